This is an optimization exercise on Yosys and OpenROAD, whose aim is small area, not a production implementation.
At most, simulation tests tie the RTL to the original design; equivalence was not proved.
Runs are listed by start time; runs that overlapped did not see each other's results, and the first one shown may already differ from the original design.
Not every run is shown, and edits may drop behaviour that the tests do not exercise.
No functional check of the RTL was part of runs 2 to 5.

===== flow/config.mk =====
export PLATFORM = sky130hd
export DESIGN_NAME = snake_top
export DESIGN_NICKNAME = snake_top
export VERILOG_FILES = /design/flow/design.v
export SDC_FILE = /design/flow/constraint.sdc
export NUM_CORES = 8
export LEC_CHECK = 0
export CAP_MARGIN = 20
export CORE_MARGIN = 2
export CORE_UTILIZATION = 28
export SLEW_MARGIN = 20
export SYNTH_MEMORY_MAX_BITS = 65536

===== flow/constraint.sdc =====
create_clock -name core_clock -period 40.0 [get_ports {clk}]
set_input_delay 8.0000 -clock core_clock [delete_from_list [all_inputs] [get_ports {clk}]]
set_output_delay 8.0000 -clock core_clock [all_outputs]
set_load 0.01 [all_outputs]

===== flow/design.v =====
module PS2_key (
    input i_clk,
    input i_rst_n,
    input i_key_clk,
    input i_key_data,
    output o_P1_UP,
    output o_P1_DOWN,
    output o_P1_LEFT,
    output o_P1_RIGHT,
	output o_P2_UP,
    output o_P2_DOWN,
    output o_P2_LEFT,
    output o_P2_RIGHT
);
logic	[3:0] Dir_P1;
assign o_P1_UP = Dir_P1[3];
assign o_P1_DOWN = Dir_P1[2];
assign o_P1_LEFT = Dir_P1[1];
assign o_P1_RIGHT = Dir_P1[0];
logic	[3:0] Dir_P2;
assign o_P2_UP = Dir_P2[3];
assign o_P2_DOWN = Dir_P2[2];
assign o_P2_LEFT = Dir_P2[1];
assign o_P2_RIGHT = Dir_P2[0];
logic	key_clk_r0, key_clk_r1;
logic	key_data_r0, key_data_r1;
always_ff @ (posedge i_clk or negedge i_rst_n) begin
	if(!i_rst_n) begin
		key_clk_r0 <= 1'b1;
		key_clk_r1 <= 1'b1;
		key_data_r0 <= 1'b1;
		key_data_r1 <= 1'b1;
	end else begin
		key_clk_r0 <= i_key_clk;
		key_clk_r1 <= key_clk_r0;
		key_data_r0 <= i_key_data;
		key_data_r1 <= key_data_r0;
	end
end
logic	key_clk_neg;
assign key_clk_neg = key_clk_r1 & (~key_clk_r0); 
logic				[3:0]	cnt; 
logic				[7:0]	temp_data;
logic						key_break;   
logic				[7:0]	key_byte;
always_ff @ (posedge i_clk or negedge i_rst_n) begin
	if(!i_rst_n) begin
		cnt <= 4'd0;
		temp_data <= 8'd0;
		key_break <= 1'b0;
		key_byte <= 1'b0;
		Dir_P1 <= 0;
		Dir_P2 <= 0;
	end else if(key_clk_neg) begin 
		if(cnt >= 4'd10) cnt <= 4'd0;
		else cnt <= cnt + 1'b1;
		case (cnt)
			4'd0: ;	 
			4'd1: temp_data[0] <= key_data_r1;
			4'd2: temp_data[1] <= key_data_r1;
			4'd3: temp_data[2] <= key_data_r1;
			4'd4: temp_data[3] <= key_data_r1;
			4'd5: temp_data[4] <= key_data_r1;
			4'd6: temp_data[5] <= key_data_r1;
			4'd7: temp_data[6] <= key_data_r1;
			4'd8: temp_data[7] <= key_data_r1;
			4'd9: ;
			4'd10: begin
				if(temp_data == 8'hf0) key_break <= 1'b1;	 
				else if(!key_break) begin	
					key_byte <= temp_data; 
					case (temp_data) 
						8'h1D : Dir_P1 <= 4'b1000;
						8'h1B : Dir_P1 <= 4'b0100;
						8'h1C : Dir_P1 <= 4'b0010;
						8'h23 : Dir_P1 <= 4'b0001;
						8'h43 : Dir_P2 <= 4'b1000;
						8'h42 : Dir_P2 <= 4'b0100;
						8'h3B : Dir_P2 <= 4'b0010;
						8'h4B : Dir_P2 <= 4'b0001;
					endcase
				end 
				else begin
					key_break <= 1'b0;
					case (temp_data)
						8'h1D : Dir_P1 <= 0;
						8'h1B : Dir_P1 <= 0;
						8'h1C : Dir_P1 <= 0;
						8'h23 : Dir_P1 <= 0;
						8'h43 : Dir_P2 <= 0;
						8'h42 : Dir_P2 <= 0;
						8'h3B : Dir_P2 <= 0;
						8'h4B : Dir_P2 <= 0;
					endcase
				end
				temp_data <= 0;
			end
			default: ;
		endcase
	end
end
endmodule
module VGA_control
(
	input clk,	
	input rst_n,
	input [1:0] snake_show1,			
	input [1:0] snake_show2,
	input [3:0] snake_image1,
	input [3:0] snake_image2,
	input [1:0] game_status,
	input [11:0] bcd_data,	
	input [5:0] apple_x1,
	input [4:0] apple_y1,
	input [5:0] apple_x2,
	input [4:0] apple_y2,
	input [5:0] apple_x3,
	input [4:0] apple_y3,
	input [2:0] i_apple_exist,
	input green_win,
	input red_win,
	input [5:0] boom_x_1,
	input [5:0] boom_y_1,
	input [5:0] boom1_x_1,
	input [5:0] boom1_y_1,
	input [5:0] boom2_x_1,
	input [5:0] boom2_y_1,
	input [5:0] boom3_x_1,
	input [5:0] boom3_y_1,
	input boom_display_1,
	input outside1_1,
	input outside2_1,
	input outside3_1,
	input [5:0] boom_x_2,
	input [5:0] boom_y_2,
	input [5:0] boom1_x_2,
	input [5:0] boom1_y_2,
	input [5:0] boom2_x_2,
	input [5:0] boom2_y_2,
	input [5:0] boom3_x_2,
	input [5:0] boom3_y_2,
	input boom_display_2,
	input outside1_2,
	input outside2_2,
	input outside3_2,
	output [9:0] pos_x,	
	output [9:0] pos_y,	
	output logic vga_hs,		
	output logic vga_vs,		
	output logic [23:0] vga_rgb,
	output vga_blank_n		
);
	localparam RESTART = 2'b00;		
	localparam START = 2'b01;			
	localparam PLAY = 2'b10;			
	localparam DIE = 2'b11;				
	localparam NONE = 2'b00;
	localparam HEAD = 2'b01;
	localparam BODY = 2'b10;
	localparam WALL = 2'b11;
    localparam	RED    = 24'b11111111_00000000_00000000; 
    localparam	GREEN  = 24'b00000000_11111111_00000000; 
    localparam	BLUE   = 24'b00000000_00000000_11111111;
	localparam	YELLOW = 24'b11111111_11111111_00000000;
    localparam	PINK   = 24'b11111111_00000000_11111111; 
	localparam	WHITE  = 24'b11111111_11111111_11111111;
	localparam	BLACK  = 24'b00000000_00000000_00000000;
    parameter	HS_A = 96;	
    parameter	HS_B = 48;	
    parameter	HS_C = 640;	
    parameter	HS_D = 16;	
    parameter	HS_E = 800;	
    parameter	VS_A = 2;	
    parameter	VS_B = 33;	
    parameter	VS_C = 480;	
    parameter	VS_D = 10;	
    parameter	VS_E = 525;	
    parameter	HS_WIDTH = 10;
    parameter	VS_WIDTH = 10;	
    localparam	SIDE_W  = 11'd16;	
    localparam	BLOCK_W = 11'd16;	
	parameter	height = 480;		
	parameter	width  = 640;		
	parameter	CHAR_W = 160;  	
	parameter	CHAR_H = 32;   	
	logic	[HS_WIDTH - 1:0] cnt_hs; 
    logic	[VS_WIDTH - 1:0] cnt_vs;
	logic	[27:0]	cnt;
	logic	[18:0]	cnt_rom_address1; 
	logic	[18:0]	cnt_rom_address2;
	logic   [18:0]  cnt_rom_address;
	logic	[11:0]	addr_h;   
	logic	[11:0]	addr_v;   
    logic en_hs;	
    logic en_vs;	
    logic en;	
	logic flag_clear_rom_address1;
	logic flag_clear_rom_address2;
	logic flag_clear_rom_address;
	logic flag_begin_h;			 
	logic flag_begin_v;			  
	logic picture_flag_enable;		  
	logic [23:0] rom_data;
	logic [23:0] snake_cover_data;
	logic [23:0] snake_image_data_1;
	logic [23:0] snake_image_data_2;
	logic [23:0] apple_image_data;
	logic [23:0] boom_image_data;
    always_ff @(posedge clk, negedge rst_n) begin
        if (!rst_n) begin
            cnt_hs <= 0;
		end else begin
            if (cnt_hs < HS_E - 1) begin
                cnt_hs <= cnt_hs + 1'b1;
			end else begin
                cnt_hs <= 0;
			end
		end
	end
    always_ff @ (posedge clk, negedge rst_n) begin
        if (!rst_n) begin
            cnt_vs <= 0;
		end else begin
            if (cnt_hs == HS_E - 1) begin
                if (cnt_vs < VS_E - 1) begin
                    cnt_vs <= cnt_vs + 1'b1;
				end else begin
                    cnt_vs <= 0;
				end
			end else begin
                cnt_vs <= cnt_vs;
			end
		end
	end
    always_ff @ (posedge clk, negedge rst_n) begin
        if (!rst_n) begin
            vga_hs <= 1'b1;
		end else begin
            if (cnt_hs < HS_A - 1) begin 
                vga_hs <= 1'b0;
			end else begin
                vga_hs <= 1'b1;
			end
		end
	end
    always_ff @ (posedge clk, negedge rst_n) begin
        if (!rst_n) begin
            vga_vs <= 1'b1;
		end else begin
            if (cnt_vs < VS_A - 1) begin
                vga_vs <= 1'b0;
			end else begin
                vga_vs <= 1'b1;
			end
		end
	end
	assign en_hs = (cnt_hs > HS_A + HS_B - 1)&& (cnt_hs < HS_E - HS_D);		
	assign en_vs = (cnt_vs > VS_A + VS_B - 1) && (cnt_vs < VS_E - VS_D);	
	assign en = en_hs && en_vs;
	assign vga_blank_n = en; 
	assign pos_x = en ? (cnt_hs - (HS_A + HS_B - 1'b1)) : 0;
	assign pos_y = en ? (cnt_vs - (VS_A + VS_B - 1'b1)) : 0;
	always_ff @ (posedge clk or negedge rst_n) begin
		if(!rst_n) begin
			cnt <= 0;
			vga_rgb <= 24'b000000000000000000000000;
		end else if (game_status == RESTART) begin
			vga_rgb<= 24'b000000000000000000000000;
		end else if (game_status == PLAY | game_status == START) begin 
			cnt <=0;
			if (pos_x[9:4] == apple_x1 && pos_y[9:4] == apple_y1 && i_apple_exist[0]) begin
				vga_rgb <= apple_image_data;
			end else if (pos_x[9:4] == apple_x2 && pos_y[9:4] == apple_y2 && i_apple_exist[1]) begin
				vga_rgb <= apple_image_data;
			end else if (pos_x[9:4] == apple_x3 && pos_y[9:4] == apple_y3 && i_apple_exist[2]) begin
				vga_rgb <= apple_image_data;
			end 
			else if (boom_display_1 && pos_x[9:4] == boom_x_1 && pos_y[9:4] == boom_y_1) begin
				vga_rgb <= boom_image_data;
			end else if (!boom_display_1 && ((pos_x[9:4] == boom1_x_1 && pos_y[9:4] == boom1_y_1 && !outside1_1) || (pos_x[9:4] == boom2_x_1 && pos_y[9:4] == boom2_y_1 && !outside2_1) || (pos_x[9:4] == boom3_x_1&& pos_y[9:4] == boom3_y_1 && !outside3_1))) begin
				vga_rgb <= boom_image_data;
			end else if (boom_display_2 && pos_x[9:4] == boom_x_2 && pos_y[9:4] == boom_y_2) begin
				vga_rgb <= boom_image_data;
			end else if (!boom_display_2 && ((pos_x[9:4] == boom1_x_2 && pos_y[9:4] == boom1_y_2 && !outside1_2) || (pos_x[9:4] == boom2_x_2 && pos_y[9:4] == boom2_y_2 && !outside2_2) || (pos_x[9:4] == boom3_x_2&& pos_y[9:4] == boom3_y_2 && !outside3_2))) begin
				vga_rgb <= boom_image_data;
			end	
			else if (snake_show1 == NONE && snake_show2 == NONE) begin
				vga_rgb <= BLACK; 
			end else if (snake_show1 == WALL && snake_show2 == WALL) begin
				vga_rgb <= RED;
			end else if (snake_show1 == HEAD | snake_show1 == BODY | snake_show2 == HEAD | snake_show2 == BODY) begin
				if (snake_show1 == HEAD) begin
					vga_rgb <= snake_image_data_1;
				end else if (snake_show1 == BODY) begin
					vga_rgb <= snake_image_data_1;
				end else if (snake_show2 == HEAD) begin
					vga_rgb <= snake_image_data_2;
				end else if (snake_show2 == BODY) begin
					vga_rgb <= snake_image_data_2;
				end
			end else begin
				vga_rgb <= BLACK;
			end
		end
		else if (game_status == DIE )  begin
			if(cnt < 5000)begin
				cnt<=cnt+1;
				if (pos_x[9:4] == apple_x1 && pos_y[9:4] == apple_y1 && i_apple_exist[0]) begin
					vga_rgb <= apple_image_data;
				end else if (pos_x[9:4] == apple_x2 && pos_y[9:4] == apple_y2 && i_apple_exist[1]) begin
					vga_rgb <= apple_image_data;
				end else if (pos_x[9:4] == apple_x3 && pos_y[9:4] == apple_y3 && i_apple_exist[2]) begin
					vga_rgb <= apple_image_data;
				end 
				else if (boom_display_1 && pos_x[9:4] == boom_x_1 && pos_y[9:4] == boom_y_1) begin
					vga_rgb <= boom_image_data;
				end else if (!boom_display_1 && ((pos_x[9:4] == boom1_x_1 && pos_y[9:4] == boom1_y_1 && !outside1_1) || (pos_x[9:4] == boom2_x_1 && pos_y[9:4] == boom2_y_1 && !outside2_1) || (pos_x[9:4] == boom3_x_1&& pos_y[9:4] == boom3_y_1 && !outside3_1))) begin
					vga_rgb <= boom_image_data;
				end	else if (boom_display_2 && pos_x[9:4] == boom_x_2 && pos_y[9:4] == boom_y_2) begin
					vga_rgb <= boom_image_data;
				end else if (!boom_display_2 && ((pos_x[9:4] == boom1_x_2 && pos_y[9:4] == boom1_y_2 && !outside1_2) || (pos_x[9:4] == boom2_x_2 && pos_y[9:4] == boom2_y_2 && !outside2_2) || (pos_x[9:4] == boom3_x_2&& pos_y[9:4] == boom3_y_2 && !outside3_2))) begin
					vga_rgb <= boom_image_data;
				end	
				else if (snake_show1 == NONE && snake_show2 == NONE) begin
					vga_rgb <= BLACK; 
				end else if (snake_show1 == WALL && snake_show2 == WALL) begin
					vga_rgb <= RED;
				end else if (snake_show1 == HEAD | snake_show1 == BODY | snake_show2 == HEAD | snake_show2 == BODY) begin
					if (snake_show1 == HEAD) begin
						vga_rgb <= snake_image_data_1;
					end else if (snake_show1 == BODY) begin
						vga_rgb <= snake_image_data_1;
					end else if (snake_show2 == HEAD) begin
						vga_rgb <= snake_image_data_2;
					end else if (snake_show2 == BODY) begin
						vga_rgb <= snake_image_data_2;
					end
				end else begin
					vga_rgb <= BLACK;
				end
			end else if(cnt >= 5000) begin
				if (red_win) begin
					if (pos_x[9:4] >= 15 && pos_x[9:4] < 25 && pos_y[9:4] >= 8 && pos_y[9:4] < 10 && char_red_win[char_y][159-char_x] == 1'b1) begin
						vga_rgb <= RED;
					end else begin
						vga_rgb <= BLACK;
					end
				end else begin
					if (pos_x[9:4] >= 15 && pos_x[9:4] < 25 && pos_y[9:4] >= 8 && pos_y[9:4] < 10 && char_green_win[char_y][159-char_x] == 1'b1) begin
						vga_rgb <= GREEN;
					end else begin
						vga_rgb <= BLACK;
					end
				end
			end
			else
				vga_rgb <= 24'h000000;
		end
	end
	logic [18:0] bike_rom_addr;
	logic [23:0] bike_rom_data1;
	logic [23:0] bike_rom_data2;
	assign bike_rom_addr = { pos_y[3:0], pos_x[3:0] };
	snake_image_rom_green snake_image_rom_green (
		.i_clk(clk),
    	.i_snake_image(snake_image1),
		.i_pos_x(pos_x),
		.i_pos_y(pos_y),
    	.o_snake_image_data(snake_image_data_1)
	);
	snake_image_rom_red snake_image_rom_red (
		.i_clk(clk),
    	.i_snake_image(snake_image2),
		.i_pos_x(pos_x),
		.i_pos_y(pos_y),
    	.o_snake_image_data(snake_image_data_2)
	);
	apple_image_rom apple_image_rom (
		.i_clk(clk),
		.i_pos_x(pos_x),
		.i_pos_y(pos_y),
    	.o_apple_image_data(apple_image_data)
	);
	boom_image_rom boom_image_rom (
		.i_clk(clk),
		.i_pos_x(pos_x),
		.i_pos_y(pos_y),
    	.o_boom_image_data(boom_image_data)
	);
logic    [9:0]   char_x  ; 
logic    [9:0]   char_y  ;  
logic     [159:0] char_green_win [31:0];  
logic     [159:0] char_red_win [31:0];   
assign  char_x  =   (pos_x[9:4] >=15 && pos_x[9:4] < 25 && pos_y[9:4] >= 8 && pos_y[9:4] < 10)? (pos_x - 15*16) : 0;
assign  char_y  =   (pos_x[9:4] >=15 && pos_x[9:4] < 25 && pos_y[9:4] >= 8 && pos_y[9:4] < 10)? (pos_y - 8*16) : 0;
always_comb begin
	char_red_win[0]     =  160'h0000000000000000000000000000000000000000;
	char_red_win[1]     =  160'h0000000000380000000000000000000000000000; 
	char_red_win[2]     =  160'h00c00000003e000003801c000020e1c018761e60; 
	char_red_win[3]     =  160'h01e00000007e000003c01e002078f1f81fff1ef0; 
	char_red_win[4]     =  160'h01e0007800783c0003800f007878e1fc1c7f9cf8;
	char_red_win[5]     =  160'h03c3fffc00fffe0003800f001efffffe1c73dde0;
	char_red_win[6]     =  160'h0783ce0001f07e00038187000feee1c01c71dfc0; 
	char_red_win[7]     =  160'h07180e0001e078000381871c07e0fdc01c71dfe0; 
	char_red_win[8]     =  160'h0f3c0e0003c0f0000381fffe03c3ff801c71fff0; 
	char_red_win[9]     =  160'h1e3c0e000780e000339f801e07c79e001c7ffff8; 
	char_red_win[10]     =  160'h7ff80e000f81c1c03fff80380fc78e781ff73818;
	char_red_win[11]     =  160'h7ff00e001fffffe03bbf80381fcffffc1c70383c; 
	char_red_win[12]     =  160'h3ee00e001f83c1c03bbff0303def0e701c7ffffe; 
	char_red_win[13]     =  160'h11d80e007f83c1c03bbc780071fffff81c7e7600; 
	char_red_win[14]     =  160'h03dc0e007783c1c03bbc703061ff0e001c70f700; 
	char_red_win[15]     =  160'h079e0e000783c1c03bbc707803ff0e701c71f3c0; 
	char_red_win[16]     =  160'h1f0e0e000783c1c03bbc70f803e7fff81c73fdf0; 
	char_red_win[17]     =  160'h3fff0e000783c1c03bbc71f007e70e001ff7bcfe; 
	char_red_win[18]     =  160'h3fff0e0007ffffc03bbc73e00fe70e381c7f387e; 
	char_red_win[19]     =  160'h3f0f0e00078001c03ffc7f800ee7fffc1c7e38fc; 
	char_red_win[20]     =  160'h181e0e00078001c03bbc7e001ee700001c7ffff0; 
	char_red_win[21]     =  160'h1b9c0e000780001c33a078003ce700e01c7778e0;
	char_red_win[22]     =  160'h1b8e0e000780001c03f8701c38effff01c7070e0; 
	char_red_win[23]     =  160'h19cf0e000780001c03bc701c70e7c1f0387070e0;
	char_red_win[24]     =  160'h19ef0e000780001c039c701ce0e0e3c03870f0e0; 
	char_red_win[25]     =  160'h39e70e000780001c03fe701c00e077803871e0e0; 
	char_red_win[26]     =  160'h39e70e1c0780001c3ffe701c01e03f003871c1e0;
	char_red_win[27]     =  160'h79e00e3c0780001e7f0e701c01e03f0077f3c1c0; 
	char_red_win[28]     =  160'h78dffffe07fffffe780c7ffe1fc1fffe77ff1fc0; 
	char_red_win[29]     =  160'h701e000003fffffc30007ffe0fcfe3fe61fe0fc0;
	char_red_win[30]     =  160'h00000000000000000000000007ff0078e0fc0380; 
	char_red_win[31]     =  160'h0000000000000000000000000000000000000000;
end
always_comb begin
	char_green_win[0] = 160'h0000000000000000000000000000000000000000;
	char_green_win[1] = 160'h0000000000380000000000000000000000000000;
	char_green_win[2] = 160'h0381e000003e000003801c000020e1c018761e60;
	char_green_win[3] = 160'h03c1e000007e000003c01e002078f1f81fff1ef0;
	char_green_win[4] = 160'h03c1c1c000783c0003800f007878e1fc1c7f9cf8;
	char_green_win[5] = 160'h0781ffe000fffe0003800f001efffffe1c73dde0;
	char_green_win[6] = 160'h0703c1e001f07e00038187000feee1c01c71dfc0;
	char_green_win[7] = 160'h0e0381c001e078000381871c07e0fdc01c71dfe0;
	char_green_win[8] = 160'h1e7381c003c0f0000381fffe03c3ff801c71fff0;
	char_green_win[9] = 160'h1cf381c00780e000339f801e07c79e001c7ffff8;
	char_green_win[10] = 160'h38f7ffc00f81c1c03fff80380fc78e781ff73818;
	char_green_win[11] = 160'h7fe381c01fffffe03bbf80381fcffffc1c70383c;
	char_green_win[12] = 160'h7fc003d81f83c1c03bbff0303def0e701c7ffffe;
	char_green_win[13] = 160'h338003fc7f83c1c03bbc780071fffff81c7e7600;
	char_green_win[14] = 160'h07fffffe7783c1c03bbc703061ff0e001c70f700;
	char_green_win[15] = 160'h0f7e1c000783c1c03bbc707803ff0e701c71f3c0;
	char_green_win[16] = 160'h1e7e1c300783c1c03bbc70f803e7fff81c73fdf0;
	char_green_win[17] = 160'h3c7f9c380783c1c03bbc71f007e70e001ff7bcfe;
	char_green_win[18] = 160'h7ffbde7c07ffffc03bbc73e00fe70e381c7f387e;
	char_green_win[19] = 160'h7fbbdef0078001c03ffc7f800ee7fffc1c7e38fc;
	char_green_win[20] = 160'h38f9dfe0078001c03bbc7e001ee700001c7ffff0;
	char_green_win[21] = 160'h06f1ff800780001c33a078003ce700e01c7778e0;
	char_green_win[22] = 160'h1f78ffc00780001c03f8701c38effff01c7070e0;
	char_green_win[23] = 160'h3fb9fde00780001c03bc701c70e7c1f0387070e0;
	char_green_win[24] = 160'h3bbbddf00780001c039c701ce0e0e3c03870f0e0;
	char_green_win[25] = 160'h7b9f9cfc0780001c03fe701c00e077803871e0e0;
	char_green_win[26] = 160'h73bf1c7e0780001c3ffe701c01e03f003871c1e0;
	char_green_win[27] = 160'hf3bf1c3c0780001e7f0e701c01e03f0077f3c1c0;
	char_green_win[28] = 160'h701ffc1807fffffe780c7ffe1fc1fffe77ff1fc0;
	char_green_win[29] = 160'h0000fc0003fffffc30007ffe0fcfe3fe61fe0fc0;
	char_green_win[30] = 160'h00003800000000000000000007ff0078e0fc0380;
	char_green_win[31] = 160'h0000000000000000000000000000000000000000;
end
endmodule
module apple (
	input [7:0] address,
	input clock,
	output logic [23:0] q
);
logic [7:0] addr_r;
logic [23:0] data;
always_ff @(posedge clock) begin
	addr_r <= address;
	q <= data;
end
always_comb begin
	case(addr_r)
		0: data = 24'h000000;
		1: data = 24'h000000;
		2: data = 24'h000000;
		3: data = 24'h000000;
		4: data = 24'h000000;
		5: data = 24'h000000;
		6: data = 24'h000000;
		7: data = 24'h6b3e1e;
		8: data = 24'h6b3e1e;
		9: data = 24'h000000;
		10: data = 24'h000000;
		11: data = 24'h000000;
		12: data = 24'h000000;
		13: data = 24'h000000;
		14: data = 24'h000000;
		15: data = 24'h000000;
		16: data = 24'h000000;
		17: data = 24'h000000;
		18: data = 24'h000000;
		19: data = 24'h000000;
		20: data = 24'h000000;
		21: data = 24'h000000;
		22: data = 24'h000000;
		23: data = 24'h6b3e1e;
		24: data = 24'h6b3e1e;
		25: data = 24'h2fa83a;
		26: data = 24'h2fa83a;
		27: data = 24'h000000;
		28: data = 24'h000000;
		29: data = 24'h000000;
		30: data = 24'h000000;
		31: data = 24'h000000;
		32: data = 24'h000000;
		33: data = 24'h000000;
		34: data = 24'h000000;
		35: data = 24'h000000;
		36: data = 24'h000000;
		37: data = 24'h000000;
		38: data = 24'h000000;
		39: data = 24'h6b3e1e;
		40: data = 24'h6b3e1e;
		41: data = 24'h2fa83a;
		42: data = 24'h2fa83a;
		43: data = 24'h2fa83a;
		44: data = 24'h2fa83a;
		45: data = 24'h000000;
		46: data = 24'h000000;
		47: data = 24'h000000;
		48: data = 24'h000000;
		49: data = 24'h000000;
		50: data = 24'h000000;
		51: data = 24'h000000;
		52: data = 24'h000000;
		53: data = 24'h000000;
		54: data = 24'h000000;
		55: data = 24'h6b3e1e;
		56: data = 24'h6b3e1e;
		57: data = 24'h000000;
		58: data = 24'h2fa83a;
		59: data = 24'h2fa83a;
		60: data = 24'h2fa83a;
		61: data = 24'h000000;
		62: data = 24'h000000;
		63: data = 24'h000000;
		64: data = 24'h000000;
		65: data = 24'h000000;
		66: data = 24'h000000;
		67: data = 24'h000000;
		68: data = 24'h000000;
		69: data = 24'h000000;
		70: data = 24'h000000;
		71: data = 24'ha01010;
		72: data = 24'ha01010;
		73: data = 24'h000000;
		74: data = 24'h000000;
		75: data = 24'h000000;
		76: data = 24'h2fa83a;
		77: data = 24'h000000;
		78: data = 24'h000000;
		79: data = 24'h000000;
		80: data = 24'h000000;
		81: data = 24'h000000;
		82: data = 24'h000000;
		83: data = 24'h000000;
		84: data = 24'h000000;
		85: data = 24'ha01010;
		86: data = 24'ha01010;
		87: data = 24'hd81e1e;
		88: data = 24'hd81e1e;
		89: data = 24'ha01010;
		90: data = 24'ha01010;
		91: data = 24'h000000;
		92: data = 24'h000000;
		93: data = 24'h000000;
		94: data = 24'h000000;
		95: data = 24'h000000;
		96: data = 24'h000000;
		97: data = 24'h000000;
		98: data = 24'h000000;
		99: data = 24'ha01010;
		100: data = 24'ha01010;
		101: data = 24'hff9f9f;
		102: data = 24'hff9f9f;
		103: data = 24'hd81e1e;
		104: data = 24'hd81e1e;
		105: data = 24'hd81e1e;
		106: data = 24'hd81e1e;
		107: data = 24'ha01010;
		108: data = 24'ha01010;
		109: data = 24'h000000;
		110: data = 24'h000000;
		111: data = 24'h000000;
		112: data = 24'h000000;
		113: data = 24'h000000;
		114: data = 24'h000000;
		115: data = 24'ha01010;
		116: data = 24'hd81e1e;
		117: data = 24'hff9f9f;
		118: data = 24'hff9f9f;
		119: data = 24'hd81e1e;
		120: data = 24'hd81e1e;
		121: data = 24'hd81e1e;
		122: data = 24'hd81e1e;
		123: data = 24'hd81e1e;
		124: data = 24'ha01010;
		125: data = 24'h000000;
		126: data = 24'h000000;
		127: data = 24'h000000;
		128: data = 24'h000000;
		129: data = 24'h000000;
		130: data = 24'h000000;
		131: data = 24'ha01010;
		132: data = 24'hd81e1e;
		133: data = 24'hff9f9f;
		134: data = 24'hff9f9f;
		135: data = 24'hd81e1e;
		136: data = 24'hd81e1e;
		137: data = 24'hd81e1e;
		138: data = 24'hd81e1e;
		139: data = 24'hd81e1e;
		140: data = 24'ha01010;
		141: data = 24'h000000;
		142: data = 24'h000000;
		143: data = 24'h000000;
		144: data = 24'h000000;
		145: data = 24'h000000;
		146: data = 24'ha01010;
		147: data = 24'hd81e1e;
		148: data = 24'hd81e1e;
		149: data = 24'hd81e1e;
		150: data = 24'hd81e1e;
		151: data = 24'hd81e1e;
		152: data = 24'hd81e1e;
		153: data = 24'hd81e1e;
		154: data = 24'hd81e1e;
		155: data = 24'hd81e1e;
		156: data = 24'hd81e1e;
		157: data = 24'ha01010;
		158: data = 24'h000000;
		159: data = 24'h000000;
		160: data = 24'h000000;
		161: data = 24'h000000;
		162: data = 24'h000000;
		163: data = 24'ha01010;
		164: data = 24'hd81e1e;
		165: data = 24'hd81e1e;
		166: data = 24'hd81e1e;
		167: data = 24'hd81e1e;
		168: data = 24'hd81e1e;
		169: data = 24'hd81e1e;
		170: data = 24'hd81e1e;
		171: data = 24'hd81e1e;
		172: data = 24'ha01010;
		173: data = 24'h000000;
		174: data = 24'h000000;
		175: data = 24'h000000;
		176: data = 24'h000000;
		177: data = 24'h000000;
		178: data = 24'h000000;
		179: data = 24'ha01010;
		180: data = 24'hd81e1e;
		181: data = 24'hd81e1e;
		182: data = 24'hd81e1e;
		183: data = 24'hd81e1e;
		184: data = 24'hd81e1e;
		185: data = 24'hd81e1e;
		186: data = 24'hd81e1e;
		187: data = 24'hd81e1e;
		188: data = 24'ha01010;
		189: data = 24'h000000;
		190: data = 24'h000000;
		191: data = 24'h000000;
		192: data = 24'h000000;
		193: data = 24'h000000;
		194: data = 24'h000000;
		195: data = 24'ha01010;
		196: data = 24'ha01010;
		197: data = 24'hd81e1e;
		198: data = 24'hd81e1e;
		199: data = 24'hd81e1e;
		200: data = 24'hd81e1e;
		201: data = 24'hd81e1e;
		202: data = 24'hd81e1e;
		203: data = 24'ha01010;
		204: data = 24'ha01010;
		205: data = 24'h000000;
		206: data = 24'h000000;
		207: data = 24'h000000;
		208: data = 24'h000000;
		209: data = 24'h000000;
		210: data = 24'h000000;
		211: data = 24'h000000;
		212: data = 24'h000000;
		213: data = 24'ha01010;
		214: data = 24'ha01010;
		215: data = 24'hd81e1e;
		216: data = 24'hd81e1e;
		217: data = 24'ha01010;
		218: data = 24'ha01010;
		219: data = 24'h000000;
		220: data = 24'h000000;
		221: data = 24'h000000;
		222: data = 24'h000000;
		223: data = 24'h000000;
		224: data = 24'h000000;
		225: data = 24'h000000;
		226: data = 24'h000000;
		227: data = 24'h000000;
		228: data = 24'h000000;
		229: data = 24'h000000;
		230: data = 24'h000000;
		231: data = 24'ha01010;
		232: data = 24'ha01010;
		233: data = 24'h000000;
		234: data = 24'h000000;
		235: data = 24'h000000;
		236: data = 24'h000000;
		237: data = 24'h000000;
		238: data = 24'h000000;
		239: data = 24'h000000;
		240: data = 24'h000000;
		241: data = 24'h000000;
		242: data = 24'h000000;
		243: data = 24'h000000;
		244: data = 24'h000000;
		245: data = 24'h000000;
		246: data = 24'h000000;
		247: data = 24'h000000;
		248: data = 24'h000000;
		249: data = 24'h000000;
		250: data = 24'h000000;
		251: data = 24'h000000;
		252: data = 24'h000000;
		253: data = 24'h000000;
		254: data = 24'h000000;
		255: data = 24'h000000;
		default: data = 24'h000000;
	endcase
end
endmodule
module apple_generate #(
	parameter Time = 0
) (
	input i_clk,  					
	input i_rst_n,					
	input [5:0] i_head_x1,			
	input [5:0] i_head_y1,			
	input [5:0] i_head_x2,
	input [5:0] i_head_y2,
	output [5:0] o_apple_x,		
	output [4:0] o_apple_y,		
	output logic o_apple_exist,
	output o_add_cube1,			
	output o_add_cube2
);
parameter S_WAIT = 0;
parameter S_GEN = 1;
parameter SECOND = 28'd2500;
logic state_r, state_w;
logic [27:0] cnt_time_r, cnt_time_w;
logic [10:0]	random_num, random_num_nxt;  
logic add_cube1, add_cube_nxt1, add_cube2, add_cube_nxt2;
logic [5:0] apple_x, apple_x_nxt;
logic [4:0] apple_y, apple_y_nxt;
assign o_apple_x = apple_x;
assign o_apple_y = apple_y;
assign o_add_cube1 = add_cube1;
assign o_add_cube2 = add_cube2;
logic apple_cnt, apple_cnt_nxt;
always_comb begin
	random_num_nxt = random_num + 999 * (Time+1);
	state_w = state_r;
	cnt_time_w = cnt_time_r;
	add_cube_nxt1 = 0;
	add_cube_nxt2 = 0;
	apple_x_nxt = apple_x;
	apple_y_nxt = apple_y;
	case (state_r)
		S_WAIT: begin
			o_apple_exist = 0;
			if (cnt_time_r >= SECOND * Time + 500) begin
				state_w = S_GEN;
				cnt_time_w = 0;
				apple_x_nxt = (random_num[10:5] > 38) ? (random_num[10:5] - 25) : (random_num[10:5] == 0) ? 1 : random_num[10:5];
				apple_y_nxt = (random_num[4:0] > 28) ? (random_num[4:0] - 3) : (random_num[4:0] == 0) ? 1 :random_num[4:0];
			end
			else begin
				cnt_time_w = cnt_time_r + 1;
			end
		end
		S_GEN: begin
			o_apple_exist = 1;
			if(apple_x == i_head_x1 && apple_y == i_head_y1) begin
				state_w = S_WAIT;
				cnt_time_w = 0;
				add_cube_nxt1 = 1;
				add_cube_nxt2 = add_cube2;
			end else if (apple_x == i_head_x2 && apple_y == i_head_y2) begin
				state_w = S_WAIT;
				cnt_time_w = 0;
				add_cube_nxt1 = add_cube1;
				add_cube_nxt2 = 1;
			end else begin
				add_cube_nxt1 = 0;
				add_cube_nxt2 = 0;
				apple_x_nxt = apple_x;
				apple_y_nxt = apple_y;
			end
		end
	endcase
end
always_ff@(posedge i_clk or negedge i_rst_n) begin
	if(!i_rst_n)
		random_num <= 0;
	else
		random_num <= random_num_nxt;
end
always_ff@(posedge i_clk or negedge i_rst_n) begin
	if(!i_rst_n) begin
		state_r <= S_WAIT;
		cnt_time_r <= 0;
		apple_x <= 24;
		apple_y <= 10;
		add_cube1 <= 0;
		add_cube2 <= 0;
	end else begin
		state_r <= state_w;
		cnt_time_r <= cnt_time_w;
		apple_x <= apple_x_nxt;
		apple_y <= apple_y_nxt;
		add_cube1 <= add_cube_nxt1;
		add_cube2 <= add_cube_nxt2;
	end
end
endmodule
module apple_image_rom (
    input i_clk,
    input [9:0] i_pos_x,
    input [9:0] i_pos_y,
    output [23:0] o_apple_image_data
);
logic [7:0] apple_rom_addr;
logic [23:0] apple_rom_data;
logic [3:0] addr1;
assign addr1 = i_pos_y[3:0] + 1;
logic [3:0] addr2;
assign addr2 = i_pos_x[3:0] + 1;
assign apple_rom_addr = { addr1, addr2 };
apple apple_init1 (
    .address(apple_rom_addr),
    .clock(i_clk),
    .q(o_apple_image_data)
);
endmodule
module boom_image_rom (
    input i_clk,
    input [9:0] i_pos_x,
    input [9:0] i_pos_y,
    output [23:0] o_boom_image_data
);
localparam	RED    = 24'b11111111_00000000_00000000; 	
localparam	GREEN  = 24'b00000000_11111111_00000000; 	
localparam	BLUE   = 24'b00000000_00000000_11111111; 
localparam	YELLOW = 24'b11111111_11111111_00000000; 
logic [7:0] bomb_rom_addr;
logic [23:0] bomb_rom_data;
logic [3:0] addr1;
assign addr1 = i_pos_y[3:0] - 1;
logic [3:0] addr2;
assign addr2 = i_pos_x[3:0] - 1;
assign bomb_rom_addr = { addr1, addr2 };
boom bomb_init1 (
    .address(bomb_rom_addr),
    .clock(i_clk),
    .q(o_boom_image_data)
);
endmodule
module boom (
	input [7:0] address,
	input clock,
	output logic [23:0] q
);
logic [7:0] addr_r;
logic [23:0] data;
always_ff @(posedge clock) begin
	addr_r <= address;
	q <= data;
end
always_comb begin
	case(addr_r)
		0: data = 24'h000000;
		1: data = 24'h000000;
		2: data = 24'h000000;
		3: data = 24'h000000;
		4: data = 24'h000000;
		5: data = 24'h000000;
		6: data = 24'h000000;
		7: data = 24'h000000;
		8: data = 24'h000000;
		9: data = 24'h000000;
		10: data = 24'h000000;
		11: data = 24'h000000;
		12: data = 24'hffc000;
		13: data = 24'h000000;
		14: data = 24'h000000;
		15: data = 24'h000000;
		16: data = 24'h000000;
		17: data = 24'h000000;
		18: data = 24'h000000;
		19: data = 24'h000000;
		20: data = 24'h000000;
		21: data = 24'h000000;
		22: data = 24'h000000;
		23: data = 24'h000000;
		24: data = 24'h000000;
		25: data = 24'h000000;
		26: data = 24'h000000;
		27: data = 24'hffc000;
		28: data = 24'hff4000;
		29: data = 24'hffc000;
		30: data = 24'h000000;
		31: data = 24'h000000;
		32: data = 24'h000000;
		33: data = 24'h000000;
		34: data = 24'h000000;
		35: data = 24'h000000;
		36: data = 24'h000000;
		37: data = 24'h000000;
		38: data = 24'h000000;
		39: data = 24'h000000;
		40: data = 24'h000000;
		41: data = 24'h8c6a3a;
		42: data = 24'h8c6a3a;
		43: data = 24'h000000;
		44: data = 24'hffc000;
		45: data = 24'h000000;
		46: data = 24'h000000;
		47: data = 24'h000000;
		48: data = 24'h000000;
		49: data = 24'h000000;
		50: data = 24'h000000;
		51: data = 24'h000000;
		52: data = 24'h000000;
		53: data = 24'h000000;
		54: data = 24'h000000;
		55: data = 24'h000000;
		56: data = 24'h000000;
		57: data = 24'h8c6a3a;
		58: data = 24'h8c6a3a;
		59: data = 24'h000000;
		60: data = 24'h000000;
		61: data = 24'h000000;
		62: data = 24'h000000;
		63: data = 24'h000000;
		64: data = 24'h000000;
		65: data = 24'h000000;
		66: data = 24'h000000;
		67: data = 24'h000000;
		68: data = 24'h000000;
		69: data = 24'h000000;
		70: data = 24'h18181c;
		71: data = 24'h18181c;
		72: data = 24'h18181c;
		73: data = 24'h18181c;
		74: data = 24'h000000;
		75: data = 24'h000000;
		76: data = 24'h000000;
		77: data = 24'h000000;
		78: data = 24'h000000;
		79: data = 24'h000000;
		80: data = 24'h000000;
		81: data = 24'h000000;
		82: data = 24'h000000;
		83: data = 24'h000000;
		84: data = 24'h18181c;
		85: data = 24'h18181c;
		86: data = 24'h30303a;
		87: data = 24'h30303a;
		88: data = 24'h30303a;
		89: data = 24'h30303a;
		90: data = 24'h18181c;
		91: data = 24'h18181c;
		92: data = 24'h000000;
		93: data = 24'h000000;
		94: data = 24'h000000;
		95: data = 24'h000000;
		96: data = 24'h000000;
		97: data = 24'h000000;
		98: data = 24'h000000;
		99: data = 24'h18181c;
		100: data = 24'h18181c;
		101: data = 24'h30303a;
		102: data = 24'h30303a;
		103: data = 24'h30303a;
		104: data = 24'h30303a;
		105: data = 24'h30303a;
		106: data = 24'h30303a;
		107: data = 24'h18181c;
		108: data = 24'h18181c;
		109: data = 24'h000000;
		110: data = 24'h000000;
		111: data = 24'h000000;
		112: data = 24'h000000;
		113: data = 24'h000000;
		114: data = 24'h000000;
		115: data = 24'h18181c;
		116: data = 24'h30303a;
		117: data = 24'h9a9aa8;
		118: data = 24'h9a9aa8;
		119: data = 24'h30303a;
		120: data = 24'h30303a;
		121: data = 24'h30303a;
		122: data = 24'h30303a;
		123: data = 24'h30303a;
		124: data = 24'h18181c;
		125: data = 24'h000000;
		126: data = 24'h000000;
		127: data = 24'h000000;
		128: data = 24'h000000;
		129: data = 24'h000000;
		130: data = 24'h000000;
		131: data = 24'h18181c;
		132: data = 24'h30303a;
		133: data = 24'h9a9aa8;
		134: data = 24'h9a9aa8;
		135: data = 24'h30303a;
		136: data = 24'h30303a;
		137: data = 24'h30303a;
		138: data = 24'h30303a;
		139: data = 24'h30303a;
		140: data = 24'h18181c;
		141: data = 24'h000000;
		142: data = 24'h000000;
		143: data = 24'h000000;
		144: data = 24'h000000;
		145: data = 24'h000000;
		146: data = 24'h000000;
		147: data = 24'h18181c;
		148: data = 24'h30303a;
		149: data = 24'h30303a;
		150: data = 24'h30303a;
		151: data = 24'h30303a;
		152: data = 24'h30303a;
		153: data = 24'h30303a;
		154: data = 24'h30303a;
		155: data = 24'h30303a;
		156: data = 24'h18181c;
		157: data = 24'h000000;
		158: data = 24'h000000;
		159: data = 24'h000000;
		160: data = 24'h000000;
		161: data = 24'h000000;
		162: data = 24'h000000;
		163: data = 24'h18181c;
		164: data = 24'h30303a;
		165: data = 24'h30303a;
		166: data = 24'h30303a;
		167: data = 24'h30303a;
		168: data = 24'h30303a;
		169: data = 24'h30303a;
		170: data = 24'h30303a;
		171: data = 24'h30303a;
		172: data = 24'h18181c;
		173: data = 24'h000000;
		174: data = 24'h000000;
		175: data = 24'h000000;
		176: data = 24'h000000;
		177: data = 24'h000000;
		178: data = 24'h000000;
		179: data = 24'h18181c;
		180: data = 24'h30303a;
		181: data = 24'h30303a;
		182: data = 24'h30303a;
		183: data = 24'h30303a;
		184: data = 24'h30303a;
		185: data = 24'h30303a;
		186: data = 24'h30303a;
		187: data = 24'h30303a;
		188: data = 24'h18181c;
		189: data = 24'h000000;
		190: data = 24'h000000;
		191: data = 24'h000000;
		192: data = 24'h000000;
		193: data = 24'h000000;
		194: data = 24'h000000;
		195: data = 24'h18181c;
		196: data = 24'h18181c;
		197: data = 24'h30303a;
		198: data = 24'h30303a;
		199: data = 24'h30303a;
		200: data = 24'h30303a;
		201: data = 24'h30303a;
		202: data = 24'h30303a;
		203: data = 24'h18181c;
		204: data = 24'h18181c;
		205: data = 24'h000000;
		206: data = 24'h000000;
		207: data = 24'h000000;
		208: data = 24'h000000;
		209: data = 24'h000000;
		210: data = 24'h000000;
		211: data = 24'h000000;
		212: data = 24'h18181c;
		213: data = 24'h18181c;
		214: data = 24'h30303a;
		215: data = 24'h30303a;
		216: data = 24'h30303a;
		217: data = 24'h30303a;
		218: data = 24'h18181c;
		219: data = 24'h18181c;
		220: data = 24'h000000;
		221: data = 24'h000000;
		222: data = 24'h000000;
		223: data = 24'h000000;
		224: data = 24'h000000;
		225: data = 24'h000000;
		226: data = 24'h000000;
		227: data = 24'h000000;
		228: data = 24'h000000;
		229: data = 24'h000000;
		230: data = 24'h18181c;
		231: data = 24'h18181c;
		232: data = 24'h18181c;
		233: data = 24'h18181c;
		234: data = 24'h000000;
		235: data = 24'h000000;
		236: data = 24'h000000;
		237: data = 24'h000000;
		238: data = 24'h000000;
		239: data = 24'h000000;
		240: data = 24'h000000;
		241: data = 24'h000000;
		242: data = 24'h000000;
		243: data = 24'h000000;
		244: data = 24'h000000;
		245: data = 24'h000000;
		246: data = 24'h000000;
		247: data = 24'h000000;
		248: data = 24'h000000;
		249: data = 24'h000000;
		250: data = 24'h000000;
		251: data = 24'h000000;
		252: data = 24'h000000;
		253: data = 24'h000000;
		254: data = 24'h000000;
		255: data = 24'h000000;
		default: data = 24'h000000;
	endcase
end
endmodule
module boom_generate #(
  parameter [10:0] seed = 11'd35
) (
  input i_rst_n,
  input i_clk,  
  input [5:0] i_head_x1,
  input [5:0] i_head_y1,
  input [5:0] i_head_x2,
  input [5:0] i_head_y2,
  input ready_next_boom,
  output [5:0] o_boom_x,
  output [4:0] o_boom_y,
  output o_boom_active1,
  output o_boom_active2,
  output o_boom_display
);
  logic [10:0]  random_num, random_num_nxt;
  logic boom_active1, boom_active_nxt1, boom_active2, boom_active_nxt2;
  logic [5:0] boom_x, boom_x_nxt;
  logic [4:0] boom_y, boom_y_nxt;
  logic boom_display, boom_display_nxt;
  assign o_boom_x = boom_x;
  assign o_boom_y = boom_y;
  assign o_boom_active1 = boom_active1;
  assign o_boom_active2 = boom_active2;
  assign o_boom_display = boom_display;
  always_comb begin
    random_num_nxt = random_num + seed;
    if (ready_next_boom) begin
      boom_x_nxt = (random_num[10:5] > 38) ? (random_num[10:5] - 25) : (random_num[10:5] <= 1) ? 2 : random_num[10:5];
      boom_y_nxt = (random_num[4:0] > 28) ? (random_num[4:0] - 3) : (random_num[4:0] <= 1) ? 2 : random_num[4:0];
    end else begin
      boom_x_nxt = boom_x;
      boom_y_nxt = boom_y;
    end
    if (ready_next_boom) begin
      boom_display_nxt = 1;
    end else if((boom_x == i_head_x1 && boom_y == i_head_y1) || (boom_x == i_head_x2 && boom_y == i_head_y2)) begin
      boom_display_nxt = 0;
    end else begin
      boom_display_nxt = boom_display;
    end
    if (boom_x == i_head_x1 && boom_y == i_head_y1) begin
      boom_active_nxt1 = 1;
    end else begin
      boom_active_nxt1 = 0;
    end
    if (boom_x == i_head_x2 && boom_y == i_head_y2) begin
      boom_active_nxt2 = 1;
    end else begin
      boom_active_nxt2 = 0;
    end
  end
always@(posedge i_clk or negedge i_rst_n) begin
  if(!i_rst_n)  begin
    boom_x      <= seed;
    boom_y      <= seed;
    boom_active1 <= 0;
    boom_active2 <= 0;
    boom_display <= 1;
  end else begin
    boom_x <= boom_x_nxt;
    boom_y <= boom_y_nxt;
    boom_active1 <= boom_active_nxt1;
    boom_active2 <= boom_active_nxt2;
    boom_display <= boom_display_nxt;
  end
end
always_ff @(posedge i_clk or negedge i_rst_n) begin
  if(!i_rst_n)
    random_num <= 0;
  else
    random_num <= random_num_nxt;
end
endmodule
module boom_movement (
    input   clk,
    input   rst_n,
    input   [1:0]   player1_direct,
    input   [1:0]   player2_direct,
    input   [5:0]   head_x1,
    input   [5:0]   head_y1,
    input   [5:0]   head_x2,
    input   [5:0]   head_y2,
    input   [24:0]  speed,
    input   boom_active1,
    input   boom_active2,
    input  boom_display,
    output o_outside1,
    output o_outside2,
    output o_outside3,
    output [5:0]    o_boom1_x,
    output [5:0]    o_boom1_y,
    output [5:0]    o_boom2_x,
    output [5:0]    o_boom2_y,
    output [5:0]    o_boom3_x,
    output [5:0]    o_boom3_y,
    output  o_ready_next_boom
);
localparam UP    = 2'd0;
localparam DOWN  = 2'd1;
localparam LEFT  = 2'd2;
localparam RIGHT = 2'd3;
parameter S_WAIT = 0;
parameter S_PLAYER1_ACT  = 1;
parameter S_PLAYER2_ACT  = 2;
logic ready_next_boom, ready_next_boom_nxt;
logic [31:0] clk_cnt, clk_cnt_nxt; 
logic [5:0] boom1_x, boom1_x_nxt;
logic [5:0] boom1_y, boom1_y_nxt;
logic [5:0] boom2_x, boom2_x_nxt;
logic [5:0] boom2_y, boom2_y_nxt;
logic [5:0] boom3_x, boom3_x_nxt;
logic [5:0] boom3_y, boom3_y_nxt;
logic outside1, outside1_nxt;
logic outside2, outside2_nxt;
logic outside3, outside3_nxt;
logic [1:0] direct1, direct1_nxt;
logic [1:0] direct2, direct2_nxt;
assign o_boom1_x = boom1_x;
assign o_boom1_y = boom1_y;
assign o_boom2_x = boom2_x;
assign o_boom2_y = boom2_y;
assign o_boom3_x = boom3_x;
assign o_boom3_y = boom3_y;
assign o_ready_next_boom = ready_next_boom;
assign o_outside1 = outside1;
assign o_outside2 = outside2;
assign o_outside3 = outside3;
logic all_out, all_out_nxt;
logic [1:0] state, state_nxt;
always_comb begin
    state_nxt = state;
    clk_cnt_nxt = clk_cnt;
    boom1_x_nxt = boom1_x;
    boom1_y_nxt = boom1_y;
    boom2_x_nxt = boom2_x;
    boom2_y_nxt = boom2_y;
    boom3_x_nxt = boom3_x;
    boom3_y_nxt = boom3_y;
    direct1_nxt = direct1;
    direct2_nxt = direct2;
    case (state)
        S_WAIT : begin
            clk_cnt_nxt = 0;
            boom1_x_nxt = 0;
            boom1_y_nxt = 0;
            boom2_x_nxt = 0;
            boom2_y_nxt = 0;
            boom3_x_nxt = 0;
            boom3_y_nxt = 0;
            if (boom_active1) begin
                case (player1_direct)
                    UP: begin
                        boom1_x_nxt = head_x1 - 2;
								boom1_y_nxt = head_y1;
								boom2_x_nxt = head_x1;
                        boom2_y_nxt = head_y1 - 2;
                        boom3_x_nxt = head_x1 + 2;  
								boom3_y_nxt = head_y1;
                    end 
                    DOWN: begin
                        boom1_x_nxt = head_x1 + 2;
								boom1_y_nxt = head_y1;
								boom2_x_nxt = head_x1;
                        boom2_y_nxt = head_y1 + 2;
                        boom3_x_nxt = head_x1 - 2;
								boom3_y_nxt = head_y1;
                    end
                    LEFT: begin
								boom1_x_nxt = head_x1;
                        boom1_y_nxt = head_y1 + 2;
                        boom2_x_nxt = head_x1 - 2;
								boom2_y_nxt = head_y1;
								boom3_x_nxt = head_x1;
                        boom3_y_nxt = head_y1 - 2;    
                    end
                    RIGHT: begin
								boom1_x_nxt = head_x1;
                        boom1_y_nxt = head_y1 - 2;
                        boom2_x_nxt = head_x1 + 2;
								boom2_y_nxt = head_y1;
								boom3_x_nxt = head_x1;
                        boom3_y_nxt = head_y1 + 2;
                    end 
                endcase
                direct1_nxt = player1_direct; 
                state_nxt = S_PLAYER1_ACT;
            end else if (boom_active2) begin
                case (player2_direct)
                        UP: begin
                            boom1_x_nxt = head_x2 - 2;
									 boom1_y_nxt = head_y2;
									 boom2_x_nxt = head_x2;
                            boom2_y_nxt = head_y2 - 2;
                            boom3_x_nxt = head_x2 + 2;  
									 boom3_y_nxt = head_y2; 
                        end 
                        DOWN: begin
                            boom1_x_nxt = head_x2 + 2;
									 boom1_y_nxt = head_y2;
									 boom2_x_nxt = head_x2;
                            boom2_y_nxt = head_y2 + 2;
                            boom3_x_nxt = head_x2 - 2;
									 boom3_y_nxt = head_y2; 
                        end
                        LEFT: begin
									 boom1_x_nxt = head_x2;
                            boom1_y_nxt = head_y2 + 2;
                            boom2_x_nxt = head_x2 - 2;
									 boom2_y_nxt = head_y2;
									 boom3_x_nxt = head_x2;
                            boom3_y_nxt = head_y2 - 2;    
                        end
                        RIGHT: begin
									 boom1_x_nxt = head_x2;
                            boom1_y_nxt = head_y2 - 2;
                            boom2_x_nxt = head_x2 + 2;
									 boom2_y_nxt = head_y2;
									 boom3_x_nxt = head_x2;
                            boom3_y_nxt = head_y2 + 2;
                        end 
                    endcase
                direct2_nxt = player2_direct;
                state_nxt = S_PLAYER2_ACT;
            end else begin
                state_nxt = S_WAIT;
            end
        end 
        S_PLAYER1_ACT : begin
            clk_cnt_nxt = clk_cnt + 1;
            if (all_out) begin
                state_nxt = S_WAIT;
            end else begin
                if (clk_cnt == speed)  begin
                    clk_cnt_nxt = 0;
                    case (direct1)
                        UP: begin
                            boom1_x_nxt = boom1_x - 1;
                            boom2_y_nxt = boom2_y - 1;
                            boom3_x_nxt = boom3_x + 1;  
                        end 
                        DOWN: begin
                            boom1_x_nxt = boom1_x + 1;
                            boom2_y_nxt = boom2_y + 1;
                            boom3_x_nxt = boom3_x - 1;
                        end
                        LEFT: begin
                            boom1_y_nxt = boom1_y + 1;
                            boom2_x_nxt = boom2_x - 1;
                            boom3_y_nxt = boom3_y - 1;    
                        end
                        RIGHT: begin
                            boom1_y_nxt = boom1_y - 1;
                            boom2_x_nxt = boom2_x + 1;
                            boom3_y_nxt = boom3_y + 1;
                        end 
                    endcase
                end
            end
        end
        S_PLAYER2_ACT : begin
            clk_cnt_nxt = clk_cnt + 1;
            if (all_out) begin
                state_nxt = S_WAIT;
            end else begin
                if (clk_cnt == speed)  begin
                    clk_cnt_nxt = 0;
                    case (direct2)
                        UP: begin
                            boom1_x_nxt = boom1_x - 1;
                            boom2_y_nxt = boom2_y - 1;
                            boom3_x_nxt = boom3_x + 1;  
                        end 
                        DOWN: begin
                            boom1_x_nxt = boom1_x + 1;
                            boom2_y_nxt = boom2_y + 1;
                            boom3_x_nxt = boom3_x - 1;
                        end
                        LEFT: begin
                            boom1_y_nxt = boom1_y + 1;
                            boom2_x_nxt = boom2_x - 1;
                            boom3_y_nxt = boom3_y - 1;    
                        end
                        RIGHT: begin
                            boom1_y_nxt = boom1_y - 1;
                            boom2_x_nxt = boom2_x + 1;
                            boom3_y_nxt = boom3_y + 1;
                        end 
                    endcase
                end
            end
        end
    endcase
end
always_comb begin
    if (all_out && !ready_next_boom) begin
        ready_next_boom_nxt = 1;
    end else begin
        ready_next_boom_nxt = 0;
    end
end
always_comb begin
    if (outside1 && outside2 && outside3) begin
        all_out_nxt = 1;
    end else  begin
        all_out_nxt = 0;
    end
end
always_comb begin
    if (state == S_WAIT) begin
        outside1_nxt = 0;
    end else if ((boom1_x > 38 || boom1_x < 0 || boom1_y > 28 || boom1_y < 0) && !boom_display) begin
        outside1_nxt = 1;
    end else if (all_out) begin
        outside1_nxt = 0;
    end else begin
        outside1_nxt = outside1;
    end
    if (state == S_WAIT) begin
        outside2_nxt = 0;
    end else if ((boom2_x > 38 || boom2_x < 0 || boom2_y > 28 || boom2_y < 0) && !boom_display) begin
        outside2_nxt = 1;
    end else if (all_out) begin
        outside2_nxt = 0;
    end else begin
        outside2_nxt = outside2;
    end
    if (state == S_WAIT) begin
        outside3_nxt = 0;
    end else if ((boom3_x > 38 || boom3_x < 0 || boom3_y > 28 || boom3_y < 0) && !boom_display) begin
        outside3_nxt = 1;
    end else if (all_out) begin
        outside3_nxt = 0;
    end else begin
        outside3_nxt = outside3;
    end
end
always_ff @(posedge clk or negedge rst_n) begin
    if (!rst_n) begin
        state  <= S_WAIT;
        ready_next_boom <= 0;
        all_out <= 0;
        boom1_x <= 0;
        boom1_y <= 0;
        boom2_x <= 0;
        boom2_y <= 0;
        boom3_x <= 0;
        boom3_y <= 0;
        clk_cnt <= 0;
        outside1 <= 0;
        outside2 <= 0;
        outside3 <= 0;
        direct1 <= 0;
        direct2 <= 0;
    end
    else begin
        state <= state_nxt;
        ready_next_boom <= ready_next_boom_nxt;
        all_out <= all_out_nxt;
        boom1_x <= boom1_x_nxt;
        boom1_y <= boom1_y_nxt;
        boom2_x <= boom2_x_nxt;
        boom2_y <= boom2_y_nxt;
        boom3_x <= boom3_x_nxt;
        boom3_y <= boom3_y_nxt;
        clk_cnt <= clk_cnt_nxt;
        outside1 <= outside1_nxt;
        outside2 <= outside2_nxt;
        outside3 <= outside3_nxt;
        direct1 <= direct1_nxt;
        direct2 <= direct2_nxt;
    end
end
endmodule
module game_ctrl_unit
(
 input i_clk,    
 input i_rst_n,   
 input [3:0] i_key_P1,
 input [3:0] i_key_P2,
 input key0,
 input key1,
 input key2,
 input key3,
 input [15:0][5:0] P1_cube_x,
 input [15:0][5:0] P1_cube_y,
 input [15:0][5:0] P2_cube_x,
 input [15:0][5:0] P2_cube_y,
 input [15:0] P1_is_exist,
 input [15:0] P2_is_exist,
 input i_hit_wall1,   
 input i_hit_wall2,
 input i_hit_body1,   
 input i_hit_body2,
 input [11:0] i_bcd_data1, 
 input [11:0] i_bcd_data2,
 output [1:0] o_game_status, 
 output o_red_win,
 output o_green_win
);
 localparam S_RESTART = 2'b00;   
 localparam S_START = 2'b01; 
 localparam S_PLAY = 2'b10;   
 localparam S_DIE = 2'b11;  
 logic [31:0] flash_cnt, flash_cnt_nxt; 
 logic [1:0] state, state_nxt;
 logic green_win, green_win_nxt;
 logic red_win, red_win_nxt;
 assign o_game_status = state;
 assign o_green_win = green_win;
 assign o_red_win = red_win;
 always_comb begin
 flash_cnt_nxt = flash_cnt;
 state_nxt = state;
 red_win_nxt = red_win;
 green_win_nxt = green_win;
  case(state)
   S_RESTART: begin  
    if(key0) begin
      state_nxt = S_START; 
    end else begin
      state_nxt = S_RESTART;
    end
   end
   S_START: begin
    if ((| i_key_P1 )|| (| i_key_P2)) begin 
     state_nxt = S_PLAY;
     green_win_nxt = 0;
     red_win_nxt = 0;
    end else begin
     state_nxt = S_START;
    end
   end
   S_PLAY: begin
    if(i_hit_wall1 || i_hit_body1) begin 
      state_nxt = S_DIE;
      red_win_nxt = 1;
      green_win_nxt = 0;
    end 
    else if (i_hit_wall2 || i_hit_body2) begin
      state_nxt = S_DIE;
      green_win_nxt = 1;
      red_win_nxt = 0;
    end 
    else if (
      (P1_cube_y[0] == P2_cube_y[1] && P1_cube_x[0] == P2_cube_x[1] && P2_is_exist[1] == 1)||
      (P1_cube_y[0] == P2_cube_y[2] && P1_cube_x[0] == P2_cube_x[2] && P2_is_exist[2] == 1)||
      (P1_cube_y[0] == P2_cube_y[3] && P1_cube_x[0] == P2_cube_x[3] && P2_is_exist[3] == 1)||
      (P1_cube_y[0] == P2_cube_y[4] && P1_cube_x[0] == P2_cube_x[4] && P2_is_exist[4] == 1)||
      (P1_cube_y[0] == P2_cube_y[5] && P1_cube_x[0] == P2_cube_x[5] && P2_is_exist[5] == 1)||
      (P1_cube_y[0] == P2_cube_y[6] && P1_cube_x[0] == P2_cube_x[6] && P2_is_exist[6] == 1)||
      (P1_cube_y[0] == P2_cube_y[7] && P1_cube_x[0] == P2_cube_x[7] && P2_is_exist[7] == 1)||
      (P1_cube_y[0] == P2_cube_y[8] && P1_cube_x[0] == P2_cube_x[8] && P2_is_exist[8] == 1)||
      (P1_cube_y[0] == P2_cube_y[9] && P1_cube_x[0] == P2_cube_x[9] && P2_is_exist[9] == 1)||
      (P1_cube_y[0] == P2_cube_y[10] && P1_cube_x[0] == P2_cube_x[10] && P2_is_exist[10] == 1)||
      (P1_cube_y[0] == P2_cube_y[11] && P1_cube_x[0] == P2_cube_x[11] && P2_is_exist[11] == 1)||
      (P1_cube_y[0] == P2_cube_y[12] && P1_cube_x[0] == P2_cube_x[12] && P2_is_exist[12] == 1)||
      (P1_cube_y[0] == P2_cube_y[13] && P1_cube_x[0] == P2_cube_x[13] && P2_is_exist[13] == 1)||
      (P1_cube_y[0] == P2_cube_y[14] && P1_cube_x[0] == P2_cube_x[14] && P2_is_exist[14] == 1)||
      (P1_cube_y[0] == P2_cube_y[15] && P1_cube_x[0] == P2_cube_x[15] && P2_is_exist[15] == 1)) begin
      red_win_nxt = 1;
		green_win_nxt = 0;
      state_nxt = S_DIE;
    end 
    else if (
      (P2_cube_y[0] == P1_cube_y[1] && P2_cube_x[0] == P1_cube_x[1] && P1_is_exist[1] == 1)||
      (P2_cube_y[0] == P1_cube_y[2] && P2_cube_x[0] == P1_cube_x[2] && P1_is_exist[2] == 1)||
      (P2_cube_y[0] == P1_cube_y[3] && P2_cube_x[0] == P1_cube_x[3] && P1_is_exist[3] == 1)||
      (P2_cube_y[0] == P1_cube_y[4] && P2_cube_x[0] == P1_cube_x[4] && P1_is_exist[4] == 1)||
      (P2_cube_y[0] == P1_cube_y[5] && P2_cube_x[0] == P1_cube_x[5] && P1_is_exist[5] == 1)||
      (P2_cube_y[0] == P1_cube_y[6] && P2_cube_x[0] == P1_cube_x[6] && P1_is_exist[6] == 1)||
      (P2_cube_y[0] == P1_cube_y[7] && P2_cube_x[0] == P1_cube_x[7] && P1_is_exist[7] == 1)||
      (P2_cube_y[0] == P1_cube_y[8] && P2_cube_x[0] == P1_cube_x[8] && P1_is_exist[8] == 1)||
      (P2_cube_y[0] == P1_cube_y[9] && P2_cube_x[0] == P1_cube_x[9] && P1_is_exist[9] == 1)||
      (P2_cube_y[0] == P1_cube_y[10] && P2_cube_x[0] == P1_cube_x[10] && P1_is_exist[10] == 1)||
      (P2_cube_y[0] == P1_cube_y[11] && P2_cube_x[0] == P1_cube_x[11] && P1_is_exist[11] == 1)||
      (P2_cube_y[0] == P1_cube_y[12] && P2_cube_x[0] == P1_cube_x[12] && P1_is_exist[12] == 1)||
      (P2_cube_y[0] == P1_cube_y[13] && P2_cube_x[0] == P1_cube_x[13] && P1_is_exist[13] == 1)||
      (P2_cube_y[0] == P1_cube_y[14] && P2_cube_x[0] == P1_cube_x[14] && P1_is_exist[14] == 1)||
      (P2_cube_y[0] == P1_cube_y[15] && P2_cube_x[0] == P1_cube_x[15] && P1_is_exist[15] == 1)) begin
      green_win_nxt = 1;
      state_nxt = S_DIE;
    end 
    else begin
      state_nxt = S_PLAY;
      green_win_nxt = 0;
      red_win_nxt = 0;
    end
   end
   S_DIE:begin
    if(flash_cnt <= 5000) begin  
     flash_cnt_nxt = flash_cnt + 1'b1; 
    end else if((| i_key_P1 )|| (| i_key_P2)) begin 
     flash_cnt_nxt = 0;
     state_nxt = S_RESTART;
    end else begin
     state_nxt = S_DIE;
    end
   end 
   default:begin                
    state_nxt = S_RESTART; 
   end
  endcase
 end
 always_ff @(posedge i_clk or negedge i_rst_n) begin
  if(!i_rst_n) begin
   flash_cnt <= 0;
   state <= S_RESTART; 
   green_win <= 0;
   red_win <= 0;
  end else begin
   flash_cnt <= flash_cnt_nxt;
   state <= state_nxt;
   green_win <= green_win_nxt;
   red_win <= red_win_nxt;
  end
 end
endmodule
module green_UL_data (
	input [7:0] i_addr,
	output logic [23:0] head_rom_data
);
always_comb begin
	case(i_addr)
		0: head_rom_data = 24'h 181b1d;
		1: head_rom_data = 24'h 181b1d;
		2: head_rom_data = 24'h 181b1d;
		3: head_rom_data = 24'h 074b2b;
		4: head_rom_data = 24'h c3ed80;
		5: head_rom_data = 24'h c3ed80;
		6: head_rom_data = 24'h c3ed80;
		7: head_rom_data = 24'h c3ed80;
		8: head_rom_data = 24'h c3ed80;
		9: head_rom_data = 24'h c3ed80;
		10: head_rom_data = 24'h c3ed80;
		11: head_rom_data = 24'h c3ed80;
		12: head_rom_data = 24'h 074b2b;
		13: head_rom_data = 24'h 181b1d;
		14: head_rom_data = 24'h 181b1d;
		15: head_rom_data = 24'h 181b1d;
		16: head_rom_data = 24'h 181b1d;
		17: head_rom_data = 24'h 181b1d;
		18: head_rom_data = 24'h 181b1d;
		19: head_rom_data = 24'h 074b2b;
		20: head_rom_data = 24'h c3ed80;
		21: head_rom_data = 24'h c3ed80;
		22: head_rom_data = 24'h c3ed80;
		23: head_rom_data = 24'h c3ed80;
		24: head_rom_data = 24'h c3ed80;
		25: head_rom_data = 24'h c3ed80;
		26: head_rom_data = 24'h c3ed80;
		27: head_rom_data = 24'h c3ed80;
		28: head_rom_data = 24'h 074b2b;
		29: head_rom_data = 24'h 181b1d;
		30: head_rom_data = 24'h 181b1d;
		31: head_rom_data = 24'h 181b1d;
		32: head_rom_data = 24'h 181b1d;
		33: head_rom_data = 24'h 181b1d;
		34: head_rom_data = 24'h 181b1d;
		35: head_rom_data = 24'h 074b2b;
		36: head_rom_data = 24'h 5d8721;
		37: head_rom_data = 24'h c3ed80;
		38: head_rom_data = 24'h c3ed80;
		39: head_rom_data = 24'h c3ed80;
		40: head_rom_data = 24'h c3ed80;
		41: head_rom_data = 24'h c3ed80;
		42: head_rom_data = 24'h c3ed80;
		43: head_rom_data = 24'h c3ed80;
		44: head_rom_data = 24'h 5d8721;
		45: head_rom_data = 24'h 181b1d;
		46: head_rom_data = 24'h 181b1d;
		47: head_rom_data = 24'h 181b1d;
		48: head_rom_data = 24'h 074b2b;
		49: head_rom_data = 24'h 074b2b;
		50: head_rom_data = 24'h 074b2b;
		51: head_rom_data = 24'h 5d8721;
		52: head_rom_data = 24'h 5d8721;
		53: head_rom_data = 24'h c3ed80;
		54: head_rom_data = 24'h c3ed80;
		55: head_rom_data = 24'h c3ed80;
		56: head_rom_data = 24'h c3ed80;
		57: head_rom_data = 24'h 85bf2f;
		58: head_rom_data = 24'h 85bf2f;
		59: head_rom_data = 24'h 85bf2f;
		60: head_rom_data = 24'h 5d8721;
		61: head_rom_data = 24'h 181b1d;
		62: head_rom_data = 24'h 181b1d;
		63: head_rom_data = 24'h 181b1d;
		64: head_rom_data = 24'h c3ed80;
		65: head_rom_data = 24'h c3ed80;
		66: head_rom_data = 24'h 5d8721;
		67: head_rom_data = 24'h 5d8721;
		68: head_rom_data = 24'h 85bf2f;
		69: head_rom_data = 24'h c3ed80;
		70: head_rom_data = 24'h c3ed80;
		71: head_rom_data = 24'h c3ed80;
		72: head_rom_data = 24'h c3ed80;
		73: head_rom_data = 24'h 85bf2f;
		74: head_rom_data = 24'h 85bf2f;
		75: head_rom_data = 24'h 85bf2f;
		76: head_rom_data = 24'h 5d8721;
		77: head_rom_data = 24'h 181b1d;
		78: head_rom_data = 24'h 181b1d;
		79: head_rom_data = 24'h 181b1d;
		80: head_rom_data = 24'h c3ed80;
		81: head_rom_data = 24'h c3ed80;
		82: head_rom_data = 24'h c3ed80;
		83: head_rom_data = 24'h 85bf2f;
		84: head_rom_data = 24'h 85bf2f;
		85: head_rom_data = 24'h 85bf2f;
		86: head_rom_data = 24'h c3ed80;
		87: head_rom_data = 24'h c3ed80;
		88: head_rom_data = 24'h c3ed80;
		89: head_rom_data = 24'h c3ed80;
		90: head_rom_data = 24'h c3ed80;
		91: head_rom_data = 24'h c3ed80;
		92: head_rom_data = 24'h 5d8721;
		93: head_rom_data = 24'h 181b1d;
		94: head_rom_data = 24'h 181b1d;
		95: head_rom_data = 24'h 181b1d;
		96: head_rom_data = 24'h c3ed80;
		97: head_rom_data = 24'h c3ed80;
		98: head_rom_data = 24'h c3ed80;
		99: head_rom_data = 24'h c3ed80;
		100: head_rom_data = 24'h 85bf2f;
		101: head_rom_data = 24'h 85bf2f;
		102: head_rom_data = 24'h c3ed80;
		103: head_rom_data = 24'h c3ed80;
		104: head_rom_data = 24'h c3ed80;
		105: head_rom_data = 24'h c3ed80;
		106: head_rom_data = 24'h c3ed80;
		107: head_rom_data = 24'h c3ed80;
		108: head_rom_data = 24'h 074b2b;
		109: head_rom_data = 24'h 181b1d;
		110: head_rom_data = 24'h 181b1d;
		111: head_rom_data = 24'h 181b1d;
		112: head_rom_data = 24'h c3ed80;
		113: head_rom_data = 24'h c3ed80;
		114: head_rom_data = 24'h c3ed80;
		115: head_rom_data = 24'h c3ed80;
		116: head_rom_data = 24'h c3ed80;
		117: head_rom_data = 24'h c3ed80;
		118: head_rom_data = 24'h c3ed80;
		119: head_rom_data = 24'h c3ed80;
		120: head_rom_data = 24'h c3ed80;
		121: head_rom_data = 24'h c3ed80;
		122: head_rom_data = 24'h c3ed80;
		123: head_rom_data = 24'h c3ed80;
		124: head_rom_data = 24'h 074b2b;
		125: head_rom_data = 24'h 181b1d;
		126: head_rom_data = 24'h 181b1d;
		127: head_rom_data = 24'h 181b1d;
		128: head_rom_data = 24'h c3ed80;
		129: head_rom_data = 24'h c3ed80;
		130: head_rom_data = 24'h c3ed80;
		131: head_rom_data = 24'h c3ed80;
		132: head_rom_data = 24'h c3ed80;
		133: head_rom_data = 24'h c3ed80;
		134: head_rom_data = 24'h c3ed80;
		135: head_rom_data = 24'h c3ed80;
		136: head_rom_data = 24'h c3ed80;
		137: head_rom_data = 24'h c3ed80;
		138: head_rom_data = 24'h c3ed80;
		139: head_rom_data = 24'h c3ed80;
		140: head_rom_data = 24'h 074b2b;
		141: head_rom_data = 24'h 181b1d;
		142: head_rom_data = 24'h 181b1d;
		143: head_rom_data = 24'h 181b1d;
		144: head_rom_data = 24'h c3ed80;
		145: head_rom_data = 24'h c3ed80;
		146: head_rom_data = 24'h c3ed80;
		147: head_rom_data = 24'h c3ed80;
		148: head_rom_data = 24'h c3ed80;
		149: head_rom_data = 24'h 85bf2f;
		150: head_rom_data = 24'h 85bf2f;
		151: head_rom_data = 24'h c3ed80;
		152: head_rom_data = 24'h c3ed80;
		153: head_rom_data = 24'h c3ed80;
		154: head_rom_data = 24'h c3ed80;
		155: head_rom_data = 24'h 074b2b;
		156: head_rom_data = 24'h 074b2b;
		157: head_rom_data = 24'h 181b1d;
		158: head_rom_data = 24'h 181b1d;
		159: head_rom_data = 24'h 181b1d;
		160: head_rom_data = 24'h c3ed80;
		161: head_rom_data = 24'h c3ed80;
		162: head_rom_data = 24'h c3ed80;
		163: head_rom_data = 24'h c3ed80;
		164: head_rom_data = 24'h c3ed80;
		165: head_rom_data = 24'h 85bf2f;
		166: head_rom_data = 24'h 85bf2f;
		167: head_rom_data = 24'h c3ed80;
		168: head_rom_data = 24'h c3ed80;
		169: head_rom_data = 24'h c3ed80;
		170: head_rom_data = 24'h c3ed80;
		171: head_rom_data = 24'h 074b2b;
		172: head_rom_data = 24'h 181b1d;
		173: head_rom_data = 24'h 181b1d;
		174: head_rom_data = 24'h 181b1d;
		175: head_rom_data = 24'h 181b1d;
		176: head_rom_data = 24'h c3ed80;
		177: head_rom_data = 24'h c3ed80;
		178: head_rom_data = 24'h c3ed80;
		179: head_rom_data = 24'h c3ed80;
		180: head_rom_data = 24'h c3ed80;
		181: head_rom_data = 24'h 85bf2f;
		182: head_rom_data = 24'h 85bf2f;
		183: head_rom_data = 24'h c3ed80;
		184: head_rom_data = 24'h c3ed80;
		185: head_rom_data = 24'h 074b2b;
		186: head_rom_data = 24'h 074b2b;
		187: head_rom_data = 24'h 181b1d;
		188: head_rom_data = 24'h 181b1d;
		189: head_rom_data = 24'h 181b1d;
		190: head_rom_data = 24'h 181b1d;
		191: head_rom_data = 24'h 181b1d;
		192: head_rom_data = 24'h 074b2b;
		193: head_rom_data = 24'h 074b2b;
		194: head_rom_data = 24'h 074b2b;
		195: head_rom_data = 24'h 074b2b;
		196: head_rom_data = 24'h 5d8721;
		197: head_rom_data = 24'h 5d8721;
		198: head_rom_data = 24'h 5d8721;
		199: head_rom_data = 24'h 074b2b;
		200: head_rom_data = 24'h 074b2b;
		201: head_rom_data = 24'h 181b1d;
		202: head_rom_data = 24'h 181b1d;
		203: head_rom_data = 24'h 181b1d;
		204: head_rom_data = 24'h 181b1d;
		205: head_rom_data = 24'h 181b1d;
		206: head_rom_data = 24'h 181b1d;
		207: head_rom_data = 24'h 181b1d;
		208: head_rom_data = 24'h 181b1d;
		209: head_rom_data = 24'h 181b1d;
		210: head_rom_data = 24'h 181b1d;
		211: head_rom_data = 24'h 181b1d;
		212: head_rom_data = 24'h 181b1d;
		213: head_rom_data = 24'h 181b1d;
		214: head_rom_data = 24'h 181b1d;
		215: head_rom_data = 24'h 181b1d;
		216: head_rom_data = 24'h 181b1d;
		217: head_rom_data = 24'h 181b1d;
		218: head_rom_data = 24'h 181b1d;
		219: head_rom_data = 24'h 181b1d;
		220: head_rom_data = 24'h 181b1d;
		221: head_rom_data = 24'h 181b1d;
		222: head_rom_data = 24'h 181b1d;
		223: head_rom_data = 24'h 181b1d;
		224: head_rom_data = 24'h 181b1d;
		225: head_rom_data = 24'h 181b1d;
		226: head_rom_data = 24'h 181b1d;
		227: head_rom_data = 24'h 181b1d;
		228: head_rom_data = 24'h 181b1d;
		229: head_rom_data = 24'h 181b1d;
		230: head_rom_data = 24'h 181b1d;
		231: head_rom_data = 24'h 181b1d;
		232: head_rom_data = 24'h 181b1d;
		233: head_rom_data = 24'h 181b1d;
		234: head_rom_data = 24'h 181b1d;
		235: head_rom_data = 24'h 181b1d;
		236: head_rom_data = 24'h 181b1d;
		237: head_rom_data = 24'h 181b1d;
		238: head_rom_data = 24'h 181b1d;
		239: head_rom_data = 24'h 181b1d;
		240: head_rom_data = 24'h 181b1d;
		241: head_rom_data = 24'h 181b1d;
		242: head_rom_data = 24'h 181b1d;
		243: head_rom_data = 24'h 181b1d;
		244: head_rom_data = 24'h 181b1d;
		245: head_rom_data = 24'h 181b1d;
		246: head_rom_data = 24'h 181b1d;
		247: head_rom_data = 24'h 181b1d;
		248: head_rom_data = 24'h 181b1d;
		249: head_rom_data = 24'h 181b1d;
		250: head_rom_data = 24'h 181b1d;
		251: head_rom_data = 24'h 181b1d;
		252: head_rom_data = 24'h 181b1d;
		253: head_rom_data = 24'h 181b1d;
		254: head_rom_data = 24'h 181b1d;
		255: head_rom_data = 24'h 181b1d;
		default: ;
	endcase
end
endmodule
module green_UR_data (
	input [7:0] i_addr,
	output logic [23:0] head_rom_data
);
always_comb begin
		head_rom_data = {24{1'b1}};
	case(i_addr)
		0: head_rom_data = 24'h 181b1d;
		1: head_rom_data = 24'h 181b1d;
		2: head_rom_data = 24'h 181b1d;
		3: head_rom_data = 24'h 074b2b;
		4: head_rom_data = 24'h c3ed80;
		5: head_rom_data = 24'h c3ed80;
		6: head_rom_data = 24'h c3ed80;
		7: head_rom_data = 24'h c3ed80;
		8: head_rom_data = 24'h c3ed80;
		9: head_rom_data = 24'h c3ed80;
		10: head_rom_data = 24'h c3ed80;
		11: head_rom_data = 24'h c3ed80;
		12: head_rom_data = 24'h 074b2b;
		13: head_rom_data = 24'h 181b1d;
		14: head_rom_data = 24'h 181b1d;
		15: head_rom_data = 24'h 181b1d;
		16: head_rom_data = 24'h 181b1d;
		17: head_rom_data = 24'h 181b1d;
		18: head_rom_data = 24'h 181b1d;
		19: head_rom_data = 24'h 074b2b;
		20: head_rom_data = 24'h c3ed80;
		21: head_rom_data = 24'h c3ed80;
		22: head_rom_data = 24'h c3ed80;
		23: head_rom_data = 24'h c3ed80;
		24: head_rom_data = 24'h c3ed80;
		25: head_rom_data = 24'h c3ed80;
		26: head_rom_data = 24'h c3ed80;
		27: head_rom_data = 24'h c3ed80;
		28: head_rom_data = 24'h 074b2b;
		29: head_rom_data = 24'h 181b1d;
		30: head_rom_data = 24'h 181b1d;
		31: head_rom_data = 24'h 181b1d;
		32: head_rom_data = 24'h 181b1d;
		33: head_rom_data = 24'h 181b1d;
		34: head_rom_data = 24'h 181b1d;
		35: head_rom_data = 24'h 074b2b;
		36: head_rom_data = 24'h c3ed80;
		37: head_rom_data = 24'h c3ed80;
		38: head_rom_data = 24'h c3ed80;
		39: head_rom_data = 24'h c3ed80;
		40: head_rom_data = 24'h c3ed80;
		41: head_rom_data = 24'h c3ed80;
		42: head_rom_data = 24'h c3ed80;
		43: head_rom_data = 24'h 5d8721;
		44: head_rom_data = 24'h 074b2b;
		45: head_rom_data = 24'h 181b1d;
		46: head_rom_data = 24'h 181b1d;
		47: head_rom_data = 24'h 181b1d;
		48: head_rom_data = 24'h 181b1d;
		49: head_rom_data = 24'h 181b1d;
		50: head_rom_data = 24'h 181b1d;
		51: head_rom_data = 24'h 074b2b;
		52: head_rom_data = 24'h c3ed80;
		53: head_rom_data = 24'h c3ed80;
		54: head_rom_data = 24'h c3ed80;
		55: head_rom_data = 24'h c3ed80;
		56: head_rom_data = 24'h c3ed80;
		57: head_rom_data = 24'h c3ed80;
		58: head_rom_data = 24'h 85bf2f;
		59: head_rom_data = 24'h 5d8721;
		60: head_rom_data = 24'h 5d8721;
		61: head_rom_data = 24'h 074b2b;
		62: head_rom_data = 24'h 074b2b;
		63: head_rom_data = 24'h 074b2b;
		64: head_rom_data = 24'h 181b1d;
		65: head_rom_data = 24'h 181b1d;
		66: head_rom_data = 24'h 181b1d;
		67: head_rom_data = 24'h 5d8721;
		68: head_rom_data = 24'h c3ed80;
		69: head_rom_data = 24'h c3ed80;
		70: head_rom_data = 24'h c3ed80;
		71: head_rom_data = 24'h c3ed80;
		72: head_rom_data = 24'h c3ed80;
		73: head_rom_data = 24'h 85bf2f;
		74: head_rom_data = 24'h 85bf2f;
		75: head_rom_data = 24'h 85bf2f;
		76: head_rom_data = 24'h 5d8721;
		77: head_rom_data = 24'h 5d8721;
		78: head_rom_data = 24'h c3ed80;
		79: head_rom_data = 24'h c3ed80;
		80: head_rom_data = 24'h 181b1d;
		81: head_rom_data = 24'h 181b1d;
		82: head_rom_data = 24'h 181b1d;
		83: head_rom_data = 24'h 5d8721;
		84: head_rom_data = 24'h 85bf2f;
		85: head_rom_data = 24'h 85bf2f;
		86: head_rom_data = 24'h 85bf2f;
		87: head_rom_data = 24'h c3ed80;
		88: head_rom_data = 24'h c3ed80;
		89: head_rom_data = 24'h 85bf2f;
		90: head_rom_data = 24'h 85bf2f;
		91: head_rom_data = 24'h c3ed80;
		92: head_rom_data = 24'h c3ed80;
		93: head_rom_data = 24'h c3ed80;
		94: head_rom_data = 24'h c3ed80;
		95: head_rom_data = 24'h c3ed80;
		96: head_rom_data = 24'h 181b1d;
		97: head_rom_data = 24'h 181b1d;
		98: head_rom_data = 24'h 181b1d;
		99: head_rom_data = 24'h 5d8721;
		100: head_rom_data = 24'h 85bf2f;
		101: head_rom_data = 24'h 85bf2f;
		102: head_rom_data = 24'h 85bf2f;
		103: head_rom_data = 24'h c3ed80;
		104: head_rom_data = 24'h c3ed80;
		105: head_rom_data = 24'h c3ed80;
		106: head_rom_data = 24'h c3ed80;
		107: head_rom_data = 24'h c3ed80;
		108: head_rom_data = 24'h c3ed80;
		109: head_rom_data = 24'h c3ed80;
		110: head_rom_data = 24'h c3ed80;
		111: head_rom_data = 24'h c3ed80;
		112: head_rom_data = 24'h 181b1d;
		113: head_rom_data = 24'h 181b1d;
		114: head_rom_data = 24'h 181b1d;
		115: head_rom_data = 24'h 074b2b;
		116: head_rom_data = 24'h c3ed80;
		117: head_rom_data = 24'h c3ed80;
		118: head_rom_data = 24'h c3ed80;
		119: head_rom_data = 24'h c3ed80;
		120: head_rom_data = 24'h c3ed80;
		121: head_rom_data = 24'h c3ed80;
		122: head_rom_data = 24'h c3ed80;
		123: head_rom_data = 24'h c3ed80;
		124: head_rom_data = 24'h c3ed80;
		125: head_rom_data = 24'h c3ed80;
		126: head_rom_data = 24'h c3ed80;
		127: head_rom_data = 24'h c3ed80;
		128: head_rom_data = 24'h 181b1d;
		129: head_rom_data = 24'h 181b1d;
		130: head_rom_data = 24'h 181b1d;
		131: head_rom_data = 24'h 074b2b;
		132: head_rom_data = 24'h c3ed80;
		133: head_rom_data = 24'h c3ed80;
		134: head_rom_data = 24'h c3ed80;
		135: head_rom_data = 24'h c3ed80;
		136: head_rom_data = 24'h c3ed80;
		137: head_rom_data = 24'h c3ed80;
		138: head_rom_data = 24'h c3ed80;
		139: head_rom_data = 24'h c3ed80;
		140: head_rom_data = 24'h c3ed80;
		141: head_rom_data = 24'h c3ed80;
		142: head_rom_data = 24'h c3ed80;
		143: head_rom_data = 24'h c3ed80;
		144: head_rom_data = 24'h 181b1d;
		145: head_rom_data = 24'h 181b1d;
		146: head_rom_data = 24'h 181b1d;
		147: head_rom_data = 24'h 181b1d;
		148: head_rom_data = 24'h 074b2b;
		149: head_rom_data = 24'h c3ed80;
		150: head_rom_data = 24'h c3ed80;
		151: head_rom_data = 24'h c3ed80;
		152: head_rom_data = 24'h c3ed80;
		153: head_rom_data = 24'h c3ed80;
		154: head_rom_data = 24'h c3ed80;
		155: head_rom_data = 24'h 85bf2f;
		156: head_rom_data = 24'h 85bf2f;
		157: head_rom_data = 24'h c3ed80;
		158: head_rom_data = 24'h c3ed80;
		159: head_rom_data = 24'h c3ed80;
		160: head_rom_data = 24'h 181b1d;
		161: head_rom_data = 24'h 181b1d;
		162: head_rom_data = 24'h 181b1d;
		163: head_rom_data = 24'h 181b1d;
		164: head_rom_data = 24'h 074b2b;
		165: head_rom_data = 24'h c3ed80;
		166: head_rom_data = 24'h c3ed80;
		167: head_rom_data = 24'h c3ed80;
		168: head_rom_data = 24'h c3ed80;
		169: head_rom_data = 24'h c3ed80;
		170: head_rom_data = 24'h c3ed80;
		171: head_rom_data = 24'h 85bf2f;
		172: head_rom_data = 24'h 85bf2f;
		173: head_rom_data = 24'h c3ed80;
		174: head_rom_data = 24'h c3ed80;
		175: head_rom_data = 24'h c3ed80;
		176: head_rom_data = 24'h 181b1d;
		177: head_rom_data = 24'h 181b1d;
		178: head_rom_data = 24'h 181b1d;
		179: head_rom_data = 24'h 181b1d;
		180: head_rom_data = 24'h 181b1d;
		181: head_rom_data = 24'h 074b2b;
		182: head_rom_data = 24'h 074b2b;
		183: head_rom_data = 24'h c3ed80;
		184: head_rom_data = 24'h c3ed80;
		185: head_rom_data = 24'h c3ed80;
		186: head_rom_data = 24'h c3ed80;
		187: head_rom_data = 24'h 85bf2f;
		188: head_rom_data = 24'h 85bf2f;
		189: head_rom_data = 24'h c3ed80;
		190: head_rom_data = 24'h c3ed80;
		191: head_rom_data = 24'h c3ed80;
		192: head_rom_data = 24'h 181b1d;
		193: head_rom_data = 24'h 181b1d;
		194: head_rom_data = 24'h 181b1d;
		195: head_rom_data = 24'h 181b1d;
		196: head_rom_data = 24'h 181b1d;
		197: head_rom_data = 24'h 181b1d;
		198: head_rom_data = 24'h 074b2b;
		199: head_rom_data = 24'h 074b2b;
		200: head_rom_data = 24'h 074b2b;
		201: head_rom_data = 24'h 074b2b;
		202: head_rom_data = 24'h 5d8721;
		203: head_rom_data = 24'h 5d8721;
		204: head_rom_data = 24'h 5d8721;
		205: head_rom_data = 24'h 5d8721;
		206: head_rom_data = 24'h 074b2b;
		207: head_rom_data = 24'h 074b2b;
		208: head_rom_data = 24'h 181b1d;
		209: head_rom_data = 24'h 181b1d;
		210: head_rom_data = 24'h 181b1d;
		211: head_rom_data = 24'h 181b1d;
		212: head_rom_data = 24'h 181b1d;
		213: head_rom_data = 24'h 181b1d;
		214: head_rom_data = 24'h 181b1d;
		215: head_rom_data = 24'h 181b1d;
		216: head_rom_data = 24'h 181b1d;
		217: head_rom_data = 24'h 181b1d;
		218: head_rom_data = 24'h 181b1d;
		219: head_rom_data = 24'h 181b1d;
		220: head_rom_data = 24'h 181b1d;
		221: head_rom_data = 24'h 181b1d;
		222: head_rom_data = 24'h 181b1d;
		223: head_rom_data = 24'h 181b1d;
		224: head_rom_data = 24'h 181b1d;
		225: head_rom_data = 24'h 181b1d;
		226: head_rom_data = 24'h 181b1d;
		227: head_rom_data = 24'h 181b1d;
		228: head_rom_data = 24'h 181b1d;
		229: head_rom_data = 24'h 181b1d;
		230: head_rom_data = 24'h 181b1d;
		231: head_rom_data = 24'h 181b1d;
		232: head_rom_data = 24'h 181b1d;
		233: head_rom_data = 24'h 181b1d;
		234: head_rom_data = 24'h 181b1d;
		235: head_rom_data = 24'h 181b1d;
		236: head_rom_data = 24'h 181b1d;
		237: head_rom_data = 24'h 181b1d;
		238: head_rom_data = 24'h 181b1d;
		239: head_rom_data = 24'h 181b1d;
		240: head_rom_data = 24'h 181b1d;
		241: head_rom_data = 24'h 181b1d;
		242: head_rom_data = 24'h 181b1d;
		243: head_rom_data = 24'h 181b1d;
		244: head_rom_data = 24'h 181b1d;
		245: head_rom_data = 24'h 181b1d;
		246: head_rom_data = 24'h 181b1d;
		247: head_rom_data = 24'h 181b1d;
		248: head_rom_data = 24'h 181b1d;
		249: head_rom_data = 24'h 181b1d;
		250: head_rom_data = 24'h 181b1d;
		251: head_rom_data = 24'h 181b1d;
		252: head_rom_data = 24'h 181b1d;
		253: head_rom_data = 24'h 181b1d;
		254: head_rom_data = 24'h 181b1d;
		255: head_rom_data = 24'h 181b1d;
		default: ;
	endcase
end
endmodule
module green_body_data (
	input [7:0] i_addr,
	output logic [23:0] head_rom_data
);
always_comb begin
	case(i_addr)
		0: head_rom_data = 24'h 1a1a1c;
		1: head_rom_data = 24'h 1a1a1c;
		2: head_rom_data = 24'h 1a1a1c;
		3: head_rom_data = 24'h 074b2b;
		4: head_rom_data = 24'h c3ed80;
		5: head_rom_data = 24'h c3ed80;
		6: head_rom_data = 24'h c3ed80;
		7: head_rom_data = 24'h c3ed80;
		8: head_rom_data = 24'h c3ed80;
		9: head_rom_data = 24'h c3ed80;
		10: head_rom_data = 24'h c3ed80;
		11: head_rom_data = 24'h c3ed80;
		12: head_rom_data = 24'h 074b2b;
		13: head_rom_data = 24'h 1a1a1c;
		14: head_rom_data = 24'h 1a1a1c;
		15: head_rom_data = 24'h 1a1a1c;
		16: head_rom_data = 24'h 1a1a1c;
		17: head_rom_data = 24'h 1a1a1c;
		18: head_rom_data = 24'h 181b1d;
		19: head_rom_data = 24'h 074b2b;
		20: head_rom_data = 24'h c3ed80;
		21: head_rom_data = 24'h c3ed80;
		22: head_rom_data = 24'h c3ed80;
		23: head_rom_data = 24'h c3ed80;
		24: head_rom_data = 24'h c3ed80;
		25: head_rom_data = 24'h c3ed80;
		26: head_rom_data = 24'h c3ed80;
		27: head_rom_data = 24'h c3ed80;
		28: head_rom_data = 24'h 074b2b;
		29: head_rom_data = 24'h 1a1a1c;
		30: head_rom_data = 24'h 1a1a1c;
		31: head_rom_data = 24'h 1a1a1c;
		32: head_rom_data = 24'h 1a1a1c;
		33: head_rom_data = 24'h 1a1a1c;
		34: head_rom_data = 24'h 181b1d;
		35: head_rom_data = 24'h 5d8721;
		36: head_rom_data = 24'h c3ed80;
		37: head_rom_data = 24'h c3ed80;
		38: head_rom_data = 24'h c3ed80;
		39: head_rom_data = 24'h c3ed80;
		40: head_rom_data = 24'h c3ed80;
		41: head_rom_data = 24'h c3ed80;
		42: head_rom_data = 24'h c3ed80;
		43: head_rom_data = 24'h c3ed80;
		44: head_rom_data = 24'h 5d8721;
		45: head_rom_data = 24'h 181b1d;
		46: head_rom_data = 24'h 1a1a1c;
		47: head_rom_data = 24'h 1a1a1c;
		48: head_rom_data = 24'h 1a1a1c;
		49: head_rom_data = 24'h 1a1a1c;
		50: head_rom_data = 24'h 181b1d;
		51: head_rom_data = 24'h 5d8721;
		52: head_rom_data = 24'h 85bf2f;
		53: head_rom_data = 24'h 85bf2f;
		54: head_rom_data = 24'h 85bf2f;
		55: head_rom_data = 24'h c3ed80;
		56: head_rom_data = 24'h c3ed80;
		57: head_rom_data = 24'h 85bf2f;
		58: head_rom_data = 24'h 85bf2f;
		59: head_rom_data = 24'h 85bf2f;
		60: head_rom_data = 24'h 5d8721;
		61: head_rom_data = 24'h 181b1d;
		62: head_rom_data = 24'h 1a1a1c;
		63: head_rom_data = 24'h 1a1a1c;
		64: head_rom_data = 24'h 1a1a1c;
		65: head_rom_data = 24'h 1a1a1c;
		66: head_rom_data = 24'h 181b1d;
		67: head_rom_data = 24'h 5d8721;
		68: head_rom_data = 24'h 85bf2f;
		69: head_rom_data = 24'h 85bf2f;
		70: head_rom_data = 24'h 85bf2f;
		71: head_rom_data = 24'h c3ed80;
		72: head_rom_data = 24'h c3ed80;
		73: head_rom_data = 24'h 85bf2f;
		74: head_rom_data = 24'h 85bf2f;
		75: head_rom_data = 24'h 85bf2f;
		76: head_rom_data = 24'h 5d8721;
		77: head_rom_data = 24'h 181b1d;
		78: head_rom_data = 24'h 1a1a1c;
		79: head_rom_data = 24'h 1a1a1c;
		80: head_rom_data = 24'h 1a1a1c;
		81: head_rom_data = 24'h 1a1a1c;
		82: head_rom_data = 24'h 181b1d;
		83: head_rom_data = 24'h 5d8721;
		84: head_rom_data = 24'h c3ed80;
		85: head_rom_data = 24'h c3ed80;
		86: head_rom_data = 24'h c3ed80;
		87: head_rom_data = 24'h c3ed80;
		88: head_rom_data = 24'h c3ed80;
		89: head_rom_data = 24'h c3ed80;
		90: head_rom_data = 24'h c3ed80;
		91: head_rom_data = 24'h c3ed80;
		92: head_rom_data = 24'h 5d8721;
		93: head_rom_data = 24'h 181b1d;
		94: head_rom_data = 24'h 1a1a1c;
		95: head_rom_data = 24'h 1a1a1c;
		96: head_rom_data = 24'h 1a1a1c;
		97: head_rom_data = 24'h 1a1a1c;
		98: head_rom_data = 24'h 181b1d;
		99: head_rom_data = 24'h 074b2b;
		100: head_rom_data = 24'h c3ed80;
		101: head_rom_data = 24'h c3ed80;
		102: head_rom_data = 24'h c3ed80;
		103: head_rom_data = 24'h c3ed80;
		104: head_rom_data = 24'h c3ed80;
		105: head_rom_data = 24'h c3ed80;
		106: head_rom_data = 24'h c3ed80;
		107: head_rom_data = 24'h c3ed80;
		108: head_rom_data = 24'h 074b2b;
		109: head_rom_data = 24'h 181b1d;
		110: head_rom_data = 24'h 1a1a1c;
		111: head_rom_data = 24'h 1a1a1c;
		112: head_rom_data = 24'h 1a1a1c;
		113: head_rom_data = 24'h 1a1a1c;
		114: head_rom_data = 24'h 181b1d;
		115: head_rom_data = 24'h 074b2b;
		116: head_rom_data = 24'h c3ed80;
		117: head_rom_data = 24'h c3ed80;
		118: head_rom_data = 24'h c3ed80;
		119: head_rom_data = 24'h c3ed80;
		120: head_rom_data = 24'h c3ed80;
		121: head_rom_data = 24'h c3ed80;
		122: head_rom_data = 24'h c3ed80;
		123: head_rom_data = 24'h c3ed80;
		124: head_rom_data = 24'h 074b2b;
		125: head_rom_data = 24'h 181b1d;
		126: head_rom_data = 24'h 1a1a1c;
		127: head_rom_data = 24'h 1a1a1c;
		128: head_rom_data = 24'h 1a1a1c;
		129: head_rom_data = 24'h 1a1a1c;
		130: head_rom_data = 24'h 181b1d;
		131: head_rom_data = 24'h 074b2b;
		132: head_rom_data = 24'h c3ed80;
		133: head_rom_data = 24'h c3ed80;
		134: head_rom_data = 24'h c3ed80;
		135: head_rom_data = 24'h c3ed80;
		136: head_rom_data = 24'h c3ed80;
		137: head_rom_data = 24'h c3ed80;
		138: head_rom_data = 24'h c3ed80;
		139: head_rom_data = 24'h c3ed80;
		140: head_rom_data = 24'h 074b2b;
		141: head_rom_data = 24'h 181b1d;
		142: head_rom_data = 24'h 1a1a1c;
		143: head_rom_data = 24'h 181b1d;
		144: head_rom_data = 24'h 1a1a1c;
		145: head_rom_data = 24'h 1a1a1c;
		146: head_rom_data = 24'h 181b1d;
		147: head_rom_data = 24'h 074b2b;
		148: head_rom_data = 24'h c3ed80;
		149: head_rom_data = 24'h c3ed80;
		150: head_rom_data = 24'h c3ed80;
		151: head_rom_data = 24'h c3ed80;
		152: head_rom_data = 24'h c3ed80;
		153: head_rom_data = 24'h c3ed80;
		154: head_rom_data = 24'h c3ed80;
		155: head_rom_data = 24'h c3ed80;
		156: head_rom_data = 24'h 074b2b;
		157: head_rom_data = 24'h 181b1d;
		158: head_rom_data = 24'h 1a1a1c;
		159: head_rom_data = 24'h 1a1a1c;
		160: head_rom_data = 24'h 1a1a1c;
		161: head_rom_data = 24'h 1a1a1c;
		162: head_rom_data = 24'h 181b1d;
		163: head_rom_data = 24'h 5d8721;
		164: head_rom_data = 24'h c3ed80;
		165: head_rom_data = 24'h c3ed80;
		166: head_rom_data = 24'h c3ed80;
		167: head_rom_data = 24'h c3ed80;
		168: head_rom_data = 24'h c3ed80;
		169: head_rom_data = 24'h c3ed80;
		170: head_rom_data = 24'h c3ed80;
		171: head_rom_data = 24'h c3ed80;
		172: head_rom_data = 24'h 5d8721;
		173: head_rom_data = 24'h 181b1d;
		174: head_rom_data = 24'h 1a1a1c;
		175: head_rom_data = 24'h 1a1a1c;
		176: head_rom_data = 24'h 1a1a1c;
		177: head_rom_data = 24'h 1a1a1c;
		178: head_rom_data = 24'h 181b1d;
		179: head_rom_data = 24'h 5d8721;
		180: head_rom_data = 24'h 85bf2f;
		181: head_rom_data = 24'h 85bf2f;
		182: head_rom_data = 24'h 85bf2f;
		183: head_rom_data = 24'h c3ed80;
		184: head_rom_data = 24'h c3ed80;
		185: head_rom_data = 24'h 85bf2f;
		186: head_rom_data = 24'h 85bf2f;
		187: head_rom_data = 24'h 85bf2f;
		188: head_rom_data = 24'h 5d8721;
		189: head_rom_data = 24'h 181b1d;
		190: head_rom_data = 24'h 1a1a1c;
		191: head_rom_data = 24'h 1a1a1c;
		192: head_rom_data = 24'h 1a1a1c;
		193: head_rom_data = 24'h 1a1a1c;
		194: head_rom_data = 24'h 181b1d;
		195: head_rom_data = 24'h 5d8721;
		196: head_rom_data = 24'h 85bf2f;
		197: head_rom_data = 24'h 85bf2f;
		198: head_rom_data = 24'h 85bf2f;
		199: head_rom_data = 24'h c3ed80;
		200: head_rom_data = 24'h c3ed80;
		201: head_rom_data = 24'h 85bf2f;
		202: head_rom_data = 24'h 85bf2f;
		203: head_rom_data = 24'h 85bf2f;
		204: head_rom_data = 24'h 5d8721;
		205: head_rom_data = 24'h 181b1d;
		206: head_rom_data = 24'h 1a1a1c;
		207: head_rom_data = 24'h 1a1a1c;
		208: head_rom_data = 24'h 1a1a1c;
		209: head_rom_data = 24'h 1a1a1c;
		210: head_rom_data = 24'h 181b1d;
		211: head_rom_data = 24'h 5d8721;
		212: head_rom_data = 24'h c3ed80;
		213: head_rom_data = 24'h c3ed80;
		214: head_rom_data = 24'h c3ed80;
		215: head_rom_data = 24'h c3ed80;
		216: head_rom_data = 24'h c3ed80;
		217: head_rom_data = 24'h c3ed80;
		218: head_rom_data = 24'h c3ed80;
		219: head_rom_data = 24'h c3ed80;
		220: head_rom_data = 24'h 5d8721;
		221: head_rom_data = 24'h 181b1d;
		222: head_rom_data = 24'h 1a1a1c;
		223: head_rom_data = 24'h 1a1a1c;
		224: head_rom_data = 24'h 1a1a1c;
		225: head_rom_data = 24'h 1a1a1c;
		226: head_rom_data = 24'h 181b1d;
		227: head_rom_data = 24'h 074b2b;
		228: head_rom_data = 24'h c3ed80;
		229: head_rom_data = 24'h c3ed80;
		230: head_rom_data = 24'h c3ed80;
		231: head_rom_data = 24'h c3ed80;
		232: head_rom_data = 24'h c3ed80;
		233: head_rom_data = 24'h c3ed80;
		234: head_rom_data = 24'h c3ed80;
		235: head_rom_data = 24'h c3ed80;
		236: head_rom_data = 24'h 074b2b;
		237: head_rom_data = 24'h 181b1d;
		238: head_rom_data = 24'h 1a1a1c;
		239: head_rom_data = 24'h 1a1a1c;
		240: head_rom_data = 24'h 1a1a1c;
		241: head_rom_data = 24'h 1a1a1c;
		242: head_rom_data = 24'h 1a1a1c;
		243: head_rom_data = 24'h 074b2b;
		244: head_rom_data = 24'h c3ed80;
		245: head_rom_data = 24'h c3ed80;
		246: head_rom_data = 24'h c3ed80;
		247: head_rom_data = 24'h c3ed80;
		248: head_rom_data = 24'h c3ed80;
		249: head_rom_data = 24'h c3ed80;
		250: head_rom_data = 24'h c3ed80;
		251: head_rom_data = 24'h c3ed80;
		252: head_rom_data = 24'h 074b2b;
		253: head_rom_data = 24'h 1a1a1c;
		254: head_rom_data = 24'h 1a1a1c;
		255: head_rom_data = 24'h 1a1a1c;
		default: ;
	endcase
end
endmodule
module green_head_data (
	input [7:0] i_addr,
	output logic [23:0] head_rom_data
);
always_comb begin
	case(i_addr)
		0: head_rom_data = 24'h 1a1a1c;
		1: head_rom_data = 24'h 1a1a1c;
		2: head_rom_data = 24'h 1a1a1c;
		3: head_rom_data = 24'h 1a1a1c;
		4: head_rom_data = 24'h 1a1a1c;
		5: head_rom_data = 24'h cf212b;
		6: head_rom_data = 24'h 1a1a1c;
		7: head_rom_data = 24'h 1a1a1c;
		8: head_rom_data = 24'h 1a1a1c;
		9: head_rom_data = 24'h 1a1a1c;
		10: head_rom_data = 24'h cf212b;
		11: head_rom_data = 24'h 1a1a1c;
		12: head_rom_data = 24'h 1a1a1c;
		13: head_rom_data = 24'h 1a1a1c;
		14: head_rom_data = 24'h 1a1a1c;
		15: head_rom_data = 24'h 1a1a1c;
		16: head_rom_data = 24'h 1a1a1c;
		17: head_rom_data = 24'h 1a1a1c;
		18: head_rom_data = 24'h 1a1a1c;
		19: head_rom_data = 24'h 1a1a1c;
		20: head_rom_data = 24'h 1a1a1c;
		21: head_rom_data = 24'h 1a1a1c;
		22: head_rom_data = 24'h cf212b;
		23: head_rom_data = 24'h 1a1a1c;
		24: head_rom_data = 24'h 1a1a1c;
		25: head_rom_data = 24'h cf212b;
		26: head_rom_data = 24'h 1a1a1c;
		27: head_rom_data = 24'h 1a1a1c;
		28: head_rom_data = 24'h 1a1a1c;
		29: head_rom_data = 24'h 1a1a1c;
		30: head_rom_data = 24'h 1a1a1c;
		31: head_rom_data = 24'h 1a1a1c;
		32: head_rom_data = 24'h 1a1a1c;
		33: head_rom_data = 24'h 1a1a1c;
		34: head_rom_data = 24'h 1a1a1c;
		35: head_rom_data = 24'h 1a1a1c;
		36: head_rom_data = 24'h 1a1a1c;
		37: head_rom_data = 24'h 1a1a1c;
		38: head_rom_data = 24'h 181b1d;
		39: head_rom_data = 24'h cf212b;
		40: head_rom_data = 24'h cf212b;
		41: head_rom_data = 24'h 181b1d;
		42: head_rom_data = 24'h 1a1a1c;
		43: head_rom_data = 24'h 1a1a1c;
		44: head_rom_data = 24'h 1a1a1c;
		45: head_rom_data = 24'h 1a1a1c;
		46: head_rom_data = 24'h 1a1a1c;
		47: head_rom_data = 24'h 1a1a1c;
		48: head_rom_data = 24'h 1a1a1c;
		49: head_rom_data = 24'h 1a1a1c;
		50: head_rom_data = 24'h 1a1a1c;
		51: head_rom_data = 24'h 1a1a1c;
		52: head_rom_data = 24'h 074b2b;
		53: head_rom_data = 24'h 074b2b;
		54: head_rom_data = 24'h 074b2b;
		55: head_rom_data = 24'h cf212b;
		56: head_rom_data = 24'h cf212b;
		57: head_rom_data = 24'h 074b2b;
		58: head_rom_data = 24'h 074b2b;
		59: head_rom_data = 24'h 074b2b;
		60: head_rom_data = 24'h 1a1a1c;
		61: head_rom_data = 24'h 1a1a1c;
		62: head_rom_data = 24'h 1a1a1c;
		63: head_rom_data = 24'h 1a1a1c;
		64: head_rom_data = 24'h 1a1a1c;
		65: head_rom_data = 24'h 1a1a1c;
		66: head_rom_data = 24'h 1a1a1c;
		67: head_rom_data = 24'h 1a1a1c;
		68: head_rom_data = 24'h 074b2b;
		69: head_rom_data = 24'h c3ed80;
		70: head_rom_data = 24'h c3ed80;
		71: head_rom_data = 24'h cf212b;
		72: head_rom_data = 24'h cf212b;
		73: head_rom_data = 24'h c3ed80;
		74: head_rom_data = 24'h c3ed80;
		75: head_rom_data = 24'h 074b2b;
		76: head_rom_data = 24'h 1a1a1c;
		77: head_rom_data = 24'h 1a1a1c;
		78: head_rom_data = 24'h 1a1a1c;
		79: head_rom_data = 24'h 1a1a1c;
		80: head_rom_data = 24'h 1a1a1c;
		81: head_rom_data = 24'h 1a1a1c;
		82: head_rom_data = 24'h 1a1a1c;
		83: head_rom_data = 24'h 074b2b;
		84: head_rom_data = 24'h 074b2b;
		85: head_rom_data = 24'h c3ed80;
		86: head_rom_data = 24'h c3ed80;
		87: head_rom_data = 24'h c3ed80;
		88: head_rom_data = 24'h c3ed80;
		89: head_rom_data = 24'h c3ed80;
		90: head_rom_data = 24'h c3ed80;
		91: head_rom_data = 24'h 074b2b;
		92: head_rom_data = 24'h 074b2b;
		93: head_rom_data = 24'h 1a1a1c;
		94: head_rom_data = 24'h 1a1a1c;
		95: head_rom_data = 24'h 1a1a1c;
		96: head_rom_data = 24'h 1a1a1c;
		97: head_rom_data = 24'h 1a1a1c;
		98: head_rom_data = 24'h 1a1a1c;
		99: head_rom_data = 24'h 074b2b;
		100: head_rom_data = 24'h c3ed80;
		101: head_rom_data = 24'h c3ed80;
		102: head_rom_data = 24'h c3ed80;
		103: head_rom_data = 24'h c3ed80;
		104: head_rom_data = 24'h c3ed80;
		105: head_rom_data = 24'h c3ed80;
		106: head_rom_data = 24'h c3ed80;
		107: head_rom_data = 24'h c3ed80;
		108: head_rom_data = 24'h 074b2b;
		109: head_rom_data = 24'h 1a1a1c;
		110: head_rom_data = 24'h 1a1a1c;
		111: head_rom_data = 24'h 1a1a1c;
		112: head_rom_data = 24'h 1a1a1c;
		113: head_rom_data = 24'h 1a1a1c;
		114: head_rom_data = 24'h 1a1a1c;
		115: head_rom_data = 24'h 074b2b;
		116: head_rom_data = 24'h c3ed80;
		117: head_rom_data = 24'h 1a1a1c;
		118: head_rom_data = 24'h ffffff;
		119: head_rom_data = 24'h c3ed80;
		120: head_rom_data = 24'h c3ed80;
		121: head_rom_data = 24'h ffffff;
		122: head_rom_data = 24'h 1a1a1c;
		123: head_rom_data = 24'h c3ed80;
		124: head_rom_data = 24'h 074b2b;
		125: head_rom_data = 24'h 1a1a1c;
		126: head_rom_data = 24'h 1a1a1c;
		127: head_rom_data = 24'h 1a1a1c;
		128: head_rom_data = 24'h 1a1a1c;
		129: head_rom_data = 24'h 1a1a1c;
		130: head_rom_data = 24'h 1a1a1c;
		131: head_rom_data = 24'h 074b2b;
		132: head_rom_data = 24'h c3ed80;
		133: head_rom_data = 24'h 1a1a1c;
		134: head_rom_data = 24'h 1a1a1c;
		135: head_rom_data = 24'h c3ed80;
		136: head_rom_data = 24'h c3ed80;
		137: head_rom_data = 24'h 1a1a1c;
		138: head_rom_data = 24'h 1a1a1c;
		139: head_rom_data = 24'h c3ed80;
		140: head_rom_data = 24'h 074b2b;
		141: head_rom_data = 24'h 1a1a1c;
		142: head_rom_data = 24'h 1a1a1c;
		143: head_rom_data = 24'h 1a1a1c;
		144: head_rom_data = 24'h 1a1a1c;
		145: head_rom_data = 24'h 1a1a1c;
		146: head_rom_data = 24'h 1a1a1c;
		147: head_rom_data = 24'h 074b2b;
		148: head_rom_data = 24'h c3ed80;
		149: head_rom_data = 24'h c3ed80;
		150: head_rom_data = 24'h c3ed80;
		151: head_rom_data = 24'h c3ed80;
		152: head_rom_data = 24'h c3ed80;
		153: head_rom_data = 24'h c3ed80;
		154: head_rom_data = 24'h c3ed80;
		155: head_rom_data = 24'h c3ed80;
		156: head_rom_data = 24'h 074b2b;
		157: head_rom_data = 24'h 1a1a1c;
		158: head_rom_data = 24'h 1a1a1c;
		159: head_rom_data = 24'h 1a1a1c;
		160: head_rom_data = 24'h 1a1a1c;
		161: head_rom_data = 24'h 1a1a1c;
		162: head_rom_data = 24'h 1a1a1c;
		163: head_rom_data = 24'h 074b2b;
		164: head_rom_data = 24'h c3ed80;
		165: head_rom_data = 24'h c3ed80;
		166: head_rom_data = 24'h c3ed80;
		167: head_rom_data = 24'h 85bf2f;
		168: head_rom_data = 24'h 85bf2f;
		169: head_rom_data = 24'h c3ed80;
		170: head_rom_data = 24'h c3ed80;
		171: head_rom_data = 24'h c3ed80;
		172: head_rom_data = 24'h 074b2b;
		173: head_rom_data = 24'h 1a1a1c;
		174: head_rom_data = 24'h 1a1a1c;
		175: head_rom_data = 24'h 1a1a1c;
		176: head_rom_data = 24'h 1a1a1c;
		177: head_rom_data = 24'h 1a1a1c;
		178: head_rom_data = 24'h 1a1a1c;
		179: head_rom_data = 24'h 074b2b;
		180: head_rom_data = 24'h 5d8721;
		181: head_rom_data = 24'h c3ed80;
		182: head_rom_data = 24'h c3ed80;
		183: head_rom_data = 24'h c3ed80;
		184: head_rom_data = 24'h c3ed80;
		185: head_rom_data = 24'h c3ed80;
		186: head_rom_data = 24'h c3ed80;
		187: head_rom_data = 24'h 5d8721;
		188: head_rom_data = 24'h 074b2b;
		189: head_rom_data = 24'h 1a1a1c;
		190: head_rom_data = 24'h 1a1a1c;
		191: head_rom_data = 24'h 1a1a1c;
		192: head_rom_data = 24'h 1a1a1c;
		193: head_rom_data = 24'h 1a1a1c;
		194: head_rom_data = 24'h 1a1a1c;
		195: head_rom_data = 24'h 074b2b;
		196: head_rom_data = 24'h 5d8721;
		197: head_rom_data = 24'h c3ed80;
		198: head_rom_data = 24'h c3ed80;
		199: head_rom_data = 24'h c3ed80;
		200: head_rom_data = 24'h c3ed80;
		201: head_rom_data = 24'h c3ed80;
		202: head_rom_data = 24'h c3ed80;
		203: head_rom_data = 24'h 5d8721;
		204: head_rom_data = 24'h 074b2b;
		205: head_rom_data = 24'h 1a1a1c;
		206: head_rom_data = 24'h 1a1a1c;
		207: head_rom_data = 24'h 1a1a1c;
		208: head_rom_data = 24'h 1a1a1c;
		209: head_rom_data = 24'h 1a1a1c;
		210: head_rom_data = 24'h 1a1a1c;
		211: head_rom_data = 24'h 074b2b;
		212: head_rom_data = 24'h c3ed80;
		213: head_rom_data = 24'h c3ed80;
		214: head_rom_data = 24'h 85bf2f;
		215: head_rom_data = 24'h 85bf2f;
		216: head_rom_data = 24'h 85bf2f;
		217: head_rom_data = 24'h 85bf2f;
		218: head_rom_data = 24'h c3ed80;
		219: head_rom_data = 24'h c3ed80;
		220: head_rom_data = 24'h 074b2b;
		221: head_rom_data = 24'h 1a1a1c;
		222: head_rom_data = 24'h 1a1a1c;
		223: head_rom_data = 24'h 1a1a1c;
		224: head_rom_data = 24'h 1a1a1c;
		225: head_rom_data = 24'h 1a1a1c;
		226: head_rom_data = 24'h 1a1a1c;
		227: head_rom_data = 24'h 074b2b;
		228: head_rom_data = 24'h c3ed80;
		229: head_rom_data = 24'h c3ed80;
		230: head_rom_data = 24'h 85bf2f;
		231: head_rom_data = 24'h 85bf2f;
		232: head_rom_data = 24'h 85bf2f;
		233: head_rom_data = 24'h 85bf2f;
		234: head_rom_data = 24'h c3ed80;
		235: head_rom_data = 24'h c3ed80;
		236: head_rom_data = 24'h 074b2b;
		237: head_rom_data = 24'h 1a1a1c;
		238: head_rom_data = 24'h 1a1a1c;
		239: head_rom_data = 24'h 1a1a1c;
		240: head_rom_data = 24'h 1a1a1c;
		241: head_rom_data = 24'h 1a1a1c;
		242: head_rom_data = 24'h 1a1a1c;
		243: head_rom_data = 24'h 074b2b;
		244: head_rom_data = 24'h c3ed80;
		245: head_rom_data = 24'h c3ed80;
		246: head_rom_data = 24'h c3ed80;
		247: head_rom_data = 24'h c3ed80;
		248: head_rom_data = 24'h c3ed80;
		249: head_rom_data = 24'h c3ed80;
		250: head_rom_data = 24'h c3ed80;
		251: head_rom_data = 24'h c3ed80;
		252: head_rom_data = 24'h 074b2b;
		253: head_rom_data = 24'h 1a1a1c;
		254: head_rom_data = 24'h 1a1a1c;
		255: head_rom_data = 24'h 1a1a1c;
		default: ;
	endcase
end
endmodule
module green_tail_data (
	input [7:0] i_addr,
	output logic [23:0] head_rom_data
);
always_comb begin
	case(i_addr)
		0: head_rom_data = 24'h 181b1d;
		1: head_rom_data = 24'h 181b1d;
		2: head_rom_data = 24'h 181b1d;
		3: head_rom_data = 24'h 074b2b;
		4: head_rom_data = 24'h c3ed80;
		5: head_rom_data = 24'h c3ed80;
		6: head_rom_data = 24'h c3ed80;
		7: head_rom_data = 24'h c3ed80;
		8: head_rom_data = 24'h c3ed80;
		9: head_rom_data = 24'h c3ed80;
		10: head_rom_data = 24'h c3ed80;
		11: head_rom_data = 24'h c3ed80;
		12: head_rom_data = 24'h 074b2b;
		13: head_rom_data = 24'h 181b1d;
		14: head_rom_data = 24'h 181b1d;
		15: head_rom_data = 24'h 181b1d;
		16: head_rom_data = 24'h 181b1d;
		17: head_rom_data = 24'h 181b1d;
		18: head_rom_data = 24'h 181b1d;
		19: head_rom_data = 24'h 074b2b;
		20: head_rom_data = 24'h c3ed80;
		21: head_rom_data = 24'h c3ed80;
		22: head_rom_data = 24'h c3ed80;
		23: head_rom_data = 24'h c3ed80;
		24: head_rom_data = 24'h c3ed80;
		25: head_rom_data = 24'h c3ed80;
		26: head_rom_data = 24'h c3ed80;
		27: head_rom_data = 24'h c3ed80;
		28: head_rom_data = 24'h 074b2b;
		29: head_rom_data = 24'h 181b1d;
		30: head_rom_data = 24'h 181b1d;
		31: head_rom_data = 24'h 181b1d;
		32: head_rom_data = 24'h 181b1d;
		33: head_rom_data = 24'h 181b1d;
		34: head_rom_data = 24'h 181b1d;
		35: head_rom_data = 24'h 074b2b;
		36: head_rom_data = 24'h c3ed80;
		37: head_rom_data = 24'h c3ed80;
		38: head_rom_data = 24'h c3ed80;
		39: head_rom_data = 24'h c3ed80;
		40: head_rom_data = 24'h c3ed80;
		41: head_rom_data = 24'h c3ed80;
		42: head_rom_data = 24'h c3ed80;
		43: head_rom_data = 24'h c3ed80;
		44: head_rom_data = 24'h 074b2b;
		45: head_rom_data = 24'h 181b1d;
		46: head_rom_data = 24'h 181b1d;
		47: head_rom_data = 24'h 181b1d;
		48: head_rom_data = 24'h 181b1d;
		49: head_rom_data = 24'h 181b1d;
		50: head_rom_data = 24'h 181b1d;
		51: head_rom_data = 24'h 074b2b;
		52: head_rom_data = 24'h 85bf2f;
		53: head_rom_data = 24'h 85bf2f;
		54: head_rom_data = 24'h 85bf2f;
		55: head_rom_data = 24'h c3ed80;
		56: head_rom_data = 24'h c3ed80;
		57: head_rom_data = 24'h 85bf2f;
		58: head_rom_data = 24'h 85bf2f;
		59: head_rom_data = 24'h 85bf2f;
		60: head_rom_data = 24'h 074b2b;
		61: head_rom_data = 24'h 181b1d;
		62: head_rom_data = 24'h 181b1d;
		63: head_rom_data = 24'h 181b1d;
		64: head_rom_data = 24'h 181b1d;
		65: head_rom_data = 24'h 181b1d;
		66: head_rom_data = 24'h 181b1d;
		67: head_rom_data = 24'h 074b2b;
		68: head_rom_data = 24'h 85bf2f;
		69: head_rom_data = 24'h 85bf2f;
		70: head_rom_data = 24'h 85bf2f;
		71: head_rom_data = 24'h c3ed80;
		72: head_rom_data = 24'h c3ed80;
		73: head_rom_data = 24'h 85bf2f;
		74: head_rom_data = 24'h 85bf2f;
		75: head_rom_data = 24'h 85bf2f;
		76: head_rom_data = 24'h 074b2b;
		77: head_rom_data = 24'h 181b1d;
		78: head_rom_data = 24'h 181b1d;
		79: head_rom_data = 24'h 181b1d;
		80: head_rom_data = 24'h 181b1d;
		81: head_rom_data = 24'h 181b1d;
		82: head_rom_data = 24'h 181b1d;
		83: head_rom_data = 24'h 074b2b;
		84: head_rom_data = 24'h c3ed80;
		85: head_rom_data = 24'h c3ed80;
		86: head_rom_data = 24'h c3ed80;
		87: head_rom_data = 24'h c3ed80;
		88: head_rom_data = 24'h c3ed80;
		89: head_rom_data = 24'h c3ed80;
		90: head_rom_data = 24'h c3ed80;
		91: head_rom_data = 24'h c3ed80;
		92: head_rom_data = 24'h 074b2b;
		93: head_rom_data = 24'h 181b1d;
		94: head_rom_data = 24'h 181b1d;
		95: head_rom_data = 24'h 181b1d;
		96: head_rom_data = 24'h 181b1d;
		97: head_rom_data = 24'h 181b1d;
		98: head_rom_data = 24'h 181b1d;
		99: head_rom_data = 24'h 074b2b;
		100: head_rom_data = 24'h c3ed80;
		101: head_rom_data = 24'h c3ed80;
		102: head_rom_data = 24'h c3ed80;
		103: head_rom_data = 24'h c3ed80;
		104: head_rom_data = 24'h c3ed80;
		105: head_rom_data = 24'h c3ed80;
		106: head_rom_data = 24'h c3ed80;
		107: head_rom_data = 24'h c3ed80;
		108: head_rom_data = 24'h 074b2b;
		109: head_rom_data = 24'h 181b1d;
		110: head_rom_data = 24'h 181b1d;
		111: head_rom_data = 24'h 181b1d;
		112: head_rom_data = 24'h 181b1d;
		113: head_rom_data = 24'h 181b1d;
		114: head_rom_data = 24'h 181b1d;
		115: head_rom_data = 24'h 074b2b;
		116: head_rom_data = 24'h c3ed80;
		117: head_rom_data = 24'h c3ed80;
		118: head_rom_data = 24'h c3ed80;
		119: head_rom_data = 24'h 9ce238;
		120: head_rom_data = 24'h 9ce238;
		121: head_rom_data = 24'h c3ed80;
		122: head_rom_data = 24'h c3ed80;
		123: head_rom_data = 24'h c3ed80;
		124: head_rom_data = 24'h 074b2b;
		125: head_rom_data = 24'h 181b1d;
		126: head_rom_data = 24'h 181b1d;
		127: head_rom_data = 24'h 181b1d;
		128: head_rom_data = 24'h 181b1d;
		129: head_rom_data = 24'h 181b1d;
		130: head_rom_data = 24'h 181b1d;
		131: head_rom_data = 24'h 074b2b;
		132: head_rom_data = 24'h 5d8721;
		133: head_rom_data = 24'h c3ed80;
		134: head_rom_data = 24'h c3ed80;
		135: head_rom_data = 24'h 9ce238;
		136: head_rom_data = 24'h 9ce238;
		137: head_rom_data = 24'h c3ed80;
		138: head_rom_data = 24'h c3ed80;
		139: head_rom_data = 24'h 5d8721;
		140: head_rom_data = 24'h 074b2b;
		141: head_rom_data = 24'h 181b1d;
		142: head_rom_data = 24'h 181b1d;
		143: head_rom_data = 24'h 181b1d;
		144: head_rom_data = 24'h 181b1d;
		145: head_rom_data = 24'h 181b1d;
		146: head_rom_data = 24'h 181b1d;
		147: head_rom_data = 24'h 074b2b;
		148: head_rom_data = 24'h 5d8721;
		149: head_rom_data = 24'h c3ed80;
		150: head_rom_data = 24'h c3ed80;
		151: head_rom_data = 24'h c3ed80;
		152: head_rom_data = 24'h c3ed80;
		153: head_rom_data = 24'h c3ed80;
		154: head_rom_data = 24'h c3ed80;
		155: head_rom_data = 24'h 5d8721;
		156: head_rom_data = 24'h 074b2b;
		157: head_rom_data = 24'h 181b1d;
		158: head_rom_data = 24'h 181b1d;
		159: head_rom_data = 24'h 181b1d;
		160: head_rom_data = 24'h 181b1d;
		161: head_rom_data = 24'h 181b1d;
		162: head_rom_data = 24'h 181b1d;
		163: head_rom_data = 24'h 181b1d;
		164: head_rom_data = 24'h 074b2b;
		165: head_rom_data = 24'h c3ed80;
		166: head_rom_data = 24'h c3ed80;
		167: head_rom_data = 24'h c3ed80;
		168: head_rom_data = 24'h c3ed80;
		169: head_rom_data = 24'h c3ed80;
		170: head_rom_data = 24'h c3ed80;
		171: head_rom_data = 24'h 074b2b;
		172: head_rom_data = 24'h 181b1d;
		173: head_rom_data = 24'h 181b1d;
		174: head_rom_data = 24'h 181b1d;
		175: head_rom_data = 24'h 181b1d;
		176: head_rom_data = 24'h 181b1d;
		177: head_rom_data = 24'h 181b1d;
		178: head_rom_data = 24'h 181b1d;
		179: head_rom_data = 24'h 181b1d;
		180: head_rom_data = 24'h 074b2b;
		181: head_rom_data = 24'h 5d8721;
		182: head_rom_data = 24'h 5d8721;
		183: head_rom_data = 24'h c3ed80;
		184: head_rom_data = 24'h c3ed80;
		185: head_rom_data = 24'h 5d8721;
		186: head_rom_data = 24'h 5d8721;
		187: head_rom_data = 24'h 074b2b;
		188: head_rom_data = 24'h 181b1d;
		189: head_rom_data = 24'h 181b1d;
		190: head_rom_data = 24'h 181b1d;
		191: head_rom_data = 24'h 181b1d;
		192: head_rom_data = 24'h 181b1d;
		193: head_rom_data = 24'h 181b1d;
		194: head_rom_data = 24'h 181b1d;
		195: head_rom_data = 24'h 181b1d;
		196: head_rom_data = 24'h 074b2b;
		197: head_rom_data = 24'h 074b2b;
		198: head_rom_data = 24'h 5d8721;
		199: head_rom_data = 24'h c3ed80;
		200: head_rom_data = 24'h c3ed80;
		201: head_rom_data = 24'h 5d8721;
		202: head_rom_data = 24'h 074b2b;
		203: head_rom_data = 24'h 074b2b;
		204: head_rom_data = 24'h 181b1d;
		205: head_rom_data = 24'h 181b1d;
		206: head_rom_data = 24'h 181b1d;
		207: head_rom_data = 24'h 181b1d;
		208: head_rom_data = 24'h 181b1d;
		209: head_rom_data = 24'h 181b1d;
		210: head_rom_data = 24'h 181b1d;
		211: head_rom_data = 24'h 181b1d;
		212: head_rom_data = 24'h 181b1d;
		213: head_rom_data = 24'h 181b1d;
		214: head_rom_data = 24'h 074b2b;
		215: head_rom_data = 24'h c3ed80;
		216: head_rom_data = 24'h c3ed80;
		217: head_rom_data = 24'h 074b2b;
		218: head_rom_data = 24'h 181b1d;
		219: head_rom_data = 24'h 181b1d;
		220: head_rom_data = 24'h 181b1d;
		221: head_rom_data = 24'h 181b1d;
		222: head_rom_data = 24'h 181b1d;
		223: head_rom_data = 24'h 181b1d;
		224: head_rom_data = 24'h 181b1d;
		225: head_rom_data = 24'h 181b1d;
		226: head_rom_data = 24'h 181b1d;
		227: head_rom_data = 24'h 181b1d;
		228: head_rom_data = 24'h 181b1d;
		229: head_rom_data = 24'h 181b1d;
		230: head_rom_data = 24'h 074b2b;
		231: head_rom_data = 24'h 5d8721;
		232: head_rom_data = 24'h 5d8721;
		233: head_rom_data = 24'h 074b2b;
		234: head_rom_data = 24'h 181b1d;
		235: head_rom_data = 24'h 181b1d;
		236: head_rom_data = 24'h 181b1d;
		237: head_rom_data = 24'h 181b1d;
		238: head_rom_data = 24'h 181b1d;
		239: head_rom_data = 24'h 181b1d;
		240: head_rom_data = 24'h 181b1d;
		241: head_rom_data = 24'h 181b1d;
		242: head_rom_data = 24'h 181b1d;
		243: head_rom_data = 24'h 181b1d;
		244: head_rom_data = 24'h 181b1d;
		245: head_rom_data = 24'h 181b1d;
		246: head_rom_data = 24'h 181b1d;
		247: head_rom_data = 24'h 07443a;
		248: head_rom_data = 24'h 07443a;
		249: head_rom_data = 24'h 181b1d;
		250: head_rom_data = 24'h 181b1d;
		251: head_rom_data = 24'h 181b1d;
		252: head_rom_data = 24'h 181b1d;
		253: head_rom_data = 24'h 181b1d;
		254: head_rom_data = 24'h 181b1d;
		255: head_rom_data = 24'h 181b1d;
		default: ;
	endcase
end
endmodule
module red_UL_data (
	input [7:0] i_addr,
	output logic [23:0] head_rom_data
);
always_comb begin
	case(i_addr)
		0: head_rom_data = 24'h 181b1d;
		1: head_rom_data = 24'h 181b1d;
		2: head_rom_data = 24'h 181b1d;
		3: head_rom_data = 24'h cf212b;
		4: head_rom_data = 24'h f42834;
		5: head_rom_data = 24'h f42834;
		6: head_rom_data = 24'h f42834;
		7: head_rom_data = 24'h f42834;
		8: head_rom_data = 24'h f42834;
		9: head_rom_data = 24'h f42834;
		10: head_rom_data = 24'h f42834;
		11: head_rom_data = 24'h f42834;
		12: head_rom_data = 24'h cf212b;
		13: head_rom_data = 24'h 181b1d;
		14: head_rom_data = 24'h 181b1d;
		15: head_rom_data = 24'h 181b1d;
		16: head_rom_data = 24'h 181b1d;
		17: head_rom_data = 24'h 1a1a1c;
		18: head_rom_data = 24'h 181b1d;
		19: head_rom_data = 24'h cf212b;
		20: head_rom_data = 24'h f42834;
		21: head_rom_data = 24'h f42834;
		22: head_rom_data = 24'h f42834;
		23: head_rom_data = 24'h f42834;
		24: head_rom_data = 24'h f42834;
		25: head_rom_data = 24'h f42834;
		26: head_rom_data = 24'h f42834;
		27: head_rom_data = 24'h f42834;
		28: head_rom_data = 24'h cf212b;
		29: head_rom_data = 24'h 1a1a1c;
		30: head_rom_data = 24'h 181b1d;
		31: head_rom_data = 24'h 181b1d;
		32: head_rom_data = 24'h 181b1d;
		33: head_rom_data = 24'h 181b1d;
		34: head_rom_data = 24'h 1a1a1c;
		35: head_rom_data = 24'h 91171f;
		36: head_rom_data = 24'h f42834;
		37: head_rom_data = 24'h f42834;
		38: head_rom_data = 24'h f42834;
		39: head_rom_data = 24'h f42834;
		40: head_rom_data = 24'h f42834;
		41: head_rom_data = 24'h f42834;
		42: head_rom_data = 24'h f42834;
		43: head_rom_data = 24'h f42834;
		44: head_rom_data = 24'h 91171f;
		45: head_rom_data = 24'h 1a1a1c;
		46: head_rom_data = 24'h 181b1d;
		47: head_rom_data = 24'h 181b1d;
		48: head_rom_data = 24'h cf212b;
		49: head_rom_data = 24'h cf212b;
		50: head_rom_data = 24'h cf212b;
		51: head_rom_data = 24'h 91171f;
		52: head_rom_data = 24'h f42834;
		53: head_rom_data = 24'h f42834;
		54: head_rom_data = 24'h f42834;
		55: head_rom_data = 24'h f42834;
		56: head_rom_data = 24'h f42834;
		57: head_rom_data = 24'h f42834;
		58: head_rom_data = 24'h f42834;
		59: head_rom_data = 24'h f42834;
		60: head_rom_data = 24'h 91171f;
		61: head_rom_data = 24'h 1a1a1c;
		62: head_rom_data = 24'h 181b1d;
		63: head_rom_data = 24'h 181b1d;
		64: head_rom_data = 24'h f42834;
		65: head_rom_data = 24'h 91171f;
		66: head_rom_data = 24'h 91171f;
		67: head_rom_data = 24'h 91171f;
		68: head_rom_data = 24'h cf212b;
		69: head_rom_data = 24'h f42834;
		70: head_rom_data = 24'h f42834;
		71: head_rom_data = 24'h f42834;
		72: head_rom_data = 24'h f42834;
		73: head_rom_data = 24'h f42834;
		74: head_rom_data = 24'h f42834;
		75: head_rom_data = 24'h f42834;
		76: head_rom_data = 24'h 91171f;
		77: head_rom_data = 24'h 1a1a1c;
		78: head_rom_data = 24'h 181b1d;
		79: head_rom_data = 24'h 181b1d;
		80: head_rom_data = 24'h f42834;
		81: head_rom_data = 24'h f42834;
		82: head_rom_data = 24'h f42834;
		83: head_rom_data = 24'h cf212b;
		84: head_rom_data = 24'h cf212b;
		85: head_rom_data = 24'h cf212b;
		86: head_rom_data = 24'h f42834;
		87: head_rom_data = 24'h f42834;
		88: head_rom_data = 24'h f42834;
		89: head_rom_data = 24'h f42834;
		90: head_rom_data = 24'h f42834;
		91: head_rom_data = 24'h f42834;
		92: head_rom_data = 24'h 91171f;
		93: head_rom_data = 24'h 1a1a1c;
		94: head_rom_data = 24'h 181b1d;
		95: head_rom_data = 24'h 181b1d;
		96: head_rom_data = 24'h f42834;
		97: head_rom_data = 24'h f42834;
		98: head_rom_data = 24'h f42834;
		99: head_rom_data = 24'h f42834;
		100: head_rom_data = 24'h cf212b;
		101: head_rom_data = 24'h cf212b;
		102: head_rom_data = 24'h f42834;
		103: head_rom_data = 24'h f42834;
		104: head_rom_data = 24'h f42834;
		105: head_rom_data = 24'h f42834;
		106: head_rom_data = 24'h f42834;
		107: head_rom_data = 24'h f42834;
		108: head_rom_data = 24'h cf212b;
		109: head_rom_data = 24'h 1a1a1c;
		110: head_rom_data = 24'h 181b1d;
		111: head_rom_data = 24'h 181b1d;
		112: head_rom_data = 24'h f42834;
		113: head_rom_data = 24'h f42834;
		114: head_rom_data = 24'h f42834;
		115: head_rom_data = 24'h f42834;
		116: head_rom_data = 24'h f42834;
		117: head_rom_data = 24'h f42834;
		118: head_rom_data = 24'h f42834;
		119: head_rom_data = 24'h cf212b;
		120: head_rom_data = 24'h cf212b;
		121: head_rom_data = 24'h f42834;
		122: head_rom_data = 24'h f42834;
		123: head_rom_data = 24'h f42834;
		124: head_rom_data = 24'h cf212b;
		125: head_rom_data = 24'h 1a1a1c;
		126: head_rom_data = 24'h 181b1d;
		127: head_rom_data = 24'h 181b1d;
		128: head_rom_data = 24'h f42834;
		129: head_rom_data = 24'h f42834;
		130: head_rom_data = 24'h f42834;
		131: head_rom_data = 24'h f42834;
		132: head_rom_data = 24'h f42834;
		133: head_rom_data = 24'h f42834;
		134: head_rom_data = 24'h f42834;
		135: head_rom_data = 24'h cf212b;
		136: head_rom_data = 24'h cf212b;
		137: head_rom_data = 24'h cf212b;
		138: head_rom_data = 24'h 91171f;
		139: head_rom_data = 24'h 91171f;
		140: head_rom_data = 24'h cf212b;
		141: head_rom_data = 24'h 1a1a1c;
		142: head_rom_data = 24'h 181b1d;
		143: head_rom_data = 24'h 181b1d;
		144: head_rom_data = 24'h f42834;
		145: head_rom_data = 24'h f42834;
		146: head_rom_data = 24'h f42834;
		147: head_rom_data = 24'h f42834;
		148: head_rom_data = 24'h f42834;
		149: head_rom_data = 24'h f42834;
		150: head_rom_data = 24'h f42834;
		151: head_rom_data = 24'h f42834;
		152: head_rom_data = 24'h cf212b;
		153: head_rom_data = 24'h 91171f;
		154: head_rom_data = 24'h 91171f;
		155: head_rom_data = 24'h cf212b;
		156: head_rom_data = 24'h cf212b;
		157: head_rom_data = 24'h 1a1a1c;
		158: head_rom_data = 24'h 181b1d;
		159: head_rom_data = 24'h 181b1d;
		160: head_rom_data = 24'h f42834;
		161: head_rom_data = 24'h f42834;
		162: head_rom_data = 24'h f42834;
		163: head_rom_data = 24'h f42834;
		164: head_rom_data = 24'h f42834;
		165: head_rom_data = 24'h f42834;
		166: head_rom_data = 24'h f42834;
		167: head_rom_data = 24'h f42834;
		168: head_rom_data = 24'h 91171f;
		169: head_rom_data = 24'h 91171f;
		170: head_rom_data = 24'h cf212b;
		171: head_rom_data = 24'h 1a1a1c;
		172: head_rom_data = 24'h 1a1a1c;
		173: head_rom_data = 24'h 1a1a1c;
		174: head_rom_data = 24'h 181b1d;
		175: head_rom_data = 24'h 181b1d;
		176: head_rom_data = 24'h f42834;
		177: head_rom_data = 24'h f42834;
		178: head_rom_data = 24'h 91171f;
		179: head_rom_data = 24'h 91171f;
		180: head_rom_data = 24'h 91171f;
		181: head_rom_data = 24'h 91171f;
		182: head_rom_data = 24'h f42834;
		183: head_rom_data = 24'h f42834;
		184: head_rom_data = 24'h cf212b;
		185: head_rom_data = 24'h cf212b;
		186: head_rom_data = 24'h 1a1a1c;
		187: head_rom_data = 24'h 1a1a1c;
		188: head_rom_data = 24'h 1a1a1c;
		189: head_rom_data = 24'h 1a1a1c;
		190: head_rom_data = 24'h 181b1d;
		191: head_rom_data = 24'h 181b1d;
		192: head_rom_data = 24'h cf212b;
		193: head_rom_data = 24'h cf212b;
		194: head_rom_data = 24'h cf212b;
		195: head_rom_data = 24'h cf212b;
		196: head_rom_data = 24'h cf212b;
		197: head_rom_data = 24'h cf212b;
		198: head_rom_data = 24'h cf212b;
		199: head_rom_data = 24'h cf212b;
		200: head_rom_data = 24'h cf212b;
		201: head_rom_data = 24'h 1a1a1c;
		202: head_rom_data = 24'h 1a1a1c;
		203: head_rom_data = 24'h 1a1a1c;
		204: head_rom_data = 24'h 1a1a1c;
		205: head_rom_data = 24'h 1a1a1c;
		206: head_rom_data = 24'h 1a1a1c;
		207: head_rom_data = 24'h 1a1a1c;
		208: head_rom_data = 24'h 181b1d;
		209: head_rom_data = 24'h 1a1a1c;
		210: head_rom_data = 24'h 1a1a1c;
		211: head_rom_data = 24'h 1a1a1c;
		212: head_rom_data = 24'h 1a1a1c;
		213: head_rom_data = 24'h 1a1a1c;
		214: head_rom_data = 24'h 1a1a1c;
		215: head_rom_data = 24'h 1a1a1c;
		216: head_rom_data = 24'h 1a1a1c;
		217: head_rom_data = 24'h 1a1a1c;
		218: head_rom_data = 24'h 1a1a1c;
		219: head_rom_data = 24'h 1a1a1c;
		220: head_rom_data = 24'h 1a1a1c;
		221: head_rom_data = 24'h 1a1a1c;
		222: head_rom_data = 24'h 1a1a1c;
		223: head_rom_data = 24'h 1a1a1c;
		224: head_rom_data = 24'h 181b1d;
		225: head_rom_data = 24'h 181b1d;
		226: head_rom_data = 24'h 181b1d;
		227: head_rom_data = 24'h 1a1a1c;
		228: head_rom_data = 24'h 1a1a1c;
		229: head_rom_data = 24'h 1a1a1c;
		230: head_rom_data = 24'h 1a1a1c;
		231: head_rom_data = 24'h 1a1a1c;
		232: head_rom_data = 24'h 1a1a1c;
		233: head_rom_data = 24'h 1a1a1c;
		234: head_rom_data = 24'h 1a1a1c;
		235: head_rom_data = 24'h 1a1a1c;
		236: head_rom_data = 24'h 1a1a1c;
		237: head_rom_data = 24'h 1a1a1c;
		238: head_rom_data = 24'h 1a1a1c;
		239: head_rom_data = 24'h 1a1a1c;
		240: head_rom_data = 24'h 181b1d;
		241: head_rom_data = 24'h 181b1d;
		242: head_rom_data = 24'h 181b1d;
		243: head_rom_data = 24'h 1a1a1c;
		244: head_rom_data = 24'h 1a1a1c;
		245: head_rom_data = 24'h 1a1a1c;
		246: head_rom_data = 24'h 1a1a1c;
		247: head_rom_data = 24'h 1a1a1c;
		248: head_rom_data = 24'h 1a1a1c;
		249: head_rom_data = 24'h 1a1a1c;
		250: head_rom_data = 24'h 1a1a1c;
		251: head_rom_data = 24'h 1a1a1c;
		252: head_rom_data = 24'h 1a1a1c;
		253: head_rom_data = 24'h 1a1a1c;
		254: head_rom_data = 24'h 1a1a1c;
		255: head_rom_data = 24'h 1a1a1c;
		default: ;
	endcase
end
endmodule
module red_UR_data (
	input [7:0] i_addr,
	output logic [23:0] head_rom_data
);
always_comb begin
		head_rom_data = {24{1'b1}};
	case(i_addr)
		0: head_rom_data = 24'h 181b1d;
		1: head_rom_data = 24'h 181b1d;
		2: head_rom_data = 24'h 181b1d;
		3: head_rom_data = 24'h cf212b;
		4: head_rom_data = 24'h f42834;
		5: head_rom_data = 24'h f42834;
		6: head_rom_data = 24'h f42834;
		7: head_rom_data = 24'h f42834;
		8: head_rom_data = 24'h f42834;
		9: head_rom_data = 24'h f42834;
		10: head_rom_data = 24'h f42834;
		11: head_rom_data = 24'h f42834;
		12: head_rom_data = 24'h cf212b;
		13: head_rom_data = 24'h 181b1d;
		14: head_rom_data = 24'h 181b1d;
		15: head_rom_data = 24'h 181b1d;
		16: head_rom_data = 24'h 181b1d;
		17: head_rom_data = 24'h 181b1d;
		18: head_rom_data = 24'h 1a1a1c;
		19: head_rom_data = 24'h cf212b;
		20: head_rom_data = 24'h f42834;
		21: head_rom_data = 24'h f42834;
		22: head_rom_data = 24'h f42834;
		23: head_rom_data = 24'h f42834;
		24: head_rom_data = 24'h f42834;
		25: head_rom_data = 24'h f42834;
		26: head_rom_data = 24'h f42834;
		27: head_rom_data = 24'h 91171f;
		28: head_rom_data = 24'h cf212b;
		29: head_rom_data = 24'h 181b1d;
		30: head_rom_data = 24'h 1a1a1c;
		31: head_rom_data = 24'h 181b1d;
		32: head_rom_data = 24'h 181b1d;
		33: head_rom_data = 24'h 181b1d;
		34: head_rom_data = 24'h 1a1a1c;
		35: head_rom_data = 24'h cf212b;
		36: head_rom_data = 24'h 91171f;
		37: head_rom_data = 24'h f42834;
		38: head_rom_data = 24'h f42834;
		39: head_rom_data = 24'h f42834;
		40: head_rom_data = 24'h f42834;
		41: head_rom_data = 24'h f42834;
		42: head_rom_data = 24'h f42834;
		43: head_rom_data = 24'h 91171f;
		44: head_rom_data = 24'h cf212b;
		45: head_rom_data = 24'h 1a1a1c;
		46: head_rom_data = 24'h 181b1d;
		47: head_rom_data = 24'h 181b1d;
		48: head_rom_data = 24'h 1a1a1c;
		49: head_rom_data = 24'h 1a1a1c;
		50: head_rom_data = 24'h 1a1a1c;
		51: head_rom_data = 24'h cf212b;
		52: head_rom_data = 24'h 91171f;
		53: head_rom_data = 24'h f42834;
		54: head_rom_data = 24'h f42834;
		55: head_rom_data = 24'h f42834;
		56: head_rom_data = 24'h f42834;
		57: head_rom_data = 24'h f42834;
		58: head_rom_data = 24'h cf212b;
		59: head_rom_data = 24'h 91171f;
		60: head_rom_data = 24'h 91171f;
		61: head_rom_data = 24'h 91171f;
		62: head_rom_data = 24'h cf212b;
		63: head_rom_data = 24'h cf212b;
		64: head_rom_data = 24'h 1a1a1c;
		65: head_rom_data = 24'h 1a1a1c;
		66: head_rom_data = 24'h 1a1a1c;
		67: head_rom_data = 24'h cf212b;
		68: head_rom_data = 24'h 91171f;
		69: head_rom_data = 24'h f42834;
		70: head_rom_data = 24'h f42834;
		71: head_rom_data = 24'h f42834;
		72: head_rom_data = 24'h f42834;
		73: head_rom_data = 24'h cf212b;
		74: head_rom_data = 24'h cf212b;
		75: head_rom_data = 24'h cf212b;
		76: head_rom_data = 24'h f42834;
		77: head_rom_data = 24'h f42834;
		78: head_rom_data = 24'h f42834;
		79: head_rom_data = 24'h f42834;
		80: head_rom_data = 24'h 1a1a1c;
		81: head_rom_data = 24'h 1a1a1c;
		82: head_rom_data = 24'h 1a1a1c;
		83: head_rom_data = 24'h cf212b;
		84: head_rom_data = 24'h 91171f;
		85: head_rom_data = 24'h f42834;
		86: head_rom_data = 24'h f42834;
		87: head_rom_data = 24'h f42834;
		88: head_rom_data = 24'h f42834;
		89: head_rom_data = 24'h cf212b;
		90: head_rom_data = 24'h cf212b;
		91: head_rom_data = 24'h f42834;
		92: head_rom_data = 24'h f42834;
		93: head_rom_data = 24'h f42834;
		94: head_rom_data = 24'h f42834;
		95: head_rom_data = 24'h f42834;
		96: head_rom_data = 24'h 1a1a1c;
		97: head_rom_data = 24'h 1a1a1c;
		98: head_rom_data = 24'h 1a1a1c;
		99: head_rom_data = 24'h cf212b;
		100: head_rom_data = 24'h f42834;
		101: head_rom_data = 24'h f42834;
		102: head_rom_data = 24'h f42834;
		103: head_rom_data = 24'h f42834;
		104: head_rom_data = 24'h f42834;
		105: head_rom_data = 24'h f42834;
		106: head_rom_data = 24'h f42834;
		107: head_rom_data = 24'h f42834;
		108: head_rom_data = 24'h f42834;
		109: head_rom_data = 24'h f42834;
		110: head_rom_data = 24'h f42834;
		111: head_rom_data = 24'h f42834;
		112: head_rom_data = 24'h 1a1a1c;
		113: head_rom_data = 24'h 1a1a1c;
		114: head_rom_data = 24'h 1a1a1c;
		115: head_rom_data = 24'h cf212b;
		116: head_rom_data = 24'h f42834;
		117: head_rom_data = 24'h f42834;
		118: head_rom_data = 24'h f42834;
		119: head_rom_data = 24'h cf212b;
		120: head_rom_data = 24'h cf212b;
		121: head_rom_data = 24'h f42834;
		122: head_rom_data = 24'h f42834;
		123: head_rom_data = 24'h f42834;
		124: head_rom_data = 24'h f42834;
		125: head_rom_data = 24'h f42834;
		126: head_rom_data = 24'h f42834;
		127: head_rom_data = 24'h f42834;
		128: head_rom_data = 24'h 1a1a1c;
		129: head_rom_data = 24'h 1a1a1c;
		130: head_rom_data = 24'h 1a1a1c;
		131: head_rom_data = 24'h cf212b;
		132: head_rom_data = 24'h cf212b;
		133: head_rom_data = 24'h 91171f;
		134: head_rom_data = 24'h cf212b;
		135: head_rom_data = 24'h cf212b;
		136: head_rom_data = 24'h cf212b;
		137: head_rom_data = 24'h f42834;
		138: head_rom_data = 24'h f42834;
		139: head_rom_data = 24'h f42834;
		140: head_rom_data = 24'h f42834;
		141: head_rom_data = 24'h f42834;
		142: head_rom_data = 24'h f42834;
		143: head_rom_data = 24'h f42834;
		144: head_rom_data = 24'h 1a1a1c;
		145: head_rom_data = 24'h 1a1a1c;
		146: head_rom_data = 24'h 1a1a1c;
		147: head_rom_data = 24'h 1a1a1c;
		148: head_rom_data = 24'h cf212b;
		149: head_rom_data = 24'h 91171f;
		150: head_rom_data = 24'h 91171f;
		151: head_rom_data = 24'h cf212b;
		152: head_rom_data = 24'h f42834;
		153: head_rom_data = 24'h f42834;
		154: head_rom_data = 24'h f42834;
		155: head_rom_data = 24'h f42834;
		156: head_rom_data = 24'h f42834;
		157: head_rom_data = 24'h f42834;
		158: head_rom_data = 24'h f42834;
		159: head_rom_data = 24'h f42834;
		160: head_rom_data = 24'h 1a1a1c;
		161: head_rom_data = 24'h 1a1a1c;
		162: head_rom_data = 24'h 1a1a1c;
		163: head_rom_data = 24'h 1a1a1c;
		164: head_rom_data = 24'h 1a1a1c;
		165: head_rom_data = 24'h cf212b;
		166: head_rom_data = 24'h 91171f;
		167: head_rom_data = 24'h 91171f;
		168: head_rom_data = 24'h f42834;
		169: head_rom_data = 24'h f42834;
		170: head_rom_data = 24'h f42834;
		171: head_rom_data = 24'h f42834;
		172: head_rom_data = 24'h f42834;
		173: head_rom_data = 24'h f42834;
		174: head_rom_data = 24'h f42834;
		175: head_rom_data = 24'h f42834;
		176: head_rom_data = 24'h 1a1a1c;
		177: head_rom_data = 24'h 1a1a1c;
		178: head_rom_data = 24'h 1a1a1c;
		179: head_rom_data = 24'h 1a1a1c;
		180: head_rom_data = 24'h 1a1a1c;
		181: head_rom_data = 24'h 1a1a1c;
		182: head_rom_data = 24'h cf212b;
		183: head_rom_data = 24'h 91171f;
		184: head_rom_data = 24'h f42834;
		185: head_rom_data = 24'h f42834;
		186: head_rom_data = 24'h f42834;
		187: head_rom_data = 24'h f42834;
		188: head_rom_data = 24'h f42834;
		189: head_rom_data = 24'h f42834;
		190: head_rom_data = 24'h f42834;
		191: head_rom_data = 24'h f42834;
		192: head_rom_data = 24'h 1a1a1c;
		193: head_rom_data = 24'h 1a1a1c;
		194: head_rom_data = 24'h 1a1a1c;
		195: head_rom_data = 24'h 1a1a1c;
		196: head_rom_data = 24'h 1a1a1c;
		197: head_rom_data = 24'h 1a1a1c;
		198: head_rom_data = 24'h cf212b;
		199: head_rom_data = 24'h cf212b;
		200: head_rom_data = 24'h cf212b;
		201: head_rom_data = 24'h cf212b;
		202: head_rom_data = 24'h 91171f;
		203: head_rom_data = 24'h 91171f;
		204: head_rom_data = 24'h 91171f;
		205: head_rom_data = 24'h 91171f;
		206: head_rom_data = 24'h cf212b;
		207: head_rom_data = 24'h cf212b;
		208: head_rom_data = 24'h 1a1a1c;
		209: head_rom_data = 24'h 1a1a1c;
		210: head_rom_data = 24'h 1a1a1c;
		211: head_rom_data = 24'h 1a1a1c;
		212: head_rom_data = 24'h 1a1a1c;
		213: head_rom_data = 24'h 1a1a1c;
		214: head_rom_data = 24'h 1a1a1c;
		215: head_rom_data = 24'h 1a1a1c;
		216: head_rom_data = 24'h 1a1a1c;
		217: head_rom_data = 24'h 1a1a1c;
		218: head_rom_data = 24'h 1a1a1c;
		219: head_rom_data = 24'h 1a1a1c;
		220: head_rom_data = 24'h 1a1a1c;
		221: head_rom_data = 24'h 1a1a1c;
		222: head_rom_data = 24'h 1a1a1c;
		223: head_rom_data = 24'h 181b1d;
		224: head_rom_data = 24'h 1a1a1c;
		225: head_rom_data = 24'h 1a1a1c;
		226: head_rom_data = 24'h 1a1a1c;
		227: head_rom_data = 24'h 1a1a1c;
		228: head_rom_data = 24'h 181b1d;
		229: head_rom_data = 24'h 181b1d;
		230: head_rom_data = 24'h 181b1d;
		231: head_rom_data = 24'h 181b1d;
		232: head_rom_data = 24'h 181b1d;
		233: head_rom_data = 24'h 181b1d;
		234: head_rom_data = 24'h 181b1d;
		235: head_rom_data = 24'h 181b1d;
		236: head_rom_data = 24'h 181b1d;
		237: head_rom_data = 24'h 181b1d;
		238: head_rom_data = 24'h 181b1d;
		239: head_rom_data = 24'h 181b1d;
		240: head_rom_data = 24'h 1a1a1c;
		241: head_rom_data = 24'h 1a1a1c;
		242: head_rom_data = 24'h 1a1a1c;
		243: head_rom_data = 24'h 1a1a1c;
		244: head_rom_data = 24'h 181b1d;
		245: head_rom_data = 24'h 181b1d;
		246: head_rom_data = 24'h 181b1d;
		247: head_rom_data = 24'h 181b1d;
		248: head_rom_data = 24'h 181b1d;
		249: head_rom_data = 24'h 181b1d;
		250: head_rom_data = 24'h 181b1d;
		251: head_rom_data = 24'h 181b1d;
		252: head_rom_data = 24'h 181b1d;
		253: head_rom_data = 24'h 181b1d;
		254: head_rom_data = 24'h 181b1d;
		255: head_rom_data = 24'h 181b1d;
		default: ;
	endcase
end
endmodule
module red_body_data (
	input [7:0] i_addr,
	output logic [23:0] head_rom_data
);
always_comb begin
	case(i_addr)
		0: head_rom_data = 24'h 181b1d;
		1: head_rom_data = 24'h 181b1d;
		2: head_rom_data = 24'h 181b1d;
		3: head_rom_data = 24'h cf212b;
		4: head_rom_data = 24'h f42834;
		5: head_rom_data = 24'h f42834;
		6: head_rom_data = 24'h f42834;
		7: head_rom_data = 24'h f42834;
		8: head_rom_data = 24'h f42834;
		9: head_rom_data = 24'h f42834;
		10: head_rom_data = 24'h f42834;
		11: head_rom_data = 24'h f42834;
		12: head_rom_data = 24'h cf212b;
		13: head_rom_data = 24'h 181b1d;
		14: head_rom_data = 24'h 181b1d;
		15: head_rom_data = 24'h 181b1d;
		16: head_rom_data = 24'h 181b1d;
		17: head_rom_data = 24'h 181b1d;
		18: head_rom_data = 24'h 181b1d;
		19: head_rom_data = 24'h cf212b;
		20: head_rom_data = 24'h f42834;
		21: head_rom_data = 24'h f42834;
		22: head_rom_data = 24'h f42834;
		23: head_rom_data = 24'h f42834;
		24: head_rom_data = 24'h f42834;
		25: head_rom_data = 24'h f42834;
		26: head_rom_data = 24'h f42834;
		27: head_rom_data = 24'h f42834;
		28: head_rom_data = 24'h cf212b;
		29: head_rom_data = 24'h 181b1d;
		30: head_rom_data = 24'h 181b1d;
		31: head_rom_data = 24'h 181b1d;
		32: head_rom_data = 24'h 181b1d;
		33: head_rom_data = 24'h 181b1d;
		34: head_rom_data = 24'h 181b1d;
		35: head_rom_data = 24'h 91171f;
		36: head_rom_data = 24'h f42834;
		37: head_rom_data = 24'h f42834;
		38: head_rom_data = 24'h f42834;
		39: head_rom_data = 24'h f42834;
		40: head_rom_data = 24'h f42834;
		41: head_rom_data = 24'h f42834;
		42: head_rom_data = 24'h f42834;
		43: head_rom_data = 24'h f42834;
		44: head_rom_data = 24'h 91171f;
		45: head_rom_data = 24'h 181b1d;
		46: head_rom_data = 24'h 181b1d;
		47: head_rom_data = 24'h 181b1d;
		48: head_rom_data = 24'h 181b1d;
		49: head_rom_data = 24'h 181b1d;
		50: head_rom_data = 24'h 181b1d;
		51: head_rom_data = 24'h 91171f;
		52: head_rom_data = 24'h cf212b;
		53: head_rom_data = 24'h cf212b;
		54: head_rom_data = 24'h cf212b;
		55: head_rom_data = 24'h f42834;
		56: head_rom_data = 24'h f42834;
		57: head_rom_data = 24'h cf212b;
		58: head_rom_data = 24'h cf212b;
		59: head_rom_data = 24'h cf212b;
		60: head_rom_data = 24'h 91171f;
		61: head_rom_data = 24'h 181b1d;
		62: head_rom_data = 24'h 181b1d;
		63: head_rom_data = 24'h 181b1d;
		64: head_rom_data = 24'h 181b1d;
		65: head_rom_data = 24'h 181b1d;
		66: head_rom_data = 24'h 181b1d;
		67: head_rom_data = 24'h 91171f;
		68: head_rom_data = 24'h cf212b;
		69: head_rom_data = 24'h cf212b;
		70: head_rom_data = 24'h cf212b;
		71: head_rom_data = 24'h f42834;
		72: head_rom_data = 24'h f42834;
		73: head_rom_data = 24'h cf212b;
		74: head_rom_data = 24'h cf212b;
		75: head_rom_data = 24'h cf212b;
		76: head_rom_data = 24'h 91171f;
		77: head_rom_data = 24'h 181b1d;
		78: head_rom_data = 24'h 181b1d;
		79: head_rom_data = 24'h 181b1d;
		80: head_rom_data = 24'h 181b1d;
		81: head_rom_data = 24'h 181b1d;
		82: head_rom_data = 24'h 181b1d;
		83: head_rom_data = 24'h 91171f;
		84: head_rom_data = 24'h f42834;
		85: head_rom_data = 24'h f42834;
		86: head_rom_data = 24'h f42834;
		87: head_rom_data = 24'h f42834;
		88: head_rom_data = 24'h f42834;
		89: head_rom_data = 24'h f42834;
		90: head_rom_data = 24'h f42834;
		91: head_rom_data = 24'h f42834;
		92: head_rom_data = 24'h 91171f;
		93: head_rom_data = 24'h 181b1d;
		94: head_rom_data = 24'h 181b1d;
		95: head_rom_data = 24'h 181b1d;
		96: head_rom_data = 24'h 181b1d;
		97: head_rom_data = 24'h 181b1d;
		98: head_rom_data = 24'h 181b1d;
		99: head_rom_data = 24'h cf212b;
		100: head_rom_data = 24'h f42834;
		101: head_rom_data = 24'h f42834;
		102: head_rom_data = 24'h f42834;
		103: head_rom_data = 24'h f42834;
		104: head_rom_data = 24'h f42834;
		105: head_rom_data = 24'h f42834;
		106: head_rom_data = 24'h f42834;
		107: head_rom_data = 24'h f42834;
		108: head_rom_data = 24'h cf212b;
		109: head_rom_data = 24'h 181b1d;
		110: head_rom_data = 24'h 181b1d;
		111: head_rom_data = 24'h 181b1d;
		112: head_rom_data = 24'h 181b1d;
		113: head_rom_data = 24'h 181b1d;
		114: head_rom_data = 24'h 181b1d;
		115: head_rom_data = 24'h cf212b;
		116: head_rom_data = 24'h f42834;
		117: head_rom_data = 24'h f42834;
		118: head_rom_data = 24'h f42934;
		119: head_rom_data = 24'h f42934;
		120: head_rom_data = 24'h f42934;
		121: head_rom_data = 24'h f42834;
		122: head_rom_data = 24'h f42834;
		123: head_rom_data = 24'h f42834;
		124: head_rom_data = 24'h cf212b;
		125: head_rom_data = 24'h 181b1d;
		126: head_rom_data = 24'h 181b1d;
		127: head_rom_data = 24'h 181b1d;
		128: head_rom_data = 24'h 181b1d;
		129: head_rom_data = 24'h 181b1d;
		130: head_rom_data = 24'h 181b1d;
		131: head_rom_data = 24'h cf212b;
		132: head_rom_data = 24'h f42834;
		133: head_rom_data = 24'h f42834;
		134: head_rom_data = 24'h f42934;
		135: head_rom_data = 24'h f42934;
		136: head_rom_data = 24'h f42934;
		137: head_rom_data = 24'h f42834;
		138: head_rom_data = 24'h f42834;
		139: head_rom_data = 24'h f42834;
		140: head_rom_data = 24'h cf212b;
		141: head_rom_data = 24'h 181b1d;
		142: head_rom_data = 24'h 181b1d;
		143: head_rom_data = 24'h 181b1d;
		144: head_rom_data = 24'h 181b1d;
		145: head_rom_data = 24'h 181b1d;
		146: head_rom_data = 24'h 181b1d;
		147: head_rom_data = 24'h cf212b;
		148: head_rom_data = 24'h f42834;
		149: head_rom_data = 24'h f42834;
		150: head_rom_data = 24'h f42834;
		151: head_rom_data = 24'h f42834;
		152: head_rom_data = 24'h f42834;
		153: head_rom_data = 24'h f42834;
		154: head_rom_data = 24'h f42834;
		155: head_rom_data = 24'h f42834;
		156: head_rom_data = 24'h cf212b;
		157: head_rom_data = 24'h 181b1d;
		158: head_rom_data = 24'h 181b1d;
		159: head_rom_data = 24'h 181b1d;
		160: head_rom_data = 24'h 181b1d;
		161: head_rom_data = 24'h 181b1d;
		162: head_rom_data = 24'h 181b1d;
		163: head_rom_data = 24'h 91171f;
		164: head_rom_data = 24'h f42834;
		165: head_rom_data = 24'h f42834;
		166: head_rom_data = 24'h f42834;
		167: head_rom_data = 24'h f42834;
		168: head_rom_data = 24'h f42834;
		169: head_rom_data = 24'h f42834;
		170: head_rom_data = 24'h f42834;
		171: head_rom_data = 24'h f42834;
		172: head_rom_data = 24'h 91171f;
		173: head_rom_data = 24'h 181b1d;
		174: head_rom_data = 24'h 181b1d;
		175: head_rom_data = 24'h 181b1d;
		176: head_rom_data = 24'h 181b1d;
		177: head_rom_data = 24'h 181b1d;
		178: head_rom_data = 24'h 181b1d;
		179: head_rom_data = 24'h 91171f;
		180: head_rom_data = 24'h cf212b;
		181: head_rom_data = 24'h cf212b;
		182: head_rom_data = 24'h cf212b;
		183: head_rom_data = 24'h f42834;
		184: head_rom_data = 24'h f42834;
		185: head_rom_data = 24'h cf212b;
		186: head_rom_data = 24'h cf212b;
		187: head_rom_data = 24'h cf212b;
		188: head_rom_data = 24'h 91171f;
		189: head_rom_data = 24'h 181b1d;
		190: head_rom_data = 24'h 181b1d;
		191: head_rom_data = 24'h 181b1d;
		192: head_rom_data = 24'h 181b1d;
		193: head_rom_data = 24'h 181b1d;
		194: head_rom_data = 24'h 181b1d;
		195: head_rom_data = 24'h 91171f;
		196: head_rom_data = 24'h cf212b;
		197: head_rom_data = 24'h cf212b;
		198: head_rom_data = 24'h cf212b;
		199: head_rom_data = 24'h f42834;
		200: head_rom_data = 24'h f42834;
		201: head_rom_data = 24'h cf212b;
		202: head_rom_data = 24'h cf212b;
		203: head_rom_data = 24'h cf212b;
		204: head_rom_data = 24'h 91171f;
		205: head_rom_data = 24'h 181b1d;
		206: head_rom_data = 24'h 181b1d;
		207: head_rom_data = 24'h 181b1d;
		208: head_rom_data = 24'h 181b1d;
		209: head_rom_data = 24'h 181b1d;
		210: head_rom_data = 24'h 181b1d;
		211: head_rom_data = 24'h 91171f;
		212: head_rom_data = 24'h f42834;
		213: head_rom_data = 24'h f42834;
		214: head_rom_data = 24'h f42834;
		215: head_rom_data = 24'h f42834;
		216: head_rom_data = 24'h f42834;
		217: head_rom_data = 24'h f42834;
		218: head_rom_data = 24'h f42834;
		219: head_rom_data = 24'h f42834;
		220: head_rom_data = 24'h 91171f;
		221: head_rom_data = 24'h 181b1d;
		222: head_rom_data = 24'h 181b1d;
		223: head_rom_data = 24'h 181b1d;
		224: head_rom_data = 24'h 181b1d;
		225: head_rom_data = 24'h 181b1d;
		226: head_rom_data = 24'h 181b1d;
		227: head_rom_data = 24'h cf212b;
		228: head_rom_data = 24'h f42834;
		229: head_rom_data = 24'h f42834;
		230: head_rom_data = 24'h f42834;
		231: head_rom_data = 24'h f42834;
		232: head_rom_data = 24'h f42834;
		233: head_rom_data = 24'h f42834;
		234: head_rom_data = 24'h f42834;
		235: head_rom_data = 24'h f42834;
		236: head_rom_data = 24'h cf212b;
		237: head_rom_data = 24'h 181b1d;
		238: head_rom_data = 24'h 181b1d;
		239: head_rom_data = 24'h 181b1d;
		240: head_rom_data = 24'h 181b1d;
		241: head_rom_data = 24'h 181b1d;
		242: head_rom_data = 24'h 181b1d;
		243: head_rom_data = 24'h cf212b;
		244: head_rom_data = 24'h f42834;
		245: head_rom_data = 24'h f42834;
		246: head_rom_data = 24'h f42834;
		247: head_rom_data = 24'h f42834;
		248: head_rom_data = 24'h f42834;
		249: head_rom_data = 24'h f42834;
		250: head_rom_data = 24'h f42834;
		251: head_rom_data = 24'h f42834;
		252: head_rom_data = 24'h cf212b;
		253: head_rom_data = 24'h 181b1d;
		254: head_rom_data = 24'h 181b1d;
		255: head_rom_data = 24'h 181b1d;
		default: ;
	endcase
end
endmodule
module red_head_data (
	input [7:0] i_addr,
	output logic [23:0] head_rom_data
);
always_comb begin
	case(i_addr)
		0: head_rom_data = 24'h 181b1d;
		1: head_rom_data = 24'h 181b1d;
		2: head_rom_data = 24'h 181b1d;
		3: head_rom_data = 24'h 181b1d;
		4: head_rom_data = 24'h 181b1d;
		5: head_rom_data = 24'h f9b3b5;
		6: head_rom_data = 24'h 181b1d;
		7: head_rom_data = 24'h 181b1d;
		8: head_rom_data = 24'h 181b1d;
		9: head_rom_data = 24'h 181b1d;
		10: head_rom_data = 24'h f9b3b5;
		11: head_rom_data = 24'h 181b1d;
		12: head_rom_data = 24'h 181b1d;
		13: head_rom_data = 24'h 181b1d;
		14: head_rom_data = 24'h 181b1d;
		15: head_rom_data = 24'h 181b1d;
		16: head_rom_data = 24'h 181b1d;
		17: head_rom_data = 24'h 181b1d;
		18: head_rom_data = 24'h 181b1d;
		19: head_rom_data = 24'h 181b1d;
		20: head_rom_data = 24'h 181b1d;
		21: head_rom_data = 24'h 181b1d;
		22: head_rom_data = 24'h f9b3b5;
		23: head_rom_data = 24'h 181b1d;
		24: head_rom_data = 24'h 181b1d;
		25: head_rom_data = 24'h f9b3b5;
		26: head_rom_data = 24'h 181b1d;
		27: head_rom_data = 24'h 181b1d;
		28: head_rom_data = 24'h 181b1d;
		29: head_rom_data = 24'h 181b1d;
		30: head_rom_data = 24'h 181b1d;
		31: head_rom_data = 24'h 181b1d;
		32: head_rom_data = 24'h 181b1d;
		33: head_rom_data = 24'h 181b1d;
		34: head_rom_data = 24'h 181b1d;
		35: head_rom_data = 24'h 181b1d;
		36: head_rom_data = 24'h 181b1d;
		37: head_rom_data = 24'h 181b1d;
		38: head_rom_data = 24'h 181b1d;
		39: head_rom_data = 24'h f9b3b5;
		40: head_rom_data = 24'h f9b3b5;
		41: head_rom_data = 24'h 181b1d;
		42: head_rom_data = 24'h 181b1d;
		43: head_rom_data = 24'h 181b1d;
		44: head_rom_data = 24'h 181b1d;
		45: head_rom_data = 24'h 181b1d;
		46: head_rom_data = 24'h 181b1d;
		47: head_rom_data = 24'h 181b1d;
		48: head_rom_data = 24'h 181b1d;
		49: head_rom_data = 24'h 181b1d;
		50: head_rom_data = 24'h 181b1d;
		51: head_rom_data = 24'h 181b1d;
		52: head_rom_data = 24'h cf212b;
		53: head_rom_data = 24'h cf212b;
		54: head_rom_data = 24'h cf212b;
		55: head_rom_data = 24'h f9b3b5;
		56: head_rom_data = 24'h f9b3b5;
		57: head_rom_data = 24'h cf212b;
		58: head_rom_data = 24'h cf212b;
		59: head_rom_data = 24'h cf212b;
		60: head_rom_data = 24'h 181b1d;
		61: head_rom_data = 24'h 181b1d;
		62: head_rom_data = 24'h 181b1d;
		63: head_rom_data = 24'h 181b1d;
		64: head_rom_data = 24'h 181b1d;
		65: head_rom_data = 24'h 181b1d;
		66: head_rom_data = 24'h 181b1d;
		67: head_rom_data = 24'h 181b1d;
		68: head_rom_data = 24'h cf212b;
		69: head_rom_data = 24'h f42834;
		70: head_rom_data = 24'h f42834;
		71: head_rom_data = 24'h f9b3b5;
		72: head_rom_data = 24'h f9b3b5;
		73: head_rom_data = 24'h f42834;
		74: head_rom_data = 24'h f42834;
		75: head_rom_data = 24'h cf212b;
		76: head_rom_data = 24'h 181b1d;
		77: head_rom_data = 24'h 181b1d;
		78: head_rom_data = 24'h 181b1d;
		79: head_rom_data = 24'h 181b1d;
		80: head_rom_data = 24'h 181b1d;
		81: head_rom_data = 24'h 181b1d;
		82: head_rom_data = 24'h 181b1d;
		83: head_rom_data = 24'h cf212b;
		84: head_rom_data = 24'h cf212b;
		85: head_rom_data = 24'h f42834;
		86: head_rom_data = 24'h f42834;
		87: head_rom_data = 24'h f42834;
		88: head_rom_data = 24'h f42834;
		89: head_rom_data = 24'h f42834;
		90: head_rom_data = 24'h f42834;
		91: head_rom_data = 24'h cf212b;
		92: head_rom_data = 24'h cf212b;
		93: head_rom_data = 24'h 181b1d;
		94: head_rom_data = 24'h 181b1d;
		95: head_rom_data = 24'h 181b1d;
		96: head_rom_data = 24'h 181b1d;
		97: head_rom_data = 24'h 181b1d;
		98: head_rom_data = 24'h 181b1d;
		99: head_rom_data = 24'h cf212b;
		100: head_rom_data = 24'h f42834;
		101: head_rom_data = 24'h f42834;
		102: head_rom_data = 24'h f42834;
		103: head_rom_data = 24'h f42834;
		104: head_rom_data = 24'h f42834;
		105: head_rom_data = 24'h f42834;
		106: head_rom_data = 24'h f42834;
		107: head_rom_data = 24'h f42834;
		108: head_rom_data = 24'h cf212b;
		109: head_rom_data = 24'h 181b1d;
		110: head_rom_data = 24'h 181b1d;
		111: head_rom_data = 24'h 181b1d;
		112: head_rom_data = 24'h 181b1d;
		113: head_rom_data = 24'h 181b1d;
		114: head_rom_data = 24'h 181b1d;
		115: head_rom_data = 24'h cf212b;
		116: head_rom_data = 24'h f42834;
		117: head_rom_data = 24'h 1a1a1c;
		118: head_rom_data = 24'h ffffff;
		119: head_rom_data = 24'h f42834;
		120: head_rom_data = 24'h f42834;
		121: head_rom_data = 24'h ffffff;
		122: head_rom_data = 24'h 1a1a1c;
		123: head_rom_data = 24'h f42834;
		124: head_rom_data = 24'h cf212b;
		125: head_rom_data = 24'h 181b1d;
		126: head_rom_data = 24'h 181b1d;
		127: head_rom_data = 24'h 181b1d;
		128: head_rom_data = 24'h 181b1d;
		129: head_rom_data = 24'h 181b1d;
		130: head_rom_data = 24'h 181b1d;
		131: head_rom_data = 24'h cf212b;
		132: head_rom_data = 24'h f42834;
		133: head_rom_data = 24'h ffffff;
		134: head_rom_data = 24'h ffffff;
		135: head_rom_data = 24'h f42834;
		136: head_rom_data = 24'h f42834;
		137: head_rom_data = 24'h ffffff;
		138: head_rom_data = 24'h ffffff;
		139: head_rom_data = 24'h f42834;
		140: head_rom_data = 24'h cf212b;
		141: head_rom_data = 24'h 181b1d;
		142: head_rom_data = 24'h 181b1d;
		143: head_rom_data = 24'h 181b1d;
		144: head_rom_data = 24'h 181b1d;
		145: head_rom_data = 24'h 181b1d;
		146: head_rom_data = 24'h 181b1d;
		147: head_rom_data = 24'h cf212b;
		148: head_rom_data = 24'h f42834;
		149: head_rom_data = 24'h f42834;
		150: head_rom_data = 24'h f42834;
		151: head_rom_data = 24'h f42834;
		152: head_rom_data = 24'h f42834;
		153: head_rom_data = 24'h f42834;
		154: head_rom_data = 24'h f42834;
		155: head_rom_data = 24'h f42834;
		156: head_rom_data = 24'h cf212b;
		157: head_rom_data = 24'h 181b1d;
		158: head_rom_data = 24'h 181b1d;
		159: head_rom_data = 24'h 181b1d;
		160: head_rom_data = 24'h 181b1d;
		161: head_rom_data = 24'h 181b1d;
		162: head_rom_data = 24'h 181b1d;
		163: head_rom_data = 24'h cf212b;
		164: head_rom_data = 24'h f42834;
		165: head_rom_data = 24'h f42834;
		166: head_rom_data = 24'h f42834;
		167: head_rom_data = 24'h cf212b;
		168: head_rom_data = 24'h cf212b;
		169: head_rom_data = 24'h f42834;
		170: head_rom_data = 24'h f42834;
		171: head_rom_data = 24'h f42834;
		172: head_rom_data = 24'h cf212b;
		173: head_rom_data = 24'h 181b1d;
		174: head_rom_data = 24'h 181b1d;
		175: head_rom_data = 24'h 181b1d;
		176: head_rom_data = 24'h 181b1d;
		177: head_rom_data = 24'h 181b1d;
		178: head_rom_data = 24'h 181b1d;
		179: head_rom_data = 24'h cf212b;
		180: head_rom_data = 24'h cf212b;
		181: head_rom_data = 24'h f42834;
		182: head_rom_data = 24'h f42834;
		183: head_rom_data = 24'h f42834;
		184: head_rom_data = 24'h f42834;
		185: head_rom_data = 24'h f42834;
		186: head_rom_data = 24'h f42834;
		187: head_rom_data = 24'h cf212b;
		188: head_rom_data = 24'h cf212b;
		189: head_rom_data = 24'h 181b1d;
		190: head_rom_data = 24'h 181b1d;
		191: head_rom_data = 24'h 181b1d;
		192: head_rom_data = 24'h 181b1d;
		193: head_rom_data = 24'h 181b1d;
		194: head_rom_data = 24'h 181b1d;
		195: head_rom_data = 24'h cf212b;
		196: head_rom_data = 24'h cf212b;
		197: head_rom_data = 24'h f42834;
		198: head_rom_data = 24'h f42834;
		199: head_rom_data = 24'h f42834;
		200: head_rom_data = 24'h f42834;
		201: head_rom_data = 24'h f42834;
		202: head_rom_data = 24'h f42834;
		203: head_rom_data = 24'h cf212b;
		204: head_rom_data = 24'h cf212b;
		205: head_rom_data = 24'h 181b1d;
		206: head_rom_data = 24'h 181b1d;
		207: head_rom_data = 24'h 181b1d;
		208: head_rom_data = 24'h 181b1d;
		209: head_rom_data = 24'h 181b1d;
		210: head_rom_data = 24'h 181b1d;
		211: head_rom_data = 24'h cf212b;
		212: head_rom_data = 24'h f42834;
		213: head_rom_data = 24'h f42834;
		214: head_rom_data = 24'h cf212b;
		215: head_rom_data = 24'h cf212b;
		216: head_rom_data = 24'h cf212b;
		217: head_rom_data = 24'h cf212b;
		218: head_rom_data = 24'h f42834;
		219: head_rom_data = 24'h f42834;
		220: head_rom_data = 24'h cf212b;
		221: head_rom_data = 24'h 181b1d;
		222: head_rom_data = 24'h 181b1d;
		223: head_rom_data = 24'h 181b1d;
		224: head_rom_data = 24'h 181b1d;
		225: head_rom_data = 24'h 181b1d;
		226: head_rom_data = 24'h 181b1d;
		227: head_rom_data = 24'h cf212b;
		228: head_rom_data = 24'h f42834;
		229: head_rom_data = 24'h f42834;
		230: head_rom_data = 24'h cf212b;
		231: head_rom_data = 24'h cf212b;
		232: head_rom_data = 24'h cf212b;
		233: head_rom_data = 24'h cf212b;
		234: head_rom_data = 24'h f42834;
		235: head_rom_data = 24'h f42834;
		236: head_rom_data = 24'h cf212b;
		237: head_rom_data = 24'h 181b1d;
		238: head_rom_data = 24'h 181b1d;
		239: head_rom_data = 24'h 181b1d;
		240: head_rom_data = 24'h 181b1d;
		241: head_rom_data = 24'h 181b1d;
		242: head_rom_data = 24'h 181b1d;
		243: head_rom_data = 24'h cf212b;
		244: head_rom_data = 24'h f42834;
		245: head_rom_data = 24'h f42834;
		246: head_rom_data = 24'h f42834;
		247: head_rom_data = 24'h f42834;
		248: head_rom_data = 24'h f42834;
		249: head_rom_data = 24'h f42834;
		250: head_rom_data = 24'h f42834;
		251: head_rom_data = 24'h f42834;
		252: head_rom_data = 24'h cf212b;
		253: head_rom_data = 24'h 181b1d;
		254: head_rom_data = 24'h 181b1d;
		255: head_rom_data = 24'h 181b1d;
		default: ;
	endcase
end
endmodule
module red_tail_data (
	input [7:0] i_addr,
	output logic [23:0] head_rom_data
);
always_comb begin
	case(i_addr)
		0: head_rom_data = 24'h 1a1a1c;
		1: head_rom_data = 24'h 1a1a1c;
		2: head_rom_data = 24'h 1a1a1c;
		3: head_rom_data = 24'h cf212b;
		4: head_rom_data = 24'h f42834;
		5: head_rom_data = 24'h f42834;
		6: head_rom_data = 24'h f42834;
		7: head_rom_data = 24'h f42834;
		8: head_rom_data = 24'h f42834;
		9: head_rom_data = 24'h f42834;
		10: head_rom_data = 24'h f42834;
		11: head_rom_data = 24'h f42834;
		12: head_rom_data = 24'h cf212b;
		13: head_rom_data = 24'h 181b1d;
		14: head_rom_data = 24'h 181b1d;
		15: head_rom_data = 24'h 181b1d;
		16: head_rom_data = 24'h 1a1a1c;
		17: head_rom_data = 24'h 1a1a1c;
		18: head_rom_data = 24'h 1a1a1c;
		19: head_rom_data = 24'h cf212b;
		20: head_rom_data = 24'h f42834;
		21: head_rom_data = 24'h f42834;
		22: head_rom_data = 24'h f42834;
		23: head_rom_data = 24'h f42834;
		24: head_rom_data = 24'h f42834;
		25: head_rom_data = 24'h f42834;
		26: head_rom_data = 24'h f42834;
		27: head_rom_data = 24'h f42834;
		28: head_rom_data = 24'h cf212b;
		29: head_rom_data = 24'h 181b1d;
		30: head_rom_data = 24'h 181b1d;
		31: head_rom_data = 24'h 181b1d;
		32: head_rom_data = 24'h 1a1a1c;
		33: head_rom_data = 24'h 1a1a1c;
		34: head_rom_data = 24'h 1a1a1c;
		35: head_rom_data = 24'h 91171f;
		36: head_rom_data = 24'h f42834;
		37: head_rom_data = 24'h f42834;
		38: head_rom_data = 24'h f42834;
		39: head_rom_data = 24'h f42834;
		40: head_rom_data = 24'h f42834;
		41: head_rom_data = 24'h f42834;
		42: head_rom_data = 24'h f42834;
		43: head_rom_data = 24'h f42834;
		44: head_rom_data = 24'h 91171f;
		45: head_rom_data = 24'h 1a1a1c;
		46: head_rom_data = 24'h 181b1d;
		47: head_rom_data = 24'h 181b1d;
		48: head_rom_data = 24'h 1a1a1c;
		49: head_rom_data = 24'h 1a1a1c;
		50: head_rom_data = 24'h 1a1a1c;
		51: head_rom_data = 24'h 91171f;
		52: head_rom_data = 24'h cf212b;
		53: head_rom_data = 24'h cf212b;
		54: head_rom_data = 24'h cf212b;
		55: head_rom_data = 24'h f42834;
		56: head_rom_data = 24'h f42834;
		57: head_rom_data = 24'h cf212b;
		58: head_rom_data = 24'h cf212b;
		59: head_rom_data = 24'h cf212b;
		60: head_rom_data = 24'h 91171f;
		61: head_rom_data = 24'h 1a1a1c;
		62: head_rom_data = 24'h 181b1d;
		63: head_rom_data = 24'h 181b1d;
		64: head_rom_data = 24'h 1a1a1c;
		65: head_rom_data = 24'h 1a1a1c;
		66: head_rom_data = 24'h 1a1a1c;
		67: head_rom_data = 24'h 91171f;
		68: head_rom_data = 24'h cf212b;
		69: head_rom_data = 24'h cf212b;
		70: head_rom_data = 24'h cf212b;
		71: head_rom_data = 24'h f42834;
		72: head_rom_data = 24'h f42834;
		73: head_rom_data = 24'h cf212b;
		74: head_rom_data = 24'h cf212b;
		75: head_rom_data = 24'h cf212b;
		76: head_rom_data = 24'h 91171f;
		77: head_rom_data = 24'h 1a1a1c;
		78: head_rom_data = 24'h 181b1d;
		79: head_rom_data = 24'h 181b1d;
		80: head_rom_data = 24'h 1a1a1c;
		81: head_rom_data = 24'h 1a1a1c;
		82: head_rom_data = 24'h 1a1a1c;
		83: head_rom_data = 24'h 91171f;
		84: head_rom_data = 24'h f42834;
		85: head_rom_data = 24'h f42834;
		86: head_rom_data = 24'h f42834;
		87: head_rom_data = 24'h f42834;
		88: head_rom_data = 24'h f42834;
		89: head_rom_data = 24'h f42834;
		90: head_rom_data = 24'h f42834;
		91: head_rom_data = 24'h f42834;
		92: head_rom_data = 24'h 91171f;
		93: head_rom_data = 24'h 1a1a1c;
		94: head_rom_data = 24'h 181b1d;
		95: head_rom_data = 24'h 181b1d;
		96: head_rom_data = 24'h 1a1a1c;
		97: head_rom_data = 24'h 1a1a1c;
		98: head_rom_data = 24'h 1a1a1c;
		99: head_rom_data = 24'h cf212b;
		100: head_rom_data = 24'h f42834;
		101: head_rom_data = 24'h f42834;
		102: head_rom_data = 24'h f42834;
		103: head_rom_data = 24'h f42834;
		104: head_rom_data = 24'h f42834;
		105: head_rom_data = 24'h f42834;
		106: head_rom_data = 24'h f42834;
		107: head_rom_data = 24'h f42834;
		108: head_rom_data = 24'h cf212b;
		109: head_rom_data = 24'h 1a1a1c;
		110: head_rom_data = 24'h 1a1a1c;
		111: head_rom_data = 24'h 181b1d;
		112: head_rom_data = 24'h 1a1a1c;
		113: head_rom_data = 24'h 1a1a1c;
		114: head_rom_data = 24'h 1a1a1c;
		115: head_rom_data = 24'h cf212b;
		116: head_rom_data = 24'h f42834;
		117: head_rom_data = 24'h f42834;
		118: head_rom_data = 24'h f42834;
		119: head_rom_data = 24'h cf212b;
		120: head_rom_data = 24'h cf212b;
		121: head_rom_data = 24'h f42834;
		122: head_rom_data = 24'h f42834;
		123: head_rom_data = 24'h f42834;
		124: head_rom_data = 24'h cf212b;
		125: head_rom_data = 24'h 1a1a1c;
		126: head_rom_data = 24'h 1a1a1c;
		127: head_rom_data = 24'h 181b1d;
		128: head_rom_data = 24'h 1a1a1c;
		129: head_rom_data = 24'h 1a1a1c;
		130: head_rom_data = 24'h 1a1a1c;
		131: head_rom_data = 24'h cf212b;
		132: head_rom_data = 24'h f42834;
		133: head_rom_data = 24'h f42834;
		134: head_rom_data = 24'h f42834;
		135: head_rom_data = 24'h cf212b;
		136: head_rom_data = 24'h cf212b;
		137: head_rom_data = 24'h f42834;
		138: head_rom_data = 24'h f42834;
		139: head_rom_data = 24'h f42834;
		140: head_rom_data = 24'h cf212b;
		141: head_rom_data = 24'h 1a1a1c;
		142: head_rom_data = 24'h 1a1a1c;
		143: head_rom_data = 24'h 181b1d;
		144: head_rom_data = 24'h 1a1a1c;
		145: head_rom_data = 24'h 1a1a1c;
		146: head_rom_data = 24'h 1a1a1c;
		147: head_rom_data = 24'h cf212b;
		148: head_rom_data = 24'h f42834;
		149: head_rom_data = 24'h f42834;
		150: head_rom_data = 24'h f42834;
		151: head_rom_data = 24'h f42834;
		152: head_rom_data = 24'h f42834;
		153: head_rom_data = 24'h f42834;
		154: head_rom_data = 24'h f42834;
		155: head_rom_data = 24'h f42834;
		156: head_rom_data = 24'h cf212b;
		157: head_rom_data = 24'h 1a1a1c;
		158: head_rom_data = 24'h 1a1a1c;
		159: head_rom_data = 24'h 181b1d;
		160: head_rom_data = 24'h 1a1a1c;
		161: head_rom_data = 24'h 1a1a1c;
		162: head_rom_data = 24'h 1a1a1c;
		163: head_rom_data = 24'h 1a1a1c;
		164: head_rom_data = 24'h f42834;
		165: head_rom_data = 24'h f42834;
		166: head_rom_data = 24'h f42834;
		167: head_rom_data = 24'h f42834;
		168: head_rom_data = 24'h f42834;
		169: head_rom_data = 24'h f42834;
		170: head_rom_data = 24'h f42834;
		171: head_rom_data = 24'h f42834;
		172: head_rom_data = 24'h 1a1a1c;
		173: head_rom_data = 24'h 1a1a1c;
		174: head_rom_data = 24'h 1a1a1c;
		175: head_rom_data = 24'h 181b1d;
		176: head_rom_data = 24'h 1a1a1c;
		177: head_rom_data = 24'h 1a1a1c;
		178: head_rom_data = 24'h 1a1a1c;
		179: head_rom_data = 24'h 1a1a1c;
		180: head_rom_data = 24'h cf212b;
		181: head_rom_data = 24'h cf212b;
		182: head_rom_data = 24'h cf212b;
		183: head_rom_data = 24'h f42834;
		184: head_rom_data = 24'h f42834;
		185: head_rom_data = 24'h cf212b;
		186: head_rom_data = 24'h cf212b;
		187: head_rom_data = 24'h cf212b;
		188: head_rom_data = 24'h 1a1a1c;
		189: head_rom_data = 24'h 1a1a1c;
		190: head_rom_data = 24'h 1a1a1c;
		191: head_rom_data = 24'h 181b1d;
		192: head_rom_data = 24'h 1a1a1c;
		193: head_rom_data = 24'h 1a1a1c;
		194: head_rom_data = 24'h 1a1a1c;
		195: head_rom_data = 24'h 1a1a1c;
		196: head_rom_data = 24'h 1a1a1c;
		197: head_rom_data = 24'h cf212b;
		198: head_rom_data = 24'h cf212b;
		199: head_rom_data = 24'h f42834;
		200: head_rom_data = 24'h f42834;
		201: head_rom_data = 24'h cf212b;
		202: head_rom_data = 24'h cf212b;
		203: head_rom_data = 24'h 1a1a1c;
		204: head_rom_data = 24'h 1a1a1c;
		205: head_rom_data = 24'h 1a1a1c;
		206: head_rom_data = 24'h 181b1d;
		207: head_rom_data = 24'h 181b1d;
		208: head_rom_data = 24'h 1a1a1c;
		209: head_rom_data = 24'h 1a1a1c;
		210: head_rom_data = 24'h 1a1a1c;
		211: head_rom_data = 24'h 1a1a1c;
		212: head_rom_data = 24'h 1a1a1c;
		213: head_rom_data = 24'h 1a1a1c;
		214: head_rom_data = 24'h cf212b;
		215: head_rom_data = 24'h f42834;
		216: head_rom_data = 24'h f42834;
		217: head_rom_data = 24'h cf212b;
		218: head_rom_data = 24'h 1a1a1c;
		219: head_rom_data = 24'h 1a1a1c;
		220: head_rom_data = 24'h 1a1a1c;
		221: head_rom_data = 24'h 1a1a1c;
		222: head_rom_data = 24'h 181b1d;
		223: head_rom_data = 24'h 181b1d;
		224: head_rom_data = 24'h 1a1a1c;
		225: head_rom_data = 24'h 1a1a1c;
		226: head_rom_data = 24'h 1a1a1c;
		227: head_rom_data = 24'h 1a1a1c;
		228: head_rom_data = 24'h 1a1a1c;
		229: head_rom_data = 24'h 1a1a1c;
		230: head_rom_data = 24'h cf212b;
		231: head_rom_data = 24'h cf212b;
		232: head_rom_data = 24'h cf212b;
		233: head_rom_data = 24'h cf212b;
		234: head_rom_data = 24'h 1a1a1c;
		235: head_rom_data = 24'h 1a1a1c;
		236: head_rom_data = 24'h 1a1a1c;
		237: head_rom_data = 24'h 181b1d;
		238: head_rom_data = 24'h 181b1d;
		239: head_rom_data = 24'h 181b1d;
		240: head_rom_data = 24'h 1a1a1c;
		241: head_rom_data = 24'h 1a1a1c;
		242: head_rom_data = 24'h 1a1a1c;
		243: head_rom_data = 24'h 1a1a1c;
		244: head_rom_data = 24'h 1a1a1c;
		245: head_rom_data = 24'h 1a1a1c;
		246: head_rom_data = 24'h 1a1a1c;
		247: head_rom_data = 24'h 1a1a1c;
		248: head_rom_data = 24'h 1a1a1c;
		249: head_rom_data = 24'h 1a1a1c;
		250: head_rom_data = 24'h 1a1a1c;
		251: head_rom_data = 24'h 1a1a1c;
		252: head_rom_data = 24'h 1a1a1c;
		253: head_rom_data = 24'h 181b1d;
		254: head_rom_data = 24'h 181b1d;
		255: head_rom_data = 24'h 181b1d;
		default: ;
	endcase
end
endmodule
module score_ctrl
(
	input clk,
	input rst_n,
	input add_cube,
	input [1:0]game_status,
	output [11:0] bcd_data
);
	logic [7:0]bin_data;
   localparam RESTART = 2'b00;
	always_ff@(posedge clk or negedge rst_n) begin
		if(!rst_n) 										
			bin_data <= 0;
		else if(game_status==RESTART)					
			bin_data <= 0;	
		else if(add_cube==1 && bin_data < 8'd100)		
			bin_data <= bin_data + 1;
		else 
			bin_data <= bin_data;
		end
	assign bcd_data[3:0]  = bin_data%10;				
	assign bcd_data[7:4]  = (bin_data/10)%10;			
	assign bcd_data[11:8] = (bin_data/100)%10;
endmodule
module snake #(
	parameter [4:0] x = 5'd10,
	parameter [4:0] y = 5'd5
) (
	input clk,		
	input rst_n,	
	input [11:0] score,
	input key0_right,	
	input key1_left,	
	input key2_down,	
	input key3_up,		
	input [9:0]pos_x,	
	input [9:0]pos_y,	
	input	[5:0]	boom1_x_1,
	input	[5:0]	boom1_y_1,
	input	[5:0]	boom2_x_1,
	input	[5:0]	boom2_y_1,
	input	[5:0]	boom3_x_1,
	input	[5:0]	boom3_y_1,
	input	[5:0]	boom1_x_2,
	input	[5:0]	boom1_y_2,
	input	[5:0]	boom2_x_2,
	input	[5:0]	boom2_y_2,
	input	[5:0]	boom3_x_2,
	input	[5:0]	boom3_y_2,
	output [5:0]head_x,	
	output [5:0]head_y,	
	output [1:0] o_direct,
	output [24:0] o_speed,
	input add_cube,		 
	input [1:0]game_status,
	output logic [3:0] LEDG,
	output o_hit_body,
	output reg hit_wall, 
	output [15:0][5:0] o_cube_x,
	output [15:0][5:0] o_cube_y,
	output [15:0] o_is_exist,
	output reg [1:0]snake_show,
	output logic [3:0] o_snake_image
);
	localparam UP = 2'b00;
	localparam DOWN = 2'b01;
	localparam LEFT = 2'b10;
	localparam RIGHT = 2'b11;
	localparam NONE = 2'b00;
	localparam HEAD = 2'b01;
	localparam BODY = 2'b10;
	localparam WALL = 2'b11;
    localparam RESTART = 2'b00;
	localparam PLAY = 2'b10;
	localparam DIE = 2'b11;	
	logic dead;
	logic hit_body;
	logic [3:0]cube_num;
	logic [5:0]cube_x[15:0];
	logic [5:0]cube_y[15:0];
	logic [15:0]is_exist;  
	logic addcube_state;
	logic[31:0]clk_cnt;
	logic[23:0] speed;     
	logic[1:0]direct_r;		
	logic[1:0]direct_next;	
	logic [3:0] image [15:0];
	parameter IM_HEAD_UP = 4'd0;
	parameter IM_HEAD_DOWN = 4'd1;
	parameter IM_HEAD_LEFT = 4'd2;
	parameter IM_HEAD_RIGHT = 4'd3;
	parameter IM_BODY_VERTI = 4'd4;
	parameter IM_BODY_PARAL = 4'd5;
	parameter IM_BODY_UP_RIGHT = 4'd6;
	parameter IM_BODY_DOWN_RIGHT = 4'd7;
	parameter IM_BODY_UP_LEFT = 4'd8;
	parameter IM_BODY_DOWN_LEFT = 4'd9;
	parameter IM_TAIL_UP = 4'd10;
	parameter IM_TAIL_DOWN = 4'd11;
	parameter IM_TAIL_LEFT = 4'd12;
	parameter IM_TAIL_RIGHT = 4'd13;
	integer i;
	assign head_x = cube_x[0];
	assign head_y = cube_y[0];
	genvar g;
	generate
		for (g = 0; g < 16; g = g + 1) begin : g_cube_out
			assign o_cube_x[g] = cube_x[g];
			assign o_cube_y[g] = cube_y[g];
		end
	endgenerate
	assign o_is_exist = is_exist;
	assign o_direct = direct_r;
	assign o_speed = speed;
	assign o_hit_body = hit_body | dead;
	always_ff @(posedge clk or negedge rst_n) begin		
		if(!rst_n) begin
			speed<= 24'd1250;
			direct_r<=RIGHT;
		end
		else if(game_status==RESTART) begin
			speed<= 24'd1250;
			direct_r<=RIGHT;
		end
		else begin
			direct_r <= direct_next;
			if (score <= 4) begin
				speed <= 24'd625;
			end else if (score <= 6) begin
				speed <= 24'd500;
			end else if (score <= 8) begin
				speed <= 24'd416;
			end else if (score <= 10) begin
				speed <= 24'd357;
			end else if (score <= 12) begin
				speed <= 24'd277;
			end else if (score <= 14) begin
				speed <= 24'd250;
			end else if (score <= 16) begin
				speed <= 24'd227;
			end else if (score <= 18) begin
				speed <= 24'd208;
			end else if (score <= 20) begin
				speed <= 24'd192;
			end else if (score <= 22) begin
				speed <= 24'd178;
			end else if (score <= 24) begin
				speed <= 24'd166;
			end else begin
				speed <= 24'd156;
			end
		end		
	end
	always_ff @(posedge clk or negedge rst_n) begin
		if(!rst_n) begin
			clk_cnt <= 0;
			cube_x[0] <= x;	
			cube_y[0] <= y;
			cube_x[1] <= x-1;	
			cube_y[1] <= y;
			cube_x[2] <= x-2;
			cube_y[2] <= y;
			cube_x[3] <= 0;
			cube_y[3] <= 0;
			cube_x[4] <= 0;
			cube_y[4] <= 0;
			cube_x[5] <= 0;
			cube_y[5] <= 0;
			cube_x[6] <= 0;
			cube_y[6] <= 0;
			cube_x[7] <= 0;
			cube_y[7] <= 0;
			cube_x[8] <= 0;
			cube_y[8] <= 0;
			cube_x[9] <= 0;
			cube_y[9] <= 0;					
			cube_x[10] <= 0;
			cube_y[10] <= 0;
			cube_x[11] <= 0;
			cube_y[11] <= 0;
         cube_x[12] <= 0;
			cube_y[12] <= 0;
			cube_x[13] <= 0;
			cube_y[13] <= 0;
			cube_x[14] <= 0;
			cube_y[14] <= 0;
			cube_x[15] <= 0;
			cube_y[15] <= 0;
			hit_wall <= 0;
			hit_body <= 0;
		end	
		else if(game_status==RESTART) begin
			clk_cnt <= 0;
			cube_x[0] <= x;	
			cube_y[0] <= y;
			cube_x[1] <= x-1;	
			cube_y[1] <= y;
			cube_x[2] <= x-2;	
			cube_y[2] <= y;
			cube_x[3] <= 0;
			cube_y[3] <= 0;
			cube_x[4] <= 0;
			cube_y[4] <= 0;
			cube_x[5] <= 0;
			cube_y[5] <= 0;
			cube_x[6] <= 0;
			cube_y[6] <= 0;
			cube_x[7] <= 0;
			cube_y[7] <= 0;
			cube_x[8] <= 0;
			cube_y[8] <= 0;
			cube_x[9] <= 0;
			cube_y[9] <= 0;					
			cube_x[10] <= 0;
			cube_y[10] <= 0;
			cube_x[11] <= 0;
			cube_y[11] <= 0;
         cube_x[12] <= 0;
			cube_y[12] <= 0;
			cube_x[13] <= 0;
			cube_y[13] <= 0;
			cube_x[14] <= 0;
			cube_y[14] <= 0;
			cube_x[15] <= 0;
			cube_y[15] <= 0;
			hit_wall <= 0;
			hit_body <= 0; 
		end
		else begin
			clk_cnt <= clk_cnt + 1;
				if(clk_cnt == speed) begin
					clk_cnt <= 0;
					if(game_status==PLAY) begin
						if((direct_r==UP && cube_y[0] == 1)||(direct_r==DOWN && cube_y[0] == 28)||(direct_r==LEFT && cube_x[0] == 1)||(direct_r==RIGHT && cube_x[0] == 38))begin
							hit_wall <= 1; end			
						else if((cube_y[0] == cube_y[1] && cube_x[0] == cube_x[1] && is_exist[1] == 1)||
								(cube_y[0] == cube_y[2] && cube_x[0] == cube_x[2] && is_exist[2] == 1)||
								(cube_y[0] == cube_y[3] && cube_x[0] == cube_x[3] && is_exist[3] == 1)||
								(cube_y[0] == cube_y[4] && cube_x[0] == cube_x[4] && is_exist[4] == 1)||
								(cube_y[0] == cube_y[5] && cube_x[0] == cube_x[5] && is_exist[5] == 1)||
								(cube_y[0] == cube_y[6] && cube_x[0] == cube_x[6] && is_exist[6] == 1)||
								(cube_y[0] == cube_y[7] && cube_x[0] == cube_x[7] && is_exist[7] == 1)||
								(cube_y[0] == cube_y[8] && cube_x[0] == cube_x[8] && is_exist[8] == 1)||
								(cube_y[0] == cube_y[9] && cube_x[0] == cube_x[9] && is_exist[9] == 1)||
								(cube_y[0] == cube_y[10] && cube_x[0] == cube_x[10] && is_exist[10] == 1)||
								(cube_y[0] == cube_y[11] && cube_x[0] == cube_x[11] && is_exist[11] == 1)||
								(cube_y[0] == cube_y[12] && cube_x[0] == cube_x[12] && is_exist[12] == 1)||
								(cube_y[0] == cube_y[13] && cube_x[0] == cube_x[13] && is_exist[13] == 1)||
								(cube_y[0] == cube_y[14] && cube_x[0] == cube_x[14] && is_exist[14] == 1)||
								(cube_y[0] == cube_y[15] && cube_x[0] == cube_x[15] && is_exist[15] == 1)) begin
								hit_body <= 1; end
							else begin
								cube_x[1] <= cube_x[0];
								cube_y[1] <= cube_y[0];
								cube_x[2] <= cube_x[1];
								cube_y[2] <= cube_y[1];
								cube_x[3] <= cube_x[2];
								cube_y[3] <= cube_y[2];
								cube_x[4] <= cube_x[3];
								cube_y[4] <= cube_y[3];
								cube_x[5] <= cube_x[4];
								cube_y[5] <= cube_y[4];
								cube_x[6] <= cube_x[5];
								cube_y[6] <= cube_y[5];
								cube_x[7] <= cube_x[6];
								cube_y[7] <= cube_y[6];
								cube_x[8] <= cube_x[7];
								cube_y[8] <= cube_y[7];
								cube_x[9] <= cube_x[8];
								cube_y[9] <= cube_y[8];
								cube_x[10] <= cube_x[9];
								cube_y[10] <= cube_y[9];
								cube_x[11] <= cube_x[10];
								cube_y[11] <= cube_y[10];
								cube_x[12] <= cube_x[11];
								cube_y[12] <= cube_y[11];
								cube_x[13] <= cube_x[12];
								cube_y[13] <= cube_y[12];
								cube_x[14] <= cube_x[13];
								cube_y[14] <= cube_y[13];
								cube_x[15] <= cube_x[14];
								cube_y[15] <= cube_y[14];
								if(direct_r==UP)begin
										if(cube_y[0] == 1)
										hit_wall <= 1;
										else
											cube_y[0] <= cube_y[0]-1;
										end
								else if(direct_r==DOWN)begin
										if(cube_y[0] == 28)
											hit_wall <= 1;
										else
											cube_y[0] <= cube_y[0] + 1;
										end
								else if(direct_r==LEFT)begin
										if(cube_x[0] == 1)
											hit_wall <= 1;
										else
											cube_x[0] <= cube_x[0] - 1;											
										end
								else if(direct_r==RIGHT)begin
										if(cube_x[0] == 38)
											hit_wall <= 1;
										else
											cube_x[0] <= cube_x[0] + 1;
										end
							end
						end
					end
				end
			end
	always_comb begin
		if (cube_y[0] == cube_y[1] - 1) image[0] = IM_HEAD_UP;
		else if (cube_y[0] == cube_y[1] + 1) image[0] = IM_HEAD_DOWN;
		else if (cube_x[0] == cube_x[1] + 1) image[0] = IM_HEAD_RIGHT;
		else image[0] = IM_HEAD_LEFT;
		for (i=1; i<16; i=i+1) begin
			if ((i+1 == cube_num) | (i == 15)) begin
				if (cube_y[i-1] == cube_y[i] - 1) image[i] = IM_TAIL_UP;
				else if (cube_y[i-1] == cube_y[i] + 1) image[i] = IM_TAIL_DOWN;
				else if (cube_x[i-1] == cube_x[i] + 1) image[i] = IM_TAIL_RIGHT;
				else image[i] = IM_TAIL_LEFT;
			end
			else begin
				if (cube_y[i-1] == cube_y[i] - 1) begin
					if (cube_y[i+1] == cube_y[i] + 1) begin
						image[i] = IM_BODY_VERTI;
					end 
					else if (cube_x[i+1] == cube_x[i] + 1) begin
						image[i] = IM_BODY_UP_RIGHT;
					end
					else begin
						image[i] = IM_BODY_UP_LEFT;
					end
				end
				else if (cube_y[i-1] == cube_y[i] + 1) begin
					if (cube_y[i+1] == cube_y[i] - 1) begin
						image[i] = IM_BODY_VERTI;
					end 
					else if (cube_x[i+1] == cube_x[i] + 1) begin
						image[i] = IM_BODY_DOWN_RIGHT;
					end
					else begin
						image[i] = IM_BODY_DOWN_LEFT;
					end
				end
				else if (cube_x[i-1] == cube_x[i] + 1) begin
					if (cube_x[i+1] == cube_x[i] - 1) begin
						image[i] = IM_BODY_PARAL;
					end 
					else if (cube_y[i+1] == cube_y[i] - 1) begin
						image[i] = IM_BODY_UP_RIGHT;
					end
					else begin
						image[i] = IM_BODY_DOWN_RIGHT;
					end
				end
				else begin
					if (cube_x[i+1] == cube_x[i] + 1) begin
						image[i] = IM_BODY_PARAL;
					end 
					else if (cube_y[i+1] == cube_y[i] - 1) begin
						image[i] = IM_BODY_UP_LEFT;
					end
					else begin
						image[i] = IM_BODY_DOWN_LEFT;
					end
				end
			end
		end
	end
	always_comb begin
		LEDG[0] = (image[1] == IM_BODY_DOWN_RIGHT);
		LEDG[1] = (image[1] == IM_BODY_UP_LEFT);
		LEDG[2] = (image[1] == IM_BODY_DOWN_LEFT);
		LEDG[3] = (image[1] == IM_BODY_UP_RIGHT);
	end
	always_comb begin  
		case(direct_r)	
			UP: begin  
				if(key1_left)
					direct_next = LEFT;
				else if(key0_right)
					direct_next = RIGHT;
				else
					direct_next = UP;			
				end		
			DOWN: begin 
				if(key1_left)
					direct_next = LEFT;
				else if(key0_right)
					direct_next = RIGHT;
				else
					direct_next = DOWN;			
				end		
				LEFT: begin 
				if(key3_up)
					direct_next = UP;
				else if(key2_down)
					direct_next = DOWN;
				else
					direct_next = LEFT;			
				end
				RIGHT: begin
				if(key3_up)
					direct_next = UP;
				else if(key2_down)
					direct_next = DOWN;
				else
					direct_next = RIGHT;
				end	
		endcase
	end
	always_ff @(posedge clk or negedge rst_n) begin
		if(!rst_n) begin
			is_exist <= 16'd7;
			cube_num <= 3;  
			addcube_state <= 0;
			dead <= 0;
		end  
		else if (game_status == RESTART) begin
		      is_exist <= 16'd7;
              cube_num <= 3;
              addcube_state <= 0;
			  dead <= 0;
         end
		else begin			
			case(addcube_state) 
				0:begin
					if(add_cube) begin
						cube_num <= cube_num + 1;
						is_exist[cube_num] <= 1;
						addcube_state <= 1;
					end						
				end
				1:begin
					if(!add_cube)
						addcube_state <= 0;				
				end
			endcase
			if ((boom1_y_1 == cube_y[0] && boom1_x_1 == cube_x[0]) || 
				(boom1_y_1 == cube_y[1] && boom1_x_1 == cube_x[1]) || 
				(boom1_y_1 == cube_y[2] && boom1_x_1 == cube_x[2]) ||
				(boom2_y_1 == cube_y[0] && boom2_x_1 == cube_x[0]) || 
				(boom2_y_1 == cube_y[1] && boom2_x_1 == cube_x[1]) || 
				(boom2_y_1 == cube_y[2] && boom2_x_1 == cube_x[2]) ||
				(boom3_y_1 == cube_y[0] && boom3_x_1 == cube_x[0]) || 
				(boom3_y_1 == cube_y[1] && boom3_x_1 == cube_x[1]) || 
				(boom3_y_1 == cube_y[2] && boom3_x_1 == cube_x[2]) ||
				(boom1_y_2 == cube_y[0] && boom1_x_2 == cube_x[0]) || 
				(boom1_y_2 == cube_y[1] && boom1_x_2 == cube_x[1]) || 
				(boom1_y_2 == cube_y[2] && boom1_x_2 == cube_x[2]) ||
				(boom2_y_2 == cube_y[0] && boom2_x_2 == cube_x[0]) || 
				(boom2_y_2 == cube_y[1] && boom2_x_2 == cube_x[1]) || 
				(boom2_y_2 == cube_y[2] && boom2_x_2 == cube_x[2]) ||
				(boom3_y_2 == cube_y[0] && boom3_x_2 == cube_x[0]) || 
				(boom3_y_2 == cube_y[1] && boom3_x_2 == cube_x[1]) || 
				(boom3_y_2 == cube_y[2] && boom3_x_2 == cube_x[2])) begin
				dead <= 1;
			end
			else if ((boom1_y_1 == cube_y[3] && boom1_x_1 == cube_x[3] && is_exist[3] == 1)||
					 (boom2_y_1 == cube_y[3] && boom2_x_1 == cube_x[3] && is_exist[3] == 1)||
					 (boom3_y_1 == cube_y[3] && boom3_x_1 == cube_x[3] && is_exist[3] == 1)||
					 (boom1_y_2 == cube_y[3] && boom1_x_2 == cube_x[3] && is_exist[3] == 1)||
					 (boom2_y_2 == cube_y[3] && boom2_x_2 == cube_x[3] && is_exist[3] == 1)||
					 (boom3_y_2 == cube_y[3] && boom3_x_2 == cube_x[3] && is_exist[3] == 1)) begin
				cube_num <= 3;
				is_exist[3] <= 0;
				is_exist[4] <= 0;
				is_exist[5] <= 0;
				is_exist[6] <= 0;
				is_exist[7] <= 0;
				is_exist[8] <= 0;
				is_exist[9] <= 0;
				is_exist[10] <= 0;
				is_exist[11] <= 0;
				is_exist[12] <= 0;
				is_exist[13] <= 0;
				is_exist[14] <= 0;
				is_exist[15] <= 0;
			end
			else if ((boom1_y_1 == cube_y[4] && boom1_x_1 == cube_x[4] && is_exist[4] == 1)||
					 (boom2_y_1 == cube_y[4] && boom2_x_1 == cube_x[4] && is_exist[4] == 1)||
					 (boom3_y_1 == cube_y[4] && boom3_x_1 == cube_x[4] && is_exist[4] == 1)||
					 (boom1_y_2 == cube_y[4] && boom1_x_2 == cube_x[4] && is_exist[4] == 1)||
					 (boom2_y_2 == cube_y[4] && boom2_x_2 == cube_x[4] && is_exist[4] == 1)||
					 (boom3_y_2 == cube_y[4] && boom3_x_2 == cube_x[4] && is_exist[4] == 1)) begin
				cube_num <= 4;
				is_exist[4] <= 0;
				is_exist[5] <= 0;
				is_exist[6] <= 0;
				is_exist[7] <= 0;
				is_exist[8] <= 0;
				is_exist[9] <= 0;
				is_exist[10] <= 0;
				is_exist[11] <= 0;
				is_exist[12] <= 0;
				is_exist[13] <= 0;
				is_exist[14] <= 0;
				is_exist[15] <= 0;
			end
			else if ((boom1_y_1 == cube_y[5] && boom1_x_1 == cube_x[5] && is_exist[5] == 1)||
					 (boom2_y_1 == cube_y[5] && boom2_x_1 == cube_x[5] && is_exist[5] == 1)||
					 (boom3_y_1 == cube_y[5] && boom3_x_1 == cube_x[5] && is_exist[5] == 1)||
					 (boom1_y_2 == cube_y[5] && boom1_x_2 == cube_x[5] && is_exist[5] == 1)||
					 (boom2_y_2 == cube_y[5] && boom2_x_2 == cube_x[5] && is_exist[5] == 1)||
					 (boom3_y_2 == cube_y[5] && boom3_x_2 == cube_x[5] && is_exist[5] == 1)) begin
				cube_num <= 5;
				is_exist[5] <= 0;
				is_exist[6] <= 0;
				is_exist[7] <= 0;
				is_exist[8] <= 0;
				is_exist[9] <= 0;
				is_exist[10] <= 0;
				is_exist[11] <= 0;
				is_exist[12] <= 0;
				is_exist[13] <= 0;
				is_exist[14] <= 0;
				is_exist[15] <= 0;
			end
			else if ((boom1_y_1 == cube_y[6] && boom1_x_1 == cube_x[6] && is_exist[6] == 1)||
					 (boom2_y_1 == cube_y[6] && boom2_x_1 == cube_x[6] && is_exist[6] == 1)||
					 (boom3_y_1 == cube_y[6] && boom3_x_1 == cube_x[6] && is_exist[6] == 1)||
					 (boom1_y_2 == cube_y[6] && boom1_x_2 == cube_x[6] && is_exist[6] == 1)||
					 (boom2_y_2 == cube_y[6] && boom2_x_2 == cube_x[6] && is_exist[6] == 1)||
					 (boom3_y_2 == cube_y[6] && boom3_x_2 == cube_x[6] && is_exist[6] == 1)) begin
				cube_num <= 6;
				is_exist[6] <= 0;
				is_exist[7] <= 0;
				is_exist[8] <= 0;
				is_exist[9] <= 0;
				is_exist[10] <= 0;
				is_exist[11] <= 0;
				is_exist[12] <= 0;
				is_exist[13] <= 0;
				is_exist[14] <= 0;
				is_exist[15] <= 0;
			end
			else if ((boom1_y_1 == cube_y[7] && boom1_x_1 == cube_x[7] && is_exist[7] == 1)||
					 (boom2_y_1 == cube_y[7] && boom2_x_1 == cube_x[7] && is_exist[7] == 1)||
					 (boom3_y_1 == cube_y[7] && boom3_x_1 == cube_x[7] && is_exist[7] == 1)||
					 (boom1_y_2 == cube_y[7] && boom1_x_2 == cube_x[7] && is_exist[7] == 1)||
					 (boom2_y_2 == cube_y[7] && boom2_x_2 == cube_x[7] && is_exist[7] == 1)||
					 (boom3_y_2 == cube_y[7] && boom3_x_2 == cube_x[7] && is_exist[7] == 1)) begin
				cube_num <= 7;
				is_exist[7] <= 0;
				is_exist[8] <= 0;
				is_exist[9] <= 0;
				is_exist[10] <= 0;
				is_exist[11] <= 0;
				is_exist[12] <= 0;
				is_exist[13] <= 0;
				is_exist[14] <= 0;
				is_exist[15] <= 0;
			end
			else if ((boom1_y_1 == cube_y[8] && boom1_x_1 == cube_x[8] && is_exist[8] == 1)||
					 (boom2_y_1 == cube_y[8] && boom2_x_1 == cube_x[8] && is_exist[8] == 1)||
					 (boom3_y_1 == cube_y[8] && boom3_x_1 == cube_x[8] && is_exist[8] == 1)||
					 (boom1_y_2 == cube_y[8] && boom1_x_2 == cube_x[8] && is_exist[8] == 1)||
					 (boom2_y_2 == cube_y[8] && boom2_x_2 == cube_x[8] && is_exist[8] == 1)||
					 (boom3_y_2 == cube_y[8] && boom3_x_2 == cube_x[8] && is_exist[8] == 1)) begin
				cube_num <= 8;
				is_exist[8] <= 0;
				is_exist[9] <= 0;
				is_exist[10] <= 0;
				is_exist[11] <= 0;
				is_exist[12] <= 0;
				is_exist[13] <= 0;
				is_exist[14] <= 0;
				is_exist[15] <= 0;
			end
			else if ((boom1_y_1 == cube_y[9] && boom1_x_1 == cube_x[9] && is_exist[9] == 1)||
					 (boom2_y_1 == cube_y[9] && boom2_x_1 == cube_x[9] && is_exist[9] == 1)||
					 (boom3_y_1 == cube_y[9] && boom3_x_1 == cube_x[9] && is_exist[9] == 1)||
					 (boom1_y_2 == cube_y[9] && boom1_x_2 == cube_x[9] && is_exist[9] == 1)||
					 (boom2_y_2 == cube_y[9] && boom2_x_2 == cube_x[9] && is_exist[9] == 1)||
					 (boom3_y_2 == cube_y[9] && boom3_x_2 == cube_x[9] && is_exist[9] == 1)) begin
				cube_num <= 9;
				is_exist[9] <= 0;
				is_exist[10] <= 0;
				is_exist[11] <= 0;
				is_exist[12] <= 0;
				is_exist[13] <= 0;
				is_exist[14] <= 0;
				is_exist[15] <= 0;
			end
			else if ((boom1_y_1 == cube_y[10] && boom1_x_1 == cube_x[10] && is_exist[10] == 1)||
					 (boom2_y_1 == cube_y[10] && boom2_x_1 == cube_x[10] && is_exist[10] == 1)||
					 (boom3_y_1 == cube_y[10] && boom3_x_1 == cube_x[10] && is_exist[10] == 1)||
					 (boom1_y_2 == cube_y[10] && boom1_x_2 == cube_x[10] && is_exist[10] == 1)||
					 (boom2_y_2 == cube_y[10] && boom2_x_2 == cube_x[10] && is_exist[10] == 1)||
					 (boom3_y_2 == cube_y[10] && boom3_x_2 == cube_x[10] && is_exist[10] == 1)) begin
				cube_num <= 10;
				is_exist[10] <= 0;
				is_exist[11] <= 0;
				is_exist[12] <= 0;
				is_exist[13] <= 0;
				is_exist[14] <= 0;
				is_exist[15] <= 0;
			end
			else if ((boom1_y_1 == cube_y[11] && boom1_x_1 == cube_x[11] && is_exist[11] == 1)||
					 (boom2_y_1 == cube_y[11] && boom2_x_1 == cube_x[11] && is_exist[11] == 1)||
					 (boom3_y_1 == cube_y[11] && boom3_x_1 == cube_x[11] && is_exist[11] == 1)||
					 (boom1_y_2 == cube_y[11] && boom1_x_2 == cube_x[11] && is_exist[11] == 1)||
					 (boom2_y_2 == cube_y[11] && boom2_x_2 == cube_x[11] && is_exist[11] == 1)||
					 (boom3_y_2 == cube_y[11] && boom3_x_2 == cube_x[11] && is_exist[11] == 1)) begin
				cube_num <= 11;
				is_exist[11] <= 0;
				is_exist[12] <= 0;
				is_exist[13] <= 0;
				is_exist[14] <= 0;
				is_exist[15] <= 0;
			end
			else if ((boom1_y_1 == cube_y[12] && boom1_x_1 == cube_x[12] && is_exist[12] == 1)||
					 (boom2_y_1 == cube_y[12] && boom2_x_1 == cube_x[12] && is_exist[12] == 1)||
					 (boom3_y_1 == cube_y[12] && boom3_x_1 == cube_x[12] && is_exist[12] == 1)||
					 (boom1_y_2 == cube_y[12] && boom1_x_2 == cube_x[12] && is_exist[12] == 1)||
					 (boom2_y_2 == cube_y[12] && boom2_x_2 == cube_x[12] && is_exist[12] == 1)||
					 (boom3_y_2 == cube_y[12] && boom3_x_2 == cube_x[12] && is_exist[12] == 1)) begin
				cube_num <= 12;
				is_exist[12] <= 0;
				is_exist[13] <= 0;
				is_exist[14] <= 0;
				is_exist[15] <= 0;
			end
			else if ((boom1_y_1 == cube_y[13] && boom1_x_1 == cube_x[13] && is_exist[13] == 1)||
					 (boom2_y_1 == cube_y[13] && boom2_x_1 == cube_x[13] && is_exist[13] == 1)||
					 (boom3_y_1 == cube_y[13] && boom3_x_1 == cube_x[13] && is_exist[13] == 1)||
					 (boom1_y_2 == cube_y[13] && boom1_x_2 == cube_x[13] && is_exist[13] == 1)||
					 (boom2_y_2 == cube_y[13] && boom2_x_2 == cube_x[13] && is_exist[13] == 1)||
					 (boom3_y_2 == cube_y[13] && boom3_x_2 == cube_x[13] && is_exist[13] == 1)) begin
				cube_num <= 13;
				is_exist[13] <= 0;
				is_exist[14] <= 0;
				is_exist[15] <= 0;
			end
			else if ((boom1_y_1 == cube_y[14] && boom1_x_1 == cube_x[14] && is_exist[14] == 1)||
					 (boom2_y_1 == cube_y[14] && boom2_x_1 == cube_x[14] && is_exist[14] == 1)||
					 (boom3_y_1 == cube_y[14] && boom3_x_1 == cube_x[14] && is_exist[14] == 1)||
					 (boom1_y_2 == cube_y[14] && boom1_x_2 == cube_x[14] && is_exist[14] == 1)||
					 (boom2_y_2 == cube_y[14] && boom2_x_2 == cube_x[14] && is_exist[14] == 1)||
					 (boom3_y_2 == cube_y[14] && boom3_x_2 == cube_x[14] && is_exist[14] == 1)) begin
				cube_num <= 14;
				is_exist[14] <= 0;
				is_exist[15] <= 0;
			end
			else if ((boom1_y_1 == cube_y[15] && boom1_x_1 == cube_x[15] && is_exist[15] == 1)||
					 (boom2_y_1 == cube_y[15] && boom2_x_1 == cube_x[15] && is_exist[15] == 1)||
					 (boom3_y_1 == cube_y[15] && boom3_x_1 == cube_x[15] && is_exist[15] == 1)||
					 (boom1_y_2 == cube_y[15] && boom1_x_2 == cube_x[15] && is_exist[15] == 1)||
					 (boom2_y_2 == cube_y[15] && boom2_x_2 == cube_x[15] && is_exist[15] == 1)||
					 (boom3_y_2 == cube_y[15] && boom3_x_2 == cube_x[15] && is_exist[15] == 1)) begin
				cube_num <= 15;
				is_exist[15] <= 0;
			end
		end
	end
	always_comb begin	
		o_snake_image = 4'b1111;			
		if(pos_x >= 0 && pos_x < 640 && pos_y >= 0 && pos_y < 480) begin
			if(pos_x[9:4] == 0 || pos_y[9:4] == 0 || pos_x[9:4] == 39 || pos_y[9:4] == 29)
				snake_show = WALL;
			else if(pos_x[9:4] == cube_x[0] && pos_y[9:4] == cube_y[0] && is_exist[0] == 1) begin
				snake_show = HEAD ;
				o_snake_image = image[0];
			end
				else if (pos_x[9:4] == cube_x[1] && pos_y[9:4] == cube_y[1] && is_exist[1] == 1) begin
					snake_show = BODY;
					o_snake_image = image[1];
				end
				else if (pos_x[9:4] == cube_x[2] && pos_y[9:4] == cube_y[2] && is_exist[2] == 1) begin
					snake_show = BODY;
					o_snake_image = image[2];
				end
				else if (pos_x[9:4] == cube_x[3] && pos_y[9:4] == cube_y[3] && is_exist[3] == 1) begin
					snake_show = BODY;
					o_snake_image = image[3];
				end
				else if (pos_x[9:4] == cube_x[4] && pos_y[9:4] == cube_y[4] && is_exist[4] == 1) begin
					snake_show = BODY;
					o_snake_image = image[4];
				end
				else if (pos_x[9:4] == cube_x[5] && pos_y[9:4] == cube_y[5] && is_exist[5] == 1) begin
					snake_show = BODY;
					o_snake_image = image[5];
				end
				else if (pos_x[9:4] == cube_x[6] && pos_y[9:4] == cube_y[6] && is_exist[6] == 1) begin
					snake_show = BODY;
					o_snake_image = image[6];
				end
				else if (pos_x[9:4] == cube_x[7] && pos_y[9:4] == cube_y[7] && is_exist[7] == 1) begin
					snake_show = BODY;
					o_snake_image = image[7];
				end
				else if (pos_x[9:4] == cube_x[8] && pos_y[9:4] == cube_y[8] && is_exist[8] == 1) begin
					snake_show = BODY;
					o_snake_image = image[8];
				end
				else if (pos_x[9:4] == cube_x[9] && pos_y[9:4] == cube_y[9] && is_exist[9] == 1) begin
					snake_show = BODY;
					o_snake_image = image[9];
				end
				else if (pos_x[9:4] == cube_x[10] && pos_y[9:4] == cube_y[10] && is_exist[10] == 1) begin
					snake_show = BODY;
					o_snake_image = image[10];
				end
				else if (pos_x[9:4] == cube_x[11] && pos_y[9:4] == cube_y[11] && is_exist[11] == 1) begin
					snake_show = BODY;
					o_snake_image = image[11];
				end
				else if (pos_x[9:4] == cube_x[12] && pos_y[9:4] == cube_y[12] && is_exist[12] == 1) begin
					snake_show = BODY;
					o_snake_image = image[12];
				end
				else if (pos_x[9:4] == cube_x[13] && pos_y[9:4] == cube_y[13] && is_exist[13] == 1) begin
					snake_show = BODY;
					o_snake_image = image[13];
				end
				else if (pos_x[9:4] == cube_x[14] && pos_y[9:4] == cube_y[14] && is_exist[14] == 1) begin
					snake_show = BODY;
					o_snake_image = image[14];
				end
				else if (pos_x[9:4] == cube_x[15] && pos_y[9:4] == cube_y[15] && is_exist[15] == 1) begin
					snake_show = BODY;
					o_snake_image = image[15];
				end
			else snake_show = NONE;
		end else begin
			snake_show = NONE;
		end
	end
endmodule
module snake_image_rom_green (
    input i_clk,
    input [3:0] i_snake_image,
    input [9:0] i_pos_x,
    input [9:0] i_pos_y,
	 input [8:0] LEDG,
    output logic [23:0] o_snake_image_data
);
localparam	RED    = 24'b11111111_00000000_00000000; 	
localparam	GREEN  = 24'b00000000_11111111_00000000; 	
localparam	BLUE   = 24'b00000000_00000000_11111111; 
localparam	YELLOW = 24'b11111111_11111111_00000000; 
parameter IM_HEAD_UP = 4'd0;
parameter IM_HEAD_DOWN = 4'd1;
parameter IM_HEAD_LEFT = 4'd2;
parameter IM_HEAD_RIGHT = 4'd3;
parameter IM_BODY_VERTI = 4'd4;
parameter IM_BODY_PARAL = 4'd5;
parameter IM_BODY_UP_RIGHT = 4'd6;
parameter IM_BODY_DOWN_RIGHT = 4'd7;
parameter IM_BODY_UP_LEFT = 4'd8;
parameter IM_BODY_DOWN_LEFT = 4'd9;
parameter IM_TAIL_UP = 4'd10;
parameter IM_TAIL_DOWN = 4'd11;
parameter IM_TAIL_LEFT = 4'd12;
parameter IM_TAIL_RIGHT = 4'd13;
logic [3:0] snake_image;
logic [7:0] head_rom_addr;
logic [7:0] bodyS_rom_addr;
logic [7:0] bodyT_rom_addr;
logic [7:0] tail_rom_addr;
logic [23:0] head_rom_data;
logic [23:0] bodyS_rom_data;
logic [23:0] bodyT_UR_rom_data;
logic [23:0] bodyT_UL_rom_data;
logic [23:0] bodyT_DR_rom_data;
logic [23:0] bodyT_DL_rom_data;
logic [23:0] tail_rom_data;
logic [3:0] addr1;
assign addr1 = i_pos_y[3:0];
logic [3:0] addr2;
assign addr2 = i_pos_x[3:0];
assign snake_image = i_snake_image;
always_comb begin
    head_rom_addr = 0;
    bodyS_rom_addr = 0;
    bodyT_rom_addr = 0;
    tail_rom_addr = 0;
    case (snake_image)
        IM_HEAD_UP: head_rom_addr = { addr1, addr2 };
        IM_HEAD_DOWN: head_rom_addr = { (15 - addr1), addr2 };
        IM_HEAD_RIGHT: head_rom_addr = { (15 - addr2), addr1 };
        IM_HEAD_LEFT: head_rom_addr = { addr2, addr1 };
        IM_BODY_VERTI: bodyS_rom_addr = { addr1, addr2 };
        IM_BODY_PARAL: bodyS_rom_addr = { addr2, addr1 };
        IM_BODY_UP_RIGHT: bodyT_rom_addr = { addr1, addr2 };
        IM_BODY_DOWN_RIGHT: bodyT_rom_addr = { (15 - addr1), addr2 };
        IM_BODY_UP_LEFT: bodyT_rom_addr = { addr1, addr2 };
        IM_BODY_DOWN_LEFT: bodyT_rom_addr = { addr2, addr1 };
        IM_TAIL_UP: tail_rom_addr = { addr1, addr2 };
        IM_TAIL_DOWN: tail_rom_addr = { (15 - addr1), addr2 };
        IM_TAIL_RIGHT: tail_rom_addr = { (15 - addr2), addr1 };
        IM_TAIL_LEFT: tail_rom_addr = { addr2, addr1 };
        default: ;
    endcase
end
green_head_data green_head_data(
	.i_addr(head_rom_addr),
	.head_rom_data(head_rom_data)
);
green_body_data green_body_data(
	.i_addr(bodyS_rom_addr),
	.head_rom_data(bodyS_rom_data)
);
green_UR_data green_UR_data (
	.i_addr(bodyT_rom_addr),
	.head_rom_data(bodyT_UR_rom_data)
);
green_UL_data green_UL_data (
	.i_addr(bodyT_rom_addr),
	.head_rom_data(bodyT_UL_rom_data)
);
green_tail_data green_tail_data (
	.i_addr(tail_rom_addr),
	.head_rom_data(tail_rom_data)
);
always_comb begin
    o_snake_image_data = 0;
    case (snake_image)
        IM_HEAD_UP: o_snake_image_data = head_rom_data;
        IM_HEAD_DOWN: o_snake_image_data = head_rom_data;
        IM_HEAD_LEFT: o_snake_image_data = head_rom_data;
        IM_HEAD_RIGHT: o_snake_image_data = head_rom_data;
        IM_BODY_VERTI: o_snake_image_data = bodyS_rom_data;
        IM_BODY_PARAL: o_snake_image_data = bodyS_rom_data;
        IM_BODY_UP_RIGHT: o_snake_image_data = bodyT_UR_rom_data;
        IM_BODY_DOWN_RIGHT: o_snake_image_data = bodyT_UR_rom_data;
        IM_BODY_UP_LEFT: o_snake_image_data = bodyT_UL_rom_data;
        IM_BODY_DOWN_LEFT: o_snake_image_data = bodyT_UR_rom_data;
        IM_TAIL_UP: o_snake_image_data = tail_rom_data;
        IM_TAIL_DOWN: o_snake_image_data = tail_rom_data;
        IM_TAIL_LEFT:  o_snake_image_data = tail_rom_data;
        IM_TAIL_RIGHT:  o_snake_image_data = tail_rom_data;
        default: ;
    endcase
end
endmodule
module snake_image_rom_red (
    input i_clk,
    input [3:0] i_snake_image,
    input [9:0] i_pos_x,
    input [9:0] i_pos_y,
	 input [8:0] LEDG,
    output logic [23:0] o_snake_image_data
);
localparam	RED    = 24'b11111111_00000000_00000000; 	
localparam	GREEN  = 24'b00000000_11111111_00000000; 	
localparam	BLUE   = 24'b00000000_00000000_11111111; 
localparam	YELLOW = 24'b11111111_11111111_00000000; 
parameter IM_HEAD_UP = 4'd0;
parameter IM_HEAD_DOWN = 4'd1;
parameter IM_HEAD_LEFT = 4'd2;
parameter IM_HEAD_RIGHT = 4'd3;
parameter IM_BODY_VERTI = 4'd4;
parameter IM_BODY_PARAL = 4'd5;
parameter IM_BODY_UP_RIGHT = 4'd6;
parameter IM_BODY_DOWN_RIGHT = 4'd7;
parameter IM_BODY_UP_LEFT = 4'd8;
parameter IM_BODY_DOWN_LEFT = 4'd9;
parameter IM_TAIL_UP = 4'd10;
parameter IM_TAIL_DOWN = 4'd11;
parameter IM_TAIL_LEFT = 4'd12;
parameter IM_TAIL_RIGHT = 4'd13;
logic [3:0] snake_image;
logic [7:0] head_rom_addr;
logic [7:0] bodyS_rom_addr;
logic [7:0] bodyT_rom_addr;
logic [7:0] tail_rom_addr;
logic [23:0] head_rom_data;
logic [23:0] bodyS_rom_data;
logic [23:0] bodyT_UR_rom_data;
logic [23:0] bodyT_UL_rom_data;
logic [23:0] bodyT_DR_rom_data;
logic [23:0] bodyT_DL_rom_data;
logic [23:0] tail_rom_data;
logic [3:0] addr1;
assign addr1 = i_pos_y[3:0];
logic [3:0] addr2;
assign addr2 = i_pos_x[3:0];
assign snake_image = i_snake_image;
always_comb begin
    head_rom_addr = 0;
    bodyS_rom_addr = 0;
    bodyT_rom_addr = { addr1, addr2 };
    tail_rom_addr = 0;
    case (snake_image)
        IM_HEAD_UP: head_rom_addr = { addr1, addr2 };
        IM_HEAD_DOWN: head_rom_addr = { 15 - addr1, addr2 };
        IM_HEAD_RIGHT: head_rom_addr = { 15 - addr2, addr1 };
        IM_HEAD_LEFT: head_rom_addr = { addr2, addr1 };
        IM_BODY_VERTI: bodyS_rom_addr = { addr1, addr2 };
        IM_BODY_PARAL: bodyS_rom_addr = { addr2, addr1 };
        IM_BODY_UP_RIGHT: bodyT_rom_addr = { addr1, addr2 };
        IM_BODY_DOWN_RIGHT: bodyT_rom_addr = { (15 - addr1), addr2 };
        IM_BODY_UP_LEFT: bodyT_rom_addr = { addr1, addr2 };
        IM_BODY_DOWN_LEFT: bodyT_rom_addr = { addr2, addr1 };
        IM_TAIL_UP: tail_rom_addr = { addr1, addr2 };
        IM_TAIL_DOWN: tail_rom_addr = { 15 - addr1, addr2 };
        IM_TAIL_RIGHT: tail_rom_addr = { 15 - addr2, addr1 };
        IM_TAIL_LEFT: tail_rom_addr = { addr2, addr1 };
        default: ;
    endcase
end
red_head_data red_head_data(
	.i_addr(head_rom_addr),
	.head_rom_data(head_rom_data)
);
red_body_data red_body_data(
	.i_addr(bodyS_rom_addr),
	.head_rom_data(bodyS_rom_data)
);
red_UR_data red_UR_data (
	.i_addr(bodyT_rom_addr),
	.head_rom_data(bodyT_UR_rom_data)
);
red_UL_data red_UL_data (
	.i_addr(bodyT_rom_addr),
	.head_rom_data(bodyT_UL_rom_data)
);
red_tail_data red_tail_data (
	.i_addr(tail_rom_addr),
	.head_rom_data(tail_rom_data)
);
always_comb begin
    o_snake_image_data = 0;
    case (snake_image)
        IM_HEAD_UP: o_snake_image_data = head_rom_data;
        IM_HEAD_DOWN: o_snake_image_data = head_rom_data;
        IM_HEAD_LEFT: o_snake_image_data = head_rom_data;
        IM_HEAD_RIGHT: o_snake_image_data = head_rom_data;
        IM_BODY_VERTI: o_snake_image_data = bodyS_rom_data;
        IM_BODY_PARAL: o_snake_image_data = bodyS_rom_data;
        IM_BODY_UP_RIGHT: o_snake_image_data = bodyT_UR_rom_data;
        IM_BODY_DOWN_RIGHT: o_snake_image_data = bodyT_UR_rom_data;
        IM_BODY_UP_LEFT: o_snake_image_data = bodyT_UL_rom_data;
        IM_BODY_DOWN_LEFT: o_snake_image_data = bodyT_UR_rom_data;
        IM_TAIL_UP: o_snake_image_data = tail_rom_data;
        IM_TAIL_DOWN: o_snake_image_data = tail_rom_data;
        IM_TAIL_LEFT:  o_snake_image_data = tail_rom_data;
        IM_TAIL_RIGHT:  o_snake_image_data = tail_rom_data;
        default: ;
    endcase
end
endmodule
module snake_top
(
	input clk,
	input rst_n,
	input key0,
	input ps2_clk,
	input ps2_dat,
	output vga_hsync,
	output vga_vsync,
	output vga_blank_n,
	output vga_sync_n,
	output [23:0] vga_rgb,
	output [3:0] ledg,
	output [3:0] ledr,
	output [11:0] score1,
	output [11:0] score2,
	output [1:0] game_status,
	output green_win,
	output red_win,
	output [5:0] head1_x,
	output [5:0] head1_y,
	output [5:0] head2_x,
	output [5:0] head2_y,
	output [17:0] apples_x,
	output [14:0] apples_y,
	output [2:0] apples_on
);
	logic [1:0]snake_show1;	
	logic [1:0]snake_show2;
	logic [9:0]pos_x;		
	logic [9:0]pos_y;		
	logic [5:0]boom_x_1;	
	logic [4:0]boom_y_1;	
	logic [5:0]boom_x_2;		
	logic [4:0]boom_y_2;	
	logic [5:0]head_x1;		
	logic [5:0]head_y1;		
	logic [5:0]head_x2;		
	logic [5:0]head_y2;
	logic [3:0] P1_image;
	logic [3:0] P2_image;
	logic [24:0] speed1, speed2;
	logic [5:0] boom1_x_1, boom1_y_1, boom2_x_1, boom2_y_1, boom3_x_1, boom3_y_1;
	logic [5:0] boom1_x_2, boom1_y_2, boom2_x_2, boom2_y_2, boom3_x_2, boom3_y_2;
	logic [1:0] direct1, direct2;
	logic [5:0] apple_x1;
	logic [4:0] apple_y1;
	logic [5:0] apple_x2;
	logic [4:0] apple_y2;
	logic [5:0] apple_x3;
	logic [4:0] apple_y3;
	logic [2:0] apple_exist;
	logic add_cube1;	
	logic add_cube2;
	logic add_cube1_apple1;
	logic add_cube2_apple1;
	logic add_cube1_apple2;
	logic add_cube2_apple2;
	logic add_cube1_apple3;
	logic add_cube2_apple3;
	assign add_cube1 = add_cube1_apple1 | add_cube1_apple2 | add_cube1_apple3;
	assign add_cube2 = add_cube2_apple1 | add_cube2_apple2 | add_cube2_apple3;
	logic boom_active1_1;
	logic boom_active2_1;
	logic boom_active1_2;
	logic boom_active2_2;
	logic boom_display_1;
	logic boom_display_2;
	logic outside1_1, outside2_1, outside3_1;
	logic outside1_2, outside2_2, outside3_2;
	logic [15:0][5:0] cube_x1;
	logic [15:0][5:0] cube_y1;
	logic [15:0][5:0] cube_x2;
	logic [15:0][5:0] cube_y2;
	logic [15:0] is_exist1, is_exist2;
	logic ready_next_boom_1;
	logic ready_next_boom_2;
	logic hit_wall1;			
	logic hit_body1;				
	logic hit_wall2;			
	logic hit_body2;	
	logic [31:0] cnt1, cnt1_nxt;
	logic [31:0] cnt2, cnt2_nxt;
	logic [31:0] cnt3, cnt3_nxt;
	logic apple1, apple1_nxt;
	logic apple2, apple2_nxt;
	logic apple3, apple3_nxt;
	logic [2:0] apple_cnt, apple_cnt_nxt;
	logic [11:0] bcd_data1;	
	logic [11:0] bcd_data2;
	logic P1_key_up, P1_key_down, P1_key_left, P1_key_right;
	logic P2_key_up, P2_key_down, P2_key_left, P2_key_right;
	assign head1_x = head_x1;
	assign head1_y = head_y1;
	assign head2_x = head_x2;
	assign head2_y = head_y2;
	assign apples_x = {apple_x3, apple_x2, apple_x1};
	assign apples_y = {apple_y3, apple_y2, apple_y1};
	assign apples_on = apple_exist;
	assign score1 = bcd_data1;
	assign score2 = bcd_data2;
	assign vga_sync_n = 1'b0;   
	PS2_key PS2_key (
		.i_clk(clk),
		.i_rst_n(rst_n),
		.i_key_clk(ps2_clk),
		.i_key_data(ps2_dat),
		.o_P1_UP(P1_key_up),
		.o_P1_DOWN(P1_key_down),
		.o_P1_LEFT(P1_key_left),
		.o_P1_RIGHT(P1_key_right),
		.o_P2_UP(P2_key_up),
    	.o_P2_DOWN(P2_key_down),
    	.o_P2_LEFT(P2_key_left),
    	.o_P2_RIGHT(P2_key_right)
	);
	assign ledr = { P2_key_up, P2_key_down, P2_key_left, P2_key_right };
	apple_generate #(0) Apple1 (	
		.i_clk(clk),
		.i_rst_n(rst_n),
		.i_head_x1(head_x1),
		.i_head_y1(head_y1),
		.i_head_x2(head_x2),
		.i_head_y2(head_y2),
		.o_apple_x(apple_x1),
		.o_apple_y(apple_y1),
		.o_apple_exist(apple_exist[0]),
		.o_add_cube1(add_cube1_apple1),
		.o_add_cube2(add_cube2_apple1)
	);
	apple_generate #(2) Apple2 (	
		.i_clk(clk),
		.i_rst_n(rst_n),
		.i_head_x1(head_x1),
		.i_head_y1(head_y1),
		.i_head_x2(head_x2),
		.i_head_y2(head_y2),
		.o_apple_x(apple_x2),
		.o_apple_y(apple_y2),
		.o_apple_exist(apple_exist[1]),
		.o_add_cube1(add_cube1_apple2),
		.o_add_cube2(add_cube2_apple2)
	);
	apple_generate #(4) Apple3 (	
		.i_clk(clk),
		.i_rst_n(rst_n),
		.i_head_x1(head_x1),
		.i_head_y1(head_y1),
		.i_head_x2(head_x2),
		.i_head_y2(head_y2),
		.o_apple_x(apple_x3),
		.o_apple_y(apple_y3),
		.o_apple_exist(apple_exist[2]),
		.o_add_cube1(add_cube1_apple3),
		.o_add_cube2(add_cube2_apple3)
	);
	snake #(.x(10), .y(5)) S1 (
	    .clk(clk),
		.rst_n(rst_n),
		.score(bcd_data1 + bcd_data2),
		.key0_right(P1_key_right),
		.key1_left(P1_key_left),
		.key2_down(P1_key_down),
		.key3_up(P1_key_up),
		.pos_x(pos_x),
		.pos_y(pos_y),
		.boom1_x_1(boom1_x_1),
	  .boom1_y_1(boom1_y_1),
	  .boom2_x_1(boom2_x_1),
	  .boom2_y_1(boom2_y_1),
	  .boom3_x_1(boom3_x_1),
	  .boom3_y_1(boom3_y_1),
	  .boom1_x_2(boom1_x_2),
	  .boom1_y_2(boom1_y_2),
	  .boom2_x_2(boom2_x_2),
	  .boom2_y_2(boom2_y_2),
	  .boom3_x_2(boom3_x_2),
	  .boom3_y_2(boom3_y_2),
		.o_snake_image(P1_image),
		.add_cube(add_cube1),
		.game_status(game_status),
		.head_x(head_x1),
		.head_y(head_y1),
		.o_direct(direct1),
		.o_cube_x(cube_x1),
		.o_cube_y(cube_y1),
		.o_speed(speed1),
		.o_is_exist(is_exist1),
		.o_hit_body(hit_body1),
		.hit_wall(hit_wall1),
		.snake_show(snake_show1),
		.LEDG(ledg)
	);
	snake #(.x(10), .y(20)) S2 (
	   	.clk(clk),
		.rst_n(rst_n),
		.score(bcd_data1 + bcd_data2),
		.key0_right(P2_key_right),
		.key1_left(P2_key_left),
		.key2_down(P2_key_down),
		.key3_up(P2_key_up),
		.pos_x(pos_x),
		.pos_y(pos_y),
		.boom1_x_1(boom1_x_1),
        .boom1_y_1(boom1_y_1),
        .boom2_x_1(boom2_x_1),
        .boom2_y_1(boom2_y_1),
        .boom3_x_1(boom3_x_1),
        .boom3_y_1(boom3_y_1),
        .boom1_x_2(boom1_x_2),
        .boom1_y_2(boom1_y_2),
        .boom2_x_2(boom2_x_2),
        .boom2_y_2(boom2_y_2),
        .boom3_x_2(boom3_x_2),
        .boom3_y_2(boom3_y_2),
		.o_snake_image(P2_image),
		.add_cube(add_cube2),
		.game_status(game_status),
		.head_x(head_x2),
		.head_y(head_y2),
		.o_direct(direct2),
		.o_cube_x(cube_x2),
		.o_cube_y(cube_y2),
		.o_speed(speed2),
		.o_is_exist(is_exist2),
		.o_hit_body(hit_body2),
		.hit_wall(hit_wall2),
		.snake_show(snake_show2)
	);
	boom_generate #(.seed(35)) U5_1(
		.i_clk(clk),
		.i_rst_n(rst_n),
		.i_head_x1(head_x1),
		.i_head_y1(head_y1),
		.i_head_x2(head_x2),
		.i_head_y2(head_y2),
		.ready_next_boom(ready_next_boom_1),
		.o_boom_x(boom_x_1),
		.o_boom_y(boom_y_1),
		.o_boom_active1(boom_active1_1),
		.o_boom_active2(boom_active2_1),
		.o_boom_display(boom_display_1)
	);
	boom_generate #(.seed(25)) U5_2(
		.i_clk(clk),
		.i_rst_n(rst_n),
		.i_head_x1(head_x1),
		.i_head_y1(head_y1),
		.i_head_x2(head_x2),
		.i_head_y2(head_y2),
		.ready_next_boom(ready_next_boom_2),
		.o_boom_x(boom_x_2),
		.o_boom_y(boom_y_2),
		.o_boom_active1(boom_active1_2),
		.o_boom_active2(boom_active2_2),
		.o_boom_display(boom_display_2)
	);
	boom_movement U6_1 (
		.clk(clk),
		.rst_n(rst_n),
		.player1_direct(direct1),
		.player2_direct(direct2),
		.head_x1(head_x1),
		.head_y1(head_y1),
		.head_x2(head_x2),
		.head_y2(head_y2),
		.boom_active1(boom_active1_1),
		.boom_active2(boom_active2_1),
		.speed(speed1 >> 2),
		.boom_display(boom_display_1),
		.o_boom1_x(boom1_x_1),
		.o_boom1_y(boom1_y_1),
		.o_boom2_x(boom2_x_1),
		.o_boom2_y(boom2_y_1),
		.o_boom3_x(boom3_x_1),
		.o_boom3_y(boom3_y_1),
		.o_outside1(outside1_1),
		.o_outside2(outside2_1),
		.o_outside3(outside3_1),
		.o_ready_next_boom(ready_next_boom_1)
	);
	boom_movement U6_2(
		.clk(clk),
		.rst_n(rst_n),
		.player1_direct(direct1),
		.player2_direct(direct2),
		.head_x1(head_x1),
		.head_y1(head_y1),
		.head_x2(head_x2),
		.head_y2(head_y2),
		.boom_active1(boom_active1_2),
		.boom_active2(boom_active2_2),
		.speed(speed1 >> 2),
		.boom_display(boom_display_2),
		.o_boom1_x(boom1_x_2),
		.o_boom1_y(boom1_y_2),
		.o_boom2_x(boom2_x_2),
		.o_boom2_y(boom2_y_2),
		.o_boom3_x(boom3_x_2),
		.o_boom3_y(boom3_y_2),
		.o_outside1(outside1_2),
		.o_outside2(outside2_2),
		.o_outside3(outside3_2),
		.o_ready_next_boom(ready_next_boom_2)
	);
	VGA_control U3 (
		.clk(clk),
		.rst_n(rst_n),
		.game_status(game_status),
		.bcd_data(12'd0),
		.boom_x_1(boom_x_1),
		.boom_y_1(boom_y_1),
		.boom1_x_1(boom1_x_1),
		.boom1_y_1(boom1_y_1),
		.boom2_x_1(boom2_x_1),
		.boom2_y_1(boom2_y_1),
		.boom3_x_1(boom3_x_1),
		.boom3_y_1(boom3_y_1),
		.boom_display_1(boom_display_1),
		.boom_x_2(boom_x_2),
		.boom_y_2(boom_y_2),
		.boom1_x_2(boom1_x_2),
		.boom1_y_2(boom1_y_2),
		.boom2_x_2(boom2_x_2),
		.boom2_y_2(boom2_y_2),
		.boom3_x_2(boom3_x_2),
		.boom3_y_2(boom3_y_2),
		.boom_display_2(boom_display_2),
		.outside1_1(outside1_1),
		.outside2_1(outside2_1),
		.outside3_1(outside3_1),
		.outside1_2(outside1_2),
		.outside2_2(outside2_2),
		.outside3_2(outside3_2),
		.snake_show1(snake_show1),
		.snake_show2(snake_show2),
		.snake_image1(P1_image),
        .snake_image2(P2_image),
		.apple_x1(apple_x1),
		.apple_y1(apple_y1),
		.apple_x2(apple_x2),
		.apple_y2(apple_y2),
		.apple_x3(apple_x3),
		.apple_y3(apple_y3),
		.i_apple_exist(apple_exist),
		.red_win(red_win),
		.green_win(green_win),
		.pos_x(pos_x),
		.pos_y(pos_y),
		.vga_rgb(vga_rgb),
		.vga_hs(vga_hsync),
		.vga_vs(vga_vsync),
		.vga_blank_n(vga_blank_n)
	);
	score_ctrl u4(
		.clk(clk),
		.rst_n(rst_n),
		.add_cube(add_cube1),
		.game_status(game_status),
		.bcd_data(bcd_data1)
	);
	score_ctrl u5(
		.clk(clk),
		.rst_n(rst_n),
		.add_cube(add_cube2),
		.game_status(game_status),
		.bcd_data(bcd_data2)
	);
	game_ctrl_unit U0 (  
		.i_clk(clk),
		.i_rst_n(rst_n),
		.i_key_P1({P1_key_up, P1_key_down, P1_key_left, P1_key_right}),
		.i_key_P2({P2_key_up, P2_key_down, P2_key_left, P2_key_right}),
		.key0(key0),
		.key1(1'b0),
		.key2(1'b0),
		.key3(1'b0),
		.P1_cube_x(cube_x1),
		.P1_cube_y(cube_y1),
		.P2_cube_x(cube_x2),
		.P2_cube_y(cube_y2),
		.P1_is_exist(is_exist1),
		.P2_is_exist(is_exist2),
		.i_hit_wall1(hit_wall1),
		.i_hit_wall2(hit_wall2),
		.i_hit_body1(hit_body1),
		.i_hit_body2(hit_body2),
		.i_bcd_data1(bcd_data1),
		.i_bcd_data2(bcd_data2),
		.o_game_status(game_status),
		.o_green_win(green_win),
		.o_red_win(red_win)
	);
endmodule

===== flow/run.sh =====
#!/bin/bash
# synth_recipe.tcl (not shown) runs the flow's synth.tcl, then flattens the netlist and writes it again
# the make line also repeats each setting of config.mk as NAME=value (left out here)
make -C /OpenROAD-flow-scripts/flow DESIGN_CONFIG=/design/flow/config.mk WORK_HOME=/design/flow/orfs CLKGATE_MAP_FILE= SYNTH_SCRIPT=/design/flow/synth_recipe.tcl finish

==> results.py, run 1 <==
metrics = {
    "detailed_routing": {
        "wl_per_cell_um": 34.6,
        "routed_wl_mm": 995,
        "initialDrtViolationCount": 32800,
        "vias": 187000,
        "final_antenna_net_count": 0,
        "drc_errors": 0,
        "firstDrtPassIters": 16,
        "viasPerCell": 6.51,
    },
    "logic_synthesis": {
        "synth_top_area_share_pct": 14.6,
        "synth_top_cell_by_area": "dfrtp_1",
        "synthTopCellsByArea": "dfrtp_1 (15%), xor2_1 (12%), xnor2_1 (12%)",
        "yosysUniqueCellTypes": 174,
        "syn_inst": 21800,
        "ys_seq_area_share_pct": 16.3,
        "syn_avg_cell_area_um2": 7.52,
        "async_flop_share_pct": 96.0,
        "ys_warn_count": 36,
        "ys.flop_type": "dfrtp_1",
        "synth-seq-cells": 1072,
        "synthesis.area_mm2": 0.164,
        "synth_edf_count": 0,
    },
    "timing": {
        "setup_viol": 0,
        "period_minus_slack_ns": 14.95,
        "timing.fmax_mhz": 66.9,
        "fin_hold_ws_ns": 0.357,
        "worst_pin_slew_ns": 1.39,
        "fin_tns_setup_ns": 0,
        "finalHoldViolCount": 0,
        "fin_skew_ns": 0.0960,
        "slew-limit-headroom_pct": 6.83,
        "period_share_pct": 37.4,
        "drv_slew": 0,
        "grt_setup_unrepaired": "no",
    },
    "placed_design": {
        "routabilityCongestion": 1.10,
        "dp_cells": 28400,
        "dp.final_hpwl_mm": 680,
        "port_buffers": 123,
    },
    "setup_path": {
        "r2r_cells": 27,
        "start_kind": "flop",
        "worstPathCellList": "nor2_1, inv_1, ha_1, nand3b_1, a22oi_1, maj3_1, nand2_1, o31a_1, nor3b_1, buf_4, o21ai_0, o21ai_0, xnor2_1, o221ai_1, nand2_1, nor2_1, nand3_1, a31oi_1, mux2i_1, a21oi_1, a21o_1, nor2b_1, xnor2_1, clkdlybuf4s50_1",
        "critPathTopFamily": "compound AO/OA/AOI/OAI gates",
        "crit_path_end_kind": "primary output",
        "worstPathRequired_ns": 32.00,
        "crit_fanout": 13,
        "cpPeakStageDelay_ns": 0.64,
        "crit_buf_inv": 3,
        "cp.arrival_ns": 6.95,
        "worst-setup-path-type": "reg2out",
        "cp.depth": 24,
        "critPathSlowestCell": "a22oi_1",
    },
    "clock_network": {
        "cts.path.max_buffers": 4,
        "htree_levels": 4,
        "tritoncts": "built",
        "cts_root_buffer": "clkbuf_16",
        "cts_sinks": 1072,
        "path_clk_slew_ns": 0.05,
        "cts_buffers": 148,
        "cts-resized-gates": 0,
        "postCtsHoldBufs": 0,
        "insertion_delay_ns": 0.98,
        "post_cts_buffers": 0,
    },
    "finish": {
        "nets": 21200,
        "drive_above_1_share_pct": 9.05,
        "fillers": 62500,
        "syn2layout_area_growth_pct": 9.10,
        "finalNonFillerCells": 28800,
        "postLayoutCoreUtil_pct": 30.6,
    },
    "global_routing": {
        "grt_use_met1_pct": 37.8,
        "track_usage_pct": 31.8,
        "grt_pass1_wl_mm": 1360,
        "grt_pass1_vias": 170000,
        "met3_usage_pct": 14.7,
        "grt.busiest_layer": "met2",
        "antenna_found_initial": 100,
        "grt_max_degree": 168,
        "use_met2_pct": 43.2,
        "grt.overflow.total": 0,
    },
    "die": {
        "fp-row-count": 281,
        "core_mm2": 0.584,
        "dieWidth_um": 769,
        "ios": 129,
        "die_area_mm2": 0.592,
        "die_y_um": 769,
        "start_util_pct": 28.1,
    },
    "hold_path": {
        "worstHoldPathCells": 0,
        "hold_path.class": "reg2reg",
    },
    "job": {
        "maxCapViolations": 0,
    },
    "outcome": {
        "status": "finished clean",
    },
}
-- worst paths after layout --
check | from | end | slack [ns]
worst min register to register | PS2_key.key_data_r0 | PS2_key.key_data_r1 | 0.36
worst max register to register | U3.cnt_vs[7] | U3.vga_rgb[19] | 27.51
worst min-delay path | PS2_key.key_data_r0 | PS2_key.key_data_r1 | 0.36
max in group asynchronous | rst_n | S1.cube_y[8][2] | 28.33
worst max-delay path | u4.bin_data[5] | score1[7] | 25.05
min in group asynchronous | rst_n | U0.flash_cnt[9] | 6.99
-- area by class of cell --
cell class / count / area (µm²) / area share [%]
Multi-Input combinational cell: 18000 / 127000 / 70.9
Sequential cell: 1072 / 27100 / 15.1
Tap cell: 7782 / 9740 / 5.44
Timing Repair Buffer: 984 / 7770 / 4.35
Clock buffer: 204 / 4290 / 2.40
Inverter: 546 / 2060 / 1.15
Clock inverter: 62 / 838 / 0.469
Antenna cell: 79 / 198 / 0.111
-- synth_stat cells, drive strengths merged, types with 119 or more instances --
library cell,count
a21o,132
nand4,646
nor2b,174
a21oi,861
inv,538
buf,796
a31oi,259
or3,151
nand3,956
o21ai,1259
nand2,1468
o2111ai,125
nand2b,191
a211oi,233
ha,383
clkbuf,1340
dfrtp,957
xor2,2331
nor4,707
and3,244
xnor3,132
nor2,1578
and2,218
o211ai,220
a22oi,119
nor3,629
mux2i,353
a221oi,138
xnor2,2263
o31ai,142
-- per-layer routing --
| layer | routed length (µm) | share of wire [%] |
|---|---|---|
| met1 | 365000 | 37 |
| met2 | 378000 | 38 |
| met3 | 145000 | 15 |
| met4 | 107000 | 11 |
| met5 | 1470 | 0.15 |
-- worst reg2reg max path, stage by stage, from the launching register on --
cell and delay, ns:
dfrtp_1 0.36, buf_4 0.35, nor4_4 0.49, and4b_2 0.37, o211ai_4 0.13, inv_8 0.44, buf_12 0.56, buf_4 0.77
nand2_2 0.79, xnor2_1 0.48, nor4_1 0.15, and3_1 0.38, a31oi_1 0.52, or4b_1 0.58, a221o_1 0.43, o21ai_1 0.89
nand2_1 0.30, o32ai_1 0.69, ha_1 0.74, inv_1 0.30, ha_1 0.44, nand2_1 0.35, a21oi_1 0.12, o211ai_1 0.20
o22ai_1 0.13, a2111oi_2 0.64, a41oi_1 0.41, o221a_1 0.37
-- flip-flops by register name (all words and copies together) (netlist names), 12 cells and up --
register                          flops
Apple1.cnt_time_r                    28
Apple2.cnt_time_r                    28
Apple3.cnt_time_r                    28
S1.clk_cnt                           32
S1.cube_x                            96
S1.cube_y                            96
S1.is_exist                          16
S2.clk_cnt                           32
S2.cube_x                            96
S2.cube_y                            96
S2.is_exist                          16
U0.flash_cnt                         32
U3.apple_image_rom.apple_init1.q     12
U3.boom_image_rom.bomb_init1.q       17
U3.cnt                               28
U3.vga_rgb                           24
U6_1.clk_cnt                         32
U6_2.clk_cnt                         32
-- logic make-up after synthesis --
| kind of cell | Yosys count | share of synthesized area (%) |
|---|---|---|
| AO/OA/AOI/OAI | 4922 | 20.8 |
| XOR/XNOR | 4727 | 26.4 |
| adder cells (fa/ha/maj) | 391 | 2.98 |
| buffers and inverters | 2683 | 6.75 |
| flip-flops | 1072 | 16.3 |
| multiplexers | 469 | 2.97 |
| other | 1 | 0.00229 |
| AND/OR/NAND/NOR | 7530 | 23.8 |
-- per-stage QoR --
| stage | area [µm²] | setup slack [ns] |
|---|---|---|
| CTS | 178000 | 24.97 |
| floorplan | 164000 | 27.13 |
| finish | 179000 | 25.05 |
| detailed placement | 173000 | 25.93 |
| global route | 179000 | 24.46 |
| global placement | 173000 | 25.53 |
-- cells in the final DEF (no fill, tap or decap), types with 91 or more instances in the layout --
cell type,count
a211oi_1,226
a21o_1,129
a21oi_1,841
a221oi_1,133
a22oi_1,113
a31oi_1,253
and2_1,207
and3_1,239
buf_4,852
clkbuf_16,151
clkdlybuf4s50_1,122
dfrtp_1,867
ha_1,379
inv_1,528
mux2_2,111
mux2i_1,348
nand2_1,1454
nand2b_1,190
nand3_1,951
nand4_1,646
nor2_1,1545
nor2b_1,171
nor3_1,597
nor3b_1,116
nor4_1,683
o2111ai_1,120
o211ai_1,217
o21a_1,91
o21ai_0,1193
o22ai_1,105
o31ai_1,137
or3_1,144
xnor2_1,2249
xnor3_1,131
xor2_1,2330
Power of run 1 is not shown: the default activity estimate is doubtful for this run.
--- run 2: outline of the changes from run 1 ---
flow/design.v: 5668 -> 3731 lines; modules unchanged: 0
  PS2_key: edited, 102 -> 62 lines
  VGA_control: edited, 362 -> 27 lines
  VGA_pixel: new, 129 lines
  apple_generate: edited, 95 -> 54 lines
  boom: edited, 273 -> 123 lines
  score_ctrl: edited, 24 -> 26 lines
  snake: edited, 708 -> 227 lines
  spr_rom: new, 2810 lines, shown in part
  txt_rom: new, 43 lines
  snake_top: edited, 394 -> 230 lines, not shown
  removed: apple, apple_image_rom, boom_image_rom, boom_generate, boom_movement, game_ctrl_unit, green_UL_data, green_UR_data, green_body_data, green_head_data, green_tail_data, red_UL_data, red_UR_data, red_body_data, red_head_data, red_tail_data, snake_image_rom_green, snake_image_rom_red
==> module PS2_key as of run 2 <==
module PS2_key (
	input i_clk,
	input i_rst_n,
	input i_key_clk,
	input i_key_data,
	output logic [3:0] o_dir1,    
	output logic [3:0] o_dir2
);
	logic kc0, kc1, kd0, kd1;
	always_ff @(posedge i_clk or negedge i_rst_n) begin
		if (!i_rst_n) begin
			kc0 <= 1'b1;
			kc1 <= 1'b1;
			kd0 <= 1'b1;
			kd1 <= 1'b1;
		end else begin
			kc0 <= i_key_clk;
			kc1 <= kc0;
			kd0 <= i_key_data;
			kd1 <= kd0;
		end
	end
	wire kneg = kc1 & ~kc0;
	logic [3:0] cnt;
	logic [7:0] data;
	logic brk;
	always_ff @(posedge i_clk or negedge i_rst_n) begin
		if (!i_rst_n) begin
			cnt <= 4'd0;
			data <= 8'd0;
			brk <= 1'b0;
			o_dir1 <= 4'd0;
			o_dir2 <= 4'd0;
		end else if (kneg) begin
			cnt <= (cnt == 4'd10) ? 4'd0 : cnt + 4'd1;
			if (cnt != 4'd0 && cnt <= 4'd8) data <= {kd1, data[7:1]};
			if (cnt == 4'd10) begin
				if (data == 8'hf0) brk <= 1'b1;
				else if (!brk) begin
					case (data)
						8'h1D: o_dir1 <= 4'b1000;
						8'h1B: o_dir1 <= 4'b0100;
						8'h1C: o_dir1 <= 4'b0010;
						8'h23: o_dir1 <= 4'b0001;
						8'h43: o_dir2 <= 4'b1000;
						8'h42: o_dir2 <= 4'b0100;
						8'h3B: o_dir2 <= 4'b0010;
						8'h4B: o_dir2 <= 4'b0001;
						default: ;
					endcase
				end else begin
					brk <= 1'b0;
					case (data)
						8'h1D, 8'h1B, 8'h1C, 8'h23: o_dir1 <= 4'd0;
						8'h43, 8'h42, 8'h3B, 8'h4B: o_dir2 <= 4'd0;
						default: ;
					endcase
				end
			end
		end
	end
endmodule
==> module VGA_control as of run 2 <==
module VGA_control
(
	input clk,
	input rst_n,
	output o_hs,
	output o_vs,
	output o_en,
	output [9:0] o_ha,     
	output [9:0] o_vb      
);
	logic [9:0] ha, vb;
	always_ff @(posedge clk or negedge rst_n) begin
		if (!rst_n) begin
			ha <= 10'd657;
			vb <= 10'd491;
		end else begin
			ha <= (ha == 10'd799) ? 10'd0 : ha + 10'd1;
			if (ha == 10'd656)
				vb <= (vb == 10'd524) ? 10'd0 : vb + 10'd1;
		end
	end
	assign o_hs = !(ha >= 10'd658 && ha <= 10'd752);
	assign o_vs = !((vb == 10'd491 && ha != 10'd657) || (vb == 10'd492 && ha == 10'd657));
	assign o_en = (ha != 10'd0) && (ha <= 10'd640) && (vb != 10'd0) && (vb <= 10'd480);
	assign o_ha = ha;
	assign o_vb = vb;
endmodule
==> module VGA_pixel as of run 2 <==
module VGA_pixel
(
	input clk,
	input rst_n,
	input [1:0] st,
	input flash_done,
	input rwin,
	input en,
	input [9:0] ha,
	input [9:0] vb,
	input [5:0] px,
	input [4:0] py,
	input [5:0] ax1, input [4:0] ay1,
	input [5:0] ax2, input [4:0] ay2,
	input [5:0] ax3, input [4:0] ay3,
	input [2:0] aon,
	input [5:0] bx1, input [4:0] by1, input bdisp1,
	input [5:0] c1x, input [5:0] c1y, input [5:0] c1a, input [5:0] c1b,
	input [5:0] c1c, input [5:0] c1d, input [1:0] c1dir, input [2:0] out1,
	input [5:0] bx2, input [4:0] by2, input bdisp2,
	input [5:0] c2x, input [5:0] c2y, input [5:0] c2a, input [5:0] c2b,
	input [5:0] c2c, input [5:0] c2d, input [1:0] c2dir, input [2:0] out2,
	input pm1, input [3:0] pimg1,
	input pm2, input [3:0] pimg2,
	output logic [23:0] rgb
);
	localparam [1:0] UP = 2'd0, DOWN = 2'd1, LEFT = 2'd2, RIGHT = 2'd3;
	localparam [2:0] C_BLACK = 3'd0, C_RED = 3'd1, C_GREEN = 3'd2, C_APPLE = 3'd3,
	                 C_BOOM = 3'd4, C_SNK1 = 3'd5, C_SNK2 = 3'd6;
	function automatic logic proj(input [5:0] x, input [4:0] y,
		input [5:0] bx, input [5:0] by, input [5:0] ba, input [5:0] bb,
		input [5:0] bc, input [5:0] bd, input [1:0] bdir, input [2:0] o);
		logic ex, ey, xa, xb, yc, yd, p1, p2, p3;
		ex = (x == bx);
		ey = ({1'b0, y} == by);
		xa = (x == ba);
		xb = (x == bb);
		yc = ({1'b0, y} == bc);
		yd = ({1'b0, y} == bd);
		case (bdir)
			UP:    begin p1 = xa & ey; p2 = ex & yc; p3 = xb & ey; end
			DOWN:  begin p1 = xb & ey; p2 = ex & yd; p3 = xa & ey; end
			LEFT:  begin p1 = ex & yd; p2 = xa & ey; p3 = ex & yc; end
			default: begin p1 = ex & yc; p2 = xb & ey; p3 = ex & yd; end
		endcase
		proj = (p1 & ~o[0]) | (p2 & ~o[1]) | (p3 & ~o[2]);
	endfunction
	wire apple_on = (px == ax1 && py == ay1 && aon[0]) ||
	                (px == ax2 && py == ay2 && aon[1]) ||
	                (px == ax3 && py == ay3 && aon[2]);
	wire bomb1_on = bdisp1 ? (px == bx1 && py == by1)
	                       : proj(px, py, c1x, c1y, c1a, c1b, c1c, c1d, c1dir, out1);
	wire bomb2_on = bdisp2 ? (px == bx2 && py == by2)
	                       : proj(px, py, c2x, c2y, c2a, c2b, c2c, c2d, c2dir, out2);
	wire onscreen = !(en && (ha == 10'd640 || vb == 10'd480));
	wire wall = onscreen && (px == 6'd0 || py == 5'd0 || px == 6'd39 || py == 5'd29);
	wire inbox = (px >= 6'd15) && (px < 6'd25) && (py >= 5'd8) && (py < 5'd10);
	wire [7:0] tcol = 8'(ha - 10'd240);
	logic tr, tg;
	txt_rom u_txt (.row(vb[4:0]), .col(tcol), .r(tr), .g(tg));
	logic [2:0] src;
	logic [3:0] img;
	always_ff @(posedge clk or negedge rst_n) begin
		if (!rst_n) begin
			src <= C_BLACK;
			img <= 4'd0;
		end else begin
			img <= pm1 ? pimg1 : pimg2;
			if (st == 2'd0)
				src <= C_BLACK;
			else if (st != 2'd3 || !flash_done) begin
				if (apple_on) src <= C_APPLE;
				else if (bomb1_on || bomb2_on) src <= C_BOOM;
				else if (wall) src <= C_RED;
				else if (pm1) src <= C_SNK1;
				else if (pm2) src <= C_SNK2;
				else src <= C_BLACK;
			end else begin
				if (inbox && (rwin ? tr : tg)) src <= rwin ? C_RED : C_GREEN;
				else src <= C_BLACK;
			end
		end
	end
	wire en3 = (ha >= 10'd4) && (ha <= 10'd643) && (vb != 10'd0) && (vb <= 10'd480);
	wire [3:0] x1 = ha[3:0] - 4'd1;
	wire [3:0] y0 = vb[3:0];
	logic [3:0] sid;
	logic [7:0] addr;
	always_comb begin
		sid = 4'd0;
		addr = 8'd0;
		case (src)
			C_APPLE: begin
				sid = 4'd10;
				addr = en3 ? {vb[3:0] + 4'd1, ha[3:0] - 4'd2} : 8'h11;
			end
			C_BOOM: begin
				sid = 4'd11;
				addr = en3 ? {vb[3:0] - 4'd1, ha[3:0] - 4'd4} : 8'hFF;
			end
			default: begin
				case (img)
					4'd0, 4'd4, 4'd6, 4'd8, 4'd10: addr = {y0, x1};
					4'd1, 4'd7, 4'd11:             addr = {4'd15 - y0, x1};
					4'd3, 4'd13:                   addr = {4'd15 - x1, y0};
					default:                       addr = {x1, y0};
				endcase
				case (img)
					4'd0, 4'd1, 4'd2, 4'd3: sid = 4'd0;
					4'd4, 4'd5:             sid = 4'd1;
					4'd6, 4'd7, 4'd9:       sid = 4'd2;
					4'd8:                   sid = 4'd3;
					default:                sid = 4'd4;
				endcase
				if (src == C_SNK2) sid = sid + 4'd5;
			end
		endcase
	end
	logic [23:0] srgb;
	spr_rom u_spr (.sid(sid), .addr(addr), .rgb(srgb));
	always_comb begin
		case (src)
			C_BLACK: rgb = 24'h000000;
			C_RED:   rgb = 24'hff0000;
			C_GREEN: rgb = 24'h00ff00;
			default: rgb = srgb;
		endcase
	end
endmodule
==> module apple_generate as of run 2 <==
module apple_generate #(
	parameter [10:0] INC = 11'd999,
	parameter integer TH = 500,
	parameter integer W = 9
) (
	input i_clk,
	input i_rst_n,
	input [5:0] hx1,
	input [4:0] hy1,
	input [5:0] hx2,
	input [4:0] hy2,
	output logic [5:0] ax,
	output logic [4:0] ay,
	output logic on,
	output logic eat1,
	output logic eat2
);
	logic [10:0] rnd;
	logic [W-1:0] tm;      
	wire [5:0] rx = rnd[10:5];
	wire [4:0] ry = rnd[4:0];
	wire hit1 = (ax == hx1) && (ay == hy1);
	wire hit2 = (ax == hx2) && (ay == hy2);
	always_ff @(posedge i_clk or negedge i_rst_n) begin
		if (!i_rst_n) begin
			rnd <= 11'd0;
			on <= 1'b0;
			tm <= '0;
			ax <= 6'd24;
			ay <= 5'd10;
			eat1 <= 1'b0;
			eat2 <= 1'b0;
		end else begin
			rnd <= rnd + INC;
			eat1 <= 1'b0;
			eat2 <= 1'b0;
			if (!on) begin
				if (tm == TH[W-1:0]) begin
					on <= 1'b1;
					tm <= '0;
					ax <= (rx > 6'd38) ? rx - 6'd25 : (rx == 6'd0) ? 6'd1 : rx;
					ay <= (ry > 5'd28) ? ry - 5'd3 : (ry == 5'd0) ? 5'd1 : ry;
				end else
					tm <= tm + 1'b1;
			end else if (hit1) begin
				on <= 1'b0;
				eat1 <= 1'b1;
			end else if (hit2) begin
				on <= 1'b0;
				eat2 <= 1'b1;
			end
		end
	end
endmodule
==> module boom as of run 2 <==
module boom #(
	parameter [10:0] SEED = 11'd35
) (
	input clk,
	input rst_n,
	input [5:0] hx1,
	input [4:0] hy1,
	input [5:0] hx2,
	input [4:0] hy2,
	input [1:0] pdir1,
	input [1:0] pdir2,
	input [8:0] spd4,
	output logic [5:0] bx,
	output logic [4:0] by,
	output logic disp,
	output logic [5:0] cx,
	output logic [5:0] cy,
	output [5:0] pa,         
	output [5:0] pb,         
	output [5:0] pc,         
	output [5:0] pd,         
	output logic [1:0] dir,
	output logic [2:0] outside
);
	localparam [1:0] UP = 2'd0, DOWN = 2'd1, LEFT = 2'd2, RIGHT = 2'd3;
	logic [10:0] rnd;
	logic act1, act2, ready;
	wire [5:0] rx = rnd[10:5];
	wire [4:0] ry = rnd[4:0];
	wire t1 = (bx == hx1) && (by == hy1);
	wire t2 = (bx == hx2) && (by == hy2);
	always_ff @(posedge clk or negedge rst_n) begin
		if (!rst_n) begin
			rnd <= 11'd0;
			bx <= SEED[5:0];
			by <= SEED[4:0];
			disp <= 1'b1;
			act1 <= 1'b0;
			act2 <= 1'b0;
		end else begin
			rnd <= rnd + SEED;
			if (ready) begin
				bx <= (rx > 6'd38) ? rx - 6'd25 : (rx <= 6'd1) ? 6'd2 : rx;
				by <= (ry > 5'd28) ? ry - 5'd3 : (ry <= 5'd1) ? 5'd2 : ry;
				disp <= 1'b1;
			end else if (t1 || t2)
				disp <= 1'b0;
			act1 <= t1;
			act2 <= t2;
		end
	end
	logic act, allout;
	logic [5:0] d;
	logic [31:0] cnt;
	assign pa = cx - d;
	assign pb = cx + d;
	assign pc = cy - d;
	assign pd = cy + d;
	wire oa = pa > 6'd38;
	wire ob = pb > 6'd38;
	wire ox = cx > 6'd38;
	wire oy = cy > 6'd28;
	wire oc = pc > 6'd28;
	wire od = pd > 6'd28;
	logic [2:0] pout;
	always_comb begin
		case (dir)
			UP:    pout = {ob | oy, ox | oc, oa | oy};
			DOWN:  pout = {oa | oy, ox | od, ob | oy};
			LEFT:  pout = {ox | oc, oa | oy, ox | od};
			default: pout = {ox | od, ob | oy, ox | oc};
		endcase
	end
	always_ff @(posedge clk or negedge rst_n) begin
		if (!rst_n) begin
			act <= 1'b0;
			ready <= 1'b0;
			allout <= 1'b0;
			cx <= 6'd0;
			cy <= 6'd0;
			d <= 6'd0;
			dir <= 2'd0;
			cnt <= 32'd0;
			outside <= 3'd0;
		end else begin
			ready <= allout & ~ready;
			allout <= &outside;
			for (int i = 0; i < 3; i++) begin
				if (!act) outside[i] <= 1'b0;
				else if (pout[i] && !disp) outside[i] <= 1'b1;
				else if (allout) outside[i] <= 1'b0;
			end
			if (!act) begin
				cnt <= 32'd0;
				if (act1) begin
					cx <= hx1;
					cy <= {1'b0, hy1};
					d <= 6'd2;
					dir <= pdir1;
					act <= 1'b1;
				end else if (act2) begin
					cx <= hx2;
					cy <= {1'b0, hy2};
					d <= 6'd2;
					dir <= pdir2;
					act <= 1'b1;
				end else begin
					cx <= 6'd0;
					cy <= 6'd0;
					d <= 6'd0;
				end
			end else begin
				cnt <= cnt + 32'd1;
				if (allout)
					act <= 1'b0;
				else if (cnt == {23'd0, spd4}) begin
					cnt <= 32'd0;
					d <= d + 6'd1;
				end
			end
		end
	end
endmodule
==> module score_ctrl as of run 2 <==
module score_ctrl
(
	input clk,
	input rst_n,
	input restart,
	input add,
	output logic [8:0] bcd      
);
	always_ff @(posedge clk or negedge rst_n) begin
		if (!rst_n)
			bcd <= 9'd0;
		else if (restart)
			bcd <= 9'd0;
		else if (add && !bcd[8]) begin
			if (bcd[3:0] == 4'd9) begin
				bcd[3:0] <= 4'd0;
				if (bcd[7:4] == 4'd9) begin
					bcd[7:4] <= 4'd0;
					bcd[8] <= 1'b1;
				end else
					bcd[7:4] <= bcd[7:4] + 4'd1;
			end else
				bcd[3:0] <= bcd[3:0] + 4'd1;
		end
	end
endmodule
==> module snake as of run 2 <==
module snake #(
	parameter [4:0] Y0 = 5'd5
) (
	input clk,
	input rst_n,
	input restart,
	input step,               
	input kup,
	input kdown,
	input kleft,
	input kright,
	input add,
	input [5:0] b1x, input [5:0] b1y, input [5:0] b1a, input [5:0] b1b,
	input [5:0] b1c, input [5:0] b1d, input [1:0] b1dir,
	input [5:0] b2x, input [5:0] b2y, input [5:0] b2a, input [5:0] b2b,
	input [5:0] b2c, input [5:0] b2d, input [1:0] b2dir,
	input [5:0] px,
	input [4:0] py,
	output [5:0] hx,
	output [4:0] hy,
	output [1:0] dr,
	output logic [15:0][5:0] cx,
	output logic [15:0][4:0] cy,
	output logic [15:0] live,
	output hit,
	output pm,
	output logic [3:0] pimg,
	output logic [3:0] ledg
);
	localparam [1:0] UP = 2'd0, DOWN = 2'd1, LEFT = 2'd2, RIGHT = 2'd3;
	logic [5:0] hxr;
	logic [4:0] hyr;
	logic [1:0] drr;
	logic [1:0] lk [0:14];      
	logic [1:0] l0, l1;
	logic [1:0] lh [2:14];
	always_comb begin
		lk[0] = l0;
		lk[1] = l1;
		for (int j = 2; j < 15; j++) lk[j] = lh[j];
	end
	logic [3:0] nst;            
	logic [3:0] cn;             
	logic full;                 
	logic acs;                  
	logic hitr;                 
	assign hx = hxr;
	assign hy = hyr;
	assign dr = drr;
	assign hit = hitr;
	logic [15:0] valid, exist;
	always_comb begin
		cx[0] = hxr;
		cy[0] = hyr;
		for (int j = 0; j < 15; j++) begin
			cx[j+1] = lk[j][1] ? (lk[j][0] ? cx[j] - 6'd1 : cx[j] + 6'd1) : cx[j];
			cy[j+1] = lk[j][1] ? cy[j] : (lk[j][0] ? cy[j] - 5'd1 : cy[j] + 5'd1);
		end
		for (int k = 0; k < 16; k++) begin
			valid[k] = (k < 3) ? 1'b1 : (nst >= 4'(k - 2));
			exist[k] = (k < 3) ? 1'b1 : (full || (cn > 4'(k)));
			live[k] = valid[k] & exist[k];
		end
	end
	function automatic logic bhit(input [5:0] x, input [4:0] y,
		input [5:0] bx, input [5:0] by, input [5:0] ba, input [5:0] bb,
		input [5:0] bc, input [5:0] bd, input [1:0] bdir);
		logic ex, ey, xa, xb, yc, yd;
		ex = (x == bx);
		ey = ({1'b0, y} == by);
		xa = (x == ba);
		xb = (x == bb);
		yc = ({1'b0, y} == bc);
		yd = ({1'b0, y} == bd);
		case (bdir)
			UP:    bhit = (ey & (xa | xb)) | (ex & yc);
			DOWN:  bhit = (ey & (xa | xb)) | (ex & yd);
			LEFT:  bhit = (ex & (yc | yd)) | (ey & xa);
			default: bhit = (ex & (yc | yd)) | (ey & xb);
		endcase
	endfunction
	wire z1 = bhit(6'd0, 5'd0, b1x, b1y, b1a, b1b, b1c, b1d, b1dir);
	wire z2 = bhit(6'd0, 5'd0, b2x, b2y, b2a, b2b, b2c, b2d, b2dir);
	logic [15:0] bh;
	always_comb begin
		for (int k = 0; k < 16; k++)
			bh[k] = valid[k] ? (bhit(cx[k], cy[k], b1x, b1y, b1a, b1b, b1c, b1d, b1dir) |
			                    bhit(cx[k], cy[k], b2x, b2y, b2a, b2b, b2c, b2d, b2dir))
			                 : (z1 | z2);
	end
	wire dead_now = bh[0] | bh[1] | bh[2];
	logic cut;
	logic [3:0] cutk;
	always_comb begin
		cut = 1'b0;
		cutk = 4'd0;
		for (int k = 15; k >= 3; k--)
			if (bh[k] & exist[k]) begin
				cut = 1'b1;
				cutk = 4'(k);
			end
	end
	wire wallc = (drr == UP && hyr == 5'd1) || (drr == DOWN && hyr == 5'd28) ||
	             (drr == LEFT && hxr == 6'd1) || (drr == RIGHT && hxr == 6'd38);
	logic bodyc;
	always_comb begin
		bodyc = 1'b0;
		for (int k = 2; k < 16; k = k + 2)
			bodyc = bodyc | (live[k] & (cx[k] == hxr) & (cy[k] == hyr));
	end
	logic [1:0] dnext;
	always_comb begin
		if (drr[1] == 1'b0)
			dnext = kleft ? LEFT : kright ? RIGHT : drr;
		else
			dnext = kup ? UP : kdown ? DOWN : drr;
	end
	always_ff @(posedge clk or negedge rst_n) begin
		if (!rst_n) begin
			hxr <= 6'd10;
			hyr <= Y0;
			drr <= RIGHT;
			l0 <= RIGHT;
			l1 <= RIGHT;
			nst <= 4'd0;
			cn <= 4'd3;
			full <= 1'b0;
			acs <= 1'b0;
			hitr <= 1'b0;
		end else if (restart) begin
			hxr <= 6'd10;
			hyr <= Y0;
			drr <= RIGHT;
			l0 <= RIGHT;
			l1 <= RIGHT;
			nst <= 4'd0;
			cn <= 4'd3;
			full <= 1'b0;
			acs <= 1'b0;
			hitr <= 1'b0;
		end else begin
			drr <= dnext;
			if (step) begin
				if (wallc || bodyc)
					hitr <= 1'b1;
				else begin
					case (drr)
						UP: hyr <= hyr - 5'd1;
						DOWN: hyr <= hyr + 5'd1;
						LEFT: hxr <= hxr - 6'd1;
						default: hxr <= hxr + 6'd1;
					endcase
					l0 <= drr;
					l1 <= l0;
					if (nst != 4'd13) nst <= nst + 4'd1;
				end
			end
			if (!acs) begin
				if (add) begin
					cn <= cn + 4'd1;
					full <= full | (cn == 4'd15);
					acs <= 1'b1;
				end
			end else if (!add)
				acs <= 1'b0;
			if (dead_now)
				hitr <= 1'b1;
			else if (cut) begin
				cn <= cutk;
				full <= 1'b0;
			end
		end
	end
	always_ff @(posedge clk) begin
		if (!restart && step && !(wallc || bodyc))
			for (int j = 2; j < 15; j++) lh[j] <= lk[j-1];
	end
	logic [15:0] m, s;
	always_comb begin
		for (int k = 0; k < 16; k++)
			m[k] = live[k] & (cx[k] == px) & (cy[k] == py);
		s = m & ~(m - 16'd1);     
	end
	assign pm = |m;
	logic [1:0] pv, nv;
	logic nval, tl;
	always_comb begin
		pv = 2'd0;
		nv = 2'd0;
		nval = 1'b0;
		tl = s[15];
		for (int k = 1; k < 16; k++)
			if (s[k]) pv = pv | lk[k-1];
		for (int k = 1; k < 15; k++)
			if (s[k]) begin
				nv = nv | lk[k];
				nval = nval | valid[k+1];
				tl = tl | (cn == 4'(k + 1));
			end
	end
	function automatic logic [3:0] body_img(input [1:0] p, input nu, input nd, input nl, input nr);
		case (p)
			UP:    body_img = nu ? 4'd4 : nl ? 4'd6 : 4'd8;
			DOWN:  body_img = nd ? 4'd4 : nl ? 4'd7 : 4'd9;
			RIGHT: body_img = nr ? 4'd5 : nd ? 4'd6 : 4'd7;
			default: body_img = nl ? 4'd5 : nd ? 4'd8 : 4'd9;
		endcase
	endfunction
	always_comb begin
		if (s[0])
			pimg = {2'b00, lk[0]};
		else if (tl)
			pimg = 4'd10 + {2'b00, pv};
		else if (nval)
			pimg = body_img(pv, nv == UP, nv == DOWN, nv == LEFT, nv == RIGHT);
		else
			pimg = body_img(pv, 1'b0, py == 5'd1, 1'b0, px == 6'd1);
	end
	logic [3:0] img1;
	always_comb begin
		img1 = body_img(lk[0], lk[1] == UP, lk[1] == DOWN, lk[1] == LEFT, lk[1] == RIGHT);
		if (cn == 4'd2)
			ledg = 4'd0;
		else
			ledg = {img1 == 4'd6, img1 == 4'd9, img1 == 4'd8, img1 == 4'd7};
	end
endmodule
==> module spr_rom as of run 2, first 77 of 2810 lines <==
module spr_rom(input [3:0] sid, input [7:0] addr, output logic [23:0] rgb);
logic [4:0] ix;
always_comb begin
  ix = 5'd0;
  case ({sid, addr})
    12'd0: ix = 5'd1;
    12'd1: ix = 5'd1;
    12'd2: ix = 5'd1;
    12'd3: ix = 5'd1;
    12'd4: ix = 5'd1;
    12'd5: ix = 5'd2;
    12'd6: ix = 5'd1;
    12'd7: ix = 5'd1;
    12'd8: ix = 5'd1;
    12'd9: ix = 5'd1;
    12'd10: ix = 5'd2;
    12'd11: ix = 5'd1;
    12'd12: ix = 5'd1;
    12'd13: ix = 5'd1;
    12'd14: ix = 5'd1;
    12'd15: ix = 5'd1;
    12'd16: ix = 5'd1;
    12'd17: ix = 5'd1;
    12'd18: ix = 5'd1;
    12'd19: ix = 5'd1;
    12'd20: ix = 5'd1;
    12'd21: ix = 5'd1;
    12'd22: ix = 5'd2;
    12'd23: ix = 5'd1;
    12'd24: ix = 5'd1;
    12'd25: ix = 5'd2;
    12'd26: ix = 5'd1;
    12'd27: ix = 5'd1;
    12'd28: ix = 5'd1;
    12'd29: ix = 5'd1;
    12'd30: ix = 5'd1;
    12'd31: ix = 5'd1;
    12'd32: ix = 5'd1;
    12'd33: ix = 5'd1;
    12'd34: ix = 5'd1;
    12'd35: ix = 5'd1;
    12'd36: ix = 5'd1;
    12'd37: ix = 5'd1;
    12'd38: ix = 5'd3;
    12'd39: ix = 5'd2;
    12'd40: ix = 5'd2;
    12'd41: ix = 5'd3;
    12'd42: ix = 5'd1;
    12'd43: ix = 5'd1;
    12'd44: ix = 5'd1;
    12'd45: ix = 5'd1;
    12'd46: ix = 5'd1;
    12'd47: ix = 5'd1;
    12'd48: ix = 5'd1;
    12'd49: ix = 5'd1;
    12'd50: ix = 5'd1;
    12'd51: ix = 5'd1;
    12'd52: ix = 5'd4;
    12'd53: ix = 5'd4;
    12'd54: ix = 5'd4;
    12'd55: ix = 5'd2;
    12'd56: ix = 5'd2;
    12'd57: ix = 5'd4;
    12'd58: ix = 5'd4;
    12'd59: ix = 5'd4;
    12'd60: ix = 5'd1;
    12'd61: ix = 5'd1;
    12'd62: ix = 5'd1;
    12'd63: ix = 5'd1;
    12'd64: ix = 5'd1;
    12'd65: ix = 5'd1;
    12'd66: ix = 5'd1;
    12'd67: ix = 5'd1;
    12'd68: ix = 5'd4;
    12'd69: ix = 5'd5;
    12'd70: ix = 5'd5;
    12'd71: ix = 5'd2;
==> module txt_rom as of run 2 <==
module txt_rom(input [4:0] row, input [7:0] col, output r, output g);
logic [159:0] rr, gg;
always_comb begin
  case (row)
    5'd0: begin rr = 160'h0000000000000000000000000000000000000000; gg = 160'h0000000000000000000000000000000000000000; end
    5'd1: begin rr = 160'h0000000000380000000000000000000000000000; gg = 160'h0000000000380000000000000000000000000000; end
    5'd2: begin rr = 160'h00c00000003e000003801c000020e1c018761e60; gg = 160'h0381e000003e000003801c000020e1c018761e60; end
    5'd3: begin rr = 160'h01e00000007e000003c01e002078f1f81fff1ef0; gg = 160'h03c1e000007e000003c01e002078f1f81fff1ef0; end
    5'd4: begin rr = 160'h01e0007800783c0003800f007878e1fc1c7f9cf8; gg = 160'h03c1c1c000783c0003800f007878e1fc1c7f9cf8; end
    5'd5: begin rr = 160'h03c3fffc00fffe0003800f001efffffe1c73dde0; gg = 160'h0781ffe000fffe0003800f001efffffe1c73dde0; end
    5'd6: begin rr = 160'h0783ce0001f07e00038187000feee1c01c71dfc0; gg = 160'h0703c1e001f07e00038187000feee1c01c71dfc0; end
    5'd7: begin rr = 160'h07180e0001e078000381871c07e0fdc01c71dfe0; gg = 160'h0e0381c001e078000381871c07e0fdc01c71dfe0; end
    5'd8: begin rr = 160'h0f3c0e0003c0f0000381fffe03c3ff801c71fff0; gg = 160'h1e7381c003c0f0000381fffe03c3ff801c71fff0; end
    5'd9: begin rr = 160'h1e3c0e000780e000339f801e07c79e001c7ffff8; gg = 160'h1cf381c00780e000339f801e07c79e001c7ffff8; end
    5'd10: begin rr = 160'h7ff80e000f81c1c03fff80380fc78e781ff73818; gg = 160'h38f7ffc00f81c1c03fff80380fc78e781ff73818; end
    5'd11: begin rr = 160'h7ff00e001fffffe03bbf80381fcffffc1c70383c; gg = 160'h7fe381c01fffffe03bbf80381fcffffc1c70383c; end
    5'd12: begin rr = 160'h3ee00e001f83c1c03bbff0303def0e701c7ffffe; gg = 160'h7fc003d81f83c1c03bbff0303def0e701c7ffffe; end
    5'd13: begin rr = 160'h11d80e007f83c1c03bbc780071fffff81c7e7600; gg = 160'h338003fc7f83c1c03bbc780071fffff81c7e7600; end
    5'd14: begin rr = 160'h03dc0e007783c1c03bbc703061ff0e001c70f700; gg = 160'h07fffffe7783c1c03bbc703061ff0e001c70f700; end
    5'd15: begin rr = 160'h079e0e000783c1c03bbc707803ff0e701c71f3c0; gg = 160'h0f7e1c000783c1c03bbc707803ff0e701c71f3c0; end
    5'd16: begin rr = 160'h1f0e0e000783c1c03bbc70f803e7fff81c73fdf0; gg = 160'h1e7e1c300783c1c03bbc70f803e7fff81c73fdf0; end
    5'd17: begin rr = 160'h3fff0e000783c1c03bbc71f007e70e001ff7bcfe; gg = 160'h3c7f9c380783c1c03bbc71f007e70e001ff7bcfe; end
    5'd18: begin rr = 160'h3fff0e0007ffffc03bbc73e00fe70e381c7f387e; gg = 160'h7ffbde7c07ffffc03bbc73e00fe70e381c7f387e; end
    5'd19: begin rr = 160'h3f0f0e00078001c03ffc7f800ee7fffc1c7e38fc; gg = 160'h7fbbdef0078001c03ffc7f800ee7fffc1c7e38fc; end
    5'd20: begin rr = 160'h181e0e00078001c03bbc7e001ee700001c7ffff0; gg = 160'h38f9dfe0078001c03bbc7e001ee700001c7ffff0; end
    5'd21: begin rr = 160'h1b9c0e000780001c33a078003ce700e01c7778e0; gg = 160'h06f1ff800780001c33a078003ce700e01c7778e0; end
    5'd22: begin rr = 160'h1b8e0e000780001c03f8701c38effff01c7070e0; gg = 160'h1f78ffc00780001c03f8701c38effff01c7070e0; end
    5'd23: begin rr = 160'h19cf0e000780001c03bc701c70e7c1f0387070e0; gg = 160'h3fb9fde00780001c03bc701c70e7c1f0387070e0; end
    5'd24: begin rr = 160'h19ef0e000780001c039c701ce0e0e3c03870f0e0; gg = 160'h3bbbddf00780001c039c701ce0e0e3c03870f0e0; end
    5'd25: begin rr = 160'h39e70e000780001c03fe701c00e077803871e0e0; gg = 160'h7b9f9cfc0780001c03fe701c00e077803871e0e0; end
    5'd26: begin rr = 160'h39e70e1c0780001c3ffe701c01e03f003871c1e0; gg = 160'h73bf1c7e0780001c3ffe701c01e03f003871c1e0; end
    5'd27: begin rr = 160'h79e00e3c0780001e7f0e701c01e03f0077f3c1c0; gg = 160'hf3bf1c3c0780001e7f0e701c01e03f0077f3c1c0; end
    5'd28: begin rr = 160'h78dffffe07fffffe780c7ffe1fc1fffe77ff1fc0; gg = 160'h701ffc1807fffffe780c7ffe1fc1fffe77ff1fc0; end
    5'd29: begin rr = 160'h701e000003fffffc30007ffe0fcfe3fe61fe0fc0; gg = 160'h0000fc0003fffffc30007ffe0fcfe3fe61fe0fc0; end
    5'd30: begin rr = 160'h00000000000000000000000007ff0078e0fc0380; gg = 160'h00003800000000000000000007ff0078e0fc0380; end
    5'd31: begin rr = 160'h0000000000000000000000000000000000000000; gg = 160'h0000000000000000000000000000000000000000; end
    default: begin rr = 0; gg = 0; end
  endcase
end
wire [7:0] bi = 8'd159 - col;
assign r = rr[bi];
assign g = gg[bi];
endmodule
removed: flow/run.sh
==> flow/flow/run.sh (new file) <==
#!/bin/bash
# Standard layout flow, run whole.
cp standard.sh standard.sh.txt
cp synth_recipe.tcl synth_recipe.tcl.txt
cp config.mk config.mk.txt
bash standard.sh > standard.log 2>&1
==> flow/standard.sh (new file) <==
#!/bin/bash
# synth_recipe.tcl (not shown) runs the flow's synth.tcl, then flattens the netlist and writes it again
# the make line also repeats each setting of config.mk as NAME=value (left out here)
make -C /OpenROAD-flow-scripts/flow DESIGN_CONFIG=/design/flow/config.mk WORK_HOME=/design/flow/orfs CLKGATE_MAP_FILE= SYNTH_SCRIPT=/design/flow/synth_recipe.tcl "${@:-finish}"
==> run 2 against run 1 <==
Effect of this change:
- still clean on timing, DRC and antenna
- synthesized cell count shrank 40%
- global-route usage increased by 1.5 points
- sequential share of layout area is 3.1 points lower
- routed wire length down 38%
- core utilization is 0.64 points higher
- register-to-register slack lost 15 ns
- largest cell class unchanged
- maximum frequency is 45% lower
==> results.py, run 2 <==
metrics = {
    "die": {
        "fp-row-count": 217,
        "die_y_um": 596,
        "dieWidth_um": 596,
        "die_area_mm2": 0.355,
        "ios": 129,
        "start_util_pct": 28.1,
        "core_mm2": 0.349,
    },
    "logic_synthesis": {
        "synth_edf_count": 52,
        "ys.flop_type": "dfrtp_1",
        "syn_avg_cell_area_um2": 7.46,
        "synth-seq-cells": 506,
        "synthesis.area_mm2": 0.0980,
        "async_flop_share_pct": 89.7,
        "synthTopCellsByCount": "xnor2_1 (2,312), nor2_1 (1,005), nand2_1 (941)",
        "ys_seq_area_share_pct": 13.3,
        "synthMostInstantiatedCell": "xnor2_1",
        "synthTopCellsByArea": "xnor2_1 (21%), dfrtp_1 (10%), xor2_1 (7.2%)",
        "synth_top_cell_by_area": "xnor2_1",
        "yosysUniqueCellTypes": 120,
        "synth_top_area_share_pct": 20.7,
        "ys_warn_count": 18,
        "syn_inst": 13100,
    },
    "timing": {
        "timing.fmax_mhz": 36.9,
        "period_share_pct": 67.7,
        "drv_slew": 0,
        "fin_skew_ns": 0.0631,
        "worst_pin_slew_ns": 1.41,
        "setup_viol": 0,
        "period_minus_slack_ns": 27.08,
        "finalHoldViolCount": 0,
        "grt_setup_unrepaired": "no",
        "fin_tns_setup_ns": 0,
        "slew-limit-headroom_pct": 5.86,
    },
    "detailed_routing": {
        "routed_wl_mm": 620,
        "initialDrtViolationCount": 19100,
        "vias": 113000,
        "viasPerCell": 6.46,
        "firstDrtPassIters": 14,
        "drc_errors": 0,
        "wl_per_cell_um": 35.3,
        "final_antenna_net_count": 0,
    },
    "setup_path": {
        "worst-setup-path-type": "reg2reg",
        "start_kind": "flop",
        "worstPathRequired_ns": 40.67,
        "crit_top_cell": "ha_1",
        "cp.arrival_ns": 27.75,
        "crit_path_end_kind": "flop",
        "cpPeakStageDelay_ns": 0.83,
        "critPathSlowestCell": "a21oi_1",
        "crit_fanout": 29,
    },
    "placed_design": {
        "port_buffers": 119,
        "routabilityCongestion": 1.10,
        "dp.final_hpwl_mm": 432,
    },
    "finish": {
        "final_cell_mix": "xnor2_1 (2,286), nor2_1 (993), nand2_1 (930), xor2_1 (791), a21oi_1 (697)",
        "reg_top3": "scnt (32), u_bm1.cnt (32), u_bm2.cnt (32)",
        "syn2layout_area_growth_pct": 11.2,
        "drive_above_1_share_pct": 9.26,
        "nets": 13400,
        "final_common_cell": "xnor2_1",
    },
    "clock_network": {
        "cts-resized-gates": 0,
        "insertion_delay_ns": 0.79,
        "cts.path.max_buffers": 3,
        "cts_root_buffer": "clkbuf_16",
        "htree_levels": 3,
        "post_cts_buffers": 0,
        "path_clk_slew_ns": 0.06,
        "tritoncts": "built",
        "cts_buffers": 69,
        "postCtsHoldBufs": 0,
        "cts_sinks": 506,
    },
    "hold_path": {
        "hold_path.class": "reg2reg",
    },
    "global_routing": {
        "track_usage_pct": 33.3,
        "antenna_found_initial": 51,
        "grt_max_degree": 127,
        "grt_pass1_vias": 101000,
        "grt.overflow.total": 0,
        "grt_pass1_wl_mm": 839,
    },
    "outcome": {
        "status": "finished clean",
    },
    "job": {
        "maxCapViolations": 0,
    },
}
run 2: layer usage:
layer  vias to the layer above  wire length (µm)  GRT usage (%)
li1                      46100                 -              -
met1                     54000            227000           40.6
met2                     10100            231000           44.5
met3                      3148             96900           15.0
met4                        50             64200           26.7
met5                         -               997           1.08
run 2: stage by stage:
step                instance area, µm²  util (%)  hold slack, ns  setup slack [ns]  cells
global placement                106000      30.5           0.357             14.49  17400
CTS                             109000      31.2           0.362             13.84  17500
finish                          109000      31.2           0.362             12.92  17600
detailed placement              106000      30.5           0.349             13.92  17400
floorplan                        98000         -           0.345             16.40  13100
global route                    109000      31.2           0.363             11.30  17500
run 2: area by class of cell:
| cell class | count | area [µm²] |
|---|---|---|
| Inverter | 479 | 1800 |
| Antenna cell | 39 | 97.6 |
| Tap cell | 4599 | 5750 |
| Clock buffer | 92 | 2010 |
| Timing Repair Buffer | 701 | 5660 |
| Fill cell | 37300 | 240000 |
| Clock inverter | 36 | 559 |
| Multi-Input combinational cell | 11100 | 80000 |
| Sequential cell | 506 | 13100 |
run 2: kinds of logic (layout without fill, tap and decap cells):
family	count (synthesis)	count (layout)	synth area share (%)
flip-flops	506	506	13.3
XOR/XNOR	3213	3213	30.1
AND/OR/NAND/NOR	4227	4227	21.3
adder cells (fa/ha/maj)	503	503	6.92
other	1	48	0.00383
multiplexers	222	222	2.48
buffers and inverters	1525	1308	5.97
AO/OA/AOI/OAI	2941	2941	20.0
run 2: path summary, 6_finish.rpt:
check	start	to	slack, ns	depth (start not counted)
min in group asynchronous	rst_n	u_s1.cn[2]	7.30	1
worst min register to register	u_ps2.kd0	u_ps2.kd1	0.36	0
worst max-delay path	u_s2.hyr[0]	u_s2.cn[0]	12.92	96
max in group asynchronous	rst_n	u_s2.hxr[4]	28.93	5
worst max register to register	u_s2.hyr[0]	u_s2.cn[0]	12.92	96
worst min-delay path	u_ps2.kd0	u_ps2.kd1	0.36	0
run 2: worst max-delay path: cells and delay by family (launching register included):
family                     cells  cell delay [ns]
AOI/OAI and AO/OA             26             7.33
and+or+nand+nor               27             6.78
adders and majority gates     15             5.65
buffers and inverters         12             3.12
xor gates and xnor gates      11             2.83
muxes                          5             0.82
DFF                            1             0.36
Power of run 2 is not shown: the default activity estimate is doubtful for this run.
==> inputs of run 3 (changes only) <==
--- a/flow/design.v
+++ b/flow/design.v
@@ -217,12 +217,12 @@
 	end
 endmodule
 module apple_generate #(
-	parameter [10:0] INC = 11'd999,
 	parameter integer TH = 500,
 	parameter integer W = 9
 ) (
 	input i_clk,
 	input i_rst_n,
+	input [10:0] rnd,         
 	input [5:0] hx1,
 	input [4:0] hy1,
 	input [5:0] hx2,
@@ -233,7 +233,6 @@
 	output logic eat1,
 	output logic eat2
 );
-	logic [10:0] rnd;
 	logic [W-1:0] tm;      
 	wire [5:0] rx = rnd[10:5];
 	wire [4:0] ry = rnd[4:0];
@@ -241,7 +240,6 @@
 	wire hit2 = (ax == hx2) && (ay == hy2);
 	always_ff @(posedge i_clk or negedge i_rst_n) begin
 		if (!i_rst_n) begin
-			rnd <= 11'd0;
 			on <= 1'b0;
 			tm <= '0;
 			ax <= 6'd24;
@@ -249,7 +247,6 @@
 			eat1 <= 1'b0;
 			eat2 <= 1'b0;
 		end else begin
-			rnd <= rnd + INC;
 			eat1 <= 1'b0;
 			eat2 <= 1'b0;
 			if (!on) begin
@@ -275,6 +272,7 @@
 ) (
 	input clk,
 	input rst_n,
+	input [10:0] rnd,         
 	input [5:0] hx1,
 	input [4:0] hy1,
 	input [5:0] hx2,
@@ -295,7 +293,6 @@
 	output logic [2:0] outside
 );
 	localparam [1:0] UP = 2'd0, DOWN = 2'd1, LEFT = 2'd2, RIGHT = 2'd3;
-	logic [10:0] rnd;
 	logic act1, act2, ready;
 	wire [5:0] rx = rnd[10:5];
 	wire [4:0] ry = rnd[4:0];
@@ -303,14 +300,12 @@
 	wire t2 = (bx == hx2) && (by == hy2);
 	always_ff @(posedge clk or negedge rst_n) begin
 		if (!rst_n) begin
-			rnd <= 11'd0;
 			bx <= SEED[5:0];
 			by <= SEED[4:0];
 			disp <= 1'b1;
 			act1 <= 1'b0;
 			act2 <= 1'b0;
 		end else begin
-			rnd <= rnd + SEED;
 			if (ready) begin
 				bx <= (rx > 6'd38) ? rx - 6'd25 : (rx <= 6'd1) ? 6'd2 : rx;
 				by <= (ry > 5'd28) ? ry - 5'd3 : (ry <= 5'd1) ? 5'd2 : ry;
@@ -469,13 +464,29 @@
 	assign hy = hyr;
 	assign dr = drr;
 	assign hit = hitr;
+	function automatic [5:0] incdec6(input [5:0] x, input en, input dec);
+		logic c;
+		c = en;
+		for (int i = 0; i < 6; i++) begin
+			incdec6[i] = x[i] ^ c;
+			c = c & (x[i] ^ dec);
+		end
+	endfunction
+	function automatic [4:0] incdec5(input [4:0] x, input en, input dec);
+		logic c;
+		c = en;
+		for (int i = 0; i < 5; i++) begin
+			incdec5[i] = x[i] ^ c;
+			c = c & (x[i] ^ dec);
+		end
+	endfunction
 	logic [15:0] valid, exist;
 	always_comb begin
 		cx[0] = hxr;
 		cy[0] = hyr;
 		for (int j = 0; j < 15; j++) begin
-			cx[j+1] = lk[j][1] ? (lk[j][0] ? cx[j] - 6'd1 : cx[j] + 6'd1) : cx[j];
-			cy[j+1] = lk[j][1] ? cy[j] : (lk[j][0] ? cy[j] - 5'd1 : cy[j] + 5'd1);
+			cx[j+1] = incdec6(cx[j], lk[j][1], lk[j][0]);
+			cy[j+1] = incdec5(cy[j], ~lk[j][1], lk[j][0]);
 		end
 		for (int k = 0; k < 16; k++) begin
 			valid[k] = (k < 3) ? 1'b1 : (nst >= 4'(k - 2));
@@ -502,12 +513,29 @@
 	endfunction
 	wire z1 = bhit(6'd0, 5'd0, b1x, b1y, b1a, b1b, b1c, b1d, b1dir);
 	wire z2 = bhit(6'd0, 5'd0, b2x, b2y, b2a, b2b, b2c, b2d, b2dir);
+	wire hpar = hxr[0] ^ hyr[0];
+	wire q1 = b1a[0] ^ b1y[0] ^ hpar;      
+	wire q2 = b2a[0] ^ b2y[0] ^ hpar;
+	logic [15:0] bv;
+	always_comb begin
+		for (int i = 0; i < 8; i++) begin
+			logic [5:0] x1, x2;
+			logic [4:0] y1, y2;
+			logic h1, h2;
+			x1 = q1 ? cx[2*i+1] : cx[2*i];
+			y1 = q1 ? cy[2*i+1] : cy[2*i];
+			x2 = q2 ? cx[2*i+1] : cx[2*i];
+			y2 = q2 ? cy[2*i+1] : cy[2*i];
+			h1 = bhit(x1, y1, b1x, b1y, b1a, b1b, b1c, b1d, b1dir);
+			h2 = bhit(x2, y2, b2x, b2y, b2a, b2b, b2c, b2d, b2dir);
+			bv[2*i] = (h1 & ~q1) | (h2 & ~q2);
+			bv[2*i+1] = (h1 & q1) | (h2 & q2);
+		end
+	end
 	logic [15:0] bh;
 	always_comb begin
 		for (int k = 0; k < 16; k++)
-			bh[k] = valid[k] ? (bhit(cx[k], cy[k], b1x, b1y, b1a, b1b, b1c, b1d, b1dir) |
-			                    bhit(cx[k], cy[k], b2x, b2y, b2a, b2b, b2c, b2d, b2dir))
-			                 : (z1 | z2);
+			bh[k] = valid[k] ? bv[k] : (z1 | z2);
 	end
 	wire dead_now = bh[0] | bh[1] | bh[2];
 	logic cut;
@@ -3655,9 +3683,22 @@
 	logic [4:0] ay1, ay2, ay3;
 	logic [2:0] aon;
 	logic [2:0] e1, e2;
-	apple_generate #(.INC(11'd999),  .TH(500),   .W(9))  u_ap1 (.i_clk(clk), .i_rst_n(rst_n), .hx1(hx1), .hy1(hy1), .hx2(hx2), .hy2(hy2), .ax(ax1), .ay(ay1), .on(aon[0]), .eat1(e1[0]), .eat2(e2[0]));
-	apple_generate #(.INC(11'd949),  .TH(5500),  .W(13)) u_ap2 (.i_clk(clk), .i_rst_n(rst_n), .hx1(hx1), .hy1(hy1), .hx2(hx2), .hy2(hy2), .ax(ax2), .ay(ay2), .on(aon[1]), .eat1(e1[1]), .eat2(e2[1]));
-	apple_generate #(.INC(11'd899),  .TH(10500), .W(14)) u_ap3 (.i_clk(clk), .i_rst_n(rst_n), .hx1(hx1), .hy1(hy1), .hx2(hx2), .hy2(hy2), .ax(ax3), .ay(ay3), .on(aon[2]), .eat1(e1[2]), .eat2(e2[2]));
+	logic [10:0] rb1, rb2;
+	always_ff @(posedge clk or negedge rst_n) begin
+		if (!rst_n) begin
+			rb1 <= 11'd0;
+			rb2 <= 11'd0;
+		end else begin
+			rb1 <= rb1 + 11'd35;
+			rb2 <= rb2 + 11'd25;
+		end
+	end
+	wire [10:0] ra1 = (11'd0 - rb2) ^ {rb2[0], 10'd0};
+	wire [10:0] ra2 = ra1 - {rb2[9:0], 1'b0};
+	wire [10:0] ra3 = ra1 - {rb2[8:0], 2'b0};
+	apple_generate #(.TH(500),   .W(9))  u_ap1 (.i_clk(clk), .i_rst_n(rst_n), .rnd(ra1), .hx1(hx1), .hy1(hy1), .hx2(hx2), .hy2(hy2), .ax(ax1), .ay(ay1), .on(aon[0]), .eat1(e1[0]), .eat2(e2[0]));
+	apple_generate #(.TH(5500),  .W(13)) u_ap2 (.i_clk(clk), .i_rst_n(rst_n), .rnd(ra2), .hx1(hx1), .hy1(hy1), .hx2(hx2), .hy2(hy2), .ax(ax2), .ay(ay2), .on(aon[1]), .eat1(e1[1]), .eat2(e2[1]));
+	apple_generate #(.TH(10500), .W(14)) u_ap3 (.i_clk(clk), .i_rst_n(rst_n), .rnd(ra3), .hx1(hx1), .hy1(hy1), .hx2(hx2), .hy2(hy2), .ax(ax3), .ay(ay3), .on(aon[2]), .eat1(e1[2]), .eat2(e2[2]));
 	assign add1 = |e1;
 	assign add2 = |e2;
 	assign apples_x = {ax3, ax2, ax1};
@@ -3670,11 +3711,11 @@
 	logic [5:0] c1x, c1y, c1a, c1b, c1c, c1d, c2x, c2y, c2a, c2b, c2c, c2d;
 	logic [1:0] c1dir, c2dir;
 	logic [2:0] out1, out2;
-	boom #(.SEED(11'd35)) u_bm1 (.clk(clk), .rst_n(rst_n), .hx1(hx1), .hy1(hy1), .hx2(hx2), .hy2(hy2),
+	boom #(.SEED(11'd35)) u_bm1 (.clk(clk), .rst_n(rst_n), .rnd(rb1), .hx1(hx1), .hy1(hy1), .hx2(hx2), .hy2(hy2),
 		.pdir1(dr1), .pdir2(dr2), .spd4(speed[10:2]),
 		.bx(bx1), .by(by1), .disp(bdisp1),
 		.cx(c1x), .cy(c1y), .pa(c1a), .pb(c1b), .pc(c1c), .pd(c1d), .dir(c1dir), .outside(out1));
-	boom #(.SEED(11'd25)) u_bm2 (.clk(clk), .rst_n(rst_n), .hx1(hx1), .hy1(hy1), .hx2(hx2), .hy2(hy2),
+	boom #(.SEED(11'd25)) u_bm2 (.clk(clk), .rst_n(rst_n), .rnd(rb2), .hx1(hx1), .hy1(hy1), .hx2(hx2), .hy2(hy2),
 		.pdir1(dr1), .pdir2(dr2), .spd4(speed[10:2]),
 		.bx(bx2), .by(by2), .disp(bdisp2),
 		.cx(c2x), .cy(c2y), .pa(c2a), .pb(c2b), .pc(c2c), .pd(c2d), .dir(c2dir), .outside(out2));
==> flow/flow/run.sh (replaced) <==
#!/bin/bash
# Layout flow: the standard flow, except that ABC maps the logic with an
# area-oriented script (flow/abc_map.script) instead of ORFS's default one.
# The synthesis is otherwise the standard flow's own (synth_recipe.tcl), so the registers
# are the same as the standard synthesis's.
set -euo pipefail
HERE=$(pwd)
{
  echo 'proc abc {args} {'
  echo '  set i [lsearch -exact $args -script]'
  echo "  if {\$i >= 0} { set args [lreplace \$args [expr {\$i + 1}] [expr {\$i + 1}] $HERE/flow/abc_map.script] }"
  echo '  yosys abc {*}$args'
  echo '}'
  cat synth_recipe.tcl
} > my_synth.tcl
sed "s#SYNTH_SCRIPT=[^ ]*#SYNTH_SCRIPT=$HERE/my_synth.tcl#" standard.sh > my_standard.sh
bash my_standard.sh > flow.log 2>&1
==> flow/flow/abc_map.script (new file) <==
strash
&get -n
&st
&syn2
&dch -f
&nf -R 1000 -F 8 -C 32
&put
==> run 3 against run 2 <==
Effect of this change:
- routed wire length is 40% lower
- maximum frequency is 43% higher
- synthesized cell count is 26% lower
- die area is 26% lower
- count of clock-buffer cells in the layout is 19 lower
- global-route usage is 6.3 points lower
- area after synthesis is 27% lower
- hold slack better by 0.0068 ns
- setup slack better by 8.2 ns
==> results.py, run 3 <==
metrics = {
    "outcome": {
        "status": "finished clean",
    },
    "logic_synthesis": {
        "synth_top_cell_by_area": "xnor2_1",
        "ys.flop_type": "dfrtp_1",
        "synth_top_area_share_pct": 18.2,
        "synthTopCellsByArea": "xnor2_1 (18%), dfrtp_1 (12%), xor2_1 (11%)",
        "synth_edf_count": 52,
        "synth-seq-cells": 473,
        "ys_warn_count": 18,
        "synthesis.area_mm2": 0.0720,
        "syn_inst": 9689,
        "ys_seq_area_share_pct": 16.9,
        "async_flop_share_pct": 89.0,
        "synthMostInstantiatedCell": "xnor2_1",
        "syn_avg_cell_area_um2": 7.43,
        "yosysUniqueCellTypes": 75,
        "synthTopCellsByCount": "xnor2_1 (1,500), nor2_1 (1,179), nand2_1 (952)",
    },
    "die": {
        "fp-row-count": 186,
        "die_area_mm2": 0.261,
        "core_mm2": 0.256,
        "ios": 129,
        "dieWidth_um": 511,
        "die_y_um": 511,
        "start_util_pct": 28.1,
    },
    "finish": {
        "drive_above_1_share_pct": 5.85,
        "final_cell_mix": "xnor2_1 (1,476), nor2_1 (1,172), nand2_1 (941), xor2_1 (896), a21oi_1 (811)",
        "design_area_mm2": 0.0826,
        "final_common_cell": "xnor2_1",
        "regArea_mm2": 0.0122,
        "fillers": 27700,
        "syn2layout_area_growth_pct": 14.7,
        "nets": 10400,
        "multi_input_area_mm2": 0.0595,
        "reg_top3": "scnt (32), u_bm1.cnt (32), u_bm2.cnt (32)",
    },
    "setup_path": {
        "crit_top_cell": "nand2_1",
        "cp.depth": 26,
        "crit_fanout": 33,
        "cp.arrival_ns": 10.92,
        "critPathSlowestCell": "nor3_1",
        "worstPathRequired_ns": 32.00,
        "critPathTopFamily": "simple AND/OR/NAND/NOR gates",
        "worst-setup-path-type": "reg2out",
        "crit_end": "vga_rgb[16]",
        "rr_endpoint": "u_s2.cn[0]",
        "startpoint": "u_vga_t.vb[1]",
        "start_kind": "flop",
        "rrSetupSlack_ns": 23.51,
        "cpPeakStageDelay_ns": 0.87,
        "crit_buf_inv": 7,
        "r2r_cells": 48,
        "rr_startpoint": "u_s2.hyr[0]",
        "crit_path_end_kind": "primary output",
    },
    "clock_network": {
        "tritoncts": "built",
        "cts.path.max_buffers": 3,
        "cts-resized-gates": 0,
        "htree_levels": 2,
        "cts_buffers": 59,
        "postCtsHoldBufs": 0,
        "cts_sinks": 473,
        "post_cts_buffers": 0,
        "path_clk_slew_ns": 0.06,
        "cts_root_buffer": "clkbuf_16",
        "insertion_delay_ns": 0.73,
    },
    "placed_design": {
        "placed_area_mm2": 0.0805,
        "routabilityCongestion": 1.04,
        "dp_slack_ns": 22.16,
        "port_buffers": 119,
        "dp.final_hpwl_mm": 258,
    },
    "detailed_routing": {
        "drc_errors": 0,
        "vias": 83300,
        "final_antenna_net_count": 0,
        "initialDrtViolationCount": 13700,
        "routed_wl_mm": 372,
        "viasPerCell": 6.11,
        "firstDrtPassIters": 10,
        "wl_per_cell_um": 27.3,
    },
    "timing": {
        "grt_setup_unrepaired": "no",
        "period_share_pct": 47.3,
        "fin_tns_setup_ns": 0,
        "slew-limit-headroom_pct": 21.3,
        "finalHoldViolCount": 0,
        "setup_viol": 0,
        "fin_skew_ns": 0.0611,
        "worst_pin_slew_ns": 1.18,
        "drv_slew": 0,
        "timing.fmax_mhz": 52.9,
        "timing.final.ws_setup_ns": 21.08,
        "fin_hold_ws_ns": 0.369,
        "period_minus_slack_ns": 18.92,
    },
    "global_routing": {
        "grt_pass1_wl_mm": 532,
        "antenna_found_initial": 11,
        "track_usage_pct": 27.0,
        "grt_pass1_vias": 75500,
        "grt_max_degree": 148,
        "grt.overflow.total": 0,
    },
    "hold_path": {
        "hold_path.class": "reg2reg",
    },
    "job": {
        "maxCapViolations": 0,
    },
}
## run 3: changes by cell type in the layout (fill, tap and decap cells not counted), sizes merged, moves of 82 or more
cell    delta
a21o      -82
a21oi    +109
buf      -253
clkinv   +199
ha       -202
inv      -441
nand3    -227
nand4     -87
nor2     +172
nor3     -215
xnor2    -827
xor2     +104
## run 3: how the worst min path moves through the flow
stage,from,endpoint,depth (start not counted)
final,u_ps2.kd0,u_ps2.kd1,0
after global routing,u_ps2.kd0,u_ps2.kd1,0
after CTS,u_ps2.kd0,u_ps2.kd1,0
after detailed placement,u_ps2.kd0,u_ps2.kd1,0
after global placement,u_ps2.kd0,u_ps2.kd1,0
after floorplan,u_ps2.kd0,u_ps2.kd1,0
## run 3: layout make-up
class / instances / share of cell area [%]
multi-input combinational: 8972 / 72.1
sequential: 473 / 14.8
tap: 3384 / 5.13
timing repair buffer: 447 / 4.49
clock buffer: 73 / 1.92
inverter: 236 / 1.07
clock inverter: 37 / 0.517
antenna: 5 / 0.0152
## run 3: worst reg2reg max path: cells and delay by family, from the launching register on
kind	cells	cell delay [ns]
compound gates	8	2.05
flops	1	0.78
xor+xnor	18	9.54
buf+inv	4	1.84
simple gates	18	2.22
## run 3: logic make-up (layout without fill, tap and decap cells)
group	Yosys count	after routing	share of synthesized area, %
and+or+nand+nor	3471	3471	22.1
AOI/OAI and AO/OA	2739	2739	24.3
adders and majority gates	249	249	4.46
xor gates and xnor gates	2413	2413	29.4
DFF	473	473	16.9
other	1	14	0.00521
buffers and inverters	252	793	1.40
muxes	91	91	1.41
## run 3: metrics by stage
stage / utilization (%) / instances
2_1_floorplan: - / 9697
3_3_place_gp: 31.4 / 13500
3_5_place_dp: 31.4 / 13500
4_1_cts: 32.2 / 13600
5_1_grt: 32.2 / 13600
6_report: 32.2 / 13600
## run 3: layer usage
metal	GRT usage [%]	wire length [µm]	vias to the layer above
met5	0	245	-
met4	17.6	30400	14
met3	7.57	50900	1599
met2	38.9	148000	6111
met1	35.0	142000	39000
li1	-	-	36500
Power of run 3 is not shown: the default activity estimate is doubtful for this run.
==> inputs of run 4 (changes only) <==
--- a/flow/design.v
+++ b/flow/design.v
@@ -24,16 +24,16 @@
 	logic [3:0] cnt;
 	logic [7:0] data;
 	logic brk;
+	always_ff @(posedge i_clk)
+		if (kneg && cnt != 4'd0 && cnt <= 4'd8) data <= {kd1, data[7:1]};
 	always_ff @(posedge i_clk or negedge i_rst_n) begin
 		if (!i_rst_n) begin
 			cnt <= 4'd0;
-			data <= 8'd0;
 			brk <= 1'b0;
 			o_dir1 <= 4'd0;
 			o_dir2 <= 4'd0;
 		end else if (kneg) begin
 			cnt <= (cnt == 4'd10) ? 4'd0 : cnt + 4'd1;
-			if (cnt != 4'd0 && cnt <= 4'd8) data <= {kd1, data[7:1]};
 			if (cnt == 4'd10) begin
 				if (data == 8'hf0) brk <= 1'b1;
 				else if (!brk) begin
@@ -149,12 +149,12 @@
 	txt_rom u_txt (.row(vb[4:0]), .col(tcol), .r(tr), .g(tg));
 	logic [2:0] src;
 	logic [3:0] img;
+	always_ff @(posedge clk)
+		img <= pm1 ? pimg1 : pimg2;      
 	always_ff @(posedge clk or negedge rst_n) begin
 		if (!rst_n) begin
 			src <= C_BLACK;
-			img <= 4'd0;
 		end else begin
-			img <= pm1 ? pimg1 : pimg2;
 			if (st == 2'd0)
 				src <= C_BLACK;
 			else if (st != 2'd3 || !flash_done) begin
@@ -217,8 +217,9 @@
 	end
 endmodule
 module apple_generate #(
-	parameter integer TH = 500,
-	parameter integer W = 9
+	parameter integer W = 9,
+	parameter [W-1:0] MASK = 9'h108,    
+	parameter [W-1:0] TERM = 9'h87      
 ) (
 	input i_clk,
 	input i_rst_n,
@@ -250,13 +251,13 @@
 			eat1 <= 1'b0;
 			eat2 <= 1'b0;
 			if (!on) begin
-				if (tm == TH[W-1:0]) begin
+				if (tm == TERM) begin
 					on <= 1'b1;
 					tm <= '0;
 					ax <= (rx > 6'd38) ? rx - 6'd25 : (rx == 6'd0) ? 6'd1 : rx;
 					ay <= (ry > 5'd28) ? ry - 5'd3 : (ry == 5'd0) ? 5'd1 : ry;
 				end else
-					tm <= tm + 1'b1;
+					tm <= {tm[W-2:0], ~^(tm & MASK)};
 			end else if (hit1) begin
 				on <= 1'b0;
 				eat1 <= 1'b1;
@@ -347,7 +348,6 @@
 			cy <= 6'd0;
 			d <= 6'd0;
 			dir <= 2'd0;
-			cnt <= 32'd0;
 			outside <= 3'd0;
 		end else begin
 			ready <= allout & ~ready;
@@ -358,7 +358,6 @@
 				else if (allout) outside[i] <= 1'b0;
 			end
 			if (!act) begin
-				cnt <= 32'd0;
 				if (act1) begin
 					cx <= hx1;
 					cy <= {1'b0, hy1};
@@ -377,16 +376,19 @@
 					d <= 6'd0;
 				end
 			end else begin
-				cnt <= cnt + 32'd1;
 				if (allout)
 					act <= 1'b0;
-				else if (cnt == {23'd0, spd4}) begin
-					cnt <= 32'd0;
+				else if (cnt == {23'd0, spd4})
 					d <= d + 6'd1;
-				end
 			end
 		end
 	end
+	always_ff @(posedge clk) begin
+		if (!act || (!allout && cnt == {23'd0, spd4}))
+			cnt <= 32'd0;
+		else
+			cnt <= cnt + 32'd1;
+	end
 endmodule
 module score_ctrl
 (
@@ -564,49 +566,52 @@
 		else
 			dnext = kup ? UP : kdown ? DOWN : drr;
 	end
+	wire move = step && !(wallc || bodyc);
 	always_ff @(posedge clk or negedge rst_n) begin
 		if (!rst_n) begin
 			hxr <= 6'd10;
 			hyr <= Y0;
-			drr <= RIGHT;
 			l0 <= RIGHT;
 			l1 <= RIGHT;
-			nst <= 4'd0;
 			cn <= 4'd3;
-			full <= 1'b0;
-			acs <= 1'b0;
-			hitr <= 1'b0;
 		end else if (restart) begin
 			hxr <= 6'd10;
 			hyr <= Y0;
-			drr <= RIGHT;
 			l0 <= RIGHT;
 			l1 <= RIGHT;
-			nst <= 4'd0;
 			cn <= 4'd3;
+		end else begin
+			if (move) begin
+				case (drr)
+					UP: hyr <= hyr - 5'd1;
+					DOWN: hyr <= hyr + 5'd1;
+					LEFT: hxr <= hxr - 6'd1;
+					default: hxr <= hxr + 6'd1;
+				endcase
+				l0 <= drr;
+				l1 <= l0;
+			end
+			if (!acs && add)
+				cn <= cn + 4'd1;
+			if (!dead_now && cut)
+				cn <= cutk;
+		end
+	end
+	always_ff @(posedge clk) begin
+		if (restart) begin
+			drr <= RIGHT;
+			nst <= 4'd0;
 			full <= 1'b0;
 			acs <= 1'b0;
 			hitr <= 1'b0;
 		end else begin
 			drr <= dnext;
-			if (step) begin
-				if (wallc || bodyc)
-					hitr <= 1'b1;
-				else begin
-					case (drr)
-						UP: hyr <= hyr - 5'd1;
-						DOWN: hyr <= hyr + 5'd1;
-						LEFT: hxr <= hxr - 6'd1;
-						default: hxr <= hxr + 6'd1;
-					endcase
-					l0 <= drr;
-					l1 <= l0;
-					if (nst != 4'd13) nst <= nst + 4'd1;
-				end
-			end
+			if (step && (wallc || bodyc))
+				hitr <= 1'b1;
+			if (move && nst != 4'd13)
+				nst <= nst + 4'd1;
 			if (!acs) begin
 				if (add) begin
-					cn <= cn + 4'd1;
 					full <= full | (cn == 4'd15);
 					acs <= 1'b1;
 				end
@@ -614,14 +619,12 @@
 				acs <= 1'b0;
 			if (dead_now)
 				hitr <= 1'b1;
-			else if (cut) begin
-				cn <= cutk;
+			else if (cut)
 				full <= 1'b0;
-			end
 		end
 	end
 	always_ff @(posedge clk) begin
-		if (!restart && step && !(wallc || bodyc))
+		if (!restart && move)
 			for (int j = 2; j < 15; j++) lh[j] <= lk[j-1];
 	end
 	logic [15:0] m, s;
@@ -3563,7 +3566,8 @@
 	assign ledr = dir2;
 	wire anykey = (|dir1) | (|dir2);
 	logic [1:0] st;
-	logic [12:0] flash;
+	logic [12:0] flash;      
+	localparam [12:0] FL_MASK = 13'h1013, FL_5000 = 13'h1773, FL_5001 = 13'h0ee7;
 	logic gwin, rwin;
 	logic hit1, hit2, cross1, cross2;
 	always_ff @(posedge clk or negedge rst_n) begin
@@ -3594,7 +3598,7 @@
 					end
 				end
 				default: begin
-					if (flash <= 13'd5000) flash <= flash + 13'd1;
+					if (flash != FL_5001) flash <= {flash[11:0], ~^(flash & FL_MASK)};
 					else if (anykey) begin
 						flash <= 13'd0;
 						st <= S_RESTART;
@@ -3651,11 +3655,8 @@
 		endcase
 	end
 	wire scnt_hit = (scnt == {21'd0, speed});
-	always_ff @(posedge clk or negedge rst_n) begin
-		if (!rst_n) begin
-			spd <= 4'd0;
-			scnt <= 32'd0;
-		end else if (restart) begin
+	always_ff @(posedge clk) begin
+		if (restart) begin
 			spd <= 4'd0;
 			scnt <= 32'd0;
 		end else begin
@@ -3696,9 +3697,9 @@
 	wire [10:0] ra1 = (11'd0 - rb2) ^ {rb2[0], 10'd0};
 	wire [10:0] ra2 = ra1 - {rb2[9:0], 1'b0};
 	wire [10:0] ra3 = ra1 - {rb2[8:0], 2'b0};
-	apple_generate #(.TH(500),   .W(9))  u_ap1 (.i_clk(clk), .i_rst_n(rst_n), .rnd(ra1), .hx1(hx1), .hy1(hy1), .hx2(hx2), .hy2(hy2), .ax(ax1), .ay(ay1), .on(aon[0]), .eat1(e1[0]), .eat2(e2[0]));
-	apple_generate #(.TH(5500),  .W(13)) u_ap2 (.i_clk(clk), .i_rst_n(rst_n), .rnd(ra2), .hx1(hx1), .hy1(hy1), .hx2(hx2), .hy2(hy2), .ax(ax2), .ay(ay2), .on(aon[1]), .eat1(e1[1]), .eat2(e2[1]));
-	apple_generate #(.TH(10500), .W(14)) u_ap3 (.i_clk(clk), .i_rst_n(rst_n), .rnd(ra3), .hx1(hx1), .hy1(hy1), .hx2(hx2), .hy2(hy2), .ax(ax3), .ay(ay3), .on(aon[2]), .eat1(e1[2]), .eat2(e2[2]));
+	apple_generate #(.W(9),  .MASK(9'h108),   .TERM(9'h087))   u_ap1 (.i_clk(clk), .i_rst_n(rst_n), .rnd(ra1), .hx1(hx1), .hy1(hy1), .hx2(hx2), .hy2(hy2), .ax(ax1), .ay(ay1), .on(aon[0]), .eat1(e1[0]), .eat2(e2[0]));
+	apple_generate #(.W(13), .MASK(13'h1013), .TERM(13'h1539)) u_ap2 (.i_clk(clk), .i_rst_n(rst_n), .rnd(ra2), .hx1(hx1), .hy1(hy1), .hx2(hx2), .hy2(hy2), .ax(ax2), .ay(ay2), .on(aon[1]), .eat1(e1[1]), .eat2(e2[1]));
+	apple_generate #(.W(14), .MASK(14'h2803), .TERM(14'h3ac2)) u_ap3 (.i_clk(clk), .i_rst_n(rst_n), .rnd(ra3), .hx1(hx1), .hy1(hy1), .hx2(hx2), .hy2(hy2), .ax(ax3), .ay(ay3), .on(aon[2]), .eat1(e1[2]), .eat2(e2[2]));
 	assign add1 = |e1;
 	assign add2 = |e2;
 	assign apples_x = {ax3, ax2, ax1};
@@ -3759,7 +3760,7 @@
 		end
 	end
 	VGA_pixel u_pix (
-		.clk(clk), .rst_n(rst_n), .st(st), .flash_done(flash >= 13'd5000), .rwin(rwin),
+		.clk(clk), .rst_n(rst_n), .st(st), .flash_done(flash == FL_5000 || flash == FL_5001), .rwin(rwin),
 		.en(en), .ha(ha), .vb(vb), .px(px), .py(py),
 		.ax1(ax1), .ay1(ay1), .ax2(ax2), .ay2(ay2), .ax3(ax3), .ay3(ay3), .aon(aon),
 		.bx1(bx1), .by1(by1), .bdisp1(bdisp1),
==> flow/flow/run.sh (replaced) <==
#!/bin/bash
# Layout flow: the standard flow (standard.sh) with these changes, none
# of which touches the registers, the constraints or the power grid:
#  - synthesis: ABC maps the logic with an area-oriented script
#    (flow/abc_map.script) instead of ORFS's default one, and no full/half
#    adder cells are extracted (ADDER_MAP_FILE empty);
#  - port buffers are the smallest buffer (buf_1) instead of a delay buffer;
#  - after global routing, gates on paths with slack are downsized
#    (RECOVER_POWER), which returns area.
# Each tool's output goes to flow.log and to ORFS's own logs under orfs/.
set -euo pipefail
HERE=$(pwd)
{
  echo 'proc abc {args} {'
  echo '  set i [lsearch -exact $args -script]'
  echo "  if {\$i >= 0} { set args [lreplace \$args [expr {\$i + 1}] [expr {\$i + 1}] $HERE/flow/abc_map.script] }"
  echo '  yosys abc {*}$args'
  echo '}'
  cat synth_recipe.tcl
} > my_synth.tcl
sed -e "s#SYNTH_SCRIPT=[^ ]*#SYNTH_SCRIPT=$HERE/my_synth.tcl ADDER_MAP_FILE= RECOVER_POWER=100 'BUFFER_PORTS_ARGS=-buffer_cell sky130_fd_sc_hd__buf_1'#" standard.sh > my_standard.sh
bash my_standard.sh > flow.log 2>&1
==> flow/flow/abc_map.script (replaced) <==
strash
&get -n
&deepsyn -T 120
&put
dch
amap
--- a/flow/config.mk
+++ b/flow/config.mk
@@ -5,8 +5,9 @@
 export SDC_FILE = /design/flow/constraint.sdc
 export NUM_CORES = 8
 export LEC_CHECK = 0
-export CAP_MARGIN = 20
+export CAP_MARGIN = 0
 export CORE_MARGIN = 2
 export CORE_UTILIZATION = 28
-export SLEW_MARGIN = 20
+export GPL_TIMING_DRIVEN = 0
+export SLEW_MARGIN = 0
 export SYNTH_MEMORY_MAX_BITS = 65536
==> run 4 against run 3 <==
Effect of this change:
- the layout now fails its checks (capacitance limit, slew limit)
- final area down 18%
- critical path depth up 29
- routed wire length up 9.4%
- critical path type is now reg2reg
- setup slack worse by 6.6 ns
- maximum frequency down 26%
==> results.py, run 4 <==
metrics = {
    "die": {
        "fp-row-count": 169,
        "ios": 129,
        "dieWidth_um": 465,
        "die_area_mm2": 0.216,
        "die_y_um": 465,
        "core_mm2": 0.211,
        "start_util_pct": 28.1,
    },
    "logic_synthesis": {
        "syn_avg_cell_area_um2": 6.36,
        "yosysUniqueCellTypes": 68,
        "synth_top_cell_by_area": "o22ai_1",
        "ys.flop_type": "dfrtp_1",
        "synthesis.area_mm2": 0.0594,
        "synth_top_area_share_pct": 15.2,
        "synthTopCellsByArea": "o22ai_1 (15%), nor2_1 (10%), dfrtp_1 (9.7%)",
        "synthMostInstantiatedCell": "nor2_1",
        "ys_warn_count": 18,
        "async_flop_share_pct": 61.1,
        "syn_inst": 9339,
        "ys_seq_area_share_pct": 19.6,
        "synth_edf_count": 60,
        "synth-seq-cells": 476,
        "synthTopCellsByCount": "nor2_1 (1,643), clkinv_1 (1,531), o22ai_1 (1,441)",
    },
    "global_routing": {
        "antenna_found_initial": 27,
        "grt_max_degree": 64,
        "grt_pass1_wl_mm": 567,
        "grt_pass1_vias": 77200,
        "track_usage_pct": 35.6,
        "grt.overflow.total": 0,
    },
    "setup_path": {
        "critPathSlowestCell": "dfstp_1",
        "worst-setup-path-type": "reg2reg",
        "crit_path_end_kind": "flop",
        "crit_top_cell": "clkinv_1",
        "r2r_cells": 55,
        "cp.arrival_ns": 26.11,
        "cp.depth": 55,
        "crit_buf_inv": 18,
        "rrSetupSlack_ns": 14.45,
        "critPathTopFamily": "compound AO/OA/AOI/OAI gates",
        "crit_fanout": 32,
        "worstPathRequired_ns": 40.56,
        "start_kind": "flop",
        "cpPeakStageDelay_ns": 2.59,
    },
    "clock_network": {
        "post_cts_buffers": 0,
        "insertion_delay_ns": 0.74,
        "postCtsHoldBufs": 0,
        "path_clk_slew_ns": 0.06,
        "cts-resized-gates": 0,
        "htree_levels": 2,
        "cts.path.max_buffers": 3,
        "cts_buffers": 57,
        "cts_root_buffer": "clkbuf_16",
        "tritoncts": "built",
        "cts_sinks": 476,
    },
    "job": {
        "maxCapViolations": 52,
    },
    "detailed_routing": {
        "routed_wl_mm": 407,
        "final_antenna_net_count": 0,
        "wl_per_cell_um": 32.5,
        "vias": 87800,
        "viasPerCell": 7.01,
        "firstDrtPassIters": 17,
        "drc_errors": 0,
        "initialDrtViolationCount": 16500,
    },
    "placed_design": {
        "routabilityCongestion": 1.10,
        "dp_slack_ns": 18.50,
        "port_buffers": 119,
        "dp.final_hpwl_mm": 291,
    },
    "timing": {
        "setup_viol": 0,
        "finalHoldViolCount": 0,
        "timing.fmax_mhz": 39.1,
        "fin_tns_setup_ns": 0,
        "slew-limit-headroom_pct": -105,
        "drv_slew": 1092,
        "worst_pin_slew_ns": 3.07,
        "period_share_pct": 63.9,
        "grt_setup_unrepaired": "no",
        "period_minus_slack_ns": 25.55,
        "timing.final.ws_setup_ns": 14.45,
        "fin_skew_ns": 0.0416,
    },
    "finish": {
        "final_cell_mix": "nor2_1 (1,627), clkinv_1 (1,498), o22ai_1 (1,423), o21ai_0 (648), nand2_1 (562)",
        "drive_above_1_share_pct": 3.49,
        "syn2layout_area_growth_pct": 13.8,
        "final_common_cell": "nor2_1",
        "postLayoutCoreUtil_pct": 32.0,
        "reg_top3": "scnt (32), u_bm1.cnt (32), u_bm2.cnt (32)",
        "fillers": 23600,
        "nets": 9640,
    },
    "hold_path": {
        "worstHoldPathCells": 0,
        "hold_path.class": "reg2reg",
    },
    "outcome": {
        "checkFailReasons": "capacitance limit, slew limit",
        "status": "finished with violations",
    },
}
[run 4: final timing paths]
path                             start           to
setup reg to reg           u_s1.hyr[0]         flop
min in group asynchronous        rst_n   u_s2.l0[0]
hold / removal               u_ps2.kd0    u_ps2.kd1
setup / recovery           u_s1.hyr[0]         flop
hold reg to reg              u_ps2.kd0    u_ps2.kd1
max in group asynchronous        rst_n  u_ap3.tm[7]
[run 4: cell type report]
| cell class | instances | area [µm²] | share of cell area [%] |
|---|---|---|---|
| clock inverters | 15 | 218 | 0.322 |
| repair buffers | 229 | 2160 | 3.19 |
| flip-flops and latches | 476 | 11700 | 17.3 |
| multi-input cells | 7324 | 42400 | 62.7 |
| diodes | 28 | 70.1 | 0.104 |
| inverters | 1531 | 5790 | 8.56 |
| clock buffers | 92 | 1690 | 2.50 |
| plain buffers | 16 | 113 | 0.167 |
| well taps | 2821 | 3530 | 5.22 |
[run 4: cell families (layout without fill, tap and decap cells)]
| family | Yosys count | in the layout | synth area share (%) |
|---|---|---|---|
| AOI/OAI and AO/OA | 4199 | 4199 | 47.6 |
| and+or+nand+nor | 3116 | 3116 | 22.8 |
| buffers and inverters | 1547 | 1883 | 9.88 |
| DFF | 476 | 476 | 19.6 |
| other | 1 | 37 | 0.00631 |
[run 4: metal layers]
metal  share of wire, %  vias to the layer above  routed length, µm  global-route usage, %
met4                 11                       16              44500                   29.3
met3                 16                     2445              63600                   15.3
met2                 39                     7941             158000                   50.2
li1                   -                    37400                  -                      -
met1                 35                    40000             141000                   41.7
met5              0.048                        -                195                  0.423
[run 4: worst register-to-register path, delay by kind of cell, from the launching register on]
kind	cells	cell delay, ns
flops	1	2.59
buf+inv	18	6.87
compound gates	24	13.38
simple gates	13	2.57
[run 4: per-stage QoR]
step,area [µm²],hold WS [ns],instances
2_1_floorplan,59400,0.345,9347
3_3_place_gp,63400,0.346,12300
3_5_place_dp,65700,0.349,12400
4_1_cts,67600,0.358,12500
5_1_grt,67500,0.358,12500
6_report,67600,0.356,12500
Power of run 4 is not shown: the default activity estimate is doubtful for this run.
==> inputs of run 5 (changes only) <==
--- a/flow/design.v
+++ b/flow/design.v
@@ -175,6 +175,13 @@
 	wire [3:0] y0 = vb[3:0];
 	logic [3:0] sid;
 	logic [7:0] addr;
+	wire tf_yx = (img == 4'd0) | (img == 4'd4) | (img == 4'd6) | (img == 4'd8) | (img == 4'd10);
+	wire tf_fy = (img == 4'd1) | (img == 4'd7) | (img == 4'd11);
+	wire tf_fx = (img == 4'd3) | (img == 4'd13);
+	wire [2:0] sh = (img[3:2] == 2'b00) ? 3'd0 :
+	                (img == 4'd4 || img == 4'd5) ? 3'd1 :
+	                (img == 4'd8) ? 3'd3 :
+	                (img == 4'd6 || img == 4'd7 || img == 4'd9) ? 3'd2 : 3'd4;
 	always_comb begin
 		sid = 4'd0;
 		addr = 8'd0;
@@ -188,19 +195,11 @@
 				addr = en3 ? {vb[3:0] - 4'd1, ha[3:0] - 4'd4} : 8'hFF;
 			end
 			default: begin
-				case (img)
-					4'd0, 4'd4, 4'd6, 4'd8, 4'd10: addr = {y0, x1};
-					4'd1, 4'd7, 4'd11:             addr = {4'd15 - y0, x1};
-					4'd3, 4'd13:                   addr = {4'd15 - x1, y0};
-					default:                       addr = {x1, y0};
-				endcase
-				case (img)
-					4'd0, 4'd1, 4'd2, 4'd3: sid = 4'd0;
-					4'd4, 4'd5:             sid = 4'd1;
-					4'd6, 4'd7, 4'd9:       sid = 4'd2;
-					4'd8:                   sid = 4'd3;
-					default:                sid = 4'd4;
-				endcase
+				if (tf_yx)      addr = {y0, x1};
+				else if (tf_fy) addr = {4'd15 - y0, x1};
+				else if (tf_fx) addr = {4'd15 - x1, y0};
+				else            addr = {x1, y0};
+				sid = {1'b0, sh};
 				if (src == C_SNK2) sid = sid + 4'd5;
 			end
 		endcase
--- a/flow/config.mk
+++ b/flow/config.mk
@@ -7,7 +7,7 @@
 export LEC_CHECK = 0
 export CAP_MARGIN = 0
 export CORE_MARGIN = 2
-export CORE_UTILIZATION = 28
-export GPL_TIMING_DRIVEN = 0
+export CORE_UTILIZATION = 20
+export CTS_BUF_LIST = sky130_fd_sc_hd__clkbuf_4 sky130_fd_sc_hd__clkbuf_8
 export SLEW_MARGIN = 0
 export SYNTH_MEMORY_MAX_BITS = 65536
==> run 5 against run 4 <==
Effect of this change:
- still fails the layout checks on capacitance limit, slew limit
- hold slack better by 0.0083 ns
- largest cell class unchanged
- highest routed layer unchanged
- routed wire length fell by 1.4%
- first-iteration DRC count is 4.1% higher
- final cell count rose by 11%
- synthesized cell count is 0.56% higher
- global-route usage shrank 11 points
- final area is 1.9% higher
- non-clock buffer count is 175 higher
- area after synthesis down 0.22%
- setup slack better by 2.5 ns
- die area is 39% higher
==> results.py, run 5 <==
metrics = {
    "setup_path": {
        "rr_endpoint": "u_s2.hyr[4]",
        "crit_fanout": 31,
        "r2r_cells": 51,
        "rr_startpoint": "u_s2.hxr[0]",
        "cp.arrival_ns": 23.78,
        "crit_path_end_kind": "flop",
        "cpPeakStageDelay_ns": 2.35,
        "critPathSlowestCell": "clkbuf_1",
        "rrSetupSlack_ns": 16.98,
        "worstPathRequired_ns": 40.77,
        "worst-setup-path-type": "reg2reg",
        "start_kind": "flop",
        "crit_top_cell": "clkinv_1",
    },
    "clock_network": {
        "cts.path.max_buffers": 3,
        "post_cts_buffers": 0,
        "insertion_delay_ns": 0.93,
        "cts_sinks": 473,
        "postCtsHoldBufs": 0,
        "cts-resized-gates": 0,
        "cts_buffers": 84,
        "path_clk_slew_ns": 0.06,
        "tritoncts": "built",
        "cts_root_buffer": "clkbuf_8",
        "htree_levels": 3,
    },
    "global_routing": {
        "track_usage_pct": 25.1,
        "antenna_found_initial": 28,
        "grt_pass1_vias": 76700,
        "grt_max_degree": 70,
        "grt_pass1_wl_mm": 559,
        "grt.overflow.total": 0,
    },
    "timing": {
        "grt_setup_unrepaired": "no",
        "period_share_pct": 57.5,
        "fin_tns_setup_ns": 0,
        "slew-limit-headroom_pct": -149,
        "drv_slew": 774,
        "fin_skew_ns": 0.105,
        "timing.fmax_mhz": 43.4,
        "setup_viol": 0,
        "worst_pin_slew_ns": 3.73,
        "period_minus_slack_ns": 23.02,
        "finalHoldViolCount": 0,
    },
    "logic_synthesis": {
        "synthMostInstantiatedCell": "nor2_1",
        "syn_inst": 9391,
        "synthTopCellsByArea": "o22ai_1 (14%), nor2_1 (10%), clkinv_1 (9.8%)",
        "yosysUniqueCellTypes": 68,
        "synth_edf_count": 60,
        "synth_top_cell_by_area": "o22ai_1",
        "ys.flop_type": "dfrtp_1",
        "ys_warn_count": 18,
        "synthesis.area_mm2": 0.0593,
        "synth-seq-cells": 473,
        "synthTopCellsByCount": "nor2_1 (1,648), clkinv_1 (1,555), o22ai_1 (1,345)",
        "synth_top_area_share_pct": 14.2,
        "syn_avg_cell_area_um2": 6.31,
        "ys_seq_area_share_pct": 19.6,
        "async_flop_share_pct": 61.5,
    },
    "hold_path": {
        "worstHoldStart": "u_ps2.kd0",
        "worstHoldPathCells": 0,
        "hold_path.class": "reg2reg",
        "holdPathEnd": "u_ps2.kd1",
    },
    "outcome": {
        "checkFailReasons": "capacitance limit, slew limit",
        "status": "finished with violations",
    },
    "finish": {
        "reg_top3": "scnt (32), u_bm1.cnt (32), u_bm2.cnt (32)",
        "final_cell_mix": "nor2_1 (1,635), clkinv_1 (1,550), o22ai_1 (1,341), o21ai_0 (644), nand2_1 (613)",
        "final_common_cell": "nor2_1",
        "syn2layout_area_growth_pct": 16.2,
        "nets": 9894,
        "drive_above_1_share_pct": 5.00,
    },
    "die": {
        "dieWidth_um": 548,
        "core_mm2": 0.294,
        "die_area_mm2": 0.301,
        "fp-row-count": 199,
        "start_util_pct": 20.1,
        "ios": 129,
        "die_y_um": 548,
    },
    "detailed_routing": {
        "routed_wl_mm": 402,
        "viasPerCell": 6.34,
        "firstDrtPassIters": 14,
        "initialDrtViolationCount": 17200,
        "wl_per_cell_um": 28.9,
        "final_antenna_net_count": 0,
        "drc_errors": 0,
        "vias": 88200,
    },
    "placed_design": {
        "dp.final_hpwl_mm": 293,
        "port_buffers": 119,
        "routabilityCongestion": 1.11,
    },
    "job": {
        "maxCapViolations": 35,
    },
}
## run 5: cell type report
type	instances	area, µm²
antenna	29	72.6
clock buffer	129	1590
clock inverter	27	312
fill	33600	225000
inverter	1555	5840
multi-input combinational	7355	42000
sequential	473	11600
tap	3919	4900
timing repair buffer	420	2560
## run 5: layer usage
| metal | vias up | part of all wire [%] | global-route usage [%] | wire length, µm |
|---|---|---|---|---|
| met3 | 2017 | 18 | 12.5 | 72900 |
| met5 | - | 0.066 | 0.285 | 267 |
| met1 | 40400 | 36 | 31.3 | 146000 |
| met4 | 22 | 8.9 | 17.3 | 35700 |
| li1 | 37800 | - | - | - |
| met2 | 7938 | 37 | 33.1 | 147000 |
## run 5: how the worst max path moves through the flow
stage,from,cells past startpoint,endpoint,slack (ns)
finish,u_s2.hxr[0],51,u_s2.hyr[4],16.98
global route,u_s2.hxr[0],51,u_s2.hyr[4],16.17
CTS,u_vga_t.vb[1],40,vga_rgb[9],20.31
detailed placement,u_vga_t.vb[1],40,vga_rgb[9],21.30
global placement,u_vga_t.vb[0],40,vga_rgb[9],21.22
floorplan,u_vga_t.vb[1],37,vga_rgb[9],20.67
## run 5: worst max-delay path, delay by kind of cell (launching register included)
kind	cells	cell delay, ns
compound gates	21	10.30
buf+inv	19	10.58
flops	1	0.33
simple gates	11	1.68
## run 5: logic make-up (layout without fill, tap and decap cells)
family / count (synthesis) / count (layout) / synth area share, %
AO/OA/AOI/OAI: 4140 / 4140 / 46.9
AND/OR/NAND/NOR: 3205 / 3205 / 23.4
buffers and inverters: 1571 / 2131 / 10.1
flip-flops: 473 / 473 / 19.6
other: 1 / 38 / 0.00633
XOR/XNOR: 1 / 1 / 0.0148
## run 5: stage by stage
stage / util [%] / worst slack, ns / cell area, µm² / std cells / hold slack (ns)
floorplan: - / 20.67 / 59300 / 9399 / 0.345
global placement: 22.8 / 21.22 / 67100 / 13700 / 0.355
detailed placement: 22.8 / 21.30 / 67100 / 13700 / 0.356
CTS: 23.4 / 20.31 / 69000 / 13900 / 0.365
global route: 23.4 / 16.17 / 68800 / 13900 / 0.371
finish: 23.4 / 16.98 / 68900 / 13900 / 0.364
Power of run 5 is not shown: the default activity estimate is doubtful for this run.
==> inputs of run 6 (changes only) <==
--- a/flow/design.v
+++ b/flow/design.v
@@ -554,8 +554,8 @@
 	             (drr == LEFT && hxr == 6'd1) || (drr == RIGHT && hxr == 6'd38);
 	logic bodyc;
 	always_comb begin
-		bodyc = 1'b0;
-		for (int k = 2; k < 16; k = k + 2)
+		bodyc = (l0[1] == l1[1]) && (l0[0] != l1[0]);
+		for (int k = 4; k < 16; k = k + 2)
 			bodyc = bodyc | (live[k] & (cx[k] == hxr) & (cy[k] == hyr));
 	end
 	logic [1:0] dnext;
==> flow/flow/run.sh (replaced) <==
#!/bin/bash
# Layout flow: the standard flow (standard.sh), except for two synthesis
# settings that only change how the combinational logic is mapped:
#  - ABC maps with an area-oriented script (flow/abc_map.script) instead of
#    ORFS's default one;
#  - no full/half-adder cell extraction (ADDER_MAP_FILE empty).
# Registers come out of the standard flow's own synthesis script unchanged.
set -euo pipefail
HERE=$(pwd)
{
  echo 'proc abc {args} {'
  echo '  set i [lsearch -exact $args -script]'
  echo "  if {\$i >= 0} { set args [lreplace \$args [expr {\$i + 1}] [expr {\$i + 1}] $HERE/flow/abc_map.script] }"
  echo '  yosys abc {*}$args'
  echo '}'
  cat synth_recipe.tcl
} > my_synth.tcl
sed -e "s#SYNTH_SCRIPT=[^ ]*#SYNTH_SCRIPT=$HERE/my_synth.tcl ADDER_MAP_FILE=#" standard.sh > my_standard.sh
bash my_standard.sh > flow.log 2>&1
==> flow/flow/abc_map.script (replaced) <==
strash
&get -n
&st
&syn2
&dch -f
&nf -R 1000 -F 8 -C 32
&put
==> flow/config.mk (replaced) <==
export PLATFORM = sky130hd
export DESIGN_NAME = snake_top
export DESIGN_NICKNAME = snake_top
export VERILOG_FILES = /design/flow/design.v
export SDC_FILE = /design/flow/constraint.sdc
export NUM_CORES = 8
export LEC_CHECK = 0
export CAP_MARGIN = 20
export CORE_MARGIN = 2
export CORE_UTILIZATION = 28
export SLEW_MARGIN = 20
export SYNTH_MEMORY_MAX_BITS = 65536
==> run 6 against run 5 <==
Effect of this change:
- now clean on timing, DRC and antenna
- sequential cell count unchanged
- critical path type is now reg2out
- maximum frequency up 32%
- final area up 12%
- count of clock-buffer cells in the layout down 49
- non-clock buffer count up 24
- register-to-register slack better by 7.4 ns
- routed wire length down 12%
- largest cell class unchanged
- sequential share of layout area down 1.8 points
- clock skew down 0.067 ns
- die area down 19%
==> results.py, run 6 <==
metrics = {
    "clock_network": {
        "tritoncts": "built",
        "htree_levels": 2,
        "path_clk_slew_ns": 0.06,
        "cts_sinks": 473,
        "post_cts_buffers": 0,
        "cts_buffers": 60,
        "cts-resized-gates": 0,
        "postCtsHoldBufs": 0,
        "cts.path.max_buffers": 3,
        "cts_root_buffer": "clkbuf_16",
        "insertion_delay_ns": 0.73,
    },
    "die": {
        "die_area_mm2": 0.243,
        "fp-row-count": 179,
        "ios": 129,
        "die_y_um": 493,
        "dieWidth_um": 493,
        "core_mm2": 0.238,
        "start_util_pct": 28.1,
    },
    "finish": {
        "drive_above_1_share_pct": 6.13,
        "syn2layout_area_growth_pct": 15.4,
        "nets": 9699,
        "final_common_cell": "xnor2_1",
        "reg_top3": "scnt (32), u_bm1.cnt (32), u_bm2.cnt (32)",
        "final_cell_mix": "xnor2_1 (1,419), nor2_1 (1,035), nand2_1 (960), xor2_1 (790), a21oi_1 (787)",
    },
    "setup_path": {
        "cp.arrival_ns": 9.41,
        "rrSetupSlack_ns": 24.40,
        "crit_path_end_kind": "primary output",
        "crit_fanout": 32,
        "r2r_cells": 42,
        "worstPathRequired_ns": 32.00,
        "start_kind": "flop",
        "rr_startpoint": "u_s2.l0[1]",
        "rr_endpoint": "u_s2.cn[3]",
        "worst-setup-path-type": "reg2out",
    },
    "logic_synthesis": {
        "ys_warn_count": 18,
        "synth_top_cell_by_area": "xnor2_1",
        "async_flop_share_pct": 61.5,
        "synthMostInstantiatedCell": "xnor2_1",
        "syn_inst": 9196,
        "synth-seq-cells": 473,
        "synthTopCellsByArea": "xnor2_1 (19%), xor2_1 (10%), dfrtp_1 (8.6%)",
        "synthTopCellsByCount": "xnor2_1 (1,454), nor2_1 (1,043), nand2_1 (971)",
        "ys_seq_area_share_pct": 17.3,
        "syn_avg_cell_area_um2": 7.28,
        "synth_edf_count": 60,
        "synthesis.area_mm2": 0.0669,
        "synth_top_area_share_pct": 19.0,
        "ys.flop_type": "dfrtp_1",
        "yosysUniqueCellTypes": 77,
    },
    "placed_design": {
        "routabilityCongestion": 1.05,
        "dp.final_hpwl_mm": 243,
        "port_buffers": 119,
    },
    "detailed_routing": {
        "firstDrtPassIters": 19,
        "drc_errors": 0,
        "wl_per_cell_um": 27.3,
        "routed_wl_mm": 353,
        "viasPerCell": 6.22,
        "final_antenna_net_count": 0,
        "initialDrtViolationCount": 13000,
        "vias": 80400,
    },
    "timing": {
        "worst_pin_slew_ns": 1.27,
        "setup_viol": 0,
        "timing.fmax_mhz": 57.4,
        "finalHoldViolCount": 0,
        "fin_skew_ns": 0.0382,
        "grt_setup_unrepaired": "no",
        "slew-limit-headroom_pct": 15.4,
        "period_minus_slack_ns": 17.41,
        "period_share_pct": 43.5,
        "fin_tns_setup_ns": 0,
        "drv_slew": 0,
    },
    "hold_path": {
        "worstHoldStart": "u_ps2.kd0",
        "hold_path.class": "reg2reg",
        "worstHoldPathCells": 0,
        "holdPathEnd": "u_ps2.kd1",
    },
    "global_routing": {
        "grt.overflow.total": 0,
        "grt_pass1_wl_mm": 507,
        "grt_pass1_vias": 72100,
        "antenna_found_initial": 23,
        "grt_max_degree": 73,
        "track_usage_pct": 27.6,
    },
    "outcome": {
        "status": "finished clean",
    },
    "job": {
        "maxCapViolations": 0,
    },
}
-- run 6: changes by cell type in the layout (fill, tap and decap cells not counted), sizes merged, moves of 92 or more --
cell / previous run / this run
xnor2: 0 / 1454
a22oi: 142 / 50
clkbuf: 184 / 80
xor2: 1 / 802
a21oi: 546 / 790
nand4: 46 / 146
nor2: 1648 / 1043
nor3: 412 / 293
clkinv: 1564 / 183
clkdlybuf4s50: 0 / 118
o221ai: 347 / 72
nand2: 613 / 971
nand3: 103 / 255
o22ai: 1345 / 112
-- run 6: cell families (layout without fill, tap and decap cells) --
group	count (synthesis)	in the layout	synth area share, %
buf+inv	177	719	1.08
compound gates	2830	2830	27.2
other cells	1	24	0.00560
xor+xnor	2256	2256	29.5
flops	473	473	17.3
simple gates	3328	3328	22.9
fa+ha+maj	16	16	0.239
mux	115	115	1.78
-- run 6: worst max-delay path by stage --
stage | to | cells past startpoint | from | slack, ns
floorplan | vga_rgb[2] | 19 | u_vga_t.vb[1] | 22.59
global placement | vga_rgb[18] | 27 | u_vga_t.vb[3] | 23.53
detailed placement | vga_rgb[20] | 28 | u_vga_t.vb[3] | 23.65
CTS | vga_rgb[18] | 27 | u_vga_t.vb[3] | 22.89
global route | vga_rgb[19] | 26 | u_vga_t.vb[3] | 22.10
finish | vga_rgb[19] | 25 | u_vga_t.vb[3] | 22.59
-- run 6: cell type report --
cell class                      count  area (µm²)
Clock inverter                     34         354
Multi-Input combinational cell   8554       55300
Inverter                          161         604
Antenna cell                       15        37.5
Sequential cell                   473       11600
Clock buffer                       80        1720
Timing Repair Buffer              444        3640
Tap cell                         3167        3960
Fill cell                       25700      161000
-- run 6: routing by layer --
layer	global-route usage [%]	share of wire [%]
met1	34.4	37
met5	0.157	0.056
met4	18.9	8.8
met2	39.8	40
met3	9.42	14
-- run 6: critical path, stage by stage (launching register included) --
cell and delay (ns):
dfstp_2 0.55, nor2_1 0.58, nand2_1 0.24, o32ai_1 0.78, a211oi_1 0.10, buf_4 0.22
nand2b_1 0.19, nor2_1 0.11, a211o_1 0.29, buf_4 0.25, nand2b_1 0.82, nor2_1 0.46
nand2_1 0.21, a21oi_1 0.09, o311ai_0 0.42, o41ai_1 0.23, a21oi_1 0.25, a22o_1 0.56
clkinv_1 0.56, nor2_1 0.35, or2_0 0.31, o21ai_0 0.12, a21oi_1 0.11, o21ba_1 0.16
o21ai_0 0.15, clkdlybuf4s50_1 0.57
-- run 6: per-stage QoR --
step | area (µm²) | utilization [%] | hold WS [ns] | worst slack [ns] | std cells
after floorplan | 67000 | - | 0.345 | 22.59 | 9204
after global placement | 75100 | 31.6 | 0.346 | 23.53 | 12800
after detailed placement | 75100 | 31.6 | 0.347 | 23.65 | 12800
after CTS | 77200 | 32.4 | 0.356 | 22.89 | 12900
after global routing | 77200 | 32.5 | 0.360 | 22.10 | 12900
final | 77300 | 32.5 | 0.355 | 22.59 | 12900
Power of run 6 is not shown: the default activity estimate is doubtful for this run.
==> inputs of run 7 (changes only) <==
==> flow/flow/run.sh (replaced) <==
#!/bin/bash
# Layout flow: the standard flow (standard.sh) with these changes, none
# of which touches the registers, the constraints or the power grid:
#  - synthesis: ABC maps the logic with an area-oriented script (deep AIG optimisation, then &nf)
#    (flow/abc_map.script) instead of ORFS's default one, and no full/half
#    adder cells are extracted (ADDER_MAP_FILE empty);
#  - port buffers are the smallest buffer (buf_1) instead of a delay buffer;
#  - after global routing, gates on paths with slack are downsized
#    (RECOVER_POWER), which returns area.
# Each tool's output goes to flow.log and to ORFS's own logs under orfs/.
set -euo pipefail
HERE=$(pwd)
{
  echo 'proc abc {args} {'
  echo '  set i [lsearch -exact $args -script]'
  echo "  if {\$i >= 0} { set args [lreplace \$args [expr {\$i + 1}] [expr {\$i + 1}] $HERE/flow/abc_map.script] }"
  echo '  yosys abc {*}$args'
  echo '}'
  cat synth_recipe.tcl
} > my_synth.tcl
sed -e "s#SYNTH_SCRIPT=[^ ]*#SYNTH_SCRIPT=$HERE/my_synth.tcl ADDER_MAP_FILE= RECOVER_POWER=100 'BUFFER_PORTS_ARGS=-buffer_cell sky130_fd_sc_hd__buf_1'#" standard.sh > my_standard.sh
bash my_standard.sh > flow.log 2>&1
==> flow/flow/abc_map.script (replaced) <==
strash
&get -n
&deepsyn -T 120
&dch -f
&nf -R 1000 -F 8 -C 32
&put
--- a/flow/config.mk
+++ b/flow/config.mk
@@ -7,6 +7,7 @@
 export LEC_CHECK = 0
 export CAP_MARGIN = 20
 export CORE_MARGIN = 2
-export CORE_UTILIZATION = 28
+export CORE_UTILIZATION = 25
+export CTS_BUF_LIST = sky130_fd_sc_hd__clkbuf_4
 export SLEW_MARGIN = 20
 export SYNTH_MEMORY_MAX_BITS = 65536
==> run 7 against run 6 <==
Effect of this change:
- the layout now fails its checks (capacitance limit, slew limit)
- largest cell class unchanged
- final cell count is 7.5% lower
- highest routed layer unchanged
- first-iteration DRC count is 18% lower
- final area shrank 11%
- count of clock-buffer cells in the layout increased by 141
==> results.py, run 7 <==
metrics = {
    "die": {
        "core_mm2": 0.240,
        "ios": 129,
        "die_y_um": 495,
        "fp-row-count": 180,
        "die_area_mm2": 0.245,
        "start_util_pct": 25.1,
        "dieWidth_um": 495,
    },
    "finish": {
        "syn2layout_area_growth_pct": 13.9,
        "drive_above_1_share_pct": 6.71,
        "final_common_cell": "xnor2_1",
        "design_area_mm2": 0.0688,
        "fillers": 26500,
        "multi_input_area_mm2": 0.0482,
        "regArea_mm2": 0.0116,
        "reg_top3": "scnt (32), u_bm1.cnt (32), u_bm2.cnt (32)",
        "postLayoutCoreUtil_pct": 28.6,
        "final_cell_mix": "xnor2_1 (1,051), nor2_1 (887), nand2_1 (793), a21oi_1 (782), o21ai_0 (608)",
        "finalNonFillerCells": 12000,
        "nets": 8640,
    },
    "clock_network": {
        "cts.path.max_buffers": 3,
        "insertion_delay_ns": 1.19,
        "path_clk_slew_ns": 0.07,
        "cts_buffers": 143,
        "cts-resized-gates": 0,
        "cts_sinks": 473,
        "tritoncts": "built",
        "post_cts_buffers": 0,
        "cts_root_buffer": "clkbuf_4",
        "postCtsHoldBufs": 0,
        "htree_levels": 4,
    },
    "placed_design": {
        "routabilityCongestion": 1.06,
        "dp_cells": 11700,
        "port_buffers": 119,
        "dp.final_hpwl_mm": 227,
        "placed_area_mm2": 0.0670,
    },
    "logic_synthesis": {
        "synth_top_area_share_pct": 15.6,
        "synth_edf_count": 60,
        "synthTopCellsByCount": "xnor2_1 (1,077), nor2_1 (889), nand2_1 (801)",
        "syn_inst": 8122,
        "ys_warn_count": 18,
        "syn_avg_cell_area_um2": 7.43,
        "synthMostInstantiatedCell": "xnor2_1",
        "async_flop_share_pct": 61.5,
        "ys.flop_type": "dfrtp_1",
        "yosysUniqueCellTypes": 78,
        "synth_top_cell_by_area": "xnor2_1",
        "synthesis.area_mm2": 0.0604,
        "synthTopCellsByArea": "xnor2_1 (16%), dfrtp_1 (9.6%), xor2_1 (8.8%)",
        "ys_seq_area_share_pct": 19.2,
        "synth-seq-cells": 473,
    },
    "hold_path": {
        "hold_path.class": "reg2reg",
    },
    "detailed_routing": {
        "wl_met2_mm": 125,
        "routed_wl_mm": 316,
        "vias": 71800,
        "wirelength_met1_mm": 124,
        "drc_errors": 0,
        "wl_per_cell_um": 26.5,
        "wl_met3_mm": 46.6,
        "viasPerCell": 6.00,
        "final_antenna_net_count": 0,
        "initialDrtViolationCount": 10700,
        "top_layer": "met5",
        "firstDrtPassIters": 9,
    },
    "setup_path": {
        "cp.arrival_ns": 11.15,
        "crit_fanout": 19,
        "crit_path_end_kind": "primary output",
        "start_kind": "flop",
        "worst-setup-path-type": "reg2out",
        "cpPeakStageDelay_ns": 0.81,
        "critPathSlowestCell": "dfrtp_1",
        "worstPathRequired_ns": 32.00,
        "crit_top_cell": "nor2_1",
    },
    "outcome": {
        "status": "finished with violations",
        "checkFailReasons": "capacitance limit, slew limit",
    },
    "global_routing": {
        "antenna_found_initial": 20,
        "grt.overflow.total": 0,
        "track_usage_pct": 24.5,
        "grt_pass1_vias": 64600,
        "grt_max_degree": 150,
        "grt_pass1_wl_mm": 452,
    },
    "timing": {
        "grt_setup_unrepaired": "no",
        "drv_slew": 981,
        "finalHoldViolCount": 0,
        "timing.fmax_mhz": 52.2,
        "slew-limit-headroom_pct": -457,
        "fin_tns_setup_ns": 0,
        "period_share_pct": 47.9,
        "period_minus_slack_ns": 19.15,
        "setup_viol": 0,
        "worst_pin_slew_ns": 8.36,
        "fin_skew_ns": 0.164,
    },
    "job": {
        "maxCapViolations": 32,
    },
}
==> run 7: cell count changes in the layout (fill, tap and decap cells not counted), sizes merged, moves of 28 or more <==
cell           before   now
clkinv            183   237
mux4                0    31
xnor2            1454  1077
nor2             1043   889
clkdlybuf4s50     118     0
clkbuf             80   271
nor3              293   265
nand3             255   219
xor2              802   603
nand2             971   801
mux2i              81   128
nand4             146   106
o21ai             715   610
==> run 7: metal layers <==
| metal | vias up | global-route usage, % |
|---|---|---|
| met2 | 5146 | 34.3 |
| li1 | 31700 | - |
| met5 | - | 0 |
| met1 | 33900 | 32.2 |
| met3 | 1057 | 8.97 |
| met4 | 8 | 13.7 |
==> run 7: stage by stage <==
step	setup slack [ns]	hold WS [ns]
2_1_floorplan	24.29	0.345
3_3_place_gp	22.86	0.349
3_5_place_dp	23.13	0.349
4_1_cts	21.78	0.358
5_1_grt	20.13	0.360
6_report	20.85	0.356
==> run 7: area by class of cell <==
cell class / instances / area share, %
tap: 3185 / 5.80
clock inverter: 42 / 0.380
clock buffer: 221 / 2.41
timing repair buffer: 376 / 3.22
sequential: 473 / 16.9
inverter: 208 / 1.14
antenna: 17 / 0.0619
multi-input combinational: 7433 / 70.1
==> run 7: kinds of logic (layout without fill, tap and decap cells) <==
group / after synthesis / count (layout) / synth area share (%)
DFF: 473 / 473 / 19.2
and+or+nand+nor: 2895 / 2895 / 22.3
other: 1 / 26 / 0.00621
AOI/OAI and AO/OA: 2618 / 2618 / 28.0
adders and majority gates: 17 / 17 / 0.282
xor gates and xnor gates: 1680 / 1680 / 24.4
muxes: 214 / 214 / 4.31
buffers and inverters: 224 / 847 / 1.49
==> run 7: path summary, 6_finish.rpt <==
path	from	end	slack, ns	cells past startpoint
worst max-delay path	u_vga_t.ha[3]	vga_rgb[9]	20.85	39
min in group asynchronous	rst_n	u_ap3.tm[0]	7.75	1
max in group asynchronous	rst_n	u_s2.hyr[3]	22.49	2
worst min-delay path	u_ps2.kd0	u_ps2.kd1	0.36	0
worst max register to register	u_s1.hyr[1]	u_s1.cn[3]	22.63	34
worst min register to register	u_ps2.kd0	u_ps2.kd1	0.36	0
==> run 7: critical path, delay by kind of cell (launching register included) <==
family	cells	cell delay (ns)
flops	1	0.81
compound gates	16	2.94
buf+inv	4	1.79
simple gates	19	4.43
Power of run 7 is not shown: default switching activity piles up to over one toggle a cycle in this logic, so the estimate is an artifact.
==> inputs of run 8 (changes only) <==
==> flow/flow/run.sh (replaced) <==
#!/bin/bash
# Layout flow: the standard flow (standard.sh) with these changes, none
# of which touches the registers, the constraints or the power grid:
#  - synthesis: ABC maps the logic with an area-oriented script
#    (flow/abc_map.script) instead of ORFS's default one, and no full/half
#    adder cells are extracted (ADDER_MAP_FILE empty);
#  - port buffers are the smallest buffer (buf_1) instead of a delay buffer;


# Each tool's output goes to flow.log and to ORFS's own logs under orfs/.
set -euo pipefail
HERE=$(pwd)
{
  echo 'proc abc {args} {'
  echo '  set i [lsearch -exact $args -script]'
  echo "  if {\$i >= 0} { set args [lreplace \$args [expr {\$i + 1}] [expr {\$i + 1}] $HERE/flow/abc_map.script] }"
  echo '  yosys abc {*}$args'
  echo '}'
  cat synth_recipe.tcl
} > my_synth.tcl
sed -e "s#SYNTH_SCRIPT=[^ ]*#SYNTH_SCRIPT=$HERE/my_synth.tcl ADDER_MAP_FILE= 'BUFFER_PORTS_ARGS=-buffer_cell sky130_fd_sc_hd__buf_1'#" standard.sh > my_standard.sh
bash my_standard.sh > flow.log 2>&1
==> flow/flow/abc_map.script (replaced) <==
strash
&get -n
&deepsyn -T 120
&put
dch
amap
==> run 8 against run 7 <==
Effect of this change:
- final area down 0.58%
- via count up 25%
- die area down 2.0%
- final cell count up 11%
- count of clock-buffer cells in the layout down 23
- hold slack better by 0.0013 ns
- non-clock buffer count up 85
- first-iteration DRC count up 63%
- area after synthesis down 2.0%
- sequential cell count unchanged
- clock skew up 0.0057 ns
- synthesized cell count up 15%
- now clean on timing, DRC and antenna
==> results.py, run 8 <==
metrics = {
    "logic_synthesis": {
        "synth_top_cell_by_area": "o22ai_1",
        "synth-seq-cells": 473,
        "ys_warn_count": 18,
        "synthTopCellsByArea": "o22ai_1 (14%), nor2_1 (10%), dfrtp_1 (9.8%)",
        "ys_seq_area_share_pct": 19.6,
        "synthMostInstantiatedCell": "nor2_1",
        "async_flop_share_pct": 61.5,
        "synthesis.area_mm2": 0.0592,
        "syn_inst": 9320,
        "syn_avg_cell_area_um2": 6.35,
        "ys.flop_type": "dfrtp_1",
        "synthTopCellsByCount": "nor2_1 (1,643), clkinv_1 (1,490), o22ai_1 (1,322)",
        "synth_edf_count": 60,
        "synth_top_area_share_pct": 14.0,
        "yosysUniqueCellTypes": 65,
    },
    "hold_path": {
        "hold_path.class": "reg2reg",
        "worstHoldStart": "u_ps2.kd0",
    },
    "timing": {
        "drv_slew": 0,
        "fin_skew_ns": 0.170,
        "finalHoldViolCount": 0,
        "timing.fmax_mhz": 48.3,
        "worst_pin_slew_ns": 1.38,
        "period_minus_slack_ns": 20.71,
        "fin_tns_setup_ns": 0,
        "period_share_pct": 51.8,
        "slew-limit-headroom_pct": 7.71,
        "grt_setup_unrepaired": "no",
        "setup_viol": 0,
    },
    "detailed_routing": {
        "wl_met2_mm": 167,
        "viasPerCell": 6.79,
        "vias": 89800,
        "initialDrtViolationCount": 17400,
        "routed_wl_mm": 441,
        "drc_errors": 0,
        "wirelength_met1_mm": 157,
        "firstDrtPassIters": 15,
        "top_layer": "met5",
        "final_antenna_net_count": 0,
        "wl_per_cell_um": 33.4,
        "wl_met3_mm": 73.6,
    },
    "finish": {
        "final_cell_mix": "nor2_1 (1,623), clkinv_1 (1,514), o22ai_1 (1,313), o21ai_0 (628), nand2_1 (614)",
        "fillers": 26500,
        "syn2layout_area_growth_pct": 15.5,
        "reg_top3": "scnt (32), u_bm1.cnt (32), u_bm2.cnt (32)",
        "postLayoutCoreUtil_pct": 29.1,
        "drive_above_1_share_pct": 6.98,
        "nets": 9919,
        "final_common_cell": "nor2_1",
    },
    "global_routing": {
        "grt_max_degree": 68,
        "grt_pass1_wl_mm": 606,
        "grt.overflow.total": 0,
        "track_usage_pct": 34.8,
        "grt_pass1_vias": 78700,
        "antenna_found_initial": 47,
    },
    "clock_network": {
        "htree_levels": 4,
        "postCtsHoldBufs": 0,
        "cts-resized-gates": 0,
        "cts_root_buffer": "clkbuf_4",
        "cts_buffers": 139,
        "post_cts_buffers": 0,
        "insertion_delay_ns": 1.32,
        "tritoncts": "built",
        "cts_sinks": 473,
        "cts.path.max_buffers": 3,
        "path_clk_slew_ns": 0.07,
    },
    "setup_path": {
        "crit_top_cell": "nor2_1",
        "start_kind": "flop",
        "cpPeakStageDelay_ns": 0.74,
        "rrSetupSlack_ns": 21.46,
        "startpoint": "u_vga_t.vb[3]",
        "rr_startpoint": "u_s2.hxr[0]",
        "worstPathRequired_ns": 32.00,
        "crit_fanout": 29,
        "crit_path_end_kind": "primary output",
        "cp.arrival_ns": 12.71,
        "critPathSlowestCell": "clkinv_1",
        "worst-setup-path-type": "reg2out",
    },
    "die": {
        "die_area_mm2": 0.241,
        "ios": 129,
        "die_y_um": 490,
        "dieWidth_um": 490,
        "start_util_pct": 25.2,
        "core_mm2": 0.235,
        "fp-row-count": 178,
    },
    "placed_design": {
        "dp.final_hpwl_mm": 313,
        "port_buffers": 119,
        "routabilityCongestion": 1.13,
    },
    "outcome": {
        "status": "finished clean",
    },
    "job": {
        "maxCapViolations": 0,
    },
}
==> run 8: cell types whose count changed in the layout (fill, tap and decap cells not counted), moves of 194 or more <==
cell | previous run | this run
a21oi_1 | 782 | 588
o22ai_1 | 114 | 1313
nor2_1 | 887 | 1623
clkinv_1 | 229 | 1514
o221ai_1 | 84 | 322
xor2_1 | 596 | 0
xnor2_1 | 1051 | 2
==> run 8: per-stage QoR <==
stage | setup WS (ns) | instance area, µm² | hold WS, ns | std cells
after floorplan | 22.56 | 59200 | 0.345 | 9328
after global placement | 20.52 | 66400 | 0.346 | 12900
after detailed placement | 20.95 | 66400 | 0.350 | 12900
after CTS | 19.51 | 68200 | 0.359 | 13200
after global routing | 18.44 | 68300 | 0.360 | 13200
final | 19.29 | 68400 | 0.357 | 13200
==> run 8: path summary, 6_finish.rpt <==
| path | cells after the start | endpoint |
|---|---|---|
| worst max-delay path | 46 | vga_rgb[21] |
| worst min-delay path | 0 | u_ps2.kd1 |
| worst max register to register | 57 | u_s2.cn[1] |
| worst min register to register | 0 | u_ps2.kd1 |
| max in group asynchronous | 4 | u_s2.hxr[2] |
| min in group asynchronous | 1 | u_s1.cn[2] |
==> run 8: routing by layer <==
layer | vias to the layer above | track usage (%)
li1 | 38000 | -
met1 | 41000 | 41.6
met2 | 8462 | 47.0
met3 | 2355 | 16.7
met4 | 31 | 26.9
met5 | - | 0.694
==> run 8: critical path: cells and delay by family, from the launching register on <==
kind	cells	cell delay [ns]
AOI/OAI and AO/OA	13	2.89
buffers and inverters	13	3.20
and+or+nand+nor	20	4.95
DFF	1	0.36
==> run 8: logic make-up after synthesis <==
group,share of synthesized area [%]
compound gates,48.0
xor+xnor,0.0296
buf+inv,9.66
flops,19.6
other cells,0.00634
simple gates,22.7
==> run 8: final cells by class <==
cell class | count | area [µm²] | area share [%]
Multi-Input combinational cell | 7349 | 42300 | 61.8
Timing Repair Buffer | 461 | 3030 | 4.43
Clock inverter | 57 | 307 | 0.448
Inverter | 1490 | 5600 | 8.18
Tap cell | 3150 | 3940 | 5.77
Sequential cell | 473 | 11600 | 17.0
Antenna cell | 51 | 128 | 0.187
Clock buffer | 198 | 1490 | 2.17
Power of run 8 is left out for the same reason.
==> inputs of run 9 (changes only) <==
--- a/flow/flow/run.sh
+++ b/flow/flow/run.sh
@@ -1,7 +1,7 @@
 #!/bin/bash
 # Layout flow: the standard flow (standard.sh) with these changes, none
 # of which touches the registers, the constraints or the power grid:
-#  - synthesis: ABC maps the logic with an area-oriented script
+#  - synthesis: ABC maps the logic with an area-oriented script (deep AIG optimisation, then &nf)
 #    (flow/abc_map.script) instead of ORFS's default one, and no full/half
 #    adder cells are extracted (ADDER_MAP_FILE empty);
 #  - port buffers are the smallest buffer (buf_1) instead of a delay buffer;
==> flow/flow/abc_map.script (replaced) <==
strash
&get -n
&deepsyn -T 120
&dch -f
&nf -R 1000 -F 8 -C 32
&put
==> run 9 against run 8 <==
Effect of this change:
- critical path type unchanged
- non-clock buffer count decreased by 85
- sequential cell count stayed put
- register-to-register slack better by 3.3 ns
- synthesized cell count shrank 13%
- global-route usage fell by 10 points
- setup slack gained 2.5 ns
- via count shrank 20%
- routed wire length decreased by 28%
- sequential share of layout area decreased by 0.15 points
- critical path depth shrank 10
- largest cell class unchanged
- clock skew fell by 0.0045 ns
- area after synthesis grew 2.0%
==> results.py, run 9 <==
metrics = {
    "setup_path": {
        "rr_endpoint": "u_s1.cn[3]",
        "cpPeakStageDelay_ns": 0.88,
        "cp.arrival_ns": 10.24,
        "crit_fanout": 39,
        "worst-setup-path-type": "reg2out",
        "start_kind": "flop",
        "critPathSlowestCell": "a2111oi_0",
        "crit_top_cell": "nor2_1",
        "crit_path_end_kind": "primary output",
        "r2r_cells": 39,
        "worstPathRequired_ns": 32.00,
        "rrSetupSlack_ns": 24.75,
        "rr_startpoint": "u_s1.l0[0]",
    },
    "hold_path": {
        "worstHoldStart": "u_ps2.kd0",
        "holdPathEnd": "u_ps2.kd1",
        "worstHoldPathCells": 0,
        "hold_path.class": "reg2reg",
    },
    "global_routing": {
        "grt_max_degree": 150,
        "antenna_found_initial": 19,
        "grt_pass1_vias": 64600,
        "track_usage_pct": 24.5,
        "grt_pass1_wl_mm": 452,
        "grt.overflow.total": 0,
    },
    "logic_synthesis": {
        "syn_avg_cell_area_um2": 7.43,
        "ys_warn_count": 18,
        "syn_inst": 8122,
        "async_flop_share_pct": 61.5,
        "yosysUniqueCellTypes": 78,
        "synthMostInstantiatedCell": "xnor2_1",
        "synth_edf_count": 60,
        "ys.flop_type": "dfrtp_1",
        "synth_top_cell_by_area": "xnor2_1",
        "synth-seq-cells": 473,
        "synthTopCellsByCount": "xnor2_1 (1,077), nor2_1 (889), nand2_1 (801)",
        "ys_seq_area_share_pct": 19.2,
        "synth_top_area_share_pct": 15.6,
        "synthesis.area_mm2": 0.0604,
        "synthTopCellsByArea": "xnor2_1 (16%), dfrtp_1 (9.6%), xor2_1 (8.8%)",
    },
    "detailed_routing": {
        "top_layer": "met5",
        "initialDrtViolationCount": 10500,
        "wirelength_met1_mm": 124,
        "wl_met3_mm": 46.4,
        "wl_per_cell_um": 26.5,
        "routed_wl_mm": 316,
        "wl_met2_mm": 125,
        "firstDrtPassIters": 10,
        "vias": 72000,
        "final_antenna_net_count": 0,
        "drc_errors": 0,
        "viasPerCell": 6.02,
    },
    "clock_network": {
        "tritoncts": "built",
        "cts.path.max_buffers": 3,
        "htree_levels": 4,
        "path_clk_slew_ns": 0.07,
        "cts-resized-gates": 0,
        "postCtsHoldBufs": 0,
        "cts_root_buffer": "clkbuf_4",
        "insertion_delay_ns": 1.18,
        "post_cts_buffers": 0,
        "cts_buffers": 143,
        "cts_sinks": 473,
    },
    "die": {
        "die_area_mm2": 0.245,
        "die_y_um": 495,
        "core_mm2": 0.240,
        "start_util_pct": 25.1,
        "fp-row-count": 180,
        "ios": 129,
        "dieWidth_um": 495,
    },
    "outcome": {
        "status": "finished clean",
    },
    "job": {
        "maxCapViolations": 0,
    },
    "finish": {
        "final_cell_mix": "xnor2_1 (1,051), nor2_1 (885), nand2_1 (792), a21oi_1 (782), o21ai_0 (608)",
        "nets": 8640,
        "reg_top3": "scnt (32), u_bm1.cnt (32), u_bm2.cnt (32)",
        "drive_above_1_share_pct": 7.60,
        "final_common_cell": "xnor2_1",
        "postLayoutCoreUtil_pct": 28.7,
        "syn2layout_area_growth_pct": 14.3,
    },
    "timing": {
        "worst_pin_slew_ns": 1.22,
        "drv_slew": 0,
        "grt_setup_unrepaired": "no",
        "fin_skew_ns": 0.165,
        "timing.fmax_mhz": 54.8,
        "slew-limit-headroom_pct": 17.7,
        "fin_tns_setup_ns": 0,
        "period_share_pct": 45.6,
        "finalHoldViolCount": 0,
        "period_minus_slack_ns": 18.24,
        "setup_viol": 0,
    },
    "placed_design": {
        "dp.final_hpwl_mm": 227,
        "routabilityCongestion": 1.06,
        "port_buffers": 119,
    },
}
-- run 9: changes by cell type after synthesis, sizes merged, moves of 239 or more --
cell / change
clkinv: -1282
nor2: -754
o221ai: -239
o22ai: -1208
xnor2: +1075
xor2: +603
-- run 9: worst max-delay path, delay by kind of cell (launching register included) --
kind                   cells  cell delay [ns]
buffers and inverters      5             0.99
and+or+nand+nor           16             4.18
AOI/OAI and AO/OA         15             3.54
DFF                        1             0.36
-- run 9: final cells by class --
| cell class | count | area [µm²] |
|---|---|---|
| antenna | 14 | 35.0 |
| clock buffer | 221 | 1660 |
| clock inverter | 42 | 262 |
| fill | 26500 | 171000 |
| inverter | 208 | 781 |
| multi-input combinational | 7433 | 48300 |
| sequential | 473 | 11600 |
| tap | 3185 | 3990 |
| timing repair buffer | 376 | 2390 |
-- run 9: metal layers --
metal  vias up  GRT usage, %
li1      31700             -
met1     34100          32.2
met2      5165          34.3
met3      1079          8.97
met4        10          13.7
met5         -             0
-- run 9: cell families (layout without fill, tap and decap cells) --
family                     after synthesis  count (layout)  synth area share, %
other                                    1              23              0.00621
and+or+nand+nor                       2895            2895                 22.3
buffers and inverters                  224             847                 1.49
adders and majority gates               17              17                0.282
DFF                                    473             473                 19.2
AOI/OAI and AO/OA                     2618            2618                 28.0
xor gates and xnor gates              1680            1680                 24.4
muxes                                  214             214                 4.31
-- run 9: worst max-delay path by stage --
| stage | from | to | slack [ns] | cells after the start |
|---|---|---|---|---|
| 2_1_floorplan | u_vga_t.vb[4] | vga_rgb[6] | 24.29 | 35 |
| 3_3_place_gp | u_vga_t.ha[0] | vga_rgb[21] | 22.86 | 34 |
| 3_5_place_dp | u_vga_t.ha[0] | vga_rgb[21] | 23.13 | 34 |
| 4_1_cts | u_vga_t.ha[0] | vga_rgb[21] | 21.78 | 34 |
| 5_1_grt | u_vga_t.ha[3] | vga_rgb[21] | 20.99 | 33 |
| 6_report | u_vga_t.vb[4] | vga_rgb[21] | 21.76 | 36 |
-- run 9: per-stage QoR --
| stage | instances | instance area (µm²) | hold slack [ns] | worst slack, ns |
|---|---|---|---|---|
| 2_1_floorplan | 8130 | 60400 | 0.345 | 24.29 |
| 3_3_place_gp | 11700 | 67000 | 0.349 | 22.86 |
| 3_5_place_dp | 11700 | 67000 | 0.349 | 23.13 |
| 4_1_cts | 11900 | 68900 | 0.358 | 21.78 |
| 5_1_grt | 11900 | 69000 | 0.360 | 20.99 |
| 6_report | 12000 | 69000 | 0.356 | 21.76 |
Power of run 9 is left out for the same reason.
## Run 10: large edit since run 9, in outline
flow/design.v: 3772 -> 2130 lines; modules unchanged: 8
  VGA_pixel: edited, 128 -> 127 lines
  spr_rom: edited, 2810 -> 1169 lines, shown in part
==> module VGA_pixel, changes in run 10 <==
@@ -98,11 +98,11 @@
 		addr = 8'd0;
 		case (src)
 			C_APPLE: begin
-				sid = 4'd10;
+				sid = 4'd5;
 				addr = en3 ? {vb[3:0] + 4'd1, ha[3:0] - 4'd2} : 8'h11;
 			end
 			C_BOOM: begin
-				sid = 4'd11;
+				sid = 4'd6;
 				addr = en3 ? {vb[3:0] - 4'd1, ha[3:0] - 4'd4} : 8'hFF;
 			end
 			default: begin
@@ -111,12 +111,11 @@
 				else if (tf_fx) addr = {4'd15 - x1, y0};
 				else            addr = {x1, y0};
 				sid = {1'b0, sh};
-				if (src == C_SNK2) sid = sid + 4'd5;
 			end
 		endcase
 	end
 	logic [23:0] srgb;
-	spr_rom u_spr (.sid(sid), .addr(addr), .rgb(srgb));
+	spr_rom u_spr (.sid(sid[2:0]), .red(src == C_SNK2), .addr(addr), .rgb(srgb));
 	always_comb begin
 		case (src)
 			C_BLACK: rgb = 24'h000000;
==> module spr_rom as of run 10, first 76 of 1169 lines <==
module spr_rom(input [2:0] sid, input red, input [7:0] addr, output logic [23:0] rgb);
logic [4:0] ix;
always_comb begin
  ix = 5'd0;
  case ({sid, addr})
    11'd0: ix = 5'd2;
    11'd1: ix = 5'd2;
    11'd2: ix = 5'd2;
    11'd3: ix = 5'd2;
    11'd4: ix = 5'd2;
    11'd5: ix = 5'd11;
    11'd6: ix = 5'd2;
    11'd7: ix = 5'd2;
    11'd8: ix = 5'd2;
    11'd9: ix = 5'd2;
    11'd10: ix = 5'd11;
    11'd11: ix = 5'd2;
    11'd12: ix = 5'd2;
    11'd13: ix = 5'd2;
    11'd14: ix = 5'd2;
    11'd15: ix = 5'd2;
    11'd16: ix = 5'd2;
    11'd17: ix = 5'd2;
    11'd18: ix = 5'd2;
    11'd19: ix = 5'd2;
    11'd20: ix = 5'd2;
    11'd21: ix = 5'd2;
    11'd22: ix = 5'd11;
    11'd23: ix = 5'd2;
    11'd24: ix = 5'd2;
    11'd25: ix = 5'd11;
    11'd26: ix = 5'd2;
    11'd27: ix = 5'd2;
    11'd28: ix = 5'd2;
    11'd29: ix = 5'd2;
    11'd30: ix = 5'd2;
    11'd31: ix = 5'd2;
    11'd32: ix = 5'd2;
    11'd33: ix = 5'd2;
    11'd34: ix = 5'd2;
    11'd35: ix = 5'd2;
    11'd36: ix = 5'd2;
    11'd37: ix = 5'd2;
    11'd38: ix = 5'd3;
    11'd39: ix = 5'd11;
    11'd40: ix = 5'd11;
    11'd41: ix = 5'd3;
    11'd42: ix = 5'd2;
    11'd43: ix = 5'd2;
    11'd44: ix = 5'd2;
    11'd45: ix = 5'd2;
    11'd46: ix = 5'd2;
    11'd47: ix = 5'd2;
    11'd48: ix = 5'd2;
    11'd49: ix = 5'd2;
    11'd50: ix = 5'd2;
    11'd51: ix = 5'd2;
    11'd52: ix = 5'd4;
    11'd53: ix = 5'd4;
    11'd54: ix = 5'd4;
    11'd55: ix = 5'd11;
    11'd56: ix = 5'd11;
    11'd57: ix = 5'd4;
    11'd58: ix = 5'd4;
    11'd59: ix = 5'd4;
    11'd60: ix = 5'd2;
    11'd61: ix = 5'd2;
    11'd62: ix = 5'd2;
    11'd63: ix = 5'd2;
    11'd64: ix = 5'd2;
    11'd65: ix = 5'd2;
    11'd66: ix = 5'd2;
    11'd67: ix = 5'd2;
    11'd68: ix = 5'd4;
    11'd71: ix = 5'd11;
    11'd72: ix = 5'd11;
--- a/flow/flow/run.sh
+++ b/flow/flow/run.sh
@@ -1,12 +1,12 @@
 #!/bin/bash
 # Layout flow: the standard flow (standard.sh) with these changes, none
 # of which touches the registers, the constraints or the power grid:
-#  - synthesis: ABC maps the logic with an area-oriented script (deep AIG optimisation, then &nf)
-#    (flow/abc_map.script) instead of ORFS's default one, and no full/half
-#    adder cells are extracted (ADDER_MAP_FILE empty);
-#  - port buffers are the smallest buffer (buf_1) instead of a delay buffer;
-
-
+#  - synthesis: ABC maps the logic with an area-oriented script
+#    (flow/abc_map.script: deep AIG optimisation, then &nf area mapping)
+#    instead of ORFS's default one, and no full/half adder cells are
+#    extracted (ADDER_MAP_FILE empty); the rest of the synthesis is the standard flow's
+#    own synth_recipe.tcl, so the registers are the standard synthesis's;
+#  - port buffers are the smallest buffer (buf_1) instead of a delay buffer.
 # Each tool's output goes to flow.log and to ORFS's own logs under orfs/.
 set -euo pipefail
 HERE=$(pwd)
==> run 10 against run 9 <==
Effect of this change:
- synthesized cell count increased by 3.2%
- largest cell class unchanged
- area after synthesis increased by 2.0%
- die area increased by 2.0%
- sequential cell count unchanged
- final area increased by 1.9%
- count of clock-buffer cells in the layout decreased by 4
==> results.py, run 10 <==
metrics = {
    "finish": {
        "fillers": 27100,
        "syn2layout_area_growth_pct": 14.2,
        "nets": 8898,
        "final_common_cell": "xnor2_1",
        "regArea_mm2": 0.0116,
        "reg_top3": "scnt (32), u_bm1.cnt (32), u_bm2.cnt (32)",
        "drive_above_1_share_pct": 7.36,
        "final_cell_mix": "xnor2_1 (1,106), nor2_1 (997), nand2_1 (871), a21oi_1 (737), o21ai_0 (603)",
        "multi_input_area_mm2": 0.0495,
    },
    "placed_design": {
        "routabilityCongestion": 1.07,
        "dp.final_hpwl_mm": 241,
        "dp_slack_ns": 21.87,
        "port_buffers": 119,
    },
    "timing": {
        "drv_slew": 0,
        "fin_skew_ns": 0.124,
        "timing.fmax_mhz": 50.5,
        "finalHoldViolCount": 0,
        "setup_viol": 0,
        "timing.final.ws_setup_ns": 20.20,
        "fin_tns_setup_ns": 0,
        "period_share_pct": 49.5,
        "period_minus_slack_ns": 19.80,
        "slew-limit-headroom_pct": 17.6,
        "worst_pin_slew_ns": 1.23,
        "grt_setup_unrepaired": "no",
    },
    "logic_synthesis": {
        "synth-seq-cells": 473,
        "async_flop_share_pct": 61.5,
        "synth_top_cell_by_area": "xnor2_1",
        "ys_seq_area_share_pct": 18.8,
        "synth_edf_count": 60,
        "syn_avg_cell_area_um2": 7.35,
        "yosys.area_share.xor_xnor_pct": 24.4,
        "yosysUniqueCellTypes": 78,
        "synth_top_area_share_pct": 16.1,
        "synthTopCellsByArea": "xnor2_1 (16%), dfrtp_1 (9.4%), xor2_1 (8.4%)",
        "synthMuxAreaShare_pct": 4.08,
        "synth_fa_ha_area_share_pct": 0.244,
        "synthSimpleGateAreaFrac_pct": 24.1,
        "ys.flop_type": "dfrtp_1",
        "synth_compound_area_share_pct": 26.8,
        "synthMostInstantiatedCell": "xnor2_1",
        "ys_warn_count": 18,
        "syn_inst": 8381,
        "synthesis.area_mm2": 0.0616,
        "synthTopCellsByCount": "xnor2_1 (1,130), nor2_1 (998), nand2_1 (882)",
        "synth_top_family_by_area": "compound AO/OA/AOI/OAI gates",
    },
    "setup_path": {
        "start_kind": "flop",
        "rrSetupSlack_ns": 24.05,
        "rr_endpoint": "u_s2.cn[1]",
        "crit_buf_inv": 6,
        "crit_end": "vga_rgb[22]",
        "startpoint": "u_vga_t.vb[1]",
        "cp.depth": 41,
        "crit_path_end_kind": "primary output",
        "crit_top_cell": "o21ai_0",
        "critPathTopFamily": "compound AO/OA/AOI/OAI gates",
        "crit_fanout": 37,
        "cpPeakStageDelay_ns": 0.88,
        "r2r_cells": 41,
        "critPathSlowestCell": "a2111oi_0",
        "rr_startpoint": "u_s2.l0[1]",
        "worstPathRequired_ns": 32.00,
        "worst-setup-path-type": "reg2out",
        "cp.arrival_ns": 11.80,
    },
    "detailed_routing": {
        "wl_per_cell_um": 27.4,
        "firstDrtPassIters": 10,
        "drc_errors": 0,
        "viasPerCell": 6.07,
        "initialDrtViolationCount": 11100,
        "vias": 74300,
        "routed_wl_mm": 335,
        "final_antenna_net_count": 0,
    },
    "clock_network": {
        "insertion_delay_ns": 1.23,
        "cts-resized-gates": 0,
        "path_clk_slew_ns": 0.08,
        "cts.path.max_buffers": 3,
        "tritoncts": "built",
        "htree_levels": 4,
        "postCtsHoldBufs": 0,
        "cts_root_buffer": "clkbuf_4",
        "cts_sinks": 473,
        "post_cts_buffers": 0,
        "cts_buffers": 141,
    },
    "global_routing": {
        "antenna_found_initial": 14,
        "track_usage_pct": 25.5,
        "grt_max_degree": 77,
        "grt_pass1_wl_mm": 476,
        "grt_pass1_vias": 66900,
        "grt.overflow.total": 0,
    },
    "outcome": {
        "status": "finished clean",
    },
    "job": {
        "maxCapViolations": 0,
    },
    "die": {
        "start_util_pct": 25.1,
        "die_area_mm2": 0.250,
        "die_y_um": 500,
        "core_mm2": 0.245,
        "dieWidth_um": 500,
        "fp-row-count": 182,
        "ios": 129,
    },
    "hold_path": {
        "hold_path.class": "reg2reg",
    },
}
==> run 10: cell types whose count changed after synthesis, moves of 21 or more <==
| cell | previous run | this run |
|---|---|---|
| nand2_1 | 801 | 882 |
| a221oi_1 | 102 | 123 |
| nor4_1 | 114 | 139 |
| nor2_1 | 889 | 998 |
| o211ai_1 | 86 | 65 |
| xnor2_1 | 1077 | 1130 |
| nand4_1 | 106 | 127 |
| a21oi_1 | 783 | 737 |
==> run 10: final cells by class <==
| type | count | share of cell area, % |
|---|---|---|
| inverter | 219 | 1.17 |
| tap | 3220 | 5.73 |
| sequential | 473 | 16.5 |
| antenna | 9 | 0.0320 |
| clock inverter | 45 | 0.440 |
| multi-input combinational | 7681 | 70.4 |
| timing repair buffer | 377 | 3.40 |
| clock buffer | 217 | 2.32 |
==> run 10: kinds of logic (layout without fill, tap and decap cells) <==
logic type | after synthesis | after routing
AO/OA/AOI/OAI | 2549 | 2549
AND/OR/NAND/NOR | 3179 | 3179
buffers and inverters | 235 | 858
other | 1 | 18
adder cells (fa/ha/maj) | 15 | 15
XOR/XNOR | 1718 | 1718
flip-flops | 473 | 473
multiplexers | 211 | 211
==> run 10: how the worst min path moves through the flow <==
stage                   start         to  slack, ns  cells after the start
global placement    u_ps2.kd0  u_ps2.kd1       0.35                      0
finish              u_ps2.kd0  u_ps2.kd1       0.36                      0
global route        u_ps2.kc0  u_ps2.kc1       0.36                      0
floorplan           u_ps2.kd0  u_ps2.kd1       0.35                      0
detailed placement  u_ps2.kd0  u_ps2.kd1       0.35                      0
CTS                 u_ps2.kd0  u_ps2.kd1       0.36                      0
==> run 10: layer usage <==
layer	global-route usage (%)	part of all wire (%)	routed length (µm)
met4	17.4	8.3	27800
met3	8.01	14	45800
met1	32.4	38	127000
met5	0.174	0.037	125
met2	36.3	40	134000
==> run 10: stage by stage <==
stage,hold slack (ns),util (%),area (µm²),instances
2_1_floorplan,0.345,-,61600,8389
3_3_place_gp,0.353,27.8,68300,12000
3_5_place_dp,0.348,27.8,68300,12000
4_1_cts,0.361,28.6,70300,12200
5_1_grt,0.365,28.6,70300,12200
6_report,0.363,28.6,70300,12200
Power of run 10 is not shown: the default activity estimate is doubtful for this run.
==> inputs of run 11 (changes only) <==
--- a/flow/design.v
+++ b/flow/design.v
@@ -144,9 +144,8 @@
 	wire onscreen = !(en && (ha == 10'd640 || vb == 10'd480));
 	wire wall = onscreen && (px == 6'd0 || py == 5'd0 || px == 6'd39 || py == 5'd29);
 	wire inbox = (px >= 6'd15) && (px < 6'd25) && (py >= 5'd8) && (py < 5'd10);
-	wire [7:0] tcol = 8'(ha - 10'd240);
 	logic tr, tg;
-	txt_rom u_txt (.row(vb[4:0]), .col(tcol), .r(tr), .g(tg));
+	txt_rom u_txt (.row(vb[4:0]), .hcol(ha[8:0]), .r(tr), .g(tg));
 	logic [2:0] src;
 	logic [3:0] img;
 	always_ff @(posedge clk)
@@ -1844,48 +1843,47 @@
   end
 end
 endmodule
-module txt_rom(input [4:0] row, input [7:0] col, output r, output g);
-logic [159:0] rr, gg;
+module txt_rom(input [4:0] row, input [8:0] hcol, output r, output g);
+logic [511:0] rr, gg;
 always_comb begin
   case (row)
-    5'd0: begin rr = 160'h0000000000000000000000000000000000000000; gg = 160'h0000000000000000000000000000000000000000; end
-    5'd1: begin rr = 160'h0000000000380000000000000000000000000000; gg = 160'h0000000000380000000000000000000000000000; end
-    5'd2: begin rr = 160'h00c00000003e000003801c000020e1c018761e60; gg = 160'h0381e000003e000003801c000020e1c018761e60; end
-    5'd3: begin rr = 160'h01e00000007e000003c01e002078f1f81fff1ef0; gg = 160'h03c1e000007e000003c01e002078f1f81fff1ef0; end
-    5'd4: begin rr = 160'h01e0007800783c0003800f007878e1fc1c7f9cf8; gg = 160'h03c1c1c000783c0003800f007878e1fc1c7f9cf8; end
-    5'd5: begin rr = 160'h03c3fffc00fffe0003800f001efffffe1c73dde0; gg = 160'h0781ffe000fffe0003800f001efffffe1c73dde0; end
-    5'd6: begin rr = 160'h0783ce0001f07e00038187000feee1c01c71dfc0; gg = 160'h0703c1e001f07e00038187000feee1c01c71dfc0; end
-    5'd7: begin rr = 160'h07180e0001e078000381871c07e0fdc01c71dfe0; gg = 160'h0e0381c001e078000381871c07e0fdc01c71dfe0; end
-    5'd8: begin rr = 160'h0f3c0e0003c0f0000381fffe03c3ff801c71fff0; gg = 160'h1e7381c003c0f0000381fffe03c3ff801c71fff0; end
-    5'd9: begin rr = 160'h1e3c0e000780e000339f801e07c79e001c7ffff8; gg = 160'h1cf381c00780e000339f801e07c79e001c7ffff8; end
-    5'd10: begin rr = 160'h7ff80e000f81c1c03fff80380fc78e781ff73818; gg = 160'h38f7ffc00f81c1c03fff80380fc78e781ff73818; end
-    5'd11: begin rr = 160'h7ff00e001fffffe03bbf80381fcffffc1c70383c; gg = 160'h7fe381c01fffffe03bbf80381fcffffc1c70383c; end
-    5'd12: begin rr = 160'h3ee00e001f83c1c03bbff0303def0e701c7ffffe; gg = 160'h7fc003d81f83c1c03bbff0303def0e701c7ffffe; end
-    5'd13: begin rr = 160'h11d80e007f83c1c03bbc780071fffff81c7e7600; gg = 160'h338003fc7f83c1c03bbc780071fffff81c7e7600; end
-    5'd14: begin rr = 160'h03dc0e007783c1c03bbc703061ff0e001c70f700; gg = 160'h07fffffe7783c1c03bbc703061ff0e001c70f700; end
-    5'd15: begin rr = 160'h079e0e000783c1c03bbc707803ff0e701c71f3c0; gg = 160'h0f7e1c000783c1c03bbc707803ff0e701c71f3c0; end
-    5'd16: begin rr = 160'h1f0e0e000783c1c03bbc70f803e7fff81c73fdf0; gg = 160'h1e7e1c300783c1c03bbc70f803e7fff81c73fdf0; end
-    5'd17: begin rr = 160'h3fff0e000783c1c03bbc71f007e70e001ff7bcfe; gg = 160'h3c7f9c380783c1c03bbc71f007e70e001ff7bcfe; end
-    5'd18: begin rr = 160'h3fff0e0007ffffc03bbc73e00fe70e381c7f387e; gg = 160'h7ffbde7c07ffffc03bbc73e00fe70e381c7f387e; end
-    5'd19: begin rr = 160'h3f0f0e00078001c03ffc7f800ee7fffc1c7e38fc; gg = 160'h7fbbdef0078001c03ffc7f800ee7fffc1c7e38fc; end
-    5'd20: begin rr = 160'h181e0e00078001c03bbc7e001ee700001c7ffff0; gg = 160'h38f9dfe0078001c03bbc7e001ee700001c7ffff0; end
-    5'd21: begin rr = 160'h1b9c0e000780001c33a078003ce700e01c7778e0; gg = 160'h06f1ff800780001c33a078003ce700e01c7778e0; end
-    5'd22: begin rr = 160'h1b8e0e000780001c03f8701c38effff01c7070e0; gg = 160'h1f78ffc00780001c03f8701c38effff01c7070e0; end
-    5'd23: begin rr = 160'h19cf0e000780001c03bc701c70e7c1f0387070e0; gg = 160'h3fb9fde00780001c03bc701c70e7c1f0387070e0; end
-    5'd24: begin rr = 160'h19ef0e000780001c039c701ce0e0e3c03870f0e0; gg = 160'h3bbbddf00780001c039c701ce0e0e3c03870f0e0; end
-    5'd25: begin rr = 160'h39e70e000780001c03fe701c00e077803871e0e0; gg = 160'h7b9f9cfc0780001c03fe701c00e077803871e0e0; end
-    5'd26: begin rr = 160'h39e70e1c0780001c3ffe701c01e03f003871c1e0; gg = 160'h73bf1c7e0780001c3ffe701c01e03f003871c1e0; end
-    5'd27: begin rr = 160'h79e00e3c0780001e7f0e701c01e03f0077f3c1c0; gg = 160'hf3bf1c3c0780001e7f0e701c01e03f0077f3c1c0; end
-    5'd28: begin rr = 160'h78dffffe07fffffe780c7ffe1fc1fffe77ff1fc0; gg = 160'h701ffc1807fffffe780c7ffe1fc1fffe77ff1fc0; end
-    5'd29: begin rr = 160'h701e000003fffffc30007ffe0fcfe3fe61fe0fc0; gg = 160'h0000fc0003fffffc30007ffe0fcfe3fe61fe0fc0; end
-    5'd30: begin rr = 160'h00000000000000000000000007ff0078e0fc0380; gg = 160'h00003800000000000000000007ff0078e0fc0380; end
-    5'd31: begin rr = 160'h0000000000000000000000000000000000000000; gg = 160'h0000000000000000000000000000000000000000; end
+    5'd0: begin rr = 512'h00000000000000000000000000000000000000000000000000000000000000000000000000000000000000000000000000000000000000000000000000000000; gg = 512'h00000000000000000000000000000000000000000000000000000000000000000000000000000000000000000000000000000000000000000000000000000000; end
+    5'd1: begin rr = 512'h000000000000000000000000000000000000000000000000000000001c0000000000000000000000000000000000000000000000000000000000000000000000; gg = 512'h000000000000000000000000000000000000000000000000000000001c0000000000000000000000000000000000000000000000000000000000000000000000; end
+    5'd2: begin rr = 512'h000000000000000000000000000006786e1803870400003801c000007c0000000300000000000000000000000000000000000000000000000000000000000000; gg = 512'h000000000000000000000000000006786e1803870400003801c000007c00000781c0000000000000000000000000000000000000000000000000000000000000; end
+    5'd3: begin rr = 512'h00000000000000000000000000000f78fff81f8f1e04007803c000007e0000000780000000000000000000000000000000000000000000000000000000000000; gg = 512'h00000000000000000000000000000f78fff81f8f1e04007803c000007e00000783c0000000000000000000000000000000000000000000000000000000000000; end
+    5'd4: begin rr = 512'h00000000000000000000000000001f39fe383f871e1e00f001c0003c1e001e000780000000000000000000000000000000000000000000000000000000000000; gg = 512'h00000000000000000000000000001f39fe383f871e1e00f001c0003c1e00038383c0000000000000000000000000000000000000000000000000000000000000; end
+    5'd5: begin rr = 512'h000000000000000000000000000007bbce387fffff7800f001c0007fff003fffc3c0000000000000000000000000000000000000000000000000000000000000; gg = 512'h000000000000000000000000000007bbce387fffff7800f001c0007fff0007ff81e0000000000000000000000000000000000000000000000000000000000000; end
+    5'd6: begin rr = 512'h000000000000000000000000000003fb8e38038777f000e181c0007e0f800073c1e0000000000000000000000000000000000000000000000000000000000000; gg = 512'h000000000000000000000000000003fb8e38038777f000e181c0007e0f800783c0e0000000000000000000000000000000000000000000000000000000000000; end
+    5'd7: begin rr = 512'h000000000000000000000000000007fb8e3803bf07e038e181c0001e0780007018e0000000000000000000000000000000000000000000000000000000000000; gg = 512'h000000000000000000000000000007fb8e3803bf07e038e181c0001e07800381c070000000000000000000000000000000000000000000000000000000000000; end
+    5'd8: begin rr = 512'h00000000000000000000000000000fff8e3801ffc3c07fff81c0000f03c000703cf0000000000000000000000000000000000000000000000000000000000000; gg = 512'h00000000000000000000000000000fff8e3801ffc3c07fff81c0000f03c00381ce78000000000000000000000000000000000000000000000000000000000000; end
+    5'd9: begin rr = 512'h00000000000000000000000000001ffffe380079e3e07801f9cc000701e000703c78000000000000000000000000000000000000000000000000000000000000; gg = 512'h00000000000000000000000000001ffffe380079e3e07801f9cc000701e00381cf38000000000000000000000000000000000000000000000000000000000000; end
+    5'd10: begin rr = 512'h0000000000000000000000000000181ceff81e71e3f01c01fffc038381f000701ffe000000000000000000000000000000000000000000000000000000000000; gg = 512'h0000000000000000000000000000181ceff81e71e3f01c01fffc038381f003ffef1c000000000000000000000000000000000000000000000000000000000000; end
+    5'd11: begin rr = 512'h00000000000000000000000000003c1c0e383ffff3f81c01fddc07fffff800700ffe000000000000000000000000000000000000000000000000000000000000; gg = 512'h00000000000000000000000000003c1c0e383ffff3f81c01fddc07fffff80381c7fe000000000000000000000000000000000000000000000000000000000000; end
+    5'd12: begin rr = 512'h00000000000000000000000000007ffffe380e70f7bc0c0ffddc0383c1f80070077c000000000000000000000000000000000000000000000000000000000000; gg = 512'h00000000000000000000000000007ffffe380e70f7bc0c0ffddc0383c1f81bc003fe000000000000000000000000000000000000000000000000000000000000; end
+    5'd13: begin rr = 512'h0000000000000000000000000000006e7e381fffff8e001e3ddc0383c1fe00701b88000000000000000000000000000000000000000000000000000000000000; gg = 512'h0000000000000000000000000000006e7e381fffff8e001e3ddc0383c1fe3fc001cc000000000000000000000000000000000000000000000000000000000000; end
+    5'd14: begin rr = 512'h000000000000000000000000000000ef0e380070ff860c0e3ddc0383c1ee00703bc0000000000000000000000000000000000000000000000000000000000000; gg = 512'h000000000000000000000000000000ef0e380070ff860c0e3ddc0383c1ee7fffffe0000000000000000000000000000000000000000000000000000000000000; end
+    5'd15: begin rr = 512'h000000000000000000000000000003cf8e380e70ffc01e0e3ddc0383c1e0007079e0000000000000000000000000000000000000000000000000000000000000; gg = 512'h000000000000000000000000000003cf8e380e70ffc01e0e3ddc0383c1e000387ef0000000000000000000000000000000000000000000000000000000000000; end
+    5'd16: begin rr = 512'h00000000000000000000000000000fbfce381fffe7c01f0e3ddc0383c1e0007070f8000000000000000000000000000000000000000000000000000000000000; gg = 512'h00000000000000000000000000000fbfce381fffe7c01f0e3ddc0383c1e00c387e78000000000000000000000000000000000000000000000000000000000000; end
+    5'd17: begin rr = 512'h00000000000000000000000000007f3deff80070e7e00f8e3ddc0383c1e00070fffc000000000000000000000000000000000000000000000000000000000000; gg = 512'h00000000000000000000000000007f3deff80070e7e00f8e3ddc0383c1e01c39fe3c000000000000000000000000000000000000000000000000000000000000; end
+    5'd18: begin rr = 512'h00000000000000000000000000007e1cfe381c70e7f007ce3ddc03ffffe00070fffc000000000000000000000000000000000000000000000000000000000000; gg = 512'h00000000000000000000000000007e1cfe381c70e7f007ce3ddc03ffffe03e7bdffe000000000000000000000000000000000000000000000000000000000000; end
+    5'd19: begin rr = 512'h00000000000000000000000000003f1c7e383fffe77001fe3ffc038001e00070f0fc000000000000000000000000000000000000000000000000000000000000; gg = 512'h00000000000000000000000000003f1c7e383fffe77001fe3ffc038001e00f7bddfe000000000000000000000000000000000000000000000000000000000000; end
+    5'd20: begin rr = 512'h00000000000000000000000000000ffffe380000e778007e3ddc038001e000707818000000000000000000000000000000000000000000000000000000000000; gg = 512'h00000000000000000000000000000ffffe380000e778007e3ddc038001e007fb9f1c000000000000000000000000000000000000000000000000000000000000; end
+    5'd21: begin rr = 512'h0000000000000000000000000000071eee380700e73c001e05cc380001e0007039d8000000000000000000000000000000000000000000000000000000000000; gg = 512'h0000000000000000000000000000071eee380700e73c001e05cc380001e001ff8f60000000000000000000000000000000000000000000000000000000000000; end
+    5'd22: begin rr = 512'h0000000000000000000000000000070e0e380ffff71c380e1fc0380001e0007071d8000000000000000000000000000000000000000000000000000000000000; gg = 512'h0000000000000000000000000000070e0e380ffff71c380e1fc0380001e003ff1ef8000000000000000000000000000000000000000000000000000000000000; end
+    5'd23: begin rr = 512'h0000000000000000000000000000070e0e1c0f83e70e380e3dc0380001e00070f398000000000000000000000000000000000000000000000000000000000000; gg = 512'h0000000000000000000000000000070e0e1c0f83e70e380e3dc0380001e007bf9dfc000000000000000000000000000000000000000000000000000000000000; end
+    5'd24: begin rr = 512'h0000000000000000000000000000070f0e1c03c70707380e39c0380001e00070f798000000000000000000000000000000000000000000000000000000000000; gg = 512'h0000000000000000000000000000070f0e1c03c70707380e39c0380001e00fbbdddc000000000000000000000000000000000000000000000000000000000000; end
+    5'd25: begin rr = 512'h000000000000000000000000000007078e1c01ee0700380e7fc0380001e00070e79c000000000000000000000000000000000000000000000000000000000000; gg = 512'h000000000000000000000000000007078e1c01ee0700380e7fc0380001e03f39f9de000000000000000000000000000000000000000000000000000000000000; end
+    5'd26: begin rr = 512'h000000000000000000000000000007838e1c00fc0780380e7ffc380001e03870e79c000000000000000000000000000000000000000000000000000000000000; gg = 512'h000000000000000000000000000007838e1c00fc0780380e7ffc380001e07e38fdce000000000000000000000000000000000000000000000000000000000000; end
+    5'd27: begin rr = 512'h00000000000000000000000000000383cfee00fc0780380e70fe780001e03c70079e000000000000000000000000000000000000000000000000000000000000; gg = 512'h00000000000000000000000000000383cfee00fc0780380e70fe780001e03c38fdcf000000000000000000000000000000000000000000000000000000000000; end
+    5'd28: begin rr = 512'h000000000000000000000000000003f8ffee7fff83f87ffe301e7fffffe07ffffb1e000000000000000000000000000000000000000000000000000000000000; gg = 512'h000000000000000000000000000003f8ffee7fff83f87ffe301e7fffffe0183ff80e000000000000000000000000000000000000000000000000000000000000; end
+    5'd29: begin rr = 512'h000000000000000000000000000003f07f867fc7f3f07ffe000c3fffffc00000780e000000000000000000000000000000000000000000000000000000000000; gg = 512'h000000000000000000000000000003f07f867fc7f3f07ffe000c3fffffc0003f0000000000000000000000000000000000000000000000000000000000000000; end
+    5'd30: begin rr = 512'h000000000000000000000000000001c03f071e00ffe0000000000000000000000000000000000000000000000000000000000000000000000000000000000000; gg = 512'h000000000000000000000000000001c03f071e00ffe00000000000000000001c0000000000000000000000000000000000000000000000000000000000000000; end
+    5'd31: begin rr = 512'h00000000000000000000000000000000000000000000000000000000000000000000000000000000000000000000000000000000000000000000000000000000; gg = 512'h00000000000000000000000000000000000000000000000000000000000000000000000000000000000000000000000000000000000000000000000000000000; end
     default: begin rr = 0; gg = 0; end
   endcase
 end
-wire [7:0] bi = 8'd159 - col;
-assign r = rr[bi];
-assign g = gg[bi];
+assign r = rr[hcol];
+assign g = gg[hcol];
 endmodule
 module snake_top
 (
--- a/flow/flow/run.sh
+++ b/flow/flow/run.sh
@@ -2,7 +2,7 @@
 # Layout flow: the standard flow (standard.sh) with these changes, none
 # of which touches the registers, the constraints or the power grid:
 #  - synthesis: ABC maps the logic with an area-oriented script
-#    (flow/abc_map.script: deep AIG optimisation, then &nf area mapping)
+#    (flow/abc_map.script: deep AIG optimisation, then amap area mapping)
 #    instead of ORFS's default one, and no full/half adder cells are
 #    extracted (ADDER_MAP_FILE empty); the rest of the synthesis is the standard flow's
 #    own synth_recipe.tcl, so the registers are the standard synthesis's;
==> flow/flow/abc_map.script (replaced) <==
strash
&get -n
&deepsyn -T 120
&put
dch
amap
--- a/flow/config.mk
+++ b/flow/config.mk
@@ -8,6 +8,5 @@
 export CAP_MARGIN = 20
 export CORE_MARGIN = 2
 export CORE_UTILIZATION = 25
-export CTS_BUF_LIST = sky130_fd_sc_hd__clkbuf_4
 export SLEW_MARGIN = 20
 export SYNTH_MEMORY_MAX_BITS = 65536
==> run 11 against run 10 <==
Effect of this change:
- synthesized cell count is 12% higher
- clock skew is 0.021 ns higher
- critical path depth is 8 higher
- final area is 2.2% lower
==> results.py, run 11 <==
metrics = {
    "outcome": {
        "status": "finished clean",
    },
    "setup_path": {
        "rrSetupSlack_ns": 20.60,
        "startpoint": "u_s2.l0[1]",
        "crit_buf_inv": 17,
        "cp.arrival_ns": 20.07,
        "crit_fanout": 11,
        "worst-setup-path-type": "reg2reg",
        "start_kind": "flop",
        "cpPeakStageDelay_ns": 1.03,
        "rr_startpoint": "u_s2.l0[1]",
        "crit_top_cell": "clkinv_1",
        "crit_path_end_kind": "flop",
        "critPathTopFamily": "compound AO/OA/AOI/OAI gates",
        "critPathSlowestCell": "a2111oi_2",
        "worstPathRequired_ns": 40.67,
    },
    "finish": {
        "fillers": 26700,
        "final_common_cell": "nor2_1",
        "reg_top3": "scnt (32), u_bm1.cnt (32), u_bm2.cnt (32)",
        "drive_above_1_share_pct": 5.76,
        "final_cell_mix": "nor2_1 (1,690), clkinv_1 (1,544), o22ai_1 (1,312), o21ai_0 (656), a21oi_1 (599)",
        "syn2layout_area_growth_pct": 15.9,
        "nets": 9898,
    },
    "die": {
        "core_mm2": 0.236,
        "die_area_mm2": 0.241,
        "fp-row-count": 178,
        "die_y_um": 491,
        "ios": 129,
        "start_util_pct": 25.2,
        "dieWidth_um": 491,
    },
    "timing": {
        "slew-limit-headroom_pct": 9.25,
        "fin_skew_ns": 0.145,
        "period_minus_slack_ns": 19.40,
        "drv_slew": 0,
        "finalHoldViolCount": 0,
        "period_share_pct": 48.5,
        "setup_viol": 0,
        "worst_pin_slew_ns": 1.33,
        "timing.final.ws_setup_ns": 20.60,
        "fin_hold_ws_ns": 0.357,
        "grt_setup_unrepaired": "no",
        "fin_tns_setup_ns": 0,
        "timing.fmax_mhz": 51.6,
    },
    "clock_network": {
        "cts_sinks": 473,
        "htree_levels": 2,
        "cts_root_buffer": "clkbuf_16",
        "post_cts_buffers": 0,
        "postCtsHoldBufs": 0,
        "cts.path.max_buffers": 3,
        "cts_buffers": 61,
        "path_clk_slew_ns": 0.07,
        "cts-resized-gates": 0,
        "insertion_delay_ns": 0.84,
        "tritoncts": "built",
    },
    "placed_design": {
        "routabilityCongestion": 1.09,
        "port_buffers": 119,
        "dp.final_hpwl_mm": 316,
        "dp_slack_ns": 21.97,
    },
    "detailed_routing": {
        "vias": 88500,
        "firstDrtPassIters": 14,
        "viasPerCell": 6.74,
        "drc_errors": 0,
        "initialDrtViolationCount": 15900,
        "wl_per_cell_um": 33.1,
        "routed_wl_mm": 434,
        "final_antenna_net_count": 0,
    },
    "logic_synthesis": {
        "synth_top_cell_by_area": "o22ai_1",
        "syn_inst": 9380,
        "synth-seq-cells": 473,
        "synthTopCellsByCount": "nor2_1 (1,706), clkinv_1 (1,552), o22ai_1 (1,320)",
        "synth_edf_count": 60,
        "synthesis.area_mm2": 0.0593,
        "synthMostInstantiatedCell": "nor2_1",
        "synth_top_area_share_pct": 13.9,
        "synthTopCellsByArea": "o22ai_1 (14%), nor2_1 (11%), clkinv_1 (9.8%)",
        "ys.flop_type": "dfrtp_1",
        "yosysUniqueCellTypes": 66,
        "syn_avg_cell_area_um2": 6.33,
        "ys_seq_area_share_pct": 19.6,
        "async_flop_share_pct": 61.5,
        "ys_warn_count": 18,
    },
    "global_routing": {
        "grt.overflow.total": 0,
        "track_usage_pct": 33.9,
        "grt_pass1_vias": 78900,
        "grt_max_degree": 146,
        "antenna_found_initial": 29,
        "grt_pass1_wl_mm": 599,
    },
    "hold_path": {
        "worstHoldStart": "u_ps2.kd0",
        "hold_path.class": "reg2reg",
    },
    "job": {
        "maxCapViolations": 0,
    },
}
==> run 11: logic make-up (layout without fill, tap and decap cells) <==
group / after synthesis / in the layout / synth area share (%)
flops: 473 / 473 / 19.6
simple gates: 3141 / 3141 / 22.9
buf+inv: 1568 / 2126 / 10.0
other cells: 1 / 40 / 0.00632
compound gates: 4197 / 4197 / 47.6
==> run 11: area by class of cell <==
cell class	count	area (µm²)	share of cell area (%)
clock inverters	23	214	0.311
flip-flops and latches	473	11600	16.9
multi-input cells	7347	42200	61.3
diodes	31	77.6	0.113
well taps	3150	3940	5.73
clock buffers	93	1850	2.69
inverters	1552	5830	8.47
repair buffers	458	3060	4.45
==> run 11: path summary, 6_finish.rpt <==
kind | end | cells past startpoint
max reg2reg | u_pix.img[1] | 49
min | u_ps2.kd1 | 0
max in group asynchronous | u_ap2.tm[2] | 4
min reg2reg | u_ps2.kd1 | 0
max | u_pix.img[1] | 49
min in group asynchronous | u_bm1.cy[3] | 1
==> run 11: per-layer routing <==
| metal | GRT usage (%) | vias up | wire (µm) |
|---|---|---|---|
| li1 | - | 37800 | - |
| met1 | 40.3 | 40800 | 154000 |
| met2 | 47.7 | 7590 | 169000 |
| met3 | 13.4 | 2292 | 64700 |
| met4 | 28.1 | 36 | 46000 |
| met5 | 0.377 | - | 423 |
==> run 11: through the flow <==
stage / util [%] / instances / instance area (µm²)
2_1_floorplan: - / 9388 / 59400
3_3_place_gp: 28.2 / 13000 / 66500
3_5_place_dp: 28.2 / 13000 / 66500
4_1_cts: 29.1 / 13100 / 68600
5_1_grt: 29.2 / 13100 / 68700
6_report: 29.2 / 13100 / 68800
Power of run 11 is not shown: the default activity estimate is doubtful for this run.
==> inputs of run 12 (changes only) <==
--- a/flow/flow/run.sh
+++ b/flow/flow/run.sh
@@ -2,7 +2,7 @@
 # Layout flow: the standard flow (standard.sh) with these changes, none
 # of which touches the registers, the constraints or the power grid:
 #  - synthesis: ABC maps the logic with an area-oriented script
-#    (flow/abc_map.script: deep AIG optimisation, then amap area mapping)
+#    (flow/abc_map.script: deep AIG optimisation, then &nf area mapping)
 #    instead of ORFS's default one, and no full/half adder cells are
 #    extracted (ADDER_MAP_FILE empty); the rest of the synthesis is the standard flow's
 #    own synth_recipe.tcl, so the registers are the standard synthesis's;
==> flow/flow/abc_map.script (replaced) <==
strash
&get -n
&deepsyn -T 120
&dch -f
&nf -R 1000 -F 8 -C 32
&put
==> run 12 against run 11 <==
Effect of this change:
- first-iteration DRC count is 35% lower
- hold slack better by 0.0043 ns
- synthesized cell count is 14% lower
- sequential cell count stayed put
- setup slack better by 1.3 ns
- routed wire length is 28% lower
- register-to-register slack better by 3.3 ns
==> results.py, run 12 <==
metrics = {
    "detailed_routing": {
        "routed_wl_mm": 313,
        "firstDrtPassIters": 7,
        "wl_per_cell_um": 26.5,
        "viasPerCell": 6.01,
        "vias": 70900,
        "initialDrtViolationCount": 10400,
        "drc_errors": 0,
        "final_antenna_net_count": 0,
    },
    "logic_synthesis": {
        "syn_avg_cell_area_um2": 7.46,
        "syn_inst": 8105,
        "synthMostInstantiatedCell": "xnor2_1",
        "synth_top_area_share_pct": 15.6,
        "synth_edf_count": 60,
        "async_flop_share_pct": 61.5,
        "yosysUniqueCellTypes": 76,
        "synth_compound_area_share_pct": 27.1,
        "synthSimpleGateAreaFrac_pct": 22.9,
        "synthesis.area_mm2": 0.0605,
        "ys_seq_area_share_pct": 19.2,
        "synth_fa_ha_area_share_pct": 0.248,
        "synthTopCellsByArea": "xnor2_1 (16%), dfrtp_1 (9.6%), xor2_1 (8.7%)",
        "yosys.area_share.xor_xnor_pct": 24.4,
        "ys.flop_type": "dfrtp_1",
        "synthMuxAreaShare_pct": 4.64,
        "synth-seq-cells": 473,
        "synthTopCellsByCount": "xnor2_1 (1,080), nor2_1 (872), nand2_1 (805)",
        "synth_top_family_by_area": "compound AO/OA/AOI/OAI gates",
        "ys_warn_count": 18,
        "synth_top_cell_by_area": "xnor2_1",
    },
    "timing": {
        "drv_slew": 0,
        "period_share_pct": 45.3,
        "setup_viol": 0,
        "finalHoldViolCount": 0,
        "fin_skew_ns": 0.0503,
        "period_minus_slack_ns": 18.10,
        "worst_pin_slew_ns": 1.18,
        "fin_tns_setup_ns": 0,
        "timing.fmax_mhz": 55.2,
        "fin_hold_ws_ns": 0.361,
        "slew-limit-headroom_pct": 20.1,
        "grt_setup_unrepaired": "no",
    },
    "global_routing": {
        "grt_use_met1_pct": 32.2,
        "antenna_found_initial": 14,
        "met3_usage_pct": 7.62,
        "grt.busiest_layer": "met2",
        "grt_max_degree": 84,
        "grt.overflow.total": 0,
        "grt_pass1_wl_mm": 450,
        "track_usage_pct": 24.3,
        "grt_pass1_vias": 64300,
        "use_met2_pct": 34.6,
    },
    "die": {
        "ios": 129,
        "core_mm2": 0.241,
        "die_area_mm2": 0.246,
        "fp-row-count": 180,
        "die_y_um": 496,
        "start_util_pct": 25.2,
        "dieWidth_um": 496,
    },
    "clock_network": {
        "tritoncts": "built",
        "insertion_delay_ns": 0.72,
        "htree_levels": 2,
        "cts_sinks": 473,
        "postCtsHoldBufs": 0,
        "post_cts_buffers": 0,
        "path_clk_slew_ns": 0.06,
        "cts-resized-gates": 0,
        "cts_root_buffer": "clkbuf_16",
        "cts_buffers": 58,
        "cts.path.max_buffers": 3,
    },
    "setup_path": {
        "crit_path_end_kind": "primary output",
        "crit_top_cell": "nand2_1",
        "crit_fanout": 49,
        "critPathSlowestCell": "nor2_1",
        "crit_buf_inv": 7,
        "cp.depth": 30,
        "worstPathRequired_ns": 32.00,
        "worst-setup-path-type": "reg2out",
        "critPathTopFamily": "simple AND/OR/NAND/NOR gates",
        "cpPeakStageDelay_ns": 0.76,
        "cp.arrival_ns": 10.10,
        "start_kind": "flop",
        "r2r_cells": 42,
    },
    "hold_path": {
        "worstHoldPathCells": 0,
        "hold_path.class": "reg2reg",
    },
    "placed_design": {
        "dp.final_hpwl_mm": 228,
        "port_buffers": 119,
        "routabilityCongestion": 1.07,
    },
    "finish": {
        "drive_above_1_share_pct": 6.48,
        "syn2layout_area_growth_pct": 14.7,
        "final_cell_mix": "xnor2_1 (1,067), nor2_1 (870), nand2_1 (794), a21oi_1 (717), o21ai_0 (616)",
        "fillers": 26500,
        "multi_input_area_mm2": 0.0483,
        "reg_top3": "scnt (32), u_bm1.cnt (32), u_bm2.cnt (32)",
        "regArea_mm2": 0.0116,
        "final_common_cell": "xnor2_1",
        "nets": 8564,
    },
    "outcome": {
        "status": "finished clean",
    },
    "job": {
        "maxCapViolations": 0,
    },
}
[run 12: cell types whose count changed in the layout (fill, tap and decap cells not counted), sizes merged, moves of 100 or more]
cell and delta:
nand2 +249, xnor2 +1080, o22ai -1184, nand3 +100, xor2 +603, a21oi +111
mux2i +116, clkinv -1322, a22oi -116, nor2 -834, o221ai -275
[run 12: layout make-up]
| cell class | instances | area share (%) |
|---|---|---|
| clock inverter | 31 | 0.548 |
| multi-input combinational | 7409 | 69.7 |
| timing repair buffer | 402 | 3.72 |
| sequential | 473 | 16.7 |
| tap | 3185 | 5.75 |
| clock buffer | 79 | 2.35 |
| antenna | 8 | 0.0289 |
| inverter | 215 | 1.16 |
[run 12: metrics by stage]
step / cells / instance area (µm²) / util [%] / worst slack, ns
finish: 11800 / 69400 / 28.8 / 21.90
global route: 11800 / 69300 / 28.8 / 21.31
CTS: 11800 / 69300 / 28.8 / 22.21
detailed placement: 11700 / 67300 / 28.0 / 22.92
global placement: 11700 / 67300 / 28.0 / 22.92
floorplan: 8113 / 60500 / - / 23.99
[run 12: worst paths after layout]
check | startpoint | endpoint | slack [ns]
max | u_vga_t.ha[0] | vga_rgb[1] | 21.90
min reg2reg | u_ps2.kd0 | u_ps2.kd1 | 0.36
min | u_ps2.kd0 | u_ps2.kd1 | 0.36
max reg2reg | u_s1.l0[1] | u_s1.cn[0] | 23.87
max in group asynchronous | rst_n | rwin | 30.65
min in group asynchronous | rst_n | u_ap2.ax[0] | 7.26
[run 12: layer usage]
metal	vias up	part of all wire (%)
met1	33600	40
li1	31300	-
met3	1003	14
met4	6	6.6
met5	-	0.013
met2	5027	40
[run 12: logic make-up (layout without fill, tap and decap cells)]
family	count (synthesis)	after routing
flip-flops	473	473
multiplexers	213	213
AO/OA/AOI/OAI	2541	2541
adder cells (fa/ha/maj)	15	15
other	1	17
AND/OR/NAND/NOR	2948	2948
XOR/XNOR	1683	1683
buffers and inverters	231	727
Power of run 12 is not shown: the default activity estimate is doubtful for this run.
==> inputs of run 13 (changes only) <==
==> flow/flow/run.sh (replaced) <==
#!/bin/bash
# Layout flow: the standard flow (standard.sh) with these changes, none
# of which touches the registers, the constraints or the power grid:
#  - synthesis: ABC maps the logic with area-oriented scripts instead of
#    ORFS's default one. Several scripts are tried on the same logic (deep
#    AIG optimisation with different random seeds, then &nf or amap area
#    mapping; see the *.script files written below) and the mapping with the
#    smallest cell area is kept. No full/half adder cells are extracted
#    (ADDER_MAP_FILE empty). The rest of the synthesis is the standard flow's own
#    synth_recipe.tcl, so the registers are the standard synthesis's.
#  - port buffers are the smallest buffer (buf_1) instead of a delay buffer.
# Each tool's output goes to flow.log and to ORFS's own logs under orfs/.
set -euo pipefail
HERE=$(pwd)
mkdir -p abc
n=0
for s in 1 2 3; do
  for m in nf amap; do
    n=$((n + 1))
    {
      echo strash
      echo '&get -n'
      echo "&deepsyn -T 90 -S $s"
      if [ $m = nf ]; then
        printf '%s\n' '&dch -f' '&nf -R 1000 -F 8 -C 32' '&put'
      else
        printf '%s\n' '&put' 'dch' 'amap'
      fi
    } > abc/map$n.script
  done
done
{
  echo 'proc abc {args} {'
  echo '  set i [lsearch -exact $args -script]'
  echo '  set j [lsearch -exact $args -liberty]'
  echo '  set lib [lindex $args [expr {$j + 1}]]'
  echo '  yosys design -save pre_abc'
  echo '  set best_area 1e30'
  echo "  foreach s [lsort [glob $HERE/abc/map*.script]] {"
  echo '    yosys design -load pre_abc'
  echo '    yosys abc {*}[lreplace $args [expr {$i + 1}] [expr {$i + 1}] $s]'
  echo '    set st [tee -q -s result.string stat -liberty $lib]'
  echo '    regexp {Chip area for [^:]*: *([0-9.]+)} $st -> area'
  echo '    puts "ABC candidate $s: area $area"'
  echo '    if {$area < $best_area} { set best_area $area; yosys design -save best_abc }'
  echo '  }'
  echo '  yosys design -load best_abc'
  echo '  puts "ABC kept area $best_area"'
  echo '}'
  cat synth_recipe.tcl
} > my_synth.tcl
sed -e "s#SYNTH_SCRIPT=[^ ]*#SYNTH_SCRIPT=$HERE/my_synth.tcl ADDER_MAP_FILE= 'BUFFER_PORTS_ARGS=-buffer_cell sky130_fd_sc_hd__buf_1'#" standard.sh > my_standard.sh
bash my_standard.sh > flow.log 2>&1
removed: flow/flow/abc_map.script
==> run 13 against run 12 <==
Effect of this change:
- still clean
- sequential cell count stayed put
- hold slack worse by 0.0040 ns
- register-to-register slack worse by 4.1 ns
- count of clock-buffer cells in the layout is 3 higher
- die area is 3.1% lower
- final cell count is 9.4% higher
- maximum frequency is 15% lower
- routed wire length is 41% higher
- final area is 1.6% lower
- critical path type unchanged
- highest routed layer unchanged
==> results.py, run 13 <==
metrics = {
    "placed_design": {
        "routabilityCongestion": 1.11,
        "port_buffers": 119,
        "dp_slack_ns": 20.22,
        "dp.final_hpwl_mm": 323,
        "placed_area_mm2": 0.0659,
    },
    "finish": {
        "final_cell_mix": "nor2_1 (1,557), clkinv_1 (1,495), o22ai_1 (1,292), o21ai_0 (598), nand2_1 (575)",
        "nets": 9703,
        "final_common_cell": "nor2_1",
        "reg_top3": "scnt (32), u_bm1.cnt (32), u_bm2.cnt (32)",
        "syn2layout_area_growth_pct": 16.4,
        "design_area_mm2": 0.0683,
        "drive_above_1_share_pct": 6.09,
    },
    "detailed_routing": {
        "wl_met2_mm": 169,
        "top_layer": "met5",
        "routed_wl_mm": 441,
        "viasPerCell": 6.84,
        "initialDrtViolationCount": 16200,
        "firstDrtPassIters": 22,
        "drc_errors": 0,
        "wl_per_cell_um": 34.2,
        "final_antenna_net_count": 0,
        "vias": 88300,
        "wl_met3_mm": 67.1,
        "wirelength_met1_mm": 155,
    },
    "timing": {
        "finalHoldViolCount": 0,
        "grt_setup_unrepaired": "no",
        "fin_hold_ws_ns": 0.357,
        "timing.fmax_mhz": 47.2,
        "slew-limit-headroom_pct": 3.32,
        "fin_tns_setup_ns": 0,
        "drv_slew": 0,
        "period_minus_slack_ns": 21.19,
        "worst_pin_slew_ns": 1.44,
        "setup_viol": 0,
        "timing.final.ws_setup_ns": 18.81,
        "period_share_pct": 53.0,
        "fin_skew_ns": 0.104,
    },
    "setup_path": {
        "crit_path_end_kind": "primary output",
        "worstPathRequired_ns": 32.00,
        "critPathSlowestCell": "nor2_1",
        "cpPeakStageDelay_ns": 0.67,
        "crit_fanout": 20,
        "worst-setup-path-type": "reg2out",
        "crit_top_cell": "nor2_1",
        "cp.arrival_ns": 13.19,
        "r2r_cells": 60,
        "start_kind": "flop",
    },
    "logic_synthesis": {
        "synth_edf_count": 60,
        "syn_inst": 9166,
        "synthTopCellsByCount": "nor2_1 (1,573), clkinv_1 (1,503), o22ai_1 (1,306)",
        "synth-seq-cells": 473,
        "synth_top_area_share_pct": 13.9,
        "ys_warn_count": 18,
        "syn_avg_cell_area_um2": 6.40,
        "ys_seq_area_share_pct": 19.8,
        "yosysUniqueCellTypes": 65,
        "synthMostInstantiatedCell": "nor2_1",
        "synth_top_cell_by_area": "o22ai_1",
        "async_flop_share_pct": 61.5,
        "synthesis.area_mm2": 0.0586,
        "synthTopCellsByArea": "o22ai_1 (14%), nor2_1 (10%), dfrtp_1 (9.9%)",
        "ys.flop_type": "dfrtp_1",
    },
    "hold_path": {
        "worstHoldPathCells": 0,
        "hold_path.class": "reg2reg",
    },
    "global_routing": {
        "antenna_found_initial": 42,
        "grt_max_degree": 149,
        "grt.overflow.total": 0,
        "grt_pass1_wl_mm": 605,
        "track_usage_pct": 35.3,
        "grt_pass1_vias": 78200,
    },
    "die": {
        "core_mm2": 0.233,
        "die_y_um": 488,
        "ios": 129,
        "die_area_mm2": 0.238,
        "start_util_pct": 25.2,
        "dieWidth_um": 488,
        "fp-row-count": 177,
    },
    "clock_network": {
        "cts.path.max_buffers": 3,
        "cts_sinks": 473,
        "post_cts_buffers": 0,
        "path_clk_slew_ns": 0.06,
        "postCtsHoldBufs": 0,
        "cts-resized-gates": 0,
        "tritoncts": "built",
        "htree_levels": 2,
        "cts_buffers": 60,
        "insertion_delay_ns": 0.79,
        "cts_root_buffer": "clkbuf_16",
    },
    "outcome": {
        "status": "finished clean",
    },
    "job": {
        "maxCapViolations": 0,
    },
}
## run 13: worst paths after layout
| check | start | to | slack [ns] |
|---|---|---|---|
| worst max-delay path | u_vga_t.vb[0] | vga_rgb[17] | 18.81 |
| worst min-delay path | u_ps2.kd0 | u_ps2.kd1 | 0.36 |
| worst max register to register | u_s1.l0[0] | u_s1.cn[0] | 19.80 |
| worst min register to register | u_ps2.kd0 | u_ps2.kd1 | 0.36 |
| max in group asynchronous | rst_n | u_vga_t.vb[9] | 29.66 |
| min in group asynchronous | rst_n | u_bm1.d[0] | 7.38 |
## run 13: worst max-delay path: cells and delay by family (launching register included)
family	cells	cell delay [ns]
AO/OA/AOI/OAI	15	3.19
AND/OR/NAND/NOR	19	5.95
buffers and inverters	10	2.73
flip-flops	1	0.53
## run 13: final cells by class
| type | instances | area, µm² |
|---|---|---|
| Sequential cell | 473 | 11600 |
| Fill cell | 26300 | 165000 |
| Multi-Input combinational cell | 7182 | 41700 |
| Tap cell | 3132 | 3920 |
| Antenna cell | 34 | 85.1 |
| Timing Repair Buffer | 478 | 3190 |
| Clock inverter | 32 | 369 |
| Inverter | 1503 | 5640 |
| Clock buffer | 82 | 1760 |
## run 13: per-layer routing
metal / vias up / track usage, %
met5: - / 0.225
met4: 28 / 30.5
met3: 2524 / 15.1
met2: 7930 / 49.0
met1: 40500 / 41.1
li1: 37300 / -
## run 13: metrics by stage
step | std cells | util, %
final | 12900 | 29.3
after global routing | 12900 | 29.3
after CTS | 12900 | 29.2
after detailed placement | 12800 | 28.3
after global placement | 12800 | 28.3
after floorplan | 9174 | -
## run 13: cells by family (layout without fill, tap and decap cells)
family | after synthesis | count (layout) | synth area share, %
AO/OA/AOI/OAI | 4157 | 4157 | 48.0
buffers and inverters | 1519 | 2095 | 9.83
flip-flops | 473 | 473 | 19.8
other | 1 | 43 | 0.00640
AND/OR/NAND/NOR | 3016 | 3016 | 22.3
Power of run 13 is not shown: the default activity estimate is doubtful for this run.
==> inputs of run 14 (changes only) <==
==> flow/flow/run.sh (replaced) <==
#!/bin/bash
# Layout flow: the standard flow (standard.sh) with these changes, none
# of which touches the registers, the constraints or the power grid:
#  - synthesis: ABC maps the logic with an area-oriented script
#    (flow/abc_map.script: deep AIG optimisation, then &nf area mapping)
#    instead of ORFS's default one, and no full/half adder cells are
#    extracted (ADDER_MAP_FILE empty); the rest of the synthesis is the standard flow's
#    own synth_recipe.tcl, so the registers are the standard synthesis's;
#  - port buffers are the smallest buffer (buf_1) instead of a delay buffer.
# Each tool's output goes to flow.log and to ORFS's own logs under orfs/.
set -euo pipefail
HERE=$(pwd)
{
  echo 'proc abc {args} {'
  echo '  set i [lsearch -exact $args -script]'
  echo "  if {\$i >= 0} { set args [lreplace \$args [expr {\$i + 1}] [expr {\$i + 1}] $HERE/flow/abc_map.script] }"
  echo '  yosys abc {*}$args'
  echo '}'
  cat synth_recipe.tcl
} > my_synth.tcl
sed -e "s#SYNTH_SCRIPT=[^ ]*#SYNTH_SCRIPT=$HERE/my_synth.tcl ADDER_MAP_FILE= 'BUFFER_PORTS_ARGS=-buffer_cell sky130_fd_sc_hd__buf_1'#" standard.sh > my_standard.sh
bash my_standard.sh > flow.log 2>&1
==> flow/flow/abc_map.script (new file) <==
strash
&get -n
&deepsyn -T 120
&dch -f
&nf -R 1000 -F 8 -C 32
&put
--- a/flow/config.mk
+++ b/flow/config.mk
@@ -8,5 +8,7 @@
 export CAP_MARGIN = 20
 export CORE_MARGIN = 2
 export CORE_UTILIZATION = 25
+export CTS_CLUSTER_DIAMETER = 90
+export CTS_CLUSTER_SIZE = 28
 export SLEW_MARGIN = 20
 export SYNTH_MEMORY_MAX_BITS = 65536
==> run 14 against run 13 <==
Effect of this change:
- largest cell class unchanged
- first-iteration DRC count fell by 36%
- clock skew fell by 0.011 ns
- routed wire length fell by 29%
- area after synthesis rose by 3.2%
==> results.py, run 14 <==
metrics = {
    "die": {
        "die_y_um": 496,
        "fp-row-count": 180,
        "ios": 129,
        "die_area_mm2": 0.246,
        "core_mm2": 0.241,
        "start_util_pct": 25.2,
        "dieWidth_um": 496,
    },
    "setup_path": {
        "cpPeakStageDelay_ns": 0.76,
        "critPathSlowestCell": "nor2_1",
        "rr_endpoint": "u_s1.cn[3]",
        "crit_top_cell": "nand2_1",
        "r2r_cells": 41,
        "worst-setup-path-type": "reg2out",
        "worstPathRequired_ns": 32.00,
        "cp.arrival_ns": 10.20,
        "rrSetupSlack_ns": 23.80,
        "crit_path_end_kind": "primary output",
        "rr_startpoint": "u_s1.l0[1]",
        "crit_fanout": 49,
        "start_kind": "flop",
    },
    "logic_synthesis": {
        "synth-seq-cells": 473,
        "async_flop_share_pct": 61.5,
        "synth_top_cell_by_area": "xnor2_1",
        "synthTopCellsByCount": "xnor2_1 (1,080), nor2_1 (872), nand2_1 (805)",
        "synth_edf_count": 60,
        "ys_seq_area_share_pct": 19.2,
        "synthTopCellsByArea": "xnor2_1 (16%), dfrtp_1 (9.6%), xor2_1 (8.7%)",
        "ys_warn_count": 18,
        "synth_top_area_share_pct": 15.6,
        "syn_avg_cell_area_um2": 7.46,
        "yosysUniqueCellTypes": 76,
        "ys.flop_type": "dfrtp_1",
        "synthesis.area_mm2": 0.0605,
        "synthMostInstantiatedCell": "xnor2_1",
        "syn_inst": 8105,
    },
    "clock_network": {
        "cts_buffers": 38,
        "post_cts_buffers": 0,
        "tritoncts": "built",
        "htree_levels": 2,
        "insertion_delay_ns": 0.70,
        "postCtsHoldBufs": 0,
        "path_clk_slew_ns": 0.10,
        "cts-resized-gates": 0,
        "cts.path.max_buffers": 3,
        "cts_root_buffer": "clkbuf_16",
        "cts_sinks": 473,
    },
    "detailed_routing": {
        "initialDrtViolationCount": 10400,
        "viasPerCell": 6.01,
        "wl_per_cell_um": 26.5,
        "firstDrtPassIters": 10,
        "drc_errors": 0,
        "vias": 70700,
        "routed_wl_mm": 312,
        "final_antenna_net_count": 0,
    },
    "hold_path": {
        "holdPathEnd": "u_ps2.kd1",
        "worstHoldStart": "u_ps2.kd0",
        "hold_path.class": "reg2reg",
        "worstHoldPathCells": 0,
    },
    "timing": {
        "timing.fmax_mhz": 55.0,
        "fin_tns_setup_ns": 0,
        "period_minus_slack_ns": 18.20,
        "fin_skew_ns": 0.0928,
        "finalHoldViolCount": 0,
        "slew-limit-headroom_pct": 15.8,
        "drv_slew": 0,
        "grt_setup_unrepaired": "no",
        "period_share_pct": 45.5,
        "worst_pin_slew_ns": 1.25,
        "setup_viol": 0,
    },
    "finish": {
        "syn2layout_area_growth_pct": 13.7,
        "reg_top3": "scnt (32), u_bm1.cnt (32), u_bm2.cnt (32)",
        "drive_above_1_share_pct": 6.16,
        "nets": 8544,
        "final_common_cell": "xnor2_1",
        "final_cell_mix": "xnor2_1 (1,067), nor2_1 (870), nand2_1 (794), a21oi_1 (717), o21ai_0 (616)",
    },
    "placed_design": {
        "port_buffers": 119,
        "routabilityCongestion": 1.07,
        "dp.final_hpwl_mm": 228,
    },
    "global_routing": {
        "grt_pass1_wl_mm": 449,
        "grt_max_degree": 84,
        "grt.overflow.total": 0,
        "antenna_found_initial": 12,
        "grt_pass1_vias": 64000,
        "track_usage_pct": 24.2,
    },
    "outcome": {
        "status": "finished clean",
    },
    "job": {
        "maxCapViolations": 0,
    },
}
==> run 14: cell types whose count changed after synthesis, moves of 133 or more <==
cell / previous run / this run
clkinv_1: 1503 / 215
o22ai_1: 1306 / 136
xnor2_1: 0 / 1080
nor2_1: 1573 / 872
xor2_1: 0 / 603
o221ai_1: 360 / 61
nand2_1: 575 / 805
a21oi_1: 561 / 717
a221oi_1: 243 / 110
==> run 14: how the worst max path moves through the flow <==
| stage | startpoint | to | slack, ns | cells after the start |
|---|---|---|---|---|
| after floorplan | u_vga_t.vb[4] | vga_rgb[1] | 23.99 | 25 |
| after global placement | u_vga_t.ha[0] | vga_rgb[1] | 22.92 | 30 |
| after detailed placement | u_vga_t.ha[0] | vga_rgb[1] | 22.92 | 30 |
| after CTS | u_vga_t.ha[0] | vga_rgb[1] | 22.25 | 30 |
| after global routing | u_vga_t.ha[0] | vga_rgb[1] | 21.34 | 30 |
| final | u_vga_t.ha[0] | vga_rgb[1] | 21.80 | 30 |
==> run 14: kinds of logic after synthesis <==
logic type      Yosys count  share of synthesized area (%)
other cells               1                        0.00620
compound gates         2541                           27.1
mux                     213                           4.64
simple gates           2948                           22.9
xor+xnor               1683                           24.4
fa+ha+maj                15                          0.248
flops                   473                           19.2
buf+inv                 231                           1.53
==> run 14: per-layer routing <==
metal	vias to the layer above	wire (µm)	global-route usage, %
li1	31200	-	-
met1	33500	123000	32.3
met2	4960	125000	34.4
met3	954	43500	7.39
met4	8	20400	13.4
met5	-	244	0
==> run 14: area by class of cell <==
class / count / area [µm²]
inverter: 215 / 807
clock inverter: 27 / 460
antenna: 7 / 17.5
tap: 3185 / 3990
sequential: 473 / 11600
clock buffer: 43 / 991
multi-input combinational: 7409 / 48300
timing repair buffer: 402 / 2580
fill: 26500 / 172000
==> run 14: worst max-delay path, delay by kind of cell (launching register included) <==
kind                   cells  cell delay [ns]
and+or+nand+nor           12             4.24
AOI/OAI and AO/OA         11             2.78
DFF                        1             0.52
buffers and inverters      7             2.03
==> run 14: through the flow <==
stage	hold WS (ns)	util, %	worst slack (ns)	cell area, µm²	instances
global placement	0.353	28.0	22.92	67300	11700
detailed placement	0.357	28.0	22.92	67300	11700
finish	0.370	28.6	21.80	68800	11800
global route	0.372	28.6	21.34	68800	11800
floorplan	0.345	-	23.99	60500	8113
CTS	0.372	28.6	22.25	68700	11800
Power of run 14 is not shown: the default activity estimate is doubtful for this run.
==> inputs of run 15 (changes only) <==
==> flow/flow/run.sh (replaced) <==
#!/bin/bash
# Layout flow: the standard flow (standard.sh) with these changes, none
# of which touches the registers, the constraints or the power grid:
#  - synthesis: ABC maps the logic with area-oriented scripts instead of
#    ORFS's default one. Several scripts are tried on the same logic (deep
#    AIG optimisation with different random seeds, then &nf or amap area
#    mapping; see the *.script files written below) and the mapping with the
#    smallest cell area is kept. No full/half adder cells are extracted
#    (ADDER_MAP_FILE empty). The rest of the synthesis is the standard flow's own
#    synth_recipe.tcl, so the registers are the standard synthesis's.
#  - port buffers are the smallest buffer (buf_1) instead of a delay buffer.
# Each tool's output goes to flow.log and to ORFS's own logs under orfs/.
set -euo pipefail
HERE=$(pwd)
mkdir -p abc
n=0
for s in 1 2 3; do
  for m in nf amap; do
    n=$((n + 1))
    {
      echo strash
      echo '&get -n'
      echo "&deepsyn -T 90 -S $s"
      if [ $m = nf ]; then
        printf '%s\n' '&dch -f' '&nf -R 1000 -F 8 -C 32' '&put'
      else
        printf '%s\n' '&put' 'dch' 'amap'
      fi
    } > abc/map$n.script
  done
done
{
  echo 'proc abc {args} {'
  echo '  set i [lsearch -exact $args -script]'
  echo '  set j [lsearch -exact $args -liberty]'
  echo '  set lib [lindex $args [expr {$j + 1}]]'
  echo '  yosys design -save pre_abc'
  echo '  set best_area 1e30'
  echo "  foreach s [lsort [glob $HERE/abc/map*.script]] {"
  echo '    yosys design -load pre_abc'
  echo '    yosys abc {*}[lreplace $args [expr {$i + 1}] [expr {$i + 1}] $s]'
  echo '    set st [tee -q -s result.string stat -liberty $lib]'
  echo '    regexp {Chip area for [^:]*: *([0-9.]+)} $st -> area'
  echo '    puts "ABC candidate $s: area $area"'
  echo '    if {$area < $best_area} { set best_area $area; yosys design -save best_abc }'
  echo '  }'
  echo '  yosys design -load best_abc'
  echo '  puts "ABC kept area $best_area"'
  echo '}'
  cat synth_recipe.tcl
} > my_synth.tcl
sed -e "s#SYNTH_SCRIPT=[^ ]*#SYNTH_SCRIPT=$HERE/my_synth.tcl ADDER_MAP_FILE= 'BUFFER_PORTS_ARGS=-buffer_cell sky130_fd_sc_hd__buf_1'#" standard.sh > my_standard.sh
bash my_standard.sh > flow.log 2>&1
removed: flow/flow/abc_map.script
==> run 15 against run 14 <==
Effect of this change:
- setup slack lost 2.9 ns
- sequential share of layout area grew 0.25 points
- via count grew 25%
- first-iteration DRC count grew 54%
- non-clock buffer count grew 76
- critical path depth grew 14
- routed wire length grew 41%
- area after synthesis shrank 3.1%
- register-to-register slack lost 3.8 ns
- sequential cell count is the same
- highest routed layer unchanged
- the layout now fails its checks (capacitance limit, slew limit)
==> results.py, run 15 <==
metrics = {
    "global_routing": {
        "grt_pass1_vias": 77900,
        "grt_max_degree": 149,
        "grt.overflow.total": 0,
        "track_usage_pct": 35.1,
        "grt_pass1_wl_mm": 604,
        "antenna_found_initial": 34,
    },
    "logic_synthesis": {
        "synthSimpleGateAreaFrac_pct": 22.3,
        "synthMostInstantiatedCell": "nor2_1",
        "synth_edf_count": 60,
        "ys_seq_area_share_pct": 19.8,
        "synthesis.area_mm2": 0.0586,
        "ys_warn_count": 18,
        "synthTopCellsByArea": "o22ai_1 (14%), nor2_1 (10%), dfrtp_1 (9.9%)",
        "synth_compound_area_share_pct": 48.0,
        "syn_inst": 9166,
        "synthMuxAreaShare_pct": 0,
        "syn_avg_cell_area_um2": 6.40,
        "synth_top_cell_by_area": "o22ai_1",
        "async_flop_share_pct": 61.5,
        "ys.flop_type": "dfrtp_1",
        "synth_top_family_by_area": "compound AO/OA/AOI/OAI gates",
        "synth_fa_ha_area_share_pct": 0,
        "synth-seq-cells": 473,
        "synth_top_area_share_pct": 13.9,
        "synthTopCellsByCount": "nor2_1 (1,573), clkinv_1 (1,503), o22ai_1 (1,306)",
        "yosysUniqueCellTypes": 65,
        "yosys.area_share.xor_xnor_pct": 0,
    },
    "finish": {
        "final_cell_mix": "nor2_1 (1,557), clkinv_1 (1,495), o22ai_1 (1,293), o21ai_0 (598), nand2_1 (575)",
        "nets": 9685,
        "final_common_cell": "nor2_1",
        "syn2layout_area_growth_pct": 15.6,
        "reg_top3": "scnt (32), u_bm1.cnt (32), u_bm2.cnt (32)",
        "drive_above_1_share_pct": 5.82,
        "fillers": 26300,
    },
    "setup_path": {
        "crit_top_cell": "nor2_1",
        "critPathSlowestCell": "nor2_1",
        "cp.arrival_ns": 13.07,
        "worstPathRequired_ns": 32.00,
        "crit_fanout": 20,
        "rrSetupSlack_ns": 20.00,
        "crit_buf_inv": 10,
        "critPathTopFamily": "simple AND/OR/NAND/NOR gates",
        "crit_path_end_kind": "primary output",
        "r2r_cells": 57,
        "cpPeakStageDelay_ns": 0.69,
        "worst-setup-path-type": "reg2out",
        "cp.depth": 44,
        "start_kind": "flop",
    },
    "detailed_routing": {
        "wl_per_cell_um": 34.2,
        "final_antenna_net_count": 0,
        "drc_errors": 0,
        "vias": 88000,
        "firstDrtPassIters": 14,
        "viasPerCell": 6.83,
        "routed_wl_mm": 440,
        "initialDrtViolationCount": 16000,
    },
    "clock_network": {
        "postCtsHoldBufs": 0,
        "cts_sinks": 473,
        "post_cts_buffers": 0,
        "cts.path.max_buffers": 3,
        "insertion_delay_ns": 0.73,
        "cts_root_buffer": "clkbuf_16",
        "path_clk_slew_ns": 0.10,
        "cts-resized-gates": 0,
        "tritoncts": "built",
        "cts_buffers": 42,
        "htree_levels": 2,
    },
    "timing": {
        "finalHoldViolCount": 0,
        "fin_skew_ns": 0.116,
        "drv_slew": 11,
        "period_minus_slack_ns": 21.07,
        "grt_setup_unrepaired": "no",
        "timing.fmax_mhz": 47.5,
        "setup_viol": 0,
        "period_share_pct": 52.7,
        "worst_pin_slew_ns": 1.93,
        "fin_tns_setup_ns": 0,
        "slew-limit-headroom_pct": -28.4,
    },
    "job": {
        "maxCapViolations": 2,
    },
    "die": {
        "ios": 129,
        "fp-row-count": 177,
        "dieWidth_um": 488,
        "start_util_pct": 25.2,
        "die_y_um": 488,
        "core_mm2": 0.233,
        "die_area_mm2": 0.238,
    },
    "placed_design": {
        "dp.final_hpwl_mm": 323,
        "routabilityCongestion": 1.11,
        "port_buffers": 119,
    },
    "outcome": {
        "checkFailReasons": "capacitance limit, slew limit",
        "status": "finished with violations",
    },
    "hold_path": {
        "worstHoldPathCells": 0,
        "hold_path.class": "reg2reg",
    },
}
[run 15: cell types whose count changed in the layout (fill, tap and decap cells not counted), moves of 79 or more]
cell,previous run,this run
nor2_1,870,1557
a21oi_1,717,558
xor2_1,589,0
o221ai_1,61,360
o22ai_1,136,1293
mux2i_1,116,0
xnor2_1,1067,0
a22oi_1,34,147
a221oi_1,110,243
nand2_1,794,575
clkinv_1,215,1495
nand3_1,203,87
nand2b_1,95,16
[run 15: through the flow]
step	hold WS, ns	area [µm²]	setup WS, ns	utilization [%]	instances
after global placement	0.347	65900	19.36	28.3	12800
after detailed placement	0.348	65900	20.22	28.3	12800
after floorplan	0.345	58700	22.49	-	9174
final	0.364	67800	18.93	29.1	12900
after CTS	0.364	67500	19.37	29.0	12800
after global routing	0.369	67700	18.26	29.1	12900
[run 15: worst paths after layout]
| path | startpoint | end |
|---|---|---|
| worst max-delay path | u_vga_t.vb[0] | vga_rgb[17] |
| worst min-delay path | u_ps2.kd0 | u_ps2.kd1 |
| worst max register to register | u_s1.l0[0] | u_s1.cn[0] |
| worst min register to register | u_ps2.kd0 | u_ps2.kd1 |
| max in group asynchronous | rst_n | u_vga_t.vb[2] |
| min in group asynchronous | rst_n | u_bm1.cy[2] |
[run 15: area by class of cell]
class	count	area, µm²	area share [%]
Inverter	1503	5640	8.33
Clock buffer	46	1080	1.59
Clock inverter	32	538	0.794
Tap cell	3132	3920	5.78
Antenna cell	39	97.6	0.144
Sequential cell	473	11600	17.1
Multi-Input combinational cell	7182	41700	61.5
Timing Repair Buffer	478	3210	4.73
[run 15: worst reg2reg max path, delay by kind of cell, from the launching register on]
family | cells | cell delay, ns
simple gates | 11 | 2.48
buf+inv | 20 | 6.05
compound gates | 26 | 10.59
flops | 1 | 0.81
[run 15: cell families (layout without fill, tap and decap cells)]
family | after synthesis | in the layout
AND/OR/NAND/NOR | 3016 | 3016
flip-flops | 473 | 473
buffers and inverters | 1519 | 2059
other | 1 | 48
AO/OA/AOI/OAI | 4157 | 4157
[run 15: metal layers]
metal	share of wire [%]	track usage, %	vias up
met1	35	41.0	40500
li1	-	-	37300
met5	0.17	1.78	-
met4	11	30.5	29
met3	15	14.5	2474
met2	38	49.1	7840
Power of run 15 is not shown: the default activity estimate is doubtful for this run.
==> inputs of run 16 (changes only) <==
==> flow/flow/run.sh (replaced) <==
#!/bin/bash
# Layout flow: the standard flow (standard.sh) with these changes, none
# of which touches the registers, the constraints or the power grid:
#  - synthesis: ABC maps the logic with an area-oriented script
#    (flow/abc_map.script: deep AIG optimisation, then &nf area mapping)
#    instead of ORFS's default one, and no full/half adder cells are
#    extracted (ADDER_MAP_FILE empty); the rest of the synthesis is the standard flow's
#    own synth_recipe.tcl, so the registers are the standard synthesis's;
#  - port buffers are the smallest buffer (buf_1) instead of a delay buffer.
# Each tool's output goes to flow.log and to ORFS's own logs under orfs/.
set -euo pipefail
HERE=$(pwd)
{
  echo 'proc abc {args} {'
  echo '  set i [lsearch -exact $args -script]'
  echo "  if {\$i >= 0} { set args [lreplace \$args [expr {\$i + 1}] [expr {\$i + 1}] $HERE/flow/abc_map.script] }"
  echo '  yosys abc {*}$args'
  echo '}'
  cat synth_recipe.tcl
} > my_synth.tcl
sed -e "s#SYNTH_SCRIPT=[^ ]*#SYNTH_SCRIPT=$HERE/my_synth.tcl ADDER_MAP_FILE= 'BUFFER_PORTS_ARGS=-buffer_cell sky130_fd_sc_hd__buf_1'#" standard.sh > my_standard.sh
bash my_standard.sh > flow.log 2>&1
==> flow/flow/abc_map.script (new file) <==
strash
&get -n
&deepsyn -T 120
&dch -f
&nf -R 1000 -F 8 -C 32
&put
--- a/flow/config.mk
+++ b/flow/config.mk
@@ -7,7 +7,7 @@
 export LEC_CHECK = 0
 export CAP_MARGIN = 20
 export CORE_MARGIN = 2
-export CORE_UTILIZATION = 25
+export CORE_UTILIZATION = 40
 export CTS_CLUSTER_DIAMETER = 90
 export CTS_CLUSTER_SIZE = 28
 export SLEW_MARGIN = 20
==> run 16 against run 15 <==
Effect of this change:
- the run now finishes clean
- count of clock-buffer cells in the layout down 4
- routed wire length fell by 26%
- global-route usage rose by 5.4 points
- register-to-register slack improved by 4.3 ns
- non-clock buffer count decreased by 75
- sequential cell count is the same
- setup slack better by 2.0 ns
- clock skew decreased by 0.045 ns
- final cell count down 18%
- core utilization grew 16 points
- area after synthesis grew 3.2%
- via count is 18% lower
==> results.py, run 16 <==
metrics = {
    "die": {
        "die_y_um": 393,
        "start_util_pct": 40.3,
        "fp-row-count": 142,
        "die_area_mm2": 0.154,
        "ios": 129,
        "core_mm2": 0.150,
        "dieWidth_um": 393,
    },
    "finish": {
        "nets": 8542,
        "final_common_cell": "xnor2_1",
        "reg_top3": "scnt (32), u_bm1.cnt (32), u_bm2.cnt (32)",
        "postLayoutCoreUtil_pct": 44.8,
        "syn2layout_area_growth_pct": 11.1,
        "finalNonFillerCells": 10600,
        "fillers": 15400,
        "final_cell_mix": "xnor2_1 (1,067), nor2_1 (870), nand2_1 (794), a21oi_1 (716), o21ai_0 (615)",
        "drive_above_1_share_pct": 6.07,
    },
    "outcome": {
        "status": "finished clean",
    },
    "logic_synthesis": {
        "synth_top_cell_by_area": "xnor2_1",
        "synth_top_family_by_area": "compound AO/OA/AOI/OAI gates",
        "synthSimpleGateAreaFrac_pct": 22.9,
        "synth_fa_ha_area_share_pct": 0.248,
        "synthesis.area_mm2": 0.0605,
        "synth_top_area_share_pct": 15.6,
        "synthMostInstantiatedCell": "xnor2_1",
        "synth-seq-cells": 473,
        "synth_compound_area_share_pct": 27.1,
        "synth_edf_count": 60,
        "ys.flop_type": "dfrtp_1",
        "synthMuxAreaShare_pct": 4.64,
        "synthTopCellsByCount": "xnor2_1 (1,080), nor2_1 (872), nand2_1 (805)",
        "ys_seq_area_share_pct": 19.2,
        "yosys.area_share.xor_xnor_pct": 24.4,
        "syn_inst": 8105,
        "async_flop_share_pct": 61.5,
        "ys_warn_count": 18,
        "yosysUniqueCellTypes": 76,
        "syn_avg_cell_area_um2": 7.46,
        "synthTopCellsByArea": "xnor2_1 (16%), dfrtp_1 (9.6%), xor2_1 (8.7%)",
    },
    "setup_path": {
        "start_kind": "flop",
        "crit_path_end_kind": "primary output",
        "crit_fanout": 49,
        "critPathSlowestCell": "o311ai_0",
        "cp.arrival_ns": 11.03,
        "cpPeakStageDelay_ns": 0.81,
        "worst-setup-path-type": "reg2out",
        "worstPathRequired_ns": 32.00,
        "crit_top_cell": "nand2_1",
    },
    "global_routing": {
        "grt.overflow.total": 0,
        "grt_pass1_wl_mm": 464,
        "grt_pass1_vias": 66600,
        "antenna_found_initial": 17,
        "grt_max_degree": 142,
        "track_usage_pct": 40.6,
    },
    "clock_network": {
        "cts_root_buffer": "clkbuf_16",
        "tritoncts": "built",
        "post_cts_buffers": 0,
        "path_clk_slew_ns": 0.10,
        "cts_buffers": 35,
        "cts_sinks": 473,
        "cts.path.max_buffers": 3,
        "insertion_delay_ns": 0.67,
        "htree_levels": 2,
        "cts-resized-gates": 0,
        "postCtsHoldBufs": 0,
    },
    "placed_design": {
        "dp_cells": 10500,
        "port_buffers": 119,
        "dp.final_hpwl_mm": 234,
        "dp_slack_ns": 21.88,
        "routabilityCongestion": 1.10,
    },
    "timing": {
        "fin_tns_setup_ns": 0,
        "slew-limit-headroom_pct": 12.2,
        "period_share_pct": 47.6,
        "fin_skew_ns": 0.0704,
        "finalHoldViolCount": 0,
        "timing.fmax_mhz": 52.5,
        "timing.final.ws_setup_ns": 20.97,
        "period_minus_slack_ns": 19.03,
        "grt_setup_unrepaired": "no",
        "worst_pin_slew_ns": 1.30,
        "setup_viol": 0,
        "drv_slew": 0,
    },
    "detailed_routing": {
        "wl_per_cell_um": 30.7,
        "routed_wl_mm": 325,
        "viasPerCell": 6.84,
        "firstDrtPassIters": 14,
        "drc_errors": 0,
        "initialDrtViolationCount": 11100,
        "vias": 72400,
        "final_antenna_net_count": 0,
    },
    "job": {
        "maxCapViolations": 0,
    },
    "hold_path": {
        "hold_path.class": "reg2reg",
    },
}
==> run 16: cell count changes in the layout (fill, tap and decap cells not counted), sizes merged, moves of 74 or more <==
cell,previous run,this run
mux2i,0,116
nand2,575,805
xor2,0,603
o22ai,1306,136
xnor2,0,1080
a21oi,561,717
nand3,87,203
nor2,1573,872
clkinv,1513,218
a221oi,243,110
a22oi,147,34
nand2b,16,95
buf,476,402
o221ai,360,61
==> run 16: final timing paths <==
check	end	slack, ns	startpoint	cells past startpoint
worst max-delay path	vga_rgb[16]	20.97	u_vga_t.ha[0]	32
worst min-delay path	u_ps2.kd1	0.36	u_ps2.kd0	0
worst max register to register	u_s1.cn[0]	24.28	u_s1.l0[1]	42
worst min register to register	u_ps2.kd1	0.36	u_ps2.kd0	0
max in group asynchronous	rwin	30.46	rst_n	3
min in group asynchronous	rb2[2]	7.38	rst_n	1
==> run 16: kinds of logic after synthesis <==
family,Yosys count
buffers and inverters,231
AO/OA/AOI/OAI,2541
other,1
adder cells (fa/ha/maj),15
XOR/XNOR,1683
AND/OR/NAND/NOR,2948
multiplexers,213
flip-flops,473
==> run 16: area by class of cell <==
type	instances	area (µm²)	share of cell area (%)
Inverter	215	807	1.20
Tap cell	2016	2520	3.75
Antenna cell	15	37.5	0.0558
Timing Repair Buffer	403	2640	3.93
Multi-Input combinational cell	7409	48300	71.9
Clock buffer	42	923	1.37
Clock inverter	22	345	0.514
Sequential cell	473	11600	17.3
==> run 16: per-layer routing <==
metal	wire, µm	GRT usage (%)	part of all wire, %	up-vias
met2	132000	59.0	41	5416
met1	120000	50.4	37	34300
met4	28200	28.2	8.7	18
met5	224	0	0.069	-
met3	44800	13.4	14	1406
li1	-	-	-	31300
==> run 16: critical path, delay by kind of cell (launching register included) <==
family / cells / cell delay, ns
flops: 1 / 0.52
buf+inv: 5 / 1.75
compound gates: 12 / 4.59
simple gates: 15 / 3.50
==> run 16: stage by stage <==
stage | hold WS [ns] | instance area, µm²
after detailed placement | 0.348 | 65900
after floorplan | 0.345 | 60500
after global placement | 0.348 | 65800
final | 0.362 | 67200
after CTS | 0.363 | 67100
after global routing | 0.372 | 67200
Power of run 16 is not shown: the default activity estimate is doubtful for this run.
==> inputs of run 17 (changes only) <==
==> flow/flow/run.sh (replaced) <==
#!/bin/bash
# Layout flow: the standard flow (standard.sh) with these changes, none
# of which touches the registers, the constraints or the power grid:
#  - synthesis: ABC maps the logic with area-oriented scripts instead of
#    ORFS's default one. Several scripts are tried on the same logic (deep
#    AIG optimisation with different random seeds, then &nf or amap area
#    mapping; see the *.script files written below) and the mapping with the
#    smallest cell area is kept. No full/half adder cells are extracted
#    (ADDER_MAP_FILE empty). The rest of the synthesis is the standard flow's own
#    synth_recipe.tcl, so the registers are the standard synthesis's.
#  - port buffers are the smallest buffer (buf_1) instead of a delay buffer.
# Each tool's output goes to flow.log and to ORFS's own logs under orfs/.
set -euo pipefail
HERE=$(pwd)
mkdir -p abc
n=0
for s in 1 2 3; do
  for m in nf amap; do
    n=$((n + 1))
    {
      echo strash
      echo '&get -n'
      echo "&deepsyn -T 90 -S $s"
      if [ $m = nf ]; then
        printf '%s\n' '&dch -f' '&nf -R 1000 -F 8 -C 32' '&put'
      else
        printf '%s\n' '&put' 'dch' 'amap'
      fi
    } > abc/map$n.script
  done
done
{
  echo 'proc abc {args} {'
  echo '  set i [lsearch -exact $args -script]'
  echo '  set j [lsearch -exact $args -liberty]'
  echo '  set lib [lindex $args [expr {$j + 1}]]'
  echo '  yosys design -save pre_abc'
  echo '  set best_area 1e30'
  echo "  foreach s [lsort [glob $HERE/abc/map*.script]] {"
  echo '    yosys design -load pre_abc'
  echo '    yosys abc {*}[lreplace $args [expr {$i + 1}] [expr {$i + 1}] $s]'
  echo '    set st [tee -q -s result.string stat -liberty $lib]'
  echo '    regexp {Chip area for [^:]*: *([0-9.]+)} $st -> area'
  echo '    puts "ABC candidate $s: area $area"'
  echo '    if {$area < $best_area} { set best_area $area; yosys design -save best_abc }'
  echo '  }'
  echo '  yosys design -load best_abc'
  echo '  puts "ABC kept area $best_area"'
  echo '}'
  cat synth_recipe.tcl
} > my_synth.tcl
sed -e "s#SYNTH_SCRIPT=[^ ]*#SYNTH_SCRIPT=$HERE/my_synth.tcl ADDER_MAP_FILE= 'BUFFER_PORTS_ARGS=-buffer_cell sky130_fd_sc_hd__buf_1'#" standard.sh > my_standard.sh
bash my_standard.sh > flow.log 2>&1
==> flow/config.mk (replaced) <==
export PLATFORM = sky130hd
export DESIGN_NAME = snake_top
export DESIGN_NICKNAME = snake_top
export VERILOG_FILES = /design/flow/design.v
export SDC_FILE = /design/flow/constraint.sdc
export NUM_CORES = 8
export LEC_CHECK = 0
export CAP_MARGIN = 40
export CORE_MARGIN = 2
export CORE_UTILIZATION = 25
export CTS_CLUSTER_DIAMETER = 90
export CTS_CLUSTER_SIZE = 28
export SLEW_MARGIN = 40
export SYNTH_MEMORY_MAX_BITS = 65536
removed: flow/flow/abc_map.script
==> run 17 against run 16 <==
Effect of this change:
- sequential cell count unchanged
- final cell count increased by 22%
- core utilization decreased by 16 points
- die area increased by 54%
- final area increased by 1.5%
- count of clock-buffer cells in the layout increased by 4
- sequential share of layout area decreased by 0.25 points
==> results.py, run 17 <==
metrics = {
    "timing": {
        "setup_viol": 0,
        "finalHoldViolCount": 0,
        "period_share_pct": 53.5,
        "drv_slew": 0,
        "fin_tns_setup_ns": 0,
        "grt_setup_unrepaired": "no",
        "worst_pin_slew_ns": 1.06,
        "slew-limit-headroom_pct": 28.6,
        "fin_skew_ns": 0.144,
        "period_minus_slack_ns": 21.38,
        "timing.fmax_mhz": 46.8,
    },
    "clock_network": {
        "postCtsHoldBufs": 0,
        "cts-resized-gates": 0,
        "post_cts_buffers": 0,
        "cts.path.max_buffers": 3,
        "cts_root_buffer": "clkbuf_16",
        "path_clk_slew_ns": 0.11,
        "htree_levels": 2,
        "insertion_delay_ns": 0.77,
        "tritoncts": "built",
        "cts_sinks": 473,
        "cts_buffers": 41,
    },
    "die": {
        "start_util_pct": 25.2,
        "dieWidth_um": 488,
        "die_area_mm2": 0.238,
        "fp-row-count": 177,
        "ios": 129,
        "die_y_um": 488,
        "core_mm2": 0.233,
    },
    "placed_design": {
        "port_buffers": 119,
        "dp.final_hpwl_mm": 324,
        "routabilityCongestion": 1.11,
    },
    "logic_synthesis": {
        "ys.flop_type": "dfrtp_1",
        "syn_inst": 9166,
        "syn_avg_cell_area_um2": 6.40,
        "synth_top_cell_by_area": "o22ai_1",
        "synth_top_area_share_pct": 13.9,
        "async_flop_share_pct": 61.5,
        "ys_seq_area_share_pct": 19.8,
        "synth_edf_count": 60,
        "synth-seq-cells": 473,
        "synthTopCellsByCount": "nor2_1 (1,573), clkinv_1 (1,503), o22ai_1 (1,306)",
        "yosysUniqueCellTypes": 65,
        "ys_warn_count": 18,
        "synthMostInstantiatedCell": "nor2_1",
        "synthesis.area_mm2": 0.0586,
        "synthTopCellsByArea": "o22ai_1 (14%), nor2_1 (10%), dfrtp_1 (9.9%)",
    },
    "finish": {
        "regArea_mm2": 0.0116,
        "drive_above_1_share_pct": 6.62,
        "syn2layout_area_growth_pct": 16.3,
        "final_cell_mix": "nor2_1 (1,552), clkinv_1 (1,489), o22ai_1 (1,258), o21ai_0 (587), nand2_1 (575)",
        "nets": 9686,
        "postLayoutCoreUtil_pct": 29.3,
        "reg_top3": "scnt (32), u_bm1.cnt (32), u_bm2.cnt (32)",
        "final_common_cell": "nor2_1",
        "multi_input_area_mm2": 0.0422,
        "fillers": 26400,
    },
    "setup_path": {
        "crit_top_cell": "nor2_1",
        "cp.arrival_ns": 13.38,
        "critPathSlowestCell": "nor2_1",
        "worst-setup-path-type": "reg2out",
        "crit_path_end_kind": "primary output",
        "cpPeakStageDelay_ns": 0.71,
        "rrSetupSlack_ns": 19.56,
        "start_kind": "flop",
        "crit_fanout": 20,
        "worstPathRequired_ns": 32.00,
    },
    "detailed_routing": {
        "final_antenna_net_count": 0,
        "initialDrtViolationCount": 16200,
        "firstDrtPassIters": 14,
        "viasPerCell": 6.85,
        "vias": 88300,
        "wl_per_cell_um": 34.3,
        "drc_errors": 0,
        "routed_wl_mm": 442,
    },
    "outcome": {
        "status": "finished clean",
    },
    "hold_path": {
        "hold_path.class": "reg2reg",
    },
    "global_routing": {
        "track_usage_pct": 35.3,
        "grt.overflow.total": 0,
        "grt_pass1_vias": 77800,
        "antenna_found_initial": 45,
        "grt_pass1_wl_mm": 606,
        "grt_max_degree": 85,
    },
    "job": {
        "maxCapViolations": 0,
    },
}
## run 17: cell count changes after synthesis, moves of 113 or more
cell	previous run	this run
nand3_1	203	87
nand2_1	805	575
a221oi_1	110	243
a21oi_1	717	561
xor2_1	603	0
clkinv_1	215	1503
a22oi_1	34	147
nor2_1	872	1573
xnor2_1	1080	0
o22ai_1	136	1306
o221ai_1	61	360
mux2i_1	116	0
## run 17: cell families (layout without fill, tap and decap cells)
logic type	count (synthesis)	count (layout)	share of synthesized area, %
simple gates	3016	3016	22.3
compound gates	4157	4157	48.0
other cells	1	54	0.00640
buf+inv	1519	2059	9.83
flops	473	473	19.8
## run 17: layer usage
layer | up-vias | share of wire (%) | track usage (%)
li1 | 37200 | - | -
met1 | 40600 | 35 | 41.5
met2 | 7887 | 38 | 49.3
met3 | 2488 | 15 | 14.7
met4 | 40 | 11 | 30.0
met5 | - | 0.18 | 0.429
## run 17: area by class of cell
cell class / instances / area share [%]
Multi-Input combinational cell: 7182 / 61.8
Sequential cell: 473 / 17.0
Inverter: 1503 / 8.28
Tap cell: 3132 / 5.74
Timing Repair Buffer: 480 / 4.69
Clock buffer: 46 / 1.58
Clock inverter: 30 / 0.719
Antenna cell: 45 / 0.165
## run 17: path summary, 6_finish.rpt
path | startpoint | cells past startpoint | to
hold reg to reg | u_ps2.kd0 | 0 | u_ps2.kd1
setup / recovery | u_vga_t.vb[0] | 44 | vga_rgb[17]
min in group asynchronous | rst_n | 1 | u_s1.cn[2]
hold / removal | u_ps2.kd0 | 0 | u_ps2.kd1
setup reg to reg | u_s1.l0[0] | 59 | u_s1.cn[0]
max in group asynchronous | rst_n | 5 | u_vga_t.vb[0]
## run 17: critical path: cells and delay by family (launching register included)
family	cells	cell delay, ns
and+or+nand+nor	19	6.14
DFF	1	0.53
buffers and inverters	10	2.77
AOI/OAI and AO/OA	15	3.17
## run 17: through the flow
stage,setup slack [ns],instance area [µm²],cells,hold slack (ns)
3_3_place_gp,19.36,65900,12800,0.347
6_report,18.62,68200,12900,0.319
5_1_grt,18.03,68100,12900,0.321
4_1_cts,19.23,67900,12800,0.323
2_1_floorplan,22.49,58700,9174,0.345
3_5_place_dp,20.07,66400,12800,0.355
Power of run 17 is not shown: the default activity estimate is doubtful for this run.
==> inputs of run 18 (changes only) <==
--- a/flow/config.mk
+++ b/flow/config.mk
@@ -5,10 +5,10 @@
 export SDC_FILE = /design/flow/constraint.sdc
 export NUM_CORES = 8
 export LEC_CHECK = 0
-export CAP_MARGIN = 40
+export CAP_MARGIN = 30
 export CORE_MARGIN = 2
 export CORE_UTILIZATION = 25
 export CTS_CLUSTER_DIAMETER = 90
 export CTS_CLUSTER_SIZE = 28
-export SLEW_MARGIN = 40
+export SLEW_MARGIN = 30
 export SYNTH_MEMORY_MAX_BITS = 65536
==> run 18 against run 17 <==
Effect of this change:
- clock skew down 0.042 ns
- via count up 0.11%
- first-iteration DRC count decreased by 2.7%
- critical endpoint unchanged
- critical path depth stayed put
- largest cell class unchanged
- maximum frequency up 1.0%
==> results.py, run 18 <==
metrics = {
    "outcome": {
        "status": "finished clean",
    },
    "placed_design": {
        "port_buffers": 119,
        "routabilityCongestion": 1.11,
        "placed_area_mm2": 0.0660,
        "dp_cells": 12800,
        "dp.final_hpwl_mm": 323,
    },
    "detailed_routing": {
        "firstDrtPassIters": 15,
        "initialDrtViolationCount": 15800,
        "vias": 88400,
        "final_antenna_net_count": 0,
        "wirelength_met1_mm": 155,
        "routed_wl_mm": 442,
        "viasPerCell": 6.86,
        "drc_errors": 0,
        "wl_met2_mm": 169,
        "wl_per_cell_um": 34.3,
        "wl_met3_mm": 67.7,
        "top_layer": "met5",
    },
    "hold_path": {
        "hold_path.class": "reg2reg",
    },
    "logic_synthesis": {
        "synthTopCellsByCount": "nor2_1 (1,573), clkinv_1 (1,503), o22ai_1 (1,306)",
        "synth_top_cell_by_area": "o22ai_1",
        "synthMostInstantiatedCell": "nor2_1",
        "syn_inst": 9166,
        "synth_top_area_share_pct": 13.9,
        "syn_avg_cell_area_um2": 6.40,
        "ys_seq_area_share_pct": 19.8,
        "synthesis.area_mm2": 0.0586,
        "ys_warn_count": 18,
        "synthTopCellsByArea": "o22ai_1 (14%), nor2_1 (10%), dfrtp_1 (9.9%)",
        "async_flop_share_pct": 61.5,
        "synth_edf_count": 60,
        "ys.flop_type": "dfrtp_1",
        "yosysUniqueCellTypes": 65,
        "synth-seq-cells": 473,
    },
    "finish": {
        "nets": 9687,
        "reg_top3": "scnt (32), u_bm1.cnt (32), u_bm2.cnt (32)",
        "syn2layout_area_growth_pct": 15.7,
        "postLayoutCoreUtil_pct": 29.1,
        "design_area_mm2": 0.0679,
        "final_cell_mix": "nor2_1 (1,556), clkinv_1 (1,494), o22ai_1 (1,284), o21ai_0 (596), nand2_1 (575)",
        "finalNonFillerCells": 12900,
        "drive_above_1_share_pct": 6.02,
        "final_common_cell": "nor2_1",
    },
    "die": {
        "ios": 129,
        "die_area_mm2": 0.238,
        "start_util_pct": 25.2,
        "dieWidth_um": 488,
        "core_mm2": 0.233,
        "fp-row-count": 177,
        "die_y_um": 488,
    },
    "clock_network": {
        "cts_root_buffer": "clkbuf_16",
        "tritoncts": "built",
        "cts.path.max_buffers": 3,
        "cts-resized-gates": 0,
        "post_cts_buffers": 0,
        "cts_buffers": 41,
        "htree_levels": 2,
        "postCtsHoldBufs": 0,
        "path_clk_slew_ns": 0.10,
        "cts_sinks": 473,
        "insertion_delay_ns": 0.74,
    },
    "timing": {
        "finalHoldViolCount": 0,
        "timing.fmax_mhz": 47.2,
        "slew-limit-headroom_pct": 15.5,
        "period_share_pct": 52.9,
        "fin_tns_setup_ns": 0,
        "worst_pin_slew_ns": 1.26,
        "fin_skew_ns": 0.102,
        "period_minus_slack_ns": 21.17,
        "drv_slew": 0,
        "setup_viol": 0,
        "grt_setup_unrepaired": "no",
    },
    "setup_path": {
        "critPathSlowestCell": "nor2_1",
        "crit_top_cell": "nor2_1",
        "cpPeakStageDelay_ns": 0.70,
        "start_kind": "flop",
        "cp.arrival_ns": 13.17,
        "worst-setup-path-type": "reg2out",
        "crit_path_end_kind": "primary output",
        "crit_fanout": 20,
        "worstPathRequired_ns": 32.00,
    },
    "global_routing": {
        "track_usage_pct": 35.3,
        "grt_pass1_vias": 78100,
        "grt_pass1_wl_mm": 606,
        "grt_max_degree": 149,
        "antenna_found_initial": 41,
        "grt.overflow.total": 0,
    },
    "job": {
        "maxCapViolations": 0,
    },
}
## run 18: path summary, 6_finish.rpt
check / startpoint / end / slack [ns] / cells past startpoint
min reg2reg: u_ps2.kd0 / u_ps2.kd1 / 0.37 / 0
min in group asynchronous: rst_n / u_s1.cn[2] / 7.39 / 1
min: u_ps2.kd0 / u_ps2.kd1 / 0.37 / 0
max in group asynchronous: rst_n / u_vga_t.vb[9] / 29.83 / 4
max: u_vga_t.vb[0] / vga_rgb[17] / 18.83 / 44
max reg2reg: u_s1.l0[0] / u_s1.cn[0] / 19.43 / 57
## run 18: cell type report
cell class              count  area, µm²
diodes                     36       90.1
clock buffers              45       1040
clock inverters            31        552
fillers                 26200     165000
inverters                1503       5650
multi-input cells        7182      41800
flip-flops and latches    473      11600
well taps                3132       3920
repair buffers            481       3190
## run 18: cell families (layout without fill, tap and decap cells)
family	Yosys count	count (layout)	synth area share (%)
DFF	473	473	19.8
and+or+nand+nor	3016	3016	22.3
AOI/OAI and AO/OA	4157	4157	48.0
other	1	45	0.00640
buffers and inverters	1519	2060	9.83
## run 18: metrics by stage
| step | worst slack, ns | hold slack [ns] |
|---|---|---|
| after CTS | 19.37 | 0.370 |
| after global routing | 18.09 | 0.376 |
| after detailed placement | 20.21 | 0.355 |
| after floorplan | 22.49 | 0.345 |
| final | 18.83 | 0.369 |
| after global placement | 19.36 | 0.347 |
## run 18: layer usage
metal | track usage (%) | vias up
li1 | - | 37300
met1 | 41.5 | 40800
met2 | 48.9 | 7841
met3 | 15.0 | 2458
met4 | 30.3 | 40
met5 | 0.245 | -
## run 18: worst max-delay path, delay by kind of cell (launching register included)
kind            cells  cell delay [ns]
buf+inv            10             2.77
flops               1             0.54
simple gates       19             6.03
compound gates     15             3.11
Power of run 18 is not shown: the default activity estimate is doubtful for this run.
==> inputs of run 19 (changes only) <==
--- a/flow/flow/run.sh
+++ b/flow/flow/run.sh
@@ -29,6 +29,10 @@
     } > abc/map$n.script
   done
 done
+for s in 2 4; do
+  n=$((n + 1))
+  printf '%s\n' strash '&get -n' "&deepsyn -T 90 -S $s" '&put' dch 'amap -F 2 -A 8' > abc/map$n.script
+done
 {
   echo 'proc abc {args} {'
   echo '  set i [lsearch -exact $args -script]'
==> run 19 against run 18 <==
Effect of this change:
- still clean on timing, DRC and antenna
- clock skew fell by 0.032 ns
- area after synthesis decreased by 0.50%
- sequential cell count did not move
- global-route usage fell by 2.0 points
- via count rose by 0.32%
- maximum frequency up 0.71%
==> results.py, run 19 <==
metrics = {
    "logic_synthesis": {
        "ys_seq_area_share_pct": 19.9,
        "synth-seq-cells": 473,
        "syn_inst": 9040,
        "syn_avg_cell_area_um2": 6.45,
        "synthesis.area_mm2": 0.0583,
        "synthTopCellsByCount": "clkinv_1 (1,592), o22ai_1 (1,430), nor2_1 (1,373)",
        "ys.flop_type": "dfrtp_1",
        "yosysUniqueCellTypes": 67,
        "ys_warn_count": 18,
        "synthMostInstantiatedCell": "clkinv_1",
        "synth_edf_count": 60,
        "synth_top_area_share_pct": 15.3,
        "async_flop_share_pct": 61.5,
        "synthTopCellsByArea": "o22ai_1 (15%), clkinv_1 (10%), dfrtp_1 (9.9%)",
        "synth_top_cell_by_area": "o22ai_1",
    },
    "timing": {
        "finalHoldViolCount": 0,
        "timing.fmax_mhz": 47.6,
        "fin_tns_setup_ns": 0,
        "period_minus_slack_ns": 21.02,
        "fin_skew_ns": 0.0701,
        "grt_setup_unrepaired": "no",
        "period_share_pct": 52.5,
        "slew-limit-headroom_pct": 16.6,
        "setup_viol": 0,
        "fin_hold_ws_ns": 0.368,
        "drv_slew": 0,
        "worst_pin_slew_ns": 1.25,
    },
    "setup_path": {
        "worstPathRequired_ns": 32.00,
        "rr_endpoint": "u_s1.cn[0]",
        "crit_path_end_kind": "primary output",
        "critPathTopFamily": "simple AND/OR/NAND/NOR gates",
        "start_kind": "flop",
        "rr_startpoint": "u_s1.hxr[0]",
        "crit_end": "vga_rgb[19]",
        "crit_top_cell": "nor2_1",
        "crit_fanout": 18,
        "cpPeakStageDelay_ns": 0.87,
        "critPathSlowestCell": "o221ai_1",
        "startpoint": "u_vga_t.vb[1]",
        "cp.arrival_ns": 13.02,
        "rrSetupSlack_ns": 21.06,
        "worst-setup-path-type": "reg2out",
        "cp.depth": 46,
        "crit_buf_inv": 10,
        "r2r_cells": 63,
    },
    "hold_path": {
        "worstHoldStart": "u_ps2.kd0",
        "hold_path.class": "reg2reg",
    },
    "detailed_routing": {
        "drc_errors": 0,
        "vias": 88700,
        "viasPerCell": 7.02,
        "initialDrtViolationCount": 17600,
        "firstDrtPassIters": 22,
        "routed_wl_mm": 415,
        "final_antenna_net_count": 0,
        "wl_per_cell_um": 32.9,
    },
    "clock_network": {
        "insertion_delay_ns": 0.72,
        "postCtsHoldBufs": 0,
        "cts_root_buffer": "clkbuf_16",
        "htree_levels": 2,
        "cts_buffers": 39,
        "cts.path.max_buffers": 3,
        "cts-resized-gates": 0,
        "cts_sinks": 473,
        "tritoncts": "built",
        "path_clk_slew_ns": 0.10,
        "post_cts_buffers": 0,
    },
    "finish": {
        "drive_above_1_share_pct": 5.69,
        "reg_top3": "scnt (32), u_bm1.cnt (32), u_bm2.cnt (32)",
        "final_common_cell": "clkinv_1",
        "final_cell_mix": "clkinv_1 (1,576), o22ai_1 (1,418), nor2_1 (1,353), o21ai_0 (630), a21oi_1 (540)",
        "nets": 9509,
        "design_area_mm2": 0.0670,
        "syn2layout_area_growth_pct": 14.9,
        "multi_input_area_mm2": 0.0412,
        "regArea_mm2": 0.0116,
        "fillers": 25900,
    },
    "die": {
        "start_util_pct": 25.1,
        "core_mm2": 0.232,
        "ios": 129,
        "dieWidth_um": 487,
        "die_area_mm2": 0.237,
        "die_y_um": 487,
        "fp-row-count": 177,
    },
    "job": {
        "maxCapViolations": 0,
    },
    "global_routing": {
        "track_usage_pct": 33.3,
        "grt_pass1_vias": 77700,
        "grt_max_degree": 75,
        "grt_pass1_wl_mm": 575,
        "antenna_found_initial": 48,
        "grt.overflow.total": 0,
    },
    "outcome": {
        "status": "finished clean",
    },
    "placed_design": {
        "routabilityCongestion": 1.15,
        "port_buffers": 119,
        "dp.final_hpwl_mm": 290,
        "placed_area_mm2": 0.0652,
    },
}
-- run 19: final cells by class --
cell class | instances | area share (%)
repair buffers | 431 | 4.18
inverters | 1592 | 8.92
flip-flops and latches | 473 | 17.3
clock buffers | 43 | 1.54
diodes | 50 | 0.187
well taps | 3043 | 5.68
clock inverters | 29 | 0.734
multi-input cells | 6967 | 61.4
-- run 19: worst min path at each step --
stage,end,depth (start not counted),slack [ns]
2_1_floorplan,u_ps2.kd1,0,0.35
4_1_cts,u_ps2.kd1,0,0.37
5_1_grt,u_ps2.kd1,0,0.37
3_3_place_gp,u_ps2.kd1,0,0.35
3_5_place_dp,u_ps2.kd1,0,0.35
6_report,u_ps2.kd1,0,0.37
-- run 19: logic make-up after synthesis --
logic type	after synthesis	share of synthesized area [%]
compound gates	4287	49.6
simple gates	2670	20.0
buf+inv	1608	10.4
flops	473	19.9
xor+xnor	1	0.0150
other cells	1	0.00643
-- run 19: stage by stage --
step                instances  worst slack [ns]  utilization (%)
floorplan                9048             20.95                -
global placement        12500             20.07             28.1
detailed placement      12500             20.27             28.1
CTS                     12600             19.45             28.7
global route            12600             18.15             28.8
finish                  12600             18.98             28.9
-- run 19: metal layers --
layer / vias to the layer above / part of all wire [%] / track usage, % / wire (µm)
met5: - / 0.18 / 2.10 / 743
met4: 44 / 12 / 28.6 / 48100
met3: 2955 / 17 / 18.1 / 70200
met2: 8479 / 38 / 45.3 / 157000
met1: 40300 / 34 / 37.2 / 140000
li1: 36900 / - / - / -
Power of run 19 is not shown: the default activity estimate is doubtful for this run.

-- what the ideal ports hide --
The results above use ideal ports. As a check the final layouts listed here were re-extracted and re-timed, cells and wires unchanged. Step 1: set_driving_cell puts a clkbuf_16 on clk and a buf_2 on each other input, an assumption about the parent block. Step 2 adds t to the input delays and takes it off the output delays; t is the mean of the earliest and latest rising clock arrival at the registers after step 1. Input paths then give back, and output paths get back, about the clock's delay inside the block. Slacks: ideal ports / drivers / drivers and shift; pairs: ideal ports / drivers.
run | t (ns) | slack for setup (ns) | hold slack, ns | worst setup path after step 2
run 1 | 1.070 | 25.054 / 24.915 / 25.985 | 0.357 / 0.357 / 0.357 | register to output
run 2 | 0.855 | 12.924 / 12.924 / 12.924 | 0.362 / 0.362 / 0.362 | register to register
run 3 | 0.781 | 21.082 / 21.000 / 21.781 | 0.369 / 0.369 / 0.369 | register to output
run 4 | 0.795 | 14.452 / 14.452 / 14.452 | 0.356 / 0.356 / 0.356 | register to register
run 5 | 0.966 | 16.981 / 16.981 / 16.981 | 0.364 / 0.364 / 0.364 | register to register
run 6 | 0.805 | 22.592 / 22.496 / 23.301 | 0.355 / 0.355 / 0.355 | register to output
run 7 | 1.185 | 20.846 / 20.765 / 21.347 | 0.356 / 0.356 / 0.356 | input, reset recovery
run 8 | 1.325 | 19.286 / 19.191 / 20.516 | 0.357 / 0.357 / 0.357 | register to output
run 9 | 1.178 | 21.757 / 21.678 / 22.856 | 0.356 / 0.356 / 0.356 | register to output
run 10 | 1.244 | 20.196 / 20.114 / 21.358 | 0.363 / 0.363 / 0.363 | register to output
run 11 | 0.846 | 20.604 / 20.604 / 20.604 | 0.357 / 0.357 / 0.357 | register to register
run 12 | 0.777 | 21.897 / 21.812 / 22.589 | 0.361 / 0.361 / 0.361 | register to output
run 13 | 0.832 | 18.815 / 18.716 / 19.548 | 0.357 / 0.357 / 0.357 | register to output
run 14 | 0.742 | 21.803 / 21.717 / 22.459 | 0.370 / 0.370 / 0.370 | register to output
run 15 | 0.776 | 18.934 / 18.836 / 19.612 | 0.364 / 0.364 / 0.364 | register to output
run 16 | 0.726 | 20.967 / 20.878 / 21.604 | 0.362 / 0.362 / 0.362 | register to output
run 17 | 0.792 | 18.618 / 18.520 / 19.312 | 0.319 / 0.319 / 0.319 | register to output
run 18 | 0.789 | 18.834 / 18.736 / 19.432 | 0.369 / 0.369 / 0.369 | register to register
run 19 | 0.775 | 18.982 / 18.891 / 19.666 | 0.368 / 0.368 / 0.368 | register to output
Setup slack includes reset recovery checks.
